Context: an optimization exercise on an open-source flow, tuned for a short achievable clock period and few clock cycles. The choices shown serve that exercise and are no tape-out recipe.
RTL that was checked went through simulation tests only; none was proved equivalent to the original.
The runs stand in the order in which they began. Some may have run side by side, so a run need not build on the results above it, and the first need not be the original design.
The series may have gaps, and a smaller design here may also do less where the tests do not look.
Function not checked in runs 2 to 5: the RTL went through the layout flow alone.
Power is estimated from default activity; no workload was simulated.

--- design.v ---
module ALUCPU #(parameter N = 32) (output[N-1:0] out,
								output zero,
								output reg overflow,
								input signed [N-1:0] inA, inB,
								input [4:0] op);
reg 	[N-1:0] 	out_val;
/*verilator lint_off UNUSED*/
wire 	[N:0]		unsigned_sub;
/*verilator lint_on UNUSED*/
assign unsigned_sub = {({1'b0, inA} - {1'b0, inB})};
reg [8*8-1:0] debug_string;
reg [32:0] result_ext;
always @(*) begin
	case (op)
		5'b00000:    begin {overflow, out_val} = inA + inB; debug_string = "ADD"; end
		5'b00001:    begin
			out_val = inA-inB;
			overflow = (inA[N-1] != inB[N-1]) && (out_val[N-1] != inA[N-1]);
			debug_string = "SUB"; 
		end  
		5'b00010:    begin {overflow, out_val} = {1'b0, inA ^ inB}; debug_string = "XOR"; end
		5'b00011:     begin {overflow, out_val} = {1'b0, inA | inB}; debug_string = "OR"; end
		5'b00100:    begin {overflow, out_val} = {1'b0, inA & inB}; debug_string = "AND"; end
		5'b01110:  begin {overflow, out_val} = {1'b0, (!inA & inB)}; debug_string = "CLEAR"; end
		5'b00101:    begin {overflow, out_val} = {1'b0, inA << inB[4:0]}; debug_string = "SLL"; end
		5'b00110:    begin {overflow, out_val} = {1'b0, inA >> inB[4:0]}; debug_string = "SRL"; end
		5'b00111:    begin {overflow, out_val} = {1'b0, inA >>> inB[4:0]}; debug_string = "SRA"; end
		5'b01000:    begin {overflow, out_val} = {1'b0, (inA < inB) ? 32'b1 : 32'b0}; debug_string = "SLT"; end
		5'b01001:   begin {overflow, out_val} = {1'b0, ($unsigned(inA) < $unsigned(inB)) ? 32'b1 : 32'b0}; debug_string = "SLTU"; end
		5'b01010:   begin {overflow, out_val} = {1'b0, unsigned_sub[32:1]}; debug_string = "SUBU"; end  
		5'b01011:    begin {overflow, out_val} = {1'b0, inB[31:12], 12'b0}; debug_string = "LUI"; end
		5'b01100:  begin {overflow, out_val} = inA + {inB[31:12], 12'b0}; debug_string = "AUIPC"; end
		5'b01111:    begin {overflow, out_val} = inA; debug_string = "PASS"; end
		5'b10000:    begin {overflow, out_val} = inA * inB; debug_string = "MUL"; end
		default: begin {overflow, out_val} = 33'b0; debug_string = "DEFAULT"; end
	endcase
end
assign zero = (out == 0);
assign out 	= {{(N-32){out_val[31]}}, out_val[31:0]};
endmodule
module RegFile (input clock, reset,
				input [4:0] raA, raB, wa,
				input wen,
				input [31:0] wd,
				output [31:0] rdA, rdB);
integer i;
reg [31:0] data[31:0];
always @(posedge clock or negedge reset)
begin
	if (reset == 1'b0) begin
		for (i = 0; i < 32; i = i+1)
			data[i] <= 0;
            data[2] <= 256;
    end
	else begin
		if (wen == 1'b1 && wa != 5'b0)
			data[wa] <=  wd;
	end
end
assign rdA = (wen == 1'b1 && wa == raA && wa != 5'b0) ? wd : data[raA];
assign rdB = (wen == 1'b1 && wa == raB && wa != 5'b0) ? wd : data[raB];
endmodule
module control_alu(	output reg [4:0] ALUOp,
					input [2:0] ALUcntrl,
					input [2:0] funct3,
					input [6:0] funct7);
reg [8*8-1:0] debug_string;
always @(ALUcntrl or funct3 or funct7)
begin
	debug_string = "DEFAULT";
	case (ALUcntrl)
		3'b000: begin
			case (funct3)
				3'b000:
				begin
					case (funct7)
						7'h00:	ALUOp = 5'b00000;
						7'b0100000:	ALUOp = 5'b00001;
						7'h0000001:	ALUOp = 5'b10000;  
						default:		ALUOp = 5'b00000;  
					endcase
				end
				3'b100:		ALUOp = 5'b00010;
				3'b110:			ALUOp = 5'b00011;
				3'b111:		ALUOp = 5'b00100;
				3'b001:		ALUOp = 5'b00101;
				3'b101:begin
					if(funct7 == 7'h00)
						ALUOp = 5'b00110;
					else begin
						ALUOp = (funct7 == 7'h00) ? 5'b00110 : 5'b00111;
					end
				end
				3'b010:		ALUOp = 5'b01000;
				3'b011:		ALUOp = 5'b01001;
				default:			ALUOp = 5'b00000;
			endcase
		end
		3'b001: begin
			ALUOp  = 5'b00000;
		end
		3'b010: begin
			case (funct3)
				3'b000, 3'b001, 3'b100, 3'b101:	ALUOp = 5'b00001;
				3'b110, 3'b111:							ALUOp = 5'b01010;
				default:											ALUOp = 5'b00001;
			endcase
		end
		3'b011: begin
			ALUOp = 5'b01011;
		end
		3'b100: begin
			ALUOp = 5'b01100;
		end
		3'b101: begin
			case (funct3)
				3'b000:	ALUOp = 5'b00000;
				3'b100:	ALUOp = 5'b00010;
				3'b110:	ALUOp = 5'b00011;
				3'b111:	ALUOp = 5'b00100;
				3'b001:	ALUOp = 5'b00101;
				3'b101:	ALUOp = (funct7 == 7'h00) ? 5'b00110 : 5'b00111;
				3'b010:	ALUOp = 5'b01000;
				3'b011:	ALUOp = 5'b01001;
				default:		ALUOp = 5'b00000;
			endcase
		end
		3'b110: begin
			ALUOp = 5'b00000;
		end
		default: begin
			ALUOp = 5'b00000;
		end
	endcase
end
endmodule
module control_branch(	output reg branch_taken,
						input [2:0] funct3,
						input Branch,
						input zero,
						input sign);
always @(*)
begin
	if (Branch) begin
		case (funct3)
			3'b000:	branch_taken = zero;
			3'b001:	branch_taken = ~zero;
			3'b100,
			3'b110:	branch_taken = sign;
			3'b101,
			3'b111:	branch_taken = ~sign;
			default:		branch_taken = 1'b0;
		endcase
	end
	else begin
		branch_taken = 1'b0;
	end
end
endmodule
module control_bypass_ex(
    output reg [31:0] bypassOutA,      
    output reg [31:0] bypassOutB,      
    input [4:0] idex_rs1,              
    input [4:0] idex_rs2,              
    input [31:0] idex_rdA,             
    input [31:0] idex_rdB,             
    input [31:0] wRegData,             
    input [31:0] EXMEM_ALUOut,         
    input [4:0] exmem_rd,              
    input [4:0] memwb_rd,              
    input exmem_regwrite,              
    input memwb_regwrite               
);
reg [1:0] bypassA;  
reg [1:0] bypassB;  
always @(*) begin
	if (exmem_regwrite == 1'b1 && exmem_rd != 5'b0 && exmem_rd == idex_rs1) begin
		bypassA = 2'b10;  
	end
	else if (memwb_regwrite == 1'b1 && memwb_rd != 5'b0 && memwb_rd == idex_rs1) begin
		bypassA = 2'b01;  
	end
	else begin
		bypassA = 2'b00;  
	end
end
always @(*) begin
	if (exmem_regwrite == 1'b1 && exmem_rd != 5'b0 && exmem_rd == idex_rs2) begin
		bypassB = 2'b10;  
	end
	else if (memwb_regwrite == 1'b1 && memwb_rd != 5'b0 && memwb_rd == idex_rs2) begin
		bypassB = 2'b01;  
	end
	else begin
		bypassB = 2'b00;  
	end
end
always @(*) begin
	case (bypassA)
		2'b00: bypassOutA = idex_rdA;			 
		2'b01: bypassOutA = wRegData;			 
		default: bypassOutA = EXMEM_ALUOut;		 
	endcase
end
always @(*) begin
    case (bypassB)
        2'b00: bypassOutB = idex_rdB; 			 
        2'b01: bypassOutB = wRegData; 			 
        default: bypassOutB = EXMEM_ALUOut;		 
    endcase
end
endmodule
module control_main(output reg RegDst,
					output reg Branch,
					output reg MemRead,
					output reg MemWrite,
					output reg MemToReg,
					output reg ALUSrc,
					output reg RegWrite,
					output reg Jump,
					output reg JumpJALR,
					output reg inA_is_PC,
					output reg [2:0] ALUcntrl,
					input [6:0] opcode);
always @(*)
begin
	case (opcode)
		7'b0110011: begin 
			RegDst		= 1'b1;
			MemRead		= 1'b0;
			MemWrite	= 1'b0;
			MemToReg	= 1'b0;
			ALUSrc		= 1'b0;
			RegWrite	= 1'b1;
			Branch		= 1'b0;
			Jump		= 0;
			JumpJALR	= 0;
			inA_is_PC	= 1'b0;
			ALUcntrl	= 3'b000;
		end
		7'b0010011: begin
			RegDst 		= 1'b1;
			MemRead 	= 1'b0;
			MemWrite 	= 1'b0;
			MemToReg 	= 1'b0;
			ALUSrc 		= 1'b1;
			RegWrite 	= 1'b1;
			Branch 		= 1'b0;
			Jump 		= 0;
			JumpJALR 	= 0;
			inA_is_PC 	= 1'b0;
			ALUcntrl 	= 3'b101;
		end
		7'b0000011: begin 
			RegDst		= 1'b1;
			MemRead		= 1'b1;
			MemWrite	= 1'b0;
			MemToReg	= 1'b1;
			ALUSrc		= 1'b1;
			RegWrite	= 1'b1;
			Branch		= 1'b0;
			Jump		= 0;
			JumpJALR	= 0;
			inA_is_PC	= 1'b0;
			ALUcntrl	= 3'b001;
		end
		7'b1100111: begin
			RegDst		= 1'b1;
			MemRead		= 1'b0;
			MemWrite	= 1'b0;
			MemToReg	= 1'b0;
			ALUSrc		= 1'b0;
			RegWrite	= 1'b1;
			Branch		= 1'b0;
			Jump		= 0;
			JumpJALR	= 1;
			inA_is_PC	= 1'b1;
			ALUcntrl	= 3'b110;
		end
		7'b0100011: begin 
			RegDst		= 1'b0;
			MemRead		= 1'b0;
			MemWrite	= 1'b1;
			MemToReg	= 1'b0;
			ALUSrc		= 1'b1;
			RegWrite	= 1'b0;
			Branch		= 1'b0;
			Jump		= 0;
			JumpJALR	= 0;
			inA_is_PC	= 1'b0;
			ALUcntrl	= 3'b001;
		end
		7'b1100011: begin 
			RegDst		= 1'b0;
			MemRead		= 1'b0;
			MemWrite	= 1'b0;
			MemToReg	= 1'b0;
			ALUSrc		= 1'b0;
			RegWrite	= 1'b0;
			Branch		= 1'b1;
			Jump		= 0;
			JumpJALR	= 0;
			inA_is_PC	= 1'b0;
			ALUcntrl	= 3'b010;
		end
		7'b1101111: begin
			RegDst		= 1'b1;
			MemRead		= 1'b0;
			MemWrite	= 1'b0;
			MemToReg	= 1'b0;
			ALUSrc		= 1'b0;
			RegWrite	= 1'b1;
			Branch		= 1'b0;
			Jump		= 1;
			JumpJALR	= 0;
			inA_is_PC	= 1'b1;
			ALUcntrl	= 3'b110;
		end
		7'b0110111: begin
			RegDst		= 1'b1;
			MemRead		= 1'b0;
			MemWrite	= 1'b0;
			MemToReg	= 1'b0;
			ALUSrc		= 1'b1;
			RegWrite	= 1'b1;
			Branch		= 1'b0;
			Jump		= 1'b0;
			JumpJALR	= 0;
			inA_is_PC	= 1'b0;
			ALUcntrl	= 3'b011;
		end
		7'b0010111: begin
			RegDst		= 1'b1;
			MemRead		= 1'b0;
			MemWrite	= 1'b0;
			MemToReg	= 1'b0;
			ALUSrc		= 1'b1;
			RegWrite	= 1'b1;
			Branch		= 1'b0;
			Jump		= 1'b0;
			JumpJALR	= 0;
			inA_is_PC	= 1'b1;
			ALUcntrl	= 3'b100;
		end
		default: begin
			RegDst		= 1'b0;
			MemRead		= 1'b0;
			MemWrite	= 1'b0;
			MemToReg	= 1'b0;
			ALUSrc		= 1'b0;
			RegWrite	= 1'b0;
			Branch		= 0;
			Jump		= 0;
			JumpJALR	= 0;
			inA_is_PC	= 1'b0;
			ALUcntrl	= 3'b000;
		end
	endcase
end  
endmodule
module  control_stall_id(	
	output reg bubble_ifid,
	output reg bubble_idex,
	output reg bubble_exmem,
	output reg bubble_memwb,
	output reg write_ifid,
	output reg write_idex,
	output reg write_exmem,
	output reg write_memwb,
	output reg write_pc,
	input [4:0] ifid_rs,
	input [4:0] ifid_rt,
	input [4:0] idex_rd,
	input memRead,
	input idex_memWrite,
	input idex_memread,
	input memReady,
	input Jump,
	input PCSrc);
always @(*)
begin
	bubble_ifid		= 1'b0;
	bubble_idex		= 1'b0;
	bubble_exmem	= 1'b0;
	bubble_memwb	= 1'b0;
	write_pc		= 1'b1;
	write_ifid		= 1'b1;
	write_idex		= 1'b1;
	write_exmem		= 1'b1;
	write_memwb		= 1'b1;
	if(memReady == 1'b0) begin  
		write_memwb		= 1'b0;
		write_exmem		= 1'b0;
		write_idex		= 1'b0;
		write_ifid		= 1'b0;
		write_pc		= 1'b0;
	end
	else if(memRead==1'b1 && idex_memWrite == 1'b1)begin
		bubble_idex	= 1'b1;
		write_ifid	= 1'b0;
		write_pc	= 1'b0;
	end
	else if ((idex_memread == 1'b1) && ((idex_rd==ifid_rs) || (idex_rd==ifid_rt))) begin  
		bubble_idex	= 1'b1;
		write_ifid	= 1'b0;
		write_pc	= 1'b0;
	end
	else if (Jump == 1'b1) begin  
		bubble_ifid	= 1'b1;
	end
	if (PCSrc == 1'b1) begin  
		bubble_ifid		= 1'b1;
		bubble_idex		= 1'b1;
		bubble_exmem	= 1'b1;
		write_pc	= 1'b1;
	end
end
endmodule
module SignExtendSelector(	output reg [31:0] out,
							input [31:0] imm_i,
							input [31:0] imm_s,
							input [31:0] imm_b,
							input [31:0] imm_u,
							input [31:0] imm_j,
							input [31:0] imm_z,
							input [6:0] opcode);
always @(*)
begin
	case (opcode)
		7'b0010011:	out = imm_i;
		7'b0000011:	out = imm_i;
		7'b1100111:	out = imm_i;
		7'b1110011:  out = imm_z;
		7'b0100011:		out = imm_s;
		7'b1100011:		out = imm_b;
		7'b1101111:		out = imm_j;
		7'b0010111,
		7'b0110111:	out = imm_u;
		default:		out = 32'b0;
	endcase
end
endmodule
module signExtend(	input [24:0] instr,
					output [31:0] imm_i,
					output [31:0] imm_s,
					output [31:0] imm_b,
					output [31:0] imm_u,
					output [31:0] imm_j,
					output [31:0] imm_z
					);
assign imm_i = { {20{{instr[24]}}}, instr[24:13]};
assign imm_s = { {20{instr[24]}}, instr[24:18], instr[4:0]};
assign imm_b = { {20{instr[24]}}, instr[0], instr[23:18], instr[4:1], 1'b0};
assign imm_u = { instr[24:5], {12{1'b0}}};
assign imm_j = { {12{instr[24]}}, instr[12:5], instr[13], instr[23:18], instr[17:14], 1'b0};
assign imm_z = { {27{1'b0}}, instr[19:15] };  
endmodule
module mem_read_selector(	input [2:0] mem_select,
							input [31:0] DMemOut,
							input [1:0] byte_index,
							output reg [31:0] out);
wire [7:0] byte_sel;
wire [15:0] half;
assign byte_sel = (byte_index == 2'b00) ? DMemOut[7:0] :
				(byte_index == 2'b01) ? DMemOut[15:8] :
				(byte_index == 2'b10) ? DMemOut[23:16] : DMemOut[31:24];
assign half = (byte_index[1] == 1'b0) ? DMemOut[15:0] : DMemOut[31:16];
always @(*)
begin
	case (mem_select)
		3'b000:		out = {{24{byte_sel[7]}}, byte_sel};
		3'b001:		out = {{16{half[15]}}, half};
		3'b100:	out = {{24{1'b0}}, byte_sel};
		3'b101:	out = {{16{1'b0}}, half};
		default:		out = DMemOut;
	endcase
end
endmodule
module mem_write_selector(	input [2:0] mem_select,
							input [31:0] ALUin,
							input [1:0] offset,
							output reg [3:0] byte_select_vector,
							output reg [31:0] out);
always @(*)
begin
	case (mem_select)
		3'b000  : byte_select_vector = 4'b0001 << offset; 
		3'b001  : byte_select_vector = (offset[1] == 1'b1) ? 4'b1100 : 4'b0011;
		default: byte_select_vector = 4'b1111;
	endcase
end
always @(*)
begin
	if (mem_select == 3'b000)
		case (offset)
			2'b00: out = ALUin;
			2'b01: out = ALUin << 8;
			2'b10: out = ALUin << 16;
			2'b11: out = ALUin << 24;
		endcase
	else if (mem_select == 3'b001)
		case (offset)
			2'b00:		out = ALUin;
			2'b10:		out = ALUin << 16;
			default:	out = 32'b0;
		endcase
	else
		out = ALUin;
end
endmodule
module cpu(	input clock,
			input reset,
			output 	[31:0] PC_out,
			input  	[31:0] instr_in,
			output 	[31:0] data_addr,
			output ren,
			output wen,
			output 	[31:0] data_out,
			input 	[31:0] data_in,
			output 	[3:0]  byte_select,
			input memReady
			);
reg		[31:0]	IFID_instr;
reg 	[31:0]  PC_IF2;
reg		[31:0]	PC, IFID_PC, IDEX_PC;
wire	[31:0]	JumpAddress;
reg 	[31:0] PC_new;
wire	[31:0]	instr;
reg		[31:0]	IF2_instr;
reg     [31:0]  delayed_instr;
wire			inA_is_PC, branch_taken;
wire	[31:0]	BranchInA;
reg		[31:0]	IDEX_signExtend;
wire	[31:0]	signExtend;
wire	[31:0]	rdA, rdB;
reg		[31:0]	IDEX_rdA, IDEX_rdB;
reg		[2:0]	IDEX_funct3;
reg		[6:0]	IDEX_funct7;
reg		[4:0]	IDEX_instr_rs2, IDEX_instr_rs1, IDEX_instr_rd;
reg				IDEX_RegDst, IDEX_ALUSrc, IDEX_inA_is_PC, IDEX_Jump, IDEX_JumpJALR;
reg		[2:0]	IDEX_ALUcntrl;
reg				IDEX_MemRead, IDEX_MemWrite;
reg				IDEX_MemToReg, IDEX_RegWrite;
reg 	[2:0]	EXMEM_funct3, MEMWB_funct3;
reg 	[4:0]	EXMEM_RegWriteAddr;
reg 	[31:0]	EXMEM_ALUOut;
reg 			EXMEM_overflow;
reg 	[31:0]	EXMEM_BranchALUOut;
reg				EXMEM_Zero, EXMEM_JumpJALR;
wire		[3:0]	byte_select_vector;
reg		[31:0]	EXMEM_MemWriteData;
wire	[31:0]	MemWriteData;
reg				EXMEM_MemRead, EXMEM_MemWrite, EXMEM_RegWrite, EXMEM_MemToReg;
reg		[31:0]	MEMWB_DMemOut;
reg		[4:0]	MEMWB_RegWriteAddr;
reg		[31:0]	MEMWB_ALUOut;
reg				MEMWB_MemToReg, MEMWB_RegWrite;
reg 	[31:0] 	ALUInA, ALUInB;
wire 	[31:0] 	bypassOutA, bypassOutB;
wire	[31:0]	ALUOut, BranchALUOut, DMemOut, MemOut;
reg     [31:0]  wRegData;
wire			Zero, RegDst, MemRead, MemWrite, MemToReg, ALUSrc, PCSrc, RegWrite, Jump, JumpJALR;
wire			overflow;
wire			Branch;
reg				IDEX_Branch, EXMEM_Branch;
wire			bubble_ifid, bubble_idex, bubble_exmem, bubble_memwb;    
wire			write_ifid, write_idex, write_exmem, write_memwb, write_pc;   
wire	[6:0]	opcode;
wire	[2:0]	funct3, ALUcntrl; 
wire	[6:0]	funct7;
wire	[4:0]	instr_rs1, instr_rs2, instr_rd, RegWriteAddr;
wire	[4:0]	ALUOp;
wire	[31:0]	imm_i, imm_s, imm_b, imm_u, imm_j, imm_z;
reg keepDelayInstr;
assign PC_out = PC;
assign instr = instr_in;
assign data_addr = (ren==1'b1)?ALUOut:EXMEM_ALUOut;
assign ren = IDEX_MemRead&(~branch_taken);
assign wen = EXMEM_MemWrite;
assign data_out = MemWriteData;
assign DMemOut = data_in;
assign byte_select = byte_select_vector;
always @(posedge clock or negedge reset)
begin 
	if (reset == 1'b0)
	begin
		PC <= 32'h00000000;
	end
	else if (write_pc == 1'b1)
	begin
		PC <= PC_new;
	end
end
reg bubble_ifid_delayed;
always @(posedge clock or negedge reset)
begin
	if(reset == 1'b0)begin
		PC_IF2 <= 32'b0;
		bubble_ifid_delayed <= 1'b1;
		delayed_instr <= 32'b0;
		keepDelayInstr <= 1'b0;
	end
	else begin
		if(write_pc == 1'b1)begin
			if(bubble_ifid == 1'b1)begin
				PC_IF2 <= 32'hffffffff;
			end
			else begin
				PC_IF2 <= PC;
			end
			bubble_ifid_delayed <= bubble_ifid;
			delayed_instr <= 0;
			keepDelayInstr <= 0;
		end
		else begin
			if(bubble_ifid == 1'b1||bubble_ifid_delayed == 1'b1)begin
				PC_IF2 <= 32'hffffffff;
			end
			if(keepDelayInstr ==1'b0)
			begin
				keepDelayInstr <= 1;
				delayed_instr <= (PCSrc)?32'hffffffff: instr;
			end
		end
	end
end
always@(*)
begin
	if(delayed_instr == 0) begin
		IF2_instr = instr;
	end
	else begin
		if(bubble_ifid_delayed == 1'b1||bubble_ifid==1'b1) begin
			IF2_instr = 32'b0;
		end
		else begin
			IF2_instr = delayed_instr;
		end
	end
end
always @(*) begin
	if (PCSrc == 1'b0) begin
		if (Jump == 1'b0) begin
			PC_new = PC + 32'd4;
		end
		else begin
			PC_new = JumpAddress;
		end
	end
	else begin
		PC_new = EXMEM_BranchALUOut;
	end
end
assign JumpAddress = ((IFID_PC!=32'hffffffff)?IFID_PC:(PC_IF2!=32'hffffffff)?PC_IF2:PC) + signExtend;
always @(posedge clock or negedge reset)
begin 
	if((reset == 1'b0))
	begin
		IFID_PC			<= 32'b0;
		IFID_instr		<= 32'b0;
	end
	else begin
		if (bubble_ifid_delayed||bubble_ifid == 1'b1) begin
			IFID_instr		<= 32'h13;
			IFID_PC			<= 32'hffffffff;
		end 
		else if (write_ifid == 1'b1) begin
			IFID_PC			<= PC_IF2;
			IFID_instr		<= IF2_instr;
		end
	end
end
assign opcode		= IFID_instr[6:0];
assign funct3		= IFID_instr[14:12];
assign funct7		= IFID_instr[31:25];
assign instr_rs1	= IFID_instr[19:15];
assign instr_rs2	= IFID_instr[24:20];
assign instr_rd		= IFID_instr[11:7];
signExtend signExtendUnit (
	.instr(IFID_instr[31:7]),
	.imm_i(imm_i),
	.imm_s(imm_s),
	.imm_b(imm_b),
	.imm_u(imm_u),
	.imm_j(imm_j),
	.imm_z(imm_z)
);
RegFile cpu_regs (
	.clock(clock),
	.reset(reset),
	.raA(instr_rs1),
	.raB(instr_rs2),
	.wa(MEMWB_RegWriteAddr),
	.wen(MEMWB_RegWrite),
	.wd(wRegData),
	.rdA(rdA),
	.rdB(rdB)
);
SignExtendSelector SignExtendSelector (
	.out(signExtend),
	.imm_i(imm_i),
	.imm_s(imm_s),
	.imm_b(imm_b),
	.imm_u(imm_u),
	.imm_j(imm_j),
	.imm_z(imm_z),
	.opcode(opcode)
);
always @(posedge clock or negedge reset)
begin 
	if ((reset == 1'b0)) begin
		IDEX_inA_is_PC	<= 1'b0;
		IDEX_Jump		<= 1'b0;
		IDEX_JumpJALR	<= 1'b0;
		IDEX_signExtend	<= 32'b0;
		IDEX_instr_rd	<= 5'b0;
		IDEX_instr_rs1	<= 5'b0;
		IDEX_instr_rs2	<= 5'b0;
		IDEX_RegDst		<= 1'b0;
		IDEX_ALUcntrl	<= 3'b0;
		IDEX_ALUSrc		<= 1'b0;
		IDEX_Branch		<= 1'b0;
		IDEX_MemRead	<= 1'b0;
		IDEX_MemWrite	<= 1'b0;
		IDEX_MemToReg	<= 1'b0;
		IDEX_RegWrite	<= 1'b0;
		IDEX_funct3		<= 3'b0;
		IDEX_funct7		<= 7'b0;
		IDEX_PC			<= 32'b0;
		IDEX_rdA		<= 32'b0;
		IDEX_rdB		<= 32'b0;
	end
	else
	begin
		if ((bubble_idex == 1'b1)) begin
			IDEX_inA_is_PC	<= 1'b0;
			IDEX_Jump		<= 1'b0;
			IDEX_JumpJALR	<= 1'b0;
			IDEX_signExtend	<= 32'b0;
			IDEX_instr_rd	<= 5'b0;
			IDEX_instr_rs1	<= 5'b0;
			IDEX_instr_rs2	<= 5'b0;
			IDEX_RegDst		<= 1'b0;
			IDEX_ALUcntrl	<= 3'b0;
			IDEX_ALUSrc		<= 1'b0;
			IDEX_Branch		<= 1'b0;
			IDEX_MemRead	<= 1'b0;
			IDEX_MemWrite	<= 1'b0;
			IDEX_MemToReg	<= 1'b0;
			IDEX_RegWrite	<= 1'b0;
			IDEX_funct3		<= 3'b0;
			IDEX_funct7		<= 7'b0;
			IDEX_rdA		<= 32'b0;
			IDEX_rdB		<= 32'b0;
			IDEX_PC			<= 32'hffffffff;
		end
		else if (write_idex == 1'b1) begin
			IDEX_inA_is_PC	<= inA_is_PC;
			IDEX_Jump		<= Jump;
			IDEX_JumpJALR	<= JumpJALR;
			IDEX_signExtend	<= signExtend;
			IDEX_instr_rd	<= instr_rd;
			IDEX_instr_rs1	<= instr_rs1;
			IDEX_instr_rs2	<= instr_rs2;
			IDEX_RegDst		<= RegDst;
			IDEX_ALUcntrl	<= ALUcntrl;
			IDEX_ALUSrc		<= ALUSrc;
			IDEX_Branch		<= Branch;
			IDEX_MemRead	<= MemRead;
			IDEX_MemWrite	<= MemWrite;
			IDEX_MemToReg	<= MemToReg;
			IDEX_RegWrite	<= RegWrite;
			IDEX_funct3		<= funct3;
			IDEX_funct7		<= funct7;
			IDEX_PC			<= IFID_PC;
			IDEX_rdA		<= rdA;
			IDEX_rdB		<= rdB;
		end
	end
end
control_main control_main (
	.RegDst(RegDst),
	.Branch(Branch),
	.MemRead(MemRead),
	.MemWrite(MemWrite),
	.MemToReg(MemToReg),
	.ALUSrc(ALUSrc),
	.RegWrite(RegWrite),
	.Jump(Jump),
	.JumpJALR(JumpJALR),
	.inA_is_PC(inA_is_PC),
	.ALUcntrl(ALUcntrl),
	.opcode(opcode)
);
control_stall_id control_stall_id (
	.bubble_ifid	(bubble_ifid),
	.bubble_idex	(bubble_idex),
	.bubble_exmem	(bubble_exmem),
	.bubble_memwb	(bubble_memwb),
	.write_ifid		(write_ifid),
	.write_idex		(write_idex),
	.write_exmem	(write_exmem),
	.write_memwb	(write_memwb),
	.write_pc		(write_pc),
	.ifid_rs		(instr_rs1),
	.ifid_rt		(instr_rs2),
	.idex_rd		(IDEX_instr_rd),
	.memRead		(MemRead),
	.idex_memWrite	(IDEX_MemWrite),
	.idex_memread	(IDEX_MemRead),
	.Jump			(Jump),
	.memReady		(memReady),
	.PCSrc			(PCSrc));
always @(*) begin
    if (IDEX_inA_is_PC == 1'b1) begin
        ALUInA = IDEX_PC;
    end else begin
        ALUInA = bypassOutA;
    end
end
always @(*) begin
    if (IDEX_Jump == 1'b1 || IDEX_JumpJALR == 1'b1) begin
        ALUInB = 32'd4;
    end else if (IDEX_ALUSrc == 1'b0) begin
        ALUInB = bypassOutB;
    end else begin
        ALUInB = IDEX_signExtend;
    end
end
assign BranchInA = (IDEX_JumpJALR == 1'b1) ? bypassOutA : IDEX_PC;
assign BranchALUOut = BranchInA + IDEX_signExtend;
ALUCPU cpu_alu(.out(ALUOut),
			.zero(Zero),	
			.overflow(overflow),
			.inA(ALUInA),
			.inB(ALUInB),
			.op(ALUOp));
assign RegWriteAddr = (IDEX_RegDst==1'b0) ? IDEX_instr_rs2 : IDEX_instr_rd;
always @(posedge clock or negedge reset)
begin
	if ((reset == 1'b0)) begin
		EXMEM_ALUOut		<= 32'b0;
		EXMEM_overflow		<= 1'b0;
		EXMEM_JumpJALR 		<= 1'b0;
		EXMEM_BranchALUOut	<= 32'b0;
		EXMEM_RegWriteAddr	<= 5'b0;
		EXMEM_MemWriteData	<= 32'b0;
		EXMEM_Zero			<= 1'b0;
		EXMEM_Branch		<= 1'b0;
		EXMEM_MemRead		<= 1'b0;
		EXMEM_MemWrite		<= 1'b0;
		EXMEM_MemToReg		<= 1'b0;
		EXMEM_RegWrite		<= 1'b0;
		EXMEM_funct3		<= 3'b0;
	end 
	else
	begin
		if ((bubble_exmem == 1'b1)) begin
			EXMEM_overflow		<= 1'b0;
			EXMEM_ALUOut		<= 32'b0;
			EXMEM_JumpJALR 		<= 1'b0;
			EXMEM_BranchALUOut	<= 32'b0;
			EXMEM_RegWriteAddr	<= 5'b0;
			EXMEM_MemWriteData	<= 32'b0;
			EXMEM_Zero			<= 1'b0;
			EXMEM_Branch		<= 1'b0;
			EXMEM_MemRead		<= 1'b0;
			EXMEM_MemWrite		<= 1'b0;
			EXMEM_MemToReg		<= 1'b0;
			EXMEM_RegWrite		<= 1'b0;
			EXMEM_funct3		<= 3'b0;
		end 
		else if (write_exmem == 1'b1) begin
			EXMEM_ALUOut		<= ALUOut;
			EXMEM_JumpJALR		<= IDEX_JumpJALR;
			EXMEM_BranchALUOut	<= BranchALUOut;
			EXMEM_RegWriteAddr	<= RegWriteAddr;
			EXMEM_MemWriteData	<= bypassOutB;
			EXMEM_Zero			<= Zero;
			EXMEM_Branch		<= IDEX_Branch;
			EXMEM_MemRead		<= IDEX_MemRead;
			EXMEM_MemWrite		<= IDEX_MemWrite;
			EXMEM_MemToReg		<= IDEX_MemToReg;
			EXMEM_RegWrite		<= IDEX_RegWrite;
			EXMEM_funct3		<= IDEX_funct3;
			EXMEM_overflow		<= overflow;
		end
	end
end
control_alu control_alu(
	.ALUOp(ALUOp), 
	.ALUcntrl(IDEX_ALUcntrl), 
	.funct3(IDEX_funct3), 
	.funct7(IDEX_funct7)
);
control_bypass_ex control_bypass_ex(
	.bypassOutA(bypassOutA),
	.bypassOutB(bypassOutB),
	.idex_rs1(IDEX_instr_rs1), 
	.idex_rs2(IDEX_instr_rs2),
	.idex_rdA(IDEX_rdA),
	.idex_rdB(IDEX_rdB),
	.wRegData(wRegData),
	.EXMEM_ALUOut(EXMEM_ALUOut),
	.exmem_rd(EXMEM_RegWriteAddr), 
	.memwb_rd(MEMWB_RegWriteAddr),
	.exmem_regwrite(EXMEM_RegWrite), 
	.memwb_regwrite(MEMWB_RegWrite)
);
mem_write_selector mem_write_selector(
	.mem_select(EXMEM_funct3),
	.ALUin(EXMEM_MemWriteData),
	.offset(EXMEM_ALUOut[1:0]),
	.byte_select_vector(byte_select_vector),
	.out(MemWriteData)
);
always @(posedge clock or negedge reset)
begin 
	if (reset == 1'b0) begin
		MEMWB_DMemOut		<= 32'b0;
		MEMWB_ALUOut		<= 32'b0;
		MEMWB_RegWriteAddr	<= 5'b0;
		MEMWB_MemToReg		<= 1'b0;
		MEMWB_RegWrite		<= 1'b0;
		MEMWB_funct3		<= 3'b0;
	end 
	else 
	begin
		if(bubble_memwb == 1'b1) begin
			MEMWB_DMemOut		<= 32'b0;
			MEMWB_ALUOut		<= 32'b0;
			MEMWB_RegWriteAddr	<= 5'b0;
			MEMWB_MemToReg		<= 1'b0;
			MEMWB_RegWrite		<= 1'b0;
			MEMWB_funct3		<= 3'b0;
		end 
		else if (write_memwb == 1'b1) begin
			MEMWB_DMemOut		<= DMemOut;
			MEMWB_ALUOut		<= EXMEM_ALUOut;
			MEMWB_RegWriteAddr	<= EXMEM_RegWriteAddr;
			MEMWB_MemToReg		<= EXMEM_MemToReg;
			MEMWB_RegWrite		<= EXMEM_RegWrite;
			MEMWB_funct3		<= EXMEM_funct3;
		end
	end
end
control_branch control_branch (
	.branch_taken(branch_taken),
	.funct3(EXMEM_funct3),
	.Branch(EXMEM_Branch),
	.zero(EXMEM_Zero),
	.sign(EXMEM_ALUOut[31]^EXMEM_overflow)
);
assign PCSrc = (EXMEM_JumpJALR) ? 1'b1 : branch_taken;
mem_read_selector mem_read_selector(
	.mem_select(MEMWB_funct3),
	.DMemOut(MEMWB_DMemOut),
	.byte_index(MEMWB_ALUOut[1:0]),
	.out(MemOut)
);
always @(*) begin
	if (MEMWB_MemToReg == 1'b0) begin
		wRegData = MEMWB_ALUOut;
	end else begin
		wRegData = MemOut;
	end
end
endmodule
--- config.mk ---
export PLATFORM = sky130hd
export DESIGN_NAME = cpu
export DESIGN_NICKNAME = cpu
export VERILOG_FILES = /design/flow/design.v
export SDC_FILE = /design/flow/constraint.sdc
export NUM_CORES = 8
export LEC_CHECK = 0
export CAP_MARGIN = 20
export CORE_MARGIN = 2
export CORE_UTILIZATION = 40
export SLEW_MARGIN = 20
--- run.sh ---
#!/bin/bash
# synth_recipe.tcl (not shown) runs the flow's synth.tcl, then flattens the netlist and writes it again
# the make line also repeats each setting of config.mk as NAME=value (left out here)
make -C /OpenROAD-flow-scripts/flow DESIGN_CONFIG=/design/flow/config.mk WORK_HOME=/design/flow/orfs CLKGATE_MAP_FILE= SYNTH_SCRIPT=/design/flow/synth_recipe.tcl finish
--- constraint.sdc ---
create_clock -name core_clock -period 20.0 [get_ports {clock}]
set_input_delay 4.0000 -clock core_clock [delete_from_list [all_inputs] [get_ports {clock}]]
set_output_delay 4.0000 -clock core_clock [all_outputs]
set_load 0.01 [all_outputs]
==> results of run 1 <==
==> metal layers <==
metal  track usage (%)  part of all wire [%]  up-vias
met5            0.3105                 0.032        -
li1                  -                     -    41525
met1             52.69                    38    51376
met3             15.61                    14     2596
met4             27.53                   8.5       24
met2             56.39                    40     8699
==> flip-flops by register name, indices dropped and copies added, names as in the netlist, 7 cells and up <==
signal	flops
IFID_PC	32
IFID_instr	32
IDEX_PC	32
MEMWB_ALUOut	32
IDEX_signExtend	32
MEMWB_DMemOut	32
PC	32
EXMEM_BranchALUOut	32
delayed_instr	32
cpu_regs.data	1024
EXMEM_ALUOut	32
IDEX_funct7	7
EXMEM_MemWriteData	32
PC_IF2	32
IDEX_rdB	32
IDEX_rdA	32
==> cells by family (layout without fill, tap and decap cells) <==
kind of cell,Yosys count,in the layout,share of synthesized area (%)
mux,275,275,2.797
other cells,0,40,0
buf+inv,1616,1449,5.967
xor+xnor,238,238,2.016
fa+ha+maj,755,755,12.36
simple gates,3339,3339,13.77
compound gates,4020,4020,25.94
flops,1535,1535,37.15
==> Yosys cell counts (31+ instances only) <==
| cell | number |
|---|---|
| and3_1 | 38 |
| buf_1 | 84 |
| nor3_1 | 108 |
| clkbuf_1 | 886 |
| mux2i_1 | 166 |
| nand2b_1 | 44 |
| nor2_1 | 927 |
| mux2_2 | 108 |
| a221oi_1 | 341 |
| nor4_1 | 35 |
| nand3_1 | 147 |
| a22oi_1 | 404 |
| buf_2 | 37 |
| nand2_1 | 1659 |
| o21bai_1 | 31 |
| and2_1 | 48 |
| xnor2_1 | 177 |
| a31oi_1 | 65 |
| o22a_1 | 85 |
| inv_1 | 576 |
| o32a_1 | 57 |
| or3_1 | 31 |
| dfrtp_1 | 1533 |
| a21o_1 | 56 |
| fa_1 | 444 |
| o21a_1 | 54 |
| o22ai_1 | 83 |
| nand4_1 | 163 |
| a211oi_1 | 119 |
| o211ai_1 | 79 |
| nor2b_1 | 38 |
| a21oi_1 | 421 |
| ha_1 | 311 |
| xor2_1 | 61 |
| a22o_1 | 433 |
| o21ai_0 | 1513 |
| o221ai_1 | 42 |
==> cells in the final DEF (no fill, tap or decap), types with 65 or more instances in the layout <==
| master | n |
|---|---|
| clkdlybuf4s50_1 | 166 |
| nand3_1 | 136 |
| nor2_4 | 69 |
| nand2_1 | 1631 |
| nor3_1 | 106 |
| a22oi_1 | 404 |
| a221oi_1 | 339 |
| inv_1 | 575 |
| o211ai_1 | 79 |
| nand4_1 | 163 |
| dfrtp_1 | 1528 |
| o22a_1 | 85 |
| a211oi_1 | 117 |
| nor2_1 | 857 |
| mux2i_1 | 166 |
| ha_1 | 311 |
| o22ai_1 | 81 |
| o21ai_0 | 1512 |
| buf_4 | 349 |
| a31oi_1 | 65 |
| xnor2_1 | 177 |
| a22o_1 | 433 |
| fa_1 | 444 |
| mux2_2 | 108 |
| clkbuf_16 | 175 |
| a21oi_1 | 418 |
==> through the flow <==
stage	util [%]	instances	cell area [µm²]	setup WS, ps
after floorplan	-	11778	103400	6212
after global placement	42.47	14666	109100	3982
after detailed placement	42.48	14666	109100	3877
after CTS	44.88	14989	115300	2943
after global routing	44.93	14996	115400	2256
final	44.96	15035	115500	2946
==> worst min path at each step <==
stage	from	slack, ps	end
after CTS	cpu_regs.data[0][22]	410	cpu_regs.data[0][22]
after global placement	cpu_regs.data[0][28]	390	cpu_regs.data[0][28]
after detailed placement	cpu_regs.data[0][31]	390	cpu_regs.data[0][31]
after floorplan	EXMEM_BranchALUOut[12]	440	PC[12]
after global routing	cpu_regs.data[0][18]	420	cpu_regs.data[0][18]
final	cpu_regs.data[0][22]	410	cpu_regs.data[0][22]
==> cell type report <==
cell class | count | area (µm²)
Sequential cell | 1535 | 38420
Fill cell | 24952 | 141400
Clock inverter | 76 | 1144
Clock buffer | 247 | 5030
Tap cell | 3384 | 4234
Timing Repair Buffer | 527 | 4501
Antenna cell | 40 | 100.1
Inverter | 599 | 2253
Multi-Input combinational cell | 8627 | 59840
==> metrics.md, run 1 <==
| Metric | Value |
|---|---|
| Status | no timing/DRC/antenna violations |
| Chip height | a little over 500 µm |
| Worst r2r path cells | 35 |
| P&R area growth vs syn | 11.73% |
| Setup violators final | 0 |
| Setup TNS | 0 ps |
| Pin count of the biggest net entering global routing | roughly 170 |
| Primary FF master, synth | dfrtp_1 |
| H-tree depth | 4 |
| Worst Setup End Kind | output port |
| Syn Area/Cell | a little under 9 µm² |
| Core outline area | roughly 0.26 mm² |
| Final hold vios | 0 |
| Routed WL | 551700 µm |
| Critical Path Fanout Max | 34 |
| Period utilization | 85.27% |
| Setup Fix Bufs, Post-CTS | 0 |
| Critical path startpoint | MEMWB_funct3[1] |
| Initial antenna violation count | 30 |
| Grt total ovfl | 0 |
| Setup CP Type | reg2out |
| # IOs | between 150 and 200 |
| Vias per cell | ~6.9 |
| Largest buffer count on any clock path | 3 |
| Min-delay worst type | reg2reg |
| Global-route wire length before repair | between 700000 and 800000 µm |
| Rows | 186 |
| Fmax | about 59 MHz |
| IO Port Bufs | between 150 and 200 |
| Nature of the critical path startpoint | flip-flop |
| CP Capture Point | data_addr[28] |
| Die area | between 0.2 and 0.3 mm² |
| Top-area cell type share of the netlist area | a little under two fifths |
| Worst rel slew slack | between 10 and 15% |
| CP Data Arrival Time | between 10000 and 15000 ps |
| CTS Buf Count | 174 |
| Post-synth EDFFs | 0 |
| Clock Pin Slew Worst Setup and Hold Paths | about 60 ps |
| Reg2reg start | MEMWB_RegWriteAddr[1] |
| Seq/Total Area, Yosys | roughly 37% |
| CTS tree | yes |
| Tmin final | approximately 17000 ps |
| Worst hold stages | 0 |
| Global Route Usage Sum | between 40% and 50% |
| Reg2Reg Capture Point | EXMEM_Zero |
| Synth Instances | between 10000 and 15000 |
| Root buf cell | clkbuf_16 |
| CTS resizes | 0 |
| Max_cap viols | 0 |
| Routed vias | roughly 100k |
| Synthesized cell area | 0.1034 mm² |
| Ys async rst share | 100.0% |
| FF-to-FF setup slack | between 7000 and 8000 ps |
| Worst skew pair latency | 910 ps |
| Vias in the first global route | roughly 100000 |
| Unrepaired setup endpoints after global routing | no |
| Die W | between 500 and 600 µm |
| Slew @ Worst Pin | 1310 ps |
| Gpl congestion | between 1 and 1.5 |
| Yosys top cell by area | dfrtp_1 |
| Mapped Nets | roughly 13000 |
| Initial core utilization | slightly above 40% |
| Pins Over Slew Limit | 0 |
| Crit-path slowest cell | dfrtp_1 |
| Ys Warns | 12 |
| First-pass DRT Iterations | 10 |
| Area contributors post-synth | dfrtp_1, fa_1, o21ai_0, nand2_1, ha_1 |
| Yosys cell types | between 100 and 150 |
| Count of hold buffers inserted by post-cts repair | 0 |
| Largest stage delay, worst path | 920 ps |
| CP bufs+invs | 8 |
| Layout cells sized above 1 | 8.587% |
| Routed WL per cell | around 37 µm |
| Hpwl dp | about 360000 µm |
| Post-layout nets | about 12000 |
| Seq cells post-synth | around 1500 |
| Worst path depth | 37 |
| Setup Skew | around 110 ps |
| Clock Sinks | approximately 1500 |
| Fin Hold WS | between 400 and 500 ps |
| Initial DRC count | ~17000 |
| Final ANT Viol Nets | 0 |
| DRC viols | 0 |
| CP top delay family | adder cells |
| Worst endpoint required time | 16000 ps |
Testbench counts, summed over its fixed seeds: cycles 159,265.
Power of run 1 is not shown: the default activity estimate is doubtful for this run.
==> inputs of run 2 (changes only) <==
==> design.v (replaced) <==
module mul_csa(input [31:0] a, input [31:0] b, output [31:0] s, output [31:0] c);
wire p1 = a[0] & b[0];
wire p2 = a[0] & b[1];
wire p3 = a[1] & b[0];
wire p4 = a[0] & b[2];
wire p5 = a[1] & b[1];
wire p6 = a[2] & b[0];
wire p7 = a[0] & b[3];
wire p8 = a[1] & b[2];
wire p9 = a[2] & b[1];
wire p10 = a[3] & b[0];
wire p11 = a[0] & b[4];
wire p12 = a[1] & b[3];
wire p13 = a[2] & b[2];
wire p14 = a[3] & b[1];
wire p15 = a[4] & b[0];
wire p16 = a[0] & b[5];
wire p17 = a[1] & b[4];
wire p18 = a[2] & b[3];
wire p19 = a[3] & b[2];
wire p20 = a[4] & b[1];
wire p21 = a[5] & b[0];
wire p22 = a[0] & b[6];
wire p23 = a[1] & b[5];
wire p24 = a[2] & b[4];
wire p25 = a[3] & b[3];
wire p26 = a[4] & b[2];
wire p27 = a[5] & b[1];
wire p28 = a[6] & b[0];
wire p29 = a[0] & b[7];
wire p30 = a[1] & b[6];
wire p31 = a[2] & b[5];
wire p32 = a[3] & b[4];
wire p33 = a[4] & b[3];
wire p34 = a[5] & b[2];
wire p35 = a[6] & b[1];
wire p36 = a[7] & b[0];
wire p37 = a[0] & b[8];
wire p38 = a[1] & b[7];
wire p39 = a[2] & b[6];
wire p40 = a[3] & b[5];
wire p41 = a[4] & b[4];
wire p42 = a[5] & b[3];
wire p43 = a[6] & b[2];
wire p44 = a[7] & b[1];
wire p45 = a[8] & b[0];
wire p46 = a[0] & b[9];
wire p47 = a[1] & b[8];
wire p48 = a[2] & b[7];
wire p49 = a[3] & b[6];
wire p50 = a[4] & b[5];
wire p51 = a[5] & b[4];
wire p52 = a[6] & b[3];
wire p53 = a[7] & b[2];
wire p54 = a[8] & b[1];
wire p55 = a[9] & b[0];
wire p56 = a[0] & b[10];
wire p57 = a[1] & b[9];
wire p58 = a[2] & b[8];
wire p59 = a[3] & b[7];
wire p60 = a[4] & b[6];
wire p61 = a[5] & b[5];
wire p62 = a[6] & b[4];
wire p63 = a[7] & b[3];
wire p64 = a[8] & b[2];
wire p65 = a[9] & b[1];
wire p66 = a[10] & b[0];
wire p67 = a[0] & b[11];
wire p68 = a[1] & b[10];
wire p69 = a[2] & b[9];
wire p70 = a[3] & b[8];
wire p71 = a[4] & b[7];
wire p72 = a[5] & b[6];
wire p73 = a[6] & b[5];
wire p74 = a[7] & b[4];
wire p75 = a[8] & b[3];
wire p76 = a[9] & b[2];
wire p77 = a[10] & b[1];
wire p78 = a[11] & b[0];
wire p79 = a[0] & b[12];
wire p80 = a[1] & b[11];
wire p81 = a[2] & b[10];
wire p82 = a[3] & b[9];
wire p83 = a[4] & b[8];
wire p84 = a[5] & b[7];
wire p85 = a[6] & b[6];
wire p86 = a[7] & b[5];
wire p87 = a[8] & b[4];
wire p88 = a[9] & b[3];
wire p89 = a[10] & b[2];
wire p90 = a[11] & b[1];
wire p91 = a[12] & b[0];
wire p92 = a[0] & b[13];
wire p93 = a[1] & b[12];
wire p94 = a[2] & b[11];
wire p95 = a[3] & b[10];
wire p96 = a[4] & b[9];
wire p97 = a[5] & b[8];
wire p98 = a[6] & b[7];
wire p99 = a[7] & b[6];
wire p100 = a[8] & b[5];
wire p101 = a[9] & b[4];
wire p102 = a[10] & b[3];
wire p103 = a[11] & b[2];
wire p104 = a[12] & b[1];
wire p105 = a[13] & b[0];
wire p106 = a[0] & b[14];
wire p107 = a[1] & b[13];
wire p108 = a[2] & b[12];
wire p109 = a[3] & b[11];
wire p110 = a[4] & b[10];
wire p111 = a[5] & b[9];
wire p112 = a[6] & b[8];
wire p113 = a[7] & b[7];
wire p114 = a[8] & b[6];
wire p115 = a[9] & b[5];
wire p116 = a[10] & b[4];
wire p117 = a[11] & b[3];
wire p118 = a[12] & b[2];
wire p119 = a[13] & b[1];
wire p120 = a[14] & b[0];
wire p121 = a[0] & b[15];
wire p122 = a[1] & b[14];
wire p123 = a[2] & b[13];
wire p124 = a[3] & b[12];
wire p125 = a[4] & b[11];
wire p126 = a[5] & b[10];
wire p127 = a[6] & b[9];
wire p128 = a[7] & b[8];
wire p129 = a[8] & b[7];
wire p130 = a[9] & b[6];
wire p131 = a[10] & b[5];
wire p132 = a[11] & b[4];
wire p133 = a[12] & b[3];
wire p134 = a[13] & b[2];
wire p135 = a[14] & b[1];
wire p136 = a[15] & b[0];
wire p137 = a[0] & b[16];
wire p138 = a[1] & b[15];
wire p139 = a[2] & b[14];
wire p140 = a[3] & b[13];
wire p141 = a[4] & b[12];
wire p142 = a[5] & b[11];
wire p143 = a[6] & b[10];
wire p144 = a[7] & b[9];
wire p145 = a[8] & b[8];
wire p146 = a[9] & b[7];
wire p147 = a[10] & b[6];
wire p148 = a[11] & b[5];
wire p149 = a[12] & b[4];
wire p150 = a[13] & b[3];
wire p151 = a[14] & b[2];
wire p152 = a[15] & b[1];
wire p153 = a[16] & b[0];
wire p154 = a[0] & b[17];
wire p155 = a[1] & b[16];
wire p156 = a[2] & b[15];
wire p157 = a[3] & b[14];
wire p158 = a[4] & b[13];
wire p159 = a[5] & b[12];
wire p160 = a[6] & b[11];
wire p161 = a[7] & b[10];
wire p162 = a[8] & b[9];
wire p163 = a[9] & b[8];
wire p164 = a[10] & b[7];
wire p165 = a[11] & b[6];
wire p166 = a[12] & b[5];
wire p167 = a[13] & b[4];
wire p168 = a[14] & b[3];
wire p169 = a[15] & b[2];
wire p170 = a[16] & b[1];
wire p171 = a[17] & b[0];
wire p172 = a[0] & b[18];
wire p173 = a[1] & b[17];
wire p174 = a[2] & b[16];
wire p175 = a[3] & b[15];
wire p176 = a[4] & b[14];
wire p177 = a[5] & b[13];
wire p178 = a[6] & b[12];
wire p179 = a[7] & b[11];
wire p180 = a[8] & b[10];
wire p181 = a[9] & b[9];
wire p182 = a[10] & b[8];
wire p183 = a[11] & b[7];
wire p184 = a[12] & b[6];
wire p185 = a[13] & b[5];
wire p186 = a[14] & b[4];
wire p187 = a[15] & b[3];
wire p188 = a[16] & b[2];
wire p189 = a[17] & b[1];
wire p190 = a[18] & b[0];
wire p191 = a[0] & b[19];
wire p192 = a[1] & b[18];
wire p193 = a[2] & b[17];
wire p194 = a[3] & b[16];
wire p195 = a[4] & b[15];
wire p196 = a[5] & b[14];
wire p197 = a[6] & b[13];
wire p198 = a[7] & b[12];
wire p199 = a[8] & b[11];
wire p200 = a[9] & b[10];
wire p201 = a[10] & b[9];
wire p202 = a[11] & b[8];
wire p203 = a[12] & b[7];
wire p204 = a[13] & b[6];
wire p205 = a[14] & b[5];
wire p206 = a[15] & b[4];
wire p207 = a[16] & b[3];
wire p208 = a[17] & b[2];
wire p209 = a[18] & b[1];
wire p210 = a[19] & b[0];
wire p211 = a[0] & b[20];
wire p212 = a[1] & b[19];
wire p213 = a[2] & b[18];
wire p214 = a[3] & b[17];
wire p215 = a[4] & b[16];
wire p216 = a[5] & b[15];
wire p217 = a[6] & b[14];
wire p218 = a[7] & b[13];
wire p219 = a[8] & b[12];
wire p220 = a[9] & b[11];
wire p221 = a[10] & b[10];
wire p222 = a[11] & b[9];
wire p223 = a[12] & b[8];
wire p224 = a[13] & b[7];
wire p225 = a[14] & b[6];
wire p226 = a[15] & b[5];
wire p227 = a[16] & b[4];
wire p228 = a[17] & b[3];
wire p229 = a[18] & b[2];
wire p230 = a[19] & b[1];
wire p231 = a[20] & b[0];
wire p232 = a[0] & b[21];
wire p233 = a[1] & b[20];
wire p234 = a[2] & b[19];
wire p235 = a[3] & b[18];
wire p236 = a[4] & b[17];
wire p237 = a[5] & b[16];
wire p238 = a[6] & b[15];
wire p239 = a[7] & b[14];
wire p240 = a[8] & b[13];
wire p241 = a[9] & b[12];
wire p242 = a[10] & b[11];
wire p243 = a[11] & b[10];
wire p244 = a[12] & b[9];
wire p245 = a[13] & b[8];
wire p246 = a[14] & b[7];
wire p247 = a[15] & b[6];
wire p248 = a[16] & b[5];
wire p249 = a[17] & b[4];
wire p250 = a[18] & b[3];
wire p251 = a[19] & b[2];
wire p252 = a[20] & b[1];
wire p253 = a[21] & b[0];
wire p254 = a[0] & b[22];
wire p255 = a[1] & b[21];
wire p256 = a[2] & b[20];
wire p257 = a[3] & b[19];
wire p258 = a[4] & b[18];
wire p259 = a[5] & b[17];
wire p260 = a[6] & b[16];
wire p261 = a[7] & b[15];
wire p262 = a[8] & b[14];
wire p263 = a[9] & b[13];
wire p264 = a[10] & b[12];
wire p265 = a[11] & b[11];
wire p266 = a[12] & b[10];
wire p267 = a[13] & b[9];
wire p268 = a[14] & b[8];
wire p269 = a[15] & b[7];
wire p270 = a[16] & b[6];
wire p271 = a[17] & b[5];
wire p272 = a[18] & b[4];
wire p273 = a[19] & b[3];
wire p274 = a[20] & b[2];
wire p275 = a[21] & b[1];
wire p276 = a[22] & b[0];
wire p277 = a[0] & b[23];
wire p278 = a[1] & b[22];
wire p279 = a[2] & b[21];
wire p280 = a[3] & b[20];
wire p281 = a[4] & b[19];
wire p282 = a[5] & b[18];
wire p283 = a[6] & b[17];
wire p284 = a[7] & b[16];
wire p285 = a[8] & b[15];
wire p286 = a[9] & b[14];
wire p287 = a[10] & b[13];
wire p288 = a[11] & b[12];
wire p289 = a[12] & b[11];
wire p290 = a[13] & b[10];
wire p291 = a[14] & b[9];
wire p292 = a[15] & b[8];
wire p293 = a[16] & b[7];
wire p294 = a[17] & b[6];
wire p295 = a[18] & b[5];
wire p296 = a[19] & b[4];
wire p297 = a[20] & b[3];
wire p298 = a[21] & b[2];
wire p299 = a[22] & b[1];
wire p300 = a[23] & b[0];
wire p301 = a[0] & b[24];
wire p302 = a[1] & b[23];
wire p303 = a[2] & b[22];
wire p304 = a[3] & b[21];
wire p305 = a[4] & b[20];
wire p306 = a[5] & b[19];
wire p307 = a[6] & b[18];
wire p308 = a[7] & b[17];
wire p309 = a[8] & b[16];
wire p310 = a[9] & b[15];
wire p311 = a[10] & b[14];
wire p312 = a[11] & b[13];
wire p313 = a[12] & b[12];
wire p314 = a[13] & b[11];
wire p315 = a[14] & b[10];
wire p316 = a[15] & b[9];
wire p317 = a[16] & b[8];
wire p318 = a[17] & b[7];
wire p319 = a[18] & b[6];
wire p320 = a[19] & b[5];
wire p321 = a[20] & b[4];
wire p322 = a[21] & b[3];
wire p323 = a[22] & b[2];
wire p324 = a[23] & b[1];
wire p325 = a[24] & b[0];
wire p326 = a[0] & b[25];
wire p327 = a[1] & b[24];
wire p328 = a[2] & b[23];
wire p329 = a[3] & b[22];
wire p330 = a[4] & b[21];
wire p331 = a[5] & b[20];
wire p332 = a[6] & b[19];
wire p333 = a[7] & b[18];
wire p334 = a[8] & b[17];
wire p335 = a[9] & b[16];
wire p336 = a[10] & b[15];
wire p337 = a[11] & b[14];
wire p338 = a[12] & b[13];
wire p339 = a[13] & b[12];
wire p340 = a[14] & b[11];
wire p341 = a[15] & b[10];
wire p342 = a[16] & b[9];
wire p343 = a[17] & b[8];
wire p344 = a[18] & b[7];
wire p345 = a[19] & b[6];
wire p346 = a[20] & b[5];
wire p347 = a[21] & b[4];
wire p348 = a[22] & b[3];
wire p349 = a[23] & b[2];
wire p350 = a[24] & b[1];
wire p351 = a[25] & b[0];
wire p352 = a[0] & b[26];
wire p353 = a[1] & b[25];
wire p354 = a[2] & b[24];
wire p355 = a[3] & b[23];
wire p356 = a[4] & b[22];
wire p357 = a[5] & b[21];
wire p358 = a[6] & b[20];
wire p359 = a[7] & b[19];
wire p360 = a[8] & b[18];
wire p361 = a[9] & b[17];
wire p362 = a[10] & b[16];
wire p363 = a[11] & b[15];
wire p364 = a[12] & b[14];
wire p365 = a[13] & b[13];
wire p366 = a[14] & b[12];
wire p367 = a[15] & b[11];
wire p368 = a[16] & b[10];
wire p369 = a[17] & b[9];
wire p370 = a[18] & b[8];
wire p371 = a[19] & b[7];
wire p372 = a[20] & b[6];
wire p373 = a[21] & b[5];
wire p374 = a[22] & b[4];
wire p375 = a[23] & b[3];
wire p376 = a[24] & b[2];
wire p377 = a[25] & b[1];
wire p378 = a[26] & b[0];
wire p379 = a[0] & b[27];
wire p380 = a[1] & b[26];
wire p381 = a[2] & b[25];
wire p382 = a[3] & b[24];
wire p383 = a[4] & b[23];
wire p384 = a[5] & b[22];
wire p385 = a[6] & b[21];
wire p386 = a[7] & b[20];
wire p387 = a[8] & b[19];
wire p388 = a[9] & b[18];
wire p389 = a[10] & b[17];
wire p390 = a[11] & b[16];
wire p391 = a[12] & b[15];
wire p392 = a[13] & b[14];
wire p393 = a[14] & b[13];
wire p394 = a[15] & b[12];
wire p395 = a[16] & b[11];
wire p396 = a[17] & b[10];
wire p397 = a[18] & b[9];
wire p398 = a[19] & b[8];
wire p399 = a[20] & b[7];
wire p400 = a[21] & b[6];
wire p401 = a[22] & b[5];
wire p402 = a[23] & b[4];
wire p403 = a[24] & b[3];
wire p404 = a[25] & b[2];
wire p405 = a[26] & b[1];
wire p406 = a[27] & b[0];
wire p407 = a[0] & b[28];
wire p408 = a[1] & b[27];
wire p409 = a[2] & b[26];
wire p410 = a[3] & b[25];
wire p411 = a[4] & b[24];
wire p412 = a[5] & b[23];
wire p413 = a[6] & b[22];
wire p414 = a[7] & b[21];
wire p415 = a[8] & b[20];
wire p416 = a[9] & b[19];
wire p417 = a[10] & b[18];
wire p418 = a[11] & b[17];
wire p419 = a[12] & b[16];
wire p420 = a[13] & b[15];
wire p421 = a[14] & b[14];
wire p422 = a[15] & b[13];
wire p423 = a[16] & b[12];
wire p424 = a[17] & b[11];
wire p425 = a[18] & b[10];
wire p426 = a[19] & b[9];
wire p427 = a[20] & b[8];
wire p428 = a[21] & b[7];
wire p429 = a[22] & b[6];
wire p430 = a[23] & b[5];
wire p431 = a[24] & b[4];
wire p432 = a[25] & b[3];
wire p433 = a[26] & b[2];
wire p434 = a[27] & b[1];
wire p435 = a[28] & b[0];
wire p436 = a[0] & b[29];
wire p437 = a[1] & b[28];
wire p438 = a[2] & b[27];
wire p439 = a[3] & b[26];
wire p440 = a[4] & b[25];
wire p441 = a[5] & b[24];
wire p442 = a[6] & b[23];
wire p443 = a[7] & b[22];
wire p444 = a[8] & b[21];
wire p445 = a[9] & b[20];
wire p446 = a[10] & b[19];
wire p447 = a[11] & b[18];
wire p448 = a[12] & b[17];
wire p449 = a[13] & b[16];
wire p450 = a[14] & b[15];
wire p451 = a[15] & b[14];
wire p452 = a[16] & b[13];
wire p453 = a[17] & b[12];
wire p454 = a[18] & b[11];
wire p455 = a[19] & b[10];
wire p456 = a[20] & b[9];
wire p457 = a[21] & b[8];
wire p458 = a[22] & b[7];
wire p459 = a[23] & b[6];
wire p460 = a[24] & b[5];
wire p461 = a[25] & b[4];
wire p462 = a[26] & b[3];
wire p463 = a[27] & b[2];
wire p464 = a[28] & b[1];
wire p465 = a[29] & b[0];
wire p466 = a[0] & b[30];
wire p467 = a[1] & b[29];
wire p468 = a[2] & b[28];
wire p469 = a[3] & b[27];
wire p470 = a[4] & b[26];
wire p471 = a[5] & b[25];
wire p472 = a[6] & b[24];
wire p473 = a[7] & b[23];
wire p474 = a[8] & b[22];
wire p475 = a[9] & b[21];
wire p476 = a[10] & b[20];
wire p477 = a[11] & b[19];
wire p478 = a[12] & b[18];
wire p479 = a[13] & b[17];
wire p480 = a[14] & b[16];
wire p481 = a[15] & b[15];
wire p482 = a[16] & b[14];
wire p483 = a[17] & b[13];
wire p484 = a[18] & b[12];
wire p485 = a[19] & b[11];
wire p486 = a[20] & b[10];
wire p487 = a[21] & b[9];
wire p488 = a[22] & b[8];
wire p489 = a[23] & b[7];
wire p490 = a[24] & b[6];
wire p491 = a[25] & b[5];
wire p492 = a[26] & b[4];
wire p493 = a[27] & b[3];
wire p494 = a[28] & b[2];
wire p495 = a[29] & b[1];
wire p496 = a[30] & b[0];
wire p497 = a[0] & b[31];
wire p498 = a[1] & b[30];
wire p499 = a[2] & b[29];
wire p500 = a[3] & b[28];
wire p501 = a[4] & b[27];
wire p502 = a[5] & b[26];
wire p503 = a[6] & b[25];
wire p504 = a[7] & b[24];
wire p505 = a[8] & b[23];
wire p506 = a[9] & b[22];
wire p507 = a[10] & b[21];
wire p508 = a[11] & b[20];
wire p509 = a[12] & b[19];
wire p510 = a[13] & b[18];
wire p511 = a[14] & b[17];
wire p512 = a[15] & b[16];
wire p513 = a[16] & b[15];
wire p514 = a[17] & b[14];
wire p515 = a[18] & b[13];
wire p516 = a[19] & b[12];
wire p517 = a[20] & b[11];
wire p518 = a[21] & b[10];
wire p519 = a[22] & b[9];
wire p520 = a[23] & b[8];
wire p521 = a[24] & b[7];
wire p522 = a[25] & b[6];
wire p523 = a[26] & b[5];
wire p524 = a[27] & b[4];
wire p525 = a[28] & b[3];
wire p526 = a[29] & b[2];
wire p527 = a[30] & b[1];
wire p528 = a[31] & b[0];
wire s529 = p407 ^ p408;
wire c530 = p407 & p408;
wire s531 = p436 ^ p437 ^ p438;
wire c532 = (p436 & p437) | (p436 & p438) | (p437 & p438);
wire s533 = p439 ^ p440;
wire c534 = p439 & p440;
wire s535 = p466 ^ p467 ^ p468;
wire c536 = (p466 & p467) | (p466 & p468) | (p467 & p468);
wire s537 = p469 ^ p470 ^ p471;
wire c538 = (p469 & p470) | (p469 & p471) | (p470 & p471);
wire s539 = p472 ^ p473;
wire c540 = p472 & p473;
wire s541 = p497 ^ p498 ^ p499;
wire c542 = (p497 & p498) | (p497 & p499) | (p498 & p499);
wire s543 = p500 ^ p501 ^ p502;
wire c544 = (p500 & p501) | (p500 & p502) | (p501 & p502);
wire s545 = p503 ^ p504 ^ p505;
wire c546 = (p503 & p504) | (p503 & p505) | (p504 & p505);
wire s547 = p506 ^ p507;
wire c548 = p506 & p507;
wire s549 = p191 ^ p192;
wire c550 = p191 & p192;
wire s551 = p211 ^ p212 ^ p213;
wire c552 = (p211 & p212) | (p211 & p213) | (p212 & p213);
wire s553 = p214 ^ p215;
wire c554 = p214 & p215;
wire s555 = p232 ^ p233 ^ p234;
wire c556 = (p232 & p233) | (p232 & p234) | (p233 & p234);
wire s557 = p235 ^ p236 ^ p237;
wire c558 = (p235 & p236) | (p235 & p237) | (p236 & p237);
wire s559 = p238 ^ p239;
wire c560 = p238 & p239;
wire s561 = p254 ^ p255 ^ p256;
wire c562 = (p254 & p255) | (p254 & p256) | (p255 & p256);
wire s563 = p257 ^ p258 ^ p259;
wire c564 = (p257 & p258) | (p257 & p259) | (p258 & p259);
wire s565 = p260 ^ p261 ^ p262;
wire c566 = (p260 & p261) | (p260 & p262) | (p261 & p262);
wire s567 = p263 ^ p264;
wire c568 = p263 & p264;
wire s569 = p277 ^ p278 ^ p279;
wire c570 = (p277 & p278) | (p277 & p279) | (p278 & p279);
wire s571 = p280 ^ p281 ^ p282;
wire c572 = (p280 & p281) | (p280 & p282) | (p281 & p282);
wire s573 = p283 ^ p284 ^ p285;
wire c574 = (p283 & p284) | (p283 & p285) | (p284 & p285);
wire s575 = p286 ^ p287 ^ p288;
wire c576 = (p286 & p287) | (p286 & p288) | (p287 & p288);
wire s577 = p289 ^ p290;
wire c578 = p289 & p290;
wire s579 = p301 ^ p302 ^ p303;
wire c580 = (p301 & p302) | (p301 & p303) | (p302 & p303);
wire s581 = p304 ^ p305 ^ p306;
wire c582 = (p304 & p305) | (p304 & p306) | (p305 & p306);
wire s583 = p307 ^ p308 ^ p309;
wire c584 = (p307 & p308) | (p307 & p309) | (p308 & p309);
wire s585 = p310 ^ p311 ^ p312;
wire c586 = (p310 & p311) | (p310 & p312) | (p311 & p312);
wire s587 = p313 ^ p314 ^ p315;
wire c588 = (p313 & p314) | (p313 & p315) | (p314 & p315);
wire s589 = p316 ^ p317;
wire c590 = p316 & p317;
wire s591 = p326 ^ p327 ^ p328;
wire c592 = (p326 & p327) | (p326 & p328) | (p327 & p328);
wire s593 = p329 ^ p330 ^ p331;
wire c594 = (p329 & p330) | (p329 & p331) | (p330 & p331);
wire s595 = p332 ^ p333 ^ p334;
wire c596 = (p332 & p333) | (p332 & p334) | (p333 & p334);
wire s597 = p335 ^ p336 ^ p337;
wire c598 = (p335 & p336) | (p335 & p337) | (p336 & p337);
wire s599 = p338 ^ p339 ^ p340;
wire c600 = (p338 & p339) | (p338 & p340) | (p339 & p340);
wire s601 = p341 ^ p342 ^ p343;
wire c602 = (p341 & p342) | (p341 & p343) | (p342 & p343);
wire s603 = p344 ^ p345;
wire c604 = p344 & p345;
wire s605 = p352 ^ p353 ^ p354;
wire c606 = (p352 & p353) | (p352 & p354) | (p353 & p354);
wire s607 = p355 ^ p356 ^ p357;
wire c608 = (p355 & p356) | (p355 & p357) | (p356 & p357);
wire s609 = p358 ^ p359 ^ p360;
wire c610 = (p358 & p359) | (p358 & p360) | (p359 & p360);
wire s611 = p361 ^ p362 ^ p363;
wire c612 = (p361 & p362) | (p361 & p363) | (p362 & p363);
wire s613 = p364 ^ p365 ^ p366;
wire c614 = (p364 & p365) | (p364 & p366) | (p365 & p366);
wire s615 = p367 ^ p368 ^ p369;
wire c616 = (p367 & p368) | (p367 & p369) | (p368 & p369);
wire s617 = p370 ^ p371 ^ p372;
wire c618 = (p370 & p371) | (p370 & p372) | (p371 & p372);
wire s619 = p373 ^ p374;
wire c620 = p373 & p374;
wire s621 = p379 ^ p380 ^ p381;
wire c622 = (p379 & p380) | (p379 & p381) | (p380 & p381);
wire s623 = p382 ^ p383 ^ p384;
wire c624 = (p382 & p383) | (p382 & p384) | (p383 & p384);
wire s625 = p385 ^ p386 ^ p387;
wire c626 = (p385 & p386) | (p385 & p387) | (p386 & p387);
wire s627 = p388 ^ p389 ^ p390;
wire c628 = (p388 & p389) | (p388 & p390) | (p389 & p390);
wire s629 = p391 ^ p392 ^ p393;
wire c630 = (p391 & p392) | (p391 & p393) | (p392 & p393);
wire s631 = p394 ^ p395 ^ p396;
wire c632 = (p394 & p395) | (p394 & p396) | (p395 & p396);
wire s633 = p397 ^ p398 ^ p399;
wire c634 = (p397 & p398) | (p397 & p399) | (p398 & p399);
wire s635 = p400 ^ p401 ^ p402;
wire c636 = (p400 & p401) | (p400 & p402) | (p401 & p402);
wire s637 = p403 ^ p404;
wire c638 = p403 & p404;
wire s639 = s529 ^ p409 ^ p410;
wire c640 = (s529 & p409) | (s529 & p410) | (p409 & p410);
wire s641 = p411 ^ p412 ^ p413;
wire c642 = (p411 & p412) | (p411 & p413) | (p412 & p413);
wire s643 = p414 ^ p415 ^ p416;
wire c644 = (p414 & p415) | (p414 & p416) | (p415 & p416);
wire s645 = p417 ^ p418 ^ p419;
wire c646 = (p417 & p418) | (p417 & p419) | (p418 & p419);
wire s647 = p420 ^ p421 ^ p422;
wire c648 = (p420 & p421) | (p420 & p422) | (p421 & p422);
wire s649 = p423 ^ p424 ^ p425;
wire c650 = (p423 & p424) | (p423 & p425) | (p424 & p425);
wire s651 = p426 ^ p427 ^ p428;
wire c652 = (p426 & p427) | (p426 & p428) | (p427 & p428);
wire s653 = p429 ^ p430 ^ p431;
wire c654 = (p429 & p430) | (p429 & p431) | (p430 & p431);
wire s655 = p432 ^ p433 ^ p434;
wire c656 = (p432 & p433) | (p432 & p434) | (p433 & p434);
wire s657 = s531 ^ s533 ^ p441;
wire c658 = (s531 & s533) | (s531 & p441) | (s533 & p441);
wire s659 = p442 ^ p443 ^ p444;
wire c660 = (p442 & p443) | (p442 & p444) | (p443 & p444);
wire s661 = p445 ^ p446 ^ p447;
wire c662 = (p445 & p446) | (p445 & p447) | (p446 & p447);
wire s663 = p448 ^ p449 ^ p450;
wire c664 = (p448 & p449) | (p448 & p450) | (p449 & p450);
wire s665 = p451 ^ p452 ^ p453;
wire c666 = (p451 & p452) | (p451 & p453) | (p452 & p453);
wire s667 = p454 ^ p455 ^ p456;
wire c668 = (p454 & p455) | (p454 & p456) | (p455 & p456);
wire s669 = p457 ^ p458 ^ p459;
wire c670 = (p457 & p458) | (p457 & p459) | (p458 & p459);
wire s671 = p460 ^ p461 ^ p462;
wire c672 = (p460 & p461) | (p460 & p462) | (p461 & p462);
wire s673 = p463 ^ p464 ^ p465;
wire c674 = (p463 & p464) | (p463 & p465) | (p464 & p465);
wire s675 = s535 ^ s537 ^ s539;
wire c676 = (s535 & s537) | (s535 & s539) | (s537 & s539);
wire s677 = p474 ^ p475 ^ p476;
wire c678 = (p474 & p475) | (p474 & p476) | (p475 & p476);
wire s679 = p477 ^ p478 ^ p479;
wire c680 = (p477 & p478) | (p477 & p479) | (p478 & p479);
wire s681 = p480 ^ p481 ^ p482;
wire c682 = (p480 & p481) | (p480 & p482) | (p481 & p482);
wire s683 = p483 ^ p484 ^ p485;
wire c684 = (p483 & p484) | (p483 & p485) | (p484 & p485);
wire s685 = p486 ^ p487 ^ p488;
wire c686 = (p486 & p487) | (p486 & p488) | (p487 & p488);
wire s687 = p489 ^ p490 ^ p491;
wire c688 = (p489 & p490) | (p489 & p491) | (p490 & p491);
wire s689 = p492 ^ p493 ^ p494;
wire c690 = (p492 & p493) | (p492 & p494) | (p493 & p494);
wire s691 = p495 ^ p496 ^ c532;
wire c692 = (p495 & p496) | (p495 & c532) | (p496 & c532);
wire s693 = s541 ^ s543 ^ s545;
wire c694 = (s541 & s543) | (s541 & s545) | (s543 & s545);
wire s695 = s547 ^ p508 ^ p509;
wire c696 = (s547 & p508) | (s547 & p509) | (p508 & p509);
wire s697 = p510 ^ p511 ^ p512;
wire c698 = (p510 & p511) | (p510 & p512) | (p511 & p512);
wire s699 = p513 ^ p514 ^ p515;
wire c700 = (p513 & p514) | (p513 & p515) | (p514 & p515);
wire s701 = p516 ^ p517 ^ p518;
wire c702 = (p516 & p517) | (p516 & p518) | (p517 & p518);
wire s703 = p519 ^ p520 ^ p521;
wire c704 = (p519 & p520) | (p519 & p521) | (p520 & p521);
wire s705 = p522 ^ p523 ^ p524;
wire c706 = (p522 & p523) | (p522 & p524) | (p523 & p524);
wire s707 = p525 ^ p526 ^ p527;
wire c708 = (p525 & p526) | (p525 & p527) | (p526 & p527);
wire s709 = p528 ^ c536 ^ c538;
wire c710 = (p528 & c536) | (p528 & c538) | (c536 & c538);
wire s711 = p92 ^ p93;
wire c712 = p92 & p93;
wire s713 = p106 ^ p107 ^ p108;
wire c714 = (p106 & p107) | (p106 & p108) | (p107 & p108);
wire s715 = p109 ^ p110;
wire c716 = p109 & p110;
wire s717 = p121 ^ p122 ^ p123;
wire c718 = (p121 & p122) | (p121 & p123) | (p122 & p123);
wire s719 = p124 ^ p125 ^ p126;
wire c720 = (p124 & p125) | (p124 & p126) | (p125 & p126);
wire s721 = p127 ^ p128;
wire c722 = p127 & p128;
wire s723 = p137 ^ p138 ^ p139;
wire c724 = (p137 & p138) | (p137 & p139) | (p138 & p139);
wire s725 = p140 ^ p141 ^ p142;
wire c726 = (p140 & p141) | (p140 & p142) | (p141 & p142);
wire s727 = p143 ^ p144 ^ p145;
wire c728 = (p143 & p144) | (p143 & p145) | (p144 & p145);
wire s729 = p146 ^ p147;
wire c730 = p146 & p147;
wire s731 = p154 ^ p155 ^ p156;
wire c732 = (p154 & p155) | (p154 & p156) | (p155 & p156);
wire s733 = p157 ^ p158 ^ p159;
wire c734 = (p157 & p158) | (p157 & p159) | (p158 & p159);
wire s735 = p160 ^ p161 ^ p162;
wire c736 = (p160 & p161) | (p160 & p162) | (p161 & p162);
wire s737 = p163 ^ p164 ^ p165;
wire c738 = (p163 & p164) | (p163 & p165) | (p164 & p165);
wire s739 = p166 ^ p167;
wire c740 = p166 & p167;
wire s741 = p172 ^ p173 ^ p174;
wire c742 = (p172 & p173) | (p172 & p174) | (p173 & p174);
wire s743 = p175 ^ p176 ^ p177;
wire c744 = (p175 & p176) | (p175 & p177) | (p176 & p177);
wire s745 = p178 ^ p179 ^ p180;
wire c746 = (p178 & p179) | (p178 & p180) | (p179 & p180);
wire s747 = p181 ^ p182 ^ p183;
wire c748 = (p181 & p182) | (p181 & p183) | (p182 & p183);
wire s749 = p184 ^ p185 ^ p186;
wire c750 = (p184 & p185) | (p184 & p186) | (p185 & p186);
wire s751 = p187 ^ p188;
wire c752 = p187 & p188;
wire s753 = s549 ^ p193 ^ p194;
wire c754 = (s549 & p193) | (s549 & p194) | (p193 & p194);
wire s755 = p195 ^ p196 ^ p197;
wire c756 = (p195 & p196) | (p195 & p197) | (p196 & p197);
wire s757 = p198 ^ p199 ^ p200;
wire c758 = (p198 & p199) | (p198 & p200) | (p199 & p200);
wire s759 = p201 ^ p202 ^ p203;
wire c760 = (p201 & p202) | (p201 & p203) | (p202 & p203);
wire s761 = p204 ^ p205 ^ p206;
wire c762 = (p204 & p205) | (p204 & p206) | (p205 & p206);
wire s763 = p207 ^ p208 ^ p209;
wire c764 = (p207 & p208) | (p207 & p209) | (p208 & p209);
wire s765 = s551 ^ s553 ^ p216;
wire c766 = (s551 & s553) | (s551 & p216) | (s553 & p216);
wire s767 = p217 ^ p218 ^ p219;
wire c768 = (p217 & p218) | (p217 & p219) | (p218 & p219);
wire s769 = p220 ^ p221 ^ p222;
wire c770 = (p220 & p221) | (p220 & p222) | (p221 & p222);
wire s771 = p223 ^ p224 ^ p225;
wire c772 = (p223 & p224) | (p223 & p225) | (p224 & p225);
wire s773 = p226 ^ p227 ^ p228;
wire c774 = (p226 & p227) | (p226 & p228) | (p227 & p228);
wire s775 = p229 ^ p230 ^ p231;
wire c776 = (p229 & p230) | (p229 & p231) | (p230 & p231);
wire s777 = s555 ^ s557 ^ s559;
wire c778 = (s555 & s557) | (s555 & s559) | (s557 & s559);
wire s779 = p240 ^ p241 ^ p242;
wire c780 = (p240 & p241) | (p240 & p242) | (p241 & p242);
wire s781 = p243 ^ p244 ^ p245;
wire c782 = (p243 & p244) | (p243 & p245) | (p244 & p245);
wire s783 = p246 ^ p247 ^ p248;
wire c784 = (p246 & p247) | (p246 & p248) | (p247 & p248);
wire s785 = p249 ^ p250 ^ p251;
wire c786 = (p249 & p250) | (p249 & p251) | (p250 & p251);
wire s787 = p252 ^ p253 ^ c552;
wire c788 = (p252 & p253) | (p252 & c552) | (p253 & c552);
wire s789 = s561 ^ s563 ^ s565;
wire c790 = (s561 & s563) | (s561 & s565) | (s563 & s565);
wire s791 = s567 ^ p265 ^ p266;
wire c792 = (s567 & p265) | (s567 & p266) | (p265 & p266);
wire s793 = p267 ^ p268 ^ p269;
wire c794 = (p267 & p268) | (p267 & p269) | (p268 & p269);
wire s795 = p270 ^ p271 ^ p272;
wire c796 = (p270 & p271) | (p270 & p272) | (p271 & p272);
wire s797 = p273 ^ p274 ^ p275;
wire c798 = (p273 & p274) | (p273 & p275) | (p274 & p275);
wire s799 = p276 ^ c556 ^ c558;
wire c800 = (p276 & c556) | (p276 & c558) | (c556 & c558);
wire s801 = s569 ^ s571 ^ s573;
wire c802 = (s569 & s571) | (s569 & s573) | (s571 & s573);
wire s803 = s575 ^ s577 ^ p291;
wire c804 = (s575 & s577) | (s575 & p291) | (s577 & p291);
wire s805 = p292 ^ p293 ^ p294;
wire c806 = (p292 & p293) | (p292 & p294) | (p293 & p294);
wire s807 = p295 ^ p296 ^ p297;
wire c808 = (p295 & p296) | (p295 & p297) | (p296 & p297);
wire s809 = p298 ^ p299 ^ p300;
wire c810 = (p298 & p299) | (p298 & p300) | (p299 & p300);
wire s811 = c562 ^ c564 ^ c566;
wire c812 = (c562 & c564) | (c562 & c566) | (c564 & c566);
wire s813 = s579 ^ s581 ^ s583;
wire c814 = (s579 & s581) | (s579 & s583) | (s581 & s583);
wire s815 = s585 ^ s587 ^ s589;
wire c816 = (s585 & s587) | (s585 & s589) | (s587 & s589);
wire s817 = p318 ^ p319 ^ p320;
wire c818 = (p318 & p319) | (p318 & p320) | (p319 & p320);
wire s819 = p321 ^ p322 ^ p323;
wire c820 = (p321 & p322) | (p321 & p323) | (p322 & p323);
wire s821 = p324 ^ p325 ^ c570;
wire c822 = (p324 & p325) | (p324 & c570) | (p325 & c570);
wire s823 = c572 ^ c574 ^ c576;
wire c824 = (c572 & c574) | (c572 & c576) | (c574 & c576);
wire s825 = s591 ^ s593 ^ s595;
wire c826 = (s591 & s593) | (s591 & s595) | (s593 & s595);
wire s827 = s597 ^ s599 ^ s601;
wire c828 = (s597 & s599) | (s597 & s601) | (s599 & s601);
wire s829 = s603 ^ p346 ^ p347;
wire c830 = (s603 & p346) | (s603 & p347) | (p346 & p347);
wire s831 = p348 ^ p349 ^ p350;
wire c832 = (p348 & p349) | (p348 & p350) | (p349 & p350);
wire s833 = p351 ^ c580 ^ c582;
wire c834 = (p351 & c580) | (p351 & c582) | (c580 & c582);
wire s835 = c584 ^ c586 ^ c588;
wire c836 = (c584 & c586) | (c584 & c588) | (c586 & c588);
wire s837 = s605 ^ s607 ^ s609;
wire c838 = (s605 & s607) | (s605 & s609) | (s607 & s609);
wire s839 = s611 ^ s613 ^ s615;
wire c840 = (s611 & s613) | (s611 & s615) | (s613 & s615);
wire s841 = s617 ^ s619 ^ p375;
wire c842 = (s617 & s619) | (s617 & p375) | (s619 & p375);
wire s843 = p376 ^ p377 ^ p378;
wire c844 = (p376 & p377) | (p376 & p378) | (p377 & p378);
wire s845 = c592 ^ c594 ^ c596;
wire c846 = (c592 & c594) | (c592 & c596) | (c594 & c596);
wire s847 = c598 ^ c600 ^ c602;
wire c848 = (c598 & c600) | (c598 & c602) | (c600 & c602);
wire s849 = s621 ^ s623 ^ s625;
wire c850 = (s621 & s623) | (s621 & s625) | (s623 & s625);
wire s851 = s627 ^ s629 ^ s631;
wire c852 = (s627 & s629) | (s627 & s631) | (s629 & s631);
wire s853 = s633 ^ s635 ^ s637;
wire c854 = (s633 & s635) | (s633 & s637) | (s635 & s637);
wire s855 = p405 ^ p406 ^ c606;
wire c856 = (p405 & p406) | (p405 & c606) | (p406 & c606);
wire s857 = c608 ^ c610 ^ c612;
wire c858 = (c608 & c610) | (c608 & c612) | (c610 & c612);
wire s859 = c614 ^ c616 ^ c618;
wire c860 = (c614 & c616) | (c614 & c618) | (c616 & c618);
wire s861 = s639 ^ s641 ^ s643;
wire c862 = (s639 & s641) | (s639 & s643) | (s641 & s643);
wire s863 = s645 ^ s647 ^ s649;
wire c864 = (s645 & s647) | (s645 & s649) | (s647 & s649);
wire s865 = s651 ^ s653 ^ s655;
wire c866 = (s651 & s653) | (s651 & s655) | (s653 & s655);
wire s867 = p435 ^ c622 ^ c624;
wire c868 = (p435 & c622) | (p435 & c624) | (c622 & c624);
wire s869 = c626 ^ c628 ^ c630;
wire c870 = (c626 & c628) | (c626 & c630) | (c628 & c630);
wire s871 = c632 ^ c634 ^ c636;
wire c872 = (c632 & c634) | (c632 & c636) | (c634 & c636);
wire s873 = s657 ^ s659 ^ s661;
wire c874 = (s657 & s659) | (s657 & s661) | (s659 & s661);
wire s875 = s663 ^ s665 ^ s667;
wire c876 = (s663 & s665) | (s663 & s667) | (s665 & s667);
wire s877 = s669 ^ s671 ^ s673;
wire c878 = (s669 & s671) | (s669 & s673) | (s671 & s673);
wire s879 = c530 ^ c640 ^ c642;
wire c880 = (c530 & c640) | (c530 & c642) | (c640 & c642);
wire s881 = c644 ^ c646 ^ c648;
wire c882 = (c644 & c646) | (c644 & c648) | (c646 & c648);
wire s883 = c650 ^ c652 ^ c654;
wire c884 = (c650 & c652) | (c650 & c654) | (c652 & c654);
wire s885 = s675 ^ s677 ^ s679;
wire c886 = (s675 & s677) | (s675 & s679) | (s677 & s679);
wire s887 = s681 ^ s683 ^ s685;
wire c888 = (s681 & s683) | (s681 & s685) | (s683 & s685);
wire s889 = s687 ^ s689 ^ s691;
wire c890 = (s687 & s689) | (s687 & s691) | (s689 & s691);
wire s891 = c534 ^ c658 ^ c660;
wire c892 = (c534 & c658) | (c534 & c660) | (c658 & c660);
wire s893 = c662 ^ c664 ^ c666;
wire c894 = (c662 & c664) | (c662 & c666) | (c664 & c666);
wire s895 = c668 ^ c670 ^ c672;
wire c896 = (c668 & c670) | (c668 & c672) | (c670 & c672);
wire s897 = s693 ^ s695 ^ s697;
wire c898 = (s693 & s695) | (s693 & s697) | (s695 & s697);
wire s899 = s699 ^ s701 ^ s703;
wire c900 = (s699 & s701) | (s699 & s703) | (s701 & s703);
wire s901 = s705 ^ s707 ^ s709;
wire c902 = (s705 & s707) | (s705 & s709) | (s707 & s709);
wire s903 = c540 ^ c676 ^ c678;
wire c904 = (c540 & c676) | (c540 & c678) | (c676 & c678);
wire s905 = c680 ^ c682 ^ c684;
wire c906 = (c680 & c682) | (c680 & c684) | (c682 & c684);
wire s907 = c686 ^ c688 ^ c690;
wire c908 = (c686 & c688) | (c686 & c690) | (c688 & c690);
wire s909 = p46 ^ p47;
wire c910 = p46 & p47;
wire s911 = p56 ^ p57 ^ p58;
wire c912 = (p56 & p57) | (p56 & p58) | (p57 & p58);
wire s913 = p59 ^ p60;
wire c914 = p59 & p60;
wire s915 = p67 ^ p68 ^ p69;
wire c916 = (p67 & p68) | (p67 & p69) | (p68 & p69);
wire s917 = p70 ^ p71 ^ p72;
wire c918 = (p70 & p71) | (p70 & p72) | (p71 & p72);
wire s919 = p73 ^ p74;
wire c920 = p73 & p74;
wire s921 = p79 ^ p80 ^ p81;
wire c922 = (p79 & p80) | (p79 & p81) | (p80 & p81);
wire s923 = p82 ^ p83 ^ p84;
wire c924 = (p82 & p83) | (p82 & p84) | (p83 & p84);
wire s925 = p85 ^ p86 ^ p87;
wire c926 = (p85 & p86) | (p85 & p87) | (p86 & p87);
wire s927 = p88 ^ p89;
wire c928 = p88 & p89;
wire s929 = s711 ^ p94 ^ p95;
wire c930 = (s711 & p94) | (s711 & p95) | (p94 & p95);
wire s931 = p96 ^ p97 ^ p98;
wire c932 = (p96 & p97) | (p96 & p98) | (p97 & p98);
wire s933 = p99 ^ p100 ^ p101;
wire c934 = (p99 & p100) | (p99 & p101) | (p100 & p101);
wire s935 = p102 ^ p103 ^ p104;
wire c936 = (p102 & p103) | (p102 & p104) | (p103 & p104);
wire s937 = s713 ^ s715 ^ p111;
wire c938 = (s713 & s715) | (s713 & p111) | (s715 & p111);
wire s939 = p112 ^ p113 ^ p114;
wire c940 = (p112 & p113) | (p112 & p114) | (p113 & p114);
wire s941 = p115 ^ p116 ^ p117;
wire c942 = (p115 & p116) | (p115 & p117) | (p116 & p117);
wire s943 = p118 ^ p119 ^ p120;
wire c944 = (p118 & p119) | (p118 & p120) | (p119 & p120);
wire s945 = s717 ^ s719 ^ s721;
wire c946 = (s717 & s719) | (s717 & s721) | (s719 & s721);
wire s947 = p129 ^ p130 ^ p131;
wire c948 = (p129 & p130) | (p129 & p131) | (p130 & p131);
wire s949 = p132 ^ p133 ^ p134;
wire c950 = (p132 & p133) | (p132 & p134) | (p133 & p134);
wire s951 = p135 ^ p136 ^ c714;
wire c952 = (p135 & p136) | (p135 & c714) | (p136 & c714);
wire s953 = s723 ^ s725 ^ s727;
wire c954 = (s723 & s725) | (s723 & s727) | (s725 & s727);
wire s955 = s729 ^ p148 ^ p149;
wire c956 = (s729 & p148) | (s729 & p149) | (p148 & p149);
wire s957 = p150 ^ p151 ^ p152;
wire c958 = (p150 & p151) | (p150 & p152) | (p151 & p152);
wire s959 = p153 ^ c718 ^ c720;
wire c960 = (p153 & c718) | (p153 & c720) | (c718 & c720);
wire s961 = s731 ^ s733 ^ s735;
wire c962 = (s731 & s733) | (s731 & s735) | (s733 & s735);
wire s963 = s737 ^ s739 ^ p168;
wire c964 = (s737 & s739) | (s737 & p168) | (s739 & p168);
wire s965 = p169 ^ p170 ^ p171;
wire c966 = (p169 & p170) | (p169 & p171) | (p170 & p171);
wire s967 = c724 ^ c726 ^ c728;
wire c968 = (c724 & c726) | (c724 & c728) | (c726 & c728);
wire s969 = s741 ^ s743 ^ s745;
wire c970 = (s741 & s743) | (s741 & s745) | (s743 & s745);
wire s971 = s747 ^ s749 ^ s751;
wire c972 = (s747 & s749) | (s747 & s751) | (s749 & s751);
wire s973 = p189 ^ p190 ^ c732;
wire c974 = (p189 & p190) | (p189 & c732) | (p190 & c732);
wire s975 = c734 ^ c736 ^ c738;
wire c976 = (c734 & c736) | (c734 & c738) | (c736 & c738);
wire s977 = s753 ^ s755 ^ s757;
wire c978 = (s753 & s755) | (s753 & s757) | (s755 & s757);
wire s979 = s759 ^ s761 ^ s763;
wire c980 = (s759 & s761) | (s759 & s763) | (s761 & s763);
wire s981 = p210 ^ c742 ^ c744;
wire c982 = (p210 & c742) | (p210 & c744) | (c742 & c744);
wire s983 = c746 ^ c748 ^ c750;
wire c984 = (c746 & c748) | (c746 & c750) | (c748 & c750);
wire s985 = s765 ^ s767 ^ s769;
wire c986 = (s765 & s767) | (s765 & s769) | (s767 & s769);
wire s987 = s771 ^ s773 ^ s775;
wire c988 = (s771 & s773) | (s771 & s775) | (s773 & s775);
wire s989 = c550 ^ c754 ^ c756;
wire c990 = (c550 & c754) | (c550 & c756) | (c754 & c756);
wire s991 = c758 ^ c760 ^ c762;
wire c992 = (c758 & c760) | (c758 & c762) | (c760 & c762);
wire s993 = s777 ^ s779 ^ s781;
wire c994 = (s777 & s779) | (s777 & s781) | (s779 & s781);
wire s995 = s783 ^ s785 ^ s787;
wire c996 = (s783 & s785) | (s783 & s787) | (s785 & s787);
wire s997 = c554 ^ c766 ^ c768;
wire c998 = (c554 & c766) | (c554 & c768) | (c766 & c768);
wire s999 = c770 ^ c772 ^ c774;
wire c1000 = (c770 & c772) | (c770 & c774) | (c772 & c774);
wire s1001 = s789 ^ s791 ^ s793;
wire c1002 = (s789 & s791) | (s789 & s793) | (s791 & s793);
wire s1003 = s795 ^ s797 ^ s799;
wire c1004 = (s795 & s797) | (s795 & s799) | (s797 & s799);
wire s1005 = c560 ^ c778 ^ c780;
wire c1006 = (c560 & c778) | (c560 & c780) | (c778 & c780);
wire s1007 = c782 ^ c784 ^ c786;
wire c1008 = (c782 & c784) | (c782 & c786) | (c784 & c786);
wire s1009 = s801 ^ s803 ^ s805;
wire c1010 = (s801 & s803) | (s801 & s805) | (s803 & s805);
wire s1011 = s807 ^ s809 ^ s811;
wire c1012 = (s807 & s809) | (s807 & s811) | (s809 & s811);
wire s1013 = c568 ^ c790 ^ c792;
wire c1014 = (c568 & c790) | (c568 & c792) | (c790 & c792);
wire s1015 = c794 ^ c796 ^ c798;
wire c1016 = (c794 & c796) | (c794 & c798) | (c796 & c798);
wire s1017 = s813 ^ s815 ^ s817;
wire c1018 = (s813 & s815) | (s813 & s817) | (s815 & s817);
wire s1019 = s819 ^ s821 ^ s823;
wire c1020 = (s819 & s821) | (s819 & s823) | (s821 & s823);
wire s1021 = c578 ^ c802 ^ c804;
wire c1022 = (c578 & c802) | (c578 & c804) | (c802 & c804);
wire s1023 = c806 ^ c808 ^ c810;
wire c1024 = (c806 & c808) | (c806 & c810) | (c808 & c810);
wire s1025 = s825 ^ s827 ^ s829;
wire c1026 = (s825 & s827) | (s825 & s829) | (s827 & s829);
wire s1027 = s831 ^ s833 ^ s835;
wire c1028 = (s831 & s833) | (s831 & s835) | (s833 & s835);
wire s1029 = c590 ^ c814 ^ c816;
wire c1030 = (c590 & c814) | (c590 & c816) | (c814 & c816);
wire s1031 = c818 ^ c820 ^ c822;
wire c1032 = (c818 & c820) | (c818 & c822) | (c820 & c822);
wire s1033 = s837 ^ s839 ^ s841;
wire c1034 = (s837 & s839) | (s837 & s841) | (s839 & s841);
wire s1035 = s843 ^ s845 ^ s847;
wire c1036 = (s843 & s845) | (s843 & s847) | (s845 & s847);
wire s1037 = c604 ^ c826 ^ c828;
wire c1038 = (c604 & c826) | (c604 & c828) | (c826 & c828);
wire s1039 = c830 ^ c832 ^ c834;
wire c1040 = (c830 & c832) | (c830 & c834) | (c832 & c834);
wire s1041 = s849 ^ s851 ^ s853;
wire c1042 = (s849 & s851) | (s849 & s853) | (s851 & s853);
wire s1043 = s855 ^ s857 ^ s859;
wire c1044 = (s855 & s857) | (s855 & s859) | (s857 & s859);
wire s1045 = c620 ^ c838 ^ c840;
wire c1046 = (c620 & c838) | (c620 & c840) | (c838 & c840);
wire s1047 = c842 ^ c844 ^ c846;
wire c1048 = (c842 & c844) | (c842 & c846) | (c844 & c846);
wire s1049 = s861 ^ s863 ^ s865;
wire c1050 = (s861 & s863) | (s861 & s865) | (s863 & s865);
wire s1051 = s867 ^ s869 ^ s871;
wire c1052 = (s867 & s869) | (s867 & s871) | (s869 & s871);
wire s1053 = c638 ^ c850 ^ c852;
wire c1054 = (c638 & c850) | (c638 & c852) | (c850 & c852);
wire s1055 = c854 ^ c856 ^ c858;
wire c1056 = (c854 & c856) | (c854 & c858) | (c856 & c858);
wire s1057 = s873 ^ s875 ^ s877;
wire c1058 = (s873 & s875) | (s873 & s877) | (s875 & s877);
wire s1059 = s879 ^ s881 ^ s883;
wire c1060 = (s879 & s881) | (s879 & s883) | (s881 & s883);
wire s1061 = c656 ^ c862 ^ c864;
wire c1062 = (c656 & c862) | (c656 & c864) | (c862 & c864);
wire s1063 = c866 ^ c868 ^ c870;
wire c1064 = (c866 & c868) | (c866 & c870) | (c868 & c870);
wire s1065 = s885 ^ s887 ^ s889;
wire c1066 = (s885 & s887) | (s885 & s889) | (s887 & s889);
wire s1067 = s891 ^ s893 ^ s895;
wire c1068 = (s891 & s893) | (s891 & s895) | (s893 & s895);
wire s1069 = c674 ^ c874 ^ c876;
wire c1070 = (c674 & c874) | (c674 & c876) | (c874 & c876);
wire s1071 = c878 ^ c880 ^ c882;
wire c1072 = (c878 & c880) | (c878 & c882) | (c880 & c882);
wire s1073 = s897 ^ s899 ^ s901;
wire c1074 = (s897 & s899) | (s897 & s901) | (s899 & s901);
wire s1075 = s903 ^ s905 ^ s907;
wire c1076 = (s903 & s905) | (s903 & s907) | (s905 & s907);
wire s1077 = c692 ^ c886 ^ c888;
wire c1078 = (c692 & c886) | (c692 & c888) | (c886 & c888);
wire s1079 = c890 ^ c892 ^ c894;
wire c1080 = (c890 & c892) | (c890 & c894) | (c892 & c894);
wire s1081 = p22 ^ p23;
wire c1082 = p22 & p23;
wire s1083 = p29 ^ p30 ^ p31;
wire c1084 = (p29 & p30) | (p29 & p31) | (p30 & p31);
wire s1085 = p32 ^ p33;
wire c1086 = p32 & p33;
wire s1087 = p37 ^ p38 ^ p39;
wire c1088 = (p37 & p38) | (p37 & p39) | (p38 & p39);
wire s1089 = p40 ^ p41 ^ p42;
wire c1090 = (p40 & p41) | (p40 & p42) | (p41 & p42);
wire s1091 = p43 ^ p44;
wire c1092 = p43 & p44;
wire s1093 = s909 ^ p48 ^ p49;
wire c1094 = (s909 & p48) | (s909 & p49) | (p48 & p49);
wire s1095 = p50 ^ p51 ^ p52;
wire c1096 = (p50 & p51) | (p50 & p52) | (p51 & p52);
wire s1097 = p53 ^ p54 ^ p55;
wire c1098 = (p53 & p54) | (p53 & p55) | (p54 & p55);
wire s1099 = s911 ^ s913 ^ p61;
wire c1100 = (s911 & s913) | (s911 & p61) | (s913 & p61);
wire s1101 = p62 ^ p63 ^ p64;
wire c1102 = (p62 & p63) | (p62 & p64) | (p63 & p64);
wire s1103 = p65 ^ p66 ^ c910;
wire c1104 = (p65 & p66) | (p65 & c910) | (p66 & c910);
wire s1105 = s915 ^ s917 ^ s919;
wire c1106 = (s915 & s917) | (s915 & s919) | (s917 & s919);
wire s1107 = p75 ^ p76 ^ p77;
wire c1108 = (p75 & p76) | (p75 & p77) | (p76 & p77);
wire s1109 = p78 ^ c912 ^ c914;
wire c1110 = (p78 & c912) | (p78 & c914) | (c912 & c914);
wire s1111 = s921 ^ s923 ^ s925;
wire c1112 = (s921 & s923) | (s921 & s925) | (s923 & s925);
wire s1113 = s927 ^ p90 ^ p91;
wire c1114 = (s927 & p90) | (s927 & p91) | (p90 & p91);
wire s1115 = c916 ^ c918 ^ c920;
wire c1116 = (c916 & c918) | (c916 & c920) | (c918 & c920);
wire s1117 = s929 ^ s931 ^ s933;
wire c1118 = (s929 & s931) | (s929 & s933) | (s931 & s933);
wire s1119 = s935 ^ p105 ^ c922;
wire c1120 = (s935 & p105) | (s935 & c922) | (p105 & c922);
wire s1121 = c924 ^ c926 ^ c928;
wire c1122 = (c924 & c926) | (c924 & c928) | (c926 & c928);
wire s1123 = s937 ^ s939 ^ s941;
wire c1124 = (s937 & s939) | (s937 & s941) | (s939 & s941);
wire s1125 = s943 ^ c712 ^ c930;
wire c1126 = (s943 & c712) | (s943 & c930) | (c712 & c930);
wire s1127 = c932 ^ c934 ^ c936;
wire c1128 = (c932 & c934) | (c932 & c936) | (c934 & c936);
wire s1129 = s945 ^ s947 ^ s949;
wire c1130 = (s945 & s947) | (s945 & s949) | (s947 & s949);
wire s1131 = s951 ^ c716 ^ c938;
wire c1132 = (s951 & c716) | (s951 & c938) | (c716 & c938);
wire s1133 = c940 ^ c942 ^ c944;
wire c1134 = (c940 & c942) | (c940 & c944) | (c942 & c944);
wire s1135 = s953 ^ s955 ^ s957;
wire c1136 = (s953 & s955) | (s953 & s957) | (s955 & s957);
wire s1137 = s959 ^ c722 ^ c946;
wire c1138 = (s959 & c722) | (s959 & c946) | (c722 & c946);
wire s1139 = c948 ^ c950 ^ c952;
wire c1140 = (c948 & c950) | (c948 & c952) | (c950 & c952);
wire s1141 = s961 ^ s963 ^ s965;
wire c1142 = (s961 & s963) | (s961 & s965) | (s963 & s965);
wire s1143 = s967 ^ c730 ^ c954;
wire c1144 = (s967 & c730) | (s967 & c954) | (c730 & c954);
wire s1145 = c956 ^ c958 ^ c960;
wire c1146 = (c956 & c958) | (c956 & c960) | (c958 & c960);
wire s1147 = s969 ^ s971 ^ s973;
wire c1148 = (s969 & s971) | (s969 & s973) | (s971 & s973);
wire s1149 = s975 ^ c740 ^ c962;
wire c1150 = (s975 & c740) | (s975 & c962) | (c740 & c962);
wire s1151 = c964 ^ c966 ^ c968;
wire c1152 = (c964 & c966) | (c964 & c968) | (c966 & c968);
wire s1153 = s977 ^ s979 ^ s981;
wire c1154 = (s977 & s979) | (s977 & s981) | (s979 & s981);
wire s1155 = s983 ^ c752 ^ c970;
wire c1156 = (s983 & c752) | (s983 & c970) | (c752 & c970);
wire s1157 = c972 ^ c974 ^ c976;
wire c1158 = (c972 & c974) | (c972 & c976) | (c974 & c976);
wire s1159 = s985 ^ s987 ^ s989;
wire c1160 = (s985 & s987) | (s985 & s989) | (s987 & s989);
wire s1161 = s991 ^ c764 ^ c978;
wire c1162 = (s991 & c764) | (s991 & c978) | (c764 & c978);
wire s1163 = c980 ^ c982 ^ c984;
wire c1164 = (c980 & c982) | (c980 & c984) | (c982 & c984);
wire s1165 = s993 ^ s995 ^ s997;
wire c1166 = (s993 & s995) | (s993 & s997) | (s995 & s997);
wire s1167 = s999 ^ c776 ^ c986;
wire c1168 = (s999 & c776) | (s999 & c986) | (c776 & c986);
wire s1169 = c988 ^ c990 ^ c992;
wire c1170 = (c988 & c990) | (c988 & c992) | (c990 & c992);
wire s1171 = s1001 ^ s1003 ^ s1005;
wire c1172 = (s1001 & s1003) | (s1001 & s1005) | (s1003 & s1005);
wire s1173 = s1007 ^ c788 ^ c994;
wire c1174 = (s1007 & c788) | (s1007 & c994) | (c788 & c994);
wire s1175 = c996 ^ c998 ^ c1000;
wire c1176 = (c996 & c998) | (c996 & c1000) | (c998 & c1000);
wire s1177 = s1009 ^ s1011 ^ s1013;
wire c1178 = (s1009 & s1011) | (s1009 & s1013) | (s1011 & s1013);
wire s1179 = s1015 ^ c800 ^ c1002;
wire c1180 = (s1015 & c800) | (s1015 & c1002) | (c800 & c1002);
wire s1181 = c1004 ^ c1006 ^ c1008;
wire c1182 = (c1004 & c1006) | (c1004 & c1008) | (c1006 & c1008);
wire s1183 = s1017 ^ s1019 ^ s1021;
wire c1184 = (s1017 & s1019) | (s1017 & s1021) | (s1019 & s1021);
wire s1185 = s1023 ^ c812 ^ c1010;
wire c1186 = (s1023 & c812) | (s1023 & c1010) | (c812 & c1010);
wire s1187 = c1012 ^ c1014 ^ c1016;
wire c1188 = (c1012 & c1014) | (c1012 & c1016) | (c1014 & c1016);
wire s1189 = s1025 ^ s1027 ^ s1029;
wire c1190 = (s1025 & s1027) | (s1025 & s1029) | (s1027 & s1029);
wire s1191 = s1031 ^ c824 ^ c1018;
wire c1192 = (s1031 & c824) | (s1031 & c1018) | (c824 & c1018);
wire s1193 = c1020 ^ c1022 ^ c1024;
wire c1194 = (c1020 & c1022) | (c1020 & c1024) | (c1022 & c1024);
wire s1195 = s1033 ^ s1035 ^ s1037;
wire c1196 = (s1033 & s1035) | (s1033 & s1037) | (s1035 & s1037);
wire s1197 = s1039 ^ c836 ^ c1026;
wire c1198 = (s1039 & c836) | (s1039 & c1026) | (c836 & c1026);
wire s1199 = c1028 ^ c1030 ^ c1032;
wire c1200 = (c1028 & c1030) | (c1028 & c1032) | (c1030 & c1032);
wire s1201 = s1041 ^ s1043 ^ s1045;
wire c1202 = (s1041 & s1043) | (s1041 & s1045) | (s1043 & s1045);
wire s1203 = s1047 ^ c848 ^ c1034;
wire c1204 = (s1047 & c848) | (s1047 & c1034) | (c848 & c1034);
wire s1205 = c1036 ^ c1038 ^ c1040;
wire c1206 = (c1036 & c1038) | (c1036 & c1040) | (c1038 & c1040);
wire s1207 = s1049 ^ s1051 ^ s1053;
wire c1208 = (s1049 & s1051) | (s1049 & s1053) | (s1051 & s1053);
wire s1209 = s1055 ^ c860 ^ c1042;
wire c1210 = (s1055 & c860) | (s1055 & c1042) | (c860 & c1042);
wire s1211 = c1044 ^ c1046 ^ c1048;
wire c1212 = (c1044 & c1046) | (c1044 & c1048) | (c1046 & c1048);
wire s1213 = s1057 ^ s1059 ^ s1061;
wire c1214 = (s1057 & s1059) | (s1057 & s1061) | (s1059 & s1061);
wire s1215 = s1063 ^ c872 ^ c1050;
wire c1216 = (s1063 & c872) | (s1063 & c1050) | (c872 & c1050);
wire s1217 = c1052 ^ c1054 ^ c1056;
wire c1218 = (c1052 & c1054) | (c1052 & c1056) | (c1054 & c1056);
wire s1219 = s1065 ^ s1067 ^ s1069;
wire c1220 = (s1065 & s1067) | (s1065 & s1069) | (s1067 & s1069);
wire s1221 = s1071 ^ c884 ^ c1058;
wire c1222 = (s1071 & c884) | (s1071 & c1058) | (c884 & c1058);
wire s1223 = c1060 ^ c1062 ^ c1064;
wire c1224 = (c1060 & c1062) | (c1060 & c1064) | (c1062 & c1064);
wire s1225 = s1073 ^ s1075 ^ s1077;
wire c1226 = (s1073 & s1075) | (s1073 & s1077) | (s1075 & s1077);
wire s1227 = s1079 ^ c896 ^ c1066;
wire c1228 = (s1079 & c896) | (s1079 & c1066) | (c896 & c1066);
wire s1229 = c1068 ^ c1070 ^ c1072;
wire c1230 = (c1068 & c1070) | (c1068 & c1072) | (c1070 & c1072);
wire s1231 = p11 ^ p12;
wire c1232 = p11 & p12;
wire s1233 = p16 ^ p17 ^ p18;
wire c1234 = (p16 & p17) | (p16 & p18) | (p17 & p18);
wire s1235 = p19 ^ p20;
wire c1236 = p19 & p20;
wire s1237 = s1081 ^ p24 ^ p25;
wire c1238 = (s1081 & p24) | (s1081 & p25) | (p24 & p25);
wire s1239 = p26 ^ p27 ^ p28;
wire c1240 = (p26 & p27) | (p26 & p28) | (p27 & p28);
wire s1241 = s1083 ^ s1085 ^ p34;
wire c1242 = (s1083 & s1085) | (s1083 & p34) | (s1085 & p34);
wire s1243 = p35 ^ p36 ^ c1082;
wire c1244 = (p35 & p36) | (p35 & c1082) | (p36 & c1082);
wire s1245 = s1087 ^ s1089 ^ s1091;
wire c1246 = (s1087 & s1089) | (s1087 & s1091) | (s1089 & s1091);
wire s1247 = p45 ^ c1084 ^ c1086;
wire c1248 = (p45 & c1084) | (p45 & c1086) | (c1084 & c1086);
wire s1249 = s1093 ^ s1095 ^ s1097;
wire c1250 = (s1093 & s1095) | (s1093 & s1097) | (s1095 & s1097);
wire s1251 = c1088 ^ c1090 ^ c1092;
wire c1252 = (c1088 & c1090) | (c1088 & c1092) | (c1090 & c1092);
wire s1253 = s1099 ^ s1101 ^ s1103;
wire c1254 = (s1099 & s1101) | (s1099 & s1103) | (s1101 & s1103);
wire s1255 = c1094 ^ c1096 ^ c1098;
wire c1256 = (c1094 & c1096) | (c1094 & c1098) | (c1096 & c1098);
wire s1257 = s1105 ^ s1107 ^ s1109;
wire c1258 = (s1105 & s1107) | (s1105 & s1109) | (s1107 & s1109);
wire s1259 = c1100 ^ c1102 ^ c1104;
wire c1260 = (c1100 & c1102) | (c1100 & c1104) | (c1102 & c1104);
wire s1261 = s1111 ^ s1113 ^ s1115;
wire c1262 = (s1111 & s1113) | (s1111 & s1115) | (s1113 & s1115);
wire s1263 = c1106 ^ c1108 ^ c1110;
wire c1264 = (c1106 & c1108) | (c1106 & c1110) | (c1108 & c1110);
wire s1265 = s1117 ^ s1119 ^ s1121;
wire c1266 = (s1117 & s1119) | (s1117 & s1121) | (s1119 & s1121);
wire s1267 = c1112 ^ c1114 ^ c1116;
wire c1268 = (c1112 & c1114) | (c1112 & c1116) | (c1114 & c1116);
wire s1269 = s1123 ^ s1125 ^ s1127;
wire c1270 = (s1123 & s1125) | (s1123 & s1127) | (s1125 & s1127);
wire s1271 = c1118 ^ c1120 ^ c1122;
wire c1272 = (c1118 & c1120) | (c1118 & c1122) | (c1120 & c1122);
wire s1273 = s1129 ^ s1131 ^ s1133;
wire c1274 = (s1129 & s1131) | (s1129 & s1133) | (s1131 & s1133);
wire s1275 = c1124 ^ c1126 ^ c1128;
wire c1276 = (c1124 & c1126) | (c1124 & c1128) | (c1126 & c1128);
wire s1277 = s1135 ^ s1137 ^ s1139;
wire c1278 = (s1135 & s1137) | (s1135 & s1139) | (s1137 & s1139);
wire s1279 = c1130 ^ c1132 ^ c1134;
wire c1280 = (c1130 & c1132) | (c1130 & c1134) | (c1132 & c1134);
wire s1281 = s1141 ^ s1143 ^ s1145;
wire c1282 = (s1141 & s1143) | (s1141 & s1145) | (s1143 & s1145);
wire s1283 = c1136 ^ c1138 ^ c1140;
wire c1284 = (c1136 & c1138) | (c1136 & c1140) | (c1138 & c1140);
wire s1285 = s1147 ^ s1149 ^ s1151;
wire c1286 = (s1147 & s1149) | (s1147 & s1151) | (s1149 & s1151);
wire s1287 = c1142 ^ c1144 ^ c1146;
wire c1288 = (c1142 & c1144) | (c1142 & c1146) | (c1144 & c1146);
wire s1289 = s1153 ^ s1155 ^ s1157;
wire c1290 = (s1153 & s1155) | (s1153 & s1157) | (s1155 & s1157);
wire s1291 = c1148 ^ c1150 ^ c1152;
wire c1292 = (c1148 & c1150) | (c1148 & c1152) | (c1150 & c1152);
wire s1293 = s1159 ^ s1161 ^ s1163;
wire c1294 = (s1159 & s1161) | (s1159 & s1163) | (s1161 & s1163);
wire s1295 = c1154 ^ c1156 ^ c1158;
wire c1296 = (c1154 & c1156) | (c1154 & c1158) | (c1156 & c1158);
wire s1297 = s1165 ^ s1167 ^ s1169;
wire c1298 = (s1165 & s1167) | (s1165 & s1169) | (s1167 & s1169);
wire s1299 = c1160 ^ c1162 ^ c1164;
wire c1300 = (c1160 & c1162) | (c1160 & c1164) | (c1162 & c1164);
wire s1301 = s1171 ^ s1173 ^ s1175;
wire c1302 = (s1171 & s1173) | (s1171 & s1175) | (s1173 & s1175);
wire s1303 = c1166 ^ c1168 ^ c1170;
wire c1304 = (c1166 & c1168) | (c1166 & c1170) | (c1168 & c1170);
wire s1305 = s1177 ^ s1179 ^ s1181;
wire c1306 = (s1177 & s1179) | (s1177 & s1181) | (s1179 & s1181);
wire s1307 = c1172 ^ c1174 ^ c1176;
wire c1308 = (c1172 & c1174) | (c1172 & c1176) | (c1174 & c1176);
wire s1309 = s1183 ^ s1185 ^ s1187;
wire c1310 = (s1183 & s1185) | (s1183 & s1187) | (s1185 & s1187);
wire s1311 = c1178 ^ c1180 ^ c1182;
wire c1312 = (c1178 & c1180) | (c1178 & c1182) | (c1180 & c1182);
wire s1313 = s1189 ^ s1191 ^ s1193;
wire c1314 = (s1189 & s1191) | (s1189 & s1193) | (s1191 & s1193);
wire s1315 = c1184 ^ c1186 ^ c1188;
wire c1316 = (c1184 & c1186) | (c1184 & c1188) | (c1186 & c1188);
wire s1317 = s1195 ^ s1197 ^ s1199;
wire c1318 = (s1195 & s1197) | (s1195 & s1199) | (s1197 & s1199);
wire s1319 = c1190 ^ c1192 ^ c1194;
wire c1320 = (c1190 & c1192) | (c1190 & c1194) | (c1192 & c1194);
wire s1321 = s1201 ^ s1203 ^ s1205;
wire c1322 = (s1201 & s1203) | (s1201 & s1205) | (s1203 & s1205);
wire s1323 = c1196 ^ c1198 ^ c1200;
wire c1324 = (c1196 & c1198) | (c1196 & c1200) | (c1198 & c1200);
wire s1325 = s1207 ^ s1209 ^ s1211;
wire c1326 = (s1207 & s1209) | (s1207 & s1211) | (s1209 & s1211);
wire s1327 = c1202 ^ c1204 ^ c1206;
wire c1328 = (c1202 & c1204) | (c1202 & c1206) | (c1204 & c1206);
wire s1329 = s1213 ^ s1215 ^ s1217;
wire c1330 = (s1213 & s1215) | (s1213 & s1217) | (s1215 & s1217);
wire s1331 = c1208 ^ c1210 ^ c1212;
wire c1332 = (c1208 & c1210) | (c1208 & c1212) | (c1210 & c1212);
wire s1333 = s1219 ^ s1221 ^ s1223;
wire c1334 = (s1219 & s1221) | (s1219 & s1223) | (s1221 & s1223);
wire s1335 = c1214 ^ c1216 ^ c1218;
wire c1336 = (c1214 & c1216) | (c1214 & c1218) | (c1216 & c1218);
wire s1337 = s1225 ^ s1227 ^ s1229;
wire c1338 = (s1225 & s1227) | (s1225 & s1229) | (s1227 & s1229);
wire s1339 = c1220 ^ c1222 ^ c1224;
wire c1340 = (c1220 & c1222) | (c1220 & c1224) | (c1222 & c1224);
wire s1341 = p7 ^ p8;
wire c1342 = p7 & p8;
wire s1343 = s1231 ^ p13 ^ p14;
wire c1344 = (s1231 & p13) | (s1231 & p14) | (p13 & p14);
wire s1345 = s1233 ^ s1235 ^ p21;
wire c1346 = (s1233 & s1235) | (s1233 & p21) | (s1235 & p21);
wire s1347 = s1237 ^ s1239 ^ c1234;
wire c1348 = (s1237 & s1239) | (s1237 & c1234) | (s1239 & c1234);
wire s1349 = s1241 ^ s1243 ^ c1238;
wire c1350 = (s1241 & s1243) | (s1241 & c1238) | (s1243 & c1238);
wire s1351 = s1245 ^ s1247 ^ c1242;
wire c1352 = (s1245 & s1247) | (s1245 & c1242) | (s1247 & c1242);
wire s1353 = s1249 ^ s1251 ^ c1246;
wire c1354 = (s1249 & s1251) | (s1249 & c1246) | (s1251 & c1246);
wire s1355 = s1253 ^ s1255 ^ c1250;
wire c1356 = (s1253 & s1255) | (s1253 & c1250) | (s1255 & c1250);
wire s1357 = s1257 ^ s1259 ^ c1254;
wire c1358 = (s1257 & s1259) | (s1257 & c1254) | (s1259 & c1254);
wire s1359 = s1261 ^ s1263 ^ c1258;
wire c1360 = (s1261 & s1263) | (s1261 & c1258) | (s1263 & c1258);
wire s1361 = s1265 ^ s1267 ^ c1262;
wire c1362 = (s1265 & s1267) | (s1265 & c1262) | (s1267 & c1262);
wire s1363 = s1269 ^ s1271 ^ c1266;
wire c1364 = (s1269 & s1271) | (s1269 & c1266) | (s1271 & c1266);
wire s1365 = s1273 ^ s1275 ^ c1270;
wire c1366 = (s1273 & s1275) | (s1273 & c1270) | (s1275 & c1270);
wire s1367 = s1277 ^ s1279 ^ c1274;
wire c1368 = (s1277 & s1279) | (s1277 & c1274) | (s1279 & c1274);
wire s1369 = s1281 ^ s1283 ^ c1278;
wire c1370 = (s1281 & s1283) | (s1281 & c1278) | (s1283 & c1278);
wire s1371 = s1285 ^ s1287 ^ c1282;
wire c1372 = (s1285 & s1287) | (s1285 & c1282) | (s1287 & c1282);
wire s1373 = s1289 ^ s1291 ^ c1286;
wire c1374 = (s1289 & s1291) | (s1289 & c1286) | (s1291 & c1286);
wire s1375 = s1293 ^ s1295 ^ c1290;
wire c1376 = (s1293 & s1295) | (s1293 & c1290) | (s1295 & c1290);
wire s1377 = s1297 ^ s1299 ^ c1294;
wire c1378 = (s1297 & s1299) | (s1297 & c1294) | (s1299 & c1294);
wire s1379 = s1301 ^ s1303 ^ c1298;
wire c1380 = (s1301 & s1303) | (s1301 & c1298) | (s1303 & c1298);
wire s1381 = s1305 ^ s1307 ^ c1302;
wire c1382 = (s1305 & s1307) | (s1305 & c1302) | (s1307 & c1302);
wire s1383 = s1309 ^ s1311 ^ c1306;
wire c1384 = (s1309 & s1311) | (s1309 & c1306) | (s1311 & c1306);
wire s1385 = s1313 ^ s1315 ^ c1310;
wire c1386 = (s1313 & s1315) | (s1313 & c1310) | (s1315 & c1310);
wire s1387 = s1317 ^ s1319 ^ c1314;
wire c1388 = (s1317 & s1319) | (s1317 & c1314) | (s1319 & c1314);
wire s1389 = s1321 ^ s1323 ^ c1318;
wire c1390 = (s1321 & s1323) | (s1321 & c1318) | (s1323 & c1318);
wire s1391 = s1325 ^ s1327 ^ c1322;
wire c1392 = (s1325 & s1327) | (s1325 & c1322) | (s1327 & c1322);
wire s1393 = s1329 ^ s1331 ^ c1326;
wire c1394 = (s1329 & s1331) | (s1329 & c1326) | (s1331 & c1326);
wire s1395 = s1333 ^ s1335 ^ c1330;
wire c1396 = (s1333 & s1335) | (s1333 & c1330) | (s1335 & c1330);
wire s1397 = s1337 ^ s1339 ^ c1334;
wire c1398 = (s1337 & s1339) | (s1337 & c1334) | (s1339 & c1334);
wire s1399 = p4 ^ p5;
wire c1400 = p4 & p5;
wire s1401 = s1341 ^ p9 ^ p10;
wire c1402 = (s1341 & p9) | (s1341 & p10) | (p9 & p10);
wire s1403 = s1343 ^ p15 ^ c1342;
wire c1404 = (s1343 & p15) | (s1343 & c1342) | (p15 & c1342);
wire s1405 = s1345 ^ c1232 ^ c1344;
wire c1406 = (s1345 & c1232) | (s1345 & c1344) | (c1232 & c1344);
wire s1407 = s1347 ^ c1236 ^ c1346;
wire c1408 = (s1347 & c1236) | (s1347 & c1346) | (c1236 & c1346);
wire s1409 = s1349 ^ c1240 ^ c1348;
wire c1410 = (s1349 & c1240) | (s1349 & c1348) | (c1240 & c1348);
wire s1411 = s1351 ^ c1244 ^ c1350;
wire c1412 = (s1351 & c1244) | (s1351 & c1350) | (c1244 & c1350);
wire s1413 = s1353 ^ c1248 ^ c1352;
wire c1414 = (s1353 & c1248) | (s1353 & c1352) | (c1248 & c1352);
wire s1415 = s1355 ^ c1252 ^ c1354;
wire c1416 = (s1355 & c1252) | (s1355 & c1354) | (c1252 & c1354);
wire s1417 = s1357 ^ c1256 ^ c1356;
wire c1418 = (s1357 & c1256) | (s1357 & c1356) | (c1256 & c1356);
wire s1419 = s1359 ^ c1260 ^ c1358;
wire c1420 = (s1359 & c1260) | (s1359 & c1358) | (c1260 & c1358);
wire s1421 = s1361 ^ c1264 ^ c1360;
wire c1422 = (s1361 & c1264) | (s1361 & c1360) | (c1264 & c1360);
wire s1423 = s1363 ^ c1268 ^ c1362;
wire c1424 = (s1363 & c1268) | (s1363 & c1362) | (c1268 & c1362);
wire s1425 = s1365 ^ c1272 ^ c1364;
wire c1426 = (s1365 & c1272) | (s1365 & c1364) | (c1272 & c1364);
wire s1427 = s1367 ^ c1276 ^ c1366;
wire c1428 = (s1367 & c1276) | (s1367 & c1366) | (c1276 & c1366);
wire s1429 = s1369 ^ c1280 ^ c1368;
wire c1430 = (s1369 & c1280) | (s1369 & c1368) | (c1280 & c1368);
wire s1431 = s1371 ^ c1284 ^ c1370;
wire c1432 = (s1371 & c1284) | (s1371 & c1370) | (c1284 & c1370);
wire s1433 = s1373 ^ c1288 ^ c1372;
wire c1434 = (s1373 & c1288) | (s1373 & c1372) | (c1288 & c1372);
wire s1435 = s1375 ^ c1292 ^ c1374;
wire c1436 = (s1375 & c1292) | (s1375 & c1374) | (c1292 & c1374);
wire s1437 = s1377 ^ c1296 ^ c1376;
wire c1438 = (s1377 & c1296) | (s1377 & c1376) | (c1296 & c1376);
wire s1439 = s1379 ^ c1300 ^ c1378;
wire c1440 = (s1379 & c1300) | (s1379 & c1378) | (c1300 & c1378);
wire s1441 = s1381 ^ c1304 ^ c1380;
wire c1442 = (s1381 & c1304) | (s1381 & c1380) | (c1304 & c1380);
wire s1443 = s1383 ^ c1308 ^ c1382;
wire c1444 = (s1383 & c1308) | (s1383 & c1382) | (c1308 & c1382);
wire s1445 = s1385 ^ c1312 ^ c1384;
wire c1446 = (s1385 & c1312) | (s1385 & c1384) | (c1312 & c1384);
wire s1447 = s1387 ^ c1316 ^ c1386;
wire c1448 = (s1387 & c1316) | (s1387 & c1386) | (c1316 & c1386);
wire s1449 = s1389 ^ c1320 ^ c1388;
wire c1450 = (s1389 & c1320) | (s1389 & c1388) | (c1320 & c1388);
wire s1451 = s1391 ^ c1324 ^ c1390;
wire c1452 = (s1391 & c1324) | (s1391 & c1390) | (c1324 & c1390);
wire s1453 = s1393 ^ c1328 ^ c1392;
wire c1454 = (s1393 & c1328) | (s1393 & c1392) | (c1328 & c1392);
wire s1455 = s1395 ^ c1332 ^ c1394;
wire c1456 = (s1395 & c1332) | (s1395 & c1394) | (c1332 & c1394);
wire s1457 = s1397 ^ c1336 ^ c1396;
wire c1458 = (s1397 & c1336) | (s1397 & c1396) | (c1336 & c1396);
assign s = {s1457, s1455, s1453, s1451, s1449, s1447, s1445, s1443, s1441, s1439, s1437, s1435, s1433, s1431, s1429, s1427, s1425, s1423, s1421, s1419, s1417, s1415, s1413, s1411, s1409, s1407, s1405, s1403, s1401, s1399, p2, p1};
assign c = {c1456, c1454, c1452, c1450, c1448, c1446, c1444, c1442, c1440, c1438, c1436, c1434, c1432, c1430, c1428, c1426, c1424, c1422, c1420, c1418, c1416, c1414, c1412, c1410, c1408, c1406, c1404, c1402, c1400, p6, p3, 1'b0};
endmodule
module cpu(	input clock,
			input reset,
			output 	[31:0] PC_out,
			input  	[31:0] instr_in,
			output 	[31:0] data_addr,
			output ren,
			output wen,
			output 	[31:0] data_out,
			input 	[31:0] data_in,
			output 	[3:0]  byte_select,
			input memReady
			);
localparam BTB_N = 64;
reg [31:0] pc_f1;
reg [15:2] pc_bt;    
reg        f2_v;
reg [31:0] f2_pc, f2_pnpc;
reg        f2_bhit;
reg [1:0]  f2_bctr;
reg        s_v;
reg [31:0] s_ir, s_pc, s_pnpc;
reg        s_bhit;
reg [1:0]  s_bctr;
reg        d_v;
reg [31:0] d_ir, d_pc, d_pnpc;
reg        d_bhit;
reg [1:0]  d_bctr;
reg        x_v;
reg [31:0] x_pc, x_a, x_b, x_imm, x_link, x_btgt, x_pnpc;
reg [4:0]  x_rs1, x_rs2, x_rd;
reg        x_use1, x_use2, x_wr;
reg        x_selpc, x_selimm, x_zeroa;
reg [2:0]  x_f3;
reg        x_sub, x_sra;
reg        x_br, x_jal, x_jalr, x_mul, x_mulph;
reg        x_ptaken, x_tgtok, x_bhit, x_ret;
reg [1:0]  x_bctr;
reg [31:0] x_ms, x_mc;
reg        x_l1, x_l2;       
reg [31:0] rf [1:31];
reg [31:1] rf_ok;            
reg [31:0] ld_pend;
reg        q0_v, q0_ld, q0_st, q0_dp;
reg [31:0] q0_addr, q0_data;
reg [3:0]  q0_bsel;
reg [4:0]  q0_rd;
reg [2:0]  q0_f3;
reg        q1_v, q1_ld, q1_st, q1_dp;
reg [31:0] q1_addr, q1_data;
reg [3:0]  q1_bsel;
reg [4:0]  q1_rd;
reg [2:0]  q1_f3;
reg        o_v;
reg [4:0]  o_rd;
reg [2:0]  o_f3;
reg [1:0]  o_a;
reg [24:0] dc_tag  [0:31];
reg [3:0]  dc_bv   [0:31];
reg [31:0] dc_data [0:31];
reg        x_ld, x_st;
reg [31:0] x_addr;
reg [3:0]  x_bsel;
reg [2:0]  x_lf3;
reg        q0_fill, q1_fill, o_fill, ld_fill;    
reg [29:0] o_w, ld_w;
reg [31:0] ld_raw;
reg        ld_v;
reg [4:0]  ld_rd;
reg [31:0] ldr;
reg        btb_v   [0:BTB_N-1];
reg [7:0]  btb_tag [0:BTB_N-1];
reg [13:0] btb_tgt [0:BTB_N-1];    
reg [1:0]  btb_ctr [0:BTB_N-1];
reg        btb_ret [0:BTB_N-1];
reg [31:0] ras   [0:15];
reg        ras_v [0:15];
reg [3:0]  ras_sp;
assign PC_out      = pc_f1;
assign data_addr   = q0_addr;
assign ren         = q0_v & q0_ld;
assign wen         = q0_v & q0_st & ~q0_dp;
assign data_out    = q0_data;
assign byte_select = q0_bsel;
wire [31:0] ras_top  = ras[ras_sp];
wire        ras_topv = ras_v[ras_sp];
wire [5:0]  f1_idx  = pc_bt[7:2];
wire        f1_bhit = btb_v[f1_idx] & (btb_tag[f1_idx] == pc_bt[15:8]);
wire [1:0]  f1_bctr = btb_ctr[f1_idx];
wire [31:0] f1_seq  = pc_f1 + 32'd4;
wire        f1_useras = btb_ret[f1_idx] & ras_topv;
wire [31:0] f1_pnpc = (f1_bhit & f1_bctr[1]) ? (f1_useras ? ras_top : {pc_f1[31:16], btb_tgt[f1_idx], 2'b00}) : f1_seq;
wire [6:0] d_op  = d_ir[6:0];
wire [2:0] d_f3  = d_ir[14:12];
wire [4:0] d_rd  = d_ir[11:7];
wire [4:0] d_rs1 = d_ir[19:15];
wire [4:0] d_rs2 = d_ir[24:20];
wire d_lui   = (d_op == 7'b0110111);
wire d_auipc = (d_op == 7'b0010111);
wire d_jal   = (d_op == 7'b1101111);
wire d_jalr  = (d_op == 7'b1100111);
wire d_br    = (d_op == 7'b1100011);
wire d_ld    = (d_op == 7'b0000011);
wire d_st    = (d_op == 7'b0100011);
wire d_opi   = (d_op == 7'b0010011);
wire d_opr   = (d_op == 7'b0110011);
wire d_mul   = d_opr & (d_ir[31:25] == 7'b0000001);
wire d_mem   = d_ld | d_st;
wire d_use1  = d_jalr | d_br | d_ld | d_st | d_opi | d_opr;
wire d_use2  = d_br | d_st | d_opr;
wire d_wr    = (d_lui | d_auipc | d_jal | d_jalr | d_ld | d_opi | d_opr) & (d_rd != 5'd0);
wire [31:0] imm_i = {{20{d_ir[31]}}, d_ir[31:20]};
wire [31:0] imm_s = {{20{d_ir[31]}}, d_ir[31:25], d_ir[11:7]};
wire [31:0] imm_b = {{19{d_ir[31]}}, d_ir[31], d_ir[7], d_ir[30:25], d_ir[11:8], 1'b0};
wire [31:0] imm_u = {d_ir[31:12], 12'b0};
wire [31:0] imm_j = {{11{d_ir[31]}}, d_ir[31], d_ir[19:12], d_ir[20], d_ir[30:21], 1'b0};
wire [31:0] d_imm  = (d_lui | d_auipc) ? imm_u : imm_i;
wire [31:0] d_aimm = d_st ? imm_s : imm_i;
wire [31:0] d_link = d_pc + 32'd4;
wire [31:0] d_btgt = d_pc + imm_b;
wire [31:0] d_jtgt = d_pc + imm_j;
wire [31:0] rf1 = (d_rs1 == 5'd0) ? 32'd0 : (rf_ok[d_rs1] ? rf[d_rs1] : ((d_rs1 == 5'd2) ? 32'd256 : 32'd0));
wire [31:0] rf2 = (d_rs2 == 5'd0) ? 32'd0 : (rf_ok[d_rs2] ? rf[d_rs2] : ((d_rs2 == 5'd2) ? 32'd256 : 32'd0));
wire        ld_wr = ld_v & (ld_rd != 5'd0);
wire        ldm1  = ld_wr & (ld_rd == d_rs1);
wire        ldm2  = ld_wr & (ld_rd == d_rs2);
wire        x_done;         
wire        x_wen;          
wire [31:0] x_res;
wire        xm1 = x_wen & (x_rd == d_rs1);
wire        xm2 = x_wen & (x_rd == d_rs2);
wire [31:0] rs1_nox = ldm1 ? ldr : rf1;
wire [31:0] rs2_nox = ldm2 ? ldr : rf2;
wire [31:0] d_a = xm1 ? x_res : rs1_nox;
wire [31:0] d_b = xm2 ? x_res : rs2_nox;
wire [31:0] d_addr = rs1_nox + d_aimm;
reg  [3:0]  d_bsel;
always @(*) begin
	case (d_f3[1:0])
		2'b00:   d_bsel = 4'b0001 << d_addr[1:0];
		2'b01:   d_bsel = d_addr[1] ? 4'b1100 : 4'b0011;
		default: d_bsel = 4'b1111;
	endcase
end
wire x_wrpend = x_v & x_wr;    
wire pend1 = ld_pend[d_rs1] & ~ldm1;
wire pend2 = ld_pend[d_rs2] & ~ldm2;
wire pendd = ld_pend[d_rd] & ~(ld_wr & (ld_rd == d_rd));
wire haz_base = d_mem & (pend1 | (x_wrpend & (x_rd == d_rs1) & (d_rs1 != 5'd0)));
wire d_rdsrc  = (d_use1 & (d_rs1 == d_rd)) | (d_use2 & (d_rs2 == d_rd));
wire haz_waw  = d_wr & (pendd | (x_v & x_ld & (x_rd == d_rd))) & ~(d_rdsrc & ~d_mem);
wire x_stall;
wire x_redirect;
wire [31:0] x_target;
wire d_stall = x_stall | haz_base | haz_waw;
wire d_adv   = d_v & ~d_stall & ~x_redirect;
wire d_ctl      = d_br | d_jal | d_jalr;
wire d_link_rd  = (d_rd == 5'd1) | (d_rd == 5'd5);
wire d_link_rs  = (d_rs1 == 5'd1) | (d_rs1 == 5'd5);
wire d_call     = (d_jal | d_jalr) & d_link_rd;
wire d_ret      = d_jalr & d_link_rs & ~d_link_rd;
wire d_bad_seq  = ~d_ctl & (d_pnpc != d_link);
wire d_bad_jal  = d_jal & (d_pnpc != d_jtgt);
wire d_bad_ret  = d_ret & ras_topv & (d_pnpc != ras_top);
wire d_redirect = d_v & ~x_redirect & (d_bad_seq | d_bad_jal | d_bad_ret);
wire [31:0] d_target = d_jal ? d_jtgt : (d_ret ? ras_top : d_link);
wire xl1 = ld_v & x_l1;
wire xl2 = ld_v & x_l2;
wire x_wait = (x_use1 & ld_pend[x_rs1] & ~xl1) | (x_use2 & ld_pend[x_rs2] & ~xl2);
wire [31:0] xa = x_a;
wire [31:0] xb = x_b;
assign x_stall = x_v & (x_wait | (x_mul & ~x_mulph) | ((x_ld | x_st) & q1_v));
assign x_done  = x_v & ~x_stall;
wire [29:0] x_w      = x_addr[31:2];
wire [4:0]  x_idx    = x_w[4:0] ^ x_w[9:5] ^ x_w[14:10];
wire        x_tagok  = (dc_tag[x_idx] == x_w[29:5]);
wire        x_hit    = x_tagok & ((dc_bv[x_idx] & x_bsel) == x_bsel);
wire [31:0] dcw      = dc_data[x_idx];
reg  [31:0] dc_al;
always @(*) begin
	case (x_lf3)
		3'd0: case (x_addr[1:0])
				2'd0: dc_al = {{24{dcw[7]}},  dcw[7:0]};
				2'd1: dc_al = {{24{dcw[15]}}, dcw[15:8]};
				2'd2: dc_al = {{24{dcw[23]}}, dcw[23:16]};
				default: dc_al = {{24{dcw[31]}}, dcw[31:24]};
			endcase
		3'd4: case (x_addr[1:0])
				2'd0: dc_al = {24'd0, dcw[7:0]};
				2'd1: dc_al = {24'd0, dcw[15:8]};
				2'd2: dc_al = {24'd0, dcw[23:16]};
				default: dc_al = {24'd0, dcw[31:24]};
			endcase
		3'd1: dc_al = x_addr[1] ? {{16{dcw[31]}}, dcw[31:16]} : {{16{dcw[15]}}, dcw[15:0]};
		3'd5: dc_al = x_addr[1] ? {16'd0, dcw[31:16]} : {16'd0, dcw[15:0]};
		default: dc_al = dcw;
	endcase
end
assign x_wen   = x_done & x_wr & (~x_ld | x_hit);
wire   x_push  = x_done & (x_st | (x_ld & ~x_hit));
wire   st_upd  = x_done & x_st;
wire [31:0] inA = x_selpc ? x_pc : (x_zeroa ? 32'd0 : xa);
wire [31:0] inB = x_selimm ? x_imm : xb;
wire [31:0] sum  = x_sub ? (inA - inB) : (inA + inB);
wire        ltu  = (inA < inB);
wire        lt   = (inA[31] ^ inB[31]) ? inA[31] : ltu;
wire [31:0] sll  = inA << inB[4:0];
wire [31:0] srx  = (inA >> inB[4:0]) | ((x_sra & inA[31]) ? ~(32'hffffffff >> inB[4:0]) : 32'd0);
reg [31:0] alu;
always @(*) begin
	case (x_f3)
		3'd0: alu = sum;
		3'd1: alu = sll;
		3'd2: alu = {31'd0, lt};
		3'd3: alu = {31'd0, ltu};
		3'd4: alu = inA ^ inB;
		3'd5: alu = srx;
		3'd6: alu = inA | inB;
		default: alu = inA & inB;
	endcase
end
wire [31:0] ms, mc;
mul_csa mul_tree(.a(xa), .b(xb), .s(ms), .c(mc));
wire [31:0] mul_res = x_ms + x_mc;
assign x_res = x_ld ? dc_al : (x_mul ? mul_res : ((x_jal | x_jalr) ? x_link : alu));
wire beq = (xa == xb);
reg  btaken;
always @(*) begin
	case (x_f3)
		3'd0: btaken = beq;
		3'd1: btaken = ~beq;
		3'd4: btaken = lt;
		3'd5: btaken = ~lt;
		3'd6: btaken = ltu;
		3'd7: btaken = ~ltu;
		default: btaken = 1'b0;
	endcase
end
wire [31:0] jalr_t = (xa + x_imm) & 32'hfffffffe;
wire br_mis   = x_br & (btaken ? ~(x_ptaken & x_tgtok) : x_ptaken);
wire jalr_mis = x_jalr & (jalr_t != x_pnpc);
assign x_redirect = x_done & (br_mis | jalr_mis);
assign x_target   = x_jalr ? jalr_t : (btaken ? x_btgt : x_link);
wire        bt_upd   = x_done & (x_br | x_jal | x_jalr);
wire        bt_taken = x_jal | x_jalr | btaken;
wire [31:0] bt_tgt   = x_jalr ? jalr_t : x_btgt;
wire [5:0]  bt_idx   = x_pc[7:2];
reg  [1:0]  bt_ctr;
always @(*) begin
	if (x_jal | x_jalr)      bt_ctr = 2'd3;
	else if (btaken)         bt_ctr = x_bhit ? ((x_bctr == 2'd3) ? 2'd3 : x_bctr + 2'd1) : 2'd2;
	else                     bt_ctr = (x_bctr == 2'd0) ? 2'd0 : x_bctr - 2'd1;
end
wire q_acc   = q0_v & ~q0_dp & memReady;
wire arrive  = o_v & memReady;
reg [31:0] ld_al;
always @(*) begin
	case (o_f3)
		3'd0: case (o_a)
				2'd0: ld_al = {{24{data_in[7]}},  data_in[7:0]};
				2'd1: ld_al = {{24{data_in[15]}}, data_in[15:8]};
				2'd2: ld_al = {{24{data_in[23]}}, data_in[23:16]};
				default: ld_al = {{24{data_in[31]}}, data_in[31:24]};
			endcase
		3'd4: case (o_a)
				2'd0: ld_al = {24'd0, data_in[7:0]};
				2'd1: ld_al = {24'd0, data_in[15:8]};
				2'd2: ld_al = {24'd0, data_in[23:16]};
				default: ld_al = {24'd0, data_in[31:24]};
			endcase
		3'd1: ld_al = o_a[1] ? {{16{data_in[31]}}, data_in[31:16]} : {{16{data_in[15]}}, data_in[15:0]};
		3'd5: ld_al = o_a[1] ? {16'd0, data_in[31:16]} : {16'd0, data_in[15:0]};
		default: ld_al = data_in;
	endcase
end
reg  [31:0] x_sd;
always @(*) begin
	case (x_lf3[1:0])
		2'b00:   x_sd = {4{x_b[7:0]}};
		2'b01:   x_sd = {2{x_b[15:0]}};
		default: x_sd = x_b;
	endcase
end
wire        n_dp  = x_st & ld_pend[x_rs2] & ~xl2;
wire [4:0]  n_rd  = x_st ? x_rs2 : x_rd;
wire        q0_cap = q0_dp & ld_v & (ld_rd == q0_rd);
wire        q1_cap = q1_dp & ld_v & (ld_rd == q1_rd);
reg  [31:0] q0_dnew, q1_dnew;
always @(*) begin
	case (q0_f3[1:0])
		2'b00:   q0_dnew = {4{ldr[7:0]}};
		2'b01:   q0_dnew = {2{ldr[15:0]}};
		default: q0_dnew = ldr;
	endcase
	case (q1_f3[1:0])
		2'b00:   q1_dnew = {4{ldr[7:0]}};
		2'b01:   q1_dnew = {2{ldr[15:0]}};
		default: q1_dnew = ldr;
	endcase
end
wire [31:0] q0_dc  = q0_cap ? q0_dnew : q0_data;
wire [31:0] q1_dc  = q1_cap ? q1_dnew : q1_data;
wire        q0_dpc = q0_dp & ~q0_cap;
wire        q1_dpc = q1_dp & ~q1_cap;
wire        q_shift = ~q0_v | q_acc;    
wire d_take   = ~d_v | d_adv;
wire d_take_p = ~d_v | ~d_stall;      
wire s_v_nx_p = (s_v & ~d_take_p) | (f2_v & (s_v | ~d_take_p));
wire s_v_next = (s_v & ~d_take) | (f2_v & (s_v | ~d_take));
wire issue    = ~s_v_next;
wire d_from_s = d_take & s_v;
always @(posedge clock or negedge reset) begin
	if (reset == 1'b0) begin
		pc_f1 <= 32'd0;
		pc_bt <= 14'h3fff;
		f2_v  <= 1'b0;
		s_v   <= 1'b0;
		d_v   <= 1'b0;
	end else if (x_redirect) begin
		pc_f1 <= x_target;
		pc_bt <= x_target[15:2];
		f2_v  <= 1'b0;
		s_v   <= 1'b0;
		d_v   <= 1'b0;
	end else if (d_redirect) begin
		pc_f1 <= d_target;
		pc_bt <= d_target[15:2];
		f2_v  <= 1'b0;
		s_v   <= 1'b0;
		if (d_adv)
			d_v <= 1'b0;
	end else begin
		if (d_take)
			d_v <= s_v | f2_v;
		s_v  <= s_v_next;
		f2_v <= issue;
		if (issue) begin
			pc_f1 <= f1_pnpc;
			pc_bt <= f1_pnpc[15:2];
		end
	end
end
always @(posedge clock) begin
	if (d_take_p) begin
		if (s_v) begin
			d_ir   <= s_ir;
			d_pc   <= s_pc;
			d_pnpc <= s_pnpc;
			d_bhit <= s_bhit;
			d_bctr <= s_bctr;
		end else begin
			d_ir   <= instr_in;
			d_pc   <= f2_pc;
			d_pnpc <= f2_pnpc;
			d_bhit <= f2_bhit;
			d_bctr <= f2_bctr;
		end
	end else if (d_redirect) begin
		d_pnpc <= d_target;
	end
	if (f2_v & ((d_take_p & s_v) | ~d_take_p)) begin
		s_ir   <= instr_in;
		s_pc   <= f2_pc;
		s_pnpc <= f2_pnpc;
		s_bhit <= f2_bhit;
		s_bctr <= f2_bctr;
	end
	if (~s_v_nx_p) begin
		f2_pc   <= pc_f1;
		f2_pnpc <= f1_pnpc;
		f2_bhit <= f1_bhit;
		f2_bctr <= f1_bctr;
	end
end
always @(posedge clock or negedge reset) begin
	if (reset == 1'b0) begin
		x_v     <= 1'b0;
		x_mulph <= 1'b0;
	end else if (x_stall) begin
		if (x_mul & ~x_wait)
			x_mulph <= 1'b1;
	end else begin
		x_v     <= d_adv;
		x_mulph <= 1'b0;
	end
end
wire [4:0] x_rs1_n = x_stall ? x_rs1 : d_rs1;
wire [4:0] x_rs2_n = x_stall ? x_rs2 : d_rs2;
wire       ca1 = (o_rd == x_rs1_n) & (o_rd != 5'd0);
wire       ca2 = (o_rd == x_rs2_n) & (o_rd != 5'd0);
always @(posedge clock) begin
	x_l1 <= ca1;
	x_l2 <= ca2;
	if (arrive & ca1)
		x_a <= ld_al;
	else if (~x_stall)
		x_a <= d_a;
	if (arrive & ca2)
		x_b <= ld_al;
	else if (~x_stall)
		x_b <= d_b;
	if (x_stall) begin
		if (x_mul & ~x_wait) begin
			x_ms <= ms;
			x_mc <= mc;
		end
	end else begin
		x_pc    <= d_pc;
		x_imm   <= d_imm;
		x_link  <= d_link;
		x_btgt  <= d_jal ? d_jtgt : d_btgt;
		x_pnpc  <= d_pnpc;
		x_rs1   <= d_rs1;
		x_rs2   <= d_rs2;
		x_rd    <= d_rd;
		x_use1  <= d_use1 & ~d_mem;
		x_use2  <= d_use2 & ~d_mem;
		x_wr    <= d_wr;
		x_ld    <= d_ld;
		x_st    <= d_st;
		x_addr  <= d_addr;
		x_bsel  <= d_bsel;
		x_lf3   <= d_f3;
		x_selpc <= d_auipc;
		x_zeroa <= d_lui;
		x_selimm <= ~(d_opr | d_br);
		x_f3    <= (d_opi | d_opr | d_br) ? d_f3 : 3'd0;
		x_sub   <= d_opr & d_ir[30];
		x_sra   <= d_ir[30];
		x_br    <= d_br;
		x_jal   <= d_jal;
		x_jalr  <= d_jalr;
		x_mul   <= d_mul;
		x_ptaken <= (d_pnpc != d_link);
		x_tgtok  <= (d_pnpc == d_btgt);
		x_bhit  <= d_bhit;
		x_bctr  <= d_bctr;
		x_ret   <= d_ret;
	end
end
integer ri;
always @(posedge clock) begin
	for (ri = 1; ri < 32; ri = ri + 1) begin
		if (x_wen & (x_rd == ri))
			rf[ri] <= x_res;
		else if (ld_v & (ld_rd == ri))
			rf[ri] <= ldr;
	end
end
integer vi;
always @(posedge clock or negedge reset) begin
	if (reset == 1'b0) begin
		rf_ok <= 31'd0;
	end else begin
		for (vi = 1; vi < 32; vi = vi + 1)
			if ((x_wen & (x_rd == vi)) | (ld_v & (ld_rd == vi)))
				rf_ok[vi] <= 1'b1;
	end
end
integer pi;
always @(posedge clock or negedge reset) begin
	if (reset == 1'b0) begin
		ld_pend <= 32'd0;
	end else begin
		for (pi = 1; pi < 32; pi = pi + 1) begin
			if (x_push & x_ld & (x_rd == pi))
				ld_pend[pi] <= 1'b1;
			else if (ld_v & (ld_rd == pi))
				ld_pend[pi] <= 1'b0;
		end
		ld_pend[0] <= 1'b0;
	end
end
always @(posedge clock or negedge reset) begin
	if (reset == 1'b0) begin
		q0_v <= 1'b0;
		q1_v <= 1'b0;
	end else if (q_shift) begin
		q0_v <= q1_v | x_push;
		q1_v <= q1_v & x_push;
	end else if (x_push) begin
		q1_v <= 1'b1;
	end
end
wire q0_fill_c = q0_fill & ~(st_upd & (q0_addr[31:2] == x_w));
wire q1_fill_c = q1_fill & ~(st_upd & (q1_addr[31:2] == x_w));
wire o_fill_c  = o_fill  & ~(st_upd & (o_w == x_w));
always @(posedge clock) begin
	if (q_shift) begin
		q0_fill <= q1_v ? q1_fill_c : 1'b1;
		q1_fill <= 1'b1;
	end else begin
		q0_fill <= q0_fill_c;
		q1_fill <= q1_v ? q1_fill_c : 1'b1;
	end
	if (q_shift) begin
		if (q1_v) begin
			q0_ld <= q1_ld; q0_st <= q1_st; q0_addr <= q1_addr; q0_data <= q1_dc;
			q0_bsel <= q1_bsel; q0_rd <= q1_rd; q0_f3 <= q1_f3; q0_dp <= q1_dpc;
			q1_ld <= x_ld; q1_st <= x_st; q1_addr <= x_addr; q1_data <= x_sd;
			q1_bsel <= x_bsel; q1_rd <= n_rd; q1_f3 <= x_lf3; q1_dp <= n_dp;
		end else begin
			q0_ld <= x_ld; q0_st <= x_st; q0_addr <= x_addr; q0_data <= x_sd;
			q0_bsel <= x_bsel; q0_rd <= n_rd; q0_f3 <= x_lf3; q0_dp <= n_dp;
		end
	end else begin
		q0_data <= q0_dc;
		q0_dp   <= q0_dpc;
		if (~q1_v) begin
			q1_ld <= x_ld; q1_st <= x_st; q1_addr <= x_addr; q1_data <= x_sd;
			q1_bsel <= x_bsel; q1_rd <= n_rd; q1_f3 <= x_lf3; q1_dp <= n_dp;
		end else begin
			q1_data <= q1_dc;
			q1_dp   <= q1_dpc;
		end
	end
end
always @(posedge clock or negedge reset) begin
	if (reset == 1'b0) begin
		o_v  <= 1'b0;
		ld_v <= 1'b0;
	end else begin
		if (q_acc & q0_ld)
			o_v <= 1'b1;
		else if (arrive)
			o_v <= 1'b0;
		ld_v <= arrive;
	end
end
always @(posedge clock) begin
	if (q_acc & q0_ld) begin
		o_w  <= q0_addr[31:2];
		o_fill <= q0_fill_c;
		o_rd <= q0_rd;
		o_f3 <= q0_f3;
		o_a  <= q0_addr[1:0];
	end else begin
		o_fill <= o_fill_c;
	end
	ld_rd <= o_rd;
	ldr   <= ld_al;
	ld_raw <= data_in;
	ld_w   <= o_w;
	ld_fill <= o_fill_c;
end
wire [4:0] fill_idx = ld_w[4:0] ^ ld_w[9:5] ^ ld_w[14:10];
wire       fill_ok  = ld_v & ld_fill & ~(st_upd & (x_idx == fill_idx));
integer ci;
always @(posedge clock or negedge reset) begin
	if (reset == 1'b0) begin
		for (ci = 0; ci < 32; ci = ci + 1)
			dc_bv[ci] <= 4'd0;
	end else begin
		if (fill_ok)
			dc_bv[fill_idx] <= 4'hf;
		if (st_upd) begin
			if (n_dp)
				dc_bv[x_idx] <= x_tagok ? (dc_bv[x_idx] & ~x_bsel) : dc_bv[x_idx];
			else
				dc_bv[x_idx] <= x_tagok ? (dc_bv[x_idx] | x_bsel) : x_bsel;
		end
	end
end
always @(posedge clock) begin
	if (fill_ok) begin
		dc_tag[fill_idx]  <= ld_w[29:5];
		dc_data[fill_idx] <= ld_raw;
	end
	if (st_upd & ~n_dp) begin
		dc_tag[x_idx] <= x_w[29:5];
		if (x_bsel[0]) dc_data[x_idx][7:0]   <= x_sd[7:0];
		if (x_bsel[1]) dc_data[x_idx][15:8]  <= x_sd[15:8];
		if (x_bsel[2]) dc_data[x_idx][23:16] <= x_sd[23:16];
		if (x_bsel[3]) dc_data[x_idx][31:24] <= x_sd[31:24];
	end
end
integer ai;
always @(posedge clock or negedge reset) begin
	if (reset == 1'b0) begin
		ras_sp <= 4'd0;
		for (ai = 0; ai < 16; ai = ai + 1)
			ras_v[ai] <= 1'b0;
	end else if (d_adv) begin
		if (d_call) begin
			ras_v[ras_sp + 4'd1] <= 1'b1;
			ras_sp <= ras_sp + 4'd1;
		end else if (d_ret) begin
			ras_sp <= ras_sp - 4'd1;
		end
	end
end
always @(posedge clock) begin
	if (d_adv & d_call)
		ras[ras_sp + 4'd1] <= d_link;
end
integer bi;
always @(posedge clock or negedge reset) begin
	if (reset == 1'b0) begin
		for (bi = 0; bi < BTB_N; bi = bi + 1)
			btb_v[bi] <= 1'b0;
	end else if (bt_upd & bt_taken) begin
		btb_v[bt_idx] <= 1'b1;
	end
end
always @(posedge clock) begin
	if (bt_upd) begin
		if (bt_taken) begin
			btb_tag[bt_idx] <= x_pc[15:8];
			btb_tgt[bt_idx] <= bt_tgt[15:2];
			btb_ctr[bt_idx] <= bt_ctr;
			btb_ret[bt_idx] <= x_ret;
		end else if (x_bhit) begin
			btb_ctr[bt_idx] <= bt_ctr;
		end
	end
end
endmodule
==> flow/run.sh (new file) <==
#!/bin/bash
# Own layout flow: the standard synthesis unchanged, then ORFS from floorplan to
# finish with a tighter setup repair target (the design's SDC is unchanged; only
# repair_timing's margin is raised) and buf_4 cells as the port buffers.
set -euo pipefail
bash standard.sh synth > synth_make.log 2>&1
bash standard.sh finish SETUP_SLACK_MARGIN=14 TNS_END_PERCENT=100 \
  "BUFFER_PORTS_ARGS=-buffer_cell sky130_fd_sc_hd__buf_4" > layout_make.log 2>&1
==> standard.sh (new file) <==
#!/bin/bash
# synth_recipe.tcl (not shown) runs the flow's synth.tcl, then flattens the netlist and writes it again
# the make line also repeats each setting of config.mk as NAME=value (left out here)
make -C /OpenROAD-flow-scripts/flow DESIGN_CONFIG=/design/flow/config.mk WORK_HOME=/design/flow/orfs CLKGATE_MAP_FILE= SYNTH_SCRIPT=/design/flow/synth_recipe.tcl "${@:-finish}"
--- a/config.mk
+++ b/config.mk
@@ -5,6 +5,7 @@
 export SDC_FILE = /design/flow/constraint.sdc
 export NUM_CORES = 8
 export LEC_CHECK = 0
+export ABC_CLOCK_PERIOD_IN_PS = 5000
 export CAP_MARGIN = 20
 export CORE_MARGIN = 2
 export CORE_UTILIZATION = 40
removed: run.sh
==> metrics.md, run 2 <==
| Metric | Value |
|---|---|
| Status | stopped before the end (was no timing/DRC/antenna violations) |
| Exit stage | 5_1_grt |
| First error | [ERROR GRT-0232] Routing congestion too high. Check the congestion heatmap in the GUI. |
| Clock Sinks | 6186 (was 1535) |
| Mapped Nets | 25298 (was 12600) |
| Gpl congestion | 1.062 (was 1.050) |
| Chip height | 896.6 µm (was 512.4 µm) |
| Count of hold buffers inserted by post-cts repair | 0 (unchanged) |
| Global Route Usage Sum | 38.63% |
| Yosys top cell by area | edfxtp_1 (was dfrtp_1) |
| # IOs | 169 (unchanged) |
| Rows | 327 (was 186) |
| Initial core utilization | 40.17% (was 40.24%) |
| Die W | 896.6 µm (was 512.4 µm) |
| Seq/Total Area, Yosys | 57.42% (was 37.15%) |
| CTS Buf Count | 662 (was 174) |
| Ys async rst share | 5.318% (was 100.0%) |
| H-tree depth | 6 (was 4) |
| Top-area cell type share of the netlist area | 54.10% (was 37.10%) |
| Post-synth EDFFs | 5741 (was 0) |
| IO Port Bufs | 168 (unchanged) |
| Hpwl dp | 858400 µm (was 363600 µm) |
| Synthesized cell area | 0.3187 mm² (was 0.1034 mm²) |
| Synth Instances | 24525 (was 11778) |
| Pin count of the biggest net entering global routing | roughly 120 |
| Seq cells post-synth | 6186 (was 1535) |
| Largest buffer count on any clock path | 4 (was 3) |
| Count leader, synth | edfxtp_1 (was nand2_1) |
| Yosys cell types | 105 (was 102) |
| Primary FF master, synth | edfxtp_1 (was dfrtp_1) |
| Ys Warns | 37 (was 12) |
| Grt total ovfl | 6 |
| Placed Cells | 33995 (was 14666) |
| Syn Area/Cell | 12.99 µm² (was 8.779 µm²) |
| Root buf cell | clkbuf_16 (unchanged) |
| Area contributors post-synth | edfxtp_1, mux4_2, mux2_2, nand2_1, o21ai_0 (was dfrtp_1, fa_1, o21ai_0, nand2_1, ha_1) |
| Synth cell count leaders | edfxtp_1, nand2_1, o21ai_0, clkbuf_1, mux2_2 (was nand2_1, dfrtp_1, o21ai_0, nor2_1, clkbuf_1) |
-- run 2: per-layer routing --
metal  overflow  GRT usage [%]
met1          0          45.73
met2          0          51.85
met3          5          21.87
met4          1          26.10
met5          0          12.11
-- run 2: worst max path at each step --
stage                 to  depth (start not counted)
4_1_cts        rf[21][3]                         21
3_5_place_dp   rf[19][1]                         18
3_3_place_gp   rf[19][1]                         18
2_1_floorplan  rf[12][0]                         17
-- run 2: repair_timing --
| item | 4_1_cts |
|---|---|
| setup buffers | 636 |
| resized for setup | 2405 |
| endpoints found under the setup margin | 6824 |
| gates cloned | 326 |
| endpoints found under the hold margin | 0 |
| pin swaps | 358 |
-- run 2: cell families after synthesis --
family | Yosys count | share of synthesized area [%]
DFF | 6186 | 57.42
and+or+nand+nor | 5951 | 8.396
adders and majority gates | 707 | 3.748
xor gates and xnor gates | 633 | 1.807
buffers and inverters | 2810 | 3.441
muxes | 3179 | 14.96
AOI/OAI and AO/OA | 5059 | 10.23
-- run 2: per-stage QoR --
step / setup slack (ps) / instance area [µm²]
CTS: 13490 / 377900
detailed placement: 10100 / 334900
global placement: 10110 / 334700
floorplan: 13350 / 319000
==> inputs of run 3 (changes only) <==
--- a/design.v
+++ b/design.v
@@ -1479,14 +1479,17 @@
 reg [31:0] f2_pc, f2_pnpc;
 reg        f2_bhit;
 reg [1:0]  f2_bctr;
+reg [7:0]  f2_phi;
 reg        s_v;
 reg [31:0] s_ir, s_pc, s_pnpc;
 reg        s_bhit;
 reg [1:0]  s_bctr;
+reg [7:0]  s_phi;
 reg        d_v;
 reg [31:0] d_ir, d_pc, d_pnpc;
 reg        d_bhit;
 reg [1:0]  d_bctr;
+reg [7:0]  d_phi;
 reg        x_v;
 reg [31:0] x_pc, x_a, x_b, x_imm, x_link, x_btgt, x_pnpc;
 reg [4:0]  x_rs1, x_rs2, x_rd;
@@ -1497,6 +1500,7 @@
 reg        x_br, x_jal, x_jalr, x_mul, x_mulph;
 reg        x_ptaken, x_tgtok, x_bhit, x_ret;
 reg [1:0]  x_bctr;
+reg [7:0]  x_phi;
 reg [31:0] x_ms, x_mc;
 reg        x_l1, x_l2;       
 reg [31:0] rf [1:31];
@@ -1525,6 +1529,9 @@
 reg [2:0]  x_lf3;
 reg        q0_fill, q1_fill, o_fill, ld_fill;    
 reg [29:0] o_w, ld_w;
+reg [29:0] x_pw;             
+reg        pf_v;             
+reg [29:0] pf_w;
 reg [31:0] ld_raw;
 reg        ld_v;
 reg [4:0]  ld_rd;
@@ -1532,7 +1539,9 @@
 reg        btb_v   [0:BTB_N-1];
 reg [7:0]  btb_tag [0:BTB_N-1];
 reg [13:0] btb_tgt [0:BTB_N-1];    
-reg [1:0]  btb_ctr [0:BTB_N-1];
+reg        btb_br  [0:BTB_N-1];    
+reg [5:0]  lh  [0:63];
+reg [1:0]  pht [0:255];
 reg        btb_ret [0:BTB_N-1];
 reg [31:0] ras   [0:15];
 reg        ras_v [0:15];
@@ -1547,10 +1556,13 @@
 wire        ras_topv = ras_v[ras_sp];
 wire [5:0]  f1_idx  = pc_bt[7:2];
 wire        f1_bhit = btb_v[f1_idx] & (btb_tag[f1_idx] == pc_bt[15:8]);
-wire [1:0]  f1_bctr = btb_ctr[f1_idx];
+wire [5:0]  f1_hist = lh[pc_bt[7:2]];
+wire [7:0]  f1_phi  = {f1_hist, 2'b00} ^ pc_bt[9:2];
+wire [1:0]  f1_bctr = pht[f1_phi];
+wire        f1_take = f1_bhit & (~btb_br[f1_idx] | f1_bctr[1]);
 wire [31:0] f1_seq  = pc_f1 + 32'd4;
 wire        f1_useras = btb_ret[f1_idx] & ras_topv;
-wire [31:0] f1_pnpc = (f1_bhit & f1_bctr[1]) ? (f1_useras ? ras_top : {pc_f1[31:16], btb_tgt[f1_idx], 2'b00}) : f1_seq;
+wire [31:0] f1_pnpc = f1_take ? (f1_useras ? ras_top : {pc_f1[31:16], btb_tgt[f1_idx], 2'b00}) : f1_seq;
 wire [6:0] d_op  = d_ir[6:0];
 wire [2:0] d_f3  = d_ir[14:12];
 wire [4:0] d_rd  = d_ir[11:7];
@@ -1595,6 +1607,7 @@
 wire [31:0] d_a = xm1 ? x_res : rs1_nox;
 wire [31:0] d_b = xm2 ? x_res : rs2_nox;
 wire [31:0] d_addr = rs1_nox + d_aimm;
+wire [31:0] d_paddr = rs1_nox + (d_aimm + 32'd4);
 reg  [3:0]  d_bsel;
 always @(*) begin
 	case (d_f3[1:0])
@@ -1657,9 +1670,12 @@
 		default: dc_al = dcw;
 	endcase
 end
-assign x_wen   = x_done & x_wr & (~x_ld | x_hit);
+assign x_wen   = x_done & x_wr;
 wire   x_push  = x_done & (x_st | (x_ld & ~x_hit));
 wire   st_upd  = x_done & x_st;
+wire [4:0]  x_pidx  = x_pw[4:0] ^ x_pw[9:5] ^ x_pw[14:10];
+wire        x_pin   = (dc_tag[x_pidx] == x_pw[29:5]) & (dc_bv[x_pidx] == 4'hf);
+wire        pf_req  = x_done & x_ld & ~x_pin;
 wire [31:0] inA = x_selpc ? x_pc : (x_zeroa ? 32'd0 : xa);
 wire [31:0] inB = x_selimm ? x_imm : xb;
 wire [31:0] sum  = x_sub ? (inA - inB) : (inA + inB);
@@ -1708,8 +1724,7 @@
 wire [5:0]  bt_idx   = x_pc[7:2];
 reg  [1:0]  bt_ctr;
 always @(*) begin
-	if (x_jal | x_jalr)      bt_ctr = 2'd3;
-	else if (btaken)         bt_ctr = x_bhit ? ((x_bctr == 2'd3) ? 2'd3 : x_bctr + 2'd1) : 2'd2;
+	if (btaken)              bt_ctr = (x_bctr == 2'd3) ? 2'd3 : x_bctr + 2'd1;
 	else                     bt_ctr = (x_bctr == 2'd0) ? 2'd0 : x_bctr - 2'd1;
 end
 wire q_acc   = q0_v & ~q0_dp & memReady;
@@ -1809,12 +1824,14 @@
 			d_pnpc <= s_pnpc;
 			d_bhit <= s_bhit;
 			d_bctr <= s_bctr;
+			d_phi  <= s_phi;
 		end else begin
 			d_ir   <= instr_in;
 			d_pc   <= f2_pc;
 			d_pnpc <= f2_pnpc;
 			d_bhit <= f2_bhit;
 			d_bctr <= f2_bctr;
+			d_phi  <= f2_phi;
 		end
 	end else if (d_redirect) begin
 		d_pnpc <= d_target;
@@ -1825,12 +1842,14 @@
 		s_pnpc <= f2_pnpc;
 		s_bhit <= f2_bhit;
 		s_bctr <= f2_bctr;
+		s_phi  <= f2_phi;
 	end
 	if (~s_v_nx_p) begin
 		f2_pc   <= pc_f1;
 		f2_pnpc <= f1_pnpc;
 		f2_bhit <= f1_bhit;
 		f2_bctr <= f1_bctr;
+		f2_phi  <= f1_phi;
 	end
 end
 always @(posedge clock or negedge reset) begin
@@ -1880,6 +1899,7 @@
 		x_ld    <= d_ld;
 		x_st    <= d_st;
 		x_addr  <= d_addr;
+		x_pw    <= d_paddr[31:2];
 		x_bsel  <= d_bsel;
 		x_lf3   <= d_f3;
 		x_selpc <= d_auipc;
@@ -1896,6 +1916,7 @@
 		x_tgtok  <= (d_pnpc == d_btgt);
 		x_bhit  <= d_bhit;
 		x_bctr  <= d_bctr;
+		x_phi   <= d_phi;
 		x_ret   <= d_ret;
 	end
 end
@@ -1937,8 +1958,8 @@
 		q0_v <= 1'b0;
 		q1_v <= 1'b0;
 	end else if (q_shift) begin
-		q0_v <= q1_v | x_push;
-		q1_v <= q1_v & x_push;
+		q0_v <= q1_v | x_push | pf_v;
+		q1_v <= (q1_v | pf_v) & x_push;
 	end else if (x_push) begin
 		q1_v <= 1'b1;
 	end
@@ -1946,9 +1967,21 @@
 wire q0_fill_c = q0_fill & ~(st_upd & (q0_addr[31:2] == x_w));
 wire q1_fill_c = q1_fill & ~(st_upd & (q1_addr[31:2] == x_w));
 wire o_fill_c  = o_fill  & ~(st_upd & (o_w == x_w));
+wire pf_take = q_shift & ~q1_v & pf_v;
+always @(posedge clock or negedge reset) begin
+	if (reset == 1'b0)
+		pf_v <= 1'b0;
+	else if (pf_req)
+		pf_v <= 1'b1;
+	else if (pf_take | (st_upd & (x_w == pf_w)))
+		pf_v <= 1'b0;
+end
+always @(posedge clock)
+	if (pf_req)
+		pf_w <= x_pw;
 always @(posedge clock) begin
 	if (q_shift) begin
-		q0_fill <= q1_v ? q1_fill_c : 1'b1;
+		q0_fill <= q1_v ? q1_fill_c : ~(pf_v & st_upd & (pf_w == x_w));
 		q1_fill <= 1'b1;
 	end else begin
 		q0_fill <= q0_fill_c;
@@ -1960,9 +1993,14 @@
 			q0_bsel <= q1_bsel; q0_rd <= q1_rd; q0_f3 <= q1_f3; q0_dp <= q1_dpc;
 			q1_ld <= x_ld; q1_st <= x_st; q1_addr <= x_addr; q1_data <= x_sd;
 			q1_bsel <= x_bsel; q1_rd <= n_rd; q1_f3 <= x_lf3; q1_dp <= n_dp;
-		end else begin
+		end else if (~pf_v) begin
 			q0_ld <= x_ld; q0_st <= x_st; q0_addr <= x_addr; q0_data <= x_sd;
 			q0_bsel <= x_bsel; q0_rd <= n_rd; q0_f3 <= x_lf3; q0_dp <= n_dp;
+		end else begin
+			q0_ld <= 1'b1; q0_st <= 1'b0; q0_addr <= {pf_w, 2'b00};
+			q0_rd <= 5'd0; q0_f3 <= 3'd2; q0_dp <= 1'b0;
+			q1_ld <= x_ld; q1_st <= x_st; q1_addr <= x_addr; q1_data <= x_sd;
+			q1_bsel <= x_bsel; q1_rd <= n_rd; q1_f3 <= x_lf3; q1_dp <= n_dp;
 		end
 	end else begin
 		q0_data <= q0_dc;
@@ -2054,6 +2092,18 @@
 	if (d_adv & d_call)
 		ras[ras_sp + 4'd1] <= d_link;
 end
+integer hi;
+always @(posedge clock or negedge reset) begin
+	if (reset == 1'b0) begin
+		for (hi = 0; hi < 64; hi = hi + 1)
+			lh[hi] <= 6'd0;
+		for (hi = 0; hi < 256; hi = hi + 1)
+			pht[hi] <= 2'd2;
+	end else if (x_done & x_br) begin
+		lh[x_pc[7:2]] <= {lh[x_pc[7:2]][4:0], btaken};
+		pht[x_phi]    <= bt_ctr;
+	end
+end
 integer bi;
 always @(posedge clock or negedge reset) begin
 	if (reset == 1'b0) begin
@@ -2068,10 +2118,8 @@
 		if (bt_taken) begin
 			btb_tag[bt_idx] <= x_pc[15:8];
 			btb_tgt[bt_idx] <= bt_tgt[15:2];
-			btb_ctr[bt_idx] <= bt_ctr;
+			btb_br[bt_idx]  <= x_br;
 			btb_ret[bt_idx] <= x_ret;
-		end else if (x_bhit) begin
-			btb_ctr[bt_idx] <= bt_ctr;
 		end
 	end
 end
--- a/config.mk
+++ b/config.mk
@@ -8,5 +8,5 @@
 export ABC_CLOCK_PERIOD_IN_PS = 5000
 export CAP_MARGIN = 20
 export CORE_MARGIN = 2
-export CORE_UTILIZATION = 40
+export CORE_UTILIZATION = 30
 export SLEW_MARGIN = 20
==> metrics.md, run 3 <==
| Metric | Value |
|---|---|
| Post-route core utilization | 36.65% |
| Ys async rst share | 17.25% (was 5.318%) |
| Synth Area in Compound Gates | 10.03% (was 10.23%) |
| Setup WS pre-CTS | 9982 ps (was 10100 ps) |
| IR drop worst, VDD | about 0.19 mV |
| Seq/Total Area, Yosys | 55.57% (was 57.42%) |
| Critical Path Fanout Max | 24 |
| IO Port Bufs | 168 (unchanged) |
| Routed vias | about 300k |
| Tmin final | just over 7000 ps |
| Min-delay worst type | reg2reg |
| Core outline area | between 1 and 1.5 mm² |
| Fin Hold WS | roughly 290 ps |
| Chip height | 1117 µm (was 896.6 µm) |
| Worst endpoint required time | 20960 ps |
| Worst Setup End Kind | flip-flop |
| Max reg flops | a little over 1000 |
| Ys Warns | 39 (was 37) |
| Hpwl dp | 1138000 µm (was 858400 µm) |
| Setup CP Type | reg2reg |
| Nature of the critical path startpoint | flip-flop |
| Post-layout nets | about 32000 |
| Status | no timing/DRC/antenna violations (was stopped before the end) |
| Post-route setup slack | roughly 13000 ps |
| Global-route wire length before repair | around 2500000 µm |
| Count leader, synth | edfxtp_1 (unchanged) |
| Clock Pin Slew Worst Setup and Hold Paths | ~60 ps |
| Synth cell count leaders | edfxtp_1, nand2_1, mux2_2, clkbuf_1, o21ai_0 (was edfxtp_1, nand2_1, o21ai_0, clkbuf_1, mux2_2) |
| Setup violators final | 0 |
| Leakage power | 0.1639 µW |
| Rows | 408 (was 327) |
| Die area | between 1 and 1.5 mm² |
| Reg with most FFs | dc_data |
| Worst hold stages | 0 |
| CTS Buf Count | 785 (was 662) |
| Reg2Reg Capture Point | x_addr[30] |
| Pin count of the biggest net entering global routing | roughly 160 |
| Reg2reg start | d_ir[15] |
| CTS tree | yes |
| Fmax | ~140 MHz |
| PD cells | roughly 110 mW/mm² |
| Largest stage delay, worst path | 640 ps |
| Vias in the first global route | between 200k and 300k |
| # IOs | 169 (unchanged) |
| Count of hold buffers inserted by post-cts repair | 0 (unchanged) |
| Most frequent cells in the layout | edfxtp_1, nand2_1, mux2_2 |
| Post-synth EDFFs | 5765 (was 5741) |
| Global Route Usage Sum | 28.34% |
| Layout cells sized above 1 | 29.07% |
| Primary FF master, synth | edfxtp_1 (unchanged) |
| Pins Over Slew Limit | 0 |
| Xor-xnor portion of the synthesized cell area | 1.861% (was 1.807%) |
| Largest family of logic cells by synthesized area | multiplexers (unchanged) |
| Initial antenna violation count | between 150 and 200 |
| Placed Cells | 45057 (was 33995) |
| CP Data Arrival Time | roughly 8000 ps |
| Final ANT Viol Nets | 0 |
| Root buf cell | clkbuf_16 (unchanged) |
| Largest regs | dc_data: 1024 flops, rf: 992 flops, btb_tgt: 896 flops |
| Unrepaired setup endpoints after global routing | yes |
| Finished Layout Cells | approximately 48000 |
| P&R area growth vs syn | 21.75% |
| First-pass DRT Iterations | 14 |
| Hold Startpoint | o_w[20] |
| Commonest non-fill, non-tap cell in the layout | edfxtp_1 |
| Period utilization | between 30% and 40% |
| DRC viols | 0 |
| Synth Instances | 29819 (was 24525) |
| Area contributors post-synth | edfxtp_1, mux4_2, dfrtp_1, mux2_2, nand2_1 (was edfxtp_1, mux4_2, mux2_2, nand2_1, o21ai_0) |
| Slew @ Worst Pin | 1399 ps |
| Synthesized cell area | 0.3715 mm² (was 0.3187 mm²) |
| Seq cells post-synth | 7107 (was 6186) |
| Yosys top cell by area | edfxtp_1 (unchanged) |
| Mux share of post-synthesis cell area | 15.62% (was 14.96%) |
| Clock Sinks | 7107 (was 6186) |
| Initial DRC count | about 52000 |
| Setup TNS | 0 ps |
| H-tree depth | 6 (unchanged) |
| Routed WL per cell | 38.94 µm |
| Worst skew pair latency | around 1400 ps |
| Die W | 1117 µm (was 896.6 µm) |
| Mapped Nets | 30622 (was 25298) |
| Setup Skew | roughly 210 ps |
| Vias per cell | ~6.2 |
| Synth Area in Simple Gates | 10.31% (was 8.396%) |
| Largest buffer count on any clock path | 5 (was 4) |
| Gpl congestion | 1.014 (was 1.062) |
| Routed WL | around 1900000 µm |
| Grt total ovfl | 0 |
| Syn Area/Cell | 12.46 µm² (was 12.99 µm²) |
| Yosys cell types | 125 (was 105) |
| Worst rel slew slack | 6.710% |
| Final hold vios | 0 |
| Worst r2r path cells | 33 |
| Top-area cell type share of the netlist area | 46.60% (was 54.10%) |
| FF-to-FF setup slack | 12940 ps |
| Adder-cell share of the synthesized area | 3.319% (was 3.748%) |
| Max_cap viols | 0 |
| Initial core utilization | 30.10% (was 40.17%) |
| Crit-path slowest cell | buf_4 |
| WHS Endpoint | ld_w[20] |
-- run 3: cell types whose count changed after synthesis, sizes merged, moves of 181 or more --
cell / delta
clkbuf: +361
dfstp: +256
a21oi: +181
dfrtp: +641
mux4: +230
nand2: +1387
a22oi: +306
nand3: +202
mux2: +796
nor2: +350
mux2i: -381
and3: +281
-- run 3: cell type report --
cell class                 instances  area (µm²)
antenna                          111       277.8
clock buffer                    1023       21150
clock inverter                   421        4850
fill                          116791      782000
inverter                         715        2776
multi-input combinational      19574      163200
sequential                      7107      206500
tap                            16400       20520
timing repair buffer            2567       32960
timing repair inverter             3       22.52
-- run 3: stage by stage --
stage	instance area, µm²	power (µW)
global placement	396100	32800
CTS	444500	49590
global route	452100	51630
detailed placement	396200	32860
finish	452300	50860
floorplan	371700	26130
-- run 3: kinds of logic (layout without fill, tap and decap cells) --
kind of cell / count (synthesis) / after routing
and+or+nand+nor: 8517 / 8555
DFF: 7107 / 7107
AOI/OAI and AO/OA: 5691 / 5703
muxes: 3824 / 3824
buffers and inverters: 3188 / 4729
xor gates and xnor gates: 754 / 754
adders and majority gates: 738 / 738
other: 0 / 111
-- run 3: critical path: cells and delay by family, from the launching register on --
family          cells  cell delay (ps)
fa+ha+maj           3             1100
buf+inv             5             1150
xor+xnor            1              120
flops               1              390
compound gates     16             2770
simple gates        8             1200
-- run 3: timing repair --
action | 4_1_cts | 5_1_grt
pin swaps | 338 | 226
buffers inserted | 718 | 249
setup endpoints to repair | 8652 | 4259
resized for setup | 1853 | 824
cloned | 262 | 78
-- run 3: power breakdown --
group	switching, µW	total [µW]	internal [µW]
clock network	6660	15100	8400
logic	11900	18200	6380
registers	622	17600	16900
-- run 3: worst max path at each step --
stage | start | to | slack [ps]
floorplan | d_ir[16] | x_pw[28] | 12500
global placement | pc_bt[6] | pc_f1[29] | 10050
detailed placement | pc_bt[6] | pc_f1[29] | 9980
CTS | d_ir[15] | x_pw[28] | 13040
global route | d_ir[15] | x_addr[30] | 12740
finish | d_ir[15] | x_addr[30] | 12940
-- run 3: per-layer routing --
| metal | GRT usage [%] | vias up | share of wire [%] |
|---|---|---|---|
| li1 | - | 114508 | - |
| met1 | 35.23 | 150328 | 35 |
| met2 | 41.23 | 24987 | 42 |
| met3 | 9.872 | 6562 | 14 |
| met4 | 19.67 | 82 | 9.0 |
| met5 | 0.1258 | - | 0.044 |
==> inputs of run 4 (changes only) <==
--- a/design.v
+++ b/design.v
@@ -1480,6 +1480,7 @@
 reg        f2_bhit;
 reg [1:0]  f2_bctr;
 reg [7:0]  f2_phi;
+reg        f2_ptk;      
 reg        s_v;
 reg [31:0] s_ir, s_pc, s_pnpc;
 reg        s_bhit;
@@ -1505,6 +1506,9 @@
 reg        x_l1, x_l2;       
 reg [31:0] rf [1:31];
 reg [31:1] rf_ok;            
+reg        w_v;
+reg [4:0]  w_rd;
+reg [31:0] w_res;
 reg [31:0] ld_pend;
 reg        q0_v, q0_ld, q0_st, q0_dp;
 reg [31:0] q0_addr, q0_data;
@@ -1529,7 +1533,6 @@
 reg [2:0]  x_lf3;
 reg        q0_fill, q1_fill, o_fill, ld_fill;    
 reg [29:0] o_w, ld_w;
-reg [29:0] x_pw;             
 reg        pf_v;             
 reg [29:0] pf_w;
 reg [31:0] ld_raw;
@@ -1602,12 +1605,18 @@
 wire [31:0] x_res;
 wire        xm1 = x_wen & (x_rd == d_rs1);
 wire        xm2 = x_wen & (x_rd == d_rs2);
-wire [31:0] rs1_nox = ldm1 ? ldr : rf1;
-wire [31:0] rs2_nox = ldm2 ? ldr : rf2;
+wire        wm1   = w_v & (w_rd == d_rs1);
+wire        wm2   = w_v & (w_rd == d_rs2);
+wire [31:0] rs1_nox = wm1 ? w_res : (ldm1 ? ldr : rf1);
+wire [31:0] rs2_nox = wm2 ? w_res : (ldm2 ? ldr : rf2);
 wire [31:0] d_a = xm1 ? x_res : rs1_nox;
 wire [31:0] d_b = xm2 ? x_res : rs2_nox;
-wire [31:0] d_addr = rs1_nox + d_aimm;
-wire [31:0] d_paddr = rs1_nox + (d_aimm + 32'd4);
+wire [12:0] d_alo   = {1'b0, rs1_nox[11:0]} + {1'b0, d_aimm[11:0]};
+wire [19:0] d_ahi0  = rs1_nox[31:12];
+wire [19:0] d_ahip  = rs1_nox[31:12] + 20'd1;
+wire [19:0] d_ahim  = rs1_nox[31:12] - 20'd1;
+wire [19:0] d_ahi   = d_aimm[11] ? (d_alo[12] ? d_ahi0 : d_ahim) : (d_alo[12] ? d_ahip : d_ahi0);
+wire [31:0] d_addr  = {d_ahi, d_alo[11:0]};
 reg  [3:0]  d_bsel;
 always @(*) begin
 	case (d_f3[1:0])
@@ -1673,6 +1682,7 @@
 assign x_wen   = x_done & x_wr;
 wire   x_push  = x_done & (x_st | (x_ld & ~x_hit));
 wire   st_upd  = x_done & x_st;
+wire [29:0] x_pw    = x_w + 30'd1;     
 wire [4:0]  x_pidx  = x_pw[4:0] ^ x_pw[9:5] ^ x_pw[14:10];
 wire        x_pin   = (dc_tag[x_pidx] == x_pw[29:5]) & (dc_bv[x_pidx] == 4'hf);
 wire        pf_req  = x_done & x_ld & ~x_pin;
@@ -1700,16 +1710,18 @@
 mul_csa mul_tree(.a(xa), .b(xb), .s(ms), .c(mc));
 wire [31:0] mul_res = x_ms + x_mc;
 assign x_res = x_ld ? dc_al : (x_mul ? mul_res : ((x_jal | x_jalr) ? x_link : alu));
-wire beq = (xa == xb);
+wire beq  = (xa == xb);
+wire bltu = (xa < xb);
+wire blt  = (xa[31] ^ xb[31]) ? xa[31] : bltu;
 reg  btaken;
 always @(*) begin
 	case (x_f3)
 		3'd0: btaken = beq;
 		3'd1: btaken = ~beq;
-		3'd4: btaken = lt;
-		3'd5: btaken = ~lt;
-		3'd6: btaken = ltu;
-		3'd7: btaken = ~ltu;
+		3'd4: btaken = blt;
+		3'd5: btaken = ~blt;
+		3'd6: btaken = bltu;
+		3'd7: btaken = ~bltu;
 		default: btaken = 1'b0;
 	endcase
 end
@@ -1780,6 +1792,10 @@
 wire        q1_dpc = q1_dp & ~q1_cap;
 wire        q_shift = ~q0_v | q_acc;    
 wire d_take   = ~d_v | d_adv;
+wire        f2_isjal = (instr_in[6:0] == 7'b1101111);
+wire [31:0] f2_jt    = f2_pc + {{11{instr_in[31]}}, instr_in[31], instr_in[19:12], instr_in[20], instr_in[30:21], 1'b0};
+wire        f2_redir = f2_v & f2_isjal & ~f2_ptk;
+wire [31:0] f2_pn    = f2_redir ? f2_jt : f2_pnpc;
 wire d_take_p = ~d_v | ~d_stall;      
 wire s_v_nx_p = (s_v & ~d_take_p) | (f2_v & (s_v | ~d_take_p));
 wire s_v_next = (s_v & ~d_take) | (f2_v & (s_v | ~d_take));
@@ -1805,6 +1821,13 @@
 		s_v   <= 1'b0;
 		if (d_adv)
 			d_v <= 1'b0;
+	end else if (f2_redir) begin
+		pc_f1 <= f2_jt;
+		pc_bt <= f2_jt[15:2];
+		f2_v  <= 1'b0;
+		if (d_take)
+			d_v <= s_v | f2_v;
+		s_v  <= s_v_next;
 	end else begin
 		if (d_take)
 			d_v <= s_v | f2_v;
@@ -1828,7 +1851,7 @@
 		end else begin
 			d_ir   <= instr_in;
 			d_pc   <= f2_pc;
-			d_pnpc <= f2_pnpc;
+			d_pnpc <= f2_pn;
 			d_bhit <= f2_bhit;
 			d_bctr <= f2_bctr;
 			d_phi  <= f2_phi;
@@ -1839,7 +1862,7 @@
 	if (f2_v & ((d_take_p & s_v) | ~d_take_p)) begin
 		s_ir   <= instr_in;
 		s_pc   <= f2_pc;
-		s_pnpc <= f2_pnpc;
+		s_pnpc <= f2_pn;
 		s_bhit <= f2_bhit;
 		s_bctr <= f2_bctr;
 		s_phi  <= f2_phi;
@@ -1850,6 +1873,7 @@
 		f2_bhit <= f1_bhit;
 		f2_bctr <= f1_bctr;
 		f2_phi  <= f1_phi;
+		f2_ptk  <= f1_take;
 	end
 end
 always @(posedge clock or negedge reset) begin
@@ -1899,7 +1923,6 @@
 		x_ld    <= d_ld;
 		x_st    <= d_st;
 		x_addr  <= d_addr;
-		x_pw    <= d_paddr[31:2];
 		x_bsel  <= d_bsel;
 		x_lf3   <= d_f3;
 		x_selpc <= d_auipc;
@@ -1920,11 +1943,21 @@
 		x_ret   <= d_ret;
 	end
 end
+always @(posedge clock or negedge reset) begin
+	if (reset == 1'b0)
+		w_v <= 1'b0;
+	else
+		w_v <= x_wen;
+end
+always @(posedge clock) begin
+	w_rd  <= x_rd;
+	w_res <= x_res;
+end
 integer ri;
 always @(posedge clock) begin
 	for (ri = 1; ri < 32; ri = ri + 1) begin
-		if (x_wen & (x_rd == ri))
-			rf[ri] <= x_res;
+		if (w_v & (w_rd == ri))
+			rf[ri] <= w_res;
 		else if (ld_v & (ld_rd == ri))
 			rf[ri] <= ldr;
 	end
@@ -1935,7 +1968,7 @@
 		rf_ok <= 31'd0;
 	end else begin
 		for (vi = 1; vi < 32; vi = vi + 1)
-			if ((x_wen & (x_rd == vi)) | (ld_v & (ld_rd == vi)))
+			if ((w_v & (w_rd == vi)) | (ld_v & (ld_rd == vi)))
 				rf_ok[vi] <= 1'b1;
 	end
 end
--- a/config.mk
+++ b/config.mk
@@ -5,7 +5,7 @@
 export SDC_FILE = /design/flow/constraint.sdc
 export NUM_CORES = 8
 export LEC_CHECK = 0
-export ABC_CLOCK_PERIOD_IN_PS = 5000
+export ABC_CLOCK_PERIOD_IN_PS = 2500
 export CAP_MARGIN = 20
 export CORE_MARGIN = 2
 export CORE_UTILIZATION = 30
==> metrics.md, run 4 <==
| Metric | Value |
|---|---|
| Status | no timing/DRC/antenna violations (unchanged) |
| Ys async rst share | 17.24% (was 17.25%) |
| Global Route Usage Sum | 26.85% (was 28.34%) |
| Xor-xnor portion of the synthesized cell area | 1.896% (was 1.861%) |
| Clock Sinks | 7116 (was 7107) |
| Seq/Total Area, Yosys | 55.47% (was 55.57%) |
| Tmin final | 7109 ps (was 7058 ps) |
| Global-route wire length before repair | 2343000 µm (was 2450000 µm) |
| PD cells | 115.9 mW/mm² (was 112.4 mW/mm²) |
| Initial antenna violation count | 210 (was 198) |
| Area contributors post-synth | edfxtp_1, mux4_2, mux2_2, dfrtp_1, nand2_1 (was edfxtp_1, mux4_2, dfrtp_1, mux2_2, nand2_1) |
| Root buf cell | clkbuf_16 (unchanged) |
| Pins Over Slew Limit | 0 (unchanged) |
| Synthesized cell area | 0.3720 mm² (was 0.3715 mm²) |
| Largest regs | dc_data: 1024 flops, rf: 992 flops, btb_tgt: 896 flops (unchanged) |
| Clock Pin Slew Worst Setup and Hold Paths | 60 ps (about the same) |
| Setup CP Type | reg2reg (unchanged) |
| Ys Warns | 39 (unchanged) |
| Rows | 409 (was 408) |
| Synth cell count leaders | edfxtp_1, nand2_1, mux2_2, clkbuf_1, o21ai_0 (unchanged) |
| # IOs | 169 (unchanged) |
| Worst endpoint required time | 20910 ps (was 20960 ps) |
| Adder-cell share of the synthesized area | 3.373% (was 3.319%) |
| Slew @ Worst Pin | 1374 ps (was 1399 ps) |
| Core outline area | 1.238 mm² (was 1.234 mm²) |
| Period utilization | 35.54% (was 35.29%) |
| Mux share of post-synthesis cell area | 16.48% (was 15.62%) |
| Final ANT Viol Nets | 0 (unchanged) |
| Unrepaired setup endpoints after global routing | yes (unchanged) |
| Chip height | 1118 µm (was 1117 µm) |
| Nature of the critical path startpoint | flip-flop (unchanged) |
| Initial DRC count | 53528 (was 51678) |
| CP Data Arrival Time | 8010 ps (about the same) |
| Initial core utilization | 30.04% (was 30.10%) |
| Die W | 1118 µm (was 1117 µm) |
| Worst skew pair latency | 1270 ps (was 1350 ps) |
| DRC viols | 0 (unchanged) |
| Most frequent cells in the layout | edfxtp_1, nand2_1, mux2_2 (unchanged) |
| Routed WL | 1752000 µm (was 1866000 µm) |
| Post-layout nets | 30680 (was 31556) |
| Setup TNS | 0 ps (unchanged) |
| Vias in the first global route | 272617 (was 279189) |
| IO Port Bufs | 168 (unchanged) |
| Grt total ovfl | 0 (unchanged) |
| Total Power | 50980 µW (was 50860 µW) |
| Hpwl dp | 1123000 µm (was 1138000 µm) |
| Fmax | 140.7 MHz (was 141.7 MHz) |
| Leakage power | 0.1556 µW (was 0.1639 µW) |
| Post-route core utilization | 35.53% (was 36.65%) |
| Routed vias | 289749 (was 296467) |
| Commonest non-fill, non-tap cell in the layout | edfxtp_1 (unchanged) |
| Yosys cell types | 108 (was 125) |
| Yosys top cell by area | edfxtp_1 (unchanged) |
| Min-delay worst type | reg2reg (unchanged) |
| Synth Instances | 29458 (was 29819) |
| Final hold vios | 0 (unchanged) |
| Synth Area in Compound Gates | 10.16% (was 10.03%) |
| Largest family of logic cells by synthesized area | multiplexers (unchanged) |
| Mapped Nets | 30278 (was 30622) |
| Synth Area in Simple Gates | 9.295% (was 10.31%) |
| Worst rel slew slack | 7.757% (was 6.710%) |
| Critical Path Fanout Max | 13 (was 24) |
| Setup Skew | 146.4 ps (was 214.2 ps) |
| Top-area cell type share of the netlist area | 46.30% (was 46.60%) |
| Syn Area/Cell | 12.63 µm² (was 12.46 µm²) |
| Count leader, synth | edfxtp_1 (unchanged) |
| Largest buffer count on any clock path | 5 (unchanged) |
| CTS tree | yes (unchanged) |
| Post-synth EDFFs | 5736 (was 5765) |
| Gpl congestion | 1.035 (was 1.014) |
| Layout cells sized above 1 | 28.87% (was 29.07%) |
| Finished Layout Cells | 47086 (was 47921) |
| Placed Cells | 44788 (was 45057) |
| Setup violators final | 0 (unchanged) |
| Max_cap viols | 0 (unchanged) |
| P&R area growth vs syn | 18.27% (was 21.75%) |
| IR drop worst, VDD | 0.1158 mV (was 0.1878 mV) |
| Seq cells post-synth | 7116 (was 7107) |
| Primary FF master, synth | edfxtp_1 (unchanged) |
| H-tree depth | 6 (unchanged) |
| Pin count of the biggest net entering global routing | 172 (was 159) |
| Max reg flops | 1024 (unchanged) |
| Die area | 1.249 mm² (was 1.247 mm²) |
| Worst Setup End Kind | flip-flop (unchanged) |
| Vias per cell | 6.154 (was 6.187) |
| First-pass DRT Iterations | 9 (was 14) |
| CTS Buf Count | 775 (was 785) |
| Routed WL per cell | 37.21 µm (was 38.94 µm) |
| Reg with most FFs | dc_data (unchanged) |
| Filler cells | 118885 (was 116791) |
-- run 4: critical path, stage by stage, from the launching register on --
cell      delay [ps]
edfxtp_1         410
buf_12           150
buf_4            110
ha_1             310
nand2b_2         210
nor2_4           600
buf_4            530
buf_4            440
a221oi_1         180
nand4_1          140
nor3_1            70
o21ai_1          360
o21ai_2          210
mux2i_1          180
mux2_2           310
ha_1             320
a21boi_2         190
o21ai_2          150
a21boi_2          80
o21ai_1          160
nand2b_1         110
or3_4            410
nor3_4           170
nand3_2          130
or3_4            460
o32ai_4          270
xor2_1           100
-- run 4: final cells by class --
cell class	count	area (µm²)	share of cell area [%]
timing repair buffer	2076	21010	4.775
inverter	801	3103	0.7053
timing repair inverter	3	33.78	0.007678
clock buffer	982	20710	4.707
multi-input combinational	19087	162200	36.87
clock inverter	453	5543	1.260
antenna	128	320.3	0.07280
tap	16440	20570	4.675
sequential	7116	206500	46.93
-- run 4: path summary, 6_finish.rpt --
check                          from      endpoint  slack [ps]  cells after the start
min in group asynchronous     reset  dc_bv[16][3]        2660                      1
hold reg to reg              o_w[4]       ld_w[4]         390                      0
setup reg to reg           d_ir[15]    x_addr[29]       12890                     26
max in group asynchronous     reset     pc_f1[12]       14340                      4
hold / removal               o_w[4]       ld_w[4]         390                      0
setup / recovery           d_ir[15]    x_addr[29]       12890                     26
-- run 4: cell families after synthesis --
| group | Yosys count |
|---|---|
| AO/OA/AOI/OAI | 5816 |
| multiplexers | 4108 |
| XOR/XNOR | 778 |
| buffers and inverters | 3261 |
| adder cells (fa/ha/maj) | 755 |
| AND/OR/NAND/NOR | 7624 |
| flip-flops | 7116 |
-- run 4: layer usage --
metal | track usage, % | wire length, µm
met1 | 35.18 | 650500
met2 | 39.73 | 747000
met3 | 8.258 | 233000
met4 | 14.51 | 120800
met5 | 0 | 625
-- run 4: where the power goes --
group	switching [µW]	internal, µW
Sequential	850	17200
Clock	6580	8430
Combinational	11600	6350
Total	19000	32000
-- run 4: timing repair --
action	4_1_cts	5_1_grt
pin swaps	287	247
hold buffers	0	0
setup endpoints to repair	6219	1442
cloned	54	27
buffers inserted	431	214
gates resized for setup	1358	520
-- run 4: stage by stage --
step | worst slack, ps | hold slack [ps] | cell area [µm²]
floorplan | 11160 | 346.2 | 372200
global placement | 9964 | 371.1 | 397100
detailed placement | 10030 | 375.9 | 397300
CTS | 13050 | 387.2 | 434600
global route | 12860 | 393.2 | 439700
finish | 12890 | 389.3 | 440000
==> inputs of run 5 (changes only) <==
--- a/config.mk
+++ b/config.mk
@@ -5,7 +5,7 @@
 export SDC_FILE = /design/flow/constraint.sdc
 export NUM_CORES = 8
 export LEC_CHECK = 0
-export ABC_CLOCK_PERIOD_IN_PS = 2500
+export ABC_CLOCK_PERIOD_IN_PS = 5000
 export CAP_MARGIN = 20
 export CORE_MARGIN = 2
 export CORE_UTILIZATION = 30
==> metrics.md, run 5 <==
| Metric | Value |
|---|---|
| Post-route core utilization | 35.53% (unchanged) |
| Leakage power | 0.1556 µW (unchanged) |
| Die W | 1118 µm (unchanged) |
| Worst Setup End Kind | flip-flop (unchanged) |
| Routed vias | 289749 (unchanged) |
| Core outline area | 1.238 mm² (unchanged) |
| Primary FF master, synth | edfxtp_1 (unchanged) |
| Largest buffer count on any clock path | 5 (unchanged) |
| Layout cells sized above 1 | 28.87% (unchanged) |
| Max_cap viols | 0 (unchanged) |
| Setup violators final | 0 (unchanged) |
| Initial DRC count | 53528 (unchanged) |
| Worst rel slew slack | 7.757% (unchanged) |
| Worst skew pair latency | 1270 ps (about the same) |
| Count of hold buffers inserted by post-cts repair | 0 (unchanged) |
| Rows | 409 (unchanged) |
| Top-area cell type share of the netlist area | 46.30% (unchanged) |
| Filler cells | 118885 (unchanged) |
| Setup Skew | 146.4 ps (unchanged) |
| Synthesized cell area | 0.3720 mm² (unchanged) |
| Unrepaired setup endpoints after global routing | yes (unchanged) |
| Count leader, synth | edfxtp_1 (unchanged) |
| First-pass DRT Iterations | 9 (unchanged) |
| Pins Over Slew Limit | 0 (unchanged) |
| Gpl congestion | 1.035 (unchanged) |
| Syn Area/Cell | 12.63 µm² (unchanged) |
| Vias in the first global route | 272617 (unchanged) |
| Post-synth EDFFs | 5736 (unchanged) |
| Psw | 19020 µW (unchanged) |
| Root buf cell | clkbuf_16 (unchanged) |
| Min-delay worst type | reg2reg (unchanged) |
| Area contributors post-synth | edfxtp_1, mux4_2, mux2_2, dfrtp_1, nand2_1 (unchanged) |
| Sw Share | 37.32% (unchanged) |
| Synth Instances | 29458 (unchanged) |
| Worst endpoint required time | 20910 ps (about the same) |
| DRC viols | 0 (unchanged) |
| Reg with most FFs | dc_data (unchanged) |
| Fin Hold WS | 389.3 ps (unchanged) |
| Routed WL | 1752000 µm (unchanged) |
| Pin count of the biggest net entering global routing | 172 (unchanged) |
| Initial antenna violation count | 210 (unchanged) |
| Chip height | 1118 µm (unchanged) |
| Setup CP Type | reg2reg (unchanged) |
| Global-route wire length before repair | 2343000 µm (unchanged) |
| Critical Path Fanout Max | 13 (unchanged) |
| Synth cell count leaders | edfxtp_1, nand2_1, mux2_2, clkbuf_1, o21ai_0 (unchanged) |
| # IOs | 169 (unchanged) |
| Slew @ Worst Pin | 1374 ps (unchanged) |
| Mapped Nets | 30278 (unchanged) |
| Fmax | 140.7 MHz (unchanged) |
| Ys async rst share | 17.24% (unchanged) |
| Clock Sinks | 7116 (unchanged) |
| Initial core utilization | 30.04% (unchanged) |
| Period utilization | 35.54% (unchanged) |
| Largest regs | dc_data: 1024 flops, rf: 992 flops, btb_tgt: 896 flops (unchanged) |
| H-tree depth | 6 (unchanged) |
| Setup TNS | 0 ps (unchanged) |
| Most frequent cells in the layout | edfxtp_1, nand2_1, mux2_2 (unchanged) |
| P&R area growth vs syn | 18.27% (unchanged) |
| CP Data Arrival Time | 8010 ps (about the same) |
| Routed WL per cell | 37.21 µm (unchanged) |
| Final ANT Viol Nets | 0 (unchanged) |
| Die area | 1.249 mm² (unchanged) |
| Internal | 31960 µW (unchanged) |
| Ys Warns | 39 (unchanged) |
| Final hold vios | 0 (unchanged) |
| Seq pwr share | 35.4% (about the same) |
| Hpwl dp | 1123000 µm (unchanged) |
| Nature of the critical path startpoint | flip-flop (unchanged) |
| Comb pwr share | 35.2% (about the same) |
| Commonest non-fill, non-tap cell in the layout | edfxtp_1 (unchanged) |
| CTS tree | yes (unchanged) |
| Clock Pin Slew Worst Setup and Hold Paths | 60 ps (about the same) |
| Seq/Total Area, Yosys | 55.47% (unchanged) |
| CTS Buf Count | 775 (unchanged) |
| Max reg flops | 1024 (unchanged) |
| Yosys cell types | 108 (unchanged) |
| Seq cells post-synth | 7116 (unchanged) |
| Status | no timing/DRC/antenna violations (unchanged) |
| Vias per cell | 6.154 (unchanged) |
| Post-layout nets | 30680 (unchanged) |
| Grt total ovfl | 0 (unchanged) |
| Yosys top cell by area | edfxtp_1 (unchanged) |
| Clock power share | 29.5% (about the same) |
| PD cells | 115.9 mW/mm² (unchanged) |
| IO Port Bufs | 168 (unchanged) |
| IR drop worst, VDD | 0.1158 mV (unchanged) |
| Global Route Usage Sum | 26.85% (unchanged) |
| Tmin final | 7109 ps (unchanged) |
## run 5: cell counts after synthesis
No cell type changed its count.
## run 5: cell families after synthesis
group | after synthesis | synth area share [%]
buffers and inverters | 3261 | 3.327
AND/OR/NAND/NOR | 7624 | 9.295
adder cells (fa/ha/maj) | 755 | 3.373
XOR/XNOR | 778 | 1.896
flip-flops | 7116 | 55.47
AO/OA/AOI/OAI | 5816 | 10.16
multiplexers | 4108 | 16.48
## run 5: layer usage
layer | track usage [%] | vias to the layer above | share of wire, %
met5 | 0 | - | 0.036
met1 | 35.18 | 148188 | 37
met2 | 39.73 | 23691 | 43
met3 | 8.258 | 5278 | 13
li1 | - | 112508 | -
met4 | 14.51 | 84 | 6.9
## run 5: cell type report
type / count / area (µm²) / area share (%)
Tap cell: 16440 / 20570 / 4.675
Timing Repair inverter: 3 / 33.78 / 0.007678
Inverter: 801 / 3103 / 0.7053
Multi-Input combinational cell: 19087 / 162200 / 36.87
Clock buffer: 982 / 20710 / 4.707
Antenna cell: 128 / 320.3 / 0.07280
Timing Repair Buffer: 2076 / 21010 / 4.775
Clock inverter: 453 / 5543 / 1.260
Sequential cell: 7116 / 206500 / 46.93
## run 5: worst paths after layout
check | start | endpoint | slack, ps | cells past startpoint
min in group asynchronous | reset | dc_bv[16][3] | 2660 | 1
setup reg to reg | d_ir[15] | x_addr[29] | 12890 | 26
hold reg to reg | o_w[4] | ld_w[4] | 390 | 0
max in group asynchronous | reset | pc_f1[12] | 14340 | 4
hold / removal | o_w[4] | ld_w[4] | 390 | 0
setup / recovery | d_ir[15] | x_addr[29] | 12890 | 26
## run 5: what timing repair did
action | in CTS | in global routing
pin swaps | 287 | 247
gates resized for setup | 1358 | 520
hold endpoints to repair | 0 | 0
cloned | 54 | 27
setup buffers | 431 | 214
endpoints found under the setup margin | 6219 | 1442
## run 5: power by group through the flow
stage	registers (µW)	logic [µW]	clock network [µW]
2_1_floorplan	17900	8710	0
3_3_place_gp	18400	14900	0
3_5_place_dp	18400	15000	0
4_1_cts	18000	16700	15100
5_1_grt	18000	18300	15600
6_report	18000	17900	15000
## run 5: worst max-delay path, cell delays in order (launching register included)
cell	delay (ps)
edfxtp_1	410
buf_12	150
buf_4	110
ha_1	310
nand2b_2	210
nor2_4	600
buf_4	530
buf_4	440
a221oi_1	180
nand4_1	140
nor3_1	70
o21ai_1	360
o21ai_2	210
mux2i_1	180
mux2_2	310
ha_1	320
a21boi_2	190
o21ai_2	150
a21boi_2	80
o21ai_1	160
nand2b_1	110
or3_4	410
nor3_4	170
nand3_2	130
or3_4	460
o32ai_4	270
xor2_1	100
## run 5: through the flow
| stage | instances | total power, µW | setup slack, ps | instance area (µm²) |
|---|---|---|---|---|
| finish | 47086 | 50980 | 12890 | 440000 |
| global route | 46996 | 51920 | 12860 | 439700 |
| CTS | 46708 | 49780 | 13050 | 434600 |
| detailed placement | 44788 | 33420 | 10030 | 397300 |
| global placement | 44779 | 33330 | 9964 | 397100 |
| floorplan | 29458 | 26590 | 11160 | 372200 |
==> inputs of run 6 (changes only) <==
--- a/design.v
+++ b/design.v
@@ -1460,6 +1460,35 @@
 assign s = {s1457, s1455, s1453, s1451, s1449, s1447, s1445, s1443, s1441, s1439, s1437, s1435, s1433, s1431, s1429, s1427, s1425, s1423, s1421, s1419, s1417, s1415, s1413, s1411, s1409, s1407, s1405, s1403, s1401, s1399, p2, p1};
 assign c = {c1456, c1454, c1452, c1450, c1448, c1446, c1444, c1442, c1440, c1438, c1436, c1434, c1432, c1430, c1428, c1426, c1424, c1422, c1420, c1418, c1416, c1414, c1412, c1410, c1408, c1406, c1404, c1402, c1400, p6, p3, 1'b0};
 endmodule
+module pfx_add #(parameter W = 32, parameter L = 5) (
+	input  [W-1:0] a,
+	input  [W-1:0] b,
+	input          cin,
+	output [W-1:0] s,
+	output         co
+);
+wire [W*(L+1)-1:0] g, p;
+wire [W-1:0] x = a ^ b;
+assign g[W-1:0] = (a & b) | {{(W-1){1'b0}}, x[0] & cin};
+assign p[W-1:0] = x;
+genvar l, i;
+generate
+	for (l = 1; l <= L; l = l + 1) begin : lvl
+		for (i = 0; i < W; i = i + 1) begin : bt
+			if (i >= (1 << (l - 1))) begin : cmb
+				assign g[l*W+i] = g[(l-1)*W+i] | (p[(l-1)*W+i] & g[(l-1)*W+i-(1<<(l-1))]);
+				assign p[l*W+i] = p[(l-1)*W+i] & p[(l-1)*W+i-(1<<(l-1))];
+			end else begin : cpy
+				assign g[l*W+i] = g[(l-1)*W+i];
+				assign p[l*W+i] = p[(l-1)*W+i];
+			end
+		end
+	end
+endgenerate
+wire [W-1:0] c = {g[L*W+W-2:L*W], cin};
+assign s  = x ^ c;
+assign co = g[L*W+W-1];
+endmodule
 module cpu(	input clock,
 			input reset,
 			output 	[31:0] PC_out,
@@ -1479,18 +1508,19 @@
 reg [31:0] f2_pc, f2_pnpc;
 reg        f2_bhit;
 reg [1:0]  f2_bctr;
-reg [7:0]  f2_phi;
 reg        f2_ptk;      
 reg        s_v;
 reg [31:0] s_ir, s_pc, s_pnpc;
+reg [31:1] s_s1oh, s_s2oh;
 reg        s_bhit;
 reg [1:0]  s_bctr;
-reg [7:0]  s_phi;
 reg        d_v;
 reg [31:0] d_ir, d_pc, d_pnpc;
+reg [31:1] d_s1oh, d_s2oh;   
+reg        d_w1, d_w2;       
+reg        d_l1, d_l2;       
 reg        d_bhit;
 reg [1:0]  d_bctr;
-reg [7:0]  d_phi;
 reg        x_v;
 reg [31:0] x_pc, x_a, x_b, x_imm, x_link, x_btgt, x_pnpc;
 reg [4:0]  x_rs1, x_rs2, x_rd;
@@ -1501,7 +1531,6 @@
 reg        x_br, x_jal, x_jalr, x_mul, x_mulph;
 reg        x_ptaken, x_tgtok, x_bhit, x_ret;
 reg [1:0]  x_bctr;
-reg [7:0]  x_phi;
 reg [31:0] x_ms, x_mc;
 reg        x_l1, x_l2;       
 reg [31:0] rf [1:31];
@@ -1542,9 +1571,7 @@
 reg        btb_v   [0:BTB_N-1];
 reg [7:0]  btb_tag [0:BTB_N-1];
 reg [13:0] btb_tgt [0:BTB_N-1];    
-reg        btb_br  [0:BTB_N-1];    
-reg [5:0]  lh  [0:63];
-reg [1:0]  pht [0:255];
+reg [1:0]  btb_ctr [0:BTB_N-1];
 reg        btb_ret [0:BTB_N-1];
 reg [31:0] ras   [0:15];
 reg        ras_v [0:15];
@@ -1559,11 +1586,11 @@
 wire        ras_topv = ras_v[ras_sp];
 wire [5:0]  f1_idx  = pc_bt[7:2];
 wire        f1_bhit = btb_v[f1_idx] & (btb_tag[f1_idx] == pc_bt[15:8]);
-wire [5:0]  f1_hist = lh[pc_bt[7:2]];
-wire [7:0]  f1_phi  = {f1_hist, 2'b00} ^ pc_bt[9:2];
-wire [1:0]  f1_bctr = pht[f1_phi];
-wire        f1_take = f1_bhit & (~btb_br[f1_idx] | f1_bctr[1]);
-wire [31:0] f1_seq  = pc_f1 + 32'd4;
+wire [1:0]  f1_bctr = btb_ctr[f1_idx];
+wire        f1_take = f1_bhit & f1_bctr[1];
+wire [31:0] f1_seq;
+wire        f1_seq_co;
+pfx_add add_f1seq(.a(pc_f1), .b(32'd4), .cin(1'b0), .s(f1_seq), .co(f1_seq_co));
 wire        f1_useras = btb_ret[f1_idx] & ras_topv;
 wire [31:0] f1_pnpc = f1_take ? (f1_useras ? ras_top : {pc_f1[31:16], btb_tgt[f1_idx], 2'b00}) : f1_seq;
 wire [6:0] d_op  = d_ir[6:0];
@@ -1592,31 +1619,40 @@
 wire [31:0] imm_j = {{11{d_ir[31]}}, d_ir[31], d_ir[19:12], d_ir[20], d_ir[30:21], 1'b0};
 wire [31:0] d_imm  = (d_lui | d_auipc) ? imm_u : imm_i;
 wire [31:0] d_aimm = d_st ? imm_s : imm_i;
-wire [31:0] d_link = d_pc + 32'd4;
-wire [31:0] d_btgt = d_pc + imm_b;
-wire [31:0] d_jtgt = d_pc + imm_j;
-wire [31:0] rf1 = (d_rs1 == 5'd0) ? 32'd0 : (rf_ok[d_rs1] ? rf[d_rs1] : ((d_rs1 == 5'd2) ? 32'd256 : 32'd0));
-wire [31:0] rf2 = (d_rs2 == 5'd0) ? 32'd0 : (rf_ok[d_rs2] ? rf[d_rs2] : ((d_rs2 == 5'd2) ? 32'd256 : 32'd0));
+wire [31:0] d_link, d_btgt, d_jtgt;
+wire        d_link_co, d_btgt_co, d_jtgt_co;
+pfx_add add_dlink(.a(d_pc), .b(32'd4), .cin(1'b0), .s(d_link), .co(d_link_co));
+pfx_add add_dbtgt(.a(d_pc), .b(imm_b), .cin(1'b0), .s(d_btgt), .co(d_btgt_co));
+pfx_add add_djtgt(.a(d_pc), .b(imm_j), .cin(1'b0), .s(d_jtgt), .co(d_jtgt_co));
+reg [31:0] rf1, rf2;
+integer ki;
+always @(*) begin
+	rf1 = 32'd0;
+	rf2 = 32'd0;
+	for (ki = 1; ki < 32; ki = ki + 1) begin
+		rf1 = rf1 | ({32{d_s1oh[ki] & rf_ok[ki]}} & rf[ki]);
+		rf2 = rf2 | ({32{d_s2oh[ki] & rf_ok[ki]}} & rf[ki]);
+	end
+	rf1[8] = rf1[8] | (d_s1oh[2] & ~rf_ok[2]);
+	rf2[8] = rf2[8] | (d_s2oh[2] & ~rf_ok[2]);
+end
 wire        ld_wr = ld_v & (ld_rd != 5'd0);
-wire        ldm1  = ld_wr & (ld_rd == d_rs1);
-wire        ldm2  = ld_wr & (ld_rd == d_rs2);
+wire        ldm1  = ld_v & d_l1;
+wire        ldm2  = ld_v & d_l2;
 wire        x_done;         
 wire        x_wen;          
 wire [31:0] x_res;
 wire        xm1 = x_wen & (x_rd == d_rs1);
 wire        xm2 = x_wen & (x_rd == d_rs2);
-wire        wm1   = w_v & (w_rd == d_rs1);
-wire        wm2   = w_v & (w_rd == d_rs2);
+wire        wm1   = w_v & d_w1;
+wire        wm2   = w_v & d_w2;
 wire [31:0] rs1_nox = wm1 ? w_res : (ldm1 ? ldr : rf1);
 wire [31:0] rs2_nox = wm2 ? w_res : (ldm2 ? ldr : rf2);
 wire [31:0] d_a = xm1 ? x_res : rs1_nox;
 wire [31:0] d_b = xm2 ? x_res : rs2_nox;
-wire [12:0] d_alo   = {1'b0, rs1_nox[11:0]} + {1'b0, d_aimm[11:0]};
-wire [19:0] d_ahi0  = rs1_nox[31:12];
-wire [19:0] d_ahip  = rs1_nox[31:12] + 20'd1;
-wire [19:0] d_ahim  = rs1_nox[31:12] - 20'd1;
-wire [19:0] d_ahi   = d_aimm[11] ? (d_alo[12] ? d_ahi0 : d_ahim) : (d_alo[12] ? d_ahip : d_ahi0);
-wire [31:0] d_addr  = {d_ahi, d_alo[11:0]};
+wire [31:0] d_addr;
+wire        d_addr_co;
+pfx_add add_agu(.a(rs1_nox), .b(d_aimm), .cin(1'b0), .s(d_addr), .co(d_addr_co));
 reg  [3:0]  d_bsel;
 always @(*) begin
 	case (d_f3[1:0])
@@ -1682,14 +1718,19 @@
 assign x_wen   = x_done & x_wr;
 wire   x_push  = x_done & (x_st | (x_ld & ~x_hit));
 wire   st_upd  = x_done & x_st;
-wire [29:0] x_pw    = x_w + 30'd1;     
+wire [29:0] x_pw;                       
+wire        x_pw_co;
+pfx_add #(30, 5) add_pw(.a(x_w), .b(30'd0), .cin(1'b1), .s(x_pw), .co(x_pw_co));
 wire [4:0]  x_pidx  = x_pw[4:0] ^ x_pw[9:5] ^ x_pw[14:10];
 wire        x_pin   = (dc_tag[x_pidx] == x_pw[29:5]) & (dc_bv[x_pidx] == 4'hf);
 wire        pf_req  = x_done & x_ld & ~x_pin;
 wire [31:0] inA = x_selpc ? x_pc : (x_zeroa ? 32'd0 : xa);
 wire [31:0] inB = x_selimm ? x_imm : xb;
-wire [31:0] sum  = x_sub ? (inA - inB) : (inA + inB);
-wire        ltu  = (inA < inB);
+wire [31:0] sum, cmp_d;
+wire        sum_co, cmp_co;
+pfx_add add_alu(.a(inA), .b(x_sub ? ~inB : inB), .cin(x_sub), .s(sum), .co(sum_co));
+pfx_add add_cmp(.a(inA), .b(~inB), .cin(1'b1), .s(cmp_d), .co(cmp_co));
+wire        ltu  = ~cmp_co;
 wire        lt   = (inA[31] ^ inB[31]) ? inA[31] : ltu;
 wire [31:0] sll  = inA << inB[4:0];
 wire [31:0] srx  = (inA >> inB[4:0]) | ((x_sra & inA[31]) ? ~(32'hffffffff >> inB[4:0]) : 32'd0);
@@ -1708,10 +1749,15 @@
 end
 wire [31:0] ms, mc;
 mul_csa mul_tree(.a(xa), .b(xb), .s(ms), .c(mc));
-wire [31:0] mul_res = x_ms + x_mc;
+wire [31:0] mul_res;
+wire        mul_co;
+pfx_add add_mul(.a(x_ms), .b(x_mc), .cin(1'b0), .s(mul_res), .co(mul_co));
 assign x_res = x_ld ? dc_al : (x_mul ? mul_res : ((x_jal | x_jalr) ? x_link : alu));
 wire beq  = (xa == xb);
-wire bltu = (xa < xb);
+wire [31:0] bcmp_d;
+wire        bcmp_co;
+pfx_add add_bcmp(.a(xa), .b(~xb), .cin(1'b1), .s(bcmp_d), .co(bcmp_co));
+wire bltu = ~bcmp_co;
 wire blt  = (xa[31] ^ xb[31]) ? xa[31] : bltu;
 reg  btaken;
 always @(*) begin
@@ -1725,7 +1771,10 @@
 		default: btaken = 1'b0;
 	endcase
 end
-wire [31:0] jalr_t = (xa + x_imm) & 32'hfffffffe;
+wire [31:0] jalr_s;
+wire        jalr_co;
+pfx_add add_jalr(.a(xa), .b(x_imm), .cin(1'b0), .s(jalr_s), .co(jalr_co));
+wire [31:0] jalr_t = jalr_s & 32'hfffffffe;
 wire br_mis   = x_br & (btaken ? ~(x_ptaken & x_tgtok) : x_ptaken);
 wire jalr_mis = x_jalr & (jalr_t != x_pnpc);
 assign x_redirect = x_done & (br_mis | jalr_mis);
@@ -1736,7 +1785,8 @@
 wire [5:0]  bt_idx   = x_pc[7:2];
 reg  [1:0]  bt_ctr;
 always @(*) begin
-	if (btaken)              bt_ctr = (x_bctr == 2'd3) ? 2'd3 : x_bctr + 2'd1;
+	if (x_jal | x_jalr)      bt_ctr = 2'd3;
+	else if (btaken)         bt_ctr = x_bhit ? ((x_bctr == 2'd3) ? 2'd3 : x_bctr + 2'd1) : 2'd2;
 	else                     bt_ctr = (x_bctr == 2'd0) ? 2'd0 : x_bctr - 2'd1;
 end
 wire q_acc   = q0_v & ~q0_dp & memReady;
@@ -1793,10 +1843,24 @@
 wire        q_shift = ~q0_v | q_acc;    
 wire d_take   = ~d_v | d_adv;
 wire        f2_isjal = (instr_in[6:0] == 7'b1101111);
-wire [31:0] f2_jt    = f2_pc + {{11{instr_in[31]}}, instr_in[31], instr_in[19:12], instr_in[20], instr_in[30:21], 1'b0};
+wire [31:0] f2_jt;
+wire        f2_jt_co;
+pfx_add add_f2jt(.a(f2_pc), .b({{11{instr_in[31]}}, instr_in[31], instr_in[19:12], instr_in[20], instr_in[30:21], 1'b0}), .cin(1'b0), .s(f2_jt), .co(f2_jt_co));
 wire        f2_redir = f2_v & f2_isjal & ~f2_ptk;
 wire [31:0] f2_pn    = f2_redir ? f2_jt : f2_pnpc;
-wire d_take_p = ~d_v | ~d_stall;      
+wire d_take_p = ~d_v | ~d_stall;
+wire [31:0] in_d1   = 32'd1 << instr_in[19:15];
+wire [31:0] in_d2   = 32'd1 << instr_in[24:20];
+wire [31:1] in_s1oh = in_d1[31:1];
+wire [31:1] in_s2oh = in_d2[31:1];
+wire [4:0]  n_rs1   = d_take_p ? (s_v ? s_ir[19:15] : instr_in[19:15]) : d_rs1;
+wire [4:0]  n_rs2   = d_take_p ? (s_v ? s_ir[24:20] : instr_in[24:20]) : d_rs2;
+always @(posedge clock) begin
+	d_w1 <= (n_rs1 == x_rd);
+	d_w2 <= (n_rs2 == x_rd);
+	d_l1 <= (n_rs1 == o_rd) & (o_rd != 5'd0);
+	d_l2 <= (n_rs2 == o_rd) & (o_rd != 5'd0);
+end      
 wire s_v_nx_p = (s_v & ~d_take_p) | (f2_v & (s_v | ~d_take_p));
 wire s_v_next = (s_v & ~d_take) | (f2_v & (s_v | ~d_take));
 wire issue    = ~s_v_next;
@@ -1843,36 +1907,38 @@
 	if (d_take_p) begin
 		if (s_v) begin
 			d_ir   <= s_ir;
+			d_s1oh <= s_s1oh;
+			d_s2oh <= s_s2oh;
 			d_pc   <= s_pc;
 			d_pnpc <= s_pnpc;
 			d_bhit <= s_bhit;
 			d_bctr <= s_bctr;
-			d_phi  <= s_phi;
 		end else begin
 			d_ir   <= instr_in;
+			d_s1oh <= in_s1oh;
+			d_s2oh <= in_s2oh;
 			d_pc   <= f2_pc;
 			d_pnpc <= f2_pn;
 			d_bhit <= f2_bhit;
 			d_bctr <= f2_bctr;
-			d_phi  <= f2_phi;
 		end
 	end else if (d_redirect) begin
 		d_pnpc <= d_target;
 	end
 	if (f2_v & ((d_take_p & s_v) | ~d_take_p)) begin
 		s_ir   <= instr_in;
+		s_s1oh <= in_s1oh;
+		s_s2oh <= in_s2oh;
 		s_pc   <= f2_pc;
 		s_pnpc <= f2_pn;
 		s_bhit <= f2_bhit;
 		s_bctr <= f2_bctr;
-		s_phi  <= f2_phi;
 	end
 	if (~s_v_nx_p) begin
 		f2_pc   <= pc_f1;
 		f2_pnpc <= f1_pnpc;
 		f2_bhit <= f1_bhit;
 		f2_bctr <= f1_bctr;
-		f2_phi  <= f1_phi;
 		f2_ptk  <= f1_take;
 	end
 end
@@ -1939,7 +2005,6 @@
 		x_tgtok  <= (d_pnpc == d_btgt);
 		x_bhit  <= d_bhit;
 		x_bctr  <= d_bctr;
-		x_phi   <= d_phi;
 		x_ret   <= d_ret;
 	end
 end
@@ -2125,18 +2190,6 @@
 	if (d_adv & d_call)
 		ras[ras_sp + 4'd1] <= d_link;
 end
-integer hi;
-always @(posedge clock or negedge reset) begin
-	if (reset == 1'b0) begin
-		for (hi = 0; hi < 64; hi = hi + 1)
-			lh[hi] <= 6'd0;
-		for (hi = 0; hi < 256; hi = hi + 1)
-			pht[hi] <= 2'd2;
-	end else if (x_done & x_br) begin
-		lh[x_pc[7:2]] <= {lh[x_pc[7:2]][4:0], btaken};
-		pht[x_phi]    <= bt_ctr;
-	end
-end
 integer bi;
 always @(posedge clock or negedge reset) begin
 	if (reset == 1'b0) begin
@@ -2151,8 +2204,10 @@
 		if (bt_taken) begin
 			btb_tag[bt_idx] <= x_pc[15:8];
 			btb_tgt[bt_idx] <= bt_tgt[15:2];
-			btb_br[bt_idx]  <= x_br;
+			btb_ctr[bt_idx] <= bt_ctr;
 			btb_ret[bt_idx] <= x_ret;
+		end else if (x_bhit) begin
+			btb_ctr[bt_idx] <= bt_ctr;
 		end
 	end
 end
==> metrics.md, run 6 <==
| Metric | Value |
|---|---|
| Status | no timing/DRC/antenna violations (unchanged) |
| Worst r2r path cells | 20 (was 26) |
| Finished Layout Cells | 42028 (was 47086) |
| Critical path startpoint | ld_v (was d_ir[15]) |
| Count of hold buffers inserted by post-cts repair | 0 (unchanged) |
| CTS Buf Count | 696 (was 775) |
| Post-synth EDFFs | 5896 (was 5736) |
| Clock Pin Slew Worst Setup and Hold Paths | 70 ps (was 60 ps) |
| Tmin final | 6198 ps (was 7109 ps) |
| Seq/Total Area, Yosys | 55.51% (was 55.47%) |
| P&R area growth vs syn | 14.62% (was 18.27%) |
| Initial core utilization | 30.10% (was 30.04%) |
| Mapped Nets | 27341 (was 30278) |
| Worst rel slew slack | 6.885% (was 7.757%) |
| IR drop worst, VDD | 0.2021 mV (was 0.1158 mV) |
| Largest regs | dc_data: 1024 flops, rf: 992 flops, btb_tgt: 896 flops (unchanged) |
| IO Port Bufs | 168 (unchanged) |
| Initial antenna violation count | 197 (was 210) |
| Global Route Usage Sum | 25.66% (was 26.85%) |
| DRC viols | 0 (unchanged) |
| Clock Sinks | 6384 (was 7116) |
| Commonest non-fill, non-tap cell in the layout | edfxtp_1 (unchanged) |
| Top-area cell type share of the netlist area | 52.14% (was 46.30%) |
| Nature of the critical path startpoint | flip-flop (unchanged) |
| Min-delay worst type | reg2reg (unchanged) |
| Routed WL per cell | 36.40 µm (was 37.21 µm) |
| Comb pwr share | 39.5% (was 35.2%) |
| First-pass DRT Iterations | 12 (was 9) |
| Clock power share | 26.5% (was 29.5%) |
| Fmax | 161.4 MHz (was 140.7 MHz) |
| Final ANT Viol Nets | 0 (unchanged) |
| Total Power | 49570 µW (was 50980 µW) |
| Routed vias | 259490 (was 289749) |
| Layout cells sized above 1 | 23.94% (was 28.87%) |
| Worst Setup End Kind | flip-flop (unchanged) |
| Seq pwr share | 34.0% (was 35.4%) |
| Vias in the first global route | 243670 (was 272617) |
| Slew @ Worst Pin | 1397 ps (was 1374 ps) |
| Period utilization | 30.99% (was 35.54%) |
| Chip height | 1068 µm (was 1118 µm) |
| Synth Instances | 26485 (was 29458) |
| Max reg flops | 1024 (unchanged) |
| Seq cells post-synth | 6384 (was 7116) |
| Setup violators final | 0 (unchanged) |
| Reg2Reg Capture Point | x_addr[31] (was x_addr[29]) |
| Count leader, synth | edfxtp_1 (unchanged) |
| H-tree depth | 6 (unchanged) |
| Syn Area/Cell | 12.82 µm² (was 12.63 µm²) |
| Gpl congestion | 1.014 (was 1.035) |
| CP Data Arrival Time | 7120 ps (was 8010 ps) |
| Pin count of the biggest net entering global routing | 134 (was 172) |
| FF-to-FF setup slack | 13800 ps (was 12890 ps) |
| Setup TNS | 0 ps (unchanged) |
| Die area | 1.140 mm² (was 1.249 mm²) |
| Critical Path Fanout Max | 20 (was 13) |
| Post-layout nets | 27101 (was 30680) |
| Most frequent cells in the layout | edfxtp_1, nand2_1, mux2_2 (unchanged) |
| Unrepaired setup endpoints after global routing | yes (unchanged) |
| Synthesized cell area | 0.3395 mm² (was 0.3720 mm²) |
| Worst skew pair latency | 1200 ps (was 1270 ps) |
| Vias per cell | 6.174 (was 6.154) |
| Max_cap viols | 0 (unchanged) |
| Reg2reg start | ld_v (was d_ir[15]) |
| Sw Share | 39.80% (was 37.32%) |
| Area contributors post-synth | edfxtp_1, mux4_2, mux2_2, nand2_1, fa_1 (was edfxtp_1, mux4_2, mux2_2, dfrtp_1, nand2_1) |
| Root buf cell | clkbuf_16 (unchanged) |
| CP Capture Point | x_addr[31] (was x_addr[29]) |
| PD cells | 127.4 mW/mm² (was 115.9 mW/mm²) |
| Die W | 1068 µm (was 1118 µm) |
| Initial DRC count | 48660 (was 53528) |
| Final hold vios | 0 (unchanged) |
| Synth cell count leaders | edfxtp_1, nand2_1, mux2_2, clkbuf_1, o21ai_0 (unchanged) |
| Rows | 390 (was 409) |
| Yosys top cell by area | edfxtp_1 (unchanged) |
| Placed Cells | 40372 (was 44788) |
| # IOs | 169 (unchanged) |
| Internal | 29840 µW (was 31960 µW) |
| Reg with most FFs | dc_data (unchanged) |
| Global-route wire length before repair | 2053000 µm (was 2343000 µm) |
| Psw | 19730 µW (was 19020 µW) |
| Setup Skew | 178.9 ps (was 146.4 ps) |
| Ys async rst share | 5.185% (was 17.24%) |
| Yosys cell types | 113 (was 108) |
| Leakage power | 0.1370 µW (was 0.1556 µW) |
| Worst endpoint required time | 20920 ps (was 20910 ps) |
| Core outline area | 1.128 mm² (was 1.238 mm²) |
| CTS tree | yes (unchanged) |
| Hpwl dp | 945700 µm (was 1123000 µm) |
| Grt total ovfl | 0 (unchanged) |
| Largest buffer count on any clock path | 5 (unchanged) |
| Ys Warns | 5 (was 39) |
| Setup CP Type | reg2reg (unchanged) |
| Primary FF master, synth | edfxtp_1 (unchanged) |
| Routed WL | 1530000 µm (was 1752000 µm) |
| Pins Over Slew Limit | 0 (unchanged) |
run 6: how the worst min path moves through the flow:
stage	depth (start not counted)	to	start	slack (ps)
final	2	d_s1oh[19]	s_s1oh[19]	360
after global routing	0	ld_w[10]	o_w[10]	400
after CTS	0	ld_w[10]	o_w[10]	390
after detailed placement	0	ld_w[10]	o_w[10]	380
after global placement	0	ld_w[10]	o_w[10]	370
after floorplan	0	ld_rd[0]	o_rd[0]	350
run 6: cell families after synthesis:
| family | share of synthesized area (%) |
|---|---|
| mux | 16.54 |
| flops | 55.51 |
| buf+inv | 3.523 |
| fa+ha+maj | 3.823 |
| simple gates | 9.056 |
| xor+xnor | 2.051 |
| compound gates | 9.488 |
run 6: repair_timing:
item                        CTS  global route
hold endpoints to repair      0             0
cloned                       52            20
pin swaps                    84            49
setup buffers               139            51
setup endpoints to repair  4463          2251
gates resized for setup     411           235
run 6: layout make-up:
class	instances	area, µm²
Tap cell	15092	18880
Inverter	692	2636
Clock buffer	892	18860
Fill cell	109620	739000
Clock inverter	364	3546
Timing Repair Buffer	1359	12580
Multi-Input combinational cell	17112	143800
Sequential cell	6384	188600
Antenna cell	133	332.8
run 6: stage by stage:
stage	worst slack (ps)	util, %	area (µm²)	hold WS (ps)
2_1_floorplan	13150	-	339800	346.2
3_3_place_gp	11450	31.93	360200	371.1
3_5_place_dp	11570	31.94	360400	375.7
4_1_cts	13880	34.28	386800	389.2
5_1_grt	13780	34.48	389000	395.1
6_report	13800	34.50	389200	359.9
run 6: power groups by stage:
| stage | combinational, µW | clock (µW) | sequential (µW) |
|---|---|---|---|
| 2_1_floorplan | 10500 | 0 | 16600 |
| 3_3_place_gp | 17600 | 0 | 17100 |
| 3_5_place_dp | 17700 | 0 | 17100 |
| 4_1_cts | 18500 | 13200 | 16800 |
| 5_1_grt | 19900 | 13700 | 16800 |
| 6_report | 19600 | 13100 | 16900 |
run 6: worst max-delay path, stage by stage (launching register included):
cell and delay (ps):
dfrtp_4 640, and2_2 240, buf_4 440, buf_8 430
a21oi_1 100, nand3_1 100, o32ai_1 100, buf_4 210
o21ai_0 1040, ha_1 460, nor2b_1 150, o21ai_0 180
o21a_1 160, o211ai_1 160, a311oi_2 300, o31a_1 190
nor3_1 70, or4_1 470, a21o_1 170, a21oi_1 170
xnor2_1 80
run 6: routing by layer:
metal | GRT usage (%) | vias to the layer above | part of all wire [%]
met3 | 9.972 | 5406 | 15
met1 | 33.22 | 131015 | 36
met4 | 15.41 | 98 | 7.5
li1 | - | 100090 | -
met5 | 0.07860 | - | 0.055
met2 | 36.15 | 22881 | 41
Testbench counts for the RTL of run 6, summed over its fixed seeds: cycles 97,283.
==> inputs of run 7 (changes only) <==
--- a/design.v
+++ b/design.v
@@ -1501,7 +1501,7 @@
 			output 	[3:0]  byte_select,
 			input memReady
 			);
-localparam BTB_N = 64;
+localparam BTB_N = 32;
 reg [31:0] pc_f1;
 reg [15:2] pc_bt;    
 reg        f2_v;
@@ -1528,6 +1528,7 @@
 reg        x_selpc, x_selimm, x_zeroa;
 reg [2:0]  x_f3;
 reg        x_sub, x_sra;
+reg        x_isadd;          
 reg        x_br, x_jal, x_jalr, x_mul, x_mulph;
 reg        x_ptaken, x_tgtok, x_bhit, x_ret;
 reg [1:0]  x_bctr;
@@ -1560,6 +1561,8 @@
 reg [31:0] x_addr;
 reg [3:0]  x_bsel;
 reg [2:0]  x_lf3;
+reg [4:0]  x_idx;            
+reg [31:0] x_ioh;            
 reg        q0_fill, q1_fill, o_fill, ld_fill;    
 reg [29:0] o_w, ld_w;
 reg        pf_v;             
@@ -1573,19 +1576,20 @@
 reg [13:0] btb_tgt [0:BTB_N-1];    
 reg [1:0]  btb_ctr [0:BTB_N-1];
 reg        btb_ret [0:BTB_N-1];
-reg [31:0] ras   [0:15];
-reg        ras_v [0:15];
-reg [3:0]  ras_sp;
+reg [15:2] ras   [0:7];     
+reg        ras_v [0:7];
+reg [2:0]  ras_sp;
 assign PC_out      = pc_f1;
 assign data_addr   = q0_addr;
-assign ren         = q0_v & q0_ld;
-assign wen         = q0_v & q0_st & ~q0_dp;
+reg ren_q, wen_q;    
+assign ren         = ren_q;
+assign wen         = wen_q;
 assign data_out    = q0_data;
 assign byte_select = q0_bsel;
-wire [31:0] ras_top  = ras[ras_sp];
+wire [31:0] ras_top  = {d_pc[31:16], ras[ras_sp], 2'b00};
 wire        ras_topv = ras_v[ras_sp];
-wire [5:0]  f1_idx  = pc_bt[7:2];
-wire        f1_bhit = btb_v[f1_idx] & (btb_tag[f1_idx] == pc_bt[15:8]);
+wire [4:0]  f1_idx  = pc_bt[6:2];
+wire        f1_bhit = btb_v[f1_idx] & (btb_tag[f1_idx] == pc_bt[14:7]);
 wire [1:0]  f1_bctr = btb_ctr[f1_idx];
 wire        f1_take = f1_bhit & f1_bctr[1];
 wire [31:0] f1_seq;
@@ -1650,9 +1654,17 @@
 wire [31:0] rs2_nox = wm2 ? w_res : (ldm2 ? ldr : rf2);
 wire [31:0] d_a = xm1 ? x_res : rs1_nox;
 wire [31:0] d_b = xm2 ? x_res : rs2_nox;
-wire [31:0] d_addr;
-wire        d_addr_co;
-pfx_add add_agu(.a(rs1_nox), .b(d_aimm), .cin(1'b0), .s(d_addr), .co(d_addr_co));
+wire [31:0] inA, inB;
+wire [31:0] d_addr_r, d_addr_x;
+wire        d_addr_co, d_addrx_co;
+pfx_add add_agu(.a(rs1_nox), .b(d_aimm), .cin(1'b0), .s(d_addr_r), .co(d_addr_co));
+wire [31:0] csa_s = inA ^ inB ^ d_aimm;
+wire [31:0] csa_c = {(inA[30:0] & inB[30:0]) | (inA[30:0] & d_aimm[30:0]) | (inB[30:0] & d_aimm[30:0]), 1'b0};
+pfx_add add_agux(.a(csa_s), .b(csa_c), .cin(1'b0), .s(d_addr_x), .co(d_addrx_co));
+wire        d_xadd = x_v & x_isadd & (x_rd == d_rs1);
+wire [31:0] d_addr = d_xadd ? d_addr_x : d_addr_r;
+wire [4:0]  d_idx  = d_addr[6:2] ^ d_addr[11:7] ^ d_addr[16:12];
+wire [31:0] d_ioh  = 32'd1 << d_idx;
 reg  [3:0]  d_bsel;
 always @(*) begin
 	case (d_f3[1:0])
@@ -1665,7 +1677,7 @@
 wire pend1 = ld_pend[d_rs1] & ~ldm1;
 wire pend2 = ld_pend[d_rs2] & ~ldm2;
 wire pendd = ld_pend[d_rd] & ~(ld_wr & (ld_rd == d_rd));
-wire haz_base = d_mem & (pend1 | (x_wrpend & (x_rd == d_rs1) & (d_rs1 != 5'd0)));
+wire haz_base = d_mem & (pend1 | (x_wrpend & (x_rd == d_rs1) & (d_rs1 != 5'd0) & ~x_isadd));
 wire d_rdsrc  = (d_use1 & (d_rs1 == d_rd)) | (d_use2 & (d_rs2 == d_rd));
 wire haz_waw  = d_wr & (pendd | (x_v & x_ld & (x_rd == d_rd))) & ~(d_rdsrc & ~d_mem);
 wire x_stall;
@@ -1691,10 +1703,24 @@
 assign x_stall = x_v & (x_wait | (x_mul & ~x_mulph) | ((x_ld | x_st) & q1_v));
 assign x_done  = x_v & ~x_stall;
 wire [29:0] x_w      = x_addr[31:2];
-wire [4:0]  x_idx    = x_w[4:0] ^ x_w[9:5] ^ x_w[14:10];
-wire        x_tagok  = (dc_tag[x_idx] == x_w[29:5]);
-wire        x_hit    = x_tagok & ((dc_bv[x_idx] & x_bsel) == x_bsel);
-wire [31:0] dcw      = dc_data[x_idx];
+reg  [31:0] dc_tagm;
+integer ti;
+always @(*)
+	for (ti = 0; ti < 32; ti = ti + 1)
+		dc_tagm[ti] = (dc_tag[ti] == x_w[29:5]);
+reg  [31:0] dcw;
+reg  [3:0]  x_bvr;
+integer ri2;
+always @(*) begin
+	dcw   = 32'd0;
+	x_bvr = 4'd0;
+	for (ri2 = 0; ri2 < 32; ri2 = ri2 + 1) begin
+		dcw   = dcw   | ({32{x_ioh[ri2]}} & dc_data[ri2]);
+		x_bvr = x_bvr | ({4{x_ioh[ri2]}} & dc_bv[ri2]);
+	end
+end
+wire        x_tagok  = |(x_ioh & dc_tagm);
+wire        x_hit    = x_tagok & ((x_bvr & x_bsel) == x_bsel);
 reg  [31:0] dc_al;
 always @(*) begin
 	case (x_lf3)
@@ -1721,11 +1747,21 @@
 wire [29:0] x_pw;                       
 wire        x_pw_co;
 pfx_add #(30, 5) add_pw(.a(x_w), .b(30'd0), .cin(1'b1), .s(x_pw), .co(x_pw_co));
-wire [4:0]  x_pidx  = x_pw[4:0] ^ x_pw[9:5] ^ x_pw[14:10];
-wire        x_pin   = (dc_tag[x_pidx] == x_pw[29:5]) & (dc_bv[x_pidx] == 4'hf);
-wire        pf_req  = x_done & x_ld & ~x_pin;
-wire [31:0] inA = x_selpc ? x_pc : (x_zeroa ? 32'd0 : xa);
-wire [31:0] inB = x_selimm ? x_imm : xb;
+reg         pfc_v;
+reg  [29:0] pfc_w;
+wire [4:0]  pfc_idx = pfc_w[4:0] ^ pfc_w[9:5] ^ pfc_w[14:10];
+wire        pfc_in  = (dc_tag[pfc_idx] == pfc_w[29:5]) & (dc_bv[pfc_idx] == 4'hf);
+wire        pf_req  = pfc_v & ~pfc_in;
+always @(posedge clock or negedge reset) begin
+	if (reset == 1'b0)
+		pfc_v <= 1'b0;
+	else
+		pfc_v <= x_done & x_ld;
+end
+always @(posedge clock)
+	pfc_w <= x_pw;
+assign inA = x_selpc ? x_pc : (x_zeroa ? 32'd0 : xa);
+assign inB = x_selimm ? x_imm : xb;
 wire [31:0] sum, cmp_d;
 wire        sum_co, cmp_co;
 pfx_add add_alu(.a(inA), .b(x_sub ? ~inB : inB), .cin(x_sub), .s(sum), .co(sum_co));
@@ -1782,7 +1818,7 @@
 wire        bt_upd   = x_done & (x_br | x_jal | x_jalr);
 wire        bt_taken = x_jal | x_jalr | btaken;
 wire [31:0] bt_tgt   = x_jalr ? jalr_t : x_btgt;
-wire [5:0]  bt_idx   = x_pc[7:2];
+wire [4:0]  bt_idx   = x_pc[6:2];
 reg  [1:0]  bt_ctr;
 always @(*) begin
 	if (x_jal | x_jalr)      bt_ctr = 2'd3;
@@ -1843,10 +1879,18 @@
 wire        q_shift = ~q0_v | q_acc;    
 wire d_take   = ~d_v | d_adv;
 wire        f2_isjal = (instr_in[6:0] == 7'b1101111);
-wire [31:0] f2_jt;
-wire        f2_jt_co;
-pfx_add add_f2jt(.a(f2_pc), .b({{11{instr_in[31]}}, instr_in[31], instr_in[19:12], instr_in[20], instr_in[30:21], 1'b0}), .cin(1'b0), .s(f2_jt), .co(f2_jt_co));
-wire        f2_redir = f2_v & f2_isjal & ~f2_ptk;
+wire [11:0] f2_jlo   = {instr_in[20], instr_in[30:21], 1'b0};
+wire        f2_jsgn  = instr_in[31];
+wire        f2_small = (instr_in[19:12] == {8{f2_jsgn}}) & (instr_in[20] == f2_jsgn);
+wire [12:0] f2_lo    = {1'b0, f2_pc[11:0]} + {1'b0, f2_jlo};
+wire [19:0] f2_hi0   = f2_pc[31:12];
+wire [19:0] f2_hip, f2_him;
+wire        f2_hip_co, f2_him_co;
+pfx_add #(20, 5) add_f2hip(.a(f2_pc[31:12]), .b(20'd0), .cin(1'b1), .s(f2_hip), .co(f2_hip_co));
+pfx_add #(20, 5) add_f2him(.a(f2_pc[31:12]), .b(20'hfffff), .cin(1'b0), .s(f2_him), .co(f2_him_co));
+wire [19:0] f2_hi    = f2_jsgn ? (f2_lo[12] ? f2_hi0 : f2_him) : (f2_lo[12] ? f2_hip : f2_hi0);
+wire [31:0] f2_jt    = {f2_hi, f2_lo[11:0]};
+wire        f2_redir = f2_v & f2_isjal & f2_small & ~f2_ptk;
 wire [31:0] f2_pn    = f2_redir ? f2_jt : f2_pnpc;
 wire d_take_p = ~d_v | ~d_stall;
 wire [31:0] in_d1   = 32'd1 << instr_in[19:15];
@@ -1989,6 +2033,8 @@
 		x_ld    <= d_ld;
 		x_st    <= d_st;
 		x_addr  <= d_addr;
+		x_idx   <= d_idx;
+		x_ioh   <= d_ioh;
 		x_bsel  <= d_bsel;
 		x_lf3   <= d_f3;
 		x_selpc <= d_auipc;
@@ -1996,6 +2042,7 @@
 		x_selimm <= ~(d_opr | d_br);
 		x_f3    <= (d_opi | d_opr | d_br) ? d_f3 : 3'd0;
 		x_sub   <= d_opr & d_ir[30];
+		x_isadd <= d_wr & ((d_opi & (d_f3 == 3'd0)) | (d_opr & (d_f3 == 3'd0) & ~d_ir[30] & ~d_mul) | d_lui | d_auipc);
 		x_sra   <= d_ir[30];
 		x_br    <= d_br;
 		x_jal   <= d_jal;
@@ -2062,6 +2109,19 @@
 		q1_v <= 1'b1;
 	end
 end
+wire q0_v_n  = q_shift ? (q1_v | x_push | pf_v) : q0_v;
+wire q0_ld_n = q_shift ? (q1_v ? q1_ld : (~pf_v ? x_ld : 1'b1)) : q0_ld;
+wire q0_st_n = q_shift ? (q1_v ? q1_st : (~pf_v ? x_st : 1'b0)) : q0_st;
+wire q0_dp_n = q_shift ? (q1_v ? q1_dpc : (~pf_v ? n_dp : 1'b0)) : q0_dpc;
+always @(posedge clock or negedge reset) begin
+	if (reset == 1'b0) begin
+		ren_q <= 1'b0;
+		wen_q <= 1'b0;
+	end else begin
+		ren_q <= q0_v_n & q0_ld_n;
+		wen_q <= q0_v_n & q0_st_n & ~q0_dp_n;
+	end
+end
 wire q0_fill_c = q0_fill & ~(st_upd & (q0_addr[31:2] == x_w));
 wire q1_fill_c = q1_fill & ~(st_upd & (q1_addr[31:2] == x_w));
 wire o_fill_c  = o_fill  & ~(st_upd & (o_w == x_w));
@@ -2076,7 +2136,7 @@
 end
 always @(posedge clock)
 	if (pf_req)
-		pf_w <= x_pw;
+		pf_w <= pfc_w;
 always @(posedge clock) begin
 	if (q_shift) begin
 		q0_fill <= q1_v ? q1_fill_c : ~(pf_v & st_upd & (pf_w == x_w));
@@ -2171,24 +2231,25 @@
 		if (x_bsel[3]) dc_data[x_idx][31:24] <= x_sd[31:24];
 	end
 end
+wire ras_upd = d_adv;
 integer ai;
 always @(posedge clock or negedge reset) begin
 	if (reset == 1'b0) begin
-		ras_sp <= 4'd0;
-		for (ai = 0; ai < 16; ai = ai + 1)
+		ras_sp <= 3'd0;
+		for (ai = 0; ai < 8; ai = ai + 1)
 			ras_v[ai] <= 1'b0;
-	end else if (d_adv) begin
+	end else if (ras_upd) begin
 		if (d_call) begin
-			ras_v[ras_sp + 4'd1] <= 1'b1;
-			ras_sp <= ras_sp + 4'd1;
+			ras_v[ras_sp + 3'd1] <= 1'b1;
+			ras_sp <= ras_sp + 3'd1;
 		end else if (d_ret) begin
-			ras_sp <= ras_sp - 4'd1;
+			ras_sp <= ras_sp - 3'd1;
 		end
 	end
 end
 always @(posedge clock) begin
-	if (d_adv & d_call)
-		ras[ras_sp + 4'd1] <= d_link;
+	if (ras_upd & d_call)
+		ras[ras_sp + 3'd1] <= d_link[15:2];
 end
 integer bi;
 always @(posedge clock or negedge reset) begin
@@ -2202,7 +2263,7 @@
 always @(posedge clock) begin
 	if (bt_upd) begin
 		if (bt_taken) begin
-			btb_tag[bt_idx] <= x_pc[15:8];
+			btb_tag[bt_idx] <= x_pc[14:7];
 			btb_tgt[bt_idx] <= bt_tgt[15:2];
 			btb_ctr[bt_idx] <= bt_ctr;
 			btb_ret[bt_idx] <= x_ret;
==> metrics.md, run 7 <==
| Metric | Value |
|---|---|
| Global-route wire length before repair | 1878000 µm (was 2053000 µm) |
| Fmax | 157.3 MHz (was 161.4 MHz) |
| Yosys cell types | 114 (was 113) |
| Worst skew pair latency | 1160 ps (was 1200 ps) |
| Worst hold stages | 0 (was 2) |
| Largest stage delay, worst path | 1030 ps (was 1040 ps) |
| H-tree depth | 6 (unchanged) |
| Critical Path Fanout Max | 1 (was 20) |
| Die W | 993.0 µm (was 1068 µm) |
| Placed Cells | 36470 (was 40372) |
| Pins Over Slew Limit | 0 (unchanged) |
| Max reg flops | 1024 (unchanged) |
| Post-route setup slack | 13640 ps (was 13800 ps) |
| Critical Path, Cell by Cell | buf_6 (was and2_2, buf_4, buf_8, a21oi_1, nand3_1, o32ai_1, buf_4, o21ai_0, ha_1, nor2b_1, o21ai_0, o21a_1, o211ai_1, a311oi_2, o31a_1, nor3_1, or4_1, a21o_1, a21oi_1, xnor2_1) |
| Routed WL per cell | 37.18 µm (was 36.40 µm) |
| Gpl congestion | 1.020 (was 1.014) |
| Initial core utilization | 30.06% (was 30.10%) |
| Setup WS pre-CTS | 11860 ps (was 11570 ps) |
| Setup TNS | 0 ps (unchanged) |
| Routed vias | 232470 (was 259490) |
| Initial antenna violation count | 135 (was 197) |
| Global Route Usage Sum | 27.32% (was 25.66%) |
| Setup CP Type | reg2out (was reg2reg) |
| Min-delay worst type | reg2reg (unchanged) |
| Unrepaired setup endpoints after global routing | yes (unchanged) |
| Ys async rst share | 5.601% (was 5.185%) |
| CP bufs+invs | 1 (was 3) |
| Hpwl dp | 921900 µm (was 945700 µm) |
| Crit-path slowest cell | edfxtp_1 (was o21ai_0) |
| Clock Pin Slew Worst Setup and Hold Paths | 60 ps (was 70 ps) |
| Post-synth EDFFs | 4732 (was 5896) |
| Setup violators final | 0 (unchanged) |
| Met2 wire length | 580600 µm (was 624900 µm) |
| Largest regs | dc_data: 1024 flops, rf: 992 flops, dc_tag: 800 flops (was dc_data: 1024 flops, rf: 992 flops, btb_tgt: 896 flops) |
| CP Data Arrival Time | 2360 ps (was 7120 ps) |
| Worst rel slew slack | 4.094% (was 6.885%) |
| Ys Warns | 5 (unchanged) |
| DRC viols | 0 (unchanged) |
| CTS tree | yes (unchanged) |
| FF-to-FF setup slack | 13650 ps (was 13800 ps) |
| Top-area cell type share of the netlist area | 48.43% (was 52.14%) |
| Synthesized cell area | 0.2934 mm² (was 0.3395 mm²) |
| Hold Startpoint | o_w[21] (was s_s1oh[19]) |
| Vias in the first global route | 217616 (was 243670) |
| Synth cell count leaders | edfxtp_1, nand2_1, mux2_2, clkbuf_1, o21ai_0 (unchanged) |
| Grt total ovfl | 0 (unchanged) |
| Tmin final | 6357 ps (was 6198 ps) |
| Reg with most FFs | dc_data (unchanged) |
| Worst endpoint required time | 16000 ps (was 20920 ps) |
| Max Used Layer | met5 (unchanged) |
| Syn Area/Cell | 11.89 µm² (was 12.82 µm²) |
| Final ANT Viol Nets | 0 (unchanged) |
| Period utilization | 31.79% (was 30.99%) |
| Clock Sinks | 5213 (was 6384) |
| Seq/Total Area, Yosys | 52.21% (was 55.51%) |
| Reg2reg start | x_ioh[6] (was ld_v) |
| WL met3 | 195900 µm (was 235900 µm) |
| Chip height | 993.0 µm (was 1068 µm) |
| Mapped Nets | 25591 (was 27341) |
| Yosys top cell by area | edfxtp_1 (unchanged) |
| Root buf cell | clkbuf_16 (unchanged) |
| Finished Layout Cells | 37729 (was 42028) |
| Count leader, synth | edfxtp_1 (unchanged) |
| Wl on met1 | 515100 µm (was 553500 µm) |
| First-pass DRT Iterations | 9 (was 12) |
| Slew @ Worst Pin | 1439 ps (was 1397 ps) |
| Final hold vios | 0 (unchanged) |
| P&R area growth vs syn | 13.94% (was 14.62%) |
| Most frequent cells in the layout | edfxtp_1, nand2_1, mux2_2 (unchanged) |
| Post-layout nets | 25143 (was 27101) |
| Leakage power | 0.1188 µW (was 0.1370 µW) |
| Total Power | 36960 µW (was 49570 µW) |
| Largest buffer count on any clock path | 5 (unchanged) |
| Core outline area | 0.9760 mm² (was 1.128 mm²) |
| Commonest non-fill, non-tap cell in the layout | edfxtp_1 (unchanged) |
| Filler cells | 95426 (was 109620) |
| PD cells | 110.6 mW/mm² (was 127.4 mW/mm²) |
| Vias per cell | 6.162 (was 6.174) |
| Reg2Reg Capture Point | x_b[22] (was x_addr[31]) |
| IR drop worst, VDD | 0.4014 mV (was 0.2021 mV) |
| Status | no timing/DRC/antenna violations (unchanged) |
| Fin Hold WS | 382.4 ps (was 359.9 ps) |
| Max_cap viols | 0 (unchanged) |
| WHS Endpoint | ld_w[21] (was d_s1oh[19]) |
| Nature of the critical path startpoint | flip-flop (unchanged) |
| Primary FF master, synth | edfxtp_1 (unchanged) |
| CP top delay family | flip-flops (was compound AO/OA/AOI/OAI gates) |
| Seq cells post-synth | 5213 (was 6384) |
| Synth Instances | 24687 (was 26485) |
| Pin count of the biggest net entering global routing | 146 (was 134) |
| Worst r2r path cells | 14 (was 20) |
| Rows | 363 (was 390) |
| Area contributors post-synth | edfxtp_1, mux2_2, mux4_2, nand2_1, fa_1 (was edfxtp_1, mux4_2, mux2_2, nand2_1, fa_1) |
| Setup Skew | 108.8 ps (was 178.9 ps) |
| Initial DRC count | 41948 (was 48660) |
| Layout cells sized above 1 | 21.81% (was 23.94%) |
| Routed WL | 1403000 µm (was 1530000 µm) |
| IO Port Bufs | 168 (unchanged) |
| CTS Buf Count | 613 (was 696) |
| Worst Setup End Kind | output port (was flip-flop) |
| # IOs | 169 (unchanged) |
| Die area | 0.9860 mm² (was 1.140 mm²) |
run 7: metal layers:
| metal | global-route usage, % | up-vias |
|---|---|---|
| met1 | 34.81 | 116685 |
| met4 | 17.22 | 86 |
| met3 | 9.871 | 4873 |
| met5 | 0.1447 | - |
| li1 | - | 91320 |
| met2 | 39.25 | 19506 |
run 7: through the flow:
stage	area, µm²	utilization [%]
3_3_place_gp	311600	31.92
4_1_cts	332300	34.04
3_5_place_dp	311900	31.95
6_report	334300	34.25
2_1_floorplan	294000	-
5_1_grt	334100	34.23
run 7: layout make-up:
class | instances | area (µm²) | share of cell area (%)
diodes | 85 | 212.7 | 0.06362
clock buffers | 770 | 16430 | 4.914
clock inverters | 293 | 2613 | 0.7815
inverters | 708 | 2685 | 0.8032
multi-input cells | 16526 | 132800 | 39.72
flip-flops and latches | 5213 | 153300 | 45.85
well taps | 12957 | 16210 | 4.849
repair buffers | 1177 | 10100 | 3.021
run 7: worst max path at each step:
stage / start / depth (start not counted) / slack (ps) / end
floorplan: x_rs2[0] / 14 / 10390 / f2_bctr[0]
global placement: d_s1oh[22] / 22 / 11770 / x_ioh[4]
detailed placement: d_s1oh[22] / 22 / 11860 / x_ioh[4]
CTS: q0_data[2] / 1 / 13720 / data_out[2]
global route: q0_data[2] / 1 / 13650 / data_out[2]
finish: q0_data[2] / 1 / 13640 / data_out[2]
run 7: kinds of logic after synthesis:
group                    Yosys count  synth area share (%)
XOR/XNOR                        1586                 4.763
AND/OR/NAND/NOR                 6068                 9.600
adder cells (fa/ha/maj)          837                 4.708
flip-flops                      5213                 52.21
AO/OA/AOI/OAI                   5113                 11.70
multiplexers                    2920                 13.18
buffers and inverters           2950                 3.839
run 7: repair_timing:
| action | 4_1_cts | 5_1_grt |
|---|---|---|
| endpoints found under the setup margin | 4010 | 1754 |
| pin swaps | 22 | 63 |
| cloned | 2 | 2 |
| hold buffers | 0 | 0 |
| resized for setup | 199 | 284 |
| buffers inserted | 47 | 56 |
run 7: report_power, final:
group | internal (µW) | total [µW] | switching (µW)
Combinational | 3820 | 12000 | 8220
Sequential | 12800 | 13800 | 1000
Clock | 6350 | 11200 | 4810
Testbench counts for the RTL of run 7, summed over its fixed seeds: cycles 94,842.
==> inputs of run 8 (changes only) <==
--- a/flow/run.sh
+++ b/flow/run.sh
@@ -4,5 +4,5 @@
 # repair_timing's margin is raised) and buf_4 cells as the port buffers.
 set -euo pipefail
 bash standard.sh synth > synth_make.log 2>&1
-bash standard.sh finish SETUP_SLACK_MARGIN=14 TNS_END_PERCENT=100 \
+bash standard.sh finish SETUP_SLACK_MARGIN=14.6 TNS_END_PERCENT=100 \
   "BUFFER_PORTS_ARGS=-buffer_cell sky130_fd_sc_hd__buf_4" > layout_make.log 2>&1
==> metrics.md, run 8 <==
| Metric | Value |
|---|---|
| Status | no timing/DRC/antenna violations (unchanged) |
| Global-route wire length before repair | 1921000 µm (was 1878000 µm) |
| Core outline area | 0.9760 mm² (unchanged) |
| Critical path startpoint | instr_in[24] (was q0_data[2]) |
| Seq/Total Area, Yosys | 52.21% (unchanged) |
| Area contributors post-synth | edfxtp_1, mux2_2, mux4_2, nand2_1, fa_1 (unchanged) |
| Seq cells post-synth | 5213 (unchanged) |
| Reg2Reg Capture Point | x_ioh[27] (was x_b[22]) |
| Yosys cell types | 114 (unchanged) |
| P&R area growth vs syn | 16.95% (was 13.94%) |
| Mapped Nets | 25591 (unchanged) |
| Pin count of the biggest net entering global routing | 162 (was 146) |
| Period utilization | 30.08% (was 31.79%) |
| Sw Share | 37.98% (about the same) |
| Unrepaired setup endpoints after global routing | yes (unchanged) |
| Max_cap viols | 0 (unchanged) |
| CTS Buf Count | 613 (unchanged) |
| Routed WL per cell | 37.73 µm (was 37.18 µm) |
| Gpl congestion | 0.9975 (was 1.020) |
| Critical Path, Cell by Cell | buf_12, ha_4, o21ai_2, o21a_1, nor3_4, a2111oi_4, or2_4, nand4b_1, or3_4, nand2_4, o21ai_2, xor2_1, nand2_1, o21a_1, mux2i_1, mux2i_1 (was buf_6) |
| Final hold vios | 0 (unchanged) |
| Max reg flops | 1024 (unchanged) |
| Synthesized cell area | 0.2934 mm² (unchanged) |
| Min-delay worst type | reg2reg (unchanged) |
| FF-to-FF setup slack | 14070 ps (was 13650 ps) |
| Internal | 23520 µW (was 22920 µW) |
| Largest buffer count on any clock path | 5 (unchanged) |
| Commonest non-fill, non-tap cell in the layout | edfxtp_1 (unchanged) |
| Primary FF master, synth | edfxtp_1 (unchanged) |
| Root buf cell | clkbuf_16 (unchanged) |
| Placed Cells | 36476 (was 36470) |
| Reg with most FFs | dc_data (unchanged) |
| Routed vias | 236406 (was 232470) |
| Crit-path slowest cell | or3_4 (was edfxtp_1) |
| Chip height | 993.0 µm (unchanged) |
| Hpwl dp | 928200 µm (was 921900 µm) |
| First-pass DRT Iterations | 9 (unchanged) |
| Worst endpoint required time | 20840 ps (was 16000 ps) |
| Largest stage delay, worst path | 520 ps (was 1030 ps) |
| PD cells | 110.5 mW/mm² (was 110.6 mW/mm²) |
| Worst path depth | 16 (was 1) |
| Vias per cell | 6.194 (was 6.162) |
| Post-route setup slack | 13980 ps (was 13640 ps) |
| CTS tree | yes (unchanged) |
| Initial core utilization | 30.06% (unchanged) |
| Initial antenna violation count | 142 (was 135) |
| Slew @ Worst Pin | 1343 ps (was 1439 ps) |
| Leakage power | 0.1226 µW (was 0.1188 µW) |
| Seq pwr share | 35.9% (was 37.2%) |
| IO Port Bufs | 168 (unchanged) |
| Setup Skew | 123.1 ps (was 108.8 ps) |
| Clock Sinks | 5213 (unchanged) |
| Psw | 14400 µW (was 14040 µW) |
| Reg2reg start | rf_ok[15] (was x_ioh[6]) |
| Largest regs | dc_data: 1024 flops, rf: 992 flops, dc_tag: 800 flops (unchanged) |
| Routed WL | 1440000 µm (was 1403000 µm) |
| Ys async rst share | 5.601% (unchanged) |
| Count leader, synth | edfxtp_1 (unchanged) |
| Post-layout nets | 25584 (was 25143) |
| Worst Setup End Kind | flip-flop (was output port) |
| Synth Instances | 24687 (unchanged) |
| Global Route Usage Sum | 27.99% (was 27.32%) |
| Nature of the critical path startpoint | primary input (was flip-flop) |
| Fmax | 166.2 MHz (was 157.3 MHz) |
| Vias in the first global route | 221368 (was 217616) |
| Worst rel slew slack | 9.710% (was 4.094%) |
| DRC viols | 0 (unchanged) |
| Setup CP Type | in2reg (was reg2out) |
| Yosys top cell by area | edfxtp_1 (unchanged) |
| Final ANT Viol Nets | 0 (unchanged) |
| Layout cells sized above 1 | 25.08% (was 21.81%) |
| Comb pwr share | 34.4% (was 32.6%) |
| # IOs | 169 (unchanged) |
| Worst skew pair latency | 1130 ps (was 1160 ps) |
| H-tree depth | 6 (unchanged) |
| Setup violators final | 0 (unchanged) |
| Setup WS pre-CTS | 12150 ps (was 11860 ps) |
| Syn Area/Cell | 11.89 µm² (unchanged) |
| Top-area cell type share of the netlist area | 48.43% (unchanged) |
| CP top delay family | simple AND/OR/NAND/NOR gates (was flip-flops) |
| Critical Path Fanout Max | 5 (was 1) |
| Most frequent cells in the layout | edfxtp_1, nand2_1, mux2_2 (unchanged) |
| Worst r2r path cells | 25 (was 14) |
| IR drop worst, VDD | 0.2178 mV (was 0.4014 mV) |
| Rows | 363 (unchanged) |
| Grt total ovfl | 0 (unchanged) |
| Clock Pin Slew Worst Setup and Hold Paths | 60 ps (about the same) |
| CP bufs+invs | 1 (unchanged) |
| Post-synth EDFFs | 4732 (unchanged) |
| CP Data Arrival Time | 6860 ps (was 2360 ps) |
| Finished Layout Cells | 38168 (was 37729) |
| CP Capture Point | d_pnpc[29] (was data_out[2]) |
| Die area | 0.9860 mm² (unchanged) |
| Setup TNS | 0 ps (unchanged) |
| Synth cell count leaders | edfxtp_1, nand2_1, mux2_2, clkbuf_1, o21ai_0 (unchanged) |
| Initial DRC count | 42939 (was 41948) |
| Ys Warns | 5 (unchanged) |
| Pins Over Slew Limit | 0 (unchanged) |
| Tmin final | 6015 ps (was 6357 ps) |
| Clock power share | 29.8% (was 30.2%) |
| Die W | 993.0 µm (unchanged) |
[run 8: power by group through the flow]
stage | Clock [µW] | Combinational [µW] | Sequential (µW)
3_3_place_gp | 0 | 11400 | 13900
4_1_cts | 11300 | 12200 | 13600
3_5_place_dp | 0 | 11400 | 13900
6_report | 11300 | 13000 | 13600
2_1_floorplan | 0 | 6650 | 13300
5_1_grt | 11700 | 13300 | 13600
[run 8: worst min path at each step]
stage	startpoint	endpoint	cells after the start
3_3_place_gp	o_w[16]	ld_w[16]	0
4_1_cts	o_w[26]	ld_w[26]	0
5_1_grt	o_w[9]	ld_w[9]	0
6_report	o_w[28]	ld_w[28]	0
2_1_floorplan	o_rd[0]	ld_rd[0]	0
3_5_place_dp	o_w[26]	ld_w[26]	0
[run 8: stage by stage]
step | power, µW | cell area, µm² | utilization (%) | hold WS (ps)
after floorplan | 19970 | 294200 | - | 346.2
after global placement | 25300 | 311900 | 31.96 | 373.4
after detailed placement | 25310 | 312100 | 31.97 | 376.5
after CTS | 37120 | 339900 | 34.83 | 389.5
after global routing | 38590 | 343000 | 35.14 | 396.5
final | 37930 | 343200 | 35.16 | 391.1
[run 8: layer usage]
metal	global-route usage, %	vias to the layer above	part of all wire, %
met1	35.37	119032	36
li1	-	92222	-
met4	18.49	76	8.1
met5	0	-	0.049
met2	40.27	20102	41
met3	10.00	4974	14
[run 8: repair_timing]
action                                  in CTS  in global routing
pin swaps                                  234                223
cloned                                      35                  8
hold buffers                                 0                  0
endpoints found under the hold margin        0                  0
resized for setup                         1065                404
endpoints found under the setup margin    5536               2778
buffers inserted                           370                124
[run 8: kinds of logic (layout without fill, tap and decap cells)]
| logic type | Yosys count | after routing | synth area share [%] |
|---|---|---|---|
| AO/OA/AOI/OAI | 5113 | 5114 | 11.70 |
| XOR/XNOR | 1586 | 1586 | 4.763 |
| adder cells (fa/ha/maj) | 837 | 837 | 4.708 |
| buffers and inverters | 2950 | 3382 | 3.839 |
| flip-flops | 5213 | 5213 | 52.21 |
| multiplexers | 2920 | 2920 | 13.18 |
| other | 0 | 85 | 0 |
| AND/OR/NAND/NOR | 6068 | 6074 | 9.600 |
[run 8: layout make-up]
type / count / area (µm²)
antenna: 85 / 212.7
clock buffer: 782 / 16630
clock inverter: 279 / 2688
fill: 94575 / 632900
inverter: 708 / 2715
multi-input combinational: 16531 / 135400
sequential: 5213 / 153300
tap: 12957 / 16210
timing repair buffer: 1611 / 15940
timing repair inverter: 2 / 32.53
[run 8: worst register-to-register path: cells and delay by family, from the launching register on]
| kind | cells | cell delay (ps) |
|---|---|---|
| compound gates | 11 | 2740 |
| simple gates | 5 | 930 |
| buf+inv | 5 | 720 |
| fa+ha+maj | 2 | 470 |
| xor+xnor | 2 | 410 |
| flops | 1 | 400 |
==> inputs of run 9 (changes only) <==
--- a/flow/run.sh
+++ b/flow/run.sh
@@ -4,5 +4,5 @@
 # repair_timing's margin is raised) and buf_4 cells as the port buffers.
 set -euo pipefail
 bash standard.sh synth > synth_make.log 2>&1
-bash standard.sh finish SETUP_SLACK_MARGIN=14.6 TNS_END_PERCENT=100 \
+bash standard.sh finish SETUP_SLACK_MARGIN=14.8 TNS_END_PERCENT=100 \
   "BUFFER_PORTS_ARGS=-buffer_cell sky130_fd_sc_hd__buf_4" > layout_make.log 2>&1
--- a/config.mk
+++ b/config.mk
@@ -8,5 +8,5 @@
 export ABC_CLOCK_PERIOD_IN_PS = 5000
 export CAP_MARGIN = 20
 export CORE_MARGIN = 2
-export CORE_UTILIZATION = 30
+export CORE_UTILIZATION = 40
 export SLEW_MARGIN = 20
==> metrics.md, run 9 <==
| Metric | Value |
|---|---|
| Largest stage delay, worst path | 430 ps (was 520 ps) |
| Core outline area | 0.7311 mm² (was 0.9760 mm²) |
| Mapped Nets | 25591 (unchanged) |
| Routed WL | 1421000 µm (was 1440000 µm) |
| Top-area cell type share of the netlist area | 48.43% (unchanged) |
| Finished Layout Cells | 35079 (was 38168) |
| Most frequent cells in the layout | edfxtp_1, nand2_1, mux2_2 (unchanged) |
| Reg2Reg Capture Point | x_ms[31] (was x_ioh[27]) |
| Min-delay worst type | reg2reg (unchanged) |
| IO Port Bufs | 168 (unchanged) |
| Critical path startpoint | instr_in[28] (was instr_in[24]) |
| CP Data Arrival Time | 6850 ps (was 6860 ps) |
| # IOs | 169 (unchanged) |
| Gpl congestion | 1.024 (was 0.9975) |
| FF-to-FF setup slack | 14250 ps (was 14070 ps) |
| IR drop worst, VDD | 0.1170 mV (was 0.2178 mV) |
| Die W | 860.5 µm (was 993.0 µm) |
| Worst r2r path cells | 19 (was 25) |
| Ys Warns | 5 (unchanged) |
| Max reg flops | 1024 (unchanged) |
| Pin count of the biggest net entering global routing | 139 (was 162) |
| Slew @ Worst Pin | 1365 ps (was 1343 ps) |
| Vias in the first global route | 220379 (was 221368) |
| Crit-path slowest cell | or3_4 (unchanged) |
| Reg2reg start | x_a[3] (was rf_ok[15]) |
| Die area | 0.7404 mm² (was 0.9860 mm²) |
| CTS tree | yes (unchanged) |
| Setup Skew | 83.58 ps (was 123.1 ps) |
| Worst rel slew slack | 9.006% (was 9.710%) |
| Grt total ovfl | 0 (unchanged) |
| Initial DRC count | 42386 (was 42939) |
| First-pass DRT Iterations | 14 (was 9) |
| Pins Over Slew Limit | 0 (unchanged) |
| Setup violators final | 0 (unchanged) |
| Hpwl dp | 905300 µm (was 928200 µm) |
| Layout cells sized above 1 | 25.92% (was 25.08%) |
| Yosys cell types | 114 (unchanged) |
| Clock Sinks | 5213 (unchanged) |
| Leakage power | 0.1232 µW (was 0.1226 µW) |
| Worst endpoint required time | 20870 ps (was 20840 ps) |
| Syn Area/Cell | 11.89 µm² (unchanged) |
| Critical Path, Cell by Cell | buf_4, ha_1, nand3_2, nor3_4, a2111oi_4, or2_4, nand4b_1, or3_4, buf_6, nor2_1, a21oi_1, xnor2_1, nand2_1, nand2_2, mux2i_1, a21oi_1 (was buf_12, ha_4, o21ai_2, o21a_1, nor3_4, a2111oi_4, or2_4, nand4b_1, or3_4, nand2_4, o21ai_2, xor2_1, nand2_1, o21a_1, mux2i_1, mux2i_1) |
| Seq cells post-synth | 5213 (unchanged) |
| Seq/Total Area, Yosys | 52.21% (unchanged) |
| Clock Pin Slew Worst Setup and Hold Paths | 60 ps (about the same) |
| Synthesized cell area | 0.2934 mm² (unchanged) |
| Yosys top cell by area | edfxtp_1 (unchanged) |
| Synth cell count leaders | edfxtp_1, nand2_1, mux2_2, clkbuf_1, o21ai_0 (unchanged) |
| Synth Instances | 24687 (unchanged) |
| DRC viols | 0 (unchanged) |
| Global Route Usage Sum | 36.76% (was 27.99%) |
| Post-layout nets | 25620 (was 25584) |
| Largest regs | dc_data: 1024 flops, rf: 992 flops, dc_tag: 800 flops (unchanged) |
| Unrepaired setup endpoints after global routing | yes (unchanged) |
| Total Power | 37850 µW (was 37930 µW) |
| CP Capture Point | d_pnpc[27] (was d_pnpc[29]) |
| Initial antenna violation count | 156 (was 142) |
| Max_cap viols | 0 (unchanged) |
| Tmin final | 5974 ps (was 6015 ps) |
| Area contributors post-synth | edfxtp_1, mux2_2, mux4_2, nand2_1, fa_1 (unchanged) |
| Count leader, synth | edfxtp_1 (unchanged) |
| Ys async rst share | 5.601% (unchanged) |
| Reg with most FFs | dc_data (unchanged) |
| H-tree depth | 6 (unchanged) |
| Root buf cell | clkbuf_16 (unchanged) |
| Worst skew pair latency | 1180 ps (was 1130 ps) |
| Placed Cells | 33264 (was 36476) |
| Final hold vios | 0 (unchanged) |
| Rows | 314 (was 363) |
| Nature of the critical path startpoint | primary input (unchanged) |
| Status | no timing/DRC/antenna violations (unchanged) |
| Routed WL per cell | 40.52 µm (was 37.73 µm) |
| Setup CP Type | in2reg (unchanged) |
| Period utilization | 29.87% (was 30.08%) |
| Largest buffer count on any clock path | 4 (was 5) |
| Initial core utilization | 40.13% (was 30.06%) |
| PD cells | 110.9 mW/mm² (was 110.5 mW/mm²) |
| Commonest non-fill, non-tap cell in the layout | edfxtp_1 (unchanged) |
| Routed vias | 236703 (was 236406) |
| P&R area growth vs syn | 16.30% (was 16.95%) |
| Fmax | 167.4 MHz (was 166.2 MHz) |
| Chip height | 860.5 µm (was 993.0 µm) |
| Critical Path Fanout Max | 4 (was 5) |
| Post-synth EDFFs | 4732 (unchanged) |
| Most used cell, CP | a21oi_1 |
| Primary FF master, synth | edfxtp_1 (unchanged) |
| Worst hold stages | 0 (unchanged) |
| CTS Buf Count | 588 (was 613) |
| Final ANT Viol Nets | 0 (unchanged) |
| Setup TNS | 0 ps (unchanged) |
| Worst Setup End Kind | flip-flop (unchanged) |
| Filler cells | 65305 (was 94575) |
| Vias per cell | 6.748 (was 6.194) |
| Global-route wire length before repair | 1894000 µm (was 1921000 µm) |
-- run 9: kinds of logic (layout without fill, tap and decap cells) --
| kind of cell | count (synthesis) | after routing | share of synthesized area (%) |
|---|---|---|---|
| flops | 5213 | 5213 | 52.21 |
| buf+inv | 2950 | 3436 | 3.839 |
| xor+xnor | 1586 | 1587 | 4.763 |
| fa+ha+maj | 837 | 837 | 4.708 |
| compound gates | 5113 | 5119 | 11.70 |
| mux | 2920 | 2920 | 13.18 |
| other cells | 0 | 92 | 0 |
| simple gates | 6068 | 6079 | 9.600 |
-- run 9: worst min-delay path by stage --
stage	start	end	slack, ps
after floorplan	o_rd[0]	ld_rd[0]	350
after global placement	o_w[12]	ld_w[12]	370
after detailed placement	o_w[20]	ld_w[20]	380
after CTS	o_w[20]	ld_w[20]	390
after global routing	o_w[29]	ld_w[29]	400
final	o_w[26]	ld_w[26]	390
-- run 9: report_power, final --
part           internal [µW]  total, µW  switching, µW
combinational           4400      13300           8930
sequential             12800      13600            833
clock                   6090      10900           4840
total                  23200      37900          14600
-- run 9: through the flow --
step / hold WS, ps / util, % / setup slack (ps) / instance area, µm²
2_1_floorplan: 346.2 / - / 10390 / 294400
3_3_place_gp: 371.7 / 42.08 / 12470 / 307600
3_5_place_dp: 376.4 / 42.09 / 12430 / 307800
4_1_cts: 394.6 / 46.02 / 14050 / 336500
5_1_grt: 400.3 / 46.64 / 13860 / 341000
6_report: 387.8 / 46.67 / 14030 / 341200
-- run 9: repair_timing --
action	CTS	global route
pin swaps	241	216
gates resized for setup	1315	584
endpoints found under the hold margin	0	0
buffers inserted	400	192
endpoints found under the setup margin	5574	3356
gates cloned	46	17
hold buffers	0	0
-- run 9: cell type report --
class,count,area (µm²),area share [%]
Clock inverter,302,2912,0.8532
Timing Repair inverter,2,22.52,0.006600
Sequential cell,5213,153300,44.93
Timing Repair Buffer,1661,17080,5.005
Clock buffer,763,15900,4.658
Multi-Input combinational cell,16542,136800,40.09
Inverter,708,2701,0.7916
Antenna cell,92,230.2,0.06747
Tap cell,9796,12260,3.592
-- run 9: critical path: cells and delay by family --
family	cells	cell delay, ps
adders and majority gates	1	360
xor gates and xnor gates	1	180
muxes	1	150
buffers and inverters	2	260
and+or+nand+nor	8	1670
AOI/OAI and AO/OA	3	220
-- run 9: layer usage --
metal  up-vias  wire length (µm)  track usage (%)
li1      92426                 -                -
met3      5251            202500            12.86
met2     20480            582800            52.02
met1    118454            511600            47.32
met4        92            123400            24.87
met5         -               947           0.1280
==> inputs of run 10 (changes only) <==
--- a/config.mk
+++ b/config.mk
@@ -8,5 +8,5 @@
 export ABC_CLOCK_PERIOD_IN_PS = 5000
 export CAP_MARGIN = 20
 export CORE_MARGIN = 2
-export CORE_UTILIZATION = 40
+export CORE_UTILIZATION = 50
 export SLEW_MARGIN = 20
==> metrics.md, run 10 <==
| Metric | Value |
|---|---|
| Grt total ovfl | 0 (unchanged) |
| Tmin final | 5934 ps (was 5974 ps) |
| Die area | 0.5930 mm² (was 0.7404 mm²) |
| GR Layer Usage met1 | 59.33% (was 47.32%) |
| Final ANT Viol Nets | 0 (unchanged) |
| Grt peak-use layer | met2 (unchanged) |
| Worst rel slew slack | 4.061% (was 9.006%) |
| Root buf cell | clkbuf_16 (unchanged) |
| IO Port Bufs | 168 (unchanged) |
| Primary FF master, synth | edfxtp_1 (unchanged) |
| Reg2reg start | x_a[1] (was x_a[3]) |
| Pins Over Slew Limit | 0 (unchanged) |
| Max_cap viols | 0 (unchanged) |
| Status | no timing/DRC/antenna violations (unchanged) |
| Setup CP Type | reg2out (was in2reg) |
| Routed WL | 1425000 µm (was 1421000 µm) |
| Synth Area in Simple Gates | 9.600% (unchanged) |
| Mapped Nets | 25591 (unchanged) |
| Post-route core utilization | 57.96% (was 46.67%) |
| Worst skew pair latency | 1210 ps (was 1180 ps) |
| Synth Instances | 24687 (unchanged) |
| Routed WL per cell | 43.07 µm (was 40.52 µm) |
| Critical path startpoint | q0_addr[1] (was instr_in[28]) |
| Yosys cell types | 114 (unchanged) |
| Initial core utilization | 50.15% (was 40.13%) |
| FF+latch area | 0.1533 mm² (unchanged) |
| Worst endpoint required time | 16000 ps (was 20870 ps) |
| Synth Area in Compound Gates | 11.70% (unchanged) |
| GR met3 Demand/Resource | 17.07% (was 12.86%) |
| Critical Path, Cell by Cell | buf_6 (was buf_4, ha_1, nand3_2, nor3_4, a2111oi_4, or2_4, nand4b_1, or3_4, buf_6, nor2_1, a21oi_1, xnor2_1, nand2_1, nand2_2, mux2i_1, a21oi_1) |
| First-pass DRT Iterations | 13 (was 14) |
| Die W | 770.1 µm (was 860.5 µm) |
| CP Data Arrival Time | 1930 ps (was 6850 ps) |
| Global-route wire length before repair | 1892000 µm (was 1894000 µm) |
| Commonest non-fill, non-tap cell in the layout | edfxtp_1 (unchanged) |
| Setup Skew | 130.7 ps (was 83.58 ps) |
| Hold Startpoint | o_w[2] (was o_w[26]) |
| Crit-path slowest cell | edfxtp_1 (was or3_4) |
| P&R area growth vs syn | 15.56% (was 16.30%) |
| FF-to-FF setup slack | 14280 ps (was 14250 ps) |
| Reg with most FFs | dc_data (unchanged) |
| Top-area cell type share of the netlist area | 48.43% (unchanged) |
| CP top delay family | flip-flops (was simple AND/OR/NAND/NOR gates) |
| Yosys top cell by area | edfxtp_1 (unchanged) |
| H-tree depth | 6 (unchanged) |
| Rows | 281 (was 314) |
| Chip height | 770.1 µm (was 860.5 µm) |
| Vias in the first global route | 219500 (was 220379) |
| # IOs | 169 (unchanged) |
| Final hold vios | 0 (unchanged) |
| Global Route Usage Sum | 46.30% (was 36.76%) |
| CP bufs+invs | 1 (was 2) |
| Synthesized cell area | 0.2934 mm² (unchanged) |
| Xor-xnor portion of the synthesized cell area | 4.763% (unchanged) |
| CTS tree | yes (unchanged) |
| Gpl congestion | 1.072 (was 1.024) |
| Period utilization | 29.67% (was 29.87%) |
| Clock Pin Slew Worst Setup and Hold Paths | 60 ps (about the same) |
| Vias per cell | 7.230 (was 6.748) |
| WHS Endpoint | ld_w[2] (was ld_w[26]) |
| PD cells | 111.6 mW/mm² (was 110.9 mW/mm²) |
| Setup TNS | 0 ps (unchanged) |
| Initial DRC count | 45015 (was 42386) |
| Seq/Total Area, Yosys | 52.21% (unchanged) |
| Largest family of logic cells by synthesized area | multiplexers (unchanged) |
| Filler cells | 47891 (was 65305) |
| Unrepaired setup endpoints after global routing | yes (unchanged) |
| Hpwl dp | 897700 µm (was 905300 µm) |
| Adder-cell share of the synthesized area | 4.708% (unchanged) |
| Worst r2r path cells | 19 (unchanged) |
| Post-layout nets | 25629 (was 25620) |
| Post-synth EDFFs | 4732 (unchanged) |
| Layout cells sized above 1 | 25.73% (was 25.92%) |
| Leakage power | 0.1235 µW (was 0.1232 µW) |
| Min-delay worst type | reg2reg (unchanged) |
| Max reg flops | 1024 (unchanged) |
| Worst Setup End Kind | output port (was flip-flop) |
| Ys Warns | 5 (unchanged) |
| Clock Sinks | 5213 (unchanged) |
| Count leader, synth | edfxtp_1 (unchanged) |
| Count of hold buffers inserted by post-cts repair | 0 (unchanged) |
| DRC viols | 0 (unchanged) |
| GRT met2 Usage | 64.95% (was 52.02%) |
| Synth cell count leaders | edfxtp_1, nand2_1, mux2_2, clkbuf_1, o21ai_0 (unchanged) |
| Setup violators final | 0 (unchanged) |
| Reg2Reg Capture Point | x_ms[31] (unchanged) |
| Fmax | 168.5 MHz (was 167.4 MHz) |
| Largest buffer count on any clock path | 4 (unchanged) |
| Slew @ Worst Pin | 1434 ps (was 1365 ps) |
| CTS Buf Count | 588 (unchanged) |
| Most frequent cells in the layout | edfxtp_1, nand2_1, mux2_2 (unchanged) |
| Area contributors post-synth | edfxtp_1, mux2_2, mux4_2, nand2_1, fa_1 (unchanged) |
| Initial antenna violation count | 154 (was 156) |
| Ys async rst share | 5.601% (unchanged) |
| Critical Path Fanout Max | 2 (was 4) |
| Syn Area/Cell | 11.89 µm² (unchanged) |
| Mux share of post-synthesis cell area | 13.18% (unchanged) |
| Routed vias | 239214 (was 236703) |
| Pin count of the biggest net entering global routing | 114 (was 139) |
| Nature of the critical path startpoint | flip-flop (was primary input) |
| Seq cells post-synth | 5213 (unchanged) |
| Largest stage delay, worst path | 550 ps (was 430 ps) |
| Area occupied by multi-input gates | 0.1365 mm² (was 0.1368 mm²) |
| IR drop worst, VDD | 0.1228 mV (was 0.1170 mV) |
| Core outline area | 0.5850 mm² (was 0.7311 mm²) |
| Largest regs | dc_data: 1024 flops, rf: 992 flops, dc_tag: 800 flops (unchanged) |
| Worst hold stages | 0 (unchanged) |
-- run 10: cell types whose count changed in the layout (fill, tap and decap cells not counted), moves of 20 or more --
cell	before	now
buf_6	266	235
nand2_1	2408	2452
nand2_4	101	69
clkbuf_16	608	628
diode_2	92	115
o21ai_2	82	56
-- run 10: how the worst max path moves through the flow --
stage / end / cells after the start
final: data_addr[1] / 1
after global routing: pc_f1[25] / 17
after CTS: data_addr[19] / 1
after detailed placement: pc_f1[31] / 7
after global placement: pc_f1[31] / 7
after floorplan: f2_bctr[0] / 14
-- run 10: through the flow --
| stage | worst slack, ps | area (µm²) | total power (µW) | hold slack [ps] | instances |
|---|---|---|---|---|---|
| after CTS | 14020 | 333600 | 36670 | 361.2 | 32736 |
| final | 14070 | 339100 | 37850 | 376.6 | 33088 |
| after global placement | 12550 | 304900 | 25220 | 370.1 | 31213 |
| after detailed placement | 12520 | 305100 | 25230 | 376.2 | 31219 |
| after global routing | 13950 | 338800 | 38380 | 389.6 | 32989 |
| after floorplan | 10390 | 294400 | 19980 | 346.2 | 24687 |
-- run 10: power breakdown --
group	internal (µW)	switching [µW]
combinational	4420	8830
clock	6100	4790
sequential	12800	956
-- run 10: cell type report --
| type | instances | area share [%] |
|---|---|---|
| diodes | 115 | 0.08487 |
| clock buffers | 756 | 4.726 |
| clock inverters | 300 | 0.8151 |
| inverters | 708 | 0.8026 |
| multi-input cells | 16536 | 40.25 |
| flip-flops and latches | 5213 | 45.22 |
| well taps | 7782 | 2.871 |
| repair buffers | 1676 | 5.220 |
| repair inverters | 2 | 0.009225 |
-- run 10: cells by family (layout without fill, tap and decap cells) --
logic type / after synthesis / count (layout)
AO/OA/AOI/OAI: 5113 / 5115
other: 0 / 115
multiplexers: 2920 / 2920
flip-flops: 5213 / 5213
XOR/XNOR: 1586 / 1586
adder cells (fa/ha/maj): 837 / 837
buffers and inverters: 2950 / 3442
AND/OR/NAND/NOR: 6068 / 6078
-- run 10: per-layer routing --
metal	vias to the layer above	share of wire, %
met1	119513	35
met2	21302	41
met4	91	9.2
li1	92480	-
met5	-	0.078
met3	5828	14
-- run 10: what timing repair did --
action,4_1_cts,5_1_grt
resized for setup,1145,581
setup buffers,407,203
endpoints found under the setup margin,5601,2584
pin swaps,214,276
gates cloned,54,29
==> inputs of run 11 (changes only) <==
--- a/design.v
+++ b/design.v
@@ -1,4 +1,4 @@
-module mul_csa(input [31:0] a, input [31:0] b, output [31:0] s, output [31:0] c);
+module mul_csa4(input [31:0] a, input [31:0] b, output [31:0] r0, output [31:0] r1, output [31:0] r2, output [31:0] r3);
 wire p1 = a[0] & b[0];
 wire p2 = a[0] & b[1];
 wire p3 = a[1] & b[0];
@@ -1339,126 +1339,16 @@
 wire c1338 = (s1225 & s1227) | (s1225 & s1229) | (s1227 & s1229);
 wire s1339 = c1220 ^ c1222 ^ c1224;
 wire c1340 = (c1220 & c1222) | (c1220 & c1224) | (c1222 & c1224);
-wire s1341 = p7 ^ p8;
-wire c1342 = p7 & p8;
-wire s1343 = s1231 ^ p13 ^ p14;
-wire c1344 = (s1231 & p13) | (s1231 & p14) | (p13 & p14);
-wire s1345 = s1233 ^ s1235 ^ p21;
-wire c1346 = (s1233 & s1235) | (s1233 & p21) | (s1235 & p21);
-wire s1347 = s1237 ^ s1239 ^ c1234;
-wire c1348 = (s1237 & s1239) | (s1237 & c1234) | (s1239 & c1234);
-wire s1349 = s1241 ^ s1243 ^ c1238;
-wire c1350 = (s1241 & s1243) | (s1241 & c1238) | (s1243 & c1238);
-wire s1351 = s1245 ^ s1247 ^ c1242;
-wire c1352 = (s1245 & s1247) | (s1245 & c1242) | (s1247 & c1242);
-wire s1353 = s1249 ^ s1251 ^ c1246;
-wire c1354 = (s1249 & s1251) | (s1249 & c1246) | (s1251 & c1246);
-wire s1355 = s1253 ^ s1255 ^ c1250;
-wire c1356 = (s1253 & s1255) | (s1253 & c1250) | (s1255 & c1250);
-wire s1357 = s1257 ^ s1259 ^ c1254;
-wire c1358 = (s1257 & s1259) | (s1257 & c1254) | (s1259 & c1254);
-wire s1359 = s1261 ^ s1263 ^ c1258;
-wire c1360 = (s1261 & s1263) | (s1261 & c1258) | (s1263 & c1258);
-wire s1361 = s1265 ^ s1267 ^ c1262;
-wire c1362 = (s1265 & s1267) | (s1265 & c1262) | (s1267 & c1262);
-wire s1363 = s1269 ^ s1271 ^ c1266;
-wire c1364 = (s1269 & s1271) | (s1269 & c1266) | (s1271 & c1266);
-wire s1365 = s1273 ^ s1275 ^ c1270;
-wire c1366 = (s1273 & s1275) | (s1273 & c1270) | (s1275 & c1270);
-wire s1367 = s1277 ^ s1279 ^ c1274;
-wire c1368 = (s1277 & s1279) | (s1277 & c1274) | (s1279 & c1274);
-wire s1369 = s1281 ^ s1283 ^ c1278;
-wire c1370 = (s1281 & s1283) | (s1281 & c1278) | (s1283 & c1278);
-wire s1371 = s1285 ^ s1287 ^ c1282;
-wire c1372 = (s1285 & s1287) | (s1285 & c1282) | (s1287 & c1282);
-wire s1373 = s1289 ^ s1291 ^ c1286;
-wire c1374 = (s1289 & s1291) | (s1289 & c1286) | (s1291 & c1286);
-wire s1375 = s1293 ^ s1295 ^ c1290;
-wire c1376 = (s1293 & s1295) | (s1293 & c1290) | (s1295 & c1290);
-wire s1377 = s1297 ^ s1299 ^ c1294;
-wire c1378 = (s1297 & s1299) | (s1297 & c1294) | (s1299 & c1294);
-wire s1379 = s1301 ^ s1303 ^ c1298;
-wire c1380 = (s1301 & s1303) | (s1301 & c1298) | (s1303 & c1298);
-wire s1381 = s1305 ^ s1307 ^ c1302;
-wire c1382 = (s1305 & s1307) | (s1305 & c1302) | (s1307 & c1302);
-wire s1383 = s1309 ^ s1311 ^ c1306;
-wire c1384 = (s1309 & s1311) | (s1309 & c1306) | (s1311 & c1306);
-wire s1385 = s1313 ^ s1315 ^ c1310;
-wire c1386 = (s1313 & s1315) | (s1313 & c1310) | (s1315 & c1310);
-wire s1387 = s1317 ^ s1319 ^ c1314;
-wire c1388 = (s1317 & s1319) | (s1317 & c1314) | (s1319 & c1314);
-wire s1389 = s1321 ^ s1323 ^ c1318;
-wire c1390 = (s1321 & s1323) | (s1321 & c1318) | (s1323 & c1318);
-wire s1391 = s1325 ^ s1327 ^ c1322;
-wire c1392 = (s1325 & s1327) | (s1325 & c1322) | (s1327 & c1322);
-wire s1393 = s1329 ^ s1331 ^ c1326;
-wire c1394 = (s1329 & s1331) | (s1329 & c1326) | (s1331 & c1326);
-wire s1395 = s1333 ^ s1335 ^ c1330;
-wire c1396 = (s1333 & s1335) | (s1333 & c1330) | (s1335 & c1330);
-wire s1397 = s1337 ^ s1339 ^ c1334;
-wire c1398 = (s1337 & s1339) | (s1337 & c1334) | (s1339 & c1334);
-wire s1399 = p4 ^ p5;
-wire c1400 = p4 & p5;
-wire s1401 = s1341 ^ p9 ^ p10;
-wire c1402 = (s1341 & p9) | (s1341 & p10) | (p9 & p10);
-wire s1403 = s1343 ^ p15 ^ c1342;
-wire c1404 = (s1343 & p15) | (s1343 & c1342) | (p15 & c1342);
-wire s1405 = s1345 ^ c1232 ^ c1344;
-wire c1406 = (s1345 & c1232) | (s1345 & c1344) | (c1232 & c1344);
-wire s1407 = s1347 ^ c1236 ^ c1346;
-wire c1408 = (s1347 & c1236) | (s1347 & c1346) | (c1236 & c1346);
-wire s1409 = s1349 ^ c1240 ^ c1348;
-wire c1410 = (s1349 & c1240) | (s1349 & c1348) | (c1240 & c1348);
-wire s1411 = s1351 ^ c1244 ^ c1350;
-wire c1412 = (s1351 & c1244) | (s1351 & c1350) | (c1244 & c1350);
-wire s1413 = s1353 ^ c1248 ^ c1352;
-wire c1414 = (s1353 & c1248) | (s1353 & c1352) | (c1248 & c1352);
-wire s1415 = s1355 ^ c1252 ^ c1354;
-wire c1416 = (s1355 & c1252) | (s1355 & c1354) | (c1252 & c1354);
-wire s1417 = s1357 ^ c1256 ^ c1356;
-wire c1418 = (s1357 & c1256) | (s1357 & c1356) | (c1256 & c1356);
-wire s1419 = s1359 ^ c1260 ^ c1358;
-wire c1420 = (s1359 & c1260) | (s1359 & c1358) | (c1260 & c1358);
-wire s1421 = s1361 ^ c1264 ^ c1360;
-wire c1422 = (s1361 & c1264) | (s1361 & c1360) | (c1264 & c1360);
-wire s1423 = s1363 ^ c1268 ^ c1362;
-wire c1424 = (s1363 & c1268) | (s1363 & c1362) | (c1268 & c1362);
-wire s1425 = s1365 ^ c1272 ^ c1364;
-wire c1426 = (s1365 & c1272) | (s1365 & c1364) | (c1272 & c1364);
-wire s1427 = s1367 ^ c1276 ^ c1366;
-wire c1428 = (s1367 & c1276) | (s1367 & c1366) | (c1276 & c1366);
-wire s1429 = s1369 ^ c1280 ^ c1368;
-wire c1430 = (s1369 & c1280) | (s1369 & c1368) | (c1280 & c1368);
-wire s1431 = s1371 ^ c1284 ^ c1370;
-wire c1432 = (s1371 & c1284) | (s1371 & c1370) | (c1284 & c1370);
-wire s1433 = s1373 ^ c1288 ^ c1372;
-wire c1434 = (s1373 & c1288) | (s1373 & c1372) | (c1288 & c1372);
-wire s1435 = s1375 ^ c1292 ^ c1374;
-wire c1436 = (s1375 & c1292) | (s1375 & c1374) | (c1292 & c1374);
-wire s1437 = s1377 ^ c1296 ^ c1376;
-wire c1438 = (s1377 & c1296) | (s1377 & c1376) | (c1296 & c1376);
-wire s1439 = s1379 ^ c1300 ^ c1378;
-wire c1440 = (s1379 & c1300) | (s1379 & c1378) | (c1300 & c1378);
-wire s1441 = s1381 ^ c1304 ^ c1380;
-wire c1442 = (s1381 & c1304) | (s1381 & c1380) | (c1304 & c1380);
-wire s1443 = s1383 ^ c1308 ^ c1382;
-wire c1444 = (s1383 & c1308) | (s1383 & c1382) | (c1308 & c1382);
-wire s1445 = s1385 ^ c1312 ^ c1384;
-wire c1446 = (s1385 & c1312) | (s1385 & c1384) | (c1312 & c1384);
-wire s1447 = s1387 ^ c1316 ^ c1386;
-wire c1448 = (s1387 & c1316) | (s1387 & c1386) | (c1316 & c1386);
-wire s1449 = s1389 ^ c1320 ^ c1388;
-wire c1450 = (s1389 & c1320) | (s1389 & c1388) | (c1320 & c1388);
-wire s1451 = s1391 ^ c1324 ^ c1390;
-wire c1452 = (s1391 & c1324) | (s1391 & c1390) | (c1324 & c1390);
-wire s1453 = s1393 ^ c1328 ^ c1392;
-wire c1454 = (s1393 & c1328) | (s1393 & c1392) | (c1328 & c1392);
-wire s1455 = s1395 ^ c1332 ^ c1394;
-wire c1456 = (s1395 & c1332) | (s1395 & c1394) | (c1332 & c1394);
-wire s1457 = s1397 ^ c1336 ^ c1396;
-wire c1458 = (s1397 & c1336) | (s1397 & c1396) | (c1336 & c1396);
-assign s = {s1457, s1455, s1453, s1451, s1449, s1447, s1445, s1443, s1441, s1439, s1437, s1435, s1433, s1431, s1429, s1427, s1425, s1423, s1421, s1419, s1417, s1415, s1413, s1411, s1409, s1407, s1405, s1403, s1401, s1399, p2, p1};
-assign c = {c1456, c1454, c1452, c1450, c1448, c1446, c1444, c1442, c1440, c1438, c1436, c1434, c1432, c1430, c1428, c1426, c1424, c1422, c1420, c1418, c1416, c1414, c1412, c1410, c1408, c1406, c1404, c1402, c1400, p6, p3, 1'b0};
+assign r0 = {s1337, s1333, s1329, s1325, s1321, s1317, s1313, s1309, s1305, s1301, s1297, s1293, s1289, s1285, s1281, s1277, s1273, s1269, s1265, s1261, s1257, s1253, s1249, s1245, s1241, s1237, s1233, s1231, p7, p4, p2, p1};
+assign r1 = {s1339, s1335, s1331, s1327, s1323, s1319, s1315, s1311, s1307, s1303, s1299, s1295, s1291, s1287, s1283, s1279, s1275, s1271, s1267, s1263, s1259, s1255, s1251, s1247, s1243, s1239, s1235, p13, p8, p5, p3, 1'b0};
+assign r2 = {c1334, c1330, c1326, c1322, c1318, c1314, c1310, c1306, c1302, c1298, c1294, c1290, c1286, c1282, c1278, c1274, c1270, c1266, c1262, c1258, c1254, c1250, c1246, c1242, c1238, c1234, p21, p14, p9, p6, 1'b0, 1'b0};
+assign r3 = {c1336, c1332, c1328, c1324, c1320, c1316, c1312, c1308, c1304, c1300, c1296, c1292, c1288, c1284, c1280, c1276, c1272, c1268, c1264, c1260, c1256, c1252, c1248, c1244, c1240, c1236, c1232, p15, p10, 1'b0, 1'b0, 1'b0};
+endmodule
+module csa_4to2(input [31:0] r0, input [31:0] r1, input [31:0] r2, input [31:0] r3, output [31:0] s, output [31:0] c);
+wire [31:0] s1 = r0 ^ r1 ^ r2;
+wire [31:0] c1 = {(r0[30:0] & r1[30:0]) | (r0[30:0] & r2[30:0]) | (r1[30:0] & r2[30:0]), 1'b0};
+assign s = s1 ^ c1 ^ r3;
+assign c = {(s1[30:0] & c1[30:0]) | (s1[30:0] & r3[30:0]) | (c1[30:0] & r3[30:0]), 1'b0};
 endmodule
 module pfx_add #(parameter W = 32, parameter L = 5) (
 	input  [W-1:0] a,
@@ -1511,11 +1401,13 @@
 reg        f2_ptk;      
 reg        s_v;
 reg [31:0] s_ir, s_pc, s_pnpc;
+reg        s_jfix;           
 reg [31:1] s_s1oh, s_s2oh;
 reg        s_bhit;
 reg [1:0]  s_bctr;
 reg        d_v;
 reg [31:0] d_ir, d_pc, d_pnpc;
+reg        d_jfix;
 reg [31:1] d_s1oh, d_s2oh;   
 reg        d_w1, d_w2;       
 reg        d_l1, d_l2;       
@@ -1529,10 +1421,16 @@
 reg [2:0]  x_f3;
 reg        x_sub, x_sra;
 reg        x_isadd;          
-reg        x_br, x_jal, x_jalr, x_mul, x_mulph;
+reg        x_br, x_jal, x_jalr, x_mul;
 reg        x_ptaken, x_tgtok, x_bhit, x_ret;
 reg [1:0]  x_bctr;
-reg [31:0] x_ms, x_mc;
+reg [31:0] x_m0, x_m1, x_m2, x_m3;    
+reg        m_v;              
+reg [4:0]  m_rd;
+reg        w2_v;             
+reg [4:0]  w2_rd;
+reg [31:0] w2_res;
+reg        d_v1, d_v2;       
 reg        x_l1, x_l2;       
 reg [31:0] rf [1:31];
 reg [31:1] rf_ok;            
@@ -1579,13 +1477,15 @@
 reg [15:2] ras   [0:7];     
 reg        ras_v [0:7];
 reg [2:0]  ras_sp;
+reg [31:0] addr_out_q, data_out_q;
+reg [3:0]  bsel_out_q;
 assign PC_out      = pc_f1;
-assign data_addr   = q0_addr;
+assign data_addr   = addr_out_q;
 reg ren_q, wen_q;    
 assign ren         = ren_q;
 assign wen         = wen_q;
-assign data_out    = q0_data;
-assign byte_select = q0_bsel;
+assign data_out    = data_out_q;
+assign byte_select = bsel_out_q;
 wire [31:0] ras_top  = {d_pc[31:16], ras[ras_sp], 2'b00};
 wire        ras_topv = ras_v[ras_sp];
 wire [4:0]  f1_idx  = pc_bt[6:2];
@@ -1650,10 +1550,15 @@
 wire        xm2 = x_wen & (x_rd == d_rs2);
 wire        wm1   = w_v & d_w1;
 wire        wm2   = w_v & d_w2;
+wire        w2m1  = w2_v & d_v1;
+wire        w2m2  = w2_v & d_v2;
 wire [31:0] rs1_nox = wm1 ? w_res : (ldm1 ? ldr : rf1);
 wire [31:0] rs2_nox = wm2 ? w_res : (ldm2 ? ldr : rf2);
-wire [31:0] d_a = xm1 ? x_res : rs1_nox;
-wire [31:0] d_b = xm2 ? x_res : rs2_nox;
+wire [31:0] m_res;
+wire        mm1   = m_v & d_w1;
+wire        mm2   = m_v & d_w2;
+wire [31:0] d_a = xm1 ? x_res : (mm1 ? m_res : ((w2m1 & ~wm1) ? w2_res : rs1_nox));
+wire [31:0] d_b = xm2 ? x_res : (mm2 ? m_res : ((w2m2 & ~wm2) ? w2_res : rs2_nox));
 wire [31:0] inA, inB;
 wire [31:0] d_addr_r, d_addr_x;
 wire        d_addr_co, d_addrx_co;
@@ -1683,7 +1588,9 @@
 wire x_stall;
 wire x_redirect;
 wire [31:0] x_target;
-wire d_stall = x_stall | haz_base | haz_waw;
+wire haz_mul  = (x_v & x_mul & x_wr & ((d_use1 & (x_rd == d_rs1)) | (d_use2 & (x_rd == d_rs2)))) |
+                (d_mem & ((m_v & (m_rd == d_rs1)) | (w2_v & (w2_rd == d_rs1))));
+wire d_stall = x_stall | haz_base | haz_waw | haz_mul;
 wire d_adv   = d_v & ~d_stall & ~x_redirect;
 wire d_ctl      = d_br | d_jal | d_jalr;
 wire d_link_rd  = (d_rd == 5'd1) | (d_rd == 5'd5);
@@ -1691,7 +1598,7 @@
 wire d_call     = (d_jal | d_jalr) & d_link_rd;
 wire d_ret      = d_jalr & d_link_rs & ~d_link_rd;
 wire d_bad_seq  = ~d_ctl & (d_pnpc != d_link);
-wire d_bad_jal  = d_jal & (d_pnpc != d_jtgt);
+wire d_bad_jal  = d_jal & ~d_jfix & (d_pnpc != d_jtgt);
 wire d_bad_ret  = d_ret & ras_topv & (d_pnpc != ras_top);
 wire d_redirect = d_v & ~x_redirect & (d_bad_seq | d_bad_jal | d_bad_ret);
 wire [31:0] d_target = d_jal ? d_jtgt : (d_ret ? ras_top : d_link);
@@ -1700,7 +1607,7 @@
 wire x_wait = (x_use1 & ld_pend[x_rs1] & ~xl1) | (x_use2 & ld_pend[x_rs2] & ~xl2);
 wire [31:0] xa = x_a;
 wire [31:0] xb = x_b;
-assign x_stall = x_v & (x_wait | (x_mul & ~x_mulph) | ((x_ld | x_st) & q1_v));
+assign x_stall = x_v & (x_wait | ((x_ld | x_st) & q1_v));
 assign x_done  = x_v & ~x_stall;
 wire [29:0] x_w      = x_addr[31:2];
 reg  [31:0] dc_tagm;
@@ -1741,7 +1648,7 @@
 		default: dc_al = dcw;
 	endcase
 end
-assign x_wen   = x_done & x_wr;
+assign x_wen   = x_done & x_wr & ~x_mul;
 wire   x_push  = x_done & (x_st | (x_ld & ~x_hit));
 wire   st_upd  = x_done & x_st;
 wire [29:0] x_pw;                       
@@ -1783,12 +1690,14 @@
 		default: alu = inA & inB;
 	endcase
 end
-wire [31:0] ms, mc;
-mul_csa mul_tree(.a(xa), .b(xb), .s(ms), .c(mc));
+wire [31:0] mr0, mr1, mr2, mr3, ms, mc;
+mul_csa4 mul_tree(.a(xa), .b(xb), .r0(mr0), .r1(mr1), .r2(mr2), .r3(mr3));
+csa_4to2 mul_last(.r0(x_m0), .r1(x_m1), .r2(x_m2), .r3(x_m3), .s(ms), .c(mc));
 wire [31:0] mul_res;
+assign m_res = mul_res;
 wire        mul_co;
-pfx_add add_mul(.a(x_ms), .b(x_mc), .cin(1'b0), .s(mul_res), .co(mul_co));
-assign x_res = x_ld ? dc_al : (x_mul ? mul_res : ((x_jal | x_jalr) ? x_link : alu));
+pfx_add add_mul(.a(ms), .b(mc), .cin(1'b0), .s(mul_res), .co(mul_co));
+assign x_res = x_ld ? dc_al : ((x_jal | x_jalr) ? x_link : alu);
 wire beq  = (xa == xb);
 wire [31:0] bcmp_d;
 wire        bcmp_co;
@@ -1882,7 +1791,8 @@
 wire [11:0] f2_jlo   = {instr_in[20], instr_in[30:21], 1'b0};
 wire        f2_jsgn  = instr_in[31];
 wire        f2_small = (instr_in[19:12] == {8{f2_jsgn}}) & (instr_in[20] == f2_jsgn);
-wire [12:0] f2_lo    = {1'b0, f2_pc[11:0]} + {1'b0, f2_jlo};
+wire [12:0] f2_lo;
+pfx_add #(12, 4) add_f2lo(.a(f2_pc[11:0]), .b(f2_jlo), .cin(1'b0), .s(f2_lo[11:0]), .co(f2_lo[12]));
 wire [19:0] f2_hi0   = f2_pc[31:12];
 wire [19:0] f2_hip, f2_him;
 wire        f2_hip_co, f2_him_co;
@@ -1891,7 +1801,6 @@
 wire [19:0] f2_hi    = f2_jsgn ? (f2_lo[12] ? f2_hi0 : f2_him) : (f2_lo[12] ? f2_hip : f2_hi0);
 wire [31:0] f2_jt    = {f2_hi, f2_lo[11:0]};
 wire        f2_redir = f2_v & f2_isjal & f2_small & ~f2_ptk;
-wire [31:0] f2_pn    = f2_redir ? f2_jt : f2_pnpc;
 wire d_take_p = ~d_v | ~d_stall;
 wire [31:0] in_d1   = 32'd1 << instr_in[19:15];
 wire [31:0] in_d2   = 32'd1 << instr_in[24:20];
@@ -1902,6 +1811,8 @@
 always @(posedge clock) begin
 	d_w1 <= (n_rs1 == x_rd);
 	d_w2 <= (n_rs2 == x_rd);
+	d_v1 <= (n_rs1 == m_rd);
+	d_v2 <= (n_rs2 == m_rd);
 	d_l1 <= (n_rs1 == o_rd) & (o_rd != 5'd0);
 	d_l2 <= (n_rs2 == o_rd) & (o_rd != 5'd0);
 end      
@@ -1911,27 +1822,19 @@
 wire d_from_s = d_take & s_v;
 always @(posedge clock or negedge reset) begin
 	if (reset == 1'b0) begin
-		pc_f1 <= 32'd0;
-		pc_bt <= 14'h3fff;
 		f2_v  <= 1'b0;
 		s_v   <= 1'b0;
 		d_v   <= 1'b0;
 	end else if (x_redirect) begin
-		pc_f1 <= x_target;
-		pc_bt <= x_target[15:2];
 		f2_v  <= 1'b0;
 		s_v   <= 1'b0;
 		d_v   <= 1'b0;
 	end else if (d_redirect) begin
-		pc_f1 <= d_target;
-		pc_bt <= d_target[15:2];
 		f2_v  <= 1'b0;
 		s_v   <= 1'b0;
 		if (d_adv)
 			d_v <= 1'b0;
 	end else if (f2_redir) begin
-		pc_f1 <= f2_jt;
-		pc_bt <= f2_jt[15:2];
 		f2_v  <= 1'b0;
 		if (d_take)
 			d_v <= s_v | f2_v;
@@ -1941,10 +1844,18 @@
 			d_v <= s_v | f2_v;
 		s_v  <= s_v_next;
 		f2_v <= issue;
-		if (issue) begin
-			pc_f1 <= f1_pnpc;
-			pc_bt <= f1_pnpc[15:2];
-		end
+	end
+end
+wire [31:0] pc_e = x_redirect ? x_target : (d_redirect ? d_target : (issue ? f1_pnpc : pc_f1));
+wire        pc_f2 = f2_redir & ~x_redirect & ~d_redirect;
+wire [31:0] pc_n = pc_f2 ? f2_jt : pc_e;
+always @(posedge clock or negedge reset) begin
+	if (reset == 1'b0) begin
+		pc_f1 <= 32'd0;
+		pc_bt <= 14'h3fff;
+	end else begin
+		pc_f1 <= pc_n;
+		pc_bt <= pc_n[15:2];
 	end
 end
 always @(posedge clock) begin
@@ -1955,6 +1866,7 @@
 			d_s2oh <= s_s2oh;
 			d_pc   <= s_pc;
 			d_pnpc <= s_pnpc;
+			d_jfix <= s_jfix;
 			d_bhit <= s_bhit;
 			d_bctr <= s_bctr;
 		end else begin
@@ -1962,7 +1874,8 @@
 			d_s1oh <= in_s1oh;
 			d_s2oh <= in_s2oh;
 			d_pc   <= f2_pc;
-			d_pnpc <= f2_pn;
+			d_pnpc <= f2_pnpc;
+			d_jfix <= f2_redir;
 			d_bhit <= f2_bhit;
 			d_bctr <= f2_bctr;
 		end
@@ -1974,7 +1887,8 @@
 		s_s1oh <= in_s1oh;
 		s_s2oh <= in_s2oh;
 		s_pc   <= f2_pc;
-		s_pnpc <= f2_pn;
+		s_pnpc <= f2_pnpc;
+		s_jfix <= f2_redir;
 		s_bhit <= f2_bhit;
 		s_bctr <= f2_bctr;
 	end
@@ -1987,16 +1901,10 @@
 	end
 end
 always @(posedge clock or negedge reset) begin
-	if (reset == 1'b0) begin
-		x_v     <= 1'b0;
-		x_mulph <= 1'b0;
-	end else if (x_stall) begin
-		if (x_mul & ~x_wait)
-			x_mulph <= 1'b1;
-	end else begin
-		x_v     <= d_adv;
-		x_mulph <= 1'b0;
-	end
+	if (reset == 1'b0)
+		x_v <= 1'b0;
+	else if (~x_stall)
+		x_v <= d_adv;
 end
 wire [4:0] x_rs1_n = x_stall ? x_rs1 : d_rs1;
 wire [4:0] x_rs2_n = x_stall ? x_rs2 : d_rs2;
@@ -2013,12 +1921,14 @@
 		x_b <= ld_al;
 	else if (~x_stall)
 		x_b <= d_b;
-	if (x_stall) begin
-		if (x_mul & ~x_wait) begin
-			x_ms <= ms;
-			x_mc <= mc;
-		end
-	end else begin
+	x_m0 <= mr0;
+	x_m1 <= mr1;
+	x_m2 <= mr2;
+	x_m3 <= mr3;
+	m_rd <= x_rd;
+	w2_rd  <= m_rd;
+	w2_res <= m_res;
+	if (~x_stall) begin
 		x_pc    <= d_pc;
 		x_imm   <= d_imm;
 		x_link  <= d_link;
@@ -2061,6 +1971,15 @@
 	else
 		w_v <= x_wen;
 end
+always @(posedge clock or negedge reset) begin
+	if (reset == 1'b0) begin
+		m_v  <= 1'b0;
+		w2_v <= 1'b0;
+	end else begin
+		m_v  <= x_done & x_mul & x_wr;
+		w2_v <= m_v;
+	end
+end
 always @(posedge clock) begin
 	w_rd  <= x_rd;
 	w_res <= x_res;
@@ -2070,6 +1989,8 @@
 	for (ri = 1; ri < 32; ri = ri + 1) begin
 		if (w_v & (w_rd == ri))
 			rf[ri] <= w_res;
+		else if (w2_v & (w2_rd == ri))
+			rf[ri] <= w2_res;
 		else if (ld_v & (ld_rd == ri))
 			rf[ri] <= ldr;
 	end
@@ -2080,7 +2001,7 @@
 		rf_ok <= 31'd0;
 	end else begin
 		for (vi = 1; vi < 32; vi = vi + 1)
-			if ((w_v & (w_rd == vi)) | (ld_v & (ld_rd == vi)))
+			if ((w_v & (w_rd == vi)) | (w2_v & (w2_rd == vi)) | (ld_v & (ld_rd == vi)))
 				rf_ok[vi] <= 1'b1;
 	end
 end
@@ -2137,6 +2058,14 @@
 always @(posedge clock)
 	if (pf_req)
 		pf_w <= pfc_w;
+wire [31:0] q0_addr_n = q_shift ? (q1_v ? q1_addr : (~pf_v ? x_addr : {pf_w, 2'b00})) : q0_addr;
+wire [31:0] q0_data_n = q_shift ? (q1_v ? q1_dc : x_sd) : q0_dc;
+wire [3:0]  q0_bsel_n = q_shift ? (q1_v ? q1_bsel : x_bsel) : q0_bsel;
+always @(posedge clock) begin
+	addr_out_q <= q0_v_n ? q0_addr_n : 32'd0;
+	data_out_q <= (q0_v_n & q0_st_n) ? q0_data_n : 32'd0;
+	bsel_out_q <= (q0_v_n & q0_st_n) ? q0_bsel_n : 4'd0;
+end
 always @(posedge clock) begin
 	if (q_shift) begin
 		q0_fill <= q1_v ? q1_fill_c : ~(pf_v & st_upd & (pf_w == x_w));
--- a/config.mk
+++ b/config.mk
@@ -6,7 +6,7 @@
 export NUM_CORES = 8
 export LEC_CHECK = 0
 export ABC_CLOCK_PERIOD_IN_PS = 5000
-export CAP_MARGIN = 20
+export CAP_MARGIN = 30
 export CORE_MARGIN = 2
-export CORE_UTILIZATION = 50
-export SLEW_MARGIN = 20
+export CORE_UTILIZATION = 40
+export SLEW_MARGIN = 30
==> metrics.md, run 11 <==
| Metric | Value |
|---|---|
| Largest stage delay, worst path | 570 ps (was 550 ps) |
| CTS Buf Count | 618 (was 588) |
| P&R area growth vs syn | 16.06% (was 15.56%) |
| Top-area cell type share of the netlist area | 45.50% (was 48.43%) |
| Die W | 878.9 µm (was 770.1 µm) |
| CP Data Arrival Time | 1990 ps (was 1930 ps) |
| Synth cell count leaders | nand2_1, edfxtp_1, o21ai_0, clkbuf_1, nor2_1 (was edfxtp_1, nand2_1, mux2_2, clkbuf_1, o21ai_0) |
| CTS tree | yes (unchanged) |
| Setup TNS | 0 ps (unchanged) |
| Leakage power | 0.1349 µW (was 0.1235 µW) |
| Worst Setup End Kind | output port (unchanged) |
| Yosys cell types | 115 (was 114) |
| Reg with most FFs | dc_data (unchanged) |
| Sw Share | 35.81% (was 38.51%) |
| Clock Sinks | 5382 (was 5213) |
| Worst r2r path cells | 22 (was 19) |
| Initial antenna violation count | 167 (was 154) |
| Pins Over Slew Limit | 0 (unchanged) |
| Pin count of the biggest net entering global routing | 110 (was 114) |
| Reg2reg start | d_s1oh[13] (was x_a[1]) |
| Global-route wire length before repair | 2121000 µm (was 1892000 µm) |
| PD cells | 100.5 mW/mm² (was 111.6 mW/mm²) |
| Slew @ Worst Pin | 1333 ps (was 1434 ps) |
| Worst rel slew slack | 11.05% (was 4.061%) |
| Crit-path slowest cell | dfxtp_4 (was edfxtp_1) |
| Area contributors post-synth | edfxtp_1, nand2_1, mux2i_1, mux4_2, o21ai_0 (was edfxtp_1, mux2_2, mux4_2, nand2_1, fa_1) |
| Commonest non-fill, non-tap cell in the layout | nand2_1 (was edfxtp_1) |
| Setup violators final | 0 (unchanged) |
| Count leader, synth | nand2_1 (was edfxtp_1) |
| Routed WL per cell | 40.52 µm (was 43.07 µm) |
| Root buf cell | clkbuf_16 (unchanged) |
| Seq/Total Area, Yosys | 50.84% (was 52.21%) |
| Initial DRC count | 51405 (was 45015) |
| Seq pwr share | 38.6% (was 36.2%) |
| Largest buffer count on any clock path | 4 (unchanged) |
| Routed WL | 1598000 µm (was 1425000 µm) |
| Largest regs | dc_data: 1024 flops, rf: 992 flops, dc_tag: 800 flops (unchanged) |
| Post-layout nets | 29523 (was 25629) |
| Min-delay worst type | reg2reg (unchanged) |
| Layout cells sized above 1 | 16.68% (was 25.73%) |
| Core outline area | 0.7635 mm² (was 0.5850 mm²) |
| Grt total ovfl | 0 (unchanged) |
| Post-synth EDFFs | 4639 (was 4732) |
| Yosys top cell by area | edfxtp_1 (unchanged) |
| Critical Path, Cell by Cell | buf_6 (unchanged) |
| DRC viols | 0 (unchanged) |
| Status | no timing/DRC/antenna violations (unchanged) |
| Clock Pin Slew Worst Setup and Hold Paths | 60 ps (about the same) |
| Max reg flops | 1024 (unchanged) |
| Reg2Reg Capture Point | x_addr[31] (was x_ms[31]) |
| Worst hold stages | 0 (unchanged) |
| Ys Warns | 5 (unchanged) |
| Hold Startpoint | x_m0[0] (was o_w[2]) |
| Tmin final | 5994 ps (was 5934 ps) |
| Synth Instances | 28923 (was 24687) |
| Setup CP Type | reg2out (unchanged) |
| # IOs | 169 (unchanged) |
| FF-to-FF setup slack | 14270 ps (was 14280 ps) |
| Psw | 12780 µW (was 14580 µW) |
| Final ANT Viol Nets | 0 (unchanged) |
| Hpwl dp | 1034000 µm (was 897700 µm) |
| Routed vias | 267766 (was 239214) |
| Die area | 0.7724 mm² (was 0.5930 mm²) |
| IO Port Bufs | 168 (unchanged) |
| Fin Hold WS | 381.7 ps (was 376.6 ps) |
| Internal | 22920 µW (was 23270 µW) |
| Gpl congestion | 1.082 (was 1.072) |
| Rows | 321 (was 281) |
| Period utilization | 29.97% (was 29.67%) |
| Worst endpoint required time | 16000 ps (about the same) |
| H-tree depth | 6 (unchanged) |
| Fmax | 166.8 MHz (was 168.5 MHz) |
| Unrepaired setup endpoints after global routing | yes (unchanged) |
| First-pass DRT Iterations | 22 (was 13) |
| Most frequent cells in the layout | nand2_1, edfxtp_1, o21ai_0 (was edfxtp_1, nand2_1, mux2_2) |
| Syn Area/Cell | 10.59 µm² (was 11.89 µm²) |
| Critical Path Fanout Max | 1 (was 2) |
| Primary FF master, synth | edfxtp_1 (unchanged) |
| Worst skew pair latency | 1270 ps (was 1210 ps) |
| Count of hold buffers inserted by post-cts repair | 0 (unchanged) |
| WHS Endpoint | w2_res[0] (was ld_w[2]) |
| CP top delay family | flip-flops (unchanged) |
| IR drop worst, VDD | 0.1197 mV (was 0.1228 mV) |
| Max_cap viols | 0 (unchanged) |
| Synthesized cell area | 0.3062 mm² (was 0.2934 mm²) |
| Clock power share | 32.6% (was 28.8%) |
| Nature of the critical path startpoint | flip-flop (unchanged) |
| Ys async rst share | 5.444% (was 5.601%) |
| Seq cells post-synth | 5382 (was 5213) |
| Setup Skew | 78.97 ps (was 130.7 ps) |
| Global Route Usage Sum | 39.57% (was 46.30%) |
| Mapped Nets | 29827 (was 25591) |
| Initial core utilization | 40.10% (was 50.15%) |
| Chip height | 878.9 µm (was 770.1 µm) |
| Comb pwr share | 28.9% (was 35.0%) |
| CP bufs+invs | 1 (unchanged) |
| Vias per cell | 6.790 (was 7.230) |
| Final hold vios | 0 (unchanged) |
| Vias in the first global route | 244759 (was 219500) |
run 11: cell types whose count changed after synthesis, sizes merged, moves of 79 or more:
| cell | delta |
|---|---|
| a221oi | +101 |
| a21oi | +586 |
| nor2 | +470 |
| nor2b | +79 |
| nand2 | +2557 |
| dfxtp | +261 |
| edfxtp | -93 |
| clkbuf | +438 |
| mux2 | -1832 |
| mux2i | +1053 |
| o21ai | +547 |
| a211oi | +127 |
| inv | -83 |
run 11: kinds of logic (layout without fill, tap and decap cells):
family,Yosys count,count (layout),synth area share (%)
AOI/OAI and AO/OA,6401,6401,13.46
muxes,2100,2100,9.018
and+or+nand+nor,9260,9291,13.37
other,0,126,0
buffers and inverters,3327,3506,4.130
xor gates and xnor gates,1615,1616,4.657
adders and majority gates,838,838,4.520
DFF,5382,5382,50.84
run 11: per-layer routing:
metal / part of all wire [%] / vias to the layer above / routed length [µm] / global-route usage (%)
met5: 0.12 / - / 1959 / 1.169
met4: 10 / 106 / 162400 / 30.13
met3: 15 / 6983 / 236800 / 15.84
met2: 40 / 24445 / 645400 / 55.42
met1: 35 / 131564 / 551400 / 48.66
li1: - / 104668 / - / -
run 11: how the worst max path moves through the flow:
stage	start	to	slack [ps]	cells after the start
floorplan	d_ir[7]	s_bctr[0]	7010	14
global placement	x_rs2[0]	dc_tag[2][1]	12410	14
detailed placement	instr_in[22]	pc_f1[30]	12710	16
CTS	ren_q	ren	14050	1
global route	data_out_q[10]	data_out[10]	14000	1
finish	data_out_q[10]	data_out[10]	14010	1
run 11: timing repair:
action	4_1_cts	5_1_grt
pin swaps	213	243
setup buffers	332	206
resized for setup	1208	539
cloned	50	23
endpoints found under the setup margin	5020	3145
run 11: power by group through the flow:
stage | logic [µW] | clock network (µW) | registers, µW
2_1_floorplan | 5360 | 0 | 13500
3_3_place_gp | 8980 | 0 | 14000
3_5_place_dp | 9010 | 0 | 14000
4_1_cts | 9620 | 11600 | 13700
5_1_grt | 10500 | 12000 | 13800
6_report | 10300 | 11600 | 13800
run 11: through the flow:
step / power [µW] / worst slack [ps] / area, µm² / cells / util (%)
2_1_floorplan: 18850 / 7010 / 307000 / 28923 / -
3_3_place_gp: 23010 / 12410 / 319800 / 37505 / 41.88
3_5_place_dp: 23050 / 12710 / 320900 / 37548 / 42.03
4_1_cts: 34950 / 14050 / 349700 / 39065 / 45.80
5_1_grt: 36280 / 14000 / 355000 / 39324 / 46.50
6_report: 35700 / 14010 / 355300 / 39434 / 46.54
run 11: area by class of cell:
class                           instances  area [µm²]
Inverter                              621        2424
Multi-Input combinational cell      20246      145600
Clock buffer                          834       17140
Antenna cell                          126       315.3
Fill cell                           69314      408200
Tap cell                            10174       12730
Sequential cell                      5382      156100
Timing Repair inverter                  1       8.758
Clock inverter                        301        2999
Timing Repair Buffer                 1749       18000
Testbench counts for the RTL of run 11, summed over its fixed seeds: cycles 94,323.
==> inputs of run 12 (changes only) <==
--- a/flow/run.sh
+++ b/flow/run.sh
@@ -4,5 +4,5 @@
 # repair_timing's margin is raised) and buf_4 cells as the port buffers.
 set -euo pipefail
 bash standard.sh synth > synth_make.log 2>&1
-bash standard.sh finish SETUP_SLACK_MARGIN=14.8 TNS_END_PERCENT=100 \
+bash standard.sh finish SETUP_SLACK_MARGIN=15.2 TNS_END_PERCENT=100 \
   "BUFFER_PORTS_ARGS=-buffer_cell sky130_fd_sc_hd__buf_4" > layout_make.log 2>&1
==> metrics.md, run 12 <==
| Metric | Value |
|---|---|
| Post-layout nets | 29820 (was 29523) |
| Pin count of the biggest net entering global routing | 112 (was 110) |
| Synthesized cell area | 0.3062 mm² (unchanged) |
| DP Area | 0.3211 mm² (was 0.3209 mm²) |
| Fmax | 165.1 MHz (was 166.8 MHz) |
| Seq cells post-synth | 5382 (unchanged) |
| Core outline area | 0.7635 mm² (unchanged) |
| First-pass DRT Iterations | 15 (was 22) |
| Tmin final | 6056 ps (was 5994 ps) |
| Critical Path, Cell by Cell | buf_12, ha_4, a21o_1, a21oi_2, o21bai_1, a21o_1, a21oi_4, buf_12, o211ai_1, buf_4, nand2_8, buf_4, buf_6, nor2_4, and4_1, a21oi_2, xnor2_1, a211oi_2, a21oi_2, a221o_1 (was buf_6) |
| Worst r2r path cells | 22 (unchanged) |
| Nature of the critical path startpoint | primary input (was flip-flop) |
| Chip height | 878.9 µm (unchanged) |
| Final hold vios | 0 (unchanged) |
| Unrepaired setup endpoints after global routing | yes (unchanged) |
| Critical Path Fanout Max | 4 (was 1) |
| PD cells | 100.9 mW/mm² (was 100.5 mW/mm²) |
| Setup Skew | 135.8 ps (was 78.97 ps) |
| Layout cells sized above 1 | 18.67% (was 16.68%) |
| Commonest non-fill, non-tap cell in the layout | nand2_1 (unchanged) |
| Largest buffer count on any clock path | 4 (unchanged) |
| Post-Layout Inst Area | 0.3629 mm² (was 0.3553 mm²) |
| Reg2reg start | rf_ok[24] (was d_s1oh[13]) |
| Primary FF master, synth | edfxtp_1 (unchanged) |
| Clock Pin Slew Worst Setup and Hold Paths | 60 ps (about the same) |
| Setup TNS | 0 ps (unchanged) |
| Ys Warns | 5 (unchanged) |
| Gpl congestion | 1.040 (was 1.082) |
| Setup CP Type | in2reg (was reg2out) |
| Reg with most FFs | dc_data (unchanged) |
| Yosys top cell by area | edfxtp_1 (unchanged) |
| GRT met2 Usage | 57.69% (was 55.42%) |
| Routed WL | 1649000 µm (was 1598000 µm) |
| # IOs | 169 (unchanged) |
| Slew @ Worst Pin | 1233 ps (was 1333 ps) |
| Status | no timing/DRC/antenna violations (unchanged) |
| Initial core utilization | 40.10% (unchanged) |
| Most used cell, CP | a21oi_2 |
| Count of hold buffers inserted by post-cts repair | 0 (unchanged) |
| Synth cell count leaders | nand2_1, edfxtp_1, o21ai_0, clkbuf_1, nor2_1 (unchanged) |
| Routed vias | 270383 (was 267766) |
| IO Port Bufs | 168 (unchanged) |
| Reg2Reg Capture Point | x_addr[31] (unchanged) |
| Leakage power | 0.1384 µW (was 0.1349 µW) |
| Die area | 0.7724 mm² (unchanged) |
| Hpwl dp | 1051000 µm (was 1034000 µm) |
| Count leader, synth | nand2_1 (unchanged) |
| Worst hold stages | 0 (unchanged) |
| Final ANT Viol Nets | 0 (unchanged) |
| Global Route Usage Sum | 40.81% (was 39.57%) |
| Setup WS pre-CTS | 12270 ps (was 12710 ps) |
| Synth Instances | 28923 (unchanged) |
| Global-route wire length before repair | 2179000 µm (was 2121000 µm) |
| Post-synth EDFFs | 4639 (unchanged) |
| Rows | 321 (unchanged) |
| Setup violators final | 0 (unchanged) |
| Area contributors post-synth | edfxtp_1, nand2_1, mux2i_1, mux4_2, o21ai_0 (unchanged) |
| Most frequent cells in the layout | nand2_1, edfxtp_1, o21ai_0 (unchanged) |
| Worst Setup End Kind | flip-flop (was output port) |
| P&R area growth vs syn | 18.54% (was 16.06%) |
| Post-route setup slack | 13940 ps (was 14010 ps) |
| Top-area cell type share of the netlist area | 45.50% (unchanged) |
| Max reg flops | 1024 (unchanged) |
| Mapped Nets | 29827 (unchanged) |
| Clock Sinks | 5382 (unchanged) |
| Routed WL per cell | 41.48 µm (was 40.52 µm) |
| Vias per cell | 6.801 (was 6.790) |
| DRC viols | 0 (unchanged) |
| Syn Area/Cell | 10.59 µm² (unchanged) |
| GR met3 Demand/Resource | 15.53% (was 15.84%) |
| Worst endpoint required time | 21050 ps (was 16000 ps) |
| Period utilization | 30.28% (was 29.97%) |
| Worst rel slew slack | 17.81% (was 11.05%) |
| Die W | 878.9 µm (unchanged) |
| CTS Buf Count | 619 (was 618) |
| Seq/Total Area, Yosys | 50.84% (unchanged) |
| H-tree depth | 6 (unchanged) |
| Min-delay worst type | reg2reg (unchanged) |
| GR Layer Usage met1 | 50.32% (was 48.66%) |
| Vias in the first global route | 246784 (was 244759) |
| CTS tree | yes (unchanged) |
| Crit-path slowest cell | a221o_1 (was dfxtp_4) |
| Pins Over Slew Limit | 0 (unchanged) |
| CP Data Arrival Time | 7110 ps (was 1990 ps) |
| Grt total ovfl | 0 (unchanged) |
| Max_cap viols | 0 (unchanged) |
| Worst skew pair latency | 1250 ps (was 1270 ps) |
| Root buf cell | clkbuf_16 (unchanged) |
| Grt peak-use layer | met2 (unchanged) |
| Largest stage delay, worst path | 330 ps (was 570 ps) |
| Hold Startpoint | o_w[9] (was x_m0[0]) |
| Ys async rst share | 5.444% (unchanged) |
| Initial DRC count | 49312 (was 51405) |
| Initial antenna violation count | 157 (was 167) |
| FF-to-FF setup slack | 14190 ps (was 14270 ps) |
| IR drop worst, VDD | 0.1168 mV (was 0.1197 mV) |
| WHS Endpoint | ld_w[9] (was w2_res[0]) |
| Largest regs | dc_data: 1024 flops, rf: 992 flops, dc_tag: 800 flops (unchanged) |
| Yosys cell types | 115 (unchanged) |
[run 12: cell counts after synthesis]
No cell type changed its count.
[run 12: through the flow]
stage | total power, µW | hold WS, ps | util, % | instances
floorplan | 18880 | 329.0 | - | 28923
global placement | 23250 | 373.4 | 41.95 | 37523
detailed placement | 23270 | 373.2 | 42.06 | 37547
CTS | 35760 | 382.3 | 46.69 | 39334
global route | 37170 | 394.1 | 47.49 | 39627
finish | 36610 | 376.5 | 47.53 | 39758
[run 12: worst max-delay path, delay by kind of cell]
| kind | cells | cell delay (ps) |
|---|---|---|
| AO/OA/AOI/OAI | 10 | 1540 |
| XOR/XNOR | 1 | 140 |
| AND/OR/NAND/NOR | 3 | 370 |
| buffers and inverters | 5 | 780 |
| adder cells (fa/ha/maj) | 1 | 250 |
[run 12: kinds of logic after synthesis]
group	count (synthesis)	share of synthesized area (%)
and+or+nand+nor	9260	13.37
DFF	5382	50.84
xor gates and xnor gates	1615	4.657
muxes	2100	9.018
buffers and inverters	3327	4.130
AOI/OAI and AO/OA	6401	13.46
adders and majority gates	838	4.520
[run 12: cell type report]
| cell class | instances | area (µm²) |
|---|---|---|
| inverter | 621 | 2442 |
| multi-input combinational | 20251 | 148600 |
| fill | 68669 | 400600 |
| timing repair inverter | 3 | 38.79 |
| timing repair buffer | 2038 | 22190 |
| tap | 10174 | 12730 |
| sequential | 5382 | 156000 |
| antenna | 153 | 382.9 |
| clock buffer | 836 | 17120 |
| clock inverter | 300 | 3433 |
[run 12: power breakdown]
group | switching, µW | internal (µW) | leakage [µW]
sequential | 770 | 13000 | 0.0507
clock | 5180 | 6650 | 0.00998
combinational | 7340 | 3690 | 0.0777
total | 13300 | 23300 | 0.138
[run 12: per-layer routing]
metal	routed length, µm	up-vias	share of wire (%)
met5	1691	-	0.10
met4	166300	88	10
met3	236700	7169	14
met2	670900	24733	41
met1	573500	133064	35
li1	-	105329	-
[run 12: worst max path at each step]
stage	slack, ps	to	cells past startpoint	from
2_1_floorplan	7010	s_bctr[0]	14	d_ir[7]
3_3_place_gp	12110	pc_f1[28]	16	instr_in[22]
3_5_place_dp	12270	pc_f1[30]	16	instr_in[22]
4_1_cts	14010	pc_f1[26]	19	instr_in[22]
5_1_grt	13830	pc_f1[28]	19	instr_in[22]
6_report	13940	pc_f1[15]	20	instr_in[22]
[run 12: what timing repair did]
item,in CTS,in global routing
pin swaps,364,298
setup endpoints to repair,6169,3428
gates resized for setup,1837,730
gates cloned,90,19
setup buffers,561,237

-- port drivers added, routing unchanged --
How much do the figures lean on ideal ports? The routed layouts below were timed once more, with nothing changed but the port constraints.
Step 1: set_driving_cell puts a clkbuf_16 on clock and a buf_2 on each other input, an assumption about the parent block.
Step 2 adds t to the input delays and takes it off the output delays; t is the mean of the earliest and latest rising clock arrival at the registers after step 1. Input paths then give back, and output paths get back, about the clock's delay inside the block.
a / b / c = ideal / step 1 / step 2; a / b = the first two.
| run | t, ns | setup WS [ns] | worst hold slack (ns) | latest minus earliest clock arrival (ns) |
|---|---|---|---|---|
| run 1 | 0.946 | 2.946 / 2.849 / 3.795 | 0.409 / 0.409 / 0.409 | 0.114 / 0.114 |
| run 3 | 1.397 | 12.942 / 12.942 / 12.942 | 0.287 / 0.287 / 0.287 | 0.235 / 0.235 |
| run 4 | 1.339 | 12.891 / 12.891 / 11.721 | 0.389 / 0.389 / 0.389 | 0.182 / 0.183 |
| run 5 | 1.339 | 12.891 / 12.891 / 11.721 | 0.389 / 0.389 / 0.389 | 0.182 / 0.183 |
| run 6 | 1.238 | 13.802 / 13.685 / 12.447 | 0.360 / 0.360 / 0.360 | 0.198 / 0.197 |
| run 7 | 1.263 | 13.643 / 13.479 / 12.732 | 0.382 / 0.382 / 0.382 | 0.115 / 0.114 |
| run 8 | 1.225 | 13.984 / 13.967 / 12.854 | 0.391 / 0.391 / 0.391 | 0.128 / 0.128 |
| run 9 | 1.292 | 14.026 / 13.989 / 12.794 | 0.388 / 0.388 / 0.388 | 0.102 / 0.101 |
| run 10 | 1.308 | 14.066 / 13.909 / 12.882 | 0.377 / 0.377 / 0.377 | 0.144 / 0.144 |
| run 11 | 1.347 | 14.006 / 13.887 / 12.982 | 0.382 / 0.382 / 0.382 | 0.084 / 0.084 |
| run 12 | 1.323 | 13.944 / 13.996 / 12.673 | 0.376 / 0.376 / 0.376 | 0.136 / 0.136 |
After both steps setup and hold are still met in every run listed. For run 6, which loses most, drivers alone change the setup slack by -0.117 ns; drivers and shift together by -1.355 ns.
